This design comes from an exercise in tuning for small area on the open sky130 flow, not from production work.
Where RTL was checked, it was by simulation tests only, not by an equivalence proof against the original.
Runs are listed by start time; runs that overlapped did not see each other's results, and the first one shown may already differ from the original design.
Some runs may be left out. An edit can pass the tests and still lose a function that they never use.
No functional check of the RTL was part of runs 4 and 5.

### flow/config.mk
export PLATFORM = sky130hd
export DESIGN_NAME = calc_top
export DESIGN_NICKNAME = calc_top
export VERILOG_FILES = /design/flow/design.v
export SDC_FILE = /design/flow/constraint.sdc
export NUM_CORES = 4
export LEC_CHECK = 0
export CAP_MARGIN = 20
export CORE_MARGIN = 2
export CORE_UTILIZATION = 40
export SLEW_MARGIN = 20
### flow/constraint.sdc
create_clock -name core_clock -period 12.0 [get_ports {clk}]
set_input_delay 2.4000 -clock core_clock [delete_from_list [all_inputs] [get_ports {clk}]]
set_output_delay 2.4000 -clock core_clock [all_outputs]
set_load 0.01 [all_outputs]
### flow/design.v
module hex2seg (
   input [3:0] number,            
   output reg [6:0] pattern );    
   always @ (number)
      case(number)
         4'h0:  pattern = 7'b0000001;   
         4'h1:  pattern = 7'b1001111;   
         4'h2:  pattern = 7'b0010010;
         4'h3:  pattern = 7'b0000110;
         4'h4:  pattern = 7'b1001100;
         4'h5:  pattern = 7'b0100100;
         4'h6:  pattern = 7'b0100000;
         4'h7:  pattern = 7'b0001111;
         4'h8:  pattern = 7'b0000000;
         4'h9:  pattern = 7'b0000100;
         4'hA:  pattern = 7'b0001000;
         4'hB:  pattern = 7'b1100000;
         4'hC:  pattern = 7'b0110001;
         4'hD:  pattern = 7'b1000010;
         4'hE:  pattern = 7'b0110000;
         4'hF:  pattern = 7'b0111000;   
      endcase   
endmodule 
`timescale 1ns / 1ps
module DisplayInterface(
    input clock,
    input reset,
    input [15:0] value,
    input [3:0] points,
    output [7:0] segment,
    output reg [7:0] digit
    );
    wire [3:0] h0, h1, h2, h3;
    reg [9:0] count10;
    reg [1:0] count2;
    reg [3:0] hex_value;
    reg point_marker;
    wire [6:0] hex_pattern;
    assign h0 = value [3:0];
    assign h1 = value [7:4];
    assign h2 = value [11:8];
    assign h3 = value [15:12];
    always @ (posedge clock)
        begin
        if (reset) count10 <= 10'b0;
        else count10 <= (count10 + 10'b1);
        end
    always @ (posedge clock)
        begin
          if (reset) count2 <= 2'b0;
          else if (count10 == 10'b0) count2 <= (count2 + 2'b1);
        end
    always @ (h0, h1, h2, h3, count2)
        case (count2)
          2'b00: hex_value = h0;
          2'b01: hex_value = h1;
          2'b10: hex_value = h2;
          2'b11: hex_value = h3;
        endcase
    always @ (count2)
        case (count2)
          2'b00: digit = 8'b11111110;
          2'b01: digit = 8'b11111101;
          2'b10: digit = 8'b11111011;
          2'b11: digit = 8'b11110111;
        endcase
    always @ (points, count2)
        case (count2)
          2'b00: point_marker = points[0];
          2'b01: point_marker = points[1];
          2'b10: point_marker = points[2];
          2'b11: point_marker = points[3];
        endcase
    hex2seg part_seg(.number(hex_value), .pattern(hex_pattern));
    assign segment = {hex_pattern, ~(point_marker)};
endmodule
 `timescale 1ns / 1ps
module myCalc(
    input clk,
    input rst,
    input [4:0] keycode,
    input newkey,
    output [15:0] Xdisplay,
    output LED_NEG_digit,
    output LED_OVW
    );
    localparam[4:0] KEY_CE = 5'b01100,
                    KEY_CA = 5'b00100,
                    KEY_MULTI = 5'b01001,
                    KEY_SUB = 5'b01010,
                    KEY_ADD = 5'b01011,
                    KEY_SQR = 5'b00001,
                    KEY_CH_SIGN = 5'b00010,
                    KEY_EQUALS = 5'b00011;
    reg signed [16:0] X, nextX, Y, nextY, ANS;
    reg [1:0] OP, nextOP;
    wire ADD = (OP == KEY_ADD [1:0]);
    wire SUB = (OP == KEY_SUB [1:0]);
    wire MULTI = (OP == KEY_MULTI [1:0]);        
    wire OP_T2 = (newkey && (keycode[4:2] == 3'b010) );
    wire CA = (newkey && (keycode == KEY_CA) );             
    wire CE = (newkey && (keycode == KEY_CE) );
    wire digit = (newkey && (keycode[4] == 1'b1) );
    wire EQUALS = (newkey && (keycode == KEY_EQUALS) );
    wire SQR = (newkey && (keycode == KEY_SQR) );
    wire CH_SIGN = (newkey && (keycode == KEY_CH_SIGN) );
    wire [6:0] CONTROL = {CE, CA, OP_T2, digit, EQUALS, SQR, CH_SIGN};  
    wire signed [16:0] ANS_ADD, ANS_MULTI, ANS_SUB, ANS_SQR, ANS_CH_SIGN;
    wire OVW_ADD, OVW_SUB, OVW_MULTI, OVW_SQR;
    assign {OVW_ADD, ANS_ADD} = X+Y;
    assign {OVW_SUB, ANS_SUB} = Y-X;
    assign {OVW_MULTI, ANS_MULTI} = X*Y;
    assign {OVW_SQR, ANS_SQR} = X*X;
    assign ANS_CH_SIGN = X*-1;  
    assign OVW = ( (OVW_ADD && ADD)||(OVW_SUB && SUB)||(OVW_MULTI && MULTI)||(OVW_SQR && SQR) );
	assign LED_OVW = OVW; 
    assign Xdisplay = X[15:0];
    assign LED_NEG_digit = X[16];  
    always @ (ADD, MULTI, SUB, ANS_ADD, ANS_MULTI, ANS_SUB, X)
        case({ADD, SUB, MULTI})
            3'b100: ANS = ANS_ADD;
            3'b010: ANS = ANS_SUB;
            3'b001: ANS = ANS_MULTI;
            default: ANS = X;
        endcase   
    always @ (CONTROL, X, keycode, ANS, ANS_SQR, ANS_CH_SIGN)
        casez(CONTROL)
            7'b1000000: nextX = 17'b0;
            7'b?1?????: nextX = 17'b0;
            7'b0010000: nextX = 17'b0;
            7'b0001000: nextX = {X[12:0], keycode[3:0]};  
            7'b0000100: nextX = ANS;
            7'b0000010: nextX = ANS_SQR;
            7'b0000001: nextX = ANS_CH_SIGN;
            default: nextX = X;
        endcase
    always @ (posedge clk or posedge rst)
    begin
        if(rst) X <= 17'b0;
        else X <= nextX;
    end
    always @ (OP_T2, CA, Y, X)
        case({OP_T2, CA})
            2'b00: nextY = Y;
            2'b10: nextY = X;
            default: nextY = 16'b0;
        endcase
    always @ (posedge clk or posedge rst)
      begin
          if(rst) Y <= 17'b0;
          else Y <= nextY;
      end
    always @ (OP_T2, CA, keycode, OP)
        case({OP_T2, CA})
            2'b00: nextOP = OP;
            2'b10: nextOP = keycode[1:0];
            default: nextOP = 2'b0;
        endcase
    always @ (posedge clk or posedge rst)
      begin
          if(rst) OP <= 2'b0;
          else OP <= nextOP;
      end
    endmodule
module calc_top(
        input clk,               
        input rst,               
        input [4:0] keycode,     
        input newkey,            
        output [15:0] calcOut,   
        output [7:0] digit,      
        output [7:0] segment,    
        output NEG_LED,
        output OVW_LED
        );
	myCalc calculator (
        .clk (clk),
        .rst (rst),
        .keycode (keycode),
        .newkey (newkey),
        .Xdisplay (calcOut),
        .LED_NEG_digit(NEG_LED),
        .LED_OVW(OVW_LED)
        );
	DisplayInterface display (
	       .clock(clk),
	       .reset(rst),
	       .value(calcOut),
	       .points(4'b0000),
		   .digit(digit),
		   .segment(segment)
		   );
endmodule
### flow/run.sh
#!/bin/bash
# synth_recipe.tcl (not shown) runs the flow's synth.tcl, then flattens the netlist and writes it again
# the make line also repeats each setting of config.mk as NAME=value (left out here)
make -C /OpenROAD-flow-scripts/flow DESIGN_CONFIG=/design/flow/config.mk WORK_HOME=/design/flow/orfs CLKGATE_MAP_FILE= SYNTH_SCRIPT=/design/flow/synth_recipe.tcl finish
==> results of run 1 <==
-- layer usage --
layer / up-vias / global-route usage [%]
met5: - / 0
met4: 0 / 8.538
met3: 87 / 1.377
met2: 373 / 40.38
met1: 5764 / 28.76
li1: 5383 / -
-- final cells by class --
cell class / count / share of cell area, %
Multi-Input combinational cell: 1210 / 74.87
Inverter: 380 / 9.345
Sequential cell: 48 / 7.476
Tap cell: 461 / 3.779
Timing Repair Buffer: 54 / 3.246
Clock buffer: 5 / 0.8197
Clock inverter: 3 / 0.4509
Antenna cell: 1 / 0.01639
-- kinds of logic (layout without fill, tap and decap cells) --
logic type / count (synthesis) / count (layout) / share of synthesized area, %
simple gates: 450 / 450 / 15.69
mux: 8 / 8 / 0.5764
compound gates: 258 / 258 / 12.43
xor+xnor: 101 / 101 / 6.175
other cells: 1 / 6 / 0.02618
buf+inv: 463 / 442 / 12.41
flops: 48 / 48 / 7.965
fa+ha+maj: 388 / 388 / 44.73
-- worst paths after layout --
kind | start | end | slack (ns)
max | calculator.X[3]$_DFFE_PP0P_ | OVW_LED | 1.88
min | display.count10[0]$_SDFF_PP0_ | display.count10[0]$_SDFF_PP0_ | 0.47
max reg2reg | calculator.X[3]$_DFFE_PP0P_ | calculator.X[16]$_DFFE_PP0P_ | 5.40
min reg2reg | display.count10[0]$_SDFF_PP0_ | display.count10[0]$_SDFF_PP0_ | 0.47
max in group asynchronous | rst | calculator.OP[0]$_DFFE_PP0P_ | 8.80
min in group asynchronous | rst | calculator.Y[10]$_DFFE_PP0P_ | 2.84
-- critical path, delay by kind of cell (launching register included) --
family | cells | cell delay [ns]
flip-flops | 1 | 0.89
adder cells (fa/ha/maj) | 7 | 3.07
XOR/XNOR | 1 | 0.14
buffers and inverters | 6 | 1.52
AND/OR/NAND/NOR | 3 | 0.52
AO/OA/AOI/OAI | 4 | 1.25
-- through the flow --
stage	cell area, um^2	hold WS, ns	worst slack [ns]
2_1_floorplan	14340	0.4258	3.642
3_3_place_gp	15070	0.4432	2.407
3_5_place_dp	15070	0.4571	2.272
4_1_cts	15260	0.4734	1.926
5_1_grt	15260	0.5297	1.594
6_report	15260	0.4671	1.880
-- sequential cells by signal, indices dropped and copies added, names as in the netlist --
signal,cells
display.count10,10
calculator.OP,2
display.count2,2
calculator.Y,17
calculator.X,17
-- Yosys cell counts, drive strengths merged (3+ instances only) --
master / instances
and4b: 3
or2: 3
and3: 11
clkbuf: 59
nand2b: 20
o21a: 6
a31oi: 9
nand3: 22
and2: 92
o211ai: 6
dfrtp: 36
a22o: 23
nor2: 117
clkinv: 10
a221o: 6
o41ai: 5
nand2: 122
fa: 207
o21ai: 50
a21oi: 66
ha: 181
mux2i: 6
xnor2: 80
nor4: 8
nor2b: 9
inv: 370
buf: 24
xor2: 21
a21o: 15
a222oi: 6
dfxtp: 12
nor3: 22
o31ai: 5
o221ai: 4
or3: 7
o22ai: 8
a221oi: 14
a211oi: 5
a22oi: 7
o21bai: 4
==> results.json, run 1 <==
{
  "grt_use_total_pct": 22.62,
  "crit_path_cell_trace": "clkinv_1 -> nor2_1 -> fa_1 -> inv_1 -> fa_1 -> inv_1 -> fa_1 -> fa_1 -> inv_1 -> fa_1 -> fa_1 -> inv_1 -> ha_1 -> a21oi_1 -> nor2_1 -> a311o_1 -> a31oi_1 -> xnor2_1 -> nor2_1 -> a2111o_1 -> clkdlybuf4s50_1",
  "fp-row-count": 69,
  "grt_pass1_wl_um": 67180,
  "layout.area.seq_um2": 1141,
  "tightest_slew_ns": 0.9969,
  "post_layout_nonfiller_instances": 2162,
  "drc_errors": 0,
  "grt_pass1_vias": 12330,
  "yosysSeqAreaShare_pct": 7.965,
  "max_freq_mhz": 98.81,
  "antenna_found_initial": 0,
  "async_flop_share_pct": 75.00,
  "via_per_inst": 5.369,
  "vias": 11610,
  "ys_top_cells_by_area": "fa_1, ha_1, inv_1",
  "ys_seq_elements": 48,
  "fillers": 3543,
  "final_common_cell": "inv_1",
  "initial_core_util_pct": 40.47,
  "fp.dieW_um": 193.3,
  "hp-class": "reg2reg",
  "syn_avg_cell_area_um2": 8.344,
  "dr_wl_met3_um": 1912,
  "met1_length_um": 17340,
  "setup_viol": 0,
  "syn_inst": 1717,
  "hold_depth": 1,
  "critPathArrivalTime_ns": 7.72,
  "fin_crit_sh_pct": 84.34,
  "fin_worst_skew_ns": 0.005795,
  "top_level_ports": 42,
  "layout-drive-gt1-share_pct": 2.941,
  "cap_violations": 0,
  "clk_transition_reported_paths_ns": 0.07,
  "yosys.area.top_type": "fa_1",
  "rsz0062_at_grt": "false",
  "maxSlewViolCount": 0,
  "synth_top_area_share_pct": 28.93,
  "cts_setup_buffers": 0,
  "clkLatencyLatePin_ns": 0.31,
  "gr-total-overflow": 0,
  "drtAntennaViolNets": 0,
  "cts_buffers": 5,
  "critPathLaunchType": "register",
  "grt_max_degree": 37,
  "rr_worst_depth": 21,
  "post-route-util_pct": 43.12,
  "place_inst": 2153,
  "drt-total-wl_um": 41310,
  "ctsLongestPathBuffers": 2,
  "gp_congestion": 0.9346,
  "multi_input_area_um2": 11430,
  "layout_common_cells": "inv_1, fa_1, ha_1",
  "cts_tree": "done",
  "cts_hold_buf": 0,
  "synth.distinct_cells": 81,
  "end_kind": "primary output",
  "final_nets": 2095,
  "h-tree-depth": 2,
  "syn-cell-area_um2": 14330,
  "fin_setup_tns_ns": 0,
  "period_minus_slack_ns": 10.12,
  "crit_fanout": 17,
  "worstSetupPathType": "reg2out",
  "die_area_um2": 37350,
  "dr.pass1.iters": 7,
  "drtIter0Drc": 857,
  "cts.sinks": 48,
  "root_buffer": "clkbuf_16",
  "areaGrowthSynthToFinish_pct": 6.542,
  "crit_top_cell": "fa_1",
  "status": "no timing/DRC/antenna violations",
  "ctsResizeCount": 0,
  "port_buffers": 36,
  "relSlewSlack_pct": 33.40,
  "cp_slowest_stage_delay_ns": 0.89,
  "wl_per_cell_um": 19.11,
  "synthFlopType": "dfrtp_1",
  "critical_path_required_ns": 9.60,
  "slowest_stage": "dfrtp_1",
  "synth_edf_count": 0,
  "top_layer_used": "met4",
  "core_um2": 35400,
  "hold_viol_final": 0,
  "yosys_warnings": 4,
  "hpwlAfterDp_um": 31470,
  "die_h_um": 193.3,
  "route.met2.wl_um": 20560
}
Power of run 1 is not shown: the default activity estimate is doubtful for this run.
==> run 2: changes to the inputs <==
==> flow/design.v (replaced) <==
module hex2seg (
   input [3:0] number,            
   output reg [6:0] pattern );    
   always @ (number)
      case(number)
         4'h0:  pattern = 7'b0000001;   
         4'h1:  pattern = 7'b1001111;   
         4'h2:  pattern = 7'b0010010;
         4'h3:  pattern = 7'b0000110;
         4'h4:  pattern = 7'b1001100;
         4'h5:  pattern = 7'b0100100;
         4'h6:  pattern = 7'b0100000;
         4'h7:  pattern = 7'b0001111;
         4'h8:  pattern = 7'b0000000;
         4'h9:  pattern = 7'b0000100;
         4'hA:  pattern = 7'b0001000;
         4'hB:  pattern = 7'b1100000;
         4'hC:  pattern = 7'b0110001;
         4'hD:  pattern = 7'b1000010;
         4'hE:  pattern = 7'b0110000;
         4'hF:  pattern = 7'b0111000;   
      endcase   
endmodule 
`timescale 1ns / 1ps
module DisplayInterface(
    input clock,
    input reset,
    input [15:0] value,
    input [3:0] points,
    output [7:0] segment,
    output reg [7:0] digit
    );
    wire [3:0] h0, h1, h2, h3;
    reg [9:0] count10;
    reg [1:0] count2;
    reg [3:0] hex_value;
    reg point_marker;
    wire [6:0] hex_pattern;
    assign h0 = value [3:0];
    assign h1 = value [7:4];
    assign h2 = value [11:8];
    assign h3 = value [15:12];
    always @ (posedge clock)
        begin
        if (reset) count10 <= 10'b0;
        else count10 <= (count10 + 10'b1);
        end
    always @ (posedge clock)
        begin
          if (reset) count2 <= 2'b0;
          else if (count10 == 10'b0) count2 <= (count2 + 2'b1);
        end
    always @ (h0, h1, h2, h3, count2)
        case (count2)
          2'b00: hex_value = h0;
          2'b01: hex_value = h1;
          2'b10: hex_value = h2;
          2'b11: hex_value = h3;
        endcase
    always @ (count2)
        case (count2)
          2'b00: digit = 8'b11111110;
          2'b01: digit = 8'b11111101;
          2'b10: digit = 8'b11111011;
          2'b11: digit = 8'b11110111;
        endcase
    always @ (points, count2)
        case (count2)
          2'b00: point_marker = points[0];
          2'b01: point_marker = points[1];
          2'b10: point_marker = points[2];
          2'b11: point_marker = points[3];
        endcase
    hex2seg part_seg(.number(hex_value), .pattern(hex_pattern));
    assign segment = {hex_pattern, ~(point_marker)};
endmodule
module myCalc(
    input clk,
    input rst,
    input [4:0] keycode,
    input newkey,
    output [15:0] Xdisplay,
    output LED_NEG_digit,
    output LED_OVW
    );
    reg [16:0] X, Y;
    reg [1:0] OP;
    wire b1 = Y[0];
    wire b2 = Y[1] & ~Y[0];
    wire p3 = (X[0] & b1) ^ Y[1];
    wire p4 = ((X[1] & b1) | (X[0] & b2)) ^ Y[1];
    wire p5 = ((X[2] & b1) | (X[1] & b2)) ^ Y[1];
    wire p6 = ((X[3] & b1) | (X[2] & b2)) ^ Y[1];
    wire p7 = ((X[4] & b1) | (X[3] & b2)) ^ Y[1];
    wire p8 = ((X[5] & b1) | (X[4] & b2)) ^ Y[1];
    wire p9 = ((X[6] & b1) | (X[5] & b2)) ^ Y[1];
    wire p10 = ((X[7] & b1) | (X[6] & b2)) ^ Y[1];
    wire p11 = ((X[8] & b1) | (X[7] & b2)) ^ Y[1];
    wire p12 = ((X[9] & b1) | (X[8] & b2)) ^ Y[1];
    wire p13 = ((X[10] & b1) | (X[9] & b2)) ^ Y[1];
    wire p14 = ((X[11] & b1) | (X[10] & b2)) ^ Y[1];
    wire p15 = ((X[12] & b1) | (X[11] & b2)) ^ Y[1];
    wire p16 = ((X[13] & b1) | (X[12] & b2)) ^ Y[1];
    wire p17 = ((X[14] & b1) | (X[13] & b2)) ^ Y[1];
    wire p18 = ((X[15] & b1) | (X[14] & b2)) ^ Y[1];
    wire p19 = ((X[16] & b1) | (X[15] & b2)) ^ Y[1];
    wire p20 = ((X[16] & b1) | (X[16] & b2)) ^ Y[1];
    wire b21 = Y[2] ^ Y[1];
    wire b22 = (Y[3] & ~Y[2] & ~Y[1]) | (~Y[3] & Y[2] & Y[1]);
    wire p23 = (X[0] & b21) ^ Y[3];
    wire p24 = ((X[1] & b21) | (X[0] & b22)) ^ Y[3];
    wire p25 = ((X[2] & b21) | (X[1] & b22)) ^ Y[3];
    wire p26 = ((X[3] & b21) | (X[2] & b22)) ^ Y[3];
    wire p27 = ((X[4] & b21) | (X[3] & b22)) ^ Y[3];
    wire p28 = ((X[5] & b21) | (X[4] & b22)) ^ Y[3];
    wire p29 = ((X[6] & b21) | (X[5] & b22)) ^ Y[3];
    wire p30 = ((X[7] & b21) | (X[6] & b22)) ^ Y[3];
    wire p31 = ((X[8] & b21) | (X[7] & b22)) ^ Y[3];
    wire p32 = ((X[9] & b21) | (X[8] & b22)) ^ Y[3];
    wire p33 = ((X[10] & b21) | (X[9] & b22)) ^ Y[3];
    wire p34 = ((X[11] & b21) | (X[10] & b22)) ^ Y[3];
    wire p35 = ((X[12] & b21) | (X[11] & b22)) ^ Y[3];
    wire p36 = ((X[13] & b21) | (X[12] & b22)) ^ Y[3];
    wire p37 = ((X[14] & b21) | (X[13] & b22)) ^ Y[3];
    wire p38 = ((X[15] & b21) | (X[14] & b22)) ^ Y[3];
    wire b39 = Y[4] ^ Y[3];
    wire b40 = (Y[5] & ~Y[4] & ~Y[3]) | (~Y[5] & Y[4] & Y[3]);
    wire p41 = (X[0] & b39) ^ Y[5];
    wire p42 = ((X[1] & b39) | (X[0] & b40)) ^ Y[5];
    wire p43 = ((X[2] & b39) | (X[1] & b40)) ^ Y[5];
    wire p44 = ((X[3] & b39) | (X[2] & b40)) ^ Y[5];
    wire p45 = ((X[4] & b39) | (X[3] & b40)) ^ Y[5];
    wire p46 = ((X[5] & b39) | (X[4] & b40)) ^ Y[5];
    wire p47 = ((X[6] & b39) | (X[5] & b40)) ^ Y[5];
    wire p48 = ((X[7] & b39) | (X[6] & b40)) ^ Y[5];
    wire p49 = ((X[8] & b39) | (X[7] & b40)) ^ Y[5];
    wire p50 = ((X[9] & b39) | (X[8] & b40)) ^ Y[5];
    wire p51 = ((X[10] & b39) | (X[9] & b40)) ^ Y[5];
    wire p52 = ((X[11] & b39) | (X[10] & b40)) ^ Y[5];
    wire p53 = ((X[12] & b39) | (X[11] & b40)) ^ Y[5];
    wire p54 = ((X[13] & b39) | (X[12] & b40)) ^ Y[5];
    wire b55 = Y[6] ^ Y[5];
    wire b56 = (Y[7] & ~Y[6] & ~Y[5]) | (~Y[7] & Y[6] & Y[5]);
    wire p57 = (X[0] & b55) ^ Y[7];
    wire p58 = ((X[1] & b55) | (X[0] & b56)) ^ Y[7];
    wire p59 = ((X[2] & b55) | (X[1] & b56)) ^ Y[7];
    wire p60 = ((X[3] & b55) | (X[2] & b56)) ^ Y[7];
    wire p61 = ((X[4] & b55) | (X[3] & b56)) ^ Y[7];
    wire p62 = ((X[5] & b55) | (X[4] & b56)) ^ Y[7];
    wire p63 = ((X[6] & b55) | (X[5] & b56)) ^ Y[7];
    wire p64 = ((X[7] & b55) | (X[6] & b56)) ^ Y[7];
    wire p65 = ((X[8] & b55) | (X[7] & b56)) ^ Y[7];
    wire p66 = ((X[9] & b55) | (X[8] & b56)) ^ Y[7];
    wire p67 = ((X[10] & b55) | (X[9] & b56)) ^ Y[7];
    wire p68 = ((X[11] & b55) | (X[10] & b56)) ^ Y[7];
    wire b69 = Y[8] ^ Y[7];
    wire b70 = (Y[9] & ~Y[8] & ~Y[7]) | (~Y[9] & Y[8] & Y[7]);
    wire p71 = (X[0] & b69) ^ Y[9];
    wire p72 = ((X[1] & b69) | (X[0] & b70)) ^ Y[9];
    wire p73 = ((X[2] & b69) | (X[1] & b70)) ^ Y[9];
    wire p74 = ((X[3] & b69) | (X[2] & b70)) ^ Y[9];
    wire p75 = ((X[4] & b69) | (X[3] & b70)) ^ Y[9];
    wire p76 = ((X[5] & b69) | (X[4] & b70)) ^ Y[9];
    wire p77 = ((X[6] & b69) | (X[5] & b70)) ^ Y[9];
    wire p78 = ((X[7] & b69) | (X[6] & b70)) ^ Y[9];
    wire p79 = ((X[8] & b69) | (X[7] & b70)) ^ Y[9];
    wire p80 = ((X[9] & b69) | (X[8] & b70)) ^ Y[9];
    wire b81 = Y[10] ^ Y[9];
    wire b82 = (Y[11] & ~Y[10] & ~Y[9]) | (~Y[11] & Y[10] & Y[9]);
    wire p83 = (X[0] & b81) ^ Y[11];
    wire p84 = ((X[1] & b81) | (X[0] & b82)) ^ Y[11];
    wire p85 = ((X[2] & b81) | (X[1] & b82)) ^ Y[11];
    wire p86 = ((X[3] & b81) | (X[2] & b82)) ^ Y[11];
    wire p87 = ((X[4] & b81) | (X[3] & b82)) ^ Y[11];
    wire p88 = ((X[5] & b81) | (X[4] & b82)) ^ Y[11];
    wire p89 = ((X[6] & b81) | (X[5] & b82)) ^ Y[11];
    wire p90 = ((X[7] & b81) | (X[6] & b82)) ^ Y[11];
    wire b91 = Y[12] ^ Y[11];
    wire b92 = (Y[13] & ~Y[12] & ~Y[11]) | (~Y[13] & Y[12] & Y[11]);
    wire p93 = (X[0] & b91) ^ Y[13];
    wire p94 = ((X[1] & b91) | (X[0] & b92)) ^ Y[13];
    wire p95 = ((X[2] & b91) | (X[1] & b92)) ^ Y[13];
    wire p96 = ((X[3] & b91) | (X[2] & b92)) ^ Y[13];
    wire p97 = ((X[4] & b91) | (X[3] & b92)) ^ Y[13];
    wire p98 = ((X[5] & b91) | (X[4] & b92)) ^ Y[13];
    wire b99 = Y[14] ^ Y[13];
    wire b100 = (Y[15] & ~Y[14] & ~Y[13]) | (~Y[15] & Y[14] & Y[13]);
    wire p101 = (X[0] & b99) ^ Y[15];
    wire p102 = ((X[1] & b99) | (X[0] & b100)) ^ Y[15];
    wire p103 = ((X[2] & b99) | (X[1] & b100)) ^ Y[15];
    wire p104 = ((X[3] & b99) | (X[2] & b100)) ^ Y[15];
    wire b105 = Y[16] ^ Y[15];
    wire b106 = (Y[16] & ~Y[16] & ~Y[15]) | (~Y[16] & Y[16] & Y[15]);
    wire p107 = (X[0] & b105) ^ Y[16];
    wire p108 = ((X[1] & b105) | (X[0] & b106)) ^ Y[16];
    wire s109, c109;
    ha u109 (Y[1], p3, s109, c109);
    wire s110, c110;
    ha u110 (p4, c109, s110, c110);
    wire s111, c111;
    fa u111 (Y[3], p5, p23, s111, c111);
    wire s112, c112;
    ha u112 (c110, s111, s112, c112);
    wire s113, c113;
    fa u113 (p6, p24, c111, s113, c113);
    wire s114, c114;
    ha u114 (c112, s113, s114, c114);
    wire s115, c115;
    fa u115 (Y[5], p7, p25, s115, c115);
    wire s116, c116;
    fa u116 (p41, s115, c113, s116, c116);
    wire s117, c117;
    ha u117 (c114, s116, s117, c117);
    wire s118, c118;
    fa u118 (p8, p26, p42, s118, c118);
    wire s119, c119;
    fa u119 (c115, s118, c116, s119, c119);
    wire s120, c120;
    ha u120 (c117, s119, s120, c120);
    wire s121, c121;
    fa u121 (Y[7], p9, p27, s121, c121);
    wire s122, c122;
    fa u122 (p43, p57, c118, s122, c122);
    wire s123, c123;
    fa u123 (s121, s122, c119, s123, c123);
    wire s124, c124;
    ha u124 (c120, s123, s124, c124);
    wire s125, c125;
    fa u125 (p10, p28, p44, s125, c125);
    wire s126, c126;
    fa u126 (p58, c121, s125, s126, c126);
    wire s127, c127;
    fa u127 (c122, s126, c123, s127, c127);
    wire s128, c128;
    ha u128 (c124, s127, s128, c128);
    wire s129, c129;
    fa u129 (Y[9], p11, p29, s129, c129);
    wire s130, c130;
    fa u130 (p45, p59, p71, s130, c130);
    wire s131, c131;
    fa u131 (c125, s129, s130, s131, c131);
    wire s132, c132;
    fa u132 (c126, s131, c127, s132, c132);
    wire s133, c133;
    ha u133 (c128, s132, s133, c133);
    wire s134, c134;
    fa u134 (p12, p30, p46, s134, c134);
    wire s135, c135;
    fa u135 (p60, p72, c129, s135, c135);
    wire s136, c136;
    fa u136 (c130, s134, s135, s136, c136);
    wire s137, c137;
    fa u137 (c131, s136, c132, s137, c137);
    wire s138, c138;
    ha u138 (c133, s137, s138, c138);
    wire s139, c139;
    fa u139 (Y[11], p13, p31, s139, c139);
    wire s140, c140;
    fa u140 (p47, p61, p73, s140, c140);
    wire s141, c141;
    fa u141 (p83, c134, s139, s141, c141);
    wire s142, c142;
    fa u142 (s140, c135, s141, s142, c142);
    wire s143, c143;
    fa u143 (c136, s142, c137, s143, c143);
    wire s144, c144;
    ha u144 (c138, s143, s144, c144);
    wire s145, c145;
    fa u145 (p14, p32, p48, s145, c145);
    wire s146, c146;
    fa u146 (p62, p74, p84, s146, c146);
    wire s147, c147;
    fa u147 (c139, c140, s145, s147, c147);
    wire s148, c148;
    fa u148 (s146, c141, s147, s148, c148);
    wire s149, c149;
    fa u149 (c142, s148, c143, s149, c149);
    wire s150, c150;
    ha u150 (c144, s149, s150, c150);
    wire s151, c151;
    fa u151 (Y[13], p15, p33, s151, c151);
    wire s152, c152;
    fa u152 (p49, p63, p75, s152, c152);
    wire s153, c153;
    fa u153 (p85, p93, c145, s153, c153);
    wire s154, c154;
    fa u154 (c146, s151, s152, s154, c154);
    wire s155, c155;
    fa u155 (s153, c147, s154, s155, c155);
    wire s156, c156;
    fa u156 (c148, s155, c149, s156, c156);
    wire s157, c157;
    ha u157 (c150, s156, s157, c157);
    wire s158, c158;
    fa u158 (p16, p34, p50, s158, c158);
    wire s159, c159;
    fa u159 (p64, p76, p86, s159, c159);
    wire s160, c160;
    fa u160 (p94, c151, c152, s160, c160);
    wire s161, c161;
    fa u161 (s158, s159, c153, s161, c161);
    wire s162, c162;
    fa u162 (s160, c154, s161, s162, c162);
    wire s163, c163;
    fa u163 (c155, s162, c156, s163, c163);
    wire s164, c164;
    ha u164 (c157, s163, s164, c164);
    wire s165, c165;
    fa u165 (Y[15], p17, p35, s165, c165);
    wire s166, c166;
    fa u166 (p51, p65, p77, s166, c166);
    wire s167, c167;
    fa u167 (p87, p95, p101, s167, c167);
    wire s168, c168;
    fa u168 (c158, c159, s165, s168, c168);
    wire s169, c169;
    fa u169 (s166, s167, c160, s169, c169);
    wire s170, c170;
    fa u170 (s168, c161, s169, s170, c170);
    wire s171, c171;
    fa u171 (c162, s170, c163, s171, c171);
    wire s172, c172;
    ha u172 (c164, s171, s172, c172);
    wire s173, c173;
    fa u173 (p18, p36, p52, s173, c173);
    wire s174, c174;
    fa u174 (p66, p78, p88, s174, c174);
    wire s175, c175;
    fa u175 (p96, p102, c165, s175, c175);
    wire s176, c176;
    fa u176 (c166, c167, s173, s176, c176);
    wire s177, c177;
    fa u177 (s174, s175, c168, s177, c177);
    wire s178, c178;
    fa u178 (s176, c169, s177, s178, c178);
    wire s179, c179;
    fa u179 (c170, s178, c171, s179, c179);
    wire s180, c180;
    ha u180 (c172, s179, s180, c180);
    wire s181, c181;
    fa u181 (Y[16], p19, p37, s181, c181);
    wire s182, c182;
    fa u182 (p53, p67, p79, s182, c182);
    wire s183, c183;
    fa u183 (p89, p97, p103, s183, c183);
    wire s184, c184;
    fa u184 (p107, c173, c174, s184, c184);
    wire s185, c185;
    fa u185 (s181, s182, s183, s185, c185);
    wire s186, c186;
    fa u186 (c175, s184, c176, s186, c186);
    wire s187, c187;
    fa u187 (s185, c177, s186, s187, c187);
    wire s188, c188;
    fa u188 (c178, s187, c179, s188, c188);
    wire s189, c189;
    ha u189 (c180, s188, s189, c189);
    wire x190 = p20 ^ p38;
    wire x191 = p54 ^ p68;
    wire x192 = p80 ^ p90;
    wire x193 = p98 ^ p104;
    wire x194 = p108 ^ x190;
    wire x195 = x191 ^ x192;
    wire x196 = x193 ^ c181;
    wire x197 = c182 ^ c183;
    wire x198 = x194 ^ x195;
    wire x199 = x196 ^ x197;
    wire x200 = x198 ^ c184;
    wire x201 = c185 ^ x199;
    wire x202 = x200 ^ x201;
    wire x203 = c186 ^ x202;
    wire x204 = x203 ^ c187;
    wire x205 = x204 ^ c188;
    wire x206 = c189 ^ x205;
    wire q207 = X[0] & X[1];
    wire q208 = X[0] & X[2];
    wire q209 = X[0] & X[3];
    wire q210 = X[1] & X[2];
    wire q211 = X[0] & X[4];
    wire q212 = X[1] & X[3];
    wire q213 = X[0] & X[5];
    wire q214 = X[1] & X[4];
    wire q215 = X[2] & X[3];
    wire q216 = X[0] & X[6];
    wire q217 = X[1] & X[5];
    wire q218 = X[2] & X[4];
    wire q219 = X[0] & X[7];
    wire q220 = X[1] & X[6];
    wire q221 = X[2] & X[5];
    wire q222 = X[3] & X[4];
    wire q223 = X[0] & X[8];
    wire q224 = X[1] & X[7];
    wire q225 = X[2] & X[6];
    wire q226 = X[3] & X[5];
    wire q227 = X[0] & X[9];
    wire q228 = X[1] & X[8];
    wire q229 = X[2] & X[7];
    wire q230 = X[3] & X[6];
    wire q231 = X[4] & X[5];
    wire q232 = X[0] & X[10];
    wire q233 = X[1] & X[9];
    wire q234 = X[2] & X[8];
    wire q235 = X[3] & X[7];
    wire q236 = X[4] & X[6];
    wire q237 = X[0] & X[11];
    wire q238 = X[1] & X[10];
    wire q239 = X[2] & X[9];
    wire q240 = X[3] & X[8];
    wire q241 = X[4] & X[7];
    wire q242 = X[5] & X[6];
    wire q243 = X[0] & X[12];
    wire q244 = X[1] & X[11];
    wire q245 = X[2] & X[10];
    wire q246 = X[3] & X[9];
    wire q247 = X[4] & X[8];
    wire q248 = X[5] & X[7];
    wire q249 = X[0] & X[13];
    wire q250 = X[1] & X[12];
    wire q251 = X[2] & X[11];
    wire q252 = X[3] & X[10];
    wire q253 = X[4] & X[9];
    wire q254 = X[5] & X[8];
    wire q255 = X[6] & X[7];
    wire q256 = X[0] & X[14];
    wire q257 = X[1] & X[13];
    wire q258 = X[2] & X[12];
    wire q259 = X[3] & X[11];
    wire q260 = X[4] & X[10];
    wire q261 = X[5] & X[9];
    wire q262 = X[6] & X[8];
    wire q263 = X[0] & X[15];
    wire q264 = X[1] & X[14];
    wire q265 = X[2] & X[13];
    wire q266 = X[3] & X[12];
    wire q267 = X[4] & X[11];
    wire q268 = X[5] & X[10];
    wire q269 = X[6] & X[9];
    wire q270 = X[7] & X[8];
    wire q271 = X[0] & X[16];
    wire q272 = X[1] & X[15];
    wire q273 = X[2] & X[14];
    wire q274 = X[3] & X[13];
    wire q275 = X[4] & X[12];
    wire q276 = X[5] & X[11];
    wire q277 = X[6] & X[10];
    wire q278 = X[7] & X[9];
    wire s279, c279;
    ha u279 (X[1], q207, s279, c279);
    wire s280, c280;
    ha u280 (q208, c279, s280, c280);
    wire s281, c281;
    fa u281 (X[2], q209, q210, s281, c281);
    wire s282, c282;
    ha u282 (c280, s281, s282, c282);
    wire s283, c283;
    fa u283 (q211, q212, c281, s283, c283);
    wire s284, c284;
    ha u284 (c282, s283, s284, c284);
    wire s285, c285;
    fa u285 (X[3], q213, q214, s285, c285);
    wire s286, c286;
    fa u286 (q215, s285, c283, s286, c286);
    wire s287, c287;
    ha u287 (c284, s286, s287, c287);
    wire s288, c288;
    fa u288 (q216, q217, q218, s288, c288);
    wire s289, c289;
    fa u289 (c285, s288, c286, s289, c289);
    wire s290, c290;
    ha u290 (c287, s289, s290, c290);
    wire s291, c291;
    fa u291 (X[4], q219, q220, s291, c291);
    wire s292, c292;
    fa u292 (q221, q222, c288, s292, c292);
    wire s293, c293;
    fa u293 (s291, s292, c289, s293, c293);
    wire s294, c294;
    ha u294 (c290, s293, s294, c294);
    wire s295, c295;
    fa u295 (q223, q224, q225, s295, c295);
    wire s296, c296;
    fa u296 (q226, c291, s295, s296, c296);
    wire s297, c297;
    fa u297 (c292, s296, c293, s297, c297);
    wire s298, c298;
    ha u298 (c294, s297, s298, c298);
    wire s299, c299;
    fa u299 (X[5], q227, q228, s299, c299);
    wire s300, c300;
    fa u300 (q229, q230, q231, s300, c300);
    wire s301, c301;
    fa u301 (c295, s299, s300, s301, c301);
    wire s302, c302;
    fa u302 (c296, s301, c297, s302, c302);
    wire s303, c303;
    ha u303 (c298, s302, s303, c303);
    wire s304, c304;
    fa u304 (q232, q233, q234, s304, c304);
    wire s305, c305;
    fa u305 (q235, q236, c299, s305, c305);
    wire s306, c306;
    fa u306 (c300, s304, s305, s306, c306);
    wire s307, c307;
    fa u307 (c301, s306, c302, s307, c307);
    wire s308, c308;
    ha u308 (c303, s307, s308, c308);
    wire s309, c309;
    fa u309 (X[6], q237, q238, s309, c309);
    wire s310, c310;
    fa u310 (q239, q240, q241, s310, c310);
    wire s311, c311;
    fa u311 (q242, c304, s309, s311, c311);
    wire s312, c312;
    fa u312 (s310, c305, s311, s312, c312);
    wire s313, c313;
    fa u313 (c306, s312, c307, s313, c313);
    wire s314, c314;
    ha u314 (c308, s313, s314, c314);
    wire s315, c315;
    fa u315 (q243, q244, q245, s315, c315);
    wire s316, c316;
    fa u316 (q246, q247, q248, s316, c316);
    wire s317, c317;
    fa u317 (c309, c310, s315, s317, c317);
    wire s318, c318;
    fa u318 (s316, c311, s317, s318, c318);
    wire s319, c319;
    fa u319 (c312, s318, c313, s319, c319);
    wire s320, c320;
    ha u320 (c314, s319, s320, c320);
    wire s321, c321;
    fa u321 (X[7], q249, q250, s321, c321);
    wire s322, c322;
    fa u322 (q251, q252, q253, s322, c322);
    wire s323, c323;
    fa u323 (q254, q255, c315, s323, c323);
    wire s324, c324;
    fa u324 (c316, s321, s322, s324, c324);
    wire s325, c325;
    fa u325 (s323, c317, s324, s325, c325);
    wire s326, c326;
    fa u326 (c318, s325, c319, s326, c326);
    wire s327, c327;
    ha u327 (c320, s326, s327, c327);
    wire s328, c328;
    fa u328 (q256, q257, q258, s328, c328);
    wire s329, c329;
    fa u329 (q259, q260, q261, s329, c329);
    wire s330, c330;
    fa u330 (q262, c321, c322, s330, c330);
    wire s331, c331;
    fa u331 (s328, s329, c323, s331, c331);
    wire s332, c332;
    fa u332 (s330, c324, s331, s332, c332);
    wire s333, c333;
    fa u333 (c325, s332, c326, s333, c333);
    wire s334, c334;
    ha u334 (c327, s333, s334, c334);
    wire s335, c335;
    fa u335 (X[8], q263, q264, s335, c335);
    wire s336, c336;
    fa u336 (q265, q266, q267, s336, c336);
    wire s337, c337;
    fa u337 (q268, q269, q270, s337, c337);
    wire s338, c338;
    fa u338 (c328, c329, s335, s338, c338);
    wire s339, c339;
    fa u339 (s336, s337, c330, s339, c339);
    wire s340, c340;
    fa u340 (s338, c331, s339, s340, c340);
    wire s341, c341;
    fa u341 (c332, s340, c333, s341, c341);
    wire s342, c342;
    ha u342 (c334, s341, s342, c342);
    wire x343 = q271 ^ q272;
    wire x344 = q273 ^ q274;
    wire x345 = q275 ^ q276;
    wire x346 = q277 ^ q278;
    wire x347 = x343 ^ x344;
    wire x348 = x345 ^ x346;
    wire x349 = c335 ^ c336;
    wire x350 = c337 ^ x347;
    wire x351 = x348 ^ x349;
    wire x352 = x350 ^ c338;
    wire x353 = x351 ^ x352;
    wire x354 = c339 ^ x353;
    wire x355 = x354 ^ c340;
    wire x356 = x355 ^ c341;
    wire x357 = c342 ^ x356;
    wire a358 = X[0] ^ ~OP[0];
    wire a359 = X[1] ^ ~OP[0];
    wire a360 = X[2] ^ ~OP[0];
    wire a361 = X[3] ^ ~OP[0];
    wire a362 = X[4] ^ ~OP[0];
    wire a363 = X[5] ^ ~OP[0];
    wire a364 = X[6] ^ ~OP[0];
    wire a365 = X[7] ^ ~OP[0];
    wire a366 = X[8] ^ ~OP[0];
    wire a367 = X[9] ^ ~OP[0];
    wire a368 = X[10] ^ ~OP[0];
    wire a369 = X[11] ^ ~OP[0];
    wire a370 = X[12] ^ ~OP[0];
    wire a371 = X[13] ^ ~OP[0];
    wire a372 = X[14] ^ ~OP[0];
    wire a373 = X[15] ^ ~OP[0];
    wire a374 = X[16] ^ ~OP[0];
    wire a375 = X[16] ^ ~OP[0];
    wire s376, c376;
    fa u376 (Y[0], ~OP[0], a358, s376, c376);
    wire s377, c377;
    fa u377 (Y[1], a359, c376, s377, c377);
    wire s378, c378;
    fa u378 (Y[2], a360, c377, s378, c378);
    wire s379, c379;
    fa u379 (Y[3], a361, c378, s379, c379);
    wire s380, c380;
    fa u380 (Y[4], a362, c379, s380, c380);
    wire s381, c381;
    fa u381 (Y[5], a363, c380, s381, c381);
    wire s382, c382;
    fa u382 (Y[6], a364, c381, s382, c382);
    wire s383, c383;
    fa u383 (Y[7], a365, c382, s383, c383);
    wire s384, c384;
    fa u384 (Y[8], a366, c383, s384, c384);
    wire s385, c385;
    fa u385 (Y[9], a367, c384, s385, c385);
    wire s386, c386;
    fa u386 (Y[10], a368, c385, s386, c386);
    wire s387, c387;
    fa u387 (Y[11], a369, c386, s387, c387);
    wire s388, c388;
    fa u388 (Y[12], a370, c387, s388, c388);
    wire s389, c389;
    fa u389 (Y[13], a371, c388, s389, c389);
    wire s390, c390;
    fa u390 (Y[14], a372, c389, s390, c390);
    wire s391, c391;
    fa u391 (Y[15], a373, c390, s391, c391);
    wire s392, c392;
    fa u392 (Y[16], a374, c391, s392, c392);
    wire x393 = Y[16] ^ a375;
    wire x394 = x393 ^ c392;
    wire g395 = X[1] ^ X[0];
    wire o396 = X[0] | X[1];
    wire g397 = X[2] ^ o396;
    wire o398 = o396 | X[2];
    wire g399 = X[3] ^ o398;
    wire o400 = o398 | X[3];
    wire g401 = X[4] ^ o400;
    wire o402 = o400 | X[4];
    wire g403 = X[5] ^ o402;
    wire o404 = o402 | X[5];
    wire g405 = X[6] ^ o404;
    wire o406 = o404 | X[6];
    wire g407 = X[7] ^ o406;
    wire o408 = o406 | X[7];
    wire g409 = X[8] ^ o408;
    wire o410 = o408 | X[8];
    wire g411 = X[9] ^ o410;
    wire o412 = o410 | X[9];
    wire g413 = X[10] ^ o412;
    wire o414 = o412 | X[10];
    wire g415 = X[11] ^ o414;
    wire o416 = o414 | X[11];
    wire g417 = X[12] ^ o416;
    wire o418 = o416 | X[12];
    wire g419 = X[13] ^ o418;
    wire o420 = o418 | X[13];
    wire g421 = X[14] ^ o420;
    wire o422 = o420 | X[14];
    wire g423 = X[15] ^ o422;
    wire o424 = o422 | X[15];
    wire g425 = X[16] ^ o424;
    wire [17:0] P = {x206, s189, s180, s172, s164, s157, s150, s144, s138, s133, s128, s124, s120, s117, s114, s112, s110, s109};    
    wire [17:0] S = {x357, s342, s334, s327, s320, s314, s308, s303, s298, s294, s290, s287, s284, s282, s280, s279, 1'b0, X[0]};    
    wire [17:0] A = {x394, s392, s391, s390, s389, s388, s387, s386, s385, s384, s383, s382, s381, s380, s379, s378, s377, s376};    
    wire [16:0] N = {g425, g423, g421, g419, g417, g415, g413, g411, g409, g407, g405, g403, g401, g399, g397, g395, X[0]};    
    wire k_digit = newkey & keycode[4];
    wire k_op    = newkey & (keycode[4:2] == 3'b010);
    wire k_ce    = newkey & (keycode == 5'b01100);
    wire k_ca    = newkey & (keycode == 5'b00100);
    wire k_eq    = newkey & (keycode == 5'b00011);
    wire k_sqr   = newkey & (keycode == 5'b00001);
    wire k_neg   = newkey & (keycode == 5'b00010);
    wire op_mul = (OP == 2'b01);
    reg [16:0] nextX;
    always @* begin
        if (k_digit)                  nextX = {X[12:0], keycode[3:0]};
        else if (k_op | k_ce | k_ca)  nextX = 17'b0;
        else if (k_eq & OP[1])        nextX = A[16:0];
        else if (k_eq & op_mul)       nextX = P[16:0];
        else if (k_sqr)               nextX = S[16:0];
        else if (k_neg)               nextX = N;
        else                          nextX = X;
    end
    always @(posedge clk or posedge rst)
        if (rst) X <= 17'b0;
        else X <= nextX;
    always @(posedge clk or posedge rst)
        if (rst) begin
            Y <= 17'b0;
            OP <= 2'b0;
        end else if (k_op) begin
            Y <= X;
            OP <= keycode[1:0];
        end else if (k_ca) begin
            Y <= 17'b0;
            OP <= 2'b0;
        end
    assign Xdisplay = X[15:0];
    assign LED_NEG_digit = X[16];
    assign LED_OVW = (OP[1] & A[17]) | (op_mul & P[17]) | (k_sqr & S[17]);
endmodule
module fa(input a, input b, input c, output s, output co);
    assign s = a ^ b ^ c;
    assign co = (a & b) | (a & c) | (b & c);
endmodule
module ha(input a, input b, output s, output co);
    assign s = a ^ b;
    assign co = a & b;
endmodule
module calc_top(
        input clk,               
        input rst,               
        input [4:0] keycode,     
        input newkey,            
        output [15:0] calcOut,   
        output [7:0] digit,      
        output [7:0] segment,    
        output NEG_LED,
        output OVW_LED
        );
	myCalc calculator (
        .clk (clk),
        .rst (rst),
        .keycode (keycode),
        .newkey (newkey),
        .Xdisplay (calcOut),
        .LED_NEG_digit(NEG_LED),
        .LED_OVW(OVW_LED)
        );
	DisplayInterface display (
	       .clock(clk),
	       .reset(rst),
	       .value(calcOut),
	       .points(4'b0000),
		   .digit(digit),
		   .segment(segment)
		   );
endmodule
--- a/flow/config.mk
+++ b/flow/config.mk
@@ -5,7 +5,9 @@
 export SDC_FILE = /design/flow/constraint.sdc
 export NUM_CORES = 4
 export LEC_CHECK = 0
+export ABC_AREA = 1
 export CAP_MARGIN = 20
 export CORE_MARGIN = 2
-export CORE_UTILIZATION = 40
+export CORE_UTILIZATION = 65
 export SLEW_MARGIN = 20
+export SYNTH_HIERARCHICAL = 1
==> results.json, run 2 <==
{
  "status": "no timing/DRC/antenna violations",
  "fillers": 1173,
  "ctsLongestPathBuffers": 2,
  "vias": 8159,
  "max_freq_mhz": 86.84,
  "layout_common_cells": "nand2_1, inv_1, fa_1",
  "fin_worst_skew_ns": 0.01489,
  "grt_max_degree": 37,
  "crit_fanout": 14,
  "critical_path_required_ns": 9.60,
  "critPathArrivalTime_ns": 9.12,
  "ys_top_cells_by_area": "fa_1, nand2_1, dfrtp_1",
  "end_kind": "primary output",
  "diodes": 0,
  "yosysSeqAreaShare_pct": 12.30,
  "top_level_ports": 42,
  "fp-row-count": 43,
  "clkLatencyLatePin_ns": 0.31,
  "dpl_cell_area_um2": 9726,
  "cts_hold_buf": 0,
  "critPathTopFamily": "adder cells",
  "met1_length_um": 10940,
  "via_per_inst": 6.008,
  "dr.pass1.iters": 5,
  "period_minus_slack_ns": 11.52,
  "path_buf_inv": 6,
  "cap_violations": 0,
  "clk_transition_reported_paths_ns": 0.08,
  "relSlewSlack_pct": 37.47,
  "synthMostInstantiatedCell": "nand2_1",
  "fp.dieW_um": 123.5,
  "grt_pass1_wl_um": 42720,
  "critPathLaunchType": "register",
  "fin_crit_sh_pct": 95.96,
  "h-tree-depth": 2,
  "synth_edf_count": 0,
  "final_nets": 1376,
  "wl_per_cell_um": 19.28,
  "layout-drive-gt1-share_pct": 5.008,
  "root_buffer": "clkbuf_16",
  "crit_top_cell": "fa_1",
  "setup_viol": 0,
  "hold_viol_final": 0,
  "fin_setup_tns_ns": 0,
  "dr_wl_met3_um": 2958,
  "yosys.area.top_type": "fa_1",
  "top_layer_used": "met4",
  "synth.top_cells.by_count": "nand2_1, inv_1, fa_1",
  "tightest_slew_ns": 0.9336,
  "cts_buffers": 5,
  "synthFlopType": "dfrtp_1",
  "core_um2": 13930,
  "initial_core_util_pct": 66.56,
  "antenna_found_initial": 0,
  "gp_congestion": 0.9473,
  "worstSetupPathType": "reg2out",
  "slowest_stage": "dfrtp_2",
  "final_common_cell": "nand2_1",
  "drtAntennaViolNets": 0,
  "port_buffers": 37,
  "die_area_um2": 15240,
  "syn_inst": 1174,
  "drc_errors": 0,
  "ys_seq_elements": 48,
  "areaGrowthSynthToFinish_pct": 6.772,
  "route.met2.wl_um": 11500,
  "rsz0062_at_grt": "false",
  "cp_slowest_stage_delay_ns": 0.54,
  "async_flop_share_pct": 75.00,
  "drt-total-wl_um": 26190,
  "yosys_warnings": 9,
  "die_h_um": 123.5,
  "hp-class": "reg2reg",
  "synth_top_area_share_pct": 28.06,
  "syn_avg_cell_area_um2": 7.900,
  "cts.sinks": 48,
  "grt_pass1_vias": 8114,
  "fin_area_um2": 9903,
  "syn-cell-area_um2": 9275,
  "maxSlewViolCount": 0,
  "drtIter0Drc": 783,
  "hpwlAfterDp_um": 19500,
  "synth.distinct_cells": 47,
  "gr-total-overflow": 0,
  "grt_use_total_pct": 36.76,
  "reg_top3": "calculator.X x17, calculator.Y x17, display.count10 x10",
  "cts_tree": "done"
}
==> run 2: cell types whose count changed in the layout (fill, tap and decap cells not counted), sizes merged, moves of 20 or more <==
| cell | change |
|---|---|
| o22ai | +79 |
| a22o | -22 |
| xor2 | +68 |
| fa | -77 |
| and2 | -89 |
| nand2 | +146 |
| nand2b | -20 |
| xnor2 | -53 |
| nor2 | -42 |
| inv | -215 |
| ha | -120 |
| a21oi | -48 |
==> run 2: through the flow <==
step | setup slack, ns | cells | hold slack (ns) | utilization [%]
floorplan | 1.491 | 1180 | 0.4590 | -
global placement | 0.8580 | 1347 | 0.4791 | 69.79
detailed placement | 0.6691 | 1347 | 0.4823 | 69.79
CTS | 0.3095 | 1355 | 0.4985 | 70.85
global route | 0.02252 | 1358 | 0.5198 | 71.07
finish | 0.4845 | 1358 | 0.4923 | 71.07
==> run 2: worst paths after layout <==
check | startpoint | to | slack [ns] | cells past startpoint
max | calculator.Y[1]$_DFFE_PP0P_ | OVW_LED | 0.48 | 36
max reg2reg | calculator.OP[0]$_DFFE_PP0P_ | calculator.X[16]$_DFFE_PP0P_ | 3.63 | 24
min | display.count10[0]$_SDFF_PP0_ | display.count10[0]$_SDFF_PP0_ | 0.49 | 1
min reg2reg | display.count10[0]$_SDFF_PP0_ | display.count10[0]$_SDFF_PP0_ | 0.49 | 1
min in group asynchronous | rst | calculator.Y[0]$_DFFE_PP0P_ | 2.74 | 3
max in group asynchronous | rst | calculator.Y[1]$_DFFE_PP0P_ | 8.88 | 3
==> run 2: repair_timing <==
action / in CTS / in global routing
endpoints found under the hold margin: 0 / 0
gates resized for setup: 0 / 3
endpoints found under the setup margin: 0 / 1
buffers inserted: 0 / 3
==> run 2: cell families after synthesis <==
kind of cell	Yosys count	share of synthesized area, %
XOR/XNOR	116	10.95
AND/OR/NAND/NOR	405	18.48
other	2	0.08097
flip-flops	48	12.30
AO/OA/AOI/OAI	182	12.03
buffers and inverters	230	9.861
adder cells (fa/ha/maj)	191	36.29
==> run 2: final cells by class <==
class                   instances  area [um^2]  area share [%]
multi-input cells             902         7244           73.15
flip-flops and latches         48         1142           11.54
inverters                     162        615.6           6.216
repair buffers                 58        528.0           5.332
well taps                     180        225.2           2.274
clock buffers                   5        125.1           1.263
clock inverters                 3        22.52          0.2274
==> run 2: routing by layer <==
metal | vias to the layer above | GRT usage [%]
li1 | 3739 | -
met1 | 3908 | 52.80
met2 | 446 | 55.19
met3 | 66 | 8.902
met4 | 0 | 11.15
met5 | - | 0
==> run 2: per-module statistics from Yosys (local to each module, per instance) <==
| module | flip-flops and latches | cells |
|---|---|---|
| ha | 0 | 1 |
| fa | 0 | 1 |
| hex2seg | 0 | 52 |
| DisplayInterface | 12 | 119 |
| calc_top | 0 | 1 |
| myCalc | 36 | 840 |
Power of run 2 is left out: the tool's default activity adds up to more than one toggle a clock period on the data nets, which glitch-free logic cannot reach.
==> run 3: changes to the inputs <==
==> flow/flow/run.sh (new file) <==
#!/bin/bash
# Standard synthesis, then the combinational logic re-mapped for area
# (flow/post.ys), then the standard layout from floorplan to finish.
set -euo pipefail
W=$(pwd)
R=$W/orfs/results/$FLOW_PLATFORM/calc_top/base
LIB=$FLOW_HOME/platforms/$FLOW_PLATFORM/lib/sky130_fd_sc_hd__tt_025C_1v80.lib
bash standard.sh synth > $W/synth.log 2>&1
cp $R/1_2_yosys.v $W/std_synth.v
sed -e "s#@LIB@#$LIB#g" -e "s#@IN@#$W/std_synth.v#" -e "s#@OUT@#$R/1_2_yosys.v#" -e "s#@W@#$W#" \
    flow/post.ys > $W/post_run.ys
yosys -s $W/post_run.ys > $W/post_yosys.log 2>&1
bash standard.sh > $W/layout.log 2>&1
==> flow/flow/post.ys (new file) <==
# Re-map the standard synthesis netlist: every combinational cell except the
# full adders is turned back into logic and mapped again by ABC for area, as
# one flat netlist. Registers, full adders and tie cells are kept as they are.
read_liberty -ignore_miss_func -ignore_miss_dir @LIB@
read_verilog @IN@
hierarchy -top calc_top
setattr -mod -set keep_hierarchy 1 sky130_fd_sc_hd__fa_* sky130_fd_sc_hd__df* sky130_fd_sc_hd__conb_1
flatten
select -module calc_top
opt -fast
abc -liberty @LIB@ -dont_use sky130_fd_sc_hd__lpflow_bleeder_1 -dont_use sky130_fd_sc_hd__lpflow_clkbufkapwr_1 -dont_use sky130_fd_sc_hd__lpflow_clkbufkapwr_16 -dont_use sky130_fd_sc_hd__lpflow_clkbufkapwr_2 -dont_use sky130_fd_sc_hd__lpflow_clkbufkapwr_4 -dont_use sky130_fd_sc_hd__lpflow_clkbufkapwr_8 -dont_use sky130_fd_sc_hd__lpflow_clkinvkapwr_1 -dont_use sky130_fd_sc_hd__lpflow_clkinvkapwr_16 -dont_use sky130_fd_sc_hd__lpflow_clkinvkapwr_2 -dont_use sky130_fd_sc_hd__lpflow_clkinvkapwr_4 -dont_use sky130_fd_sc_hd__lpflow_clkinvkapwr_8 -dont_use sky130_fd_sc_hd__lpflow_decapkapwr_12 -dont_use sky130_fd_sc_hd__lpflow_decapkapwr_3 -dont_use sky130_fd_sc_hd__lpflow_decapkapwr_4 -dont_use sky130_fd_sc_hd__lpflow_decapkapwr_6 -dont_use sky130_fd_sc_hd__lpflow_decapkapwr_8 -dont_use sky130_fd_sc_hd__lpflow_inputiso0n_1 -dont_use sky130_fd_sc_hd__lpflow_inputiso0p_1 -dont_use sky130_fd_sc_hd__lpflow_inputiso1n_1 -dont_use sky130_fd_sc_hd__lpflow_inputiso1p_1 -dont_use sky130_fd_sc_hd__lpflow_inputisolatch_1 -dont_use sky130_fd_sc_hd__lpflow_isobufsrc_1 -dont_use sky130_fd_sc_hd__lpflow_isobufsrc_16 -dont_use sky130_fd_sc_hd__lpflow_isobufsrc_2 -dont_use sky130_fd_sc_hd__lpflow_isobufsrc_4 -dont_use sky130_fd_sc_hd__lpflow_isobufsrc_8 -dont_use sky130_fd_sc_hd__lpflow_isobufsrckapwr_16 -dont_use sky130_fd_sc_hd__lpflow_lsbuf_lh_hl_isowell_tap_1 -dont_use sky130_fd_sc_hd__lpflow_lsbuf_lh_hl_isowell_tap_2 -dont_use sky130_fd_sc_hd__lpflow_lsbuf_lh_hl_isowell_tap_4 -dont_use sky130_fd_sc_hd__lpflow_lsbuf_lh_isowell_4 -dont_use sky130_fd_sc_hd__lpflow_lsbuf_lh_isowell_tap_1 -dont_use sky130_fd_sc_hd__lpflow_lsbuf_lh_isowell_tap_2 -dont_use sky130_fd_sc_hd__lpflow_lsbuf_lh_isowell_tap_4 -dont_use sky130_fd_sc_hd__probe_p_8 -dont_use sky130_fd_sc_hd__probec_p_8  -script "+strash; dch -f; amap; topo"
opt_clean -purge
hilomap -singleton -hicell sky130_fd_sc_hd__conb_1 HI -locell sky130_fd_sc_hd__conb_1 LO
splitnets
opt_clean -purge
select -clear
tee -o @W@/post_stat.txt stat -liberty @LIB@
select calc_top
write_verilog -noattr -noexpr -nohex -nodec -selected @OUT@
==> flow/standard.sh (new file) <==
#!/bin/bash
# synth_recipe.tcl (not shown) runs the flow's synth.tcl, then flattens the netlist and writes it again
# the make line also repeats each setting of config.mk as NAME=value (left out here)
make -C /OpenROAD-flow-scripts/flow DESIGN_CONFIG=/design/flow/config.mk WORK_HOME=/design/flow/orfs CLKGATE_MAP_FILE= SYNTH_SCRIPT=/design/flow/synth_recipe.tcl "${@:-finish}"
removed: flow/run.sh
==> results.json, run 3 <==
{
  "initial_core_util_pct": 67.33,
  "critPathTopFamily": "adder cells",
  "clkLatencyLatePin_ns": 0.29,
  "critPathLaunchType": "register",
  "wl_per_cell_um": 21.45,
  "syn-cell-area_um2": 7754,
  "root_buffer": "clkbuf_16",
  "fin_crit_sh_pct": 95.89,
  "vias": 8495,
  "hpwlAfterDp_um": 18790,
  "syn_inst": 988,
  "dr.pass1.iters": 17,
  "areaGrowthSynthToFinish_pct": 13.15,
  "slowest_stage": "fa_1",
  "antenna_found_initial": 0,
  "status": "no timing/DRC/antenna violations",
  "dr_wl_met3_um": 3158,
  "cp_slowest_stage_delay_ns": 0.42,
  "fin_setup_tns_ns": 0,
  "crit_top_cell": "fa_1",
  "via_per_inst": 6.992,
  "final_nets": 1209,
  "cap_violations": 0,
  "critical_path_required_ns": 9.60,
  "reg_top3": "calculator.X x17, calculator.Y x17, display.count10 x10",
  "drtIter0Drc": 1037,
  "max_freq_mhz": 86.90,
  "rsz0062_at_grt": "false",
  "cts_tree": "done",
  "layout-drive-gt1-share_pct": 4.664,
  "tightest_slew_ns": 1.044,
  "die_area_um2": 12820,
  "yosys_warnings": 9,
  "gp_congestion": 0.9689,
  "crit_fanout": 20,
  "end_kind": "primary output",
  "hp-class": "reg2reg",
  "maxSlewViolCount": 0,
  "drc_errors": 0,
  "ctsLongestPathBuffers": 2,
  "grt_use_total_pct": 41.74,
  "final_common_cell": "nor2_1",
  "post_layout_nonfiller_instances": 1215,
  "route.met2.wl_um": 11930,
  "h-tree-depth": 2,
  "drt-total-wl_um": 26070,
  "port_buffers": 36,
  "cts_hold_buf": 0,
  "hold_viol_final": 0,
  "top_layer_used": "met4",
  "met1_length_um": 9487,
  "relSlewSlack_pct": 30.10,
  "gr-total-overflow": 0,
  "worstSetupPathType": "reg2out",
  "top_level_ports": 42,
  "path_buf_inv": 4,
  "cts_buffers": 5,
  "cts.sinks": 48,
  "layout_common_cells": "nor2_1, o22ai_1, fa_1",
  "drtAntennaViolNets": 0,
  "diodes": 0,
  "post-route-util_pct": 76.18,
  "holdWs_ns": 0.4517,
  "clk_transition_reported_paths_ns": 0.07,
  "fillers": 870,
  "core_um2": 11520,
  "fp.dieW_um": 113.2,
  "syn_avg_cell_area_um2": 7.848,
  "fin_worst_skew_ns": 0.003734,
  "grt_max_degree": 37,
  "grt_pass1_vias": 8056,
  "place_inst": 1207,
  "fp-row-count": 39,
  "period_minus_slack_ns": 11.51,
  "die_h_um": 113.2,
  "grt_pass1_wl_um": 41500,
  "setup_viol": 0,
  "critPathArrivalTime_ns": 9.11
}
run 3: changes by cell type in the layout (fill, tap and decap cells not counted), sizes merged, moves of 22 or more:
cell | previous run | this run
nand2 | 268 | 108
inv | 156 | 0
nor2 | 75 | 203
xor2 | 89 | 4
ha | 61 | 0
clkinv | 8 | 63
o21ai | 49 | 104
o22ai | 87 | 139
a21oi | 18 | 59
nand3 | 41 | 4
nor3 | 4 | 34
xnor2 | 27 | 0
and3 | 0 | 22
run 3: per-stage QoR:
step	worst slack (ns)	area (um^2)
after detailed placement	0.4307	8607
after global placement	0.5815	8607
final	0.4929	8773
after floorplan	0.3307	7765
after global routing	0.1640	8773
after CTS	0.09913	8766
run 3: cell type report:
cell class	count	area, um^2	share of cell area, %
Clock inverter	1	5.005	0.05705
Sequential cell	48	1144	13.03
Multi-Input combinational cell	881	6419	73.16
Inverter	62	232.7	2.653
Clock buffer	7	153.9	1.754
Tap cell	143	178.9	2.039
Timing Repair Buffer	73	640.6	7.302
run 3: repair_timing:
| action | in CTS | in global routing |
|---|---|---|
| setup buffers | 0 | 0 |
| endpoints found under the setup margin | 0 | 1 |
| gates resized for setup | 0 | 4 |
run 3: worst register-to-register path, delay by kind of cell, from the launching register on:
family / cells / cell delay [ns]
compound gates: 4 / 0.68
fa+ha+maj: 17 / 6.99
simple gates: 1 / 0.07
flops: 1 / 0.36
buf+inv: 3 / 0.58
run 3: final timing paths:
kind                                          startpoint                       endpoint  slack (ns)  depth (start not counted)
min reg2reg                display.count10[0]$_SDFF_PP0_  display.count10[0]$_SDFF_PP0_        0.45                          1
max                          calculator.X[0]$_DFFE_PP0P_                        OVW_LED        0.49                         27
min in group asynchronous                            rst   calculator.Y[14]$_DFFE_PP0P_        2.86                          3
max in group asynchronous                            rst    calculator.Y[1]$_DFFE_PP0P_        8.74                          3
min                        display.count10[0]$_SDFF_PP0_  display.count10[0]$_SDFF_PP0_        0.45                          1
max reg2reg                  calculator.X[0]$_DFFE_PP0P_   calculator.X[16]$_DFFE_PP0P_        3.26                         25
run 3: metal layers:
metal | GRT usage, % | up-vias
li1 | - | 3762
met1 | 56.42 | 3928
met2 | 66.15 | 652
met3 | 6.374 | 153
met4 | 21.14 | 0
met5 | 0 | -
Power of run 3 is left out for the same reason.
==> run 4: changes to the inputs <==
==> flow/design.v (replaced) <==
module hex2seg (
   input [3:0] number,            
   output reg [6:0] pattern );    
   always @ (number)
      case(number)
         4'h0:  pattern = 7'b0000001;   
         4'h1:  pattern = 7'b1001111;   
         4'h2:  pattern = 7'b0010010;
         4'h3:  pattern = 7'b0000110;
         4'h4:  pattern = 7'b1001100;
         4'h5:  pattern = 7'b0100100;
         4'h6:  pattern = 7'b0100000;
         4'h7:  pattern = 7'b0001111;
         4'h8:  pattern = 7'b0000000;
         4'h9:  pattern = 7'b0000100;
         4'hA:  pattern = 7'b0001000;
         4'hB:  pattern = 7'b1100000;
         4'hC:  pattern = 7'b0110001;
         4'hD:  pattern = 7'b1000010;
         4'hE:  pattern = 7'b0110000;
         4'hF:  pattern = 7'b0111000;   
      endcase   
endmodule 
module DisplayInterface(
    input [15:0] value,
    input [9:0] count10,
    input [1:0] count2,
    output [9:0] next10,
    output at_zero,
    output [7:0] digit,
    output [7:0] segment
    );
    wire low_zero = ~|count10[8:0];
    assign at_zero = low_zero & ~count10[9];
    assign next10 = {count10[8:0], count10[9] ^ count10[6] ^ low_zero};
    reg [3:0] hex_value;
    always @*
        case (count2)
          2'b00: hex_value = value[3:0];
          2'b01: hex_value = value[7:4];
          2'b10: hex_value = value[11:8];
          2'b11: hex_value = value[15:12];
        endcase
    assign digit = {4'b1111, ~(count2 == 2'b11), ~(count2 == 2'b10),
                    ~(count2 == 2'b01), ~(count2 == 2'b00)};
    wire [6:0] hex_pattern;
    hex2seg part_seg(.number(hex_value), .pattern(hex_pattern));
    assign segment = {hex_pattern, 1'b1};
endmodule
module myCalc(
    input [16:0] X,
    input [16:0] Y,
    input [1:0] OP,
    input [4:0] keycode,
    input newkey,
    output reg [16:0] nextX,
    output loadY,
    output clearY,
    output OVW
    );
    wire sub = ~OP[0];
    wire b1 = Y[1] & ~Y[0];
    wire l2 = X[0] & Y[0];
    wire l3 = Y[1] & ~l2;
    wire p4 = ((X[1] & Y[0]) | (X[0] & b1)) ^ Y[1];
    wire p5 = ((X[2] & Y[0]) | (X[1] & b1)) ^ Y[1];
    wire p6 = ((X[3] & Y[0]) | (X[2] & b1)) ^ Y[1];
    wire p7 = ((X[4] & Y[0]) | (X[3] & b1)) ^ Y[1];
    wire p8 = ((X[5] & Y[0]) | (X[4] & b1)) ^ Y[1];
    wire p9 = ((X[6] & Y[0]) | (X[5] & b1)) ^ Y[1];
    wire p10 = ((X[7] & Y[0]) | (X[6] & b1)) ^ Y[1];
    wire p11 = ((X[8] & Y[0]) | (X[7] & b1)) ^ Y[1];
    wire p12 = ((X[9] & Y[0]) | (X[8] & b1)) ^ Y[1];
    wire p13 = ((X[10] & Y[0]) | (X[9] & b1)) ^ Y[1];
    wire p14 = ((X[11] & Y[0]) | (X[10] & b1)) ^ Y[1];
    wire p15 = ((X[12] & Y[0]) | (X[11] & b1)) ^ Y[1];
    wire p16 = ((X[13] & Y[0]) | (X[12] & b1)) ^ Y[1];
    wire p17 = ((X[14] & Y[0]) | (X[13] & b1)) ^ Y[1];
    wire p18 = ((X[15] & Y[0]) | (X[14] & b1)) ^ Y[1];
    wire p19 = ((X[16] & Y[0]) | (X[15] & b1)) ^ Y[1];
    wire p20 = ((X[16] & Y[0]) | (X[16] & b1)) ^ Y[1];
    wire b21 = Y[2] ^ Y[1];
    wire b22 = (Y[3] & ~Y[2] & ~Y[1]) | (~Y[3] & Y[2] & Y[1]);
    wire l23 = X[0] & b21;
    wire l24 = Y[3] & ~l23;
    wire p25 = ((X[1] & b21) | (X[0] & b22)) ^ Y[3];
    wire p26 = ((X[2] & b21) | (X[1] & b22)) ^ Y[3];
    wire p27 = ((X[3] & b21) | (X[2] & b22)) ^ Y[3];
    wire p28 = ((X[4] & b21) | (X[3] & b22)) ^ Y[3];
    wire p29 = ((X[5] & b21) | (X[4] & b22)) ^ Y[3];
    wire p30 = ((X[6] & b21) | (X[5] & b22)) ^ Y[3];
    wire p31 = ((X[7] & b21) | (X[6] & b22)) ^ Y[3];
    wire p32 = ((X[8] & b21) | (X[7] & b22)) ^ Y[3];
    wire p33 = ((X[9] & b21) | (X[8] & b22)) ^ Y[3];
    wire p34 = ((X[10] & b21) | (X[9] & b22)) ^ Y[3];
    wire p35 = ((X[11] & b21) | (X[10] & b22)) ^ Y[3];
    wire p36 = ((X[12] & b21) | (X[11] & b22)) ^ Y[3];
    wire p37 = ((X[13] & b21) | (X[12] & b22)) ^ Y[3];
    wire p38 = ((X[14] & b21) | (X[13] & b22)) ^ Y[3];
    wire p39 = ((X[15] & b21) | (X[14] & b22)) ^ Y[3];
    wire b40 = Y[4] ^ Y[3];
    wire b41 = (Y[5] & ~Y[4] & ~Y[3]) | (~Y[5] & Y[4] & Y[3]);
    wire l42 = X[0] & b40;
    wire l43 = Y[5] & ~l42;
    wire p44 = ((X[1] & b40) | (X[0] & b41)) ^ Y[5];
    wire p45 = ((X[2] & b40) | (X[1] & b41)) ^ Y[5];
    wire p46 = ((X[3] & b40) | (X[2] & b41)) ^ Y[5];
    wire p47 = ((X[4] & b40) | (X[3] & b41)) ^ Y[5];
    wire p48 = ((X[5] & b40) | (X[4] & b41)) ^ Y[5];
    wire p49 = ((X[6] & b40) | (X[5] & b41)) ^ Y[5];
    wire p50 = ((X[7] & b40) | (X[6] & b41)) ^ Y[5];
    wire p51 = ((X[8] & b40) | (X[7] & b41)) ^ Y[5];
    wire p52 = ((X[9] & b40) | (X[8] & b41)) ^ Y[5];
    wire p53 = ((X[10] & b40) | (X[9] & b41)) ^ Y[5];
    wire p54 = ((X[11] & b40) | (X[10] & b41)) ^ Y[5];
    wire p55 = ((X[12] & b40) | (X[11] & b41)) ^ Y[5];
    wire p56 = ((X[13] & b40) | (X[12] & b41)) ^ Y[5];
    wire b57 = Y[6] ^ Y[5];
    wire b58 = (Y[7] & ~Y[6] & ~Y[5]) | (~Y[7] & Y[6] & Y[5]);
    wire l59 = X[0] & b57;
    wire l60 = Y[7] & ~l59;
    wire p61 = ((X[1] & b57) | (X[0] & b58)) ^ Y[7];
    wire p62 = ((X[2] & b57) | (X[1] & b58)) ^ Y[7];
    wire p63 = ((X[3] & b57) | (X[2] & b58)) ^ Y[7];
    wire p64 = ((X[4] & b57) | (X[3] & b58)) ^ Y[7];
    wire p65 = ((X[5] & b57) | (X[4] & b58)) ^ Y[7];
    wire p66 = ((X[6] & b57) | (X[5] & b58)) ^ Y[7];
    wire p67 = ((X[7] & b57) | (X[6] & b58)) ^ Y[7];
    wire p68 = ((X[8] & b57) | (X[7] & b58)) ^ Y[7];
    wire p69 = ((X[9] & b57) | (X[8] & b58)) ^ Y[7];
    wire p70 = ((X[10] & b57) | (X[9] & b58)) ^ Y[7];
    wire p71 = ((X[11] & b57) | (X[10] & b58)) ^ Y[7];
    wire b72 = Y[8] ^ Y[7];
    wire b73 = (Y[9] & ~Y[8] & ~Y[7]) | (~Y[9] & Y[8] & Y[7]);
    wire l74 = X[0] & b72;
    wire l75 = Y[9] & ~l74;
    wire p76 = ((X[1] & b72) | (X[0] & b73)) ^ Y[9];
    wire p77 = ((X[2] & b72) | (X[1] & b73)) ^ Y[9];
    wire p78 = ((X[3] & b72) | (X[2] & b73)) ^ Y[9];
    wire p79 = ((X[4] & b72) | (X[3] & b73)) ^ Y[9];
    wire p80 = ((X[5] & b72) | (X[4] & b73)) ^ Y[9];
    wire p81 = ((X[6] & b72) | (X[5] & b73)) ^ Y[9];
    wire p82 = ((X[7] & b72) | (X[6] & b73)) ^ Y[9];
    wire p83 = ((X[8] & b72) | (X[7] & b73)) ^ Y[9];
    wire p84 = ((X[9] & b72) | (X[8] & b73)) ^ Y[9];
    wire b85 = Y[10] ^ Y[9];
    wire b86 = (Y[11] & ~Y[10] & ~Y[9]) | (~Y[11] & Y[10] & Y[9]);
    wire l87 = X[0] & b85;
    wire l88 = Y[11] & ~l87;
    wire p89 = ((X[1] & b85) | (X[0] & b86)) ^ Y[11];
    wire p90 = ((X[2] & b85) | (X[1] & b86)) ^ Y[11];
    wire p91 = ((X[3] & b85) | (X[2] & b86)) ^ Y[11];
    wire p92 = ((X[4] & b85) | (X[3] & b86)) ^ Y[11];
    wire p93 = ((X[5] & b85) | (X[4] & b86)) ^ Y[11];
    wire p94 = ((X[6] & b85) | (X[5] & b86)) ^ Y[11];
    wire p95 = ((X[7] & b85) | (X[6] & b86)) ^ Y[11];
    wire b96 = Y[12] ^ Y[11];
    wire b97 = (Y[13] & ~Y[12] & ~Y[11]) | (~Y[13] & Y[12] & Y[11]);
    wire l98 = X[0] & b96;
    wire l99 = Y[13] & ~l98;
    wire p100 = ((X[1] & b96) | (X[0] & b97)) ^ Y[13];
    wire p101 = ((X[2] & b96) | (X[1] & b97)) ^ Y[13];
    wire p102 = ((X[3] & b96) | (X[2] & b97)) ^ Y[13];
    wire p103 = ((X[4] & b96) | (X[3] & b97)) ^ Y[13];
    wire p104 = ((X[5] & b96) | (X[4] & b97)) ^ Y[13];
    wire b105 = Y[14] ^ Y[13];
    wire b106 = (Y[15] & ~Y[14] & ~Y[13]) | (~Y[15] & Y[14] & Y[13]);
    wire l107 = X[0] & b105;
    wire l108 = Y[15] & ~l107;
    wire p109 = ((X[1] & b105) | (X[0] & b106)) ^ Y[15];
    wire p110 = ((X[2] & b105) | (X[1] & b106)) ^ Y[15];
    wire p111 = ((X[3] & b105) | (X[2] & b106)) ^ Y[15];
    wire b112 = Y[16] ^ Y[15];
    wire b113 = (Y[16] & ~Y[16] & ~Y[15]) | (~Y[16] & Y[16] & Y[15]);
    wire l114 = X[0] & b112;
    wire l115 = Y[16] & ~l114;
    wire p116 = ((X[1] & b112) | (X[0] & b113)) ^ Y[16];
    wire ha117_0, ha117_1;
    ha u117 (l3, p4, ha117_0, ha117_1);
    wire fa118_0, fa118_1;
    fa u118 (l23, p5, ha117_1, fa118_0, fa118_1);
    wire fa119_0, fa119_1;
    fa u119 (l24, p6, p25, fa119_0, fa119_1);
    wire ha120_0, ha120_1;
    ha u120 (fa118_1, fa119_0, ha120_0, ha120_1);
    wire fa121_0, fa121_1;
    fa u121 (l42, p7, p26, fa121_0, fa121_1);
    wire fa122_0, fa122_1;
    fa u122 (fa119_1, fa121_0, ha120_1, fa122_0, fa122_1);
    wire fa123_0, fa123_1;
    fa u123 (l43, p8, p27, fa123_0, fa123_1);
    wire fa124_0, fa124_1;
    fa u124 (p44, fa121_1, fa123_0, fa124_0, fa124_1);
    wire ha125_0, ha125_1;
    ha u125 (fa122_1, fa124_0, ha125_0, ha125_1);
    wire fa126_0, fa126_1;
    fa u126 (l59, p9, p28, fa126_0, fa126_1);
    wire fa127_0, fa127_1;
    fa u127 (p45, fa123_1, fa126_0, fa127_0, fa127_1);
    wire fa128_0, fa128_1;
    fa u128 (fa124_1, fa127_0, ha125_1, fa128_0, fa128_1);
    wire fa129_0, fa129_1;
    fa u129 (l60, p10, p29, fa129_0, fa129_1);
    wire fa130_0, fa130_1;
    fa u130 (p46, p61, fa126_1, fa130_0, fa130_1);
    wire fa131_0, fa131_1;
    fa u131 (fa129_0, fa130_0, fa127_1, fa131_0, fa131_1);
    wire ha132_0, ha132_1;
    ha u132 (fa128_1, fa131_0, ha132_0, ha132_1);
    wire fa133_0, fa133_1;
    fa u133 (l74, p11, p30, fa133_0, fa133_1);
    wire fa134_0, fa134_1;
    fa u134 (p47, p62, fa129_1, fa134_0, fa134_1);
    wire fa135_0, fa135_1;
    fa u135 (fa133_0, fa130_1, fa134_0, fa135_0, fa135_1);
    wire fa136_0, fa136_1;
    fa u136 (fa131_1, fa135_0, ha132_1, fa136_0, fa136_1);
    wire fa137_0, fa137_1;
    fa u137 (l75, p12, p31, fa137_0, fa137_1);
    wire fa138_0, fa138_1;
    fa u138 (p48, p63, p76, fa138_0, fa138_1);
    wire fa139_0, fa139_1;
    fa u139 (fa133_1, fa137_0, fa138_0, fa139_0, fa139_1);
    wire fa140_0, fa140_1;
    fa u140 (fa134_1, fa139_0, fa135_1, fa140_0, fa140_1);
    wire ha141_0, ha141_1;
    ha u141 (fa136_1, fa140_0, ha141_0, ha141_1);
    wire fa142_0, fa142_1;
    fa u142 (l87, p13, p32, fa142_0, fa142_1);
    wire fa143_0, fa143_1;
    fa u143 (p49, p64, p77, fa143_0, fa143_1);
    wire fa144_0, fa144_1;
    fa u144 (fa137_1, fa138_1, fa142_0, fa144_0, fa144_1);
    wire fa145_0, fa145_1;
    fa u145 (fa143_0, fa139_1, fa144_0, fa145_0, fa145_1);
    wire fa146_0, fa146_1;
    fa u146 (fa145_0, fa140_1, ha141_1, fa146_0, fa146_1);
    wire fa147_0, fa147_1;
    fa u147 (l88, p14, p33, fa147_0, fa147_1);
    wire fa148_0, fa148_1;
    fa u148 (p50, p65, p78, fa148_0, fa148_1);
    wire fa149_0, fa149_1;
    fa u149 (p89, fa142_1, fa143_1, fa149_0, fa149_1);
    wire fa150_0, fa150_1;
    fa u150 (fa147_0, fa148_0, fa149_0, fa150_0, fa150_1);
    wire fa151_0, fa151_1;
    fa u151 (fa144_1, fa145_1, fa150_0, fa151_0, fa151_1);
    wire ha152_0, ha152_1;
    ha u152 (fa146_1, fa151_0, ha152_0, ha152_1);
    wire fa153_0, fa153_1;
    fa u153 (l98, p15, p34, fa153_0, fa153_1);
    wire fa154_0, fa154_1;
    fa u154 (p51, p66, p79, fa154_0, fa154_1);
    wire fa155_0, fa155_1;
    fa u155 (p90, fa147_1, fa148_1, fa155_0, fa155_1);
    wire fa156_0, fa156_1;
    fa u156 (fa153_0, fa154_0, fa149_1, fa156_0, fa156_1);
    wire fa157_0, fa157_1;
    fa u157 (fa155_0, fa150_1, fa156_0, fa157_0, fa157_1);
    wire fa158_0, fa158_1;
    fa u158 (fa151_1, fa157_0, ha152_1, fa158_0, fa158_1);
    wire fa159_0, fa159_1;
    fa u159 (l99, p16, p35, fa159_0, fa159_1);
    wire fa160_0, fa160_1;
    fa u160 (p52, p67, p80, fa160_0, fa160_1);
    wire fa161_0, fa161_1;
    fa u161 (p91, p100, fa153_1, fa161_0, fa161_1);
    wire fa162_0, fa162_1;
    fa u162 (fa154_1, fa159_0, fa160_0, fa162_0, fa162_1);
    wire fa163_0, fa163_1;
    fa u163 (fa155_1, fa161_0, fa162_0, fa163_0, fa163_1);
    wire fa164_0, fa164_1;
    fa u164 (fa156_1, fa163_0, fa157_1, fa164_0, fa164_1);
    wire ha165_0, ha165_1;
    ha u165 (fa158_1, fa164_0, ha165_0, ha165_1);
    wire fa166_0, fa166_1;
    fa u166 (l107, p17, p36, fa166_0, fa166_1);
    wire fa167_0, fa167_1;
    fa u167 (p53, p68, p81, fa167_0, fa167_1);
    wire fa168_0, fa168_1;
    fa u168 (p92, p101, fa159_1, fa168_0, fa168_1);
    wire fa169_0, fa169_1;
    fa u169 (fa160_1, fa166_0, fa167_0, fa169_0, fa169_1);
    wire fa170_0, fa170_1;
    fa u170 (fa161_1, fa168_0, fa162_1, fa170_0, fa170_1);
    wire fa171_0, fa171_1;
    fa u171 (fa169_0, fa163_1, fa170_0, fa171_0, fa171_1);
    wire fa172_0, fa172_1;
    fa u172 (fa171_0, fa164_1, ha165_1, fa172_0, fa172_1);
    wire fa173_0, fa173_1;
    fa u173 (l108, p18, p37, fa173_0, fa173_1);
    wire fa174_0, fa174_1;
    fa u174 (p54, p69, p82, fa174_0, fa174_1);
    wire fa175_0, fa175_1;
    fa u175 (p93, p102, p109, fa175_0, fa175_1);
    wire fa176_0, fa176_1;
    fa u176 (fa166_1, fa167_1, fa173_0, fa176_0, fa176_1);
    wire fa177_0, fa177_1;
    fa u177 (fa174_0, fa175_0, fa168_1, fa177_0, fa177_1);
    wire fa178_0, fa178_1;
    fa u178 (fa169_1, fa176_0, fa170_1, fa178_0, fa178_1);
    wire fa179_0, fa179_1;
    fa u179 (fa177_0, fa171_1, fa178_0, fa179_0, fa179_1);
    wire ha180_0, ha180_1;
    ha u180 (fa172_1, fa179_0, ha180_0, ha180_1);
    wire fa181_0, fa181_1;
    fa u181 (l114, p19, p38, fa181_0, fa181_1);
    wire fa182_0, fa182_1;
    fa u182 (p55, p70, p83, fa182_0, fa182_1);
    wire fa183_0, fa183_1;
    fa u183 (p94, p103, p110, fa183_0, fa183_1);
    wire fa184_0, fa184_1;
    fa u184 (fa173_1, fa174_1, fa175_1, fa184_0, fa184_1);
    wire fa185_0, fa185_1;
    fa u185 (fa181_0, fa182_0, fa183_0, fa185_0, fa185_1);
    wire fa186_0, fa186_1;
    fa u186 (fa184_0, fa176_1, fa185_0, fa186_0, fa186_1);
    wire fa187_0, fa187_1;
    fa u187 (fa177_1, fa186_0, fa178_1, fa187_0, fa187_1);
    wire fa188_0, fa188_1;
    fa u188 (fa179_1, fa187_0, ha180_1, fa188_0, fa188_1);
    wire x189 = l115 ^ p20;
    wire x190 = p39 ^ p56;
    wire x191 = p71 ^ p84;
    wire x192 = p95 ^ p104;
    wire x193 = p111 ^ p116;
    wire x194 = x189 ^ x190;
    wire x195 = x191 ^ x192;
    wire x196 = x193 ^ fa181_1;
    wire x197 = fa182_1 ^ fa183_1;
    wire x198 = x194 ^ x195;
    wire x199 = x196 ^ x197;
    wire x200 = x198 ^ fa184_1;
    wire x201 = fa185_1 ^ x199;
    wire x202 = x200 ^ x201;
    wire x203 = fa186_1 ^ x202;
    wire x204 = x203 ^ fa187_1;
    wire x205 = x204 ^ fa188_1;
    wire d206 = ~(X[1] & ~X[0]);
    wire q207 = ~(X[0] & X[1]);
    wire q208 = ~(X[0] & X[2]);
    wire d209 = ~(X[2] & ~X[1]);
    wire q210 = ~(X[1] & X[2]);
    wire q211 = ~(X[0] & X[3]);
    wire q212 = ~(X[0] & X[4]);
    wire q213 = ~(X[1] & X[3]);
    wire d214 = ~(X[3] & ~X[2]);
    wire q215 = ~(X[2] & X[3]);
    wire q216 = ~(X[0] & X[5]);
    wire q217 = ~(X[1] & X[4]);
    wire q218 = ~(X[0] & X[6]);
    wire q219 = ~(X[1] & X[5]);
    wire q220 = ~(X[2] & X[4]);
    wire d221 = ~(X[4] & ~X[3]);
    wire q222 = ~(X[3] & X[4]);
    wire q223 = ~(X[0] & X[7]);
    wire q224 = ~(X[1] & X[6]);
    wire q225 = ~(X[2] & X[5]);
    wire q226 = ~(X[0] & X[8]);
    wire q227 = ~(X[1] & X[7]);
    wire q228 = ~(X[2] & X[6]);
    wire q229 = ~(X[3] & X[5]);
    wire d230 = ~(X[5] & ~X[4]);
    wire q231 = ~(X[4] & X[5]);
    wire q232 = ~(X[0] & X[9]);
    wire q233 = ~(X[1] & X[8]);
    wire q234 = ~(X[2] & X[7]);
    wire q235 = ~(X[3] & X[6]);
    wire q236 = ~(X[0] & X[10]);
    wire q237 = ~(X[1] & X[9]);
    wire q238 = ~(X[2] & X[8]);
    wire q239 = ~(X[3] & X[7]);
    wire q240 = ~(X[4] & X[6]);
    wire d241 = ~(X[6] & ~X[5]);
    wire q242 = ~(X[5] & X[6]);
    wire q243 = ~(X[0] & X[11]);
    wire q244 = ~(X[1] & X[10]);
    wire q245 = ~(X[2] & X[9]);
    wire q246 = ~(X[3] & X[8]);
    wire q247 = ~(X[4] & X[7]);
    wire q248 = ~(X[0] & X[12]);
    wire q249 = ~(X[1] & X[11]);
    wire q250 = ~(X[2] & X[10]);
    wire q251 = ~(X[3] & X[9]);
    wire q252 = ~(X[4] & X[8]);
    wire q253 = ~(X[5] & X[7]);
    wire d254 = ~(X[7] & ~X[6]);
    wire q255 = ~(X[6] & X[7]);
    wire q256 = ~(X[0] & X[13]);
    wire q257 = ~(X[1] & X[12]);
    wire q258 = ~(X[2] & X[11]);
    wire q259 = ~(X[3] & X[10]);
    wire q260 = ~(X[4] & X[9]);
    wire q261 = ~(X[5] & X[8]);
    wire q262 = ~(X[0] & X[14]);
    wire q263 = ~(X[1] & X[13]);
    wire q264 = ~(X[2] & X[12]);
    wire q265 = ~(X[3] & X[11]);
    wire q266 = ~(X[4] & X[10]);
    wire q267 = ~(X[5] & X[9]);
    wire q268 = ~(X[6] & X[8]);
    wire d269 = ~(X[8] & ~X[7]);
    wire q270 = ~(X[7] & X[8]);
    wire q271 = ~(X[0] & X[15]);
    wire q272 = ~(X[1] & X[14]);
    wire q273 = ~(X[2] & X[13]);
    wire q274 = ~(X[3] & X[12]);
    wire q275 = ~(X[4] & X[11]);
    wire q276 = ~(X[5] & X[10]);
    wire q277 = ~(X[6] & X[9]);
    wire q278 = ~(X[0] & X[16]);
    wire q279 = ~(X[1] & X[15]);
    wire q280 = ~(X[2] & X[14]);
    wire q281 = ~(X[3] & X[13]);
    wire q282 = ~(X[4] & X[12]);
    wire q283 = ~(X[5] & X[11]);
    wire q284 = ~(X[6] & X[10]);
    wire q285 = ~(X[7] & X[9]);
    wire xor2m286_0;
    xor2m u286 (q207, q208, xor2m286_0);
    wire nor2m287_0;
    nor2m u287 (q207, q208, nor2m287_0);
    wire i288 = ~nor2m287_0;
    wire fa289_0, fa289_1;
    fa u289 (d209, q211, i288, fa289_0, fa289_1);
    wire fa290_0, fa290_1;
    fa u290 (q210, q212, q213, fa290_0, fa290_1);
    wire xor2m291_0;
    xor2m u291 (fa289_1, fa290_0, xor2m291_0);
    wire nor2m292_0;
    nor2m u292 (fa289_1, fa290_0, nor2m292_0);
    wire fa293_0, fa293_1;
    fa u293 (d214, q216, q217, fa293_0, fa293_1);
    wire i294 = ~nor2m292_0;
    wire fa295_0, fa295_1;
    fa u295 (fa290_1, fa293_0, i294, fa295_0, fa295_1);
    wire fa296_0, fa296_1;
    fa u296 (q215, q218, q219, fa296_0, fa296_1);
    wire fa297_0, fa297_1;
    fa u297 (q220, fa293_1, fa296_0, fa297_0, fa297_1);
    wire xor2m298_0;
    xor2m u298 (fa295_1, fa297_0, xor2m298_0);
    wire nor2m299_0;
    nor2m u299 (fa295_1, fa297_0, nor2m299_0);
    wire fa300_0, fa300_1;
    fa u300 (d221, q223, q224, fa300_0, fa300_1);
    wire fa301_0, fa301_1;
    fa u301 (q225, fa296_1, fa300_0, fa301_0, fa301_1);
    wire i302 = ~nor2m299_0;
    wire fa303_0, fa303_1;
    fa u303 (fa297_1, fa301_0, i302, fa303_0, fa303_1);
    wire fa304_0, fa304_1;
    fa u304 (q222, q226, q227, fa304_0, fa304_1);
    wire fa305_0, fa305_1;
    fa u305 (q228, q229, fa300_1, fa305_0, fa305_1);
    wire fa306_0, fa306_1;
    fa u306 (fa304_0, fa301_1, fa305_0, fa306_0, fa306_1);
    wire xor2m307_0;
    xor2m u307 (fa303_1, fa306_0, xor2m307_0);
    wire nor2m308_0;
    nor2m u308 (fa303_1, fa306_0, nor2m308_0);
    wire fa309_0, fa309_1;
    fa u309 (d230, q232, q233, fa309_0, fa309_1);
    wire fa310_0, fa310_1;
    fa u310 (q234, q235, fa304_1, fa310_0, fa310_1);
    wire fa311_0, fa311_1;
    fa u311 (fa309_0, fa305_1, fa310_0, fa311_0, fa311_1);
    wire i312 = ~nor2m308_0;
    wire fa313_0, fa313_1;
    fa u313 (fa306_1, fa311_0, i312, fa313_0, fa313_1);
    wire fa314_0, fa314_1;
    fa u314 (q231, q236, q237, fa314_0, fa314_1);
    wire fa315_0, fa315_1;
    fa u315 (q238, q239, q240, fa315_0, fa315_1);
    wire fa316_0, fa316_1;
    fa u316 (fa309_1, fa314_0, fa315_0, fa316_0, fa316_1);
    wire fa317_0, fa317_1;
    fa u317 (fa310_1, fa316_0, fa311_1, fa317_0, fa317_1);
    wire xor2m318_0;
    xor2m u318 (fa313_1, fa317_0, xor2m318_0);
    wire nor2m319_0;
    nor2m u319 (fa313_1, fa317_0, nor2m319_0);
    wire fa320_0, fa320_1;
    fa u320 (d241, q243, q244, fa320_0, fa320_1);
    wire fa321_0, fa321_1;
    fa u321 (q245, q246, q247, fa321_0, fa321_1);
    wire fa322_0, fa322_1;
    fa u322 (fa314_1, fa315_1, fa320_0, fa322_0, fa322_1);
    wire fa323_0, fa323_1;
    fa u323 (fa321_0, fa316_1, fa322_0, fa323_0, fa323_1);
    wire i324 = ~nor2m319_0;
    wire fa325_0, fa325_1;
    fa u325 (fa323_0, fa317_1, i324, fa325_0, fa325_1);
    wire fa326_0, fa326_1;
    fa u326 (q242, q248, q249, fa326_0, fa326_1);
    wire fa327_0, fa327_1;
    fa u327 (q250, q251, q252, fa327_0, fa327_1);
    wire fa328_0, fa328_1;
    fa u328 (q253, fa320_1, fa321_1, fa328_0, fa328_1);
    wire fa329_0, fa329_1;
    fa u329 (fa326_0, fa327_0, fa322_1, fa329_0, fa329_1);
    wire fa330_0, fa330_1;
    fa u330 (fa328_0, fa323_1, fa329_0, fa330_0, fa330_1);
    wire xor2m331_0;
    xor2m u331 (fa325_1, fa330_0, xor2m331_0);
    wire nor2m332_0;
    nor2m u332 (fa325_1, fa330_0, nor2m332_0);
    wire fa333_0, fa333_1;
    fa u333 (d254, q256, q257, fa333_0, fa333_1);
    wire fa334_0, fa334_1;
    fa u334 (q258, q259, q260, fa334_0, fa334_1);
    wire fa335_0, fa335_1;
    fa u335 (q261, fa326_1, fa327_1, fa335_0, fa335_1);
    wire fa336_0, fa336_1;
    fa u336 (fa333_0, fa334_0, fa328_1, fa336_0, fa336_1);
    wire fa337_0, fa337_1;
    fa u337 (fa335_0, fa329_1, fa336_0, fa337_0, fa337_1);
    wire i338 = ~nor2m332_0;
    wire fa339_0, fa339_1;
    fa u339 (fa330_1, fa337_0, i338, fa339_0, fa339_1);
    wire fa340_0, fa340_1;
    fa u340 (q255, q262, q263, fa340_0, fa340_1);
    wire fa341_0, fa341_1;
    fa u341 (q264, q265, q266, fa341_0, fa341_1);
    wire fa342_0, fa342_1;
    fa u342 (q267, q268, fa333_1, fa342_0, fa342_1);
    wire fa343_0, fa343_1;
    fa u343 (fa334_1, fa340_0, fa341_0, fa343_0, fa343_1);
    wire fa344_0, fa344_1;
    fa u344 (fa335_1, fa342_0, fa343_0, fa344_0, fa344_1);
    wire fa345_0, fa345_1;
    fa u345 (fa336_1, fa344_0, fa337_1, fa345_0, fa345_1);
    wire xor2m346_0;
    xor2m u346 (fa339_1, fa345_0, xor2m346_0);
    wire nor2m347_0;
    nor2m u347 (fa339_1, fa345_0, nor2m347_0);
    wire fa348_0, fa348_1;
    fa u348 (d269, q271, q272, fa348_0, fa348_1);
    wire fa349_0, fa349_1;
    fa u349 (q273, q274, q275, fa349_0, fa349_1);
    wire fa350_0, fa350_1;
    fa u350 (q276, q277, fa340_1, fa350_0, fa350_1);
    wire fa351_0, fa351_1;
    fa u351 (fa341_1, fa348_0, fa349_0, fa351_0, fa351_1);
    wire fa352_0, fa352_1;
    fa u352 (fa342_1, fa343_1, fa350_0, fa352_0, fa352_1);
    wire fa353_0, fa353_1;
    fa u353 (fa351_0, fa344_1, fa352_0, fa353_0, fa353_1);
    wire i354 = ~nor2m347_0;
    wire fa355_0, fa355_1;
    fa u355 (fa353_0, fa345_1, i354, fa355_0, fa355_1);
    wire x356 = q270 ^ q278;
    wire x357 = q279 ^ q280;
    wire x358 = q281 ^ q282;
    wire x359 = q283 ^ q284;
    wire x360 = q285 ^ x356;
    wire x361 = x357 ^ x358;
    wire x362 = x359 ^ fa348_1;
    wire x363 = fa349_1 ^ x360;
    wire x364 = x361 ^ x362;
    wire x365 = x363 ^ fa350_1;
    wire x366 = fa351_1 ^ x364;
    wire x367 = x365 ^ x366;
    wire x368 = fa352_1 ^ x367;
    wire x369 = x368 ^ fa353_1;
    wire x370 = x369 ^ fa355_1;
    wire a371 = X[0] ^ sub;
    wire a372 = X[1] ^ sub;
    wire a373 = X[2] ^ sub;
    wire a374 = X[3] ^ sub;
    wire a375 = X[4] ^ sub;
    wire a376 = X[5] ^ sub;
    wire a377 = X[6] ^ sub;
    wire a378 = X[7] ^ sub;
    wire a379 = X[8] ^ sub;
    wire a380 = X[9] ^ sub;
    wire a381 = X[10] ^ sub;
    wire a382 = X[11] ^ sub;
    wire a383 = X[12] ^ sub;
    wire a384 = X[13] ^ sub;
    wire a385 = X[14] ^ sub;
    wire a386 = X[15] ^ sub;
    wire a387 = X[16] ^ sub;
    wire a388 = X[16] ^ sub;
    wire fa389_0, fa389_1;
    fa u389 (Y[0], sub, a371, fa389_0, fa389_1);
    wire fa390_0, fa390_1;
    fa u390 (Y[1], a372, fa389_1, fa390_0, fa390_1);
    wire fa391_0, fa391_1;
    fa u391 (Y[2], a373, fa390_1, fa391_0, fa391_1);
    wire fa392_0, fa392_1;
    fa u392 (Y[3], a374, fa391_1, fa392_0, fa392_1);
    wire fa393_0, fa393_1;
    fa u393 (Y[4], a375, fa392_1, fa393_0, fa393_1);
    wire fa394_0, fa394_1;
    fa u394 (Y[5], a376, fa393_1, fa394_0, fa394_1);
    wire fa395_0, fa395_1;
    fa u395 (Y[6], a377, fa394_1, fa395_0, fa395_1);
    wire fa396_0, fa396_1;
    fa u396 (Y[7], a378, fa395_1, fa396_0, fa396_1);
    wire fa397_0, fa397_1;
    fa u397 (Y[8], a379, fa396_1, fa397_0, fa397_1);
    wire fa398_0, fa398_1;
    fa u398 (Y[9], a380, fa397_1, fa398_0, fa398_1);
    wire fa399_0, fa399_1;
    fa u399 (Y[10], a381, fa398_1, fa399_0, fa399_1);
    wire fa400_0, fa400_1;
    fa u400 (Y[11], a382, fa399_1, fa400_0, fa400_1);
    wire fa401_0, fa401_1;
    fa u401 (Y[12], a383, fa400_1, fa401_0, fa401_1);
    wire fa402_0, fa402_1;
    fa u402 (Y[13], a384, fa401_1, fa402_0, fa402_1);
    wire fa403_0, fa403_1;
    fa u403 (Y[14], a385, fa402_1, fa403_0, fa403_1);
    wire fa404_0, fa404_1;
    fa u404 (Y[15], a386, fa403_1, fa404_0, fa404_1);
    wire fa405_0, fa405_1;
    fa u405 (Y[16], a387, fa404_1, fa405_0, fa405_1);
    wire x406 = Y[16] ^ a388;
    wire x407 = x406 ^ fa405_1;
    wire [17:0] P = {x205, fa188_0, ha180_0, fa172_0, ha165_0, fa158_0, ha152_0, fa146_0, ha141_0, fa136_0, ha132_0, fa128_0, ha125_0, fa122_0, ha120_0, fa118_0, ha117_0, l2};    
    wire [17:0] S = {x370, ~fa355_0, xor2m346_0, ~fa339_0, xor2m331_0, ~fa325_0, xor2m318_0, ~fa313_0, xor2m307_0, ~fa303_0, xor2m298_0, ~fa295_0, xor2m291_0, ~fa289_0, xor2m286_0, ~d206, 1'b0, X[0]};    
    wire [17:0] A = {x407, fa405_0, fa404_0, fa403_0, fa402_0, fa401_0, fa400_0, fa399_0, fa398_0, fa397_0, fa396_0, fa395_0, fa394_0, fa393_0, fa392_0, fa391_0, fa390_0, fa389_0};    
    wire [15:0] below;
    prefix_or neg_carry (.x(X[15:0]), .y(below));
    wire [16:0] N = {X[16:1] ^ below[15:0], X[0]};
    wire k_digit = newkey & keycode[4];
    wire k_op    = newkey & (keycode[4:2] == 3'b010);
    wire k_ce    = newkey & (keycode == 5'b01100);
    wire k_ca    = newkey & (keycode == 5'b00100);
    wire k_eq    = newkey & (keycode == 5'b00011);
    wire k_sqr   = newkey & (keycode == 5'b00001);
    wire k_neg   = newkey & (keycode == 5'b00010);
    wire op_mul = (OP == 2'b01);
    always @* begin
        if (k_digit)                  nextX = {X[12:0], keycode[3:0]};
        else if (k_op | k_ce | k_ca)  nextX = 17'b0;
        else if (k_eq & OP[1])        nextX = A[16:0];
        else if (k_eq & op_mul)       nextX = P[16:0];
        else if (k_sqr)               nextX = S[16:0];
        else if (k_neg)               nextX = N;
        else                          nextX = X;
    end
    assign loadY = k_op;
    assign clearY = k_ca;
    assign OVW = (OP[1] & A[17]) | (op_mul & P[17]) | (k_sqr & S[17]);
endmodule
module prefix_or(input [15:0] x, output [15:0] y);
    genvar k;
    assign y[0] = x[0];
    generate for (k = 1; k < 16; k = k + 1) begin : chain
        assign y[k] = y[k-1] | x[k];
    end endgenerate
endmodule
module fa(input a, input b, input c, output s, output co);
    assign s = a ^ b ^ c;
    assign co = (a & b) | (a & c) | (b & c);
endmodule
module ha(input a, input b, output s, output co);
    assign s = a ^ b;
    assign co = a & b;
endmodule
module xor2m(input a, input b, output y);
    assign y = a ^ b;
endmodule
module nor2m(input a, input b, output y);
    assign y = ~(a | b);
endmodule
module xnor2m(input a, input b, output y);
    assign y = ~(a ^ b);
endmodule
module or2m(input a, input b, output y);
    assign y = a | b;
endmodule
module ornm(input a, input b, output y);
    assign y = a | ~b;
endmodule
module andnm(input a, input b, output y);
    assign y = a & ~b;
endmodule
module calc_top(
        input clk,               
        input rst,               
        input [4:0] keycode,     
        input newkey,            
        output [15:0] calcOut,   
        output [7:0] digit,      
        output [7:0] segment,    
        output NEG_LED,
        output OVW_LED
        );
    reg [16:0] X, Y;         
    reg [1:0] OP;            
    reg [9:0] count10;       
    reg [1:0] count2;        
    wire [16:0] nextX;
    wire loadY, clearY;
    myCalc calculator (
        .X(X), .Y(Y), .OP(OP),
        .keycode(keycode), .newkey(newkey),
        .nextX(nextX), .loadY(loadY), .clearY(clearY),
        .OVW(OVW_LED)
        );
    always @(posedge clk or posedge rst)
        if (rst) X <= 17'b0;
        else X <= nextX;
    always @(posedge clk or posedge rst)
        if (rst) begin
            Y <= 17'b0;
            OP <= 2'b0;
        end else if (loadY) begin
            Y <= X;
            OP <= keycode[1:0];
        end else if (clearY) begin
            Y <= 17'b0;
            OP <= 2'b0;
        end
    assign calcOut = X[15:0];
    assign NEG_LED = X[16];
    wire [9:0] next10;
    wire at_zero;
    DisplayInterface display (
        .value(X[15:0]), .count10(count10), .count2(count2),
        .next10(next10), .at_zero(at_zero),
        .digit(digit), .segment(segment)
        );
    always @(posedge clk or posedge rst)
        if (rst) count10 <= 10'b0;
        else count10 <= next10;
    always @(posedge clk or posedge rst)
        if (rst) count2 <= 2'b0;
        else if (at_zero) count2 <= count2 + 2'b1;
endmodule
--- a/flow/flow/run.sh
+++ b/flow/flow/run.sh
@@ -10,4 +10,4 @@
 sed -e "s#@LIB@#$LIB#g" -e "s#@IN@#$W/std_synth.v#" -e "s#@OUT@#$R/1_2_yosys.v#" -e "s#@W@#$W#" \
     flow/post.ys > $W/post_run.ys
 yosys -s $W/post_run.ys > $W/post_yosys.log 2>&1
-bash standard.sh > $W/layout.log 2>&1
+bash standard.sh BUFFER_PORTS_ARGS="-buffer_cell sky130_fd_sc_hd__buf_1" finish > $W/layout.log 2>&1
--- a/flow/config.mk
+++ b/flow/config.mk
@@ -8,6 +8,7 @@
 export ABC_AREA = 1
 export CAP_MARGIN = 20
 export CORE_MARGIN = 2
-export CORE_UTILIZATION = 65
+export CORE_UTILIZATION = 75
+export CTS_BUF_LIST = sky130_fd_sc_hd__clkbuf_8
 export SLEW_MARGIN = 20
 export SYNTH_HIERARCHICAL = 1
==> results.json, run 4 <==
{
  "status": "no timing/DRC/antenna violations",
  "drt-total-wl_um": 26490,
  "syn-cell-area_um2": 7553,
  "crit_fanout": 20,
  "tightest_slew_ns": 0.9739,
  "fillers": 641,
  "core_um2": 9774,
  "cts_tree": "done",
  "r2r_slack_ns": 3.43,
  "cts_setup_buffers": 0,
  "grt_pass1_vias": 8779,
  "critPathArrivalTime_ns": 8.91,
  "die_area_um2": 10890,
  "final_nets": 1151,
  "setup_viol": 0,
  "crit_end": "OVW_LED",
  "drtIter0Drc": 1377,
  "final_common_cell": "nand2_1",
  "fp-row-count": 36,
  "critPathLaunch": "X[0]$_DFF_PP0_",
  "h-tree-depth": 2,
  "vias": 8647,
  "rsz0062_at_grt": "false",
  "maxSlewViolCount": 0,
  "initial_core_util_pct": 77.28,
  "grt_use_total_pct": 50.17,
  "port_buffers": 36,
  "grt_max_degree": 49,
  "reg_top3": "X x17, Y x17, count10 x10",
  "critPathLaunchType": "register",
  "areaGrowthSynthToFinish_pct": 7.885,
  "hold_viol_final": 0,
  "wl_per_cell_um": 23.09,
  "fin_worst_skew_ns": 0.01283,
  "r2r_end": "X[16]$_DFF_PP0_",
  "cts_hold_buf": 0,
  "antenna_found_initial": 0,
  "worstSetupPathType": "reg2out",
  "rr_worst_depth": 20,
  "dr.pass1.iters": 8,
  "cts.sinks": 48,
  "relSlewSlack_pct": 34.89,
  "diodes": 0,
  "cap_violations": 0,
  "cts_buffers": 5,
  "clk_transition_reported_paths_ns": 0.10,
  "hpwlAfterDp_um": 18270,
  "period_minus_slack_ns": 11.31,
  "layout-drive-gt1-share_pct": 3.057,
  "post-route-util_pct": 83.37,
  "yosys_warnings": 10,
  "drtAntennaViolNets": 0,
  "syn_avg_cell_area_um2": 7.976,
  "hp-class": "reg2reg",
  "via_per_inst": 7.539,
  "syn_inst": 947,
  "rr_startpoint": "X[0]$_DFF_PP0_",
  "root_buffer": "clkbuf_8",
  "fin_crit_sh_pct": 94.28,
  "layout_common_cells": "nand2_1, o22ai_1, fa_1",
  "gr-total-overflow": 0,
  "end_kind": "primary output",
  "fin_setup_tns_ns": 0,
  "drc_errors": 0,
  "clkLatencyLatePin_ns": 0.32,
  "top_level_ports": 42,
  "ctsResizeCount": 0,
  "min_from": "count10[0]$_DFF_PP0_",
  "max_freq_mhz": 88.39,
  "gp_congestion": 1.029,
  "grt_pass1_wl_um": 42860,
  "die_h_um": 104.4,
  "fp.dieW_um": 104.4,
  "ctsLongestPathBuffers": 2,
  "critical_path_required_ns": 9.60
}
run 4: layer usage:
metal  vias up  track usage, %  wire [um]
li1       3537               -          -
met1      4000           63.70       8722
met2       849           75.63      11670
met3       261           15.79       4005
met4         0           30.50       2084
met5         -               0          0
run 4: worst max-delay path, cell delays in order (launching register included):
cell,delay (ns)
dfrtp_1,0.86
o22ai_1,0.25
fa_1,0.45
fa_1,0.41
fa_1,0.43
fa_1,0.41
fa_1,0.39
fa_1,0.39
fa_1,0.39
fa_1,0.39
fa_1,0.39
fa_1,0.42
fa_1,0.41
fa_1,0.40
fa_1,0.40
fa_1,0.39
fa_1,0.40
fa_1,0.40
fa_1,0.41
a21oi_1,0.18
nand2_1,0.07
o211ai_1,0.11
nand3_1,0.10
buf_1,0.14
run 4: metrics by stage:
step                      setup WS, ns  hold WS [ns]  cell area (um^2)  cells
final                           0.6859        0.3901              8149   1147
after global routing            0.5624        0.4020              8149   1147
after CTS                       0.8686        0.3873              8142   1147
after detailed placement         1.207        0.3656              8025   1139
after global placement           1.546        0.3636              8025   1139
after floorplan                  1.486        0.3540              7569    951
run 4: worst min-delay path by stage:
stage	endpoint	depth (start not counted)
6_report	count10[1]$_DFF_PP0_	0
5_1_grt	count10[1]$_DFF_PP0_	0
4_1_cts	count10[1]$_DFF_PP0_	0
3_5_place_dp	count10[1]$_DFF_PP0_	0
3_3_place_gp	count10[8]$_DFF_PP0_	0
2_1_floorplan	count10[2]$_DFF_PP0_	0
run 4: final cells by class:
type                    instances  area [um^2]  area share (%)
clock buffers                   5        68.82          0.8445
multi-input cells             819         6071           74.50
flip-flops and latches         48         1201           14.74
repair buffers                 55        277.8           3.409
well taps                     133        166.4           2.042
inverters                      84        316.6           3.885
clock inverters                 3        47.55          0.5834
Power of run 4 is not shown: the default activity estimate is doubtful for this run.
==> run 5: changes to the inputs <==
--- a/flow/config.mk
+++ b/flow/config.mk
@@ -8,7 +8,8 @@
 export ABC_AREA = 1
 export CAP_MARGIN = 20
 export CORE_MARGIN = 2
-export CORE_UTILIZATION = 75
+export CORE_UTILIZATION = 55
 export CTS_BUF_LIST = sky130_fd_sc_hd__clkbuf_8
+export GPL_TIMING_DRIVEN = 0
 export SLEW_MARGIN = 20
 export SYNTH_HIERARCHICAL = 1
==> results.json, run 5 <==
{
  "period_minus_slack_ns": 11.53,
  "clk_transition_reported_paths_ns": 0.08,
  "die_h_um": 121.2,
  "cts_buffers": 5,
  "vias": 7965,
  "cts.sinks": 48,
  "drt-total-wl_um": 25580,
  "hpwlAfterDp_um": 18200,
  "final_nets": 1142,
  "r2r_slack_ns": 3.15,
  "top_level_ports": 42,
  "die_area_um2": 14690,
  "fp.dieW_um": 121.2,
  "crit_top_cell": "fa_1",
  "gp_congestion": 0.9184,
  "fin_worst_skew_ns": 0.01185,
  "grt_use_total_pct": 36.58,
  "layout-drive-gt1-share_pct": 2.689,
  "end_kind": "primary output",
  "critPathTopFamily": "adder cells",
  "via_per_inst": 6.750,
  "critPathLaunchType": "register",
  "cts_tree": "done",
  "critPathArrivalTime_ns": 9.13,
  "whs_endpoint": "count10[8]$_DFF_PP0_",
  "cp_slowest_stage_delay_ns": 0.75,
  "hp-class": "reg2reg",
  "reg_top3": "X x17, Y x17, count10 x10",
  "crit_fanout": 21,
  "path_buf_inv": 2,
  "slowest_stage": "dfrtp_1",
  "rr_startpoint": "X[0]$_DFF_PP0_",
  "drtIter0Drc": 932,
  "diodes": 0,
  "root_buffer": "clkbuf_8",
  "dr.pass1.iters": 6,
  "status": "no timing/DRC/antenna violations",
  "fp-row-count": 42,
  "port_buffers": 36,
  "r2r_end": "X[16]$_DFF_PP0_",
  "path_depth": 24,
  "maxSlewViolCount": 0,
  "rr_worst_depth": 21,
  "fin_setup_tns_ns": 0,
  "yosys_warnings": 10,
  "rsz0062_at_grt": "false",
  "grt_max_degree": 37,
  "cap_violations": 0,
  "critical_path_required_ns": 9.60,
  "grt_pass1_wl_um": 41500,
  "relSlewSlack_pct": 21.78,
  "hold_depth": 0,
  "syn-cell-area_um2": 7553,
  "worstSetupPathType": "reg2out",
  "drtAntennaViolNets": 0,
  "hold_viol_final": 0,
  "h-tree-depth": 2,
  "tightest_slew_ns": 1.173,
  "fin_crit_sh_pct": 96.09,
  "crit_path_cell_trace": "clkinvlp_4 -> o22ai_1 -> fa_1 -> fa_1 -> fa_1 -> fa_1 -> fa_1 -> fa_1 -> fa_1 -> fa_1 -> fa_1 -> fa_1 -> fa_1 -> fa_1 -> fa_1 -> fa_1 -> fa_1 -> fa_1 -> fa_1 -> a21oi_1 -> nand2_1 -> o211ai_1 -> nand3_1 -> buf_1",
  "setup_viol": 0,
  "cts_setup_buffers": 0,
  "areaGrowthSynthToFinish_pct": 7.818,
  "wl_per_cell_um": 21.68,
  "max_freq_mhz": 86.73,
  "syn_avg_cell_area_um2": 7.976,
  "core_um2": 13350,
  "antenna_found_initial": 0,
  "final_common_cell": "nand2_1",
  "layout_common_cells": "nand2_1, o22ai_1, fa_1",
  "min_from": "count10[7]$_DFF_PP0_",
  "initial_core_util_pct": 56.59,
  "drc_errors": 0,
  "syn_inst": 947,
  "clkLatencyLatePin_ns": 0.32,
  "gr-total-overflow": 0,
  "grt_pass1_vias": 7838,
  "ctsLongestPathBuffers": 2
}
## run 5: area by class of cell
| class | instances | area (um^2) |
|---|---|---|
| multi-input combinational | 819 | 6101 |
| fill | 1221 | 5204 |
| sequential | 48 | 1201 |
| inverter | 84 | 324.1 |
| tap | 176 | 220.2 |
| timing repair buffer | 44 | 210.2 |
| clock buffer | 5 | 68.82 |
| timing repair inverter | 2 | 10.01 |
| clock inverter | 2 | 8.758 |
## run 5: timing repair
item / CTS / global route
gates resized for setup: 0 / 2
setup endpoints to repair: 0 / 1
hold buffers: 0 / 0
## run 5: worst max-delay path by stage
| stage | end | slack [ns] | startpoint |
|---|---|---|---|
| floorplan | OVW_LED | 1.49 | OP[0]$_DFFE_PP0P_ |
| global placement | OVW_LED | 0.74 | OP[0]$_DFFE_PP0P_ |
| detailed placement | OVW_LED | 0.57 | OP[0]$_DFFE_PP0P_ |
| CTS | OVW_LED | 0.22 | OP[0]$_DFFE_PP0P_ |
| global route | OVW_LED | 0.07 | OP[0]$_DFFE_PP0P_ |
| finish | OVW_LED | 0.47 | X[0]$_DFF_PP0_ |
## run 5: metal layers
layer  up-vias  global-route usage (%)  share of wire (%)
met1      3870                   49.86                 39
met2       486                   59.41                 47
met3        87                   6.250                 10
met4         0                   12.86                3.5
met5         -                       0                  0
li1       3522                       -                  -
## run 5: through the flow
stage / utilization [%] / hold slack (ns) / cells / worst slack [ns] / cell area [um^2]
2_1_floorplan: - / 0.3540 / 951 / 1.486 / 7569
3_3_place_gp: 59.36 / 0.3610 / 1163 / 0.7414 / 7924
3_5_place_dp: 60.26 / 0.3631 / 1171 / 0.5672 / 8043
4_1_cts: 60.84 / 0.3873 / 1178 / 0.2167 / 8120
5_1_grt: 61.01 / 0.3951 / 1180 / 0.07295 / 8144
6_report: 61.01 / 0.3835 / 1180 / 0.4696 / 8144
Power of run 5 is not shown: the default activity estimate is doubtful for this run.
==> run 6: changes to the inputs <==
==> flow/design.v (replaced) <==
module hex2seg (
   input [3:0] number,            
   output reg [6:0] pattern );    
   always @ (number)
      case(number)
         4'h0:  pattern = 7'b0000001;   
         4'h1:  pattern = 7'b1001111;   
         4'h2:  pattern = 7'b0010010;
         4'h3:  pattern = 7'b0000110;
         4'h4:  pattern = 7'b1001100;
         4'h5:  pattern = 7'b0100100;
         4'h6:  pattern = 7'b0100000;
         4'h7:  pattern = 7'b0001111;
         4'h8:  pattern = 7'b0000000;
         4'h9:  pattern = 7'b0000100;
         4'hA:  pattern = 7'b0001000;
         4'hB:  pattern = 7'b1100000;
         4'hC:  pattern = 7'b0110001;
         4'hD:  pattern = 7'b1000010;
         4'hE:  pattern = 7'b0110000;
         4'hF:  pattern = 7'b0111000;   
      endcase   
endmodule 
module DisplayInterface(
    input [15:0] value,
    input [9:0] count10,
    input [1:0] count2,
    output [9:0] next10,
    output at_zero,
    output [7:0] digit,
    output [7:0] segment
    );
    wire low_zero = ~|count10[8:0];
    assign at_zero = low_zero & ~count10[9];
    assign next10 = {count10[8:0], count10[9] ^ count10[6] ^ low_zero};
    reg [3:0] hex_value;
    always @*
        case (count2)
          2'b00: hex_value = value[3:0];
          2'b01: hex_value = value[7:4];
          2'b10: hex_value = value[11:8];
          2'b11: hex_value = value[15:12];
        endcase
    assign digit = {4'b1111, ~(count2 == 2'b11), ~(count2 == 2'b10),
                    ~(count2 == 2'b01), ~(count2 == 2'b00)};
    wire [6:0] hex_pattern;
    hex2seg part_seg(.number(hex_value), .pattern(hex_pattern));
    assign segment = {hex_pattern, 1'b1};
endmodule
module myCalc(
    input [16:0] X,
    input [16:0] Y,
    input [1:0] OP,
    input [4:0] keycode,
    input newkey,
    output reg [16:0] nextX,
    output loadY,
    output clearY,
    output OVW
    );
    wire sub = ~(OP[1] & OP[0]);
    wire b1 = Y[0] | OP[1];
    wire b2 = Y[1] & ~Y[0] & ~OP[1];
    wire b3 = Y[1] | OP[1];
    wire l4 = X[0] & b1;
    wire l5 = b3 & ~l4;
    wire p6 = ((X[1] & b1) | (X[0] & b2)) ^ b3;
    wire p7 = ((X[2] & b1) | (X[1] & b2)) ^ b3;
    wire p8 = ((X[3] & b1) | (X[2] & b2)) ^ b3;
    wire p9 = ((X[4] & b1) | (X[3] & b2)) ^ b3;
    wire p10 = ((X[5] & b1) | (X[4] & b2)) ^ b3;
    wire p11 = ((X[6] & b1) | (X[5] & b2)) ^ b3;
    wire p12 = ((X[7] & b1) | (X[6] & b2)) ^ b3;
    wire p13 = ((X[8] & b1) | (X[7] & b2)) ^ b3;
    wire p14 = ((X[9] & b1) | (X[8] & b2)) ^ b3;
    wire p15 = ((X[10] & b1) | (X[9] & b2)) ^ b3;
    wire p16 = ((X[11] & b1) | (X[10] & b2)) ^ b3;
    wire p17 = ((X[12] & b1) | (X[11] & b2)) ^ b3;
    wire p18 = ((X[13] & b1) | (X[12] & b2)) ^ b3;
    wire p19 = ((X[14] & b1) | (X[13] & b2)) ^ b3;
    wire p20 = ((X[15] & b1) | (X[14] & b2)) ^ b3;
    wire p21 = ((X[16] & b1) | (X[15] & b2)) ^ b3;
    wire p22 = ((X[16] & b1) | (X[16] & b2)) ^ b3;
    wire b23 = (Y[2] ^ Y[1]) & ~OP[1];
    wire b24 = ((Y[3] & ~Y[2] & ~Y[1]) | (~Y[3] & Y[2] & Y[1])) & ~OP[1];
    wire l25 = X[0] & b23;
    wire l26 = Y[3] & ~l25;
    wire p27 = ((X[1] & b23) | (X[0] & b24)) ^ Y[3];
    wire p28 = ((X[2] & b23) | (X[1] & b24)) ^ Y[3];
    wire p29 = ((X[3] & b23) | (X[2] & b24)) ^ Y[3];
    wire p30 = ((X[4] & b23) | (X[3] & b24)) ^ Y[3];
    wire p31 = ((X[5] & b23) | (X[4] & b24)) ^ Y[3];
    wire p32 = ((X[6] & b23) | (X[5] & b24)) ^ Y[3];
    wire p33 = ((X[7] & b23) | (X[6] & b24)) ^ Y[3];
    wire p34 = ((X[8] & b23) | (X[7] & b24)) ^ Y[3];
    wire p35 = ((X[9] & b23) | (X[8] & b24)) ^ Y[3];
    wire p36 = ((X[10] & b23) | (X[9] & b24)) ^ Y[3];
    wire p37 = ((X[11] & b23) | (X[10] & b24)) ^ Y[3];
    wire p38 = ((X[12] & b23) | (X[11] & b24)) ^ Y[3];
    wire p39 = ((X[13] & b23) | (X[12] & b24)) ^ Y[3];
    wire p40 = ((X[14] & b23) | (X[13] & b24)) ^ Y[3];
    wire p41 = ((X[15] & b23) | (X[14] & b24)) ^ Y[3];
    wire b42 = (Y[4] ^ Y[3]) & ~OP[1];
    wire b43 = ((Y[5] & ~Y[4] & ~Y[3]) | (~Y[5] & Y[4] & Y[3])) & ~OP[1];
    wire l44 = X[0] & b42;
    wire l45 = Y[5] & ~l44;
    wire p46 = ((X[1] & b42) | (X[0] & b43)) ^ Y[5];
    wire p47 = ((X[2] & b42) | (X[1] & b43)) ^ Y[5];
    wire p48 = ((X[3] & b42) | (X[2] & b43)) ^ Y[5];
    wire p49 = ((X[4] & b42) | (X[3] & b43)) ^ Y[5];
    wire p50 = ((X[5] & b42) | (X[4] & b43)) ^ Y[5];
    wire p51 = ((X[6] & b42) | (X[5] & b43)) ^ Y[5];
    wire p52 = ((X[7] & b42) | (X[6] & b43)) ^ Y[5];
    wire p53 = ((X[8] & b42) | (X[7] & b43)) ^ Y[5];
    wire p54 = ((X[9] & b42) | (X[8] & b43)) ^ Y[5];
    wire p55 = ((X[10] & b42) | (X[9] & b43)) ^ Y[5];
    wire p56 = ((X[11] & b42) | (X[10] & b43)) ^ Y[5];
    wire p57 = ((X[12] & b42) | (X[11] & b43)) ^ Y[5];
    wire p58 = ((X[13] & b42) | (X[12] & b43)) ^ Y[5];
    wire b59 = (Y[6] ^ Y[5]) & ~OP[1];
    wire b60 = ((Y[7] & ~Y[6] & ~Y[5]) | (~Y[7] & Y[6] & Y[5])) & ~OP[1];
    wire l61 = X[0] & b59;
    wire l62 = Y[7] & ~l61;
    wire p63 = ((X[1] & b59) | (X[0] & b60)) ^ Y[7];
    wire p64 = ((X[2] & b59) | (X[1] & b60)) ^ Y[7];
    wire p65 = ((X[3] & b59) | (X[2] & b60)) ^ Y[7];
    wire p66 = ((X[4] & b59) | (X[3] & b60)) ^ Y[7];
    wire p67 = ((X[5] & b59) | (X[4] & b60)) ^ Y[7];
    wire p68 = ((X[6] & b59) | (X[5] & b60)) ^ Y[7];
    wire p69 = ((X[7] & b59) | (X[6] & b60)) ^ Y[7];
    wire p70 = ((X[8] & b59) | (X[7] & b60)) ^ Y[7];
    wire p71 = ((X[9] & b59) | (X[8] & b60)) ^ Y[7];
    wire p72 = ((X[10] & b59) | (X[9] & b60)) ^ Y[7];
    wire p73 = ((X[11] & b59) | (X[10] & b60)) ^ Y[7];
    wire b74 = (Y[8] ^ Y[7]) & ~OP[1];
    wire b75 = ((Y[9] & ~Y[8] & ~Y[7]) | (~Y[9] & Y[8] & Y[7])) & ~OP[1];
    wire l76 = X[0] & b74;
    wire l77 = Y[9] & ~l76;
    wire p78 = ((X[1] & b74) | (X[0] & b75)) ^ Y[9];
    wire p79 = ((X[2] & b74) | (X[1] & b75)) ^ Y[9];
    wire p80 = ((X[3] & b74) | (X[2] & b75)) ^ Y[9];
    wire p81 = ((X[4] & b74) | (X[3] & b75)) ^ Y[9];
    wire p82 = ((X[5] & b74) | (X[4] & b75)) ^ Y[9];
    wire p83 = ((X[6] & b74) | (X[5] & b75)) ^ Y[9];
    wire p84 = ((X[7] & b74) | (X[6] & b75)) ^ Y[9];
    wire p85 = ((X[8] & b74) | (X[7] & b75)) ^ Y[9];
    wire p86 = ((X[9] & b74) | (X[8] & b75)) ^ Y[9];
    wire b87 = (Y[10] ^ Y[9]) & ~OP[1];
    wire b88 = ((Y[11] & ~Y[10] & ~Y[9]) | (~Y[11] & Y[10] & Y[9])) & ~OP[1];
    wire l89 = X[0] & b87;
    wire l90 = Y[11] & ~l89;
    wire p91 = ((X[1] & b87) | (X[0] & b88)) ^ Y[11];
    wire p92 = ((X[2] & b87) | (X[1] & b88)) ^ Y[11];
    wire p93 = ((X[3] & b87) | (X[2] & b88)) ^ Y[11];
    wire p94 = ((X[4] & b87) | (X[3] & b88)) ^ Y[11];
    wire p95 = ((X[5] & b87) | (X[4] & b88)) ^ Y[11];
    wire p96 = ((X[6] & b87) | (X[5] & b88)) ^ Y[11];
    wire p97 = ((X[7] & b87) | (X[6] & b88)) ^ Y[11];
    wire b98 = (Y[12] ^ Y[11]) & ~OP[1];
    wire b99 = ((Y[13] & ~Y[12] & ~Y[11]) | (~Y[13] & Y[12] & Y[11])) & ~OP[1];
    wire l100 = X[0] & b98;
    wire l101 = Y[13] & ~l100;
    wire p102 = ((X[1] & b98) | (X[0] & b99)) ^ Y[13];
    wire p103 = ((X[2] & b98) | (X[1] & b99)) ^ Y[13];
    wire p104 = ((X[3] & b98) | (X[2] & b99)) ^ Y[13];
    wire p105 = ((X[4] & b98) | (X[3] & b99)) ^ Y[13];
    wire p106 = ((X[5] & b98) | (X[4] & b99)) ^ Y[13];
    wire b107 = (Y[14] ^ Y[13]) & ~OP[1];
    wire b108 = ((Y[15] & ~Y[14] & ~Y[13]) | (~Y[15] & Y[14] & Y[13])) & ~OP[1];
    wire l109 = X[0] & b107;
    wire l110 = Y[15] & ~l109;
    wire p111 = ((X[1] & b107) | (X[0] & b108)) ^ Y[15];
    wire p112 = ((X[2] & b107) | (X[1] & b108)) ^ Y[15];
    wire p113 = ((X[3] & b107) | (X[2] & b108)) ^ Y[15];
    wire b114 = (Y[16] ^ Y[15]) & ~OP[1];
    wire b115 = ((Y[16] & ~Y[16] & ~Y[15]) | (~Y[16] & Y[16] & Y[15])) & ~OP[1];
    wire l116 = X[0] & b114;
    wire l117 = Y[16] & ~l116;
    wire p118 = ((X[1] & b114) | (X[0] & b115)) ^ Y[16];
    wire ha119_0, ha119_1;
    ha u119 (l5, p6, ha119_0, ha119_1);
    wire fa120_0, fa120_1;
    fa u120 (l25, p7, ha119_1, fa120_0, fa120_1);
    wire fa121_0, fa121_1;
    fa u121 (l26, p8, p27, fa121_0, fa121_1);
    wire ha122_0, ha122_1;
    ha u122 (fa120_1, fa121_0, ha122_0, ha122_1);
    wire fa123_0, fa123_1;
    fa u123 (l44, p9, p28, fa123_0, fa123_1);
    wire fa124_0, fa124_1;
    fa u124 (fa121_1, fa123_0, ha122_1, fa124_0, fa124_1);
    wire fa125_0, fa125_1;
    fa u125 (l45, p10, p29, fa125_0, fa125_1);
    wire fa126_0, fa126_1;
    fa u126 (p46, fa123_1, fa125_0, fa126_0, fa126_1);
    wire ha127_0, ha127_1;
    ha u127 (fa124_1, fa126_0, ha127_0, ha127_1);
    wire fa128_0, fa128_1;
    fa u128 (l61, p11, p30, fa128_0, fa128_1);
    wire fa129_0, fa129_1;
    fa u129 (p47, fa125_1, fa128_0, fa129_0, fa129_1);
    wire fa130_0, fa130_1;
    fa u130 (fa126_1, fa129_0, ha127_1, fa130_0, fa130_1);
    wire fa131_0, fa131_1;
    fa u131 (l62, p12, p31, fa131_0, fa131_1);
    wire fa132_0, fa132_1;
    fa u132 (p48, p63, fa128_1, fa132_0, fa132_1);
    wire fa133_0, fa133_1;
    fa u133 (fa131_0, fa132_0, fa129_1, fa133_0, fa133_1);
    wire ha134_0, ha134_1;
    ha u134 (fa130_1, fa133_0, ha134_0, ha134_1);
    wire fa135_0, fa135_1;
    fa u135 (l76, p13, p32, fa135_0, fa135_1);
    wire fa136_0, fa136_1;
    fa u136 (p49, p64, fa131_1, fa136_0, fa136_1);
    wire fa137_0, fa137_1;
    fa u137 (fa135_0, fa132_1, fa136_0, fa137_0, fa137_1);
    wire fa138_0, fa138_1;
    fa u138 (fa133_1, fa137_0, ha134_1, fa138_0, fa138_1);
    wire fa139_0, fa139_1;
    fa u139 (l77, p14, p33, fa139_0, fa139_1);
    wire fa140_0, fa140_1;
    fa u140 (p50, p65, p78, fa140_0, fa140_1);
    wire fa141_0, fa141_1;
    fa u141 (fa135_1, fa139_0, fa140_0, fa141_0, fa141_1);
    wire fa142_0, fa142_1;
    fa u142 (fa136_1, fa141_0, fa137_1, fa142_0, fa142_1);
    wire ha143_0, ha143_1;
    ha u143 (fa138_1, fa142_0, ha143_0, ha143_1);
    wire fa144_0, fa144_1;
    fa u144 (l89, p15, p34, fa144_0, fa144_1);
    wire fa145_0, fa145_1;
    fa u145 (p51, p66, p79, fa145_0, fa145_1);
    wire fa146_0, fa146_1;
    fa u146 (fa139_1, fa140_1, fa144_0, fa146_0, fa146_1);
    wire fa147_0, fa147_1;
    fa u147 (fa145_0, fa141_1, fa146_0, fa147_0, fa147_1);
    wire fa148_0, fa148_1;
    fa u148 (fa147_0, fa142_1, ha143_1, fa148_0, fa148_1);
    wire fa149_0, fa149_1;
    fa u149 (l90, p16, p35, fa149_0, fa149_1);
    wire fa150_0, fa150_1;
    fa u150 (p52, p67, p80, fa150_0, fa150_1);
    wire fa151_0, fa151_1;
    fa u151 (p91, fa144_1, fa145_1, fa151_0, fa151_1);
    wire fa152_0, fa152_1;
    fa u152 (fa149_0, fa150_0, fa151_0, fa152_0, fa152_1);
    wire fa153_0, fa153_1;
    fa u153 (fa146_1, fa147_1, fa152_0, fa153_0, fa153_1);
    wire ha154_0, ha154_1;
    ha u154 (fa148_1, fa153_0, ha154_0, ha154_1);
    wire fa155_0, fa155_1;
    fa u155 (l100, p17, p36, fa155_0, fa155_1);
    wire fa156_0, fa156_1;
    fa u156 (p53, p68, p81, fa156_0, fa156_1);
    wire fa157_0, fa157_1;
    fa u157 (p92, fa149_1, fa150_1, fa157_0, fa157_1);
    wire fa158_0, fa158_1;
    fa u158 (fa155_0, fa156_0, fa151_1, fa158_0, fa158_1);
    wire fa159_0, fa159_1;
    fa u159 (fa157_0, fa152_1, fa158_0, fa159_0, fa159_1);
    wire fa160_0, fa160_1;
    fa u160 (fa153_1, fa159_0, ha154_1, fa160_0, fa160_1);
    wire fa161_0, fa161_1;
    fa u161 (l101, p18, p37, fa161_0, fa161_1);
    wire fa162_0, fa162_1;
    fa u162 (p54, p69, p82, fa162_0, fa162_1);
    wire fa163_0, fa163_1;
    fa u163 (p93, p102, fa155_1, fa163_0, fa163_1);
    wire fa164_0, fa164_1;
    fa u164 (fa156_1, fa161_0, fa162_0, fa164_0, fa164_1);
    wire fa165_0, fa165_1;
    fa u165 (fa157_1, fa163_0, fa164_0, fa165_0, fa165_1);
    wire fa166_0, fa166_1;
    fa u166 (fa158_1, fa165_0, fa159_1, fa166_0, fa166_1);
    wire ha167_0, ha167_1;
    ha u167 (fa160_1, fa166_0, ha167_0, ha167_1);
    wire fa168_0, fa168_1;
    fa u168 (l109, p19, p38, fa168_0, fa168_1);
    wire fa169_0, fa169_1;
    fa u169 (p55, p70, p83, fa169_0, fa169_1);
    wire fa170_0, fa170_1;
    fa u170 (p94, p103, fa161_1, fa170_0, fa170_1);
    wire fa171_0, fa171_1;
    fa u171 (fa162_1, fa168_0, fa169_0, fa171_0, fa171_1);
    wire fa172_0, fa172_1;
    fa u172 (fa163_1, fa170_0, fa164_1, fa172_0, fa172_1);
    wire fa173_0, fa173_1;
    fa u173 (fa171_0, fa165_1, fa172_0, fa173_0, fa173_1);
    wire fa174_0, fa174_1;
    fa u174 (fa173_0, fa166_1, ha167_1, fa174_0, fa174_1);
    wire fa175_0, fa175_1;
    fa u175 (l110, p20, p39, fa175_0, fa175_1);
    wire fa176_0, fa176_1;
    fa u176 (p56, p71, p84, fa176_0, fa176_1);
    wire fa177_0, fa177_1;
    fa u177 (p95, p104, p111, fa177_0, fa177_1);
    wire fa178_0, fa178_1;
    fa u178 (fa168_1, fa169_1, fa175_0, fa178_0, fa178_1);
    wire fa179_0, fa179_1;
    fa u179 (fa176_0, fa177_0, fa170_1, fa179_0, fa179_1);
    wire fa180_0, fa180_1;
    fa u180 (fa171_1, fa178_0, fa172_1, fa180_0, fa180_1);
    wire fa181_0, fa181_1;
    fa u181 (fa179_0, fa173_1, fa180_0, fa181_0, fa181_1);
    wire ha182_0, ha182_1;
    ha u182 (fa174_1, fa181_0, ha182_0, ha182_1);
    wire fa183_0, fa183_1;
    fa u183 (l116, p21, p40, fa183_0, fa183_1);
    wire fa184_0, fa184_1;
    fa u184 (p57, p72, p85, fa184_0, fa184_1);
    wire fa185_0, fa185_1;
    fa u185 (p96, p105, p112, fa185_0, fa185_1);
    wire fa186_0, fa186_1;
    fa u186 (fa175_1, fa176_1, fa177_1, fa186_0, fa186_1);
    wire fa187_0, fa187_1;
    fa u187 (fa183_0, fa184_0, fa185_0, fa187_0, fa187_1);
    wire fa188_0, fa188_1;
    fa u188 (fa186_0, fa178_1, fa187_0, fa188_0, fa188_1);
    wire fa189_0, fa189_1;
    fa u189 (fa179_1, fa188_0, fa180_1, fa189_0, fa189_1);
    wire fa190_0, fa190_1;
    fa u190 (fa181_1, fa189_0, ha182_1, fa190_0, fa190_1);
    wire x191 = l117 ^ p22;
    wire x192 = p41 ^ p58;
    wire x193 = p73 ^ p86;
    wire x194 = p97 ^ p106;
    wire x195 = p113 ^ p118;
    wire x196 = x191 ^ x192;
    wire x197 = x193 ^ x194;
    wire x198 = x195 ^ fa183_1;
    wire x199 = fa184_1 ^ fa185_1;
    wire x200 = x196 ^ x197;
    wire x201 = x198 ^ x199;
    wire x202 = x200 ^ fa186_1;
    wire x203 = fa187_1 ^ x201;
    wire x204 = x202 ^ x203;
    wire x205 = fa188_1 ^ x204;
    wire x206 = x205 ^ fa189_1;
    wire x207 = x206 ^ fa190_1;
    wire d208 = ~(X[1] & ~X[0]);
    wire q209 = ~(X[0] & X[1]);
    wire q210 = ~(X[0] & X[2]);
    wire d211 = ~(X[2] & ~X[1]);
    wire q212 = ~(X[1] & X[2]);
    wire q213 = ~(X[0] & X[3]);
    wire q214 = ~(X[0] & X[4]);
    wire q215 = ~(X[1] & X[3]);
    wire d216 = ~(X[3] & ~X[2]);
    wire q217 = ~(X[2] & X[3]);
    wire q218 = ~(X[0] & X[5]);
    wire q219 = ~(X[1] & X[4]);
    wire q220 = ~(X[0] & X[6]);
    wire q221 = ~(X[1] & X[5]);
    wire q222 = ~(X[2] & X[4]);
    wire d223 = ~(X[4] & ~X[3]);
    wire q224 = ~(X[3] & X[4]);
    wire q225 = ~(X[0] & X[7]);
    wire q226 = ~(X[1] & X[6]);
    wire q227 = ~(X[2] & X[5]);
    wire q228 = ~(X[0] & X[8]);
    wire q229 = ~(X[1] & X[7]);
    wire q230 = ~(X[2] & X[6]);
    wire q231 = ~(X[3] & X[5]);
    wire d232 = ~(X[5] & ~X[4]);
    wire q233 = ~(X[4] & X[5]);
    wire q234 = ~(X[0] & X[9]);
    wire q235 = ~(X[1] & X[8]);
    wire q236 = ~(X[2] & X[7]);
    wire q237 = ~(X[3] & X[6]);
    wire q238 = ~(X[0] & X[10]);
    wire q239 = ~(X[1] & X[9]);
    wire q240 = ~(X[2] & X[8]);
    wire q241 = ~(X[3] & X[7]);
    wire q242 = ~(X[4] & X[6]);
    wire d243 = ~(X[6] & ~X[5]);
    wire q244 = ~(X[5] & X[6]);
    wire q245 = ~(X[0] & X[11]);
    wire q246 = ~(X[1] & X[10]);
    wire q247 = ~(X[2] & X[9]);
    wire q248 = ~(X[3] & X[8]);
    wire q249 = ~(X[4] & X[7]);
    wire q250 = ~(X[0] & X[12]);
    wire q251 = ~(X[1] & X[11]);
    wire q252 = ~(X[2] & X[10]);
    wire q253 = ~(X[3] & X[9]);
    wire q254 = ~(X[4] & X[8]);
    wire q255 = ~(X[5] & X[7]);
    wire d256 = ~(X[7] & ~X[6]);
    wire q257 = ~(X[6] & X[7]);
    wire q258 = ~(X[0] & X[13]);
    wire q259 = ~(X[1] & X[12]);
    wire q260 = ~(X[2] & X[11]);
    wire q261 = ~(X[3] & X[10]);
    wire q262 = ~(X[4] & X[9]);
    wire q263 = ~(X[5] & X[8]);
    wire q264 = ~(X[0] & X[14]);
    wire q265 = ~(X[1] & X[13]);
    wire q266 = ~(X[2] & X[12]);
    wire q267 = ~(X[3] & X[11]);
    wire q268 = ~(X[4] & X[10]);
    wire q269 = ~(X[5] & X[9]);
    wire q270 = ~(X[6] & X[8]);
    wire d271 = ~(X[8] & ~X[7]);
    wire q272 = ~(X[7] & X[8]);
    wire q273 = ~(X[0] & X[15]);
    wire q274 = ~(X[1] & X[14]);
    wire q275 = ~(X[2] & X[13]);
    wire q276 = ~(X[3] & X[12]);
    wire q277 = ~(X[4] & X[11]);
    wire q278 = ~(X[5] & X[10]);
    wire q279 = ~(X[6] & X[9]);
    wire q280 = ~(X[0] & X[16]);
    wire q281 = ~(X[1] & X[15]);
    wire q282 = ~(X[2] & X[14]);
    wire q283 = ~(X[3] & X[13]);
    wire q284 = ~(X[4] & X[12]);
    wire q285 = ~(X[5] & X[11]);
    wire q286 = ~(X[6] & X[10]);
    wire q287 = ~(X[7] & X[9]);
    wire xor2m288_0;
    xor2m u288 (q209, q210, xor2m288_0);
    wire nor2m289_0;
    nor2m u289 (q209, q210, nor2m289_0);
    wire i290 = ~nor2m289_0;
    wire fa291_0, fa291_1;
    fa u291 (d211, q213, i290, fa291_0, fa291_1);
    wire fa292_0, fa292_1;
    fa u292 (q212, q214, q215, fa292_0, fa292_1);
    wire xor2m293_0;
    xor2m u293 (fa291_1, fa292_0, xor2m293_0);
    wire nor2m294_0;
    nor2m u294 (fa291_1, fa292_0, nor2m294_0);
    wire fa295_0, fa295_1;
    fa u295 (d216, q218, q219, fa295_0, fa295_1);
    wire i296 = ~nor2m294_0;
    wire fa297_0, fa297_1;
    fa u297 (fa292_1, fa295_0, i296, fa297_0, fa297_1);
    wire fa298_0, fa298_1;
    fa u298 (q217, q220, q221, fa298_0, fa298_1);
    wire fa299_0, fa299_1;
    fa u299 (q222, fa295_1, fa298_0, fa299_0, fa299_1);
    wire xor2m300_0;
    xor2m u300 (fa297_1, fa299_0, xor2m300_0);
    wire nor2m301_0;
    nor2m u301 (fa297_1, fa299_0, nor2m301_0);
    wire fa302_0, fa302_1;
    fa u302 (d223, q225, q226, fa302_0, fa302_1);
    wire fa303_0, fa303_1;
    fa u303 (q227, fa298_1, fa302_0, fa303_0, fa303_1);
    wire i304 = ~nor2m301_0;
    wire fa305_0, fa305_1;
    fa u305 (fa299_1, fa303_0, i304, fa305_0, fa305_1);
    wire fa306_0, fa306_1;
    fa u306 (q224, q228, q229, fa306_0, fa306_1);
    wire fa307_0, fa307_1;
    fa u307 (q230, q231, fa302_1, fa307_0, fa307_1);
    wire fa308_0, fa308_1;
    fa u308 (fa306_0, fa303_1, fa307_0, fa308_0, fa308_1);
    wire xor2m309_0;
    xor2m u309 (fa305_1, fa308_0, xor2m309_0);
    wire nor2m310_0;
    nor2m u310 (fa305_1, fa308_0, nor2m310_0);
    wire fa311_0, fa311_1;
    fa u311 (d232, q234, q235, fa311_0, fa311_1);
    wire fa312_0, fa312_1;
    fa u312 (q236, q237, fa306_1, fa312_0, fa312_1);
    wire fa313_0, fa313_1;
    fa u313 (fa311_0, fa307_1, fa312_0, fa313_0, fa313_1);
    wire i314 = ~nor2m310_0;
    wire fa315_0, fa315_1;
    fa u315 (fa308_1, fa313_0, i314, fa315_0, fa315_1);
    wire fa316_0, fa316_1;
    fa u316 (q233, q238, q239, fa316_0, fa316_1);
    wire fa317_0, fa317_1;
    fa u317 (q240, q241, q242, fa317_0, fa317_1);
    wire fa318_0, fa318_1;
    fa u318 (fa311_1, fa316_0, fa317_0, fa318_0, fa318_1);
    wire fa319_0, fa319_1;
    fa u319 (fa312_1, fa318_0, fa313_1, fa319_0, fa319_1);
    wire xor2m320_0;
    xor2m u320 (fa315_1, fa319_0, xor2m320_0);
    wire nor2m321_0;
    nor2m u321 (fa315_1, fa319_0, nor2m321_0);
    wire fa322_0, fa322_1;
    fa u322 (d243, q245, q246, fa322_0, fa322_1);
    wire fa323_0, fa323_1;
    fa u323 (q247, q248, q249, fa323_0, fa323_1);
    wire fa324_0, fa324_1;
    fa u324 (fa316_1, fa317_1, fa322_0, fa324_0, fa324_1);
    wire fa325_0, fa325_1;
    fa u325 (fa323_0, fa318_1, fa324_0, fa325_0, fa325_1);
    wire i326 = ~nor2m321_0;
    wire fa327_0, fa327_1;
    fa u327 (fa325_0, fa319_1, i326, fa327_0, fa327_1);
    wire fa328_0, fa328_1;
    fa u328 (q244, q250, q251, fa328_0, fa328_1);
    wire fa329_0, fa329_1;
    fa u329 (q252, q253, q254, fa329_0, fa329_1);
    wire fa330_0, fa330_1;
    fa u330 (q255, fa322_1, fa323_1, fa330_0, fa330_1);
    wire fa331_0, fa331_1;
    fa u331 (fa328_0, fa329_0, fa324_1, fa331_0, fa331_1);
    wire fa332_0, fa332_1;
    fa u332 (fa330_0, fa325_1, fa331_0, fa332_0, fa332_1);
    wire xor2m333_0;
    xor2m u333 (fa327_1, fa332_0, xor2m333_0);
    wire nor2m334_0;
    nor2m u334 (fa327_1, fa332_0, nor2m334_0);
    wire fa335_0, fa335_1;
    fa u335 (d256, q258, q259, fa335_0, fa335_1);
    wire fa336_0, fa336_1;
    fa u336 (q260, q261, q262, fa336_0, fa336_1);
    wire fa337_0, fa337_1;
    fa u337 (q263, fa328_1, fa329_1, fa337_0, fa337_1);
    wire fa338_0, fa338_1;
    fa u338 (fa335_0, fa336_0, fa330_1, fa338_0, fa338_1);
    wire fa339_0, fa339_1;
    fa u339 (fa337_0, fa331_1, fa338_0, fa339_0, fa339_1);
    wire i340 = ~nor2m334_0;
    wire fa341_0, fa341_1;
    fa u341 (fa332_1, fa339_0, i340, fa341_0, fa341_1);
    wire fa342_0, fa342_1;
    fa u342 (q257, q264, q265, fa342_0, fa342_1);
    wire fa343_0, fa343_1;
    fa u343 (q266, q267, q268, fa343_0, fa343_1);
    wire fa344_0, fa344_1;
    fa u344 (q269, q270, fa335_1, fa344_0, fa344_1);
    wire fa345_0, fa345_1;
    fa u345 (fa336_1, fa342_0, fa343_0, fa345_0, fa345_1);
    wire fa346_0, fa346_1;
    fa u346 (fa337_1, fa344_0, fa345_0, fa346_0, fa346_1);
    wire fa347_0, fa347_1;
    fa u347 (fa338_1, fa346_0, fa339_1, fa347_0, fa347_1);
    wire xor2m348_0;
    xor2m u348 (fa341_1, fa347_0, xor2m348_0);
    wire nor2m349_0;
    nor2m u349 (fa341_1, fa347_0, nor2m349_0);
    wire fa350_0, fa350_1;
    fa u350 (d271, q273, q274, fa350_0, fa350_1);
    wire fa351_0, fa351_1;
    fa u351 (q275, q276, q277, fa351_0, fa351_1);
    wire fa352_0, fa352_1;
    fa u352 (q278, q279, fa342_1, fa352_0, fa352_1);
    wire fa353_0, fa353_1;
    fa u353 (fa343_1, fa350_0, fa351_0, fa353_0, fa353_1);
    wire fa354_0, fa354_1;
    fa u354 (fa344_1, fa345_1, fa352_0, fa354_0, fa354_1);
    wire fa355_0, fa355_1;
    fa u355 (fa353_0, fa346_1, fa354_0, fa355_0, fa355_1);
    wire i356 = ~nor2m349_0;
    wire fa357_0, fa357_1;
    fa u357 (fa355_0, fa347_1, i356, fa357_0, fa357_1);
    wire x358 = q272 ^ q280;
    wire x359 = q281 ^ q282;
    wire x360 = q283 ^ q284;
    wire x361 = q285 ^ q286;
    wire x362 = q287 ^ x358;
    wire x363 = x359 ^ x360;
    wire x364 = x361 ^ fa350_1;
    wire x365 = fa351_1 ^ x362;
    wire x366 = x363 ^ x364;
    wire x367 = x365 ^ fa352_1;
    wire x368 = fa353_1 ^ x366;
    wire x369 = x367 ^ x368;
    wire x370 = fa354_1 ^ x369;
    wire x371 = x370 ^ fa355_1;
    wire x372 = x371 ^ fa357_1;
    wire a373 = Y[0] & OP[1];
    wire a374 = X[0] ^ sub;
    wire a375 = Y[1] & OP[1];
    wire a376 = X[1] ^ sub;
    wire a377 = Y[2] & OP[1];
    wire a378 = X[2] ^ sub;
    wire a379 = Y[3] & OP[1];
    wire a380 = X[3] ^ sub;
    wire a381 = Y[4] & OP[1];
    wire a382 = X[4] ^ sub;
    wire a383 = Y[5] & OP[1];
    wire a384 = X[5] ^ sub;
    wire a385 = Y[6] & OP[1];
    wire a386 = X[6] ^ sub;
    wire a387 = Y[7] & OP[1];
    wire a388 = X[7] ^ sub;
    wire a389 = Y[8] & OP[1];
    wire a390 = X[8] ^ sub;
    wire a391 = Y[9] & OP[1];
    wire a392 = X[9] ^ sub;
    wire a393 = Y[10] & OP[1];
    wire a394 = X[10] ^ sub;
    wire a395 = Y[11] & OP[1];
    wire a396 = X[11] ^ sub;
    wire a397 = Y[12] & OP[1];
    wire a398 = X[12] ^ sub;
    wire a399 = Y[13] & OP[1];
    wire a400 = X[13] ^ sub;
    wire a401 = Y[14] & OP[1];
    wire a402 = X[14] ^ sub;
    wire a403 = Y[15] & OP[1];
    wire a404 = X[15] ^ sub;
    wire a405 = Y[16] & OP[1];
    wire a406 = X[16] ^ sub;
    wire a407 = Y[16] & OP[1];
    wire a408 = X[16] ^ sub;
    wire fa409_0, fa409_1;
    fa u409 (sub, a373, a374, fa409_0, fa409_1);
    wire fa410_0, fa410_1;
    fa u410 (a375, a376, fa409_1, fa410_0, fa410_1);
    wire fa411_0, fa411_1;
    fa u411 (a377, a378, fa410_1, fa411_0, fa411_1);
    wire fa412_0, fa412_1;
    fa u412 (a379, a380, fa411_1, fa412_0, fa412_1);
    wire fa413_0, fa413_1;
    fa u413 (a381, a382, fa412_1, fa413_0, fa413_1);
    wire fa414_0, fa414_1;
    fa u414 (a383, a384, fa413_1, fa414_0, fa414_1);
    wire fa415_0, fa415_1;
    fa u415 (a385, a386, fa414_1, fa415_0, fa415_1);
    wire fa416_0, fa416_1;
    fa u416 (a387, a388, fa415_1, fa416_0, fa416_1);
    wire fa417_0, fa417_1;
    fa u417 (a389, a390, fa416_1, fa417_0, fa417_1);
    wire fa418_0, fa418_1;
    fa u418 (a391, a392, fa417_1, fa418_0, fa418_1);
    wire fa419_0, fa419_1;
    fa u419 (a393, a394, fa418_1, fa419_0, fa419_1);
    wire fa420_0, fa420_1;
    fa u420 (a395, a396, fa419_1, fa420_0, fa420_1);
    wire fa421_0, fa421_1;
    fa u421 (a397, a398, fa420_1, fa421_0, fa421_1);
    wire fa422_0, fa422_1;
    fa u422 (a399, a400, fa421_1, fa422_0, fa422_1);
    wire fa423_0, fa423_1;
    fa u423 (a401, a402, fa422_1, fa423_0, fa423_1);
    wire fa424_0, fa424_1;
    fa u424 (a403, a404, fa423_1, fa424_0, fa424_1);
    wire fa425_0, fa425_1;
    fa u425 (a405, a406, fa424_1, fa425_0, fa425_1);
    wire x426 = a407 ^ a408;
    wire x427 = x426 ^ fa425_1;
    wire [17:0] P = {x207, fa190_0, ha182_0, fa174_0, ha167_0, fa160_0, ha154_0, fa148_0, ha143_0, fa138_0, ha134_0, fa130_0, ha127_0, fa124_0, ha122_0, fa120_0, ha119_0, l4};    
    wire [17:0] S = {x372, ~fa357_0, xor2m348_0, ~fa341_0, xor2m333_0, ~fa327_0, xor2m320_0, ~fa315_0, xor2m309_0, ~fa305_0, xor2m300_0, ~fa297_0, xor2m293_0, ~fa291_0, xor2m288_0, ~d208, 1'b0, X[0]};    
    wire [17:0] A = {x427, fa425_0, fa424_0, fa423_0, fa422_0, fa421_0, fa420_0, fa419_0, fa418_0, fa417_0, fa416_0, fa415_0, fa414_0, fa413_0, fa412_0, fa411_0, fa410_0, fa409_0};    
    wire k_digit = newkey & keycode[4];
    wire k_op    = newkey & (keycode[4:2] == 3'b010);
    wire k_ce    = newkey & (keycode == 5'b01100);
    wire k_ca    = newkey & (keycode == 5'b00100);
    wire k_eq    = newkey & (keycode == 5'b00011);
    wire k_sqr   = newkey & (keycode == 5'b00001);
    wire k_neg   = newkey & (keycode == 5'b00010);
    wire op_mul = (OP == 2'b01);
    always @* begin
        if (k_digit)                  nextX = {X[12:0], keycode[3:0]};
        else if (k_op | k_ce | k_ca)  nextX = 17'b0;
        else if ((k_eq & OP[1]) | (k_neg & ~OP[1]))
                                      nextX = A[16:0];
        else if ((k_eq & op_mul) | (k_neg & OP[1]))
                                      nextX = P[16:0];
        else if (k_sqr)               nextX = S[16:0];
        else                          nextX = X;
    end
    assign loadY = k_op;
    assign clearY = k_ca;
    assign OVW = (OP[1] & A[17]) | (op_mul & P[17]) | (k_sqr & S[17]);
endmodule
module fa(input a, input b, input c, output s, output co);
    assign s = a ^ b ^ c;
    assign co = (a & b) | (a & c) | (b & c);
endmodule
module ha(input a, input b, output s, output co);
    assign s = a ^ b;
    assign co = a & b;
endmodule
module xor2m(input a, input b, output y);
    assign y = a ^ b;
endmodule
module nor2m(input a, input b, output y);
    assign y = ~(a | b);
endmodule
module xnor2m(input a, input b, output y);
    assign y = ~(a ^ b);
endmodule
module or2m(input a, input b, output y);
    assign y = a | b;
endmodule
module ornm(input a, input b, output y);
    assign y = a | ~b;
endmodule
module andnm(input a, input b, output y);
    assign y = a & ~b;
endmodule
module calc_top(
        input clk,               
        input rst,               
        input [4:0] keycode,     
        input newkey,            
        output [15:0] calcOut,   
        output [7:0] digit,      
        output [7:0] segment,    
        output NEG_LED,
        output OVW_LED
        );
    reg [16:0] X, Y;         
    reg [1:0] OP;            
    reg [9:0] count10;       
    reg [1:0] count2;        
    wire [16:0] nextX;
    wire loadY, clearY;
    myCalc calculator (
        .X(X), .Y(Y), .OP(OP),
        .keycode(keycode), .newkey(newkey),
        .nextX(nextX), .loadY(loadY), .clearY(clearY),
        .OVW(OVW_LED)
        );
    always @(posedge clk or posedge rst)
        if (rst) X <= 17'b0;
        else X <= nextX;
    always @(posedge clk or posedge rst)
        if (rst) begin
            Y <= 17'b0;
            OP <= 2'b0;
        end else if (loadY) begin
            Y <= X;
            OP <= keycode[1:0];
        end else if (clearY) begin
            Y <= 17'b0;
            OP <= 2'b0;
        end
    assign calcOut = X[15:0];
    assign NEG_LED = X[16];
    wire [9:0] next10;
    wire at_zero;
    DisplayInterface display (
        .value(X[15:0]), .count10(count10), .count2(count2),
        .next10(next10), .at_zero(at_zero),
        .digit(digit), .segment(segment)
        );
    always @(posedge clk or posedge rst)
        if (rst) count10 <= 10'b0;
        else count10 <= next10;
    always @(posedge clk or posedge rst)
        if (rst) count2 <= 2'b0;
        else if (at_zero) count2 <= count2 + 2'b1;
endmodule
==> results.json, run 6 <==
{
  "worstSetupPathType": "reg2out",
  "hold_viol_final": 0,
  "hp-class": "reg2reg",
  "syn_avg_cell_area_um2": 8.194,
  "wl_per_cell_um": 21.84,
  "ctsLongestPathBuffers": 2,
  "holdWs_ns": 0.3896,
  "max_freq_mhz": 85.00,
  "rr_startpoint": "X[0]$_DFF_PP0_",
  "layout.area.seq_um2": 1202,
  "gp_congestion": 0.9079,
  "post-route-util_pct": 60.80,
  "die_h_um": 119.9,
  "cap_violations": 0,
  "layout-drive-gt1-share_pct": 2.929,
  "multi_input_area_um2": 5993,
  "drtAntennaViolNets": 0,
  "drt-total-wl_um": 24720,
  "layout_common_cells": "nand2_1, o22ai_1, fa_1",
  "grt_pass1_wl_um": 40050,
  "syn-cell-area_um2": 7391,
  "top_layer_used": "met4",
  "vias": 7520,
  "cts_tree": "done",
  "grt_use_total_pct": 35.79,
  "fin_setup_tns_ns": 0,
  "fin_worst_skew_ns": 0.01078,
  "via_per_inst": 6.643,
  "cts.sinks": 48,
  "end_kind": "primary output",
  "fp-row-count": 42,
  "min_from": "count10[3]$_DFF_PP0_",
  "clkLatencyLatePin_ns": 0.32,
  "core_um2": 13190,
  "relSlewSlack_pct": 22.62,
  "die_area_um2": 14380,
  "fp.dieW_um": 119.9,
  "final_nets": 1093,
  "initial_core_util_pct": 56.03,
  "final_common_cell": "nand2_1",
  "hold_depth": 0,
  "grt_max_degree": 41,
  "drc_errors": 0,
  "tightest_slew_ns": 1.161,
  "diodes": 0,
  "crit_fanout": 22,
  "fin_area_um2": 8020,
  "cts_buffers": 5,
  "reg_top3": "X x17, Y x17, count10 x10",
  "gr-total-overflow": 0,
  "h-tree-depth": 2,
  "dpl_cell_area_um2": 7848,
  "top_level_ports": 42,
  "dr.pass1.iters": 5,
  "maxSlewViolCount": 0,
  "fillers": 1232,
  "rr_worst_depth": 21,
  "fin_crit_sh_pct": 98.04,
  "critical_path_required_ns": 9.60,
  "port_buffers": 36,
  "cts_hold_buf": 0,
  "clk_transition_reported_paths_ns": 0.10,
  "route.met2.wl_um": 11830,
  "dr_wl_met3_um": 2268,
  "status": "no timing/DRC/antenna violations",
  "met1_length_um": 9804,
  "yosys_warnings": 10,
  "rsz0062_at_grt": "false",
  "hpwlAfterDp_um": 17130,
  "areaGrowthSynthToFinish_pct": 8.515,
  "critPathLaunch": "X[0]$_DFF_PP0_",
  "root_buffer": "clkbuf_8",
  "critPathArrivalTime_ns": 9.36,
  "grt_pass1_vias": 7579,
  "period_minus_slack_ns": 11.76,
  "syn_inst": 902,
  "critPathLaunchType": "register",
  "setup_viol": 0,
  "drtIter0Drc": 754,
  "antenna_found_initial": 0
}
[run 6: cell types whose count changed in the layout (fill, tap and decap cells not counted), moves of 7 or more]
cell	before	now
a211oi_1	8	1
or3_1	2	9
nand2_1	186	164
clkinv_1	81	66
a31oi_1	15	0
o21ai_0	106	96
nand3_1	9	2
a22oi_1	0	7
o22ai_1	139	132
[run 6: critical path, stage by stage, from the launching register on]
cell and delay (ns):
dfrtp_1 0.77, clkinvlp_4 0.48, o22ai_1 0.17, fa_1 0.46
fa_1 0.41, fa_1 0.39, fa_1 0.41, fa_1 0.40
fa_1 0.40, fa_1 0.40, fa_1 0.40, fa_1 0.40
fa_1 0.39, fa_1 0.41, fa_1 0.40, fa_1 0.39
fa_1 0.39, fa_1 0.39, fa_1 0.39, fa_1 0.40
a21oi_1 0.20, a21oi_1 0.08, o21ai_0 0.10, o311ai_0 0.22
buf_1 0.18
[run 6: path summary, 6_finish.rpt]
| path | to | slack, ns |
|---|---|---|
| max in group asynchronous | count10[0]$_DFF_PP0_ | 9.54 |
| worst min register to register | count10[4]$_DFF_PP0_ | 0.39 |
| worst max-delay path | OVW_LED | 0.24 |
| min in group asynchronous | X[1]$_DFF_PP0_ | 1.98 |
| worst max register to register | X[16]$_DFF_PP0_ | 3.19 |
| worst min-delay path | count10[4]$_DFF_PP0_ | 0.39 |
[run 6: what timing repair did]
item                       CTS  global route
pin swaps                    0             1
gates resized for setup      6             6
setup buffers                0             2
setup endpoints to repair    1             1
cloned                       0             1
[run 6: through the flow]
step | cells | setup slack [ns]
2_1_floorplan | 906 | 0.1165
3_3_place_gp | 1118 | -1.429
3_5_place_dp | 1121 | -1.708
4_1_cts | 1129 | 0.01793
5_1_grt | 1132 | 0.05544
6_report | 1132 | 0.2357
[run 6: cell type report]
class | count | share of cell area [%]
timing repair buffer | 41 | 2.496
sequential | 48 | 14.99
inverter | 72 | 3.635
multi-input combinational | 786 | 74.73
tap | 176 | 2.746
timing repair inverter | 1 | 0.06240
clock buffer | 5 | 0.8580
clock inverter | 3 | 0.4836
[run 6: per-layer routing]
| layer | global-route usage (%) | vias up |
|---|---|---|
| met4 | 11.84 | 0 |
| li1 | - | 3348 |
| met1 | 48.37 | 3631 |
| met5 | 0 | - |
| met2 | 58.45 | 466 |
| met3 | 6.654 | 75 |
Power of run 6 is not shown: the default activity estimate is doubtful for this run.
==> run 7: changes to the inputs <==
--- a/flow/design.v
+++ b/flow/design.v
@@ -649,16 +649,19 @@
     wire k_sqr   = newkey & (keycode == 5'b00001);
     wire k_neg   = newkey & (keycode == 5'b00010);
     wire op_mul = (OP == 2'b01);
-    always @* begin
-        if (k_digit)                  nextX = {X[12:0], keycode[3:0]};
-        else if (k_op | k_ce | k_ca)  nextX = 17'b0;
-        else if ((k_eq & OP[1]) | (k_neg & ~OP[1]))
-                                      nextX = A[16:0];
-        else if ((k_eq & op_mul) | (k_neg & OP[1]))
-                                      nextX = P[16:0];
-        else if (k_sqr)               nextX = S[16:0];
-        else                          nextX = X;
-    end
+    wire sel_shift = k_digit;
+    wire sel_a = (k_eq & OP[1]) | (k_neg & ~OP[1]);
+    wire sel_p = (k_eq & op_mul) | (k_neg & OP[1]);
+    wire sel_s = k_sqr;
+    wire sel_x = ~(k_digit | k_op | k_ce | k_ca | k_sqr | k_neg | (k_eq & (OP != 2'b00)));
+    wire [16:0] shifted = {X[12:0], keycode[3:0]};
+    wire [16:0] pick3_n, pick2_n;
+    genvar b;
+    generate for (b = 0; b < 17; b = b + 1) begin : pick
+        ao222_n p3 (sel_shift, shifted[b], sel_a, A[b], sel_p, P[b], pick3_n[b]);
+        ao22_n p2 (sel_s, S[b], sel_x, X[b], pick2_n[b]);
+    end endgenerate
+    always @* nextX = ~(pick3_n & pick2_n);
     assign loadY = k_op;
     assign clearY = k_ca;
     assign OVW = (OP[1] & A[17]) | (op_mul & P[17]) | (k_sqr & S[17]);
@@ -689,6 +692,12 @@
 module andnm(input a, input b, output y);
     assign y = a & ~b;
 endmodule
+module ao222_n(input a1, input b1, input a2, input b2, input a3, input b3, output y);
+    assign y = ~((a1 & b1) | (a2 & b2) | (a3 & b3));
+endmodule
+module ao22_n(input a1, input b1, input a2, input b2, output y);
+    assign y = ~((a1 & b1) | (a2 & b2));
+endmodule
 module calc_top(
         input clk,               
         input rst,               
==> flow/flow/run.sh (replaced) <==
#!/bin/bash
# The standard synthesis (kept as std_synth.v for reference), the same
# synthesis without its final flatten (hier/), the combinational logic mapped
# again for area by flow/post.ys, a check that the registers are the standard
# synthesis's, then the standard layout from floorplan to finish.
set -euo pipefail
W=$(pwd)
P=$FLOW_PLATFORM
R=$W/orfs/results/$P/calc_top/base
H=$W/hier/results/$P/calc_top/base
LIB=$FLOW_HOME/platforms/$P/lib/sky130_fd_sc_hd__tt_025C_1v80.lib
bash standard.sh synth > $W/synth.log 2>&1
cp $R/1_2_yosys.v $W/std_synth.v
sed -e "s#WORK_HOME=[^ ]*#WORK_HOME=$W/hier#" -e "s#SYNTH_SCRIPT=[^ ]*#SYNTH_SCRIPT=$W/flow/hier_synth.tcl#" \
    -e '/^if \[\[/,$d' standard.sh > $W/hier.sh
bash $W/hier.sh $H/1_2_yosys.v > $W/hier_synth.log 2>&1
sed -e "s#@LIB@#$LIB#g" -e "s#@IN@#$H/1_2_yosys.v#" -e "s#@OUT@#$R/1_2_yosys.v#" -e "s#@W@#$W#" \
    -e "s#@CELLS@#$W/flow/cells.v#" flow/post.ys > $W/post_run.ys
yosys -s $W/post_run.ys > $W/post_yosys.log 2>&1
python3 flow/check_regs.py $W/std_synth.v $R/1_2_yosys.v > $W/check_regs.log 2>&1
bash standard.sh BUFFER_PORTS_ARGS="-buffer_cell sky130_fd_sc_hd__buf_1" finish > $W/layout.log 2>&1
==> flow/flow/cells.v (new file) <==
// The design's ao222_n and ao22_n modules, each as the one library cell
// with that function.
module ao222_n(input a1, input b1, input a2, input b2, input a3, input b3, output y);
    (* keep_hierarchy *) sky130_fd_sc_hd__a222oi_1 cell (.A1(a1), .A2(b1), .B1(a2), .B2(b2), .C1(a3), .C2(b3), .Y(y));
endmodule

module ao22_n(input a1, input b1, input a2, input b2, output y);
    (* keep_hierarchy *) sky130_fd_sc_hd__a22oi_1 cell (.A1(a1), .A2(b1), .B1(a2), .B2(b2), .Y(y));
endmodule
==> flow/flow/check_regs.py (new file) <==
#!/usr/bin/env python3
"""Checks that two netlists have the same registers: the same instance names,
each in the same cell type (drive strength aside)."""
import re, sys

def regs(path):
    t = open(path).read()
    out = {}
    for typ, name in re.findall(r'\b(sky130_fd_sc_hd__(?:df|edf|sdf|dl)\w*?)_\d+\s+(\S+)\s*\(', t):
        out[name.lstrip('\\')] = typ
    return out

a, b = regs(sys.argv[1]), regs(sys.argv[2])
print(f'{len(a)} registers in {sys.argv[1]}, {len(b)} in {sys.argv[2]}')
bad = sorted(set(a) ^ set(b)) + sorted(n for n in set(a) & set(b) if a[n] != b[n])
for n in bad:
    print('mismatch:', n, a.get(n), b.get(n))
sys.exit(1 if bad else 0)
==> flow/flow/hier_synth.tcl (new file) <==
# synth_recipe.tcl (the standard synthesis) without its final flatten: the
# netlist keeps the design's modules, so post.ys can map some of them itself.
proc synth {args} { yosys synth -nofsm -noshare {*}$args }
source $::env(SCRIPTS_DIR)/synth.tcl
# left out here: clear keep_hierarchy, clean up, hide names made inside functions, write 1_2_yosys.v
==> flow/flow/post.ys (replaced) <==
# Re-map the synthesis netlist (the standard synthesis without its final
# flatten). The modules ao222_n and ao22_n become their library cells
# (flow/cells.v); registers, full adders and tie cells are kept as they are;
# every other cell is turned back into logic and mapped again by ABC for
# area, as one flat netlist.
read_liberty -ignore_miss_func -ignore_miss_dir @LIB@
read_verilog @IN@
delete ao222_n ao22_n
read_verilog @CELLS@
hierarchy -top calc_top
setattr -mod -set keep_hierarchy 1 sky130_fd_sc_hd__fa_* sky130_fd_sc_hd__df* sky130_fd_sc_hd__edf* sky130_fd_sc_hd__sdf* sky130_fd_sc_hd__dl* sky130_fd_sc_hd__conb_1
flatten
select -module calc_top
techmap
opt -fast
abc -liberty @LIB@ -dont_use sky130_fd_sc_hd__lpflow_bleeder_1 -dont_use sky130_fd_sc_hd__lpflow_clkbufkapwr_1 -dont_use sky130_fd_sc_hd__lpflow_clkbufkapwr_16 -dont_use sky130_fd_sc_hd__lpflow_clkbufkapwr_2 -dont_use sky130_fd_sc_hd__lpflow_clkbufkapwr_4 -dont_use sky130_fd_sc_hd__lpflow_clkbufkapwr_8 -dont_use sky130_fd_sc_hd__lpflow_clkinvkapwr_1 -dont_use sky130_fd_sc_hd__lpflow_clkinvkapwr_16 -dont_use sky130_fd_sc_hd__lpflow_clkinvkapwr_2 -dont_use sky130_fd_sc_hd__lpflow_clkinvkapwr_4 -dont_use sky130_fd_sc_hd__lpflow_clkinvkapwr_8 -dont_use sky130_fd_sc_hd__lpflow_decapkapwr_12 -dont_use sky130_fd_sc_hd__lpflow_decapkapwr_3 -dont_use sky130_fd_sc_hd__lpflow_decapkapwr_4 -dont_use sky130_fd_sc_hd__lpflow_decapkapwr_6 -dont_use sky130_fd_sc_hd__lpflow_decapkapwr_8 -dont_use sky130_fd_sc_hd__lpflow_inputiso0n_1 -dont_use sky130_fd_sc_hd__lpflow_inputiso0p_1 -dont_use sky130_fd_sc_hd__lpflow_inputiso1n_1 -dont_use sky130_fd_sc_hd__lpflow_inputiso1p_1 -dont_use sky130_fd_sc_hd__lpflow_inputisolatch_1 -dont_use sky130_fd_sc_hd__lpflow_isobufsrc_1 -dont_use sky130_fd_sc_hd__lpflow_isobufsrc_16 -dont_use sky130_fd_sc_hd__lpflow_isobufsrc_2 -dont_use sky130_fd_sc_hd__lpflow_isobufsrc_4 -dont_use sky130_fd_sc_hd__lpflow_isobufsrc_8 -dont_use sky130_fd_sc_hd__lpflow_isobufsrckapwr_16 -dont_use sky130_fd_sc_hd__lpflow_lsbuf_lh_hl_isowell_tap_1 -dont_use sky130_fd_sc_hd__lpflow_lsbuf_lh_hl_isowell_tap_2 -dont_use sky130_fd_sc_hd__lpflow_lsbuf_lh_hl_isowell_tap_4 -dont_use sky130_fd_sc_hd__lpflow_lsbuf_lh_isowell_4 -dont_use sky130_fd_sc_hd__lpflow_lsbuf_lh_isowell_tap_1 -dont_use sky130_fd_sc_hd__lpflow_lsbuf_lh_isowell_tap_2 -dont_use sky130_fd_sc_hd__lpflow_lsbuf_lh_isowell_tap_4 -dont_use sky130_fd_sc_hd__probe_p_8 -dont_use sky130_fd_sc_hd__probec_p_8  -script "+strash; dch -f; amap; topo"
opt_clean -purge
hilomap -singleton -hicell sky130_fd_sc_hd__conb_1 HI -locell sky130_fd_sc_hd__conb_1 LO
splitnets
opt_clean -purge
select -clear
tee -o @W@/post_stat.txt stat -liberty @LIB@
select calc_top
write_verilog -noattr -noexpr -nohex -nodec -selected @OUT@
--- a/flow/config.mk
+++ b/flow/config.mk
@@ -6,10 +6,12 @@
 export NUM_CORES = 4
 export LEC_CHECK = 0
 export ABC_AREA = 1
-export CAP_MARGIN = 20
+export CAP_MARGIN = 5
 export CORE_MARGIN = 2
 export CORE_UTILIZATION = 55
-export CTS_BUF_LIST = sky130_fd_sc_hd__clkbuf_8
+export CTS_BUF_LIST = sky130_fd_sc_hd__clkbuf_16
+export CTS_CLUSTER_DIAMETER = 200
+export CTS_CLUSTER_SIZE = 50
 export GPL_TIMING_DRIVEN = 0
-export SLEW_MARGIN = 20
+export SLEW_MARGIN = 5
 export SYNTH_HIERARCHICAL = 1
==> results.json, run 7 <==
{
  "max_freq_mhz": 86.17,
  "clk_transition_reported_paths_ns": 0.07,
  "gr-total-overflow": 0,
  "critPathLaunch": "OP[1]$_DFFE_PP0P_",
  "vias": 7377,
  "final_nets": 1083,
  "top_level_ports": 42,
  "grt_pass1_wl_um": 37850,
  "hp-class": "reg2reg",
  "setup_viol": 0,
  "areaGrowthSynthToFinish_pct": 8.617,
  "drtIter0Drc": 971,
  "r2r_slack_ns": 3.24,
  "crit_fanout": 32,
  "final_common_cell": "nand2_1",
  "met2_usage_pct": 55.68,
  "fin_area_um2": 7949,
  "layout.area.seq_um2": 1202,
  "min_from": "count10[8]$_DFF_PP0_",
  "fp.dieW_um": 119.4,
  "critPathArrivalTime_ns": 9.20,
  "cts_buffers": 5,
  "fin_worst_skew_ns": 0.004271,
  "gp_congestion": 0.8793,
  "grt_pass1_vias": 7296,
  "crit_top_cell": "fa_1",
  "die_area_um2": 14240,
  "grt-busiest-layer": "met2",
  "cts_tree": "done",
  "fin_setup_tns_ns": 0,
  "via_per_inst": 6.581,
  "cts.sinks": 48,
  "port_buffers": 36,
  "fillers": 1216,
  "hold_viol_final": 0,
  "rr_worst_depth": 22,
  "die_h_um": 119.4,
  "grtUsageMet1_pct": 45.64,
  "layout-drive-gt1-share_pct": 2.857,
  "wl_per_cell_um": 20.77,
  "drt-total-wl_um": 23280,
  "drtAntennaViolNets": 0,
  "cp_slowest_stage_delay_ns": 0.57,
  "grt_use_total_pct": 33.68,
  "yosys_warnings": 10,
  "slowest_stage": "dfrtp_2",
  "relSlewSlack_pct": 7.819,
  "layout_common_cells": "nand2_1, fa_1, o22ai_1",
  "holdWs_ns": 0.3755,
  "reg_top3": "X x17, Y x17, count10 x10",
  "end_kind": "primary output",
  "worstSetupPathType": "reg2out",
  "syn_avg_cell_area_um2": 8.232,
  "syn-cell-area_um2": 7318,
  "grt_use_met3_pct": 6.418,
  "rsz0062_at_grt": "false",
  "h-tree-depth": 2,
  "hold_depth": 0,
  "critPathLaunchType": "register",
  "dr.pass1.iters": 9,
  "initial_core_util_pct": 55.70,
  "diodes": 0,
  "clkLatencyLatePin_ns": 0.29,
  "multi_input_area_um2": 5847,
  "dpl_cell_area_um2": 7774,
  "period_minus_slack_ns": 11.60,
  "ctsLongestPathBuffers": 2,
  "status": "no timing/DRC/antenna violations",
  "critical_path_required_ns": 9.60,
  "fin_crit_sh_pct": 96.71,
  "grt_max_degree": 49,
  "root_buffer": "clkbuf_16",
  "drc_errors": 0,
  "tightest_slew_ns": 1.383,
  "maxSlewViolCount": 0,
  "whs_endpoint": "count10[9]$_DFF_PP0_",
  "syn_inst": 889,
  "hpwlAfterDp_um": 16200,
  "fp-row-count": 42,
  "antenna_found_initial": 0,
  "core_um2": 13140,
  "r2r_end": "X[16]$_DFF_PP0_",
  "cap_violations": 0,
  "rr_startpoint": "OP[1]$_DFFE_PP0P_"
}
run 7: cell type report:
class | count | area share, %
Multi-Input combinational cell | 759 | 73.56
Sequential cell | 48 | 15.13
Inverter | 86 | 4.203
Tap cell | 176 | 2.770
Timing Repair Buffer | 44 | 2.597
Clock buffer | 5 | 1.574
Clock inverter | 2 | 0.1102
Timing Repair inverter | 1 | 0.06296
run 7: metrics by stage:
step / util [%] / setup WS, ns / instances
floorplan: - / 0.1086 / 893
global placement: 58.52 / -1.250 / 1105
detailed placement: 59.17 / -1.562 / 1111
CTS: 60.41 / 0.2341 / 1120
global route: 60.50 / 0.06011 / 1121
finish: 60.50 / 0.3951 / 1121
run 7: worst max-delay path by stage:
stage | to | depth (start not counted)
CTS | OVW_LED | 25
floorplan | OVW_LED | 25
global placement | OVW_LED | 26
global route | OVW_LED | 25
finish | OVW_LED | 26
detailed placement | OVW_LED | 26
run 7: critical path: cells and delay by family, from the launching register on:
| family | cells | cell delay, ns |
|---|---|---|
| buffers and inverters | 3 | 0.75 |
| and+or+nand+nor | 2 | 0.29 |
| adders and majority gates | 17 | 6.79 |
| DFF | 1 | 0.57 |
| AOI/OAI and AO/OA | 4 | 0.49 |
run 7: per-layer routing:
metal | vias to the layer above | part of all wire (%)
met5 | - | 0
met4 | 0 | 2.7
met3 | 49 | 9.7
met2 | 456 | 48
met1 | 3565 | 40
li1 | 3307 | -
run 7: what timing repair did:
| action | in CTS | in global routing |
|---|---|---|
| gates resized for setup | 5 | 2 |
| hold endpoints to repair | 0 | 0 |
| hold buffers | 0 | 0 |
| pin swaps | 1 | 0 |
| setup buffers | 2 | 0 |
| gates cloned | 0 | 1 |
| endpoints found under the setup margin | 1 | 1 |
Power of run 7 is not shown: default switching activity piles up to over one toggle a cycle in this logic, so the estimate is an artifact.
==> run 8: changes to the inputs <==
==> flow/config.mk (replaced) <==
export PLATFORM = sky130hd
export DESIGN_NAME = calc_top
export DESIGN_NICKNAME = calc_top
export VERILOG_FILES = /design/flow/design.v
export SDC_FILE = /design/flow/constraint.sdc
export NUM_CORES = 4
export LEC_CHECK = 0
export ABC_AREA = 1
export CAP_MARGIN = 20
export CORE_MARGIN = 2
export CORE_UTILIZATION = 55
export CTS_BUF_LIST = sky130_fd_sc_hd__clkbuf_8
export GPL_TIMING_DRIVEN = 0
export SLEW_MARGIN = 20
export SYNTH_HIERARCHICAL = 1
==> results.json, run 8 <==
{
  "relSlewSlack_pct": 24.12,
  "die_h_um": 119.4,
  "crit_fanout": 32,
  "critPathArrivalTime_ns": 9.27,
  "drtAntennaViolNets": 0,
  "grt_max_degree": 37,
  "r2r_end": "X[16]$_DFF_PP0_",
  "critPathLaunchType": "register",
  "fp.dieW_um": 119.4,
  "rr_worst_depth": 23,
  "min_from": "count10[2]$_DFF_PP0_",
  "whs_endpoint": "count10[3]$_DFF_PP0_",
  "setup_viol": 0,
  "cts_buffers": 5,
  "initial_core_util_pct": 55.70,
  "clk_transition_reported_paths_ns": 0.10,
  "max_freq_mhz": 85.69,
  "drt-total-wl_um": 23180,
  "r2r_slack_ns": 3.18,
  "cts.sinks": 48,
  "antenna_found_initial": 0,
  "drc_errors": 0,
  "via_per_inst": 6.439,
  "end_kind": "primary output",
  "root_buffer": "clkbuf_8",
  "areaGrowthSynthToFinish_pct": 8.839,
  "layout_common_cells": "nand2_1, fa_1, o22ai_1",
  "cts_hold_buf": 0,
  "drtIter0Drc": 732,
  "cap_violations": 0,
  "final_common_cell": "nand2_1",
  "gr-total-overflow": 0,
  "syn_avg_cell_area_um2": 8.232,
  "rr_startpoint": "OP[1]$_DFFE_PP0P_",
  "tightest_slew_ns": 1.138,
  "wl_per_cell_um": 20.55,
  "fin_area_um2": 7965,
  "dr.pass1.iters": 7,
  "worstSetupPathType": "reg2out",
  "hp-class": "reg2reg",
  "dpl_cell_area_um2": 7811,
  "h-tree-depth": 2,
  "final_nets": 1090,
  "top_level_ports": 42,
  "fin_worst_skew_ns": 0.009509,
  "port_buffers": 36,
  "yosys_warnings": 10,
  "clkLatencyLatePin_ns": 0.32,
  "period_minus_slack_ns": 11.67,
  "multi_input_area_um2": 5859,
  "hpwlAfterDp_um": 16260,
  "fin_crit_sh_pct": 97.25,
  "reg_top3": "X x17, Y x17, count10 x10",
  "critical_path_required_ns": 9.60,
  "syn_inst": 889,
  "syn-cell-area_um2": 7318,
  "ctsLongestPathBuffers": 2,
  "fillers": 1212,
  "layout.area.seq_um2": 1202,
  "layout-drive-gt1-share_pct": 3.887,
  "maxSlewViolCount": 0,
  "die_area_um2": 14240,
  "grt_pass1_wl_um": 37560,
  "fp-row-count": 42,
  "post-route-util_pct": 60.63,
  "vias": 7263,
  "grt_pass1_vias": 7261,
  "hold_viol_final": 0,
  "core_um2": 13140,
  "cts_tree": "done",
  "diodes": 0,
  "grt_use_total_pct": 33.53,
  "gp_congestion": 0.8793,
  "status": "no timing/DRC/antenna violations",
  "hold_depth": 0
}
[run 8: through the flow]
stage / TNS (ns) / std cells / setup slack, ns / hold slack [ns]
after floorplan: 0 / 893 / 0.1086 / 0.3540
after global placement: -1.250 / 1105 / -1.250 / 0.3590
after detailed placement: -1.580 / 1114 / -1.580 / 0.3635
after CTS: 0 / 1121 / 0.1262 / 0.3842
after global routing: -0.007343 / 1128 / -0.007343 / 0.3874
final: 0 / 1128 / 0.3294 / 0.3836
[run 8: worst max-delay path, stage by stage (launching register included)]
cell and delay, ns:
dfrtp_2 0.57, clkinv_4 0.30, nor2_4 0.36, buf_4 0.18
o22ai_1 0.07, fa_1 0.44, fa_1 0.39, fa_1 0.39
fa_1 0.39, fa_1 0.40, fa_1 0.40, fa_1 0.40
fa_1 0.39, fa_1 0.39, fa_1 0.39, fa_1 0.38
fa_1 0.38, fa_1 0.40, fa_1 0.39, fa_1 0.39
fa_1 0.40, fa_1 0.39, nand2_1 0.07, o21ai_0 0.09
a21oi_1 0.15, o21ai_0 0.10, o211ai_1 0.15, buf_1 0.18
[run 8: final cells by class]
| type | count | share of cell area (%) |
|---|---|---|
| multi-input cells | 759 | 73.56 |
| flip-flops and latches | 48 | 15.10 |
| inverters | 86 | 4.210 |
| repair buffers | 51 | 3.330 |
| well taps | 176 | 2.765 |
| clock buffers | 5 | 0.8640 |
| clock inverters | 2 | 0.1100 |
| repair inverters | 1 | 0.06283 |
[run 8: repair_timing]
item | CTS | global route
cloned | 0 | 1
pin swaps | 0 | 1
gates resized for setup | 6 | 2
setup buffers | 0 | 6
setup endpoints to repair | 1 | 1
[run 8: how the worst max path moves through the flow]
stage                      start  endpoint  slack [ns]  cells after the start
3_3_place_gp   OP[1]$_DFFE_PP0P_   OVW_LED       -1.25                     26
2_1_floorplan  OP[1]$_DFFE_PP0P_   OVW_LED        0.11                     25
3_5_place_dp   OP[1]$_DFFE_PP0P_   OVW_LED       -1.58                     26
4_1_cts        OP[1]$_DFFE_PP0P_   OVW_LED        0.13                     26
5_1_grt        OP[1]$_DFFE_PP0P_   OVW_LED      -0.007                     27
6_report       OP[1]$_DFFE_PP0P_   OVW_LED        0.33                     27
[run 8: metal layers]
layer | vias to the layer above | wire (um) | global-route usage (%) | share of wire, %
met5 | - | 0 | 0 | 0
met4 | 0 | 547 | 9.559 | 2.4
met3 | 46 | 1943 | 6.370 | 8.4
met2 | 362 | 11190 | 55.06 | 48
met1 | 3528 | 9491 | 45.75 | 41
li1 | 3327 | - | - | -
Power of run 8 is left out for the same reason.
==> run 9: changes to the inputs <==
--- a/flow/design.v
+++ b/flow/design.v
@@ -53,9 +53,10 @@
     input [1:0] OP,
     input [4:0] keycode,
     input newkey,
+    input rst,
     output reg [16:0] nextX,
-    output loadY,
-    output clearY,
+    output [16:0] nextY,
+    output [1:0] nextOP,
     output OVW
     );
     wire sub = ~(OP[1] & OP[0]);
@@ -641,19 +642,20 @@
     wire [17:0] P = {x207, fa190_0, ha182_0, fa174_0, ha167_0, fa160_0, ha154_0, fa148_0, ha143_0, fa138_0, ha134_0, fa130_0, ha127_0, fa124_0, ha122_0, fa120_0, ha119_0, l4};    
     wire [17:0] S = {x372, ~fa357_0, xor2m348_0, ~fa341_0, xor2m333_0, ~fa327_0, xor2m320_0, ~fa315_0, xor2m309_0, ~fa305_0, xor2m300_0, ~fa297_0, xor2m293_0, ~fa291_0, xor2m288_0, ~d208, 1'b0, X[0]};    
     wire [17:0] A = {x427, fa425_0, fa424_0, fa423_0, fa422_0, fa421_0, fa420_0, fa419_0, fa418_0, fa417_0, fa416_0, fa415_0, fa414_0, fa413_0, fa412_0, fa411_0, fa410_0, fa409_0};    
-    wire k_digit = newkey & keycode[4];
-    wire k_op    = newkey & (keycode[4:2] == 3'b010);
-    wire k_ce    = newkey & (keycode == 5'b01100);
-    wire k_ca    = newkey & (keycode == 5'b00100);
-    wire k_eq    = newkey & (keycode == 5'b00011);
-    wire k_sqr   = newkey & (keycode == 5'b00001);
-    wire k_neg   = newkey & (keycode == 5'b00010);
+    wire key     = newkey & ~rst;
+    wire k_digit = key & keycode[4];
+    wire k_op    = key & (keycode[4:2] == 3'b010);
+    wire k_ce    = key & (keycode == 5'b01100);
+    wire k_ca    = key & (keycode == 5'b00100);
+    wire k_eq    = key & (keycode == 5'b00011);
+    wire k_sqr   = key & (keycode == 5'b00001);
+    wire k_neg   = key & (keycode == 5'b00010);
     wire op_mul = (OP == 2'b01);
     wire sel_shift = k_digit;
     wire sel_a = (k_eq & OP[1]) | (k_neg & ~OP[1]);
     wire sel_p = (k_eq & op_mul) | (k_neg & OP[1]);
     wire sel_s = k_sqr;
-    wire sel_x = ~(k_digit | k_op | k_ce | k_ca | k_sqr | k_neg | (k_eq & (OP != 2'b00)));
+    wire sel_x = ~(rst | k_digit | k_op | k_ce | k_ca | k_sqr | k_neg | (k_eq & (OP != 2'b00)));
     wire [16:0] shifted = {X[12:0], keycode[3:0]};
     wire [16:0] pick3_n, pick2_n;
     genvar b;
@@ -662,8 +664,9 @@
         ao22_n p2 (sel_s, S[b], sel_x, X[b], pick2_n[b]);
     end endgenerate
     always @* nextX = ~(pick3_n & pick2_n);
-    assign loadY = k_op;
-    assign clearY = k_ca;
+    wire hold_y = ~(rst | k_op | k_ca);
+    assign nextY = ({17{k_op}} & X) | ({17{hold_y}} & Y);
+    assign nextOP = ({2{k_op}} & keycode[1:0]) | ({2{hold_y}} & OP);
     assign OVW = (OP[1] & A[17]) | (op_mul & P[17]) | (k_sqr & S[17]);
 endmodule
 module fa(input a, input b, input c, output s, output co);
@@ -713,28 +716,19 @@
     reg [1:0] OP;            
     reg [9:0] count10;       
     reg [1:0] count2;        
-    wire [16:0] nextX;
-    wire loadY, clearY;
+    wire [16:0] nextX, nextY;
+    wire [1:0] nextOP;
     myCalc calculator (
         .X(X), .Y(Y), .OP(OP),
-        .keycode(keycode), .newkey(newkey),
-        .nextX(nextX), .loadY(loadY), .clearY(clearY),
+        .keycode(keycode), .newkey(newkey), .rst(rst),
+        .nextX(nextX), .nextY(nextY), .nextOP(nextOP),
         .OVW(OVW_LED)
         );
-    always @(posedge clk or posedge rst)
-        if (rst) X <= 17'b0;
-        else X <= nextX;
-    always @(posedge clk or posedge rst)
-        if (rst) begin
-            Y <= 17'b0;
-            OP <= 2'b0;
-        end else if (loadY) begin
-            Y <= X;
-            OP <= keycode[1:0];
-        end else if (clearY) begin
-            Y <= 17'b0;
-            OP <= 2'b0;
-        end
+    always @(posedge clk) begin
+        X <= nextX;
+        Y <= nextY;
+        OP <= nextOP;
+    end
     assign calcOut = X[15:0];
     assign NEG_LED = X[16];
     wire [9:0] next10;
==> results.json, run 9 <==
{
  "r2r_slack_ns": 3.20,
  "drtIter0Drc": 791,
  "cp_slowest_stage_delay_ns": 0.66,
  "critPathArrivalTime_ns": 9.24,
  "layout-drive-gt1-share_pct": 2.833,
  "fp.dieW_um": 117.9,
  "yosys_warnings": 10,
  "root_buffer": "clkbuf_8",
  "hold_viol_final": 0,
  "cts.sinks": 48,
  "max_freq_mhz": 85.91,
  "h-tree-depth": 2,
  "crit_top_cell": "fa_1",
  "fin_area_um2": 7740,
  "drt-total-wl_um": 22800,
  "worstSetupPathType": "reg2out",
  "critPathLaunch": "X[0]$_DFF_P_",
  "rr_worst_depth": 21,
  "dpl_cell_area_um2": 7601,
  "r2r_end": "X[16]$_DFF_P_",
  "hp-class": "reg2reg",
  "setup_viol": 0,
  "port_buffers": 36,
  "drc_errors": 0,
  "grt_pass1_wl_um": 37040,
  "syn_avg_cell_area_um2": 7.961,
  "syn_inst": 897,
  "dr.pass1.iters": 6,
  "end_kind": "primary output",
  "status": "no timing/DRC/antenna violations",
  "layout_common_cells": "nand2_1, o22ai_1, fa_1",
  "clkLatencyLatePin_ns": 0.31,
  "place_inst": 1116,
  "final_common_cell": "nand2_1",
  "maxSlewViolCount": 0,
  "relSlewSlack_pct": 17.24,
  "post_layout_nonfiller_instances": 1125,
  "die_h_um": 117.9,
  "post-route-util_pct": 61.08,
  "tightest_slew_ns": 1.241,
  "path_depth": 25,
  "fin_worst_skew_ns": 0.009563,
  "grt_use_total_pct": 33.29,
  "wl_per_cell_um": 20.27,
  "cts_buffers": 5,
  "final_nets": 1091,
  "areaGrowthSynthToFinish_pct": 8.393,
  "cap_violations": 0,
  "vias": 7306,
  "path_buf_inv": 2,
  "die_area_um2": 13910,
  "fin_crit_sh_pct": 97.01,
  "drtAntennaViolNets": 0,
  "via_per_inst": 6.494,
  "hpwlAfterDp_um": 16240,
  "gr-total-overflow": 0,
  "critPathLaunchType": "register",
  "ctsLongestPathBuffers": 2,
  "crit_end": "OVW_LED",
  "period_minus_slack_ns": 11.64,
  "antenna_found_initial": 0,
  "cts_tree": "done",
  "fillers": 1166,
  "clk_transition_reported_paths_ns": 0.09,
  "top_level_ports": 42,
  "grt_pass1_vias": 7217,
  "slowest_stage": "clkinv_1",
  "reg_top3": "X x17, Y x17, count10 x10",
  "grt_max_degree": 35,
  "fp-row-count": 41,
  "initial_core_util_pct": 56.35,
  "critPathTopFamily": "adder cells",
  "syn-cell-area_um2": 7141,
  "core_um2": 12670,
  "crit_fanout": 22,
  "diodes": 0,
  "gp_congestion": 0.9403,
  "holdWs_ns": 0.3833,
  "critical_path_required_ns": 9.60,
  "rsz0062_at_grt": "false",
  "rr_startpoint": "X[0]$_DFF_P_"
}
## run 9: area by class of cell
cell class | count | area (um^2) | share of cell area, %
timing repair buffer | 45 | 209.0 | 2.700
multi-input combinational | 767 | 5862 | 75.74
inverter | 86 | 329.1 | 4.252
tap | 172 | 215.2 | 2.780
clock inverter | 2 | 33.78 | 0.4365
clock buffer | 5 | 68.82 | 0.8891
sequential | 48 | 1022 | 13.21
## run 9: metrics by stage
step | setup TNS [ns] | worst slack (ns)
floorplan | 0 | 0.07953
global placement | -1.205 | -1.205
detailed placement | -1.541 | -1.541
CTS | 0 | 0.1927
global route | 0 | 0.03199
finish | 0 | 0.3592
## run 9: routing by layer
layer / part of all wire (%) / up-vias / track usage [%]
met5: 0 / - / 0
met2: 48 / 379 / 54.00
met1: 41 / 3567 / 45.98
met3: 8.8 / 46 / 5.184
met4: 2.6 / 0 / 10.84
li1: - / 3314 / -
## run 9: worst min-delay path by stage
| stage | start | endpoint | slack, ns | depth (start not counted) |
|---|---|---|---|---|
| 4_1_cts | count10[0]$_DFF_PP0_ | count10[1]$_DFF_PP0_ | 0.39 | 0 |
| 3_5_place_dp | count10[0]$_DFF_PP0_ | count10[1]$_DFF_PP0_ | 0.36 | 0 |
| 2_1_floorplan | count10[3]$_DFF_PP0_ | count10[4]$_DFF_PP0_ | 0.35 | 0 |
| 3_3_place_gp | count10[0]$_DFF_PP0_ | count10[1]$_DFF_PP0_ | 0.36 | 0 |
| 5_1_grt | count10[4]$_DFF_PP0_ | count10[5]$_DFF_PP0_ | 0.40 | 0 |
| 6_report | count10[4]$_DFF_PP0_ | count10[5]$_DFF_PP0_ | 0.38 | 0 |
## run 9: repair_timing
item / 4_1_cts / 5_1_grt
pin swaps: 0 / 1
gates cloned: 0 / 0
hold buffers: 0 / 0
gates resized for setup: 6 / 0
setup buffers: 0 / 1
setup endpoints to repair: 1 / 1
Power of run 9 is not shown: the default activity estimate is doubtful for this run.
==> run 10: changes to the inputs <==
--- a/flow/config.mk
+++ b/flow/config.mk
@@ -6,10 +6,10 @@
 export NUM_CORES = 4
 export LEC_CHECK = 0
 export ABC_AREA = 1
-export CAP_MARGIN = 20
+export CAP_MARGIN = 5
 export CORE_MARGIN = 2
 export CORE_UTILIZATION = 55
 export CTS_BUF_LIST = sky130_fd_sc_hd__clkbuf_8
 export GPL_TIMING_DRIVEN = 0
-export SLEW_MARGIN = 20
+export SLEW_MARGIN = 5
 export SYNTH_HIERARCHICAL = 1
==> results.json, run 10 <==
{
  "wl_per_cell_um": 20.19,
  "diodes": 0,
  "initial_core_util_pct": 56.35,
  "grt_pass1_vias": 7248,
  "critPathLaunchType": "register",
  "max_freq_mhz": 86.00,
  "ctsLongestPathBuffers": 2,
  "final_common_cell": "nand2_1",
  "die_area_um2": 13910,
  "vias": 7278,
  "worstSetupPathType": "reg2out",
  "setup_viol": 0,
  "grt_use_total_pct": 33.30,
  "cts_tree": "done",
  "relSlewSlack_pct": 7.406,
  "crit_top_cell": "fa_1",
  "yosys_warnings": 10,
  "port_buffers": 36,
  "status": "no timing/DRC/antenna violations",
  "fp.dieW_um": 117.9,
  "root_buffer": "clkbuf_8",
  "fillers": 1216,
  "cp_slowest_stage_delay_ns": 0.64,
  "pre_cts_slack_ns": -1.588,
  "hold_viol_final": 0,
  "slowest_stage": "dfxtp_1",
  "h-tree-depth": 2,
  "syn-cell-area_um2": 7141,
  "dr.pass1.iters": 9,
  "end_kind": "primary output",
  "layout_common_cells": "nand2_1, o22ai_1, fa_1",
  "drc_errors": 0,
  "clk_transition_reported_paths_ns": 0.09,
  "period_minus_slack_ns": 11.63,
  "syn_avg_cell_area_um2": 7.961,
  "fp-row-count": 41,
  "fin_worst_skew_ns": 0.01351,
  "drtIter0Drc": 942,
  "reg_top3": "X x17, Y x17, count10 x10",
  "cts_hold_buf": 0,
  "via_per_inst": 6.458,
  "top_level_ports": 42,
  "die_h_um": 117.9,
  "syn_inst": 897,
  "cts.sinks": 48,
  "multi_input_area_um2": 5847,
  "antenna_found_initial": 0,
  "post-route-util_pct": 61.04,
  "grt_pass1_wl_um": 36990,
  "critPathArrivalTime_ns": 9.23,
  "critical_path_required_ns": 9.60,
  "hpwlAfterDp_um": 16150,
  "holdWs_ns": 0.3856,
  "rsz0062_at_grt": "false",
  "fin_crit_sh_pct": 96.90,
  "drt-total-wl_um": 22760,
  "hp-class": "reg2reg",
  "final_nets": 1092,
  "areaGrowthSynthToFinish_pct": 8.323,
  "layout-drive-gt1-share_pct": 2.827,
  "clkLatencyLatePin_ns": 0.32,
  "drtAntennaViolNets": 0,
  "gp_congestion": 0.9403,
  "gr-total-overflow": 0,
  "cap_violations": 0,
  "fin_ws_ns": 0.3721,
  "core_um2": 12670,
  "layout.area.seq_um2": 1022,
  "crit_fanout": 22,
  "grt_max_degree": 35,
  "maxSlewViolCount": 0,
  "tightest_slew_ns": 1.389,
  "cts_buffers": 5
}
## run 10: per-stage QoR
stage	cell area, um^2	setup TNS [ns]	instances
final	7735	0	1127
after global routing	7735	0	1127
after CTS	7691	0	1122
after detailed placement	7582	-1.588	1114
after global placement	7506	-1.205	1109
after floorplan	7156	0	901
## run 10: path summary, 6_finish.rpt
path,from,endpoint,slack (ns),depth (start not counted)
min in group asynchronous,rst,count10[6]$_DFF_PP0_,2.03,2
worst min-delay path,count10[0]$_DFF_PP0_,count10[1]$_DFF_PP0_,0.39,0
worst max register to register,X[0]$_DFF_P_,X[16]$_DFF_P_,3.24,21
max in group asynchronous,rst,count10[2]$_DFF_PP0_,9.67,2
worst min register to register,count10[0]$_DFF_PP0_,count10[1]$_DFF_PP0_,0.39,0
worst max-delay path,X[0]$_DFF_P_,OVW_LED,0.37,25
## run 10: timing repair
item,4_1_cts,5_1_grt
gates resized for setup,6,2
pin swaps,0,1
endpoints found under the setup margin,1,1
setup buffers,0,5
hold endpoints to repair,0,0
gates cloned,0,0
## run 10: worst max-delay path: cells and delay by family, from the launching register on
| family | cells | cell delay, ns |
|---|---|---|
| adders and majority gates | 17 | 6.76 |
| buffers and inverters | 2 | 0.79 |
| DFF | 1 | 0.64 |
| AOI/OAI and AO/OA | 5 | 0.61 |
| and+or+nand+nor | 1 | 0.10 |
## run 10: layout make-up
class,instances,area share (%)
Timing Repair Buffer,46,2.863
Sequential cell,48,13.22
Tap cell,172,2.782
Clock buffer,6,1.068
Inverter,86,4.335
Clock inverter,2,0.1456
Multi-Input combinational cell,767,75.59
## run 10: metal layers
layer,share of wire (%),track usage [%],wire length [um]
met5,0,0,0
met4,3.1,11.60,716
met3,8.6,4.942,1948
met2,47,54.80,10800
met1,41,45.15,9288
Power of run 10 is not shown: the default activity estimate is doubtful for this run.
==> run 11: changes to the inputs <==
--- a/flow/design.v
+++ b/flow/design.v
@@ -339,62 +339,62 @@
     wire x205 = fa188_1 ^ x204;
     wire x206 = x205 ^ fa189_1;
     wire x207 = x206 ^ fa190_1;
-    wire d208 = ~(X[1] & ~X[0]);
-    wire q209 = ~(X[0] & X[1]);
+    wire d208 = X[1] & ~X[0];
+    wire q209 = X[0] & X[1];
     wire q210 = ~(X[0] & X[2]);
-    wire d211 = ~(X[2] & ~X[1]);
-    wire q212 = ~(X[1] & X[2]);
-    wire q213 = ~(X[0] & X[3]);
+    wire d211 = X[2] & ~X[1];
+    wire q212 = X[1] & X[2];
+    wire q213 = X[0] & X[3];
     wire q214 = ~(X[0] & X[4]);
     wire q215 = ~(X[1] & X[3]);
-    wire d216 = ~(X[3] & ~X[2]);
-    wire q217 = ~(X[2] & X[3]);
-    wire q218 = ~(X[0] & X[5]);
-    wire q219 = ~(X[1] & X[4]);
+    wire d216 = X[3] & ~X[2];
+    wire q217 = X[2] & X[3];
+    wire q218 = X[0] & X[5];
+    wire q219 = X[1] & X[4];
     wire q220 = ~(X[0] & X[6]);
     wire q221 = ~(X[1] & X[5]);
     wire q222 = ~(X[2] & X[4]);
-    wire d223 = ~(X[4] & ~X[3]);
-    wire q224 = ~(X[3] & X[4]);
-    wire q225 = ~(X[0] & X[7]);
-    wire q226 = ~(X[1] & X[6]);
-    wire q227 = ~(X[2] & X[5]);
+    wire d223 = X[4] & ~X[3];
+    wire q224 = X[3] & X[4];
+    wire q225 = X[0] & X[7];
+    wire q226 = X[1] & X[6];
+    wire q227 = X[2] & X[5];
     wire q228 = ~(X[0] & X[8]);
     wire q229 = ~(X[1] & X[7]);
     wire q230 = ~(X[2] & X[6]);
     wire q231 = ~(X[3] & X[5]);
-    wire d232 = ~(X[5] & ~X[4]);
-    wire q233 = ~(X[4] & X[5]);
-    wire q234 = ~(X[0] & X[9]);
-    wire q235 = ~(X[1] & X[8]);
-    wire q236 = ~(X[2] & X[7]);
-    wire q237 = ~(X[3] & X[6]);
+    wire d232 = X[5] & ~X[4];
+    wire q233 = X[4] & X[5];
+    wire q234 = X[0] & X[9];
+    wire q235 = X[1] & X[8];
+    wire q236 = X[2] & X[7];
+    wire q237 = X[3] & X[6];
     wire q238 = ~(X[0] & X[10]);
     wire q239 = ~(X[1] & X[9]);
     wire q240 = ~(X[2] & X[8]);
     wire q241 = ~(X[3] & X[7]);
     wire q242 = ~(X[4] & X[6]);
-    wire d243 = ~(X[6] & ~X[5]);
-    wire q244 = ~(X[5] & X[6]);
-    wire q245 = ~(X[0] & X[11]);
-    wire q246 = ~(X[1] & X[10]);
-    wire q247 = ~(X[2] & X[9]);
-    wire q248 = ~(X[3] & X[8]);
-    wire q249 = ~(X[4] & X[7]);
+    wire d243 = X[6] & ~X[5];
+    wire q244 = X[5] & X[6];
+    wire q245 = X[0] & X[11];
+    wire q246 = X[1] & X[10];
+    wire q247 = X[2] & X[9];
+    wire q248 = X[3] & X[8];
+    wire q249 = X[4] & X[7];
     wire q250 = ~(X[0] & X[12]);
     wire q251 = ~(X[1] & X[11]);
     wire q252 = ~(X[2] & X[10]);
     wire q253 = ~(X[3] & X[9]);
     wire q254 = ~(X[4] & X[8]);
     wire q255 = ~(X[5] & X[7]);
-    wire d256 = ~(X[7] & ~X[6]);
-    wire q257 = ~(X[6] & X[7]);
-    wire q258 = ~(X[0] & X[13]);
-    wire q259 = ~(X[1] & X[12]);
-    wire q260 = ~(X[2] & X[11]);
-    wire q261 = ~(X[3] & X[10]);
-    wire q262 = ~(X[4] & X[9]);
-    wire q263 = ~(X[5] & X[8]);
+    wire d256 = X[7] & ~X[6];
+    wire q257 = X[6] & X[7];
+    wire q258 = X[0] & X[13];
+    wire q259 = X[1] & X[12];
+    wire q260 = X[2] & X[11];
+    wire q261 = X[3] & X[10];
+    wire q262 = X[4] & X[9];
+    wire q263 = X[5] & X[8];
     wire q264 = ~(X[0] & X[14]);
     wire q265 = ~(X[1] & X[13]);
     wire q266 = ~(X[2] & X[12]);
@@ -402,15 +402,15 @@
     wire q268 = ~(X[4] & X[10]);
     wire q269 = ~(X[5] & X[9]);
     wire q270 = ~(X[6] & X[8]);
-    wire d271 = ~(X[8] & ~X[7]);
-    wire q272 = ~(X[7] & X[8]);
-    wire q273 = ~(X[0] & X[15]);
-    wire q274 = ~(X[1] & X[14]);
-    wire q275 = ~(X[2] & X[13]);
-    wire q276 = ~(X[3] & X[12]);
-    wire q277 = ~(X[4] & X[11]);
-    wire q278 = ~(X[5] & X[10]);
-    wire q279 = ~(X[6] & X[9]);
+    wire d271 = X[8] & ~X[7];
+    wire q272 = X[7] & X[8];
+    wire q273 = X[0] & X[15];
+    wire q274 = X[1] & X[14];
+    wire q275 = X[2] & X[13];
+    wire q276 = X[3] & X[12];
+    wire q277 = X[4] & X[11];
+    wire q278 = X[5] & X[10];
+    wire q279 = X[6] & X[9];
     wire q280 = ~(X[0] & X[16]);
     wire q281 = ~(X[1] & X[15]);
     wire q282 = ~(X[2] & X[14]);
@@ -419,229 +419,230 @@
     wire q285 = ~(X[5] & X[11]);
     wire q286 = ~(X[6] & X[10]);
     wire q287 = ~(X[7] & X[9]);
-    wire xor2m288_0;
-    xor2m u288 (q209, q210, xor2m288_0);
-    wire nor2m289_0;
-    nor2m u289 (q209, q210, nor2m289_0);
-    wire i290 = ~nor2m289_0;
-    wire fa291_0, fa291_1;
-    fa u291 (d211, q213, i290, fa291_0, fa291_1);
+    wire xnor2m288_0;
+    xnor2m u288 (q209, q210, xnor2m288_0);
+    wire andnm289_0;
+    andnm u289 (q209, q210, andnm289_0);
+    wire fa290_0, fa290_1;
+    fa u290 (d211, q213, andnm289_0, fa290_0, fa290_1);
+    wire i291 = ~q215;
     wire fa292_0, fa292_1;
-    fa u292 (q212, q214, q215, fa292_0, fa292_1);
-    wire xor2m293_0;
-    xor2m u293 (fa291_1, fa292_0, xor2m293_0);
-    wire nor2m294_0;
-    nor2m u294 (fa291_1, fa292_0, nor2m294_0);
+    fa u292 (q212, i291, fa290_1, fa292_0, fa292_1);
+    wire xnor2m293_0;
+    xnor2m u293 (fa292_0, q214, xnor2m293_0);
+    wire andnm294_0;
+    andnm u294 (fa292_0, q214, andnm294_0);
     wire fa295_0, fa295_1;
     fa u295 (d216, q218, q219, fa295_0, fa295_1);
-    wire i296 = ~nor2m294_0;
+    wire fa296_0, fa296_1;
+    fa u296 (fa295_0, fa292_1, andnm294_0, fa296_0, fa296_1);
     wire fa297_0, fa297_1;
-    fa u297 (fa292_1, fa295_0, i296, fa297_0, fa297_1);
+    fa u297 (q220, q221, q222, fa297_0, fa297_1);
     wire fa298_0, fa298_1;
-    fa u298 (q217, q220, q221, fa298_0, fa298_1);
-    wire fa299_0, fa299_1;
-    fa u299 (q222, fa295_1, fa298_0, fa299_0, fa299_1);
-    wire xor2m300_0;
-    xor2m u300 (fa297_1, fa299_0, xor2m300_0);
-    wire nor2m301_0;
-    nor2m u301 (fa297_1, fa299_0, nor2m301_0);
+    fa u298 (q217, fa295_1, fa296_1, fa298_0, fa298_1);
+    wire xnor2m299_0;
+    xnor2m u299 (fa298_0, fa297_0, xnor2m299_0);
+    wire andnm300_0;
+    andnm u300 (fa298_0, fa297_0, andnm300_0);
+    wire fa301_0, fa301_1;
+    fa u301 (d223, q225, q226, fa301_0, fa301_1);
     wire fa302_0, fa302_1;
-    fa u302 (d223, q225, q226, fa302_0, fa302_1);
-    wire fa303_0, fa303_1;
-    fa u303 (q227, fa298_1, fa302_0, fa303_0, fa303_1);
-    wire i304 = ~nor2m301_0;
+    fa u302 (q227, fa301_0, fa298_1, fa302_0, fa302_1);
+    wire i303 = ~fa297_1;
+    wire fa304_0, fa304_1;
+    fa u304 (i303, andnm300_0, fa302_0, fa304_0, fa304_1);
     wire fa305_0, fa305_1;
-    fa u305 (fa299_1, fa303_0, i304, fa305_0, fa305_1);
+    fa u305 (q228, q229, q230, fa305_0, fa305_1);
     wire fa306_0, fa306_1;
-    fa u306 (q224, q228, q229, fa306_0, fa306_1);
-    wire fa307_0, fa307_1;
-    fa u307 (q230, q231, fa302_1, fa307_0, fa307_1);
+    fa u306 (q224, fa301_1, fa302_1, fa306_0, fa306_1);
+    wire i307 = ~fa305_0;
     wire fa308_0, fa308_1;
-    fa u308 (fa306_0, fa303_1, fa307_0, fa308_0, fa308_1);
-    wire xor2m309_0;
-    xor2m u309 (fa305_1, fa308_0, xor2m309_0);
-    wire nor2m310_0;
-    nor2m u310 (fa305_1, fa308_0, nor2m310_0);
+    fa u308 (i307, fa304_1, fa306_0, fa308_0, fa308_1);
+    wire xnor2m309_0;
+    xnor2m u309 (fa308_0, q231, xnor2m309_0);
+    wire andnm310_0;
+    andnm u310 (fa308_0, q231, andnm310_0);
     wire fa311_0, fa311_1;
     fa u311 (d232, q234, q235, fa311_0, fa311_1);
     wire fa312_0, fa312_1;
-    fa u312 (q236, q237, fa306_1, fa312_0, fa312_1);
+    fa u312 (q236, q237, fa311_0, fa312_0, fa312_1);
     wire fa313_0, fa313_1;
-    fa u313 (fa311_0, fa307_1, fa312_0, fa313_0, fa313_1);
-    wire i314 = ~nor2m310_0;
+    fa u313 (fa312_0, fa306_1, fa308_1, fa313_0, fa313_1);
+    wire i314 = ~fa305_1;
     wire fa315_0, fa315_1;
-    fa u315 (fa308_1, fa313_0, i314, fa315_0, fa315_1);
+    fa u315 (i314, andnm310_0, fa313_0, fa315_0, fa315_1);
     wire fa316_0, fa316_1;
-    fa u316 (q233, q238, q239, fa316_0, fa316_1);
+    fa u316 (q238, q239, q240, fa316_0, fa316_1);
     wire fa317_0, fa317_1;
-    fa u317 (q240, q241, q242, fa317_0, fa317_1);
+    fa u317 (q241, q242, fa316_0, fa317_0, fa317_1);
     wire fa318_0, fa318_1;
-    fa u318 (fa311_1, fa316_0, fa317_0, fa318_0, fa318_1);
+    fa u318 (q233, fa311_1, fa312_1, fa318_0, fa318_1);
     wire fa319_0, fa319_1;
-    fa u319 (fa312_1, fa318_0, fa313_1, fa319_0, fa319_1);
-    wire xor2m320_0;
-    xor2m u320 (fa315_1, fa319_0, xor2m320_0);
-    wire nor2m321_0;
-    nor2m u321 (fa315_1, fa319_0, nor2m321_0);
+    fa u319 (fa318_0, fa313_1, fa315_1, fa319_0, fa319_1);
+    wire xnor2m320_0;
+    xnor2m u320 (fa319_0, fa317_0, xnor2m320_0);
+    wire andnm321_0;
+    andnm u321 (fa319_0, fa317_0, andnm321_0);
     wire fa322_0, fa322_1;
     fa u322 (d243, q245, q246, fa322_0, fa322_1);
     wire fa323_0, fa323_1;
     fa u323 (q247, q248, q249, fa323_0, fa323_1);
     wire fa324_0, fa324_1;
-    fa u324 (fa316_1, fa317_1, fa322_0, fa324_0, fa324_1);
+    fa u324 (fa322_0, fa323_0, fa318_1, fa324_0, fa324_1);
     wire fa325_0, fa325_1;
-    fa u325 (fa323_0, fa318_1, fa324_0, fa325_0, fa325_1);
-    wire i326 = ~nor2m321_0;
+    fa u325 (fa324_0, fa319_1, andnm321_0, fa325_0, fa325_1);
+    wire i326 = ~fa325_0;
     wire fa327_0, fa327_1;
-    fa u327 (fa325_0, fa319_1, i326, fa327_0, fa327_1);
+    fa u327 (fa316_1, fa317_1, i326, fa327_0, fa327_1);
     wire fa328_0, fa328_1;
-    fa u328 (q244, q250, q251, fa328_0, fa328_1);
+    fa u328 (q250, q251, q252, fa328_0, fa328_1);
     wire fa329_0, fa329_1;
-    fa u329 (q252, q253, q254, fa329_0, fa329_1);
+    fa u329 (q253, q254, q255, fa329_0, fa329_1);
     wire fa330_0, fa330_1;
-    fa u330 (q255, fa322_1, fa323_1, fa330_0, fa330_1);
+    fa u330 (q244, fa322_1, fa323_1, fa330_0, fa330_1);
     wire fa331_0, fa331_1;
-    fa u331 (fa328_0, fa329_0, fa324_1, fa331_0, fa331_1);
+    fa u331 (fa330_0, fa324_1, fa325_1, fa331_0, fa331_1);
     wire fa332_0, fa332_1;
-    fa u332 (fa330_0, fa325_1, fa331_0, fa332_0, fa332_1);
-    wire xor2m333_0;
-    xor2m u333 (fa327_1, fa332_0, xor2m333_0);
-    wire nor2m334_0;
-    nor2m u334 (fa327_1, fa332_0, nor2m334_0);
+    fa u332 (fa328_0, fa329_0, fa327_1, fa332_0, fa332_1);
+    wire xnor2m333_0;
+    xnor2m u333 (fa331_0, fa332_0, xnor2m333_0);
+    wire andnm334_0;
+    andnm u334 (fa331_0, fa332_0, andnm334_0);
     wire fa335_0, fa335_1;
     fa u335 (d256, q258, q259, fa335_0, fa335_1);
     wire fa336_0, fa336_1;
     fa u336 (q260, q261, q262, fa336_0, fa336_1);
     wire fa337_0, fa337_1;
-    fa u337 (q263, fa328_1, fa329_1, fa337_0, fa337_1);
+    fa u337 (q263, fa335_0, fa336_0, fa337_0, fa337_1);
     wire fa338_0, fa338_1;
-    fa u338 (fa335_0, fa336_0, fa330_1, fa338_0, fa338_1);
+    fa u338 (fa330_1, fa337_0, fa331_1, fa338_0, fa338_1);
     wire fa339_0, fa339_1;
-    fa u339 (fa337_0, fa331_1, fa338_0, fa339_0, fa339_1);
-    wire i340 = ~nor2m334_0;
+    fa u339 (fa328_1, fa329_1, fa332_1, fa339_0, fa339_1);
+    wire i340 = ~fa339_0;
     wire fa341_0, fa341_1;
-    fa u341 (fa332_1, fa339_0, i340, fa341_0, fa341_1);
+    fa u341 (fa338_0, andnm334_0, i340, fa341_0, fa341_1);
     wire fa342_0, fa342_1;
-    fa u342 (q257, q264, q265, fa342_0, fa342_1);
+    fa u342 (q264, q265, q266, fa342_0, fa342_1);
     wire fa343_0, fa343_1;
-    fa u343 (q266, q267, q268, fa343_0, fa343_1);
+    fa u343 (q267, q268, q269, fa343_0, fa343_1);
     wire fa344_0, fa344_1;
-    fa u344 (q269, q270, fa335_1, fa344_0, fa344_1);
+    fa u344 (q257, fa335_1, fa336_1, fa344_0, fa344_1);
     wire fa345_0, fa345_1;
-    fa u345 (fa336_1, fa342_0, fa343_0, fa345_0, fa345_1);
+    fa u345 (q270, fa342_0, fa343_0, fa345_0, fa345_1);
     wire fa346_0, fa346_1;
-    fa u346 (fa337_1, fa344_0, fa345_0, fa346_0, fa346_1);
-    wire fa347_0, fa347_1;
-    fa u347 (fa338_1, fa346_0, fa339_1, fa347_0, fa347_1);
-    wire xor2m348_0;
-    xor2m u348 (fa341_1, fa347_0, xor2m348_0);
-    wire nor2m349_0;
-    nor2m u349 (fa341_1, fa347_0, nor2m349_0);
-    wire fa350_0, fa350_1;
-    fa u350 (d271, q273, q274, fa350_0, fa350_1);
+    fa u346 (fa337_1, fa344_0, fa338_1, fa346_0, fa346_1);
+    wire i347 = ~fa339_1;
+    wire fa348_0, fa348_1;
+    fa u348 (fa346_0, i347, fa341_1, fa348_0, fa348_1);
+    wire xnor2m349_0;
+    xnor2m u349 (fa348_0, fa345_0, xnor2m349_0);
+    wire andnm350_0;
+    andnm u350 (fa348_0, fa345_0, andnm350_0);
     wire fa351_0, fa351_1;
-    fa u351 (q275, q276, q277, fa351_0, fa351_1);
+    fa u351 (d271, q273, q274, fa351_0, fa351_1);
     wire fa352_0, fa352_1;
-    fa u352 (q278, q279, fa342_1, fa352_0, fa352_1);
+    fa u352 (q275, q276, q277, fa352_0, fa352_1);
     wire fa353_0, fa353_1;
-    fa u353 (fa343_1, fa350_0, fa351_0, fa353_0, fa353_1);
+    fa u353 (q278, q279, fa351_0, fa353_0, fa353_1);
     wire fa354_0, fa354_1;
-    fa u354 (fa344_1, fa345_1, fa352_0, fa354_0, fa354_1);
+    fa u354 (fa342_1, fa343_1, fa345_1, fa354_0, fa354_1);
     wire fa355_0, fa355_1;
-    fa u355 (fa353_0, fa346_1, fa354_0, fa355_0, fa355_1);
-    wire i356 = ~nor2m349_0;
-    wire fa357_0, fa357_1;
-    fa u357 (fa355_0, fa347_1, i356, fa357_0, fa357_1);
-    wire x358 = q272 ^ q280;
-    wire x359 = q281 ^ q282;
-    wire x360 = q283 ^ q284;
-    wire x361 = q285 ^ q286;
-    wire x362 = q287 ^ x358;
-    wire x363 = x359 ^ x360;
-    wire x364 = x361 ^ fa350_1;
-    wire x365 = fa351_1 ^ x362;
-    wire x366 = x363 ^ x364;
-    wire x367 = x365 ^ fa352_1;
-    wire x368 = fa353_1 ^ x366;
+    fa u355 (fa352_0, fa344_1, fa353_0, fa355_0, fa355_1);
+    wire fa356_0, fa356_1;
+    fa u356 (fa355_0, fa346_1, fa348_1, fa356_0, fa356_1);
+    wire i357 = ~fa354_0;
+    wire fa358_0, fa358_1;
+    fa u358 (i357, andnm350_0, fa356_0, fa358_0, fa358_1);
+    wire x359 = q272 ^ q280;
+    wire x360 = q281 ^ q282;
+    wire x361 = q283 ^ q284;
+    wire x362 = q285 ^ q286;
+    wire x363 = q287 ^ x359;
+    wire x364 = x360 ^ x361;
+    wire x365 = x362 ^ fa351_1;
+    wire x366 = fa352_1 ^ x363;
+    wire x367 = x364 ^ x365;
+    wire x368 = x366 ^ fa353_1;
     wire x369 = x367 ^ x368;
-    wire x370 = fa354_1 ^ x369;
-    wire x371 = x370 ^ fa355_1;
-    wire x372 = x371 ^ fa357_1;
-    wire a373 = Y[0] & OP[1];
-    wire a374 = X[0] ^ sub;
-    wire a375 = Y[1] & OP[1];
-    wire a376 = X[1] ^ sub;
-    wire a377 = Y[2] & OP[1];
-    wire a378 = X[2] ^ sub;
-    wire a379 = Y[3] & OP[1];
-    wire a380 = X[3] ^ sub;
-    wire a381 = Y[4] & OP[1];
-    wire a382 = X[4] ^ sub;
-    wire a383 = Y[5] & OP[1];
-    wire a384 = X[5] ^ sub;
-    wire a385 = Y[6] & OP[1];
-    wire a386 = X[6] ^ sub;
-    wire a387 = Y[7] & OP[1];
-    wire a388 = X[7] ^ sub;
-    wire a389 = Y[8] & OP[1];
-    wire a390 = X[8] ^ sub;
-    wire a391 = Y[9] & OP[1];
-    wire a392 = X[9] ^ sub;
-    wire a393 = Y[10] & OP[1];
-    wire a394 = X[10] ^ sub;
-    wire a395 = Y[11] & OP[1];
-    wire a396 = X[11] ^ sub;
-    wire a397 = Y[12] & OP[1];
-    wire a398 = X[12] ^ sub;
-    wire a399 = Y[13] & OP[1];
-    wire a400 = X[13] ^ sub;
-    wire a401 = Y[14] & OP[1];
-    wire a402 = X[14] ^ sub;
-    wire a403 = Y[15] & OP[1];
-    wire a404 = X[15] ^ sub;
-    wire a405 = Y[16] & OP[1];
-    wire a406 = X[16] ^ sub;
-    wire a407 = Y[16] & OP[1];
-    wire a408 = X[16] ^ sub;
-    wire fa409_0, fa409_1;
-    fa u409 (sub, a373, a374, fa409_0, fa409_1);
+    wire x370 = fa354_1 ^ fa355_1;
+    wire x371 = x369 ^ x370;
+    wire x372 = x371 ^ fa356_1;
+    wire x373 = x372 ^ fa358_1;
+    wire a374 = Y[0] & OP[1];
+    wire a375 = X[0] ^ sub;
+    wire a376 = Y[1] & OP[1];
+    wire a377 = X[1] ^ sub;
+    wire a378 = Y[2] & OP[1];
+    wire a379 = X[2] ^ sub;
+    wire a380 = Y[3] & OP[1];
+    wire a381 = X[3] ^ sub;
+    wire a382 = Y[4] & OP[1];
+    wire a383 = X[4] ^ sub;
+    wire a384 = Y[5] & OP[1];
+    wire a385 = X[5] ^ sub;
+    wire a386 = Y[6] & OP[1];
+    wire a387 = X[6] ^ sub;
+    wire a388 = Y[7] & OP[1];
+    wire a389 = X[7] ^ sub;
+    wire a390 = Y[8] & OP[1];
+    wire a391 = X[8] ^ sub;
+    wire a392 = Y[9] & OP[1];
+    wire a393 = X[9] ^ sub;
+    wire a394 = Y[10] & OP[1];
+    wire a395 = X[10] ^ sub;
+    wire a396 = Y[11] & OP[1];
+    wire a397 = X[11] ^ sub;
+    wire a398 = Y[12] & OP[1];
+    wire a399 = X[12] ^ sub;
+    wire a400 = Y[13] & OP[1];
+    wire a401 = X[13] ^ sub;
+    wire a402 = Y[14] & OP[1];
+    wire a403 = X[14] ^ sub;
+    wire a404 = Y[15] & OP[1];
+    wire a405 = X[15] ^ sub;
+    wire a406 = Y[16] & OP[1];
+    wire a407 = X[16] ^ sub;
+    wire a408 = Y[16] & OP[1];
+    wire a409 = X[16] ^ sub;
     wire fa410_0, fa410_1;
-    fa u410 (a375, a376, fa409_1, fa410_0, fa410_1);
+    fa u410 (sub, a374, a375, fa410_0, fa410_1);
     wire fa411_0, fa411_1;
-    fa u411 (a377, a378, fa410_1, fa411_0, fa411_1);
+    fa u411 (a376, a377, fa410_1, fa411_0, fa411_1);
     wire fa412_0, fa412_1;
-    fa u412 (a379, a380, fa411_1, fa412_0, fa412_1);
+    fa u412 (a378, a379, fa411_1, fa412_0, fa412_1);
     wire fa413_0, fa413_1;
-    fa u413 (a381, a382, fa412_1, fa413_0, fa413_1);
+    fa u413 (a380, a381, fa412_1, fa413_0, fa413_1);
     wire fa414_0, fa414_1;
-    fa u414 (a383, a384, fa413_1, fa414_0, fa414_1);
+    fa u414 (a382, a383, fa413_1, fa414_0, fa414_1);
     wire fa415_0, fa415_1;
-    fa u415 (a385, a386, fa414_1, fa415_0, fa415_1);
+    fa u415 (a384, a385, fa414_1, fa415_0, fa415_1);
     wire fa416_0, fa416_1;
-    fa u416 (a387, a388, fa415_1, fa416_0, fa416_1);
+    fa u416 (a386, a387, fa415_1, fa416_0, fa416_1);
     wire fa417_0, fa417_1;
-    fa u417 (a389, a390, fa416_1, fa417_0, fa417_1);
+    fa u417 (a388, a389, fa416_1, fa417_0, fa417_1);
     wire fa418_0, fa418_1;
-    fa u418 (a391, a392, fa417_1, fa418_0, fa418_1);
+    fa u418 (a390, a391, fa417_1, fa418_0, fa418_1);
     wire fa419_0, fa419_1;
-    fa u419 (a393, a394, fa418_1, fa419_0, fa419_1);
+    fa u419 (a392, a393, fa418_1, fa419_0, fa419_1);
     wire fa420_0, fa420_1;
-    fa u420 (a395, a396, fa419_1, fa420_0, fa420_1);
+    fa u420 (a394, a395, fa419_1, fa420_0, fa420_1);
     wire fa421_0, fa421_1;
-    fa u421 (a397, a398, fa420_1, fa421_0, fa421_1);
+    fa u421 (a396, a397, fa420_1, fa421_0, fa421_1);
     wire fa422_0, fa422_1;
-    fa u422 (a399, a400, fa421_1, fa422_0, fa422_1);
+    fa u422 (a398, a399, fa421_1, fa422_0, fa422_1);
     wire fa423_0, fa423_1;
-    fa u423 (a401, a402, fa422_1, fa423_0, fa423_1);
+    fa u423 (a400, a401, fa422_1, fa423_0, fa423_1);
     wire fa424_0, fa424_1;
-    fa u424 (a403, a404, fa423_1, fa424_0, fa424_1);
+    fa u424 (a402, a403, fa423_1, fa424_0, fa424_1);
     wire fa425_0, fa425_1;
-    fa u425 (a405, a406, fa424_1, fa425_0, fa425_1);
-    wire x426 = a407 ^ a408;
-    wire x427 = x426 ^ fa425_1;
+    fa u425 (a404, a405, fa424_1, fa425_0, fa425_1);
+    wire fa426_0, fa426_1;
+    fa u426 (a406, a407, fa425_1, fa426_0, fa426_1);
+    wire x427 = a408 ^ a409;
+    wire x428 = x427 ^ fa426_1;
     wire [17:0] P = {x207, fa190_0, ha182_0, fa174_0, ha167_0, fa160_0, ha154_0, fa148_0, ha143_0, fa138_0, ha134_0, fa130_0, ha127_0, fa124_0, ha122_0, fa120_0, ha119_0, l4};    
-    wire [17:0] S = {x372, ~fa357_0, xor2m348_0, ~fa341_0, xor2m333_0, ~fa327_0, xor2m320_0, ~fa315_0, xor2m309_0, ~fa305_0, xor2m300_0, ~fa297_0, xor2m293_0, ~fa291_0, xor2m288_0, ~d208, 1'b0, X[0]};    
-    wire [17:0] A = {x427, fa425_0, fa424_0, fa423_0, fa422_0, fa421_0, fa420_0, fa419_0, fa418_0, fa417_0, fa416_0, fa415_0, fa414_0, fa413_0, fa412_0, fa411_0, fa410_0, fa409_0};    
+    wire [17:0] S = {~x373, fa358_0, xnor2m349_0, fa341_0, xnor2m333_0, ~fa327_0, xnor2m320_0, fa315_0, xnor2m309_0, fa304_0, xnor2m299_0, fa296_0, xnor2m293_0, fa290_0, xnor2m288_0, d208, 1'b0, X[0]};    
+    wire [17:0] A = {x428, fa426_0, fa425_0, fa424_0, fa423_0, fa422_0, fa421_0, fa420_0, fa419_0, fa418_0, fa417_0, fa416_0, fa415_0, fa414_0, fa413_0, fa412_0, fa411_0, fa410_0};    
     wire key     = newkey & ~rst;
     wire k_digit = key & keycode[4];
     wire k_op    = key & (keycode[4:2] == 3'b010);
==> results.json, run 11 <==
{
  "status": "failed layout checks",
  "so_faults": "setup timing",
  "post_layout_nonfiller_instances": 1121,
  "multi_input_area_um2": 5879,
  "antenna_found_initial": 0,
  "critical_path_required_ns": 9.60,
  "path_buf_inv": 6,
  "hp-class": "reg2reg",
  "initial_core_util_pct": 56.32,
  "syn_inst": 887,
  "dr.pass1.iters": 9,
  "areaGrowthSynthToFinish_pct": 10.48,
  "r2r_slack_ns": 2.86,
  "h-tree-depth": 2,
  "grt_use_total_pct": 35.83,
  "fin_ws_ns": -0.06820,
  "drt-total-wl_um": 24240,
  "max_freq_mhz": 82.86,
  "drtIter0Drc": 864,
  "fin_worst_skew_ns": 0.01869,
  "fin_setup_tns_ns": -0.06820,
  "die_h_um": 117.7,
  "syn_avg_cell_area_um2": 8.012,
  "crit_top_cell": "fa_2",
  "end_kind": "primary output",
  "critPathArrivalTime_ns": 9.67,
  "rsz0062_at_grt": "true",
  "cp_slowest_stage_delay_ns": 0.49,
  "reg_top3": "X x17, Y x17, count10 x10",
  "vias": 7413,
  "cts_tree": "done",
  "grt_max_degree": 35,
  "period_minus_slack_ns": 12.07,
  "place_inst": 1104,
  "grt_pass1_vias": 7657,
  "top_level_ports": 42,
  "post-route-util_pct": 62.21,
  "core_um2": 12620,
  "setup_viol": 1,
  "layout.area.seq_um2": 1040,
  "worstSetupPathType": "reg2out",
  "crit_fanout": 3,
  "clk_transition_reported_paths_ns": 0.10,
  "tightest_slew_ns": 1.399,
  "root_buffer": "clkbuf_8",
  "clkLatencyLatePin_ns": 0.33,
  "fin_crit_sh_pct": 100.6,
  "final_nets": 1086,
  "port_buffers": 36,
  "syn-cell-area_um2": 7107,
  "via_per_inst": 6.613,
  "cts.sinks": 48,
  "relSlewSlack_pct": 6.725,
  "drtAntennaViolNets": 0,
  "critPathLaunchType": "register",
  "die_area_um2": 13850,
  "fp-row-count": 41,
  "hpwlAfterDp_um": 16440,
  "critPathTopFamily": "adder cells",
  "fillers": 1193,
  "layout-drive-gt1-share_pct": 6.322,
  "holdWs_ns": 0.3854,
  "yosys_warnings": 10,
  "layout_common_cells": "nor2_1, nand2_1, o22ai_1",
  "slowest_stage": "fa_1",
  "gp_congestion": 0.8860,
  "diodes": 0,
  "cap_violations": 0,
  "cts_buffers": 5,
  "final_common_cell": "nor2_1",
  "drc_errors": 0,
  "maxSlewViolCount": 0,
  "fp.dieW_um": 117.7,
  "grt_pass1_wl_um": 39410,
  "wl_per_cell_um": 21.63,
  "cts_hold_buf": 0,
  "ctsLongestPathBuffers": 2,
  "hold_viol_final": 0,
  "gr-total-overflow": 0
}
[run 11: area by class of cell]
class                           count  area share, %
Clock buffer                        6          1.052
Clock inverter                      2         0.1753
Inverter                           79          4.685
Multi-Input combinational cell    764          74.88
Sequential cell                    48          13.24
Tap cell                          172          2.741
Timing Repair Buffer               47          2.884
Timing Repair inverter              3         0.3347
[run 11: what timing repair did]
item | 4_1_cts | 5_1_grt
cloned | 3 | 0
endpoints found under the setup margin | 1 | 1
setup buffers | 4 | 0
gates resized for setup | 40 | 2
pin swaps | 3 | 2
[run 11: path summary, 6_finish.rpt]
path | end | cells past startpoint | startpoint
max in group asynchronous | count10[5]$_DFF_PP0_ | 2 | rst
setup / recovery | OVW_LED | 35 | X[1]$_DFF_P_
setup reg to reg | X[16]$_DFF_P_ | 22 | OP[1]$_DFF_P_
hold reg to reg | count10[5]$_DFF_PP0_ | 0 | count10[4]$_DFF_PP0_
hold / removal | count10[5]$_DFF_PP0_ | 0 | count10[4]$_DFF_PP0_
min in group asynchronous | count10[6]$_DFF_PP0_ | 2 | rst
[run 11: layer usage]
| layer | share of wire [%] | routed length [um] | track usage, % |
|---|---|---|---|
| met2 | 48 | 11590 | 59.19 |
| met1 | 38 | 9272 | 45.54 |
| met3 | 10 | 2416 | 7.510 |
| met4 | 4.0 | 967 | 15.96 |
| met5 | 0 | 0 | 0 |
[run 11: per-stage QoR]
step	instance area (um^2)	setup WS, ns
floorplan	7138	0.005338
global placement	7488	-1.349
detailed placement	7561	-1.638
CTS	7829	-0.08292
global route	7851	-0.4734
finish	7851	-0.06820
Power of run 11 is not shown: the default activity estimate is doubtful for this run.
==> run 12: changes to the inputs <==
--- a/flow/design.v
+++ b/flow/design.v
@@ -341,39 +341,39 @@
     wire x207 = x206 ^ fa190_1;
     wire d208 = X[1] & ~X[0];
     wire q209 = X[0] & X[1];
-    wire q210 = ~(X[0] & X[2]);
+    wire q210 = X[0] & X[2];
     wire d211 = X[2] & ~X[1];
     wire q212 = X[1] & X[2];
     wire q213 = X[0] & X[3];
-    wire q214 = ~(X[0] & X[4]);
-    wire q215 = ~(X[1] & X[3]);
+    wire q214 = X[0] & X[4];
+    wire q215 = X[1] & X[3];
     wire d216 = X[3] & ~X[2];
     wire q217 = X[2] & X[3];
     wire q218 = X[0] & X[5];
     wire q219 = X[1] & X[4];
-    wire q220 = ~(X[0] & X[6]);
-    wire q221 = ~(X[1] & X[5]);
-    wire q222 = ~(X[2] & X[4]);
+    wire q220 = X[0] & X[6];
+    wire q221 = X[1] & X[5];
+    wire q222 = X[2] & X[4];
     wire d223 = X[4] & ~X[3];
     wire q224 = X[3] & X[4];
     wire q225 = X[0] & X[7];
     wire q226 = X[1] & X[6];
     wire q227 = X[2] & X[5];
-    wire q228 = ~(X[0] & X[8]);
-    wire q229 = ~(X[1] & X[7]);
-    wire q230 = ~(X[2] & X[6]);
-    wire q231 = ~(X[3] & X[5]);
+    wire q228 = X[0] & X[8];
+    wire q229 = X[1] & X[7];
+    wire q230 = X[2] & X[6];
+    wire q231 = X[3] & X[5];
     wire d232 = X[5] & ~X[4];
     wire q233 = X[4] & X[5];
     wire q234 = X[0] & X[9];
     wire q235 = X[1] & X[8];
     wire q236 = X[2] & X[7];
     wire q237 = X[3] & X[6];
-    wire q238 = ~(X[0] & X[10]);
-    wire q239 = ~(X[1] & X[9]);
-    wire q240 = ~(X[2] & X[8]);
-    wire q241 = ~(X[3] & X[7]);
-    wire q242 = ~(X[4] & X[6]);
+    wire q238 = X[0] & X[10];
+    wire q239 = X[1] & X[9];
+    wire q240 = X[2] & X[8];
+    wire q241 = X[3] & X[7];
+    wire q242 = X[4] & X[6];
     wire d243 = X[6] & ~X[5];
     wire q244 = X[5] & X[6];
     wire q245 = X[0] & X[11];
@@ -381,12 +381,12 @@
     wire q247 = X[2] & X[9];
     wire q248 = X[3] & X[8];
     wire q249 = X[4] & X[7];
-    wire q250 = ~(X[0] & X[12]);
-    wire q251 = ~(X[1] & X[11]);
-    wire q252 = ~(X[2] & X[10]);
-    wire q253 = ~(X[3] & X[9]);
-    wire q254 = ~(X[4] & X[8]);
-    wire q255 = ~(X[5] & X[7]);
+    wire q250 = X[0] & X[12];
+    wire q251 = X[1] & X[11];
+    wire q252 = X[2] & X[10];
+    wire q253 = X[3] & X[9];
+    wire q254 = X[4] & X[8];
+    wire q255 = X[5] & X[7];
     wire d256 = X[7] & ~X[6];
     wire q257 = X[6] & X[7];
     wire q258 = X[0] & X[13];
@@ -395,13 +395,13 @@
     wire q261 = X[3] & X[10];
     wire q262 = X[4] & X[9];
     wire q263 = X[5] & X[8];
-    wire q264 = ~(X[0] & X[14]);
-    wire q265 = ~(X[1] & X[13]);
-    wire q266 = ~(X[2] & X[12]);
-    wire q267 = ~(X[3] & X[11]);
-    wire q268 = ~(X[4] & X[10]);
-    wire q269 = ~(X[5] & X[9]);
-    wire q270 = ~(X[6] & X[8]);
+    wire q264 = X[0] & X[14];
+    wire q265 = X[1] & X[13];
+    wire q266 = X[2] & X[12];
+    wire q267 = X[3] & X[11];
+    wire q268 = X[4] & X[10];
+    wire q269 = X[5] & X[9];
+    wire q270 = X[6] & X[8];
     wire d271 = X[8] & ~X[7];
     wire q272 = X[7] & X[8];
     wire q273 = X[0] & X[15];
@@ -411,238 +411,216 @@
     wire q277 = X[4] & X[11];
     wire q278 = X[5] & X[10];
     wire q279 = X[6] & X[9];
-    wire q280 = ~(X[0] & X[16]);
-    wire q281 = ~(X[1] & X[15]);
-    wire q282 = ~(X[2] & X[14]);
-    wire q283 = ~(X[3] & X[13]);
-    wire q284 = ~(X[4] & X[12]);
-    wire q285 = ~(X[5] & X[11]);
-    wire q286 = ~(X[6] & X[10]);
-    wire q287 = ~(X[7] & X[9]);
-    wire xnor2m288_0;
-    xnor2m u288 (q209, q210, xnor2m288_0);
-    wire andnm289_0;
-    andnm u289 (q209, q210, andnm289_0);
+    wire q280 = X[0] & X[16];
+    wire q281 = X[1] & X[15];
+    wire q282 = X[2] & X[14];
+    wire q283 = X[3] & X[13];
+    wire q284 = X[4] & X[12];
+    wire q285 = X[5] & X[11];
+    wire q286 = X[6] & X[10];
+    wire q287 = X[7] & X[9];
+    wire ha288_0, ha288_1;
+    ha u288 (q209, q210, ha288_0, ha288_1);
+    wire fa289_0, fa289_1;
+    fa u289 (d211, q213, ha288_1, fa289_0, fa289_1);
     wire fa290_0, fa290_1;
-    fa u290 (d211, q213, andnm289_0, fa290_0, fa290_1);
-    wire i291 = ~q215;
+    fa u290 (q212, q214, q215, fa290_0, fa290_1);
+    wire ha291_0, ha291_1;
+    ha u291 (fa289_1, fa290_0, ha291_0, ha291_1);
     wire fa292_0, fa292_1;
-    fa u292 (q212, i291, fa290_1, fa292_0, fa292_1);
-    wire xnor2m293_0;
-    xnor2m u293 (fa292_0, q214, xnor2m293_0);
-    wire andnm294_0;
-    andnm u294 (fa292_0, q214, andnm294_0);
+    fa u292 (d216, q218, q219, fa292_0, fa292_1);
+    wire fa293_0, fa293_1;
+    fa u293 (fa290_1, fa292_0, ha291_1, fa293_0, fa293_1);
+    wire fa294_0, fa294_1;
+    fa u294 (q217, q220, q221, fa294_0, fa294_1);
     wire fa295_0, fa295_1;
-    fa u295 (d216, q218, q219, fa295_0, fa295_1);
-    wire fa296_0, fa296_1;
-    fa u296 (fa295_0, fa292_1, andnm294_0, fa296_0, fa296_1);
+    fa u295 (q222, fa292_1, fa294_0, fa295_0, fa295_1);
+    wire ha296_0, ha296_1;
+    ha u296 (fa293_1, fa295_0, ha296_0, ha296_1);
     wire fa297_0, fa297_1;
-    fa u297 (q220, q221, q222, fa297_0, fa297_1);
+    fa u297 (d223, q225, q226, fa297_0, fa297_1);
     wire fa298_0, fa298_1;
-    fa u298 (q217, fa295_1, fa296_1, fa298_0, fa298_1);
-    wire xnor2m299_0;
-    xnor2m u299 (fa298_0, fa297_0, xnor2m299_0);
-    wire andnm300_0;
-    andnm u300 (fa298_0, fa297_0, andnm300_0);
+    fa u298 (q227, fa294_1, fa297_0, fa298_0, fa298_1);
+    wire fa299_0, fa299_1;
+    fa u299 (fa295_1, fa298_0, ha296_1, fa299_0, fa299_1);
+    wire fa300_0, fa300_1;
+    fa u300 (q224, q228, q229, fa300_0, fa300_1);
     wire fa301_0, fa301_1;
-    fa u301 (d223, q225, q226, fa301_0, fa301_1);
+    fa u301 (q230, q231, fa297_1, fa301_0, fa301_1);
     wire fa302_0, fa302_1;
-    fa u302 (q227, fa301_0, fa298_1, fa302_0, fa302_1);
-    wire i303 = ~fa297_1;
+    fa u302 (fa300_0, fa298_1, fa301_0, fa302_0, fa302_1);
+    wire ha303_0, ha303_1;
+    ha u303 (fa299_1, fa302_0, ha303_0, ha303_1);
     wire fa304_0, fa304_1;
-    fa u304 (i303, andnm300_0, fa302_0, fa304_0, fa304_1);
+    fa u304 (d232, q234, q235, fa304_0, fa304_1);
     wire fa305_0, fa305_1;
-    fa u305 (q228, q229, q230, fa305_0, fa305_1);
+    fa u305 (q236, q237, fa300_1, fa305_0, fa305_1);
     wire fa306_0, fa306_1;
-    fa u306 (q224, fa301_1, fa302_1, fa306_0, fa306_1);
-    wire i307 = ~fa305_0;
+    fa u306 (fa304_0, fa301_1, fa305_0, fa306_0, fa306_1);
+    wire fa307_0, fa307_1;
+    fa u307 (fa302_1, fa306_0, ha303_1, fa307_0, fa307_1);
     wire fa308_0, fa308_1;
-    fa u308 (i307, fa304_1, fa306_0, fa308_0, fa308_1);
-    wire xnor2m309_0;
-    xnor2m u309 (fa308_0, q231, xnor2m309_0);
-    wire andnm310_0;
-    andnm u310 (fa308_0, q231, andnm310_0);
+    fa u308 (q233, q238, q239, fa308_0, fa308_1);
+    wire fa309_0, fa309_1;
+    fa u309 (q240, q241, q242, fa309_0, fa309_1);
+    wire fa310_0, fa310_1;
+    fa u310 (fa304_1, fa308_0, fa309_0, fa310_0, fa310_1);
     wire fa311_0, fa311_1;
-    fa u311 (d232, q234, q235, fa311_0, fa311_1);
-    wire fa312_0, fa312_1;
-    fa u312 (q236, q237, fa311_0, fa312_0, fa312_1);
+    fa u311 (fa305_1, fa310_0, fa306_1, fa311_0, fa311_1);
+    wire ha312_0, ha312_1;
+    ha u312 (fa307_1, fa311_0, ha312_0, ha312_1);
     wire fa313_0, fa313_1;
-    fa u313 (fa312_0, fa306_1, fa308_1, fa313_0, fa313_1);
-    wire i314 = ~fa305_1;
+    fa u313 (d243, q245, q246, fa313_0, fa313_1);
+    wire fa314_0, fa314_1;
+    fa u314 (q247, q248, q249, fa314_0, fa314_1);
     wire fa315_0, fa315_1;
-    fa u315 (i314, andnm310_0, fa313_0, fa315_0, fa315_1);
+    fa u315 (fa308_1, fa309_1, fa313_0, fa315_0, fa315_1);
     wire fa316_0, fa316_1;
-    fa u316 (q238, q239, q240, fa316_0, fa316_1);
+    fa u316 (fa314_0, fa310_1, fa315_0, fa316_0, fa316_1);
     wire fa317_0, fa317_1;
-    fa u317 (q241, q242, fa316_0, fa317_0, fa317_1);
+    fa u317 (fa316_0, fa311_1, ha312_1, fa317_0, fa317_1);
     wire fa318_0, fa318_1;
-    fa u318 (q233, fa311_1, fa312_1, fa318_0, fa318_1);
+    fa u318 (q244, q250, q251, fa318_0, fa318_1);
     wire fa319_0, fa319_1;
-    fa u319 (fa318_0, fa313_1, fa315_1, fa319_0, fa319_1);
-    wire xnor2m320_0;
-    xnor2m u320 (fa319_0, fa317_0, xnor2m320_0);
-    wire andnm321_0;
-    andnm u321 (fa319_0, fa317_0, andnm321_0);
+    fa u319 (q252, q253, q254, fa319_0, fa319_1);
+    wire fa320_0, fa320_1;
+    fa u320 (q255, fa313_1, fa314_1, fa320_0, fa320_1);
+    wire fa321_0, fa321_1;
+    fa u321 (fa318_0, fa319_0, fa315_1, fa321_0, fa321_1);
     wire fa322_0, fa322_1;
-    fa u322 (d243, q245, q246, fa322_0, fa322_1);
-    wire fa323_0, fa323_1;
-    fa u323 (q247, q248, q249, fa323_0, fa323_1);
+    fa u322 (fa320_0, fa316_1, fa321_0, fa322_0, fa322_1);
+    wire ha323_0, ha323_1;
+    ha u323 (fa317_1, fa322_0, ha323_0, ha323_1);
     wire fa324_0, fa324_1;
-    fa u324 (fa322_0, fa323_0, fa318_1, fa324_0, fa324_1);
+    fa u324 (d256, q258, q259, fa324_0, fa324_1);
     wire fa325_0, fa325_1;
-    fa u325 (fa324_0, fa319_1, andnm321_0, fa325_0, fa325_1);
-    wire i326 = ~fa325_0;
+    fa u325 (q260, q261, q262, fa325_0, fa325_1);
+    wire fa326_0, fa326_1;
+    fa u326 (q263, fa318_1, fa319_1, fa326_0, fa326_1);
     wire fa327_0, fa327_1;
-    fa u327 (fa316_1, fa317_1, i326, fa327_0, fa327_1);
+    fa u327 (fa324_0, fa325_0, fa320_1, fa327_0, fa327_1);
     wire fa328_0, fa328_1;
-    fa u328 (q250, q251, q252, fa328_0, fa328_1);
+    fa u328 (fa326_0, fa321_1, fa327_0, fa328_0, fa328_1);
     wire fa329_0, fa329_1;
-    fa u329 (q253, q254, q255, fa329_0, fa329_1);
+    fa u329 (fa322_1, fa328_0, ha323_1, fa329_0, fa329_1);
     wire fa330_0, fa330_1;
-    fa u330 (q244, fa322_1, fa323_1, fa330_0, fa330_1);
+    fa u330 (q257, q264, q265, fa330_0, fa330_1);
     wire fa331_0, fa331_1;
-    fa u331 (fa330_0, fa324_1, fa325_1, fa331_0, fa331_1);
+    fa u331 (q266, q267, q268, fa331_0, fa331_1);
     wire fa332_0, fa332_1;
-    fa u332 (fa328_0, fa329_0, fa327_1, fa332_0, fa332_1);
-    wire xnor2m333_0;
-    xnor2m u333 (fa331_0, fa332_0, xnor2m333_0);
-    wire andnm334_0;
-    andnm u334 (fa331_0, fa332_0, andnm334_0);
+    fa u332 (q269, q270, fa324_1, fa332_0, fa332_1);
+    wire fa333_0, fa333_1;
+    fa u333 (fa325_1, fa330_0, fa331_0, fa333_0, fa333_1);
+    wire fa334_0, fa334_1;
+    fa u334 (fa326_1, fa332_0, fa333_0, fa334_0, fa334_1);
     wire fa335_0, fa335_1;
-    fa u335 (d256, q258, q259, fa335_0, fa335_1);
-    wire fa336_0, fa336_1;
-    fa u336 (q260, q261, q262, fa336_0, fa336_1);
+    fa u335 (fa327_1, fa334_0, fa328_1, fa335_0, fa335_1);
+    wire ha336_0, ha336_1;
+    ha u336 (fa329_1, fa335_0, ha336_0, ha336_1);
     wire fa337_0, fa337_1;
-    fa u337 (q263, fa335_0, fa336_0, fa337_0, fa337_1);
+    fa u337 (d271, q273, q274, fa337_0, fa337_1);
     wire fa338_0, fa338_1;
-    fa u338 (fa330_1, fa337_0, fa331_1, fa338_0, fa338_1);
+    fa u338 (q275, q276, q277, fa338_0, fa338_1);
     wire fa339_0, fa339_1;
-    fa u339 (fa328_1, fa329_1, fa332_1, fa339_0, fa339_1);
-    wire i340 = ~fa339_0;
+    fa u339 (q278, q279, fa330_1, fa339_0, fa339_1);
+    wire fa340_0, fa340_1;
+    fa u340 (fa331_1, fa337_0, fa338_0, fa340_0, fa340_1);
     wire fa341_0, fa341_1;
-    fa u341 (fa338_0, andnm334_0, i340, fa341_0, fa341_1);
+    fa u341 (fa332_1, fa333_1, fa339_0, fa341_0, fa341_1);
     wire fa342_0, fa342_1;
-    fa u342 (q264, q265, q266, fa342_0, fa342_1);
+    fa u342 (fa340_0, fa334_1, fa341_0, fa342_0, fa342_1);
     wire fa343_0, fa343_1;
-    fa u343 (q267, q268, q269, fa343_0, fa343_1);
-    wire fa344_0, fa344_1;
-    fa u344 (q257, fa335_1, fa336_1, fa344_0, fa344_1);
-    wire fa345_0, fa345_1;
-    fa u345 (q270, fa342_0, fa343_0, fa345_0, fa345_1);
-    wire fa346_0, fa346_1;
-    fa u346 (fa337_1, fa344_0, fa338_1, fa346_0, fa346_1);
-    wire i347 = ~fa339_1;
-    wire fa348_0, fa348_1;
-    fa u348 (fa346_0, i347, fa341_1, fa348_0, fa348_1);
-    wire xnor2m349_0;
-    xnor2m u349 (fa348_0, fa345_0, xnor2m349_0);
-    wire andnm350_0;
-    andnm u350 (fa348_0, fa345_0, andnm350_0);
-    wire fa351_0, fa351_1;
-    fa u351 (d271, q273, q274, fa351_0, fa351_1);
-    wire fa352_0, fa352_1;
-    fa u352 (q275, q276, q277, fa352_0, fa352_1);
-    wire fa353_0, fa353_1;
-    fa u353 (q278, q279, fa351_0, fa353_0, fa353_1);
-    wire fa354_0, fa354_1;
-    fa u354 (fa342_1, fa343_1, fa345_1, fa354_0, fa354_1);
-    wire fa355_0, fa355_1;
-    fa u355 (fa352_0, fa344_1, fa353_0, fa355_0, fa355_1);
-    wire fa356_0, fa356_1;
-    fa u356 (fa355_0, fa346_1, fa348_1, fa356_0, fa356_1);
-    wire i357 = ~fa354_0;
-    wire fa358_0, fa358_1;
-    fa u358 (i357, andnm350_0, fa356_0, fa358_0, fa358_1);
-    wire x359 = q272 ^ q280;
-    wire x360 = q281 ^ q282;
-    wire x361 = q283 ^ q284;
-    wire x362 = q285 ^ q286;
-    wire x363 = q287 ^ x359;
-    wire x364 = x360 ^ x361;
-    wire x365 = x362 ^ fa351_1;
-    wire x366 = fa352_1 ^ x363;
-    wire x367 = x364 ^ x365;
-    wire x368 = x366 ^ fa353_1;
-    wire x369 = x367 ^ x368;
-    wire x370 = fa354_1 ^ fa355_1;
-    wire x371 = x369 ^ x370;
-    wire x372 = x371 ^ fa356_1;
-    wire x373 = x372 ^ fa358_1;
-    wire a374 = Y[0] & OP[1];
-    wire a375 = X[0] ^ sub;
-    wire a376 = Y[1] & OP[1];
-    wire a377 = X[1] ^ sub;
-    wire a378 = Y[2] & OP[1];
-    wire a379 = X[2] ^ sub;
-    wire a380 = Y[3] & OP[1];
-    wire a381 = X[3] ^ sub;
-    wire a382 = Y[4] & OP[1];
-    wire a383 = X[4] ^ sub;
-    wire a384 = Y[5] & OP[1];
-    wire a385 = X[5] ^ sub;
-    wire a386 = Y[6] & OP[1];
-    wire a387 = X[6] ^ sub;
-    wire a388 = Y[7] & OP[1];
-    wire a389 = X[7] ^ sub;
-    wire a390 = Y[8] & OP[1];
-    wire a391 = X[8] ^ sub;
-    wire a392 = Y[9] & OP[1];
-    wire a393 = X[9] ^ sub;
-    wire a394 = Y[10] & OP[1];
-    wire a395 = X[10] ^ sub;
-    wire a396 = Y[11] & OP[1];
-    wire a397 = X[11] ^ sub;
-    wire a398 = Y[12] & OP[1];
-    wire a399 = X[12] ^ sub;
-    wire a400 = Y[13] & OP[1];
-    wire a401 = X[13] ^ sub;
-    wire a402 = Y[14] & OP[1];
-    wire a403 = X[14] ^ sub;
-    wire a404 = Y[15] & OP[1];
-    wire a405 = X[15] ^ sub;
-    wire a406 = Y[16] & OP[1];
-    wire a407 = X[16] ^ sub;
-    wire a408 = Y[16] & OP[1];
-    wire a409 = X[16] ^ sub;
+    fa u343 (fa342_0, fa335_1, ha336_1, fa343_0, fa343_1);
+    wire x344 = q272 ^ q280;
+    wire x345 = q281 ^ q282;
+    wire x346 = q283 ^ q284;
+    wire x347 = q285 ^ q286;
+    wire x348 = q287 ^ x344;
+    wire x349 = x345 ^ x346;
+    wire x350 = x347 ^ fa337_1;
+    wire x351 = fa338_1 ^ x348;
+    wire x352 = x349 ^ x350;
+    wire x353 = x351 ^ fa339_1;
+    wire x354 = fa340_1 ^ x352;
+    wire x355 = x353 ^ x354;
+    wire x356 = fa341_1 ^ x355;
+    wire x357 = x356 ^ fa342_1;
+    wire x358 = x357 ^ fa343_1;
+    wire a359 = Y[0] & OP[1];
+    wire a360 = X[0] ^ sub;
+    wire a361 = Y[1] & OP[1];
+    wire a362 = X[1] ^ sub;
+    wire a363 = Y[2] & OP[1];
+    wire a364 = X[2] ^ sub;
+    wire a365 = Y[3] & OP[1];
+    wire a366 = X[3] ^ sub;
+    wire a367 = Y[4] & OP[1];
+    wire a368 = X[4] ^ sub;
+    wire a369 = Y[5] & OP[1];
+    wire a370 = X[5] ^ sub;
+    wire a371 = Y[6] & OP[1];
+    wire a372 = X[6] ^ sub;
+    wire a373 = Y[7] & OP[1];
+    wire a374 = X[7] ^ sub;
+    wire a375 = Y[8] & OP[1];
+    wire a376 = X[8] ^ sub;
+    wire a377 = Y[9] & OP[1];
+    wire a378 = X[9] ^ sub;
+    wire a379 = Y[10] & OP[1];
+    wire a380 = X[10] ^ sub;
+    wire a381 = Y[11] & OP[1];
+    wire a382 = X[11] ^ sub;
+    wire a383 = Y[12] & OP[1];
+    wire a384 = X[12] ^ sub;
+    wire a385 = Y[13] & OP[1];
+    wire a386 = X[13] ^ sub;
+    wire a387 = Y[14] & OP[1];
+    wire a388 = X[14] ^ sub;
+    wire a389 = Y[15] & OP[1];
+    wire a390 = X[15] ^ sub;
+    wire a391 = Y[16] & OP[1];
+    wire a392 = X[16] ^ sub;
+    wire a393 = Y[16] & OP[1];
+    wire a394 = X[16] ^ sub;
+    wire fa395_0, fa395_1;
+    fa u395 (sub, a359, a360, fa395_0, fa395_1);
+    wire fa396_0, fa396_1;
+    fa u396 (a361, a362, fa395_1, fa396_0, fa396_1);
+    wire fa397_0, fa397_1;
+    fa u397 (a363, a364, fa396_1, fa397_0, fa397_1);
+    wire fa398_0, fa398_1;
+    fa u398 (a365, a366, fa397_1, fa398_0, fa398_1);
+    wire fa399_0, fa399_1;
+    fa u399 (a367, a368, fa398_1, fa399_0, fa399_1);
+    wire fa400_0, fa400_1;
+    fa u400 (a369, a370, fa399_1, fa400_0, fa400_1);
+    wire fa401_0, fa401_1;
+    fa u401 (a371, a372, fa400_1, fa401_0, fa401_1);
+    wire fa402_0, fa402_1;
+    fa u402 (a373, a374, fa401_1, fa402_0, fa402_1);
+    wire fa403_0, fa403_1;
+    fa u403 (a375, a376, fa402_1, fa403_0, fa403_1);
+    wire fa404_0, fa404_1;
+    fa u404 (a377, a378, fa403_1, fa404_0, fa404_1);
+    wire fa405_0, fa405_1;
+    fa u405 (a379, a380, fa404_1, fa405_0, fa405_1);
+    wire fa406_0, fa406_1;
+    fa u406 (a381, a382, fa405_1, fa406_0, fa406_1);
+    wire fa407_0, fa407_1;
+    fa u407 (a383, a384, fa406_1, fa407_0, fa407_1);
+    wire fa408_0, fa408_1;
+    fa u408 (a385, a386, fa407_1, fa408_0, fa408_1);
+    wire fa409_0, fa409_1;
+    fa u409 (a387, a388, fa408_1, fa409_0, fa409_1);
     wire fa410_0, fa410_1;
-    fa u410 (sub, a374, a375, fa410_0, fa410_1);
+    fa u410 (a389, a390, fa409_1, fa410_0, fa410_1);
     wire fa411_0, fa411_1;
-    fa u411 (a376, a377, fa410_1, fa411_0, fa411_1);
-    wire fa412_0, fa412_1;
-    fa u412 (a378, a379, fa411_1, fa412_0, fa412_1);
-    wire fa413_0, fa413_1;
-    fa u413 (a380, a381, fa412_1, fa413_0, fa413_1);
-    wire fa414_0, fa414_1;
-    fa u414 (a382, a383, fa413_1, fa414_0, fa414_1);
-    wire fa415_0, fa415_1;
-    fa u415 (a384, a385, fa414_1, fa415_0, fa415_1);
-    wire fa416_0, fa416_1;
-    fa u416 (a386, a387, fa415_1, fa416_0, fa416_1);
-    wire fa417_0, fa417_1;
-    fa u417 (a388, a389, fa416_1, fa417_0, fa417_1);
-    wire fa418_0, fa418_1;
-    fa u418 (a390, a391, fa417_1, fa418_0, fa418_1);
-    wire fa419_0, fa419_1;
-    fa u419 (a392, a393, fa418_1, fa419_0, fa419_1);
-    wire fa420_0, fa420_1;
-    fa u420 (a394, a395, fa419_1, fa420_0, fa420_1);
-    wire fa421_0, fa421_1;
-    fa u421 (a396, a397, fa420_1, fa421_0, fa421_1);
-    wire fa422_0, fa422_1;
-    fa u422 (a398, a399, fa421_1, fa422_0, fa422_1);
-    wire fa423_0, fa423_1;
-    fa u423 (a400, a401, fa422_1, fa423_0, fa423_1);
-    wire fa424_0, fa424_1;
-    fa u424 (a402, a403, fa423_1, fa424_0, fa424_1);
-    wire fa425_0, fa425_1;
-    fa u425 (a404, a405, fa424_1, fa425_0, fa425_1);
-    wire fa426_0, fa426_1;
-    fa u426 (a406, a407, fa425_1, fa426_0, fa426_1);
-    wire x427 = a408 ^ a409;
-    wire x428 = x427 ^ fa426_1;
+    fa u411 (a391, a392, fa410_1, fa411_0, fa411_1);
+    wire x412 = a393 ^ a394;
+    wire x413 = x412 ^ fa411_1;
     wire [17:0] P = {x207, fa190_0, ha182_0, fa174_0, ha167_0, fa160_0, ha154_0, fa148_0, ha143_0, fa138_0, ha134_0, fa130_0, ha127_0, fa124_0, ha122_0, fa120_0, ha119_0, l4};    
-    wire [17:0] S = {~x373, fa358_0, xnor2m349_0, fa341_0, xnor2m333_0, ~fa327_0, xnor2m320_0, fa315_0, xnor2m309_0, fa304_0, xnor2m299_0, fa296_0, xnor2m293_0, fa290_0, xnor2m288_0, d208, 1'b0, X[0]};    
-    wire [17:0] A = {x428, fa426_0, fa425_0, fa424_0, fa423_0, fa422_0, fa421_0, fa420_0, fa419_0, fa418_0, fa417_0, fa416_0, fa415_0, fa414_0, fa413_0, fa412_0, fa411_0, fa410_0};    
+    wire [17:0] S = {x358, fa343_0, ha336_0, fa329_0, ha323_0, fa317_0, ha312_0, fa307_0, ha303_0, fa299_0, ha296_0, fa293_0, ha291_0, fa289_0, ha288_0, d208, 1'b0, X[0]};    
+    wire [17:0] A = {x413, fa411_0, fa410_0, fa409_0, fa408_0, fa407_0, fa406_0, fa405_0, fa404_0, fa403_0, fa402_0, fa401_0, fa400_0, fa399_0, fa398_0, fa397_0, fa396_0, fa395_0};    
     wire key     = newkey & ~rst;
     wire k_digit = key & keycode[4];
     wire k_op    = key & (keycode[4:2] == 3'b010);
==> results.json, run 12 <==
{
  "critical_path_required_ns": 9.60,
  "top_level_ports": 42,
  "core_um2": 12620,
  "maxSlewViolCount": 0,
  "r2r_slack_ns": 3.16,
  "syn_avg_cell_area_um2": 8.023,
  "slowest_stage": "dfxtp_2",
  "crit_end": "OVW_LED",
  "areaGrowthSynthToFinish_pct": 9.586,
  "grt_pass1_wl_um": 36760,
  "cts.sinks": 48,
  "hold_viol_final": 0,
  "drtAntennaViolNets": 0,
  "r2r_end": "X[16]$_DFF_P_",
  "dr.pass1.iters": 9,
  "fin_ws_ns": 0.2915,
  "ctsLongestPathBuffers": 2,
  "worstSetupPathType": "reg2out",
  "fin_crit_sh_pct": 97.57,
  "initial_core_util_pct": 56.27,
  "die_area_um2": 13830,
  "syn_inst": 885,
  "h-tree-depth": 2,
  "grt_max_degree": 38,
  "fp.dieW_um": 117.6,
  "end_kind": "primary output",
  "drt-total-wl_um": 22770,
  "port_buffers": 36,
  "rr_worst_depth": 22,
  "root_buffer": "clkbuf_8",
  "wl_per_cell_um": 20.35,
  "final_nets": 1084,
  "critPathLaunchType": "register",
  "relSlewSlack_pct": 12.48,
  "cp_slowest_stage_delay_ns": 0.60,
  "critPathLaunch": "OP[1]$_DFF_P_",
  "path_buf_inv": 3,
  "via_per_inst": 6.496,
  "gr-total-overflow": 0,
  "fin_worst_skew_ns": 0.005234,
  "grt_use_total_pct": 33.61,
  "drtIter0Drc": 910,
  "path_depth": 26,
  "final_common_cell": "nor2_1",
  "status": "no timing/DRC/antenna violations",
  "period_minus_slack_ns": 11.71,
  "clkLatencyLatePin_ns": 0.32,
  "fin_area_um2": 7781,
  "vias": 7269,
  "diodes": 0,
  "syn-cell-area_um2": 7101,
  "drc_errors": 0,
  "critPathArrivalTime_ns": 9.31,
  "cts_hold_buf": 0,
  "clk_transition_reported_paths_ns": 0.10,
  "pre_cts_slack_ns": -1.596,
  "tightest_slew_ns": 1.305,
  "layout-drive-gt1-share_pct": 3.379,
  "min_from": "count10[0]$_DFF_PP0_",
  "reg_top3": "X x17, Y x17, count10 x10",
  "layout_common_cells": "nor2_1, fa_1, o22ai_1",
  "cts_tree": "done",
  "max_freq_mhz": 85.41,
  "die_h_um": 117.6,
  "cap_violations": 0,
  "hp-class": "reg2reg",
  "hpwlAfterDp_um": 15870,
  "critPathTopFamily": "adder cells",
  "rr_startpoint": "OP[1]$_DFF_P_",
  "cts_buffers": 5,
  "antenna_found_initial": 0,
  "grt_pass1_vias": 7056,
  "rsz0062_at_grt": "false",
  "fp-row-count": 41,
  "crit_top_cell": "fa_1",
  "crit_fanout": 33,
  "post-route-util_pct": 61.66,
  "yosys_warnings": 10,
  "dpl_cell_area_um2": 7542,
  "gp_congestion": 0.8724,
  "setup_viol": 0
}
run 12: repair_timing:
| action | in CTS | in global routing |
|---|---|---|
| pin swaps | 0 | 1 |
| setup buffers | 0 | 6 |
| resized for setup | 6 | 1 |
| endpoints found under the setup margin | 1 | 1 |
run 12: per-stage QoR:
stage	TNS [ns]	hold WS (ns)	std cells
final	0	0.3823	1119
after global routing	0	0.3941	1119
after CTS	0	0.3839	1110
after detailed placement	-1.596	0.3627	1102
after global placement	-1.328	0.3586	1097
after floorplan	0	0.3540	889
run 12: worst reg2reg max path, delay by kind of cell (launching register included):
family | cells | cell delay (ns)
buf+inv | 2 | 0.49
simple gates | 2 | 0.38
fa+ha+maj | 17 | 6.94
compound gates | 1 | 0.32
flops | 1 | 0.60
run 12: per-layer routing:
metal	vias up	wire (um)	global-route usage, %
met5	-	0	0
met4	0	795	11.37
met3	72	2009	6.056
met2	405	10760	55.41
met1	3493	9208	44.98
li1	3299	-	-
run 12: final cells by class:
| cell class | count | area (um^2) |
|---|---|---|
| clock buffer | 5 | 68.82 |
| clock inverter | 3 | 42.54 |
| fill | 1188 | 4838 |
| inverter | 77 | 297.8 |
| multi-input combinational | 764 | 5843 |
| sequential | 48 | 1022 |
| tap | 172 | 215.2 |
| timing repair buffer | 50 | 291.5 |
run 12: worst min-delay path by stage:
stage,end,slack (ns),cells after the start
4_1_cts,count10[1]$_DFF_PP0_,0.38,0
3_5_place_dp,count10[1]$_DFF_PP0_,0.36,0
3_3_place_gp,count10[1]$_DFF_PP0_,0.36,0
2_1_floorplan,count10[3]$_DFF_PP0_,0.35,0
5_1_grt,count10[5]$_DFF_PP0_,0.39,0
6_report,count10[1]$_DFF_PP0_,0.38,0
Power of run 12 is not shown: the default activity estimate is doubtful for this run.
==> run 13: changes to the inputs <==
--- a/flow/design.v
+++ b/flow/design.v
@@ -610,17 +610,23 @@
     fa u407 (a383, a384, fa406_1, fa407_0, fa407_1);
     wire fa408_0, fa408_1;
     fa u408 (a385, a386, fa407_1, fa408_0, fa408_1);
-    wire fa409_0, fa409_1;
-    fa u409 (a387, a388, fa408_1, fa409_0, fa409_1);
-    wire fa410_0, fa410_1;
-    fa u410 (a389, a390, fa409_1, fa410_0, fa410_1);
-    wire fa411_0, fa411_1;
-    fa u411 (a391, a392, fa410_1, fa411_0, fa411_1);
-    wire x412 = a393 ^ a394;
-    wire x413 = x412 ^ fa411_1;
+    wire ha409_0, ha409_1;
+    ha u409 (a387, a388, ha409_0, ha409_1);
+    wire f410 = ha409_0 ^ fa408_1;
+    wire f411 = ha409_1 | (ha409_0 & fa408_1);
+    wire ha412_0, ha412_1;
+    ha u412 (a389, a390, ha412_0, ha412_1);
+    wire f413 = ha412_0 ^ f411;
+    wire f414 = ha412_1 | (ha412_0 & f411);
+    wire ha415_0, ha415_1;
+    ha u415 (a391, a392, ha415_0, ha415_1);
+    wire f416 = ha415_0 ^ f414;
+    wire f417 = ha415_1 | (ha415_0 & f414);
+    wire x418 = a393 ^ a394;
+    wire x419 = x418 ^ f417;
     wire [17:0] P = {x207, fa190_0, ha182_0, fa174_0, ha167_0, fa160_0, ha154_0, fa148_0, ha143_0, fa138_0, ha134_0, fa130_0, ha127_0, fa124_0, ha122_0, fa120_0, ha119_0, l4};    
     wire [17:0] S = {x358, fa343_0, ha336_0, fa329_0, ha323_0, fa317_0, ha312_0, fa307_0, ha303_0, fa299_0, ha296_0, fa293_0, ha291_0, fa289_0, ha288_0, d208, 1'b0, X[0]};    
-    wire [17:0] A = {x413, fa411_0, fa410_0, fa409_0, fa408_0, fa407_0, fa406_0, fa405_0, fa404_0, fa403_0, fa402_0, fa401_0, fa400_0, fa399_0, fa398_0, fa397_0, fa396_0, fa395_0};    
+    wire [17:0] A = {x419, f416, f413, f410, fa408_0, fa407_0, fa406_0, fa405_0, fa404_0, fa403_0, fa402_0, fa401_0, fa400_0, fa399_0, fa398_0, fa397_0, fa396_0, fa395_0};    
     wire key     = newkey & ~rst;
     wire k_digit = key & keycode[4];
     wire k_op    = key & (keycode[4:2] == 3'b010);
==> results.json, run 13 <==
{
  "root_buffer": "clkbuf_8",
  "crit_fanout": 30,
  "layout-drive-gt1-share_pct": 2.431,
  "fin_area_um2": 7699,
  "fp-row-count": 41,
  "critPathArrivalTime_ns": 9.23,
  "final_nets": 1080,
  "cts_buffers": 5,
  "die_area_um2": 13850,
  "via_per_inst": 6.595,
  "tightest_slew_ns": 1.394,
  "status": "no timing/DRC/antenna violations",
  "dr.pass1.iters": 6,
  "syn_inst": 893,
  "fin_worst_skew_ns": 0.01075,
  "worstSetupPathType": "reg2out",
  "areaGrowthSynthToFinish_pct": 8.270,
  "grt_max_degree": 38,
  "layout_common_cells": "nor2_1, o22ai_1, fa_1",
  "dpl_cell_area_um2": 7561,
  "pre_cts_slack_ns": -0.7709,
  "setup_viol": 0,
  "critical_path_required_ns": 9.60,
  "cts_setup_buffers": 0,
  "diodes": 0,
  "end_kind": "primary output",
  "relSlewSlack_pct": 7.094,
  "max_freq_mhz": 85.95,
  "hpwlAfterDp_um": 16150,
  "place_inst": 1110,
  "fin_crit_sh_pct": 96.95,
  "die_h_um": 117.7,
  "cts_tree": "done",
  "final_common_cell": "nor2_1",
  "maxSlewViolCount": 0,
  "syn-cell-area_um2": 7111,
  "clkLatencyLatePin_ns": 0.31,
  "cts.sinks": 48,
  "holdWs_ns": 0.3869,
  "hp-class": "reg2reg",
  "drt-total-wl_um": 23280,
  "drtAntennaViolNets": 0,
  "period_minus_slack_ns": 11.63,
  "port_buffers": 36,
  "clk_transition_reported_paths_ns": 0.10,
  "vias": 7373,
  "grt_pass1_wl_um": 37060,
  "hold_viol_final": 0,
  "gr-total-overflow": 0,
  "critPathLaunchType": "register",
  "grt_pass1_vias": 7156,
  "fp.dieW_um": 117.7,
  "ctsLongestPathBuffers": 2,
  "cap_violations": 0,
  "h-tree-depth": 2,
  "grt_use_total_pct": 33.47,
  "gp_congestion": 0.8813,
  "reg_top3": "X x17, Y x17, count10 x10",
  "core_um2": 12620,
  "rsz0062_at_grt": "false",
  "drtIter0Drc": 930,
  "fin_ws_ns": 0.3658,
  "yosys_warnings": 10,
  "wl_per_cell_um": 20.82,
  "antenna_found_initial": 0,
  "drc_errors": 0,
  "post_layout_nonfiller_instances": 1118,
  "initial_core_util_pct": 56.35,
  "cts_hold_buf": 0,
  "top_level_ports": 42,
  "syn_avg_cell_area_um2": 7.963
}
## run 13: changes by cell type in the layout (fill, tap and decap cells not counted), sizes merged, moves of 2 or more
cell,previous run,this run
buf,50,41
a21oi,38,45
o21ai,89,84
fa,130,127
nand2,110,107
clkinv,77,79
o22ai,126,128
## run 13: final timing paths
check                                     start              endpoint  slack, ns  depth (start not counted)
max                               OP[1]$_DFF_P_               OVW_LED       0.37                         24
min                        count10[2]$_DFF_PP0_  count10[3]$_DFF_PP0_       0.39                          0
max reg2reg                       OP[1]$_DFF_P_         X[16]$_DFF_P_       3.13                         24
min reg2reg                count10[2]$_DFF_PP0_  count10[3]$_DFF_PP0_       0.39                          0
max in group asynchronous                   rst  count10[8]$_DFF_PP0_       9.65                          2
min in group asynchronous                   rst  count10[5]$_DFF_PP0_       2.04                          2
## run 13: area by class of cell
class                      count  area, um^2
sequential                    48        1021
inverter                      81       310.3
timing repair buffer          41       192.7
clock buffer                   6       82.58
fill                        1179        4921
multi-input combinational    768        5838
tap                          172       215.2
clock inverter                 2       38.79
## run 13: what timing repair did
action | in CTS | in global routing
gates cloned | 0 | 0
pin swaps | 0 | 0
setup endpoints to repair | 1 | 1
resized for setup | 3 | 2
## run 13: critical path, stage by stage, from the launching register on
cell	delay, ns
dfxtp_1	0.82
inv_4	0.30
nor2_4	0.46
clkinvlp_4	0.45
fa_1	0.54
fa_1	0.42
fa_1	0.41
fa_1	0.40
fa_1	0.39
fa_1	0.42
fa_1	0.40
fa_1	0.39
fa_1	0.39
fa_1	0.40
fa_1	0.39
fa_1	0.39
fa_1	0.38
fa_1	0.42
a21o_1	0.19
nand2_1	0.08
o21ai_0	0.13
nor2b_1	0.16
o32ai_1	0.26
a41o_1	0.17
buf_1	0.16
## run 13: metrics by stage
step           setup TNS [ns]  util (%)
2_1_floorplan               0         -
3_3_place_gp          -0.6040     59.24
3_5_place_dp          -0.7709     59.91
4_1_cts                     0     60.95
5_1_grt                     0     61.01
6_report                    0     61.01
## run 13: per-layer routing
metal	global-route usage, %	vias up	wire, um
li1	-	3327	-
met1	44.76	3556	9291
met2	54.83	434	11000
met3	6.541	56	2248
met4	11.22	0	736
met5	0	-	0
Power of run 13 is not shown: the default activity estimate is doubtful for this run.
==> run 14: changes to the inputs <==
--- a/flow/design.v
+++ b/flow/design.v
@@ -602,31 +602,39 @@
     fa u403 (a375, a376, fa402_1, fa403_0, fa403_1);
     wire fa404_0, fa404_1;
     fa u404 (a377, a378, fa403_1, fa404_0, fa404_1);
-    wire fa405_0, fa405_1;
-    fa u405 (a379, a380, fa404_1, fa405_0, fa405_1);
-    wire fa406_0, fa406_1;
-    fa u406 (a381, a382, fa405_1, fa406_0, fa406_1);
-    wire fa407_0, fa407_1;
-    fa u407 (a383, a384, fa406_1, fa407_0, fa407_1);
-    wire fa408_0, fa408_1;
-    fa u408 (a385, a386, fa407_1, fa408_0, fa408_1);
-    wire ha409_0, ha409_1;
-    ha u409 (a387, a388, ha409_0, ha409_1);
-    wire f410 = ha409_0 ^ fa408_1;
-    wire f411 = ha409_1 | (ha409_0 & fa408_1);
-    wire ha412_0, ha412_1;
-    ha u412 (a389, a390, ha412_0, ha412_1);
-    wire f413 = ha412_0 ^ f411;
-    wire f414 = ha412_1 | (ha412_0 & f411);
-    wire ha415_0, ha415_1;
-    ha u415 (a391, a392, ha415_0, ha415_1);
-    wire f416 = ha415_0 ^ f414;
-    wire f417 = ha415_1 | (ha415_0 & f414);
-    wire x418 = a393 ^ a394;
-    wire x419 = x418 ^ f417;
+    wire ha405_0, ha405_1;
+    ha u405 (a379, a380, ha405_0, ha405_1);
+    wire f406 = ha405_0 ^ fa404_1;
+    wire f407 = ha405_1 | (ha405_0 & fa404_1);
+    wire ha408_0, ha408_1;
+    ha u408 (a381, a382, ha408_0, ha408_1);
+    wire f409 = ha408_0 ^ f407;
+    wire f410 = ha408_1 | (ha408_0 & f407);
+    wire ha411_0, ha411_1;
+    ha u411 (a383, a384, ha411_0, ha411_1);
+    wire f412 = ha411_0 ^ f410;
+    wire f413 = ha411_1 | (ha411_0 & f410);
+    wire ha414_0, ha414_1;
+    ha u414 (a385, a386, ha414_0, ha414_1);
+    wire f415 = ha414_0 ^ f413;
+    wire f416 = ha414_1 | (ha414_0 & f413);
+    wire ha417_0, ha417_1;
+    ha u417 (a387, a388, ha417_0, ha417_1);
+    wire f418 = ha417_0 ^ f416;
+    wire f419 = ha417_1 | (ha417_0 & f416);
+    wire ha420_0, ha420_1;
+    ha u420 (a389, a390, ha420_0, ha420_1);
+    wire f421 = ha420_0 ^ f419;
+    wire f422 = ha420_1 | (ha420_0 & f419);
+    wire ha423_0, ha423_1;
+    ha u423 (a391, a392, ha423_0, ha423_1);
+    wire f424 = ha423_0 ^ f422;
+    wire f425 = ha423_1 | (ha423_0 & f422);
+    wire x426 = a393 ^ a394;
+    wire x427 = x426 ^ f425;
     wire [17:0] P = {x207, fa190_0, ha182_0, fa174_0, ha167_0, fa160_0, ha154_0, fa148_0, ha143_0, fa138_0, ha134_0, fa130_0, ha127_0, fa124_0, ha122_0, fa120_0, ha119_0, l4};    
     wire [17:0] S = {x358, fa343_0, ha336_0, fa329_0, ha323_0, fa317_0, ha312_0, fa307_0, ha303_0, fa299_0, ha296_0, fa293_0, ha291_0, fa289_0, ha288_0, d208, 1'b0, X[0]};    
-    wire [17:0] A = {x419, f416, f413, f410, fa408_0, fa407_0, fa406_0, fa405_0, fa404_0, fa403_0, fa402_0, fa401_0, fa400_0, fa399_0, fa398_0, fa397_0, fa396_0, fa395_0};    
+    wire [17:0] A = {x427, f424, f421, f418, f415, f412, f409, f406, fa404_0, fa403_0, fa402_0, fa401_0, fa400_0, fa399_0, fa398_0, fa397_0, fa396_0, fa395_0};    
     wire key     = newkey & ~rst;
     wire k_digit = key & keycode[4];
     wire k_op    = key & (keycode[4:2] == 3'b010);
==> results.json, run 14 <==
{
  "yosys_warnings": 10,
  "drtAntennaViolNets": 0,
  "grtUsageMet1_pct": 44.82,
  "drt-total-wl_um": 23030,
  "port_buffers": 36,
  "layout-drive-gt1-share_pct": 2.694,
  "fin_area_um2": 7742,
  "fin_setup_tns_ns": 0,
  "core_um2": 12620,
  "grt_pass1_vias": 7357,
  "place_inst": 1126,
  "hp-class": "reg2reg",
  "end_kind": "primary output",
  "rsz0062_at_grt": "false",
  "drc_errors": 0,
  "dpl_cell_area_um2": 7566,
  "gp_congestion": 0.8721,
  "critPathLaunchType": "register",
  "met2_usage_pct": 57.41,
  "dr.pass1.iters": 9,
  "post_layout_nonfiller_instances": 1137,
  "fin_worst_skew_ns": 0.01774,
  "areaGrowthSynthToFinish_pct": 8.733,
  "maxSlewViolCount": 0,
  "syn_avg_cell_area_um2": 7.842,
  "h-tree-depth": 2,
  "via_per_inst": 6.516,
  "grt_pass1_wl_um": 37410,
  "cp_slowest_stage_delay_ns": 0.95,
  "fin_ws_ns": 0.6622,
  "die_area_um2": 13870,
  "hpwlAfterDp_um": 16060,
  "grt-busiest-layer": "met2",
  "worstSetupPathType": "reg2out",
  "relSlewSlack_pct": 9.310,
  "syn_inst": 908,
  "slowest_stage": "dfxtp_1",
  "layout_common_cells": "nor2_1, o22ai_1, fa_1",
  "pre_cts_slack_ns": 0.1384,
  "vias": 7409,
  "hold_viol_final": 0,
  "status": "no timing/DRC/antenna violations",
  "fp.dieW_um": 117.8,
  "grt_use_total_pct": 33.58,
  "root_buffer": "clkbuf_8",
  "die_h_um": 117.8,
  "diodes": 0,
  "wl_per_cell_um": 20.26,
  "final_nets": 1095,
  "grt_use_met3_pct": 4.603,
  "reg_top3": "X x17, Y x17, count10 x10",
  "cts_setup_buffers": 0,
  "clk_transition_reported_paths_ns": 0.11,
  "crit_top_cell": "fa_1",
  "final_common_cell": "nor2_1",
  "syn-cell-area_um2": 7121,
  "cts_tree": "done",
  "clkLatencyLatePin_ns": 0.32,
  "cts.sinks": 48,
  "fin_crit_sh_pct": 94.48,
  "tightest_slew_ns": 1.360,
  "critPathArrivalTime_ns": 8.94,
  "fillers": 1221,
  "initial_core_util_pct": 56.42,
  "gr-total-overflow": 0,
  "crit_fanout": 22,
  "top_level_ports": 42,
  "grt_max_degree": 38,
  "antenna_found_initial": 0,
  "cap_violations": 0,
  "period_minus_slack_ns": 11.34,
  "setup_viol": 0,
  "max_freq_mhz": 88.20,
  "ctsLongestPathBuffers": 2,
  "drtIter0Drc": 955,
  "fp-row-count": 41,
  "cts_buffers": 5,
  "critical_path_required_ns": 9.60
}
[run 14: path summary, 6_finish.rpt]
check	start	to	slack, ns	depth (start not counted)
hold / removal	count10[2]$_DFF_PP0_	count10[3]$_DFF_PP0_	0.39	0
min in group asynchronous	rst	count2[1]$_DFFE_PP0P_	2.06	2
max in group asynchronous	rst	count10[3]$_DFF_PP0_	9.64	2
setup / recovery	OP[1]$_DFF_P_	OVW_LED	0.66	28
setup reg to reg	OP[1]$_DFF_P_	X[16]$_DFF_P_	3.25	28
hold reg to reg	count10[2]$_DFF_PP0_	count10[3]$_DFF_PP0_	0.39	0
[run 14: layout make-up]
class	count	area [um^2]	share of cell area, %
well taps	172	215.2	2.780
repair inverters	1	5.005	0.06464
clock buffers	6	82.58	1.067
repair buffers	44	242.7	3.135
multi-input cells	786	5866	75.76
inverters	78	296.5	3.830
clock inverters	2	13.76	0.1778
flip-flops and latches	48	1021	13.19
[run 14: layer usage]
layer | share of wire, % | wire [um]
met1 | 40 | 9234
met3 | 8.6 | 1971
met4 | 2.6 | 592
met2 | 49 | 11230
met5 | 0 | 0
[run 14: critical path, delay by kind of cell (launching register included)]
kind	cells	cell delay (ns)
AND/OR/NAND/NOR	7	1.02
buffers and inverters	3	1.34
AO/OA/AOI/OAI	8	1.02
flip-flops	1	0.95
adder cells (fa/ha/maj)	10	4.28
[run 14: stage by stage]
step	hold slack, ns	util, %
5_1_grt	0.3918	61.35
3_3_place_gp	0.3596	59.32
3_5_place_dp	0.3686	59.95
2_1_floorplan	0.3540	-
4_1_cts	0.3865	60.74
6_report	0.3856	61.35
[run 14: repair_timing]
action | in CTS | in global routing
resized for setup | 1 | 2
endpoints found under the setup margin | 1 | 1
gates cloned | 0 | 1
hold buffers | 0 | 0
Power of run 14 is not shown: the default activity estimate is doubtful for this run.
==> run 15: changes to the inputs <==
==> flow/design.v: back to that of run 13 <==
--- a/flow/config.mk
+++ b/flow/config.mk
@@ -8,7 +8,7 @@
 export ABC_AREA = 1
 export CAP_MARGIN = 5
 export CORE_MARGIN = 2
-export CORE_UTILIZATION = 55
+export CORE_UTILIZATION = 65
 export CTS_BUF_LIST = sky130_fd_sc_hd__clkbuf_8
 export GPL_TIMING_DRIVEN = 0
 export SLEW_MARGIN = 5
==> results.json, run 15 <==
{
  "met1_length_um": 8416,
  "drt-total-wl_um": 23420,
  "diodes": 0,
  "hold_viol_final": 0,
  "top_layer_used": "met4",
  "crit_fanout": 30,
  "r2r_slack_ns": 3.13,
  "drtAntennaViolNets": 0,
  "antenna_found_initial": 0,
  "setup_viol": 0,
  "fp-row-count": 38,
  "critical_path_required_ns": 9.60,
  "die_h_um": 108.6,
  "root_buffer": "clkbuf_8",
  "min_from": "count10[1]$_DFF_PP0_",
  "post-route-util_pct": 71.88,
  "final_common_cell": "nor2_1",
  "clkLatencyLatePin_ns": 0.34,
  "worstSetupPathType": "reg2out",
  "gr-total-overflow": 0,
  "final_nets": 1086,
  "end_kind": "primary output",
  "syn_avg_cell_area_um2": 7.963,
  "core_um2": 10750,
  "relSlewSlack_pct": 9.223,
  "die_area_um2": 11790,
  "layout-drive-gt1-share_pct": 2.731,
  "via_per_inst": 7.034,
  "critPathLaunch": "OP[1]$_DFF_P_",
  "syn-cell-area_um2": 7111,
  "cts_tree": "done",
  "grt_use_total_pct": 41.79,
  "drtIter0Drc": 1235,
  "grt_pass1_vias": 7557,
  "rsz0062_at_grt": "false",
  "rr_startpoint": "OP[1]$_DFF_P_",
  "fin_crit_sh_pct": 97.41,
  "grt_pass1_wl_um": 37870,
  "critPathArrivalTime_ns": 9.29,
  "gp_congestion": 0.9743,
  "period_minus_slack_ns": 11.69,
  "max_freq_mhz": 85.55,
  "clk_transition_reported_paths_ns": 0.12,
  "cap_violations": 0,
  "h-tree-depth": 2,
  "initial_core_util_pct": 66.17,
  "maxSlewViolCount": 0,
  "cts.sinks": 48,
  "top_level_ports": 42,
  "grt_max_degree": 38,
  "dr.pass1.iters": 11,
  "ctsLongestPathBuffers": 2,
  "tightest_slew_ns": 1.362,
  "route.met2.wl_um": 10860,
  "wl_per_cell_um": 21.45,
  "status": "no timing/DRC/antenna violations",
  "vias": 7681,
  "hp-class": "reg2reg",
  "critPathLaunchType": "register",
  "port_buffers": 36,
  "areaGrowthSynthToFinish_pct": 8.622,
  "yosys_warnings": 10,
  "layout_common_cells": "nor2_1, o22ai_1, fa_1",
  "fin_worst_skew_ns": 0.01951,
  "dr_wl_met3_um": 2919,
  "cts_hold_buf": 0,
  "reg_top3": "X x17, Y x17, count10 x10",
  "fp.dieW_um": 108.6,
  "hpwlAfterDp_um": 15880,
  "cts_buffers": 5,
  "drc_errors": 0,
  "syn_inst": 893
}
==> run 15: worst paths after layout <==
path                                        endpoint  depth (start not counted)
min in group asynchronous       count10[4]$_DFF_PP0_                          2
worst min-delay path            count10[2]$_DFF_PP0_                          0
worst max-delay path                         OVW_LED                         24
worst max register to register         X[16]$_DFF_P_                         24
worst min register to register  count10[2]$_DFF_PP0_                          0
max in group asynchronous       count10[3]$_DFF_PP0_                          2
==> run 15: critical path: stages, from the launching register on <==
cell	delay, ns
dfxtp_1	0.83
inv_4	0.29
nor2_4	0.46
clkinvlp_4	0.47
fa_1	0.56
fa_1	0.41
fa_1	0.40
fa_1	0.39
fa_1	0.39
fa_1	0.39
fa_1	0.39
fa_1	0.39
fa_1	0.38
fa_1	0.39
fa_1	0.39
fa_1	0.39
fa_1	0.39
fa_1	0.42
a21o_1	0.19
nand2_1	0.07
o21ai_0	0.14
nor2b_1	0.17
o32ai_1	0.28
a41o_1	0.18
buf_1	0.16
==> run 15: area by class of cell <==
cell class                 instances  area (um^2)
timing repair buffer              47        272.8
inverter                          81        310.3
multi-input combinational        768         5829
clock inverter                     3        46.29
clock buffer                       5        68.82
fill                             881         3022
tap                              140        175.2
sequential                        48         1021
==> run 15: timing repair <==
item | 4_1_cts | 5_1_grt
gates resized for setup | 3 | 2
setup buffers | 0 | 0
endpoints found under the setup margin | 1 | 1
==> run 15: stage by stage <==
| step | hold WS [ns] | area (um^2) | TNS (ns) | std cells | worst slack (ns) |
|---|---|---|---|---|---|
| 3_5_place_dp | 0.3643 | 7532 | -0.7735 | 1081 | -0.7735 |
| 2_1_floorplan | 0.3540 | 7126 | 0 | 897 | 0.8153 |
| 3_3_place_gp | 0.3611 | 7436 | -0.6218 | 1073 | -0.6218 |
| 4_1_cts | 0.3861 | 7656 | 0 | 1089 | 0.04997 |
| 6_report | 0.3863 | 7724 | 0 | 1092 | 0.3104 |
| 5_1_grt | 0.3969 | 7724 | 0 | 1092 | 0.06836 |
==> run 15: per-layer routing <==
layer,up-vias,track usage (%)
met4,0,22.25
met2,624,65.54
li1,3337,-
met1,3605,54.56
met3,115,8.800
met5,-,0
Power of run 15 is not shown: the default activity estimate is doubtful for this run.
==> run 16: changes to the inputs <==
--- a/flow/design.v
+++ b/flow/design.v
@@ -646,7 +646,11 @@
     genvar b;
     generate for (b = 0; b < 17; b = b + 1) begin : pick
         ao222_n p3 (sel_shift, shifted[b], sel_a, A[b], sel_p, P[b], pick3_n[b]);
-        ao22_n p2 (sel_s, S[b], sel_x, X[b], pick2_n[b]);
+        if (b == 1) begin : s_zero
+            assign pick2_n[b] = ~(sel_x & X[b]);
+        end else begin : s_bit
+            ao22_n p2 (sel_s, S[b], sel_x, X[b], pick2_n[b]);
+        end
     end endgenerate
     always @* nextX = ~(pick3_n & pick2_n);
     wire hold_y = ~(rst | k_op | k_ca);
--- a/flow/config.mk
+++ b/flow/config.mk
@@ -8,7 +8,7 @@
 export ABC_AREA = 1
 export CAP_MARGIN = 5
 export CORE_MARGIN = 2
-export CORE_UTILIZATION = 65
+export CORE_UTILIZATION = 55
 export CTS_BUF_LIST = sky130_fd_sc_hd__clkbuf_8
 export GPL_TIMING_DRIVEN = 0
 export SLEW_MARGIN = 5
==> results.json, run 16 <==
{
  "critPathLaunch": "OP[1]$_DFF_P_",
  "min_from": "count10[2]$_DFF_PP0_",
  "tightest_slew_ns": 1.279,
  "initial_core_util_pct": 56.30,
  "wl_per_cell_um": 20.64,
  "critical_path_required_ns": 9.60,
  "grt_max_degree": 39,
  "areaGrowthSynthToFinish_pct": 8.894,
  "cts.sinks": 48,
  "ctsLongestPathBuffers": 2,
  "port_buffers": 36,
  "status": "no timing/DRC/antenna violations",
  "drc_errors": 0,
  "maxSlewViolCount": 0,
  "r2r_end": "X[16]$_DFF_P_",
  "r2r_slack_ns": 3.30,
  "antenna_found_initial": 0,
  "dpl_cell_area_um2": 7537,
  "post_layout_nonfiller_instances": 1121,
  "cts_setup_buffers": 0,
  "top_level_ports": 42,
  "cap_violations": 0,
  "cp_slowest_stage_delay_ns": 0.81,
  "drt-total-wl_um": 23140,
  "max_freq_mhz": 86.42,
  "layout_common_cells": "nor2_1, fa_1, o22ai_1",
  "final_nets": 1083,
  "period_minus_slack_ns": 11.57,
  "drtIter0Drc": 924,
  "grt_pass1_wl_um": 37530,
  "hp-class": "reg2reg",
  "fp-row-count": 41,
  "end_kind": "primary output",
  "syn-cell-area_um2": 7104,
  "syn_inst": 893,
  "setup_viol": 0,
  "reg_top3": "X x17, Y x17, count10 x10",
  "hpwlAfterDp_um": 15750,
  "yosys_warnings": 10,
  "syn_avg_cell_area_um2": 7.956,
  "via_per_inst": 6.548,
  "die_h_um": 117.7,
  "grt_pass1_vias": 7272,
  "rr_startpoint": "OP[1]$_DFF_P_",
  "relSlewSlack_pct": 14.23,
  "fin_area_um2": 7736,
  "critPathArrivalTime_ns": 9.17,
  "fp.dieW_um": 117.7,
  "final_common_cell": "nor2_1",
  "vias": 7340,
  "hold_viol_final": 0,
  "crit_top_cell": "fa_1",
  "fin_crit_sh_pct": 96.43,
  "crit_end": "OVW_LED",
  "crit_path_cell_trace": "inv_4 -> nor2_4 -> clkinv_2 -> fa_1 -> fa_1 -> fa_1 -> fa_1 -> fa_1 -> fa_1 -> fa_1 -> fa_1 -> fa_1 -> fa_1 -> fa_1 -> fa_1 -> fa_1 -> fa_1 -> a21o_1 -> a21oi_1 -> nor2_1 -> o311ai_0 -> buf_1",
  "clk_transition_reported_paths_ns": 0.10,
  "cts_tree": "done",
  "layout-drive-gt1-share_pct": 2.634,
  "grt_use_total_pct": 34.02,
  "worstSetupPathType": "reg2out",
  "clkLatencyLatePin_ns": 0.32,
  "drtAntennaViolNets": 0,
  "place_inst": 1110,
  "slowest_stage": "dfxtp_1",
  "core_um2": 12620,
  "crit_fanout": 29,
  "die_area_um2": 13840,
  "critPathLaunchType": "register",
  "h-tree-depth": 2,
  "gp_congestion": 0.8873,
  "diodes": 0,
  "fin_worst_skew_ns": 0.009034,
  "holdWs_ns": 0.3847,
  "rr_worst_depth": 22,
  "cts_buffers": 5,
  "root_buffer": "clkbuf_8",
  "rsz0062_at_grt": "false",
  "post-route-util_pct": 61.30,
  "gr-total-overflow": 0,
  "dr.pass1.iters": 8
}
run 16: cell count changes in the layout (fill, tap and decap cells not counted), moves of 3 or more:
| cell | change |
|---|---|
| o22ai_1 | -7 |
| nand2_1 | +6 |
| clkinv_1 | -4 |
| o21ai_0 | +3 |
run 16: what timing repair did:
action	CTS	global route
endpoints found under the hold margin	0	0
hold buffers	0	0
gates resized for setup	4	1
setup endpoints to repair	1	1
run 16: metal layers:
metal / track usage (%) / share of wire, % / wire (um) / up-vias
met5: 0 / 0 / 0 / -
met4: 10.39 / 2.7 / 614 / 0
met3: 5.669 / 8.2 / 1896 / 52
met2: 56.76 / 48 / 11190 / 366
met1: 45.67 / 41 / 9443 / 3610
li1: - / - / - / 3312
run 16: worst max-delay path, delay by kind of cell (launching register included):
family	cells	cell delay, ns
AO/OA/AOI/OAI	3	0.93
adder cells (fa/ha/maj)	14	5.70
buffers and inverters	3	0.85
AND/OR/NAND/NOR	2	0.52
flip-flops	1	0.81
run 16: worst min-delay path by stage:
stage	end	slack, ns	cells after the start
floorplan	count10[3]$_DFF_PP0_	0.35	0
detailed placement	count10[4]$_DFF_PP0_	0.37	0
finish	count10[3]$_DFF_PP0_	0.38	0
global placement	count10[3]$_DFF_PP0_	0.36	0
global route	count10[1]$_DFF_PP0_	0.40	0
CTS	count10[5]$_DFF_PP0_	0.39	0
run 16: final cells by class:
class                      instances  area [um^2]
fill                            1172         4883
sequential                        48         1021
clock inverter                     2        13.76
clock buffer                       6        82.58
timing repair buffer              44        262.8
multi-input combinational        772         5848
tap                              172        215.2
inverter                          77        292.8
run 16: through the flow:
step,setup TNS (ns),setup slack [ns]
after global placement,-0.6641,-0.6641
after floorplan,0,0.7827
final,0,0.4281
after global routing,0,0.06206
after detailed placement,-0.8844,-0.8844
after CTS,0,0.2382
Power of run 16 is not shown: the default activity estimate is doubtful for this run.
==> run 17: changes to the inputs <==
--- a/flow/design.v
+++ b/flow/design.v
@@ -646,11 +646,7 @@
     genvar b;
     generate for (b = 0; b < 17; b = b + 1) begin : pick
         ao222_n p3 (sel_shift, shifted[b], sel_a, A[b], sel_p, P[b], pick3_n[b]);
-        if (b == 1) begin : s_zero
-            assign pick2_n[b] = ~(sel_x & X[b]);
-        end else begin : s_bit
-            ao22_n p2 (sel_s, S[b], sel_x, X[b], pick2_n[b]);
-        end
+        ao22_n p2 (sel_s, S[b], sel_x, X[b], pick2_n[b]);
     end endgenerate
     always @* nextX = ~(pick3_n & pick2_n);
     wire hold_y = ~(rst | k_op | k_ca);
--- a/flow/flow/run.sh
+++ b/flow/flow/run.sh
@@ -18,4 +18,5 @@
     -e "s#@CELLS@#$W/flow/cells.v#" flow/post.ys > $W/post_run.ys
 yosys -s $W/post_run.ys > $W/post_yosys.log 2>&1
 python3 flow/check_regs.py $W/std_synth.v $R/1_2_yosys.v > $W/check_regs.log 2>&1
-bash standard.sh BUFFER_PORTS_ARGS="-buffer_cell sky130_fd_sc_hd__buf_1" finish > $W/layout.log 2>&1
+bash standard.sh BUFFER_PORTS_ARGS="-buffer_cell sky130_fd_sc_hd__buf_1" \
+    CTS_ARGS="-sink_clustering_enable -repair_clock_nets -buf_list sky130_fd_sc_hd__clkbuf_8 -dont_use_dummy_load" finish > $W/layout.log 2>&1
==> results.json, run 17 <==
{
  "status": "no timing/DRC/antenna violations",
  "core_um2": 12620,
  "fin_crit_sh_pct": 96.58,
  "syn_avg_cell_area_um2": 7.963,
  "hold_viol_final": 0,
  "layout-drive-gt1-share_pct": 2.121,
  "hpwlAfterDp_um": 16150,
  "die_h_um": 117.7,
  "syn_inst": 893,
  "rsz0062_at_grt": "false",
  "cts_tree": "done",
  "setup_viol": 0,
  "cts_buffers": 5,
  "critPathLaunchType": "register",
  "slowest_stage": "dfxtp_1",
  "cts_hold_buf": 0,
  "maxSlewViolCount": 0,
  "clk_transition_reported_paths_ns": 0.10,
  "fin_worst_skew_ns": 0.02443,
  "via_per_inst": 6.539,
  "initial_core_util_pct": 56.35,
  "period_minus_slack_ns": 11.59,
  "cap_violations": 0,
  "relSlewSlack_pct": 6.452,
  "critical_path_required_ns": 9.60,
  "diodes": 0,
  "path_buf_inv": 3,
  "drt-total-wl_um": 23210,
  "r2r_end": "X[16]$_DFF_P_",
  "dr.pass1.iters": 9,
  "hp-class": "reg2reg",
  "critPathArrivalTime_ns": 9.19,
  "drtIter0Drc": 997,
  "port_buffers": 36,
  "grt_pass1_vias": 7148,
  "r2r_slack_ns": 3.16,
  "syn-cell-area_um2": 7111,
  "grt_use_total_pct": 33.42,
  "h-tree-depth": 2,
  "crit_path_cell_trace": "inv_4 -> nor2_4 -> clkinvlp_4 -> fa_1 -> fa_1 -> fa_1 -> fa_1 -> fa_1 -> fa_1 -> fa_1 -> fa_1 -> fa_1 -> fa_1 -> fa_1 -> fa_1 -> fa_1 -> fa_1 -> a21o_1 -> nand2_1 -> o21ai_0 -> nor2b_1 -> o32ai_1 -> a41o_1 -> buf_1",
  "vias": 7291,
  "rr_startpoint": "OP[1]$_DFF_P_",
  "areaGrowthSynthToFinish_pct": 7.531,
  "critPathTopFamily": "adder cells",
  "clkLatencyLatePin_ns": 0.31,
  "root_buffer": "clkbuf_8",
  "die_area_um2": 13850,
  "drtAntennaViolNets": 0,
  "path_depth": 24,
  "wl_per_cell_um": 20.81,
  "layout_common_cells": "nor2_1, o22ai_1, fa_1",
  "fp.dieW_um": 117.7,
  "yosys_warnings": 10,
  "end_kind": "primary output",
  "crit_top_cell": "fa_1",
  "gr-total-overflow": 0,
  "ctsLongestPathBuffers": 2,
  "cp_slowest_stage_delay_ns": 0.82,
  "reg_top3": "X x17, Y x17, count10 x10",
  "worstSetupPathType": "reg2out",
  "top_level_ports": 42,
  "antenna_found_initial": 0,
  "hold_depth": 0,
  "drc_errors": 0,
  "final_nets": 1080,
  "gp_congestion": 0.8813,
  "grt_pass1_wl_um": 37000,
  "fp-row-count": 41,
  "final_common_cell": "nor2_1",
  "tightest_slew_ns": 1.403,
  "crit_fanout": 30,
  "rr_worst_depth": 24,
  "grt_max_degree": 38,
  "fin_setup_tns_ns": 0,
  "crit_end": "OVW_LED",
  "critPathLaunch": "OP[1]$_DFF_P_",
  "max_freq_mhz": 86.28,
  "cts.sinks": 48
}
-- run 17: area by class of cell --
type / count / area [um^2]
clock buffers: 5 / 68.82
fillers: 1189 / 4974
inverters: 81 / 310.3
multi-input cells: 768 / 5838
flip-flops and latches: 48 / 1021
well taps: 172 / 215.2
repair buffers: 41 / 192.7
-- run 17: worst min-delay path by stage --
| stage | startpoint | endpoint | slack [ns] |
|---|---|---|---|
| floorplan | count10[2]$_DFF_PP0_ | count10[3]$_DFF_PP0_ | 0.35 |
| global placement | count10[2]$_DFF_PP0_ | count10[3]$_DFF_PP0_ | 0.36 |
| detailed placement | count10[2]$_DFF_PP0_ | count10[3]$_DFF_PP0_ | 0.37 |
| CTS | count10[2]$_DFF_PP0_ | count10[3]$_DFF_PP0_ | 0.39 |
| global route | count10[2]$_DFF_PP0_ | count10[3]$_DFF_PP0_ | 0.40 |
| finish | count10[2]$_DFF_PP0_ | count10[3]$_DFF_PP0_ | 0.39 |
-- run 17: layer usage --
layer  wire length (um)  global-route usage, %  part of all wire (%)  vias up
met2              11060                  54.65                    48      405
met5                  0                      0                     0        -
met1               9409                  44.86                    41     3526
li1                   -                      -                     -     3320
met3               2087                  6.395                   9.0       40
met4                648                  11.22                   2.8        0
-- run 17: what timing repair did --
item                                    in CTS  in global routing
endpoints found under the setup margin       1                  1
resized for setup                            3                  2
setup buffers                                0                  0
-- run 17: through the flow --
step	area (um^2)	worst slack (ns)	cells	hold slack (ns)	util (%)
6_report	7646	0.4104	1115	0.3857	60.59
5_1_grt	7646	0.04966	1115	0.3972	60.59
4_1_cts	7639	0.07522	1115	0.3870	60.53
3_5_place_dp	7561	-0.7709	1110	0.3669	59.91
3_3_place_gp	7476	-0.6040	1105	0.3614	59.24
2_1_floorplan	7126	0.8153	897	0.3540	-
Power of run 17 is not shown: the default activity estimate is doubtful for this run.
==> run 18: changes to the inputs <==
--- a/flow/design.v
+++ b/flow/design.v
@@ -646,7 +646,11 @@
     genvar b;
     generate for (b = 0; b < 17; b = b + 1) begin : pick
         ao222_n p3 (sel_shift, shifted[b], sel_a, A[b], sel_p, P[b], pick3_n[b]);
-        ao22_n p2 (sel_s, S[b], sel_x, X[b], pick2_n[b]);
+        if (b == 1) begin : s_zero
+            assign pick2_n[b] = ~(sel_x & X[b]);
+        end else begin : s_bit
+            ao22_n p2 (sel_s, S[b], sel_x, X[b], pick2_n[b]);
+        end
     end endgenerate
     always @* nextX = ~(pick3_n & pick2_n);
     wire hold_y = ~(rst | k_op | k_ca);
==> results.json, run 18 <==
{
  "setup_viol": 0,
  "fp-row-count": 41,
  "hold_viol_final": 0,
  "wl_per_cell_um": 20.74,
  "relSlewSlack_pct": 14.44,
  "root_buffer": "clkbuf_8",
  "syn-cell-area_um2": 7104,
  "die_area_um2": 13840,
  "syn_inst": 893,
  "h-tree-depth": 2,
  "crit_fanout": 29,
  "fp.dieW_um": 117.7,
  "route.met2.wl_um": 11210,
  "r2r_slack_ns": 3.27,
  "slowest_stage": "dfxtp_1",
  "areaGrowthSynthToFinish_pct": 8.506,
  "gr-total-overflow": 0,
  "critPathLaunchType": "register",
  "initial_core_util_pct": 56.30,
  "drtAntennaViolNets": 0,
  "grt_use_total_pct": 33.98,
  "ctsLongestPathBuffers": 2,
  "antenna_found_initial": 0,
  "critPathLaunch": "OP[1]$_DFF_P_",
  "via_per_inst": 6.562,
  "tightest_slew_ns": 1.281,
  "final_common_cell": "nor2_1",
  "grt_max_degree": 39,
  "dr.pass1.iters": 7,
  "vias": 7336,
  "core_um2": 12620,
  "cts_buffers": 5,
  "min_from": "count10[2]$_DFF_PP0_",
  "multi_input_area_um2": 5848,
  "hpwlAfterDp_um": 15750,
  "critical_path_required_ns": 9.60,
  "fillers": 1175,
  "drt-total-wl_um": 23190,
  "status": "no timing/DRC/antenna violations",
  "diodes": 0,
  "final_nets": 1083,
  "layout-drive-gt1-share_pct": 2.326,
  "dpl_cell_area_um2": 7537,
  "cp_slowest_stage_delay_ns": 0.81,
  "maxSlewViolCount": 0,
  "critPathArrivalTime_ns": 9.20,
  "period_minus_slack_ns": 11.60,
  "dr_wl_met3_um": 2135,
  "cts_tree": "done",
  "path_buf_inv": 3,
  "syn_avg_cell_area_um2": 7.956,
  "hp-class": "reg2reg",
  "met1_length_um": 9308,
  "rsz0062_at_grt": "false",
  "cts.sinks": 48,
  "crit_top_cell": "fa_1",
  "drc_errors": 0,
  "clkLatencyLatePin_ns": 0.32,
  "reg_top3": "X x17, Y x17, count10 x10",
  "worstSetupPathType": "reg2out",
  "pre_cts_slack_ns": -0.8844,
  "cts_setup_buffers": 0,
  "gp_congestion": 0.8873,
  "critPathTopFamily": "adder cells",
  "drtIter0Drc": 869,
  "max_freq_mhz": 86.24,
  "place_inst": 1110,
  "top_layer_used": "met4",
  "die_h_um": 117.7,
  "end_kind": "primary output",
  "fin_ws_ns": 0.4047,
  "top_level_ports": 42,
  "post-route-util_pct": 61.08,
  "layout.area.seq_um2": 1021,
  "port_buffers": 36,
  "crit_path_cell_trace": "inv_4 -> nor2_4 -> clkinv_2 -> fa_1 -> fa_1 -> fa_1 -> fa_1 -> fa_1 -> fa_1 -> fa_1 -> fa_1 -> fa_1 -> fa_1 -> fa_1 -> fa_1 -> fa_1 -> fa_1 -> a21o_1 -> a21oi_1 -> nor2_1 -> o311ai_0 -> buf_1",
  "grt_pass1_vias": 7263,
  "fin_area_um2": 7709,
  "rr_startpoint": "OP[1]$_DFF_P_",
  "cap_violations": 0,
  "clk_transition_reported_paths_ns": 0.10,
  "fin_crit_sh_pct": 96.63,
  "yosys_warnings": 10,
  "fin_worst_skew_ns": 0.02005,
  "post_layout_nonfiller_instances": 1118,
  "layout_common_cells": "nor2_1, fa_1, o22ai_1",
  "grt_pass1_wl_um": 37500
}
==> run 18: layer usage <==
| metal | up-vias | track usage (%) |
|---|---|---|
| met5 | - | 0 |
| met4 | 0 | 10.17 |
| met3 | 53 | 5.669 |
| met2 | 414 | 56.80 |
| met1 | 3560 | 45.61 |
| li1 | 3309 | - |
==> run 18: final timing paths <==
path,cells past startpoint,end
worst max-delay path,22,OVW_LED
worst min-delay path,0,count10[3]$_DFF_PP0_
worst max register to register,22,X[16]$_DFF_P_
worst min register to register,0,count10[3]$_DFF_PP0_
max in group asynchronous,2,count2[1]$_DFFE_PP0P_
min in group asynchronous,2,count2[0]$_DFFE_PP0P_
==> run 18: final cells by class <==
class,instances,share of cell area (%)
well taps,172,2.792
flip-flops and latches,48,13.24
inverters,77,3.798
multi-input cells,772,75.86
clock buffers,5,0.8927
repair buffers,44,3.409
==> run 18: stage by stage <==
step | hold slack (ns) | TNS (ns)
2_1_floorplan | 0.3540 | 0
3_3_place_gp | 0.3591 | -0.6641
3_5_place_dp | 0.3651 | -0.8844
4_1_cts | 0.3858 | 0
5_1_grt | 0.3954 | 0
6_report | 0.3829 | 0
==> run 18: what timing repair did <==
item                                    in CTS  in global routing
pin swaps                                    0                  0
resized for setup                            4                  1
endpoints found under the setup margin       1                  1
hold buffers                                 0                  0
Power of run 18 is not shown: the default activity estimate is doubtful for this run.

-- separate check: timing with driven ports --
The flow's constraints put no driver on any port. The routed layouts listed below were extracted and timed again, unchanged, in two steps. Step 1, drivers: a clkbuf_16 drives clk and a buf_2 each remaining input, both assumed. Step 2, shift: input delay + t, output delay - t, t = (earliest + latest rising clock arrival at the registers) / 2. This alone moves slack from input paths to output paths. Three values: ideal, step 1, step 2; two values: the first two.
run | shift t [ns] | slack for setup (ns) | clock arrival spread, ns | pins driven straight from the clock port
run 1 | 0.348 | 1.880 / 1.834 / 2.183 | 0.006 / 0.007 | 1
run 2 | 0.340 | 0.485 / 0.445 / 0.784 | 0.015 / 0.015 | 1
run 3 | 0.334 | 0.493 / 0.451 / 0.785 | 0.004 / 0.004 | 1
run 4 | 0.347 | 0.686 / 0.651 / 0.997 | 0.013 / 0.013 | 1
run 5 | 0.353 | 0.470 / 0.433 / 0.786 | 0.012 / 0.012 | 1
run 6 | 0.347 | 0.236 / 0.202 / 0.548 | 0.011 / 0.011 | 1
run 7 | 0.326 | 0.395 / 0.357 / 0.682 | 0.005 / 0.005 | 1
run 8 | 0.349 | 0.329 / 0.293 / 0.642 | 0.009 / 0.010 | 1
run 9 | 0.341 | 0.359 / 0.327 / 0.668 | 0.009 / 0.010 | 1
run 10 | 0.350 | 0.372 / 0.339 / 0.689 | 0.014 / 0.013 | 1
run 11 | 0.358 | -0.068 / -0.103 / 0.256 | 0.020 / 0.019 | 1
run 12 | 0.351 | 0.292 / 0.254 / 0.606 | 0.010 / 0.011 | 1
run 13 | 0.345 | 0.366 / 0.331 / 0.675 | 0.011 / 0.011 | 1
run 14 | 0.346 | 0.662 / 0.627 / 0.973 | 0.021 / 0.021 | 1
run 15 | 0.363 | 0.310 / 0.276 / 0.639 | 0.019 / 0.019 | 1
run 16 | 0.351 | 0.428 / 0.393 / 0.745 | 0.009 / 0.009 | 1
run 17 | 0.335 | 0.410 / 0.376 / 0.711 | 0.025 / 0.024 | 1
run 18 | 0.343 | 0.405 / 0.370 / 0.713 | 0.020 / 0.020 | 1
